Source: an optimization exercise on an open RTL-to-GDS flow (aim: small area and a short achievable clock period). Production flows keep margins and buffers that such runs may drop.
RTL that was checked went through simulation tests only; none was proved equivalent to the original.
Order is by start time. A run may have started before the one above it ended, and the first run may already hold edits.
Some runs may be left out. An edit can pass the tests and still lose a function that they never use.
The RTL of runs 5 to 21, 24, 25, 27 to 31, 43, 45 to 50 and 54 was laid out without a check of its function.
Power figures rest on the tool's default switching activity, not on a simulated workload.

==> flow/design.v <==
module Stage1_Compare (
  input  wire         clk,
  input  wire         rst,
  input  wire [31:0]  A,
  input  wire [31:0]  B,
  input  wire         operation,    
  output reg          A_sign,
  output reg          B_sign,
  output reg          B_sign_eff,   
  output reg  [7:0]   A_exp,
  output reg  [7:0]   B_exp,
  output reg  [23:0]  A_man,
  output reg  [23:0]  B_man,
  output reg  [7:0]   exp_diff,
  output reg          A_bigger,
  output reg          op_out        
);
  always @(posedge clk or posedge rst) begin
    if (rst) begin
      {A_sign,B_sign,B_sign_eff,A_exp,B_exp,A_man,B_man,exp_diff,A_bigger,op_out} <= 0;
    end else begin
      A_sign <= A[31];
      B_sign <= B[31];
      B_sign_eff <= B[31] ^ operation;  
      op_out     <= operation;
      A_exp  <= A[30:23];
      B_exp  <= B[30:23];
      A_man  <= (A[30:23]==0) ? {1'b0, A[22:0]} : {1'b1, A[22:0]};  
      B_man  <= (B[30:23]==0) ? {1'b0, B[22:0]} : {1'b1, B[22:0]};
      if (A[30:23] >= B[30:23]) begin
        exp_diff  <= A[30:23] - B[30:23];
        A_bigger  <= 1;
      end else begin
        exp_diff  <= B[30:23] - A[30:23];
        A_bigger  <= 0;
      end
    end
  end
endmodule
module Stage1_5_SpecialCase (
  input  wire        clk,
  input  wire        rst,
  input  wire        sign_A,
  input  wire        sign_B_eff,
  input  wire [7:0]  exp_A,
  input  wire [7:0]  exp_B,
  input  wire [23:0] man_A,        
  input  wire [23:0] man_B,
  input  wire [7:0]  exp_diff,
  input  wire        A_is_bigger,
  input  wire        operation,    
  output reg         bypass,         
  output reg  [31:0] bypass_result,  
  output reg         sign_A_out,
  output reg         sign_B_out,
  output reg  [7:0]  exp_A_out,
  output reg  [7:0]  exp_B_out,
  output reg  [23:0] man_A_out,
  output reg  [23:0] man_B_out,
  output reg  [7:0]  exp_diff_out,
  output reg         A_is_bigger_out
);
  wire A_zero = (exp_A == 8'd0    && man_A[22:0] == 0);  
  wire B_zero = (exp_B == 8'd0    && man_B[22:0] == 0); 
  wire A_inf  = (exp_A == 8'hFF   && man_A[22:0] == 0);  
  wire B_inf  = (exp_B == 8'hFF   && man_B[22:0] == 0);
  wire A_nan  = (exp_A == 8'hFF   && man_A[22:0] != 0);  
  wire B_nan  = (exp_B == 8'hFF   && man_B[22:0] != 0);
  always @(posedge clk or posedge rst) begin
    if (rst) begin
      bypass         <= 1'b0;
      bypass_result  <= 32'd0;
      {sign_A_out, sign_B_out, exp_A_out, exp_B_out, man_A_out, man_B_out, exp_diff_out, A_is_bigger_out}
                     <= 0;
    end else begin
      bypass            <= 1'b0;
      sign_A_out        <= sign_A;
      sign_B_out        <= sign_B_eff;
      exp_A_out         <= exp_A;
      exp_B_out         <= exp_B;
      man_A_out         <= man_A;
      man_B_out         <= man_B;
      exp_diff_out      <= exp_diff;
      A_is_bigger_out   <= A_is_bigger;
      if (A_nan || B_nan) begin
        bypass        <= 1'b1;
        bypass_result <= A_nan ? {sign_A, 8'hFF, man_A[22:0]} 
                               : {sign_B_eff, 8'hFF, man_B[22:0]};
      end
      else if (A_inf || B_inf) begin
        bypass       <= 1'b1;
        if (A_inf && B_inf) begin
          if (operation && (sign_A ^ sign_B_eff)) begin  
            bypass_result <= 32'h7FC00000;  
          end else begin
            bypass_result <= { sign_A, 8'hFF, 23'd0 };
          end
        end else if (A_inf) begin
          bypass_result <= { sign_A, 8'hFF, 23'd0 };
        end else begin
          bypass_result <= { sign_B_eff, 8'hFF, 23'd0 };
        end
      end
      else if (A_zero || B_zero) begin
        bypass       <= 1'b1;
        if (A_zero && B_zero) begin
          bypass_result <= {(operation ? {sign_A ^ 1'b1} : {sign_A}) , 8'd0, 23'd0 };
        end
        else if (A_zero) begin
          bypass_result <= { sign_B_eff, exp_B, man_B[22:0] };
        end else begin
          bypass_result <= { sign_A, exp_A, man_A[22:0] };
        end
      end
    end
  end
endmodule
module Stage2_Align (
  input  wire        clk,
  input  wire        rst,
  input  wire [23:0] A_man,
  input  wire [23:0] B_man,
  input  wire [7:0]  exp_diff,
  input  wire        A_bigger,
  input  wire [7:0]  A_exp,
  input  wire [7:0]  B_exp,
  output reg  [23:0] A_man_aligned,
  output reg  [23:0] B_man_aligned,
  output reg  [7:0]  exp_out
);
  always @(posedge clk or posedge rst) begin
    if (rst) begin
      {A_man_aligned,B_man_aligned,exp_out} <= 0;
    end else if (A_bigger) begin
      A_man_aligned <= A_man;
      B_man_aligned <= B_man >> exp_diff;
      exp_out       <= A_exp;
    end else begin
      A_man_aligned <= A_man >> exp_diff;
      B_man_aligned <= B_man;
      exp_out       <= B_exp;
    end
  end
endmodule
module Stage3_Adder (
  input  wire        clk,
  input  wire        rst,
  input  wire [23:0] A_man_aligned,
  input  wire [23:0] B_man_aligned,
  input  wire        A_sign,
  input  wire        B_sign_eff,    
  output reg  [24:0] sum_man,
  output reg         sum_sign
);
  wire same_sign = (A_sign == B_sign_eff);
  reg  [24:0] temp_result;  
  always @(posedge clk or posedge rst) begin
    if (rst) begin
      sum_man  <= 0;
      sum_sign <= 0;
    end else begin
      if (same_sign) begin
        temp_result = A_man_aligned + B_man_aligned;
        sum_sign <= A_sign;   
      end else begin
        if (A_man_aligned >= B_man_aligned) begin
          temp_result = A_man_aligned - B_man_aligned;
          sum_sign <= A_sign;   
        end else begin
          temp_result = B_man_aligned - A_man_aligned;
          sum_sign <= B_sign_eff;   
        end
      end
      sum_man <= temp_result;
    end
  end
endmodule
module Stage4_Normalize (
  input  wire        clk,
  input  wire        rst,
  input  wire [24:0] sum_man,  
  input  wire [7:0]  exp_in,  
  input  wire        sum_sign,
  output reg  [31:0] result
);
  reg [7:0]  exp_adj;  
  reg [23:0] norm_man; 
  reg [4:0]  shift;  
  function integer leading_zeros;
    input [23:0] val;
    integer i;
    begin
      leading_zeros = 0;
      for (i = 0; i <= 23; i = i + 1) begin
        if (val[i] == 1'b1) begin
          leading_zeros = 23 - i;
        end
      end
    end
  endfunction
  always @(posedge clk or posedge rst) begin
    if (rst) begin
      result <= 0;
    end else begin
      if (sum_man[24]) begin
        exp_adj   = exp_in + 1;
        norm_man  = sum_man[24:1];  
      end else begin
        shift     = leading_zeros(sum_man[23:0]);
        exp_adj   = exp_in - shift;
        norm_man  = sum_man[23:0] << shift;
      end
      result <= { sum_sign, exp_adj, norm_man[22:0] };
    end
  end
endmodule
module PipelinedFAdd (
  input  wire        clk,
  input  wire        rst,
  input  wire [31:0] A,
  input  wire [31:0] B,
  input  wire        operation,
  input  wire        in_valid,
  output wire [31:0] result,
  output wire        out_valid
);
  wire        A_sign1, B_sign1_eff, A_bigger1, op1;
  wire [7:0]  A_exp1, B_exp1, diff1;
  wire [23:0] A_man1, B_man1;
  Stage1_Compare U1 (
    .clk(clk),
    .rst(rst),
    .A(A),
    .B(B),
    .operation(operation),
    .A_sign(A_sign1),
    .B_sign_eff(B_sign1_eff),
    .A_exp(A_exp1),
    .B_exp(B_exp1),
    .A_man(A_man1),
    .B_man(B_man1),
    .exp_diff(diff1),
    .A_bigger(A_bigger1),
    .op_out(op1)
  );
  wire        bypass_1_5;
  wire [31:0] bypass_res;
  wire        sA2, sB2, A_big2;
  wire [7:0]  eA2, eB2, diff2;
  wire [23:0] mA2, mB2;
  Stage1_5_SpecialCase U1_5 (
    .clk(clk),
    .rst(rst),
    .sign_A(A_sign1),
    .sign_B_eff(B_sign1_eff),
    .exp_A(A_exp1),
    .exp_B(B_exp1),
    .man_A(A_man1),
    .man_B(B_man1),
    .exp_diff(diff1),
    .A_is_bigger(A_bigger1),
    .operation(op1),
    .bypass(bypass_1_5),
    .bypass_result(bypass_res),
    .sign_A_out(sA2),
    .sign_B_out(sB2),
    .exp_A_out(eA2),
    .exp_B_out(eB2),
    .man_A_out(mA2),
    .man_B_out(mB2),
    .exp_diff_out(diff2),
    .A_is_bigger_out(A_big2)
  );
  wire [23:0] A_man2, B_man2;
  wire [7:0]  exp2;
  Stage2_Align U2 (
    .clk(clk),
    .rst(rst),
    .A_man(mA2),
    .B_man(mB2),
    .exp_diff(diff2),
    .A_bigger(A_big2),
    .A_exp(eA2),
    .B_exp(eB2),
    .A_man_aligned(A_man2),
    .B_man_aligned(B_man2),
    .exp_out(exp2)
  );
  reg        sA3, sB3;
  reg [7:0]  exp4;
  reg [2:0]  bypass_d;
  reg [31:0] bypass_res_d0, bypass_res_d1, bypass_res_d2;
  reg [4:0]  valid_d;
  always @(posedge clk or posedge rst) begin
    if (rst) begin
      {sA3, sB3, exp4, bypass_d, valid_d} <= 0;
      {bypass_res_d0, bypass_res_d1, bypass_res_d2} <= 0;
    end else begin
      sA3             <= sA2;
      sB3             <= sB2;
      exp4            <= exp2;
      bypass_d        <= {bypass_d[1:0], bypass_1_5};
      bypass_res_d0   <= bypass_res;
      bypass_res_d1   <= bypass_res_d0;
      bypass_res_d2   <= bypass_res_d1;
      valid_d         <= {valid_d[3:0], in_valid};
    end
  end
  assign out_valid = valid_d[4];
  wire [24:0] sum3;
  wire        sum_sign3;
  Stage3_Adder U3 (
    .clk(clk),
    .rst(rst),
    .A_man_aligned(A_man2),
    .B_man_aligned(B_man2),
    .A_sign(sA3),
    .B_sign_eff(sB3),
    .sum_man(sum3),
    .sum_sign(sum_sign3)
  );
  wire [31:0] result_stage4;
  Stage4_Normalize U4 (
    .clk(clk),
    .rst(rst),
    .sum_man(sum3),
    .exp_in(exp4),
    .sum_sign(sum_sign3),
    .result(result_stage4)
  );
  assign result = bypass_d[2] ? bypass_res_d2 : result_stage4;
endmodule
==> flow/run.sh <==
#!/bin/bash
# synth_recipe.tcl (not shown) runs the flow's synth.tcl, then flattens the netlist and writes it again
# the make line also repeats each setting of config.mk as NAME=value (left out here)
make -C /OpenROAD-flow-scripts/flow DESIGN_CONFIG=/design/flow/config.mk WORK_HOME=/design/flow/orfs CLKGATE_MAP_FILE= SYNTH_SCRIPT=/design/flow/synth_recipe.tcl finish
==> flow/config.mk <==
export PLATFORM = sky130hd
export DESIGN_NAME = PipelinedFAdd
export DESIGN_NICKNAME = PipelinedFAdd
export VERILOG_FILES = /design/flow/design.v
export SDC_FILE = /design/flow/constraint.sdc
export NUM_CORES = 4
export LEC_CHECK = 0
export CAP_MARGIN = 20
export CORE_MARGIN = 2
export CORE_UTILIZATION = 40
export SLEW_MARGIN = 20
==> flow/constraint.sdc <==
create_clock -name core_clock -period 8.0 [get_ports {clk}]
set_input_delay 1.6000 -clock core_clock [delete_from_list [all_inputs] [get_ports {clk}]]
set_output_delay 1.6000 -clock core_clock [all_outputs]
set_load 0.01 [all_outputs]
==> metrics.csv, run 1 <==
stage,metric,value,unit
detailed_routing,met3 wire len,2.58,mm
clocking,Clock Path Buffers,3,
clocking,Root Driver,clkbuf_16,
grt,first-pass GRT wire length,89.5,mm
detailed_routing,residual DRC count,0,
cells_and_area,Multi-input gate area,0.00915,mm^2
power,Max VDD drop,0.139,mV
critical_path,startpoint types,input pin,
yosys,Post-Synth Simple-Gate Area,11.2,%
die,Die ar.,0.0528,mm^2
run,max cap viols,0,
yosys,syn avg cell area,10.4,um^2
timing,Fmax,226,MHz
power,power per cell area,325,mW/mm^2
place,port buffer count,100,
timing,setup TNS,0,ns
critical_path,WP data arrival,4.89,ns
die,Initial Util,40.6,%
grt,vias in the first global route,15199,
yosys,top_reg_cell synth,dfrtp_1,
timing,Setup Skew,0.0167,ns
timing,Hold Slack,0.341,ns
yosys,largest family of logic cells by synthesized area,compound AO/OA/AOI/OAI gates,
critical_path,critical path class,in -> reg,
grt,grt total ovfl,0,
critical_path,crit end category,flop,
detailed_routing,wire length per cell,21.1,um
cells_and_area,Filler cells,4754,
yosys,Syn Nets,2122,
yosys,sequential area share after synthesis,50.6,%
place,HPWL Detailed,42.9,mm
detailed_routing,post-route ant nets,0,
detailed_routing,drt via density,5.48,
status,outcome,no timing/DRC/antenna violations,
clocking,"Clk pin slew, worst setup/hold paths",0.06,ns
critical_path,CP Launch Point,A[23],
detailed_routing,Via Count,14896,
cells_and_area,Post-Layout Cell Count,2720,
yosys,post-synthesis compound-gate area fraction,16.0,%
clocking,CTS buffer count,43,
detailed_routing,DR iter-0 viols,1156,
cells_and_area,nets@finish,2186,
clocking,CTS resizes,0,
die,Chip Width,230,um
clocking,CTS HTree Levels,2,
timing,Final Hold Fails,0,
yosys,multiplexer share of the synthesized area,9.42,%
clocking,post-CTS setup buffers,0,
die,I/O pin count,101,
critical_path,Required @ worst endpoint,8.47,ns
clocking,number of clock sinks,412,
timing,max-slew violations,0,
place,dpl cells,2641,
grt,Tot GR Track Use,21.8,%
grt,largest net degree at the start of global routing,152,
yosys,Synth Cell Area,0.0204,mm^2
cells_and_area,Area Growth Syn to Fin,15.6,%
die,core box area,0.0503,mm^2
clocking,Skew-Pair Late Insertion Delay,0.56,ns
grt,initial antenna violation count,0,
yosys,async set-reset flop share out of synthesis,100,%
yosys,synthesized flop and latch total,412,
clocking,Post-CTS Hold Buffers,0,
detailed_routing,max layer used,met4,
critical_path,R2R depth,16,
critical_path,Worst Path Max Fanout,12,
place,gp weighted congestion,0.901,
critical_path,R2R Path End,U4.result[30],
yosys,synth unique cells,85,
cells_and_area,Reg area,0.0103,mm^2
yosys,Adder-Cell Fraction of Synth Area,6.42,%
critical_path,end of the critical path,U1.exp_diff[7],
power,leakage,0.0104,uW
yosys,Synth Warn #,6,
timing,Final period util,55.2,%
timing,fin crit period,4.42,ns
detailed_routing,DRT Wirelength,57.3,mm
critical_path,R2R Setup Slk,3.89,ns
timing,Worst-Margin Slew,1.06,ns
die,num rows,82,
yosys,"EDFF count, synth",0,
cells_and_area,Ant. Diodes,0,
cells_and_area,layout cell share with drive strength beyond 1,9.96,%
detailed_routing,1st-pass router iterations,5,
clocking,CTS tree,yes,
detailed_routing,met2 WL,27.1,mm
yosys,XOR/XNOR share of the synthesized area,1.72,%
timing,Rel. slew slack,28.6,%
worst_hold_path,worst hold path type,reg -> reg,
timing,RSZ-0062 raised after global routing,false,
yosys,Post-Synthesis Cells,1953,
critical_path,R2R Path Start,U3.sum_man[15],
detailed_routing,DRT met1 WL,25.7,mm
timing,final setup violation count,0,
die,Die Y,230,um
sequential cells by signal, indices dropped and copies added (netlist names), 3 cells and up:
name                count
U1.B_exp                8
U2.exp_out              8
U1_5.exp_diff_out       8
U4.result              32
bypass_res_d2          32
valid_d                 5
U1.A_exp                8
bypass_res_d1          32
U1_5.man_B_out         24
U1_5.bypass_result     32
U1.A_man               24
bypass_res_d0          32
U2.A_man_aligned       24
bypass_d                3
U2.B_man_aligned       24
U1.exp_diff             8
U1_5.exp_B_out          8
U1.B_man               24
U1_5.exp_A_out          8
U1_5.man_A_out         24
U3.sum_man             25
exp4                    8
worst min path at each step:
stage               depth (start not counted)             from                    to  slack, ns
floorplan                                   0      U1.A_bigger  U1_5.A_is_bigger_out       0.33
global placement                            0  U1_5.sign_A_out                   sA3       0.33
detailed placement                          0      bypass_d[1]           bypass_d[2]       0.33
CTS                                         0      bypass_d[1]           bypass_d[2]       0.34
global route                                0      bypass_d[0]           bypass_d[1]       0.35
finish                                      0  U1_5.sign_A_out                   sA3       0.34
worst max-delay path: stages:
cell and delay [ns]:
clkdlybuf4s50_1 0.56, inv_1 0.07, ha_1 0.24, fa_1 0.39
nor2b_1 0.11, o21ai_0 0.11, a31oi_1 0.24, a31o_2 0.39
mux2_2 0.40, o31ai_1 0.22, a21oi_1 0.14, o2111a_1 0.25
nor3_1 0.17
stage by stage:
stage               power [uW]  util [%]  setup slack, ns  area [um^2]
global route              8110      46.9             3.40        23600
CTS                       7700      46.7             3.61        23500
floorplan                 4690         -            0.846        20400
global placement          5620      43.8             3.00        22000
finish                    7670      46.9             3.58        23600
detailed placement        5630      43.8             3.04        22000
synthesized netlist by cell type (all sizes together) (5+ instances only):
| master | n | area (um^2) |
|---|---|---|
| a221oi | 30 | 263 |
| dfrtp | 412 | 10300 |
| o21bai | 20 | 150 |
| o31ai | 18 | 145 |
| mux4 | 11 | 248 |
| nand2b | 9 | 56.3 |
| o221ai | 6 | 52.6 |
| mux2i | 88 | 881 |
| nand4 | 10 | 62.6 |
| nor4 | 30 | 188 |
| fa | 6 | 120 |
| a22oi | 10 | 75.1 |
| a21o | 16 | 120 |
| ha | 95 | 1190 |
| nand3 | 25 | 125 |
| o211ai | 9 | 67.6 |
| o22a | 6 | 52.6 |
| nor2 | 166 | 639 |
| o21ai | 106 | 531 |
| a21oi | 110 | 562 |
| a31oi | 22 | 138 |
| or4 | 6 | 48.8 |
| nor3 | 41 | 210 |
| a211oi | 22 | 170 |
| a22o | 20 | 175 |
| o22ai | 39 | 244 |
| xor2 | 12 | 105 |
| inv | 139 | 527 |
| xnor2 | 28 | 245 |
| or2 | 6 | 37.5 |
| clkbuf | 71 | 267 |
| and2 | 5 | 31.3 |
| nor2b | 21 | 131 |
| mux2 | 70 | 792 |
| o21a | 7 | 52.6 |
| or3 | 6 | 37.5 |
| a2bb2oi | 5 | 43.8 |
| nand2 | 154 | 578 |
| buf | 34 | 171 |
cell usage in the layout (no fill, tap or decap), types with 38 or more instances in the layout:
cell / count
mux2_2: 68
dfrtp_1: 409
mux2i_1: 88
nor3_1: 39
a21oi_1: 108
nor2_1: 164
clkdlybuf4s50_1: 100
clkbuf_16: 45
o21ai_0: 100
inv_1: 135
nand2_1: 154
ha_1: 95
o22ai_1: 38
report_power, final:
group	switching [uW]	internal, uW	total (uW)
Clock	799	1250	2050
Sequential	318	2480	2790
Combinational	1650	1180	2820
metal layers:
metal	vias to the layer above	track usage, %
met5	-	0
met4	0	7.54
met3	101	2.77
met2	442	35.9
met1	7311	29.9
li1	7042	-
final cells by class:
class	count	share of cell area, %
Tap cell	672	3.57
Sequential cell	412	43.8
Clock inverter	17	0.961
Multi-Input combinational cell	1295	38.8
Inverter	141	2.28
Clock buffer	59	5.30
Timing Repair Buffer	124	5.34
logic make-up after synthesis:
kind of cell | after synthesis
AO/OA/AOI/OAI | 489
XOR/XNOR | 40
adder cells (fa/ha/maj) | 101
buffers and inverters | 246
flip-flops | 412
multiplexers | 169
AND/OR/NAND/NOR | 496
==> inputs of run 2 (changes only) <==
==> flow/design.v (replaced) <==
module PipelinedFAdd (
  input  wire        clk,
  input  wire        rst,
  input  wire [31:0] A,
  input  wire [31:0] B,
  input  wire        operation,
  input  wire        in_valid,
  output wire [31:0] result,
  output wire        out_valid
);
  wire       sa = A[31];
  wire       sb = B[31] ^ operation;
  wire [7:0] ea = A[30:23];
  wire [7:0] eb = B[30:23];
  wire [22:0] fa = A[22:0];
  wire [22:0] fb = B[22:0];
  wire ea_max = &ea;
  wire eb_max = &eb;
  wire ea_nz  = |ea;
  wire eb_nz  = |eb;
  wire fa_nz  = |fa;
  wire fb_nz  = |fb;
  wire a_nan  = ea_max & fa_nz;
  wire a_inf  = ea_max & ~fa_nz;
  wire b_inf  = eb_max & ~fb_nz;
  wire a_zero = ~ea_nz & ~fa_nz;
  wire b_zero = ~eb_nz & ~fb_nz;
  wire special = ea_max | eb_max | a_zero | b_zero;
  wire b_gt_a = B[30:0] > A[30:0];
  wire swap   = b_gt_a & ~a_nan;
  wire [8:0] dab = {1'b0, ea} - {1'b0, eb};
  wire [7:0] dba = eb - ea;
  wire [7:0] d   = dab[8] ? dba : dab[7:0];
  wire [7:0]  e_big   = swap ? eb : ea;
  wire [22:0] f_big   = swap ? fb : fa;
  wire [22:0] f_small = swap ? fa : fb;
  wire        h_small = swap ? ea_nz : eb_nz;
  wire        h_big   = (swap ? eb_nz : ea_nz) | special;
  reg  [7:0]  r1_e;
  reg  [23:0] r1_mb, r1_ms;
  reg  [4:0]  r1_d;
  reg         r1_kill, r1_s, r1_sub, r1_qnan, r1_zflip;
  always @(posedge clk) begin
    r1_e     <= e_big;
    r1_mb    <= {h_big, f_big};
    r1_ms    <= {h_small, f_small};
    r1_d     <= d[4:0];
    r1_kill  <= special | (d > 8'd23);
    r1_s     <= swap ? sb : sa;
    r1_sub   <= sa ^ sb;
    r1_qnan  <= a_inf & b_inf & operation & (sa ^ sb);
    r1_zflip <= a_zero & b_zero & operation;
  end
  wire [23:0] ms_al = r1_kill ? 24'd0 : (r1_ms >> r1_d);
  wire [24:0] sum   = r1_sub ? ({1'b0, r1_mb} - {1'b0, ms_al})
                             : ({1'b0, r1_mb} + {1'b0, ms_al});
  reg [4:0] lz;
  integer i;
  always @(*) begin
    lz = 5'd1;
    for (i = 0; i <= 24; i = i + 1)
      if (sum[i]) lz = 5'd24 - i[4:0];
  end
  reg  [7:0]  r2_e;
  reg  [24:0] r2_sum;
  reg  [4:0]  r2_lz;
  reg         r2_s, r2_qnan;
  always @(posedge clk) begin
    r2_e    <= r1_e;
    r2_sum  <= sum;
    r2_lz   <= lz;
    r2_s    <= r1_qnan ? 1'b0 : (r1_s ^ r1_zflip);
    r2_qnan <= r1_qnan;
  end
  wire [24:0] nsum = r2_sum << r2_lz;
  wire [7:0]  e_out = r2_e + 8'd1 - {3'd0, r2_lz};
  assign result = {r2_s, e_out, nsum[23] | r2_qnan, nsum[22:1]};
  reg [1:0] vld;
  always @(posedge clk or posedge rst)
    if (rst) vld <= 2'b00;
    else     vld <= {vld[0], in_valid};
  assign out_valid = vld[1];
endmodule
==> run 2 against run 1 <==
Area after synthesis is 55% lower. Power fell by 48%. First-iteration DRC count is 55% lower. Register-to-register slack worse by 1.8 ns. Via count is 43% lower. Critical path type is now reg -> reg. Largest cell class is now multi-input combinational cells. Highest routed layer unchanged.
==> metrics.csv, run 2 <==
stage,metric,value,unit,change
clocking,Root Driver,clkbuf_16,,unchanged
die,num rows,55,,was 82
detailed_routing,Via Count,8548,,"was 14,896"
critical_path,Worst Path Max Fanout,30,,was 12
yosys,syn avg cell area,8.14,um^2,was 10.4 um^2
detailed_routing,residual DRC count,0,,unchanged
place,dpl cells,1481,,"was 2,641"
grt,initial antenna violation count,1,,was 0
critical_path,WP data arrival,6.18,ns,was 4.89 ns
cells_and_area,Area Growth Syn to Fin,16.4,%,was 15.6%
clocking,post-CTS setup buffers,0,,unchanged
place,gp weighted congestion,0.924,,was 0.901
cells_and_area,most frequent cells in the layout,"123 x nand2_1, 105 x dfxtp_1, 100 x clkdlybuf4s50_1",,"was 409 x dfrtp_1, 164 x nor2_1, 154 x nand2_1"
status,outcome,no timing/DRC/antenna violations,,unchanged
cells_and_area,layout cell share with drive strength beyond 1,9.32,%,was 9.96%
timing,Fmax,169,MHz,was 226 MHz
yosys,Post-Synthesis Cells,1135,,"was 1,953"
cells_and_area,Util after Layout,47.5,%,was 46.9%
clocking,CTS tree,yes,,unchanged
power,power per cell area,370,mW/mm^2,was 325 mW/mm^2
timing,Setup Skew,0.0125,ns,was 0.0167 ns
yosys,Syn Nets,1282,,"was 2,122"
critical_path,worst-path cell chain,buf_4 > mux4_2 > mux2i_1 > o22ai_1 > inv_1 > ha_1 > inv_1 > nor4_4 > nor2b_1 > nor2_1 > xnor2_1 > ha_1 > a21oi_1 > a21boi_0 > o2bb2ai_1 > or4_1 > nand2_1 > a21oi_1 > xnor2_1 > nor4_1 > inv_1 > a2111oi_4,,was clkdlybuf4s50_1 > inv_1 > ha_1 > fa_1 > nor2b_1 > o21ai_0 > a31oi_1 > a31o_2 > mux2_2 > o31ai_1 > a21oi_1 > o2111a_1 > nor3_1
timing,final setup violation count,0,,unchanged
timing,RSZ-0062 raised after global routing,false,,unchanged
grt,largest net degree at the start of global routing,55,,was 152
detailed_routing,post-route ant nets,0,,unchanged
clocking,Clock Path Buffers,2,,was 3
critical_path,CP bufs+invs,4,,was 2
cells_and_area,"commonest non-fill, non-tap cell in the layout",nand2_1,,was dfrtp_1
cells_and_area,Regs by FF count,"r1_mb: 24 flops, r1_ms: 24 flops, r2_sum: 24 flops",,
grt,vias in the first global route,7996,,"was 15,199"
cells_and_area,Post-Layout Cell Count,1497,,"was 2,720"
clocking,"Clk pin slew, worst setup/hold paths",0.08,ns,was 0.06 ns
yosys,most numerous cell in the Yosys netlist,nand2_1,,was dfrtp_1
timing,Worst-Margin Slew,0.836,ns,was 1.06 ns
yosys,share of the synthesized area in the top cell type,22.7,%,was 50.6%
yosys,Synth Cell Area,0.00924,mm^2,was 0.0204 mm^2
die,Die Y,156,um,was 230 um
cells_and_area,nets@finish,1354,,"was 2,186"
die,Initial Util,40.8,%,was 40.6%
detailed_routing,wire length per cell,17.3,um,was 21.1 um
detailed_routing,1st-pass router iterations,4,,was 5
yosys,Synth area leader,dfxtp_1,,was dfrtp_1
critical_path,Worst path top cell family by delay,simple AND/OR/NAND/NOR gates,,was compound AO/OA/AOI/OAI gates
yosys,top_reg_cell synth,dfxtp_1,,was dfrtp_1
critical_path,Required @ worst endpoint,8.25,ns,was 8.47 ns
power,Max VDD drop,0.163,mV,was 0.139 mV
grt,Tot GR Track Use,21.4,%,was 21.8%
critical_path,CP dominant cell by count,inv_1,,
clocking,CTS resizes,0,,unchanged
timing,Final Hold Fails,0,,unchanged
critical_path,startpoint types,flop,,was input pin
timing,Rel. slew slack,44.1,%,was 28.6%
yosys,Synth Warn #,1,,was 6
die,I/O pin count,101,,unchanged
critical_path,CP peak stage delay,0.58,ns,was 0.56 ns
grt,first-pass GRT wire length,41.3,mm,was 89.5 mm
place,port buffer count,100,,unchanged
yosys,"EDFF count, synth",0,,unchanged
timing,setup TNS,0,ns,unchanged
die,core box area,0.0226,mm^2,was 0.0503 mm^2
clocking,CTS buffer count,9,,was 43
critical_path,crit end category,flop,,unchanged
yosys,Synth area leaders,"dfxtp_1 23%, ha_1 10%, mux4_2 6.8%, nand2_1 5.0%, mux2_2 4.9%",,"was dfrtp_1 51%, ha_1 5.8%, mux2i_1 4.3%, mux2_2 3.8%, nor2_1 3.0%"
critical_path,critical path class,reg -> reg,,was in -> reg
yosys,Post-synth top cells,"123 x nand2_1, 105 x dfxtp_1, 85 x nor2_1",,"was 412 x dfrtp_1, 165 x nor2_1, 154 x nand2_1"
clocking,CTS HTree Levels,3,,was 2
power,leakage,0.00443,uW,was 0.0104 uW
grt,grt total ovfl,0,,unchanged
yosys,synth unique cells,81,,was 85
[run 2: cell types whose count changed after synthesis, moves of 34 or more]
cell	before	now
clkbuf_1	71	37
dfrtp_1	412	2
dfxtp_1	0	105
inv_1	136	81
mux2i_1	88	31
nor2_1	165	85
[run 2: final timing paths]
check / start / to / slack [ns] / depth (start not counted)
max in group asynchronous: rst / vld[1] / 6.49 / 2
hold / removal: r1_e[0] / r2_e[0] / 0.33 / 0
min in group asynchronous: rst / vld[0] / 1.39 / 2
setup reg to reg: r1_d[0] / r2_lz[4] / 2.07 / 22
setup / recovery: r1_d[0] / r2_lz[4] / 2.07 / 22
hold reg to reg: r1_e[0] / r2_e[0] / 0.33 / 0
[run 2: cells by family after synthesis]
| kind of cell | after synthesis | share of synthesized area (%) |
|---|---|---|
| fa+ha+maj | 79 | 11.0 |
| simple gates | 378 | 20.1 |
| compound gates | 291 | 20.2 |
| mux | 101 | 15.5 |
| xor+xnor | 45 | 4.26 |
| buf+inv | 134 | 5.62 |
| flops | 107 | 23.3 |
[run 2: per-stage QoR]
| step | cell area (um^2) | total power [uW] | worst slack (ns) |
|---|---|---|---|
| finish | 10800 | 3980 | 2.07 |
| global route | 10800 | 4320 | 1.46 |
| CTS | 10800 | 3990 | 2.07 |
| detailed placement | 10500 | 3560 | 2.11 |
| global placement | 10500 | 3540 | 2.23 |
| floorplan | 9240 | 2720 | 2.65 |
[run 2: layer usage]
metal  global-route usage, %  part of all wire (%)  vias up
li1                        -                     -     4274
met1                    30.1                    48     3964
met2                    34.5                    45      285
met3                    2.78                   5.3       25
met4                    5.68                   1.7        0
met5                       0                     0        -
[run 2: power breakdown]
group | switching, uW | total [uW] | internal [uW]
logic | 1530 | 2800 | 1270
registers | 97.4 | 771 | 674
clock network | 203 | 417 | 215
total | 1830 | 3980 | 2160
[run 2: layout make-up]
class	count	area, um^2
clock buffer	10	229
timing repair buffer	109	1070
inverter	86	323
sequential	107	2150
clock inverter	6	51.3
fill	2185	11900
multi-input combinational	894	6580
tap	285	357
==> inputs of run 3 (changes only) <==
--- a/flow/config.mk
+++ b/flow/config.mk
@@ -7,2 +7,3 @@
 export LEC_CHECK = 0
+export ABC_CLOCK_PERIOD_IN_PS = 4500
 export CAP_MARGIN = 20
@@ -10,2 +11,3 @@
 export CORE_UTILIZATION = 40
+export SETUP_SLACK_MARGIN = 3.5
 export SLEW_MARGIN = 20
==> run 3 against run 2 <==
Still clean on timing, DRC and antenna. Critical path depth unchanged. Flip-flop and latch count unchanged. Combinational power increased by 23%. Global-route usage increased by 0.76 points. Largest cell class unchanged.
==> metrics.csv, run 3 <==
stage,metric,value,unit,change
status,outcome,no timing/DRC/antenna violations,,unchanged
yosys,Syn Nets,1282,,unchanged
clocking,Skew-Pair Late Insertion Delay,0.36,ns,was 0.35 ns
detailed_routing,wire length per cell,17.6,um,was 17.3 um
timing,fin crit period,4.98,ns,was 5.93 ns
timing,Setup Skew,0.0204,ns,was 0.0125 ns
detailed_routing,1st-pass router iterations,5,,was 4
clocking,CTS HTree Levels,3,,unchanged
worst_hold_path,worst hold path type,reg -> reg,,unchanged
cells_and_area,"commonest non-fill, non-tap cell in the layout",nand2_1,,unchanged
place,port buffer count,100,,unchanged
run,max cap viols,0,,unchanged
clocking,Root Driver,clkbuf_16,,unchanged
die,num rows,55,,unchanged
die,Initial Util,40.8,%,unchanged
detailed_routing,residual DRC count,0,,unchanged
clocking,"Clk pin slew, worst setup/hold paths",0.09,ns,was 0.08 ns
critical_path,crit end category,flop,,unchanged
clocking,Clock Path Buffers,2,,unchanged
power,power per cell area,394,mW/mm^2,was 370 mW/mm^2
clocking,CTS buffer count,9,,unchanged
yosys,share of the synthesized area in the top cell type,22.7,%,unchanged
critical_path,Required @ worst endpoint,8.26,ns,was 8.25 ns
critical_path,Worst Path Max Fanout,7,,was 30
yosys,Post-Synthesis Cells,1135,,unchanged
grt,initial antenna violation count,0,,was 1
yosys,synth unique cells,81,,unchanged
yosys,Post-synth top cells,"123 x nand2_1, 105 x dfxtp_1, 85 x nor2_1",,unchanged
yosys,async set-reset flop share out of synthesis,1.87,%,unchanged
timing,Worst-Margin Slew,0.672,ns,was 0.836 ns
timing,Final period util,62.2,%,was 74.1%
detailed_routing,post-route ant nets,0,,unchanged
die,I/O pin count,101,,unchanged
die,Chip Width,156,um,unchanged
timing,final setup violation count,0,,unchanged
yosys,"EDFF count, synth",0,,unchanged
timing,Final Hold Fails,0,,unchanged
clocking,CTS tree,yes,,unchanged
timing,Hold Slack,0.323,ns,was 0.330 ns
die,Die ar.,0.0243,mm^2,unchanged
timing,Fmax,201,MHz,was 169 MHz
yosys,Synth area leader,dfxtp_1,,unchanged
yosys,top_reg_cell synth,dfxtp_1,,unchanged
cells_and_area,layout cell share with drive strength beyond 1,21.5,%,was 9.32%
critical_path,startpoint types,flop,,unchanged
place,pre-CTS WS,2.02,ns,was 2.11 ns
yosys,Synth Warn #,1,,unchanged
yosys,sequential area share after synthesis,23.3,%,unchanged
detailed_routing,DR iter-0 viols,647,,was 518
grt,Tot GR Track Use,22.2,%,was 21.4%
cells_and_area,Final Instance Area,0.0119,mm^2,was 0.0108 mm^2
power,sw frac,45.4,%,was 45.9%
cells_and_area,Ant. Diodes,0,,unchanged
yosys,most numerous cell in the Yosys netlist,nand2_1,,unchanged
detailed_routing,DRT Wirelength,27.4,mm,was 25.9 mm
die,Die Y,156,um,unchanged
power,Design Power,4690,uW,was 3980 uW
grt,grt total ovfl,0,,unchanged
cells_and_area,Post-Layout Cell Count,1558,,"was 1,497"
cells_and_area,nets@finish,1415,,"was 1,354"
place,HPWL Detailed,21.0,mm,was 21.1 mm
power,Max VDD drop,0.210,mV,was 0.163 mV
clocking,number of clock sinks,107,,unchanged
timing,final critical-path setup slack,3.02,ns,was 2.07 ns
critical_path,critical path class,reg -> reg,,unchanged
grt,vias in the first global route,8220,,"was 7,996"
cells_and_area,Area Growth Syn to Fin,28.9,%,was 16.4%
timing,Rel. slew slack,55.1,%,was 44.1%
place,dpl cell area,0.0105,mm^2,about the same
clocking,Post-CTS Hold Buffers,0,,unchanged
yosys,syn avg cell area,8.14,um^2,unchanged
[run 3: cell counts after synthesis]
No cell type changed its count.
[run 3: final timing paths]
check | from | end | slack [ns] | cells past startpoint
setup / recovery | r1_d[0] | r2_lz[4] | 3.02 | 22
hold / removal | r1_e[1] | r2_e[1] | 0.32 | 0
setup reg to reg | r1_d[0] | r2_lz[4] | 3.02 | 22
hold reg to reg | r1_e[1] | r2_e[1] | 0.32 | 0
max in group asynchronous | rst | vld[0] | 6.52 | 2
min in group asynchronous | rst | vld[1] | 1.37 | 2
[run 3: per-layer routing]
metal  track usage, %  vias up  wire length (um)
met5                0        -                 0
met4             5.50        0               416
met3             2.75       23              1460
met2             35.7      265             12600
met1             31.5     4235             12900
li1                 -     4395                 -
[run 3: cells by family after synthesis]
family,synth area share [%]
AO/OA/AOI/OAI,20.2
multiplexers,15.5
flip-flops,23.3
XOR/XNOR,4.26
buffers and inverters,5.62
AND/OR/NAND/NOR,20.1
adder cells (fa/ha/maj),11.0
[run 3: worst max-delay path: stages (launching register included)]
cell       delay (ns)
dfxtp_4          0.42
buf_6            0.15
mux4_2           0.56
mux2_4           0.29
a221o_2          0.40
nor4b_2          0.22
and4b_2          0.40
a31oi_4          0.11
xor2_1           0.18
ha_2             0.30
buf_4            0.17
a21o_1           0.17
a21oi_2          0.15
nor2_1           0.08
nor3b_2          0.19
buf_4            0.16
nand2_4          0.06
a21oi_4          0.15
o211a_1          0.22
inv_2            0.06
nor2_4           0.10
nand2_4          0.08
a2111oi_4        0.25
[run 3: cell type report]
cell class | instances | area, um^2
multi-input cells | 895 | 7140
clock inverters | 7 | 83.8
flip-flops and latches | 107 | 2160
repair buffers | 169 | 1610
well taps | 285 | 357
clock buffers | 9 | 225
fillers | 2122 | 10700
inverters | 86 | 332
[run 3: power groups by stage]
stage	clock network (uW)	registers, uW	logic (uW)
2_1_floorplan	0	738	2070
3_3_place_gp	0	794	2810
3_5_place_dp	0	796	2830
4_1_cts	469	781	3140
5_1_grt	496	800	3730
6_report	461	784	3440
[run 3: repair_timing]
item                                    4_1_cts  5_1_grt
gates cloned                                  2        0
buffers inserted                             42       19
endpoints found under the setup margin       78       40
resized for setup                            75       60
pin swaps                                    35       20
==> inputs of run 4 (changes only) <==
--- a/flow/config.mk
+++ b/flow/config.mk
@@ -7,3 +7,3 @@
 export LEC_CHECK = 0
-export ABC_CLOCK_PERIOD_IN_PS = 4500
+export ABC_CLOCK_PERIOD_IN_PS = 3500
 export CAP_MARGIN = 20
@@ -11,3 +11,3 @@
 export CORE_UTILIZATION = 40
-export SETUP_SLACK_MARGIN = 3.5
+export SETUP_SLACK_MARGIN = 4.5
 export SLEW_MARGIN = 20
==> run 4 against run 3 <==
Sequential share of layout area is 2.2 points lower. Clock power is 8.2% lower. Synthesized cell count stayed put. Worst hold slack better by 0.0086 ns. Non-clock buffer count is 66 higher. Global-route usage is 1.5 points higher. Die area stayed put. Register-to-register slack worse by 0.02 ns.
==> metrics.csv, run 4 <==
stage,metric,value,unit,change
clocking,Post-CTS Hold Buffers,0,,unchanged
timing,fin crit period,5.00,ns,was 4.98 ns
clocking,CTS HTree Levels,3,,unchanged
yosys,async set-reset flop share out of synthesis,1.87,%,unchanged
detailed_routing,1st-pass router iterations,5,,unchanged
clocking,"Clk pin slew, worst setup/hold paths",0.08,ns,was 0.09 ns
power,Design Power,5240,uW,was 4690 uW
grt,met3 Usage GRT,3.47,%,was 2.75%
clocking,CTS buffer count,9,,unchanged
cells_and_area,Post-Layout Cell Count,1623,,"was 1,558"
timing,Worst-Margin Slew,0.735,ns,was 0.672 ns
power,leakage,0.00576,uW,was 0.00489 uW
timing,Hold Slack,0.331,ns,was 0.323 ns
power,Power Internal,2880,uW,was 2560 uW
clocking,number of clock sinks,107,,unchanged
critical_path,Worst Path Max Fanout,8,,was 7
power,Comb power frac,76.7,%,was 73.5%
timing,Final Hold Fails,0,,unchanged
detailed_routing,drt via density,5.78,,was 5.72
place,port buffer count,100,,unchanged
run,max cap viols,0,,unchanged
detailed_routing,DR iter-0 viols,657,,was 647
status,outcome,no timing/DRC/antenna violations,,unchanged
die,Die Y,156,um,unchanged
cells_and_area,Ant. Diodes,0,,unchanged
grt,M1 GR Usage,31.3,%,was 31.5%
cells_and_area,most frequent cells in the layout,"98 x dfxtp_1, 89 x nand2_1, 87 x buf_4",,"was 120 x nand2_1, 101 x dfxtp_1, 95 x clkdlybuf4s50_1"
cells_and_area,Reg area,0.00217,mm^2,was 0.00216 mm^2
timing,Rel. slew slack,50.8,%,was 55.1%
yosys,Post-synth top cells,"123 x nand2_1, 105 x dfxtp_1, 85 x nor2_1",,unchanged
timing,Final period util,62.5,%,was 62.2%
cells_and_area,Multi-input gate area,0.00806,mm^2,was 0.00714 mm^2
cells_and_area,Filler cells,1915,,"was 2,122"
die,core box area,0.0226,mm^2,unchanged
place,dpl cells,1478,,"was 1,479"
cells_and_area,Regs by FF count,"r1_mb: 24 flops, r1_ms: 24 flops, r2_sum: 24 flops",,unchanged
critical_path,startpoint types,flop,,unchanged
yosys,Synth area leader,dfxtp_1,,unchanged
timing,setup TNS,0,ns,unchanged
die,I/O pin count,101,,unchanged
critical_path,WP data arrival,5.26,ns,was 5.24 ns
power,Max VDD drop,0.178,mV,was 0.210 mV
timing,final critical-path setup slack,3.00,ns,was 3.02 ns
cells_and_area,"commonest non-fill, non-tap cell in the layout",dfxtp_1,,was nand2_1
cells_and_area,Util after Layout,60.1,%,was 52.6%
timing,Fmax,200,MHz,was 201 MHz
yosys,Post-Synthesis Cells,1135,,unchanged
timing,max-slew violations,0,,unchanged
yosys,Synth area leaders,"dfxtp_1 23%, ha_1 10%, mux4_2 6.8%, nand2_1 5.0%, mux2_2 4.9%",,unchanged
yosys,most numerous cell in the Yosys netlist,nand2_1,,unchanged
grt,initial antenna violation count,1,,was 0
grt,Tot GR Track Use,23.7,%,was 22.2%
yosys,Syn Nets,1282,,unchanged
detailed_routing,wire length per cell,18.9,um,was 17.6 um
detailed_routing,Via Count,9375,,"was 8,918"
yosys,top_reg_cell synth,dfxtp_1,,unchanged
critical_path,critical path class,reg -> reg,,unchanged
critical_path,crit end category,flop,,unchanged
grt,GR peak layer,met2,,unchanged
power,Reg power frac,15.3,%,was 16.7%
grt,first-pass GRT wire length,45.8,mm,was 42.9 mm
cells_and_area,Area Growth Syn to Fin,47.2,%,was 28.9%
yosys,Synth Warn #,1,,unchanged
place,dpl cell area,0.0108,mm^2,was 0.0105 mm^2
timing,Setup Skew,0.0124,ns,was 0.0204 ns
timing,RSZ-0062 raised after global routing,true,,unchanged
die,num rows,55,,unchanged
die,Chip Width,156,um,unchanged
yosys,syn avg cell area,8.14,um^2,unchanged
cells_and_area,nets@finish,1480,,"was 1,415"
yosys,share of the synthesized area in the top cell type,22.7,%,unchanged
[run 4: cell counts after synthesis]
No cell type changed its count.
[run 4: layout make-up]
cell class	instances	share of cell area, %
sequential	107	15.9
inverter	86	2.69
clock inverter	6	0.423
clock buffer	10	1.68
tap	285	2.62
multi-input combinational	894	59.2
timing repair buffer	235	17.4
[run 4: cells by family after synthesis]
logic type	share of synthesized area, %
XOR/XNOR	4.26
adder cells (fa/ha/maj)	11.0
AO/OA/AOI/OAI	20.2
multiplexers	15.5
AND/OR/NAND/NOR	20.1
buffers and inverters	5.62
flip-flops	23.3
[run 4: worst max-delay path, cell delays in order, from the launching register on]
cell	delay, ns
dfxtp_4	0.43
buf_6	0.11
mux4_2	0.54
mux2_4	0.29
a221o_2	0.44
nor4b_4	0.21
and4b_2	0.31
buf_12	0.13
a31oi_4	0.07
xor2_1	0.20
ha_4	0.36
and4_4	0.25
nand2_2	0.06
or4_4	0.57
nand2_4	0.10
a21oi_4	0.07
xnor2_4	0.17
buf_6	0.14
a21oi_2	0.13
o31ai_1	0.10
a211oi_1	0.21
[run 4: timing repair]
item / 4_1_cts / 5_1_grt
cloned: 6 / 8
resized for setup: 301 / 185
endpoints found under the setup margin: 121 / 114
setup buffers: 67 / 48
pin swaps: 85 / 65
[run 4: routing by layer]
| layer | up-vias | wire (um) |
|---|---|---|
| li1 | 4532 | - |
| met1 | 4516 | 13300 |
| met2 | 272 | 15000 |
| met3 | 55 | 1510 |
| met4 | 0 | 872 |
| met5 | - | 0 |
[run 4: power groups by stage]
stage	logic (uW)	registers, uW	clock network (uW)
detailed placement	2910	804	0
CTS	3490	797	434
floorplan	2190	739	0
global placement	2900	804	0
global route	4320	818	454
finish	4020	800	423
[run 4: worst paths after layout]
check,startpoint,to,slack [ns],cells past startpoint
setup / recovery,r1_d[0],r2_lz[0],3.00,20
hold / removal,r1_e[5],r2_e[5],0.33,0
setup reg to reg,r1_d[0],r2_lz[0],3.00,20
hold reg to reg,r1_e[5],r2_e[5],0.33,0
max in group asynchronous,rst,vld[1],6.49,2
min in group asynchronous,rst,vld[0],1.39,2
==> inputs of run 5 (changes only) <==
==> flow/design.v (replaced) <==
module PipelinedFAdd (
  input  wire        clk,
  input  wire        rst,
  input  wire [31:0] A,
  input  wire [31:0] B,
  input  wire        operation,
  input  wire        in_valid,
  output wire [31:0] result,
  output wire        out_valid
);
  reg [31:0] r1_a, r1_b;
  reg        r1_op;
  always @(posedge clk) begin
    r1_a  <= A;
    r1_b  <= B;
    r1_op <= operation;
  end
  wire        sa = r1_a[31];
  wire        sb = r1_b[31] ^ r1_op;
  wire [7:0]  ea = r1_a[30:23];
  wire [7:0]  eb = r1_b[30:23];
  wire [22:0] fa = r1_a[22:0];
  wire [22:0] fb = r1_b[22:0];
  wire ea_max = &ea;
  wire eb_max = &eb;
  wire ea_nz  = |ea;
  wire eb_nz  = |eb;
  wire fa_nz  = |fa;
  wire fb_nz  = |fb;
  wire a_nan  = ea_max & fa_nz;
  wire a_inf  = ea_max & ~fa_nz;
  wire b_inf  = eb_max & ~fb_nz;
  wire a_zero = ~ea_nz & ~fa_nz;
  wire b_zero = ~eb_nz & ~fb_nz;
  wire special = ea_max | eb_max | a_zero | b_zero;
  wire b_gt_a = r1_b[30:0] > r1_a[30:0];
  wire swap   = b_gt_a & ~a_nan;
  wire [8:0] dab = {1'b0, ea} - {1'b0, eb};
  wire [7:0] dba = eb - ea;
  wire [7:0] d   = dab[8] ? dba : dab[7:0];
  reg  [7:0]  r2_e;
  reg  [23:0] r2_mb, r2_ms;
  reg  [4:0]  r2_d;
  reg         r2_kill, r2_s, r2_sub, r2_qnan;
  always @(posedge clk) begin
    r2_e    <= swap ? eb : ea;
    r2_mb   <= {(swap ? eb_nz : ea_nz) | special, swap ? fb : fa};
    r2_ms   <= {swap ? ea_nz : eb_nz, swap ? fa : fb};
    r2_d    <= d[4:0];
    r2_kill <= special | (d > 8'd23);
    r2_sub  <= sa ^ sb;
    r2_qnan <= a_inf & b_inf & r1_op & (sa ^ sb);
    r2_s    <= (a_inf & b_inf & r1_op & (sa ^ sb)) ? 1'b0 :
               ((swap ? sb : sa) ^ (a_zero & b_zero & r1_op));
  end
  wire [23:0] ms_al = r2_kill ? 24'd0 : (r2_ms >> r2_d);
  wire [24:0] sum   = r2_sub ? ({1'b0, r2_mb} - {1'b0, ms_al})
                             : ({1'b0, r2_mb} + {1'b0, ms_al});
  reg  [7:0]  r3_e;
  reg  [24:0] r3_sum;
  reg         r3_s, r3_qnan;
  always @(posedge clk) begin
    r3_e    <= r2_e;
    r3_sum  <= sum;
    r3_s    <= r2_s;
    r3_qnan <= r2_qnan;
  end
  reg [4:0] lz;
  integer i;
  always @(*) begin
    lz = 5'd1;
    for (i = 0; i <= 24; i = i + 1)
      if (r3_sum[i]) lz = 5'd24 - i[4:0];
  end
  wire [24:0] nsum  = r3_sum << lz;
  wire [7:0]  e_out = r3_e + 8'd1 - {3'd0, lz};
  reg [31:0] r4_res;
  always @(posedge clk)
    r4_res <= {r3_s, e_out, nsum[23] | r3_qnan, nsum[22:1]};
  assign result = r4_res;
  reg [3:0] vld;
  always @(posedge clk or posedge rst)
    if (rst) vld <= 4'b0000;
    else     vld <= {vld[2:0], in_valid};
  assign out_valid = vld[3];
endmodule
--- a/flow/config.mk
+++ b/flow/config.mk
@@ -7,3 +7,3 @@
 export LEC_CHECK = 0
-export ABC_CLOCK_PERIOD_IN_PS = 3500
+export ABC_CLOCK_PERIOD_IN_PS = 2500
 export CAP_MARGIN = 20
@@ -11,3 +11,3 @@
 export CORE_UTILIZATION = 40
-export SETUP_SLACK_MARGIN = 4.5
+export SETUP_SLACK_MARGIN = 5
 export SLEW_MARGIN = 20
==> run 5 against run 4 <==
Sequential power rose by 86%. Die area rose by 19%. Count of clock-buffer cells in the layout rose by 17. Maximum frequency rose by 5.8%. Synthesized cell count rose by 7.1%. Final area rose by 5.8%. Power rose by 6.7%. Critical path type unchanged. Largest power group unchanged.
==> metrics.csv, run 5 <==
stage,metric,value,unit,change
critical_path,Required @ worst endpoint,8.41,ns,was 8.26 ns
place,dpl cells,1618,,"was 1,478"
detailed_routing,wire length per cell,17.4,um,was 18.9 um
critical_path,R2R Path Start,r2_d[1],,was r1_d[0]
die,TAP cells,341,,was 285
critical_path,critical path class,reg -> reg,,unchanged
status,outcome,no timing/DRC/antenna violations,,unchanged
power,Max VDD drop,0.175,mV,was 0.178 mV
grt,met3 Usage GRT,2.58,%,was 3.47%
die,core box area,0.0270,mm^2,was 0.0226 mm^2
place,port buffer count,100,,unchanged
timing,Setup Skew,0.0160,ns,was 0.0124 ns
cells_and_area,nets@finish,1520,,"was 1,480"
grt,Tot GR Track Use,20.0,%,was 23.7%
cells_and_area,"commonest non-fill, non-tap cell in the layout",dfxtp_1,,unchanged
detailed_routing,residual DRC count,0,,unchanged
cells_and_area,# clk buffers,27,,was 10
place,HPWL Detailed,22.1,mm,was 21.6 mm
die,Initial Util,40.9,%,was 40.8%
yosys,Synth Cell Area,0.0111,mm^2,was 0.00924 mm^2
clocking,number of clock sinks,201,,was 107
critical_path,Worst Path Max Fanout,8,,unchanged
die,num rows,60,,was 55
cells_and_area,sequential cell count,201,,was 107
critical_path,R2R Setup Slk,3.27,ns,was 3.00 ns
yosys,sequential area share after synthesis,36.5,%,was 23.3%
grt,initial antenna violation count,0,,was 1
timing,Final Hold Fails,0,,unchanged
grt,first-pass GRT wire length,46.6,mm,was 45.8 mm
worst_hold_path,Worst Hold End,r3_s,,was r2_e[5]
cells_and_area,Regs by FF count,"r1_a: 32 flops, r1_b: 32 flops, r4_res: 32 flops",,"was r1_mb: 24 flops, r1_ms: 24 flops, r2_sum: 24 flops"
detailed_routing,DR iter-0 viols,490,,was 657
yosys,top_reg_cell synth,dfxtp_1,,unchanged
yosys,synth unique cells,78,,was 81
grt,largest net degree at the start of global routing,65,,was 33
detailed_routing,max layer used,met4,,unchanged
run,max cap viols,0,,unchanged
critical_path,R2R depth,21,,was 20
yosys,synthesized flop and latch total,201,,was 107
yosys,Synth area leader,dfxtp_1,,unchanged
clocking,CTS tree,yes,,unchanged
power,power per cell area,388,mW/mm^2,was 385 mW/mm^2
die,Chip Width,170,um,was 156 um
grt,grt total ovfl,0,,unchanged
timing,max-slew violations,0,,unchanged
cells_and_area,count of non-CTS inverters in the layout,89,,was 86
timing,RSZ-0062 raised after global routing,true,,unchanged
detailed_routing,DRT Wirelength,30.2,mm,was 30.7 mm
clocking,post-CTS setup buffers,44,,was 67
timing,setup TNS,0,ns,unchanged
yosys,Synth Warn #,1,,unchanged
die,Die Y,170,um,was 156 um
place,gp weighted congestion,0.955,,was 0.923
clocking,CTS HTree Levels,1,,was 3
clocking,CTS buffer count,23,,was 9
critical_path,startpoint types,flop,,unchanged
detailed_routing,DRT met1 WL,13.0,mm,was 13.3 mm
detailed_routing,met3 wire len,1.44,mm,was 1.51 mm
grt,M1 GR Usage,25.3,%,was 31.3%
critical_path,crit end category,flop,,unchanged
clocking,CTS resizes,60,,was 301
die,I/O pin count,101,,unchanged
clocking,Post-CTS Hold Buffers,0,,unchanged
detailed_routing,1st-pass router iterations,7,,was 5
detailed_routing,met2 WL,14.4,mm,was 15.0 mm
grt,vias in the first global route,9104,,"was 8,857"
clocking,Root Driver,clkbuf_16,,unchanged
timing,Worst-Margin Slew,0.932,ns,was 0.735 ns
cells_and_area,layout cell share with drive strength beyond 1,19.9,%,was 37.1%
cells_and_area,NonClk Buf Share,11.8,%,was 17.4%
timing,Final period util,59.1,%,was 62.5%
[run 5: cell count changes in the layout (fill, tap and decap cells not counted), moves of 21 or more]
cell | previous run | this run
mux2i_1 | 20 | 54
mux2_2 | 11 | 32
clkdlybuf4s50_1 | 17 | 91
dlygate4sd2_1 | 46 | 2
xnor2_1 | 18 | 39
o21ai_0 | 29 | 70
mux2_4 | 30 | 0
o21ai_2 | 28 | 0
dfxtp_1 | 98 | 187
buf_4 | 87 | 65
[run 5: stage by stage]
step	total power, uW	hold slack, ns	setup slack [ns]
3_5_place_dp	4010	0.312	2.42
4_1_cts	5400	0.326	3.28
3_3_place_gp	3990	0.311	2.57
5_1_grt	5960	0.327	3.06
6_report	5590	0.326	3.27
2_1_floorplan	3370	0.310	3.48
[run 5: kinds of logic (layout without fill, tap and decap cells)]
kind of cell | Yosys count | in the layout | share of synthesized area [%]
AND/OR/NAND/NOR | 339 | 339 | 14.7
AO/OA/AOI/OAI | 302 | 302 | 17.8
flip-flops | 201 | 201 | 36.5
buffers and inverters | 133 | 307 | 4.78
multiplexers | 110 | 110 | 12.8
adder cells (fa/ha/maj) | 79 | 79 | 9.20
XOR/XNOR | 52 | 52 | 4.12
[run 5: worst max-delay path by stage]
stage	start	to	slack [ns]	cells past startpoint
2_1_floorplan	r2_d[1]	r3_sum[21]	3.48	21
3_3_place_gp	r2_d[1]	r3_sum[21]	2.57	17
3_5_place_dp	r2_d[1]	r3_sum[21]	2.42	17
4_1_cts	r2_d[1]	r3_sum[21]	3.28	20
5_1_grt	r2_d[1]	r3_sum[21]	3.06	20
6_report	r2_d[1]	r3_sum[21]	3.27	21
[run 5: worst max-delay path: stages (launching register included)]
cell and delay, ns:
dfxtp_4 0.42, buf_6 0.15, mux4_2 0.51, a222oi_1 0.27, buf_4 0.20, a2bb2oi_2 0.15, or2_4 0.14, ha_4 0.12
inv_2 0.03, or4_4 0.46, nor2_4 0.12, a21oi_2 0.07, xor2_1 0.19, ha_1 0.34, nand2_2 0.10, nor3_2 0.18
a31oi_1 0.12, o311a_1 0.15, or4_4 0.45, a31oi_4 0.24, nand4_1 0.11, o311ai_0 0.08
[run 5: where the power goes]
| group | switching (uW) | internal (uW) |
|---|---|---|
| registers | 233 | 1260 |
| logic | 1550 | 1440 |
| clock network | 414 | 687 |
==> inputs of run 6 (changes only) <==
==> flow/design.v (replaced) <==
module Cmp31 (
  input  wire [30:0] a,
  input  wire [30:0] b,
  output wire        gt,
  output wire        eq
);
  wire [31:0] g0 = {1'b0, b & ~a};
  wire [31:0] e0 = {1'b1, ~(a ^ b)};
  wire [15:0] g1, e1;
  wire [7:0]  g2, e2;
  wire [3:0]  g3, e3;
  wire [1:0]  g4, e4;
  genvar i;
  generate
    for (i = 0; i < 16; i = i + 1) begin : l1
      assign g1[i] = g0[2*i+1] | (e0[2*i+1] & g0[2*i]);
      assign e1[i] = e0[2*i+1] & e0[2*i];
    end
    for (i = 0; i < 8; i = i + 1) begin : l2
      assign g2[i] = g1[2*i+1] | (e1[2*i+1] & g1[2*i]);
      assign e2[i] = e1[2*i+1] & e1[2*i];
    end
    for (i = 0; i < 4; i = i + 1) begin : l3
      assign g3[i] = g2[2*i+1] | (e2[2*i+1] & g2[2*i]);
      assign e3[i] = e2[2*i+1] & e2[2*i];
    end
    for (i = 0; i < 2; i = i + 1) begin : l4
      assign g4[i] = g3[2*i+1] | (e3[2*i+1] & g3[2*i]);
      assign e4[i] = e3[2*i+1] & e3[2*i];
    end
  endgenerate
  assign gt = g4[1] | (e4[1] & g4[0]);
  assign eq = e4[1] & e4[0];
endmodule
module Adder24 (
  input  wire [23:0] x,
  input  wire [23:0] y,
  input  wire        cin,
  output wire [23:0] s,
  output wire [23:0] cout
);
  wire [23:0] p = x ^ y;
  wire [23:0] g0 = x & y;
  wire [23:0] gi = {g0[23:1], g0[0] | (p[0] & cin)};
  wire [23:0] g [0:5];
  wire [23:0] pp [0:5];
  assign g[0] = gi;
  assign pp[0] = p;
  genvar l, i;
  generate
    for (l = 0; l < 5; l = l + 1) begin : lvl
      for (i = 0; i < 24; i = i + 1) begin : bt
        if (i >= (1 << l)) begin : comb
          assign g[l+1][i]  = g[l][i] | (pp[l][i] & g[l][i - (1 << l)]);
          assign pp[l+1][i] = pp[l][i] & pp[l][i - (1 << l)];
        end else begin : ps
          assign g[l+1][i]  = g[l][i];
          assign pp[l+1][i] = pp[l][i];
        end
      end
    end
  endgenerate
  assign cout = g[5];
  assign s = p ^ {g[5][22:0], cin};
endmodule
module Lzc32 (
  input  wire [31:0] x,
  output wire [4:0]  cnt,
  output wire        zero
);
  wire [15:0] z1; wire [15:0] c1;           
  wire [7:0]  z2; wire [15:0] c2;           
  wire [3:0]  z3; wire [11:0] c3;           
  wire [1:0]  z4; wire [7:0]  c4;           
  genvar i;
  generate
    for (i = 0; i < 16; i = i + 1) begin : l1
      assign z1[i] = ~(x[2*i+1] | x[2*i]);
      assign c1[i] = ~x[2*i+1];
    end
    for (i = 0; i < 8; i = i + 1) begin : l2
      assign z2[i] = z1[2*i+1] & z1[2*i];
      assign c2[2*i+1:2*i] = z1[2*i+1] ? {1'b1, c1[2*i]} : {1'b0, c1[2*i+1]};
    end
    for (i = 0; i < 4; i = i + 1) begin : l3
      assign z3[i] = z2[2*i+1] & z2[2*i];
      assign c3[3*i+2:3*i] = z2[2*i+1] ? {1'b1, c2[4*i+1:4*i]} : {1'b0, c2[4*i+3:4*i+2]};
    end
    for (i = 0; i < 2; i = i + 1) begin : l4
      assign z4[i] = z3[2*i+1] & z3[2*i];
      assign c4[4*i+3:4*i] = z3[2*i+1] ? {1'b1, c3[6*i+2:6*i]} : {1'b0, c3[6*i+5:6*i+3]};
    end
  endgenerate
  assign zero = z4[1] & z4[0];
  assign cnt  = z4[1] ? {1'b1, c4[3:0]} : {1'b0, c4[7:4]};
endmodule
module PipelinedFAdd (
  input  wire        clk,
  input  wire        rst,
  input  wire [31:0] A,
  input  wire [31:0] B,
  input  wire        operation,
  input  wire        in_valid,
  output wire [31:0] result,
  output wire        out_valid
);
  wire        sa = A[31];
  wire        sb = B[31] ^ operation;
  wire [7:0]  ea = A[30:23];
  wire [7:0]  eb = B[30:23];
  wire [22:0] fa = A[22:0];
  wire [22:0] fb = B[22:0];
  wire ea_max = &ea;
  wire eb_max = &eb;
  wire fa_nz  = |fa;
  wire fb_nz  = |fb;
  wire a_nan  = ea_max & fa_nz;
  wire a_inf  = ea_max & ~fa_nz;
  wire b_inf  = eb_max & ~fb_nz;
  wire a_zero = ~(|ea) & ~fa_nz;
  wire b_zero = ~(|eb) & ~fb_nz;
  wire special = ea_max | eb_max | a_zero | b_zero;
  wire b_gt_a, ab_eq;
  Cmp31 u_cmp (.a(A[30:0]), .b(B[30:0]), .gt(b_gt_a), .eq(ab_eq));
  wire swap = b_gt_a & ~a_nan;
  wire [8:0] dab = {1'b0, ea} - {1'b0, eb};
  wire [7:0] dba = eb - ea;
  wire [7:0] d   = dab[8] ? dba : dab[7:0];
  wire qnan  = a_inf & b_inf & operation & (sa ^ sb);
  wire zflip = a_zero & b_zero & operation;
  reg  [7:0]  r1_ea, r1_eb;
  reg  [22:0] r1_fa, r1_fb;
  reg  [4:0]  r1_d;
  reg         r1_swap, r1_kill, r1_s, r1_sub, r1_qnan;
  always @(posedge clk) begin
    r1_ea   <= ea;
    r1_eb   <= eb;
    r1_fa   <= fa;
    r1_fb   <= fb;
    r1_swap <= swap;
    r1_d    <= d[4:0];
    r1_kill <= special | (dab[8] ? (dba > 8'd23) : (dab[7:0] > 8'd23));
    r1_sub  <= sa ^ sb;
    r1_qnan <= qnan;
    r1_s    <= ~qnan & ((swap ? sb : sa) ^ zflip);
  end
  wire r1_special = (&r1_ea) | (&r1_eb) | ~(|r1_ea) & ~(|r1_fa) | ~(|r1_eb) & ~(|r1_fb);
  wire [7:0]  e_big   = r1_swap ? r1_eb : r1_ea;
  wire [22:0] f_big   = r1_swap ? r1_fb : r1_fa;
  wire [22:0] f_small = r1_swap ? r1_fa : r1_fb;
  wire        h_big   = (|e_big) | r1_special;
  wire        h_small = r1_swap ? (|r1_ea) : (|r1_eb);
  wire [23:0] ms_al   = r1_kill ? 24'd0 : ({h_small, f_small} >> r1_d);
  reg  [7:0]  r2_e;
  reg  [23:0] r2_mb, r2_ms;
  reg         r2_s, r2_sub, r2_qnan;
  always @(posedge clk) begin
    r2_e    <= e_big;
    r2_mb   <= {h_big, f_big};
    r2_ms   <= ms_al ^ {24{r1_sub}};
    r2_s    <= r1_s;
    r2_sub  <= r1_sub;
    r2_qnan <= r1_qnan;
  end
  wire [23:0] ad_s, ad_c;
  Adder24 u_add (.x(r2_mb), .y(r2_ms), .cin(r2_sub), .s(ad_s), .cout(ad_c));
  reg  [7:0]  r3_e;
  reg  [24:0] r3_sum;
  reg         r3_s, r3_qnan;
  always @(posedge clk) begin
    r3_e    <= r2_e;
    r3_sum  <= {ad_c[23] & ~r2_sub, ad_s};
    r3_s    <= r2_s;
    r3_qnan <= r2_qnan;
  end
  wire [4:0] lz;
  wire       sum_zero;
  Lzc32 u_lzc (.x({r3_sum, 7'd0}), .cnt(lz), .zero(sum_zero));
  wire [24:0] nsum  = r3_sum << lz;
  wire [7:0]  e_out = sum_zero ? r3_e : (r3_e + 8'd1 - {3'd0, lz});
  reg [31:0] r4_res;
  always @(posedge clk)
    r4_res <= {r3_s, e_out, nsum[23] | r3_qnan, nsum[22:1]};
  assign result = r4_res;
  reg [3:0] vld;
  always @(posedge clk or posedge rst)
    if (rst) vld <= 4'b0000;
    else     vld <= {vld[2:0], in_valid};
  assign out_valid = vld[3];
endmodule
==> run 6 against run 5 <==
Still clean. Synthesized cell count decreased by 8.5%. Clock skew rose by 0.0070 ns. Critical path depth decreased by 6. Count of clock-buffer cells in the layout rose by 3. Flip-flop and latch count is 1 higher. Maximum frequency rose by 41%.
==> metrics.csv, run 6 <==
stage,metric,value,unit,change
die,Die Y,167,um,was 170 um
status,outcome,no timing/DRC/antenna violations,,unchanged
cells_and_area,Final Instance Area,0.0139,mm^2,was 0.0144 mm^2
yosys,Synth Warn #,2,,was 1
clocking,CTS buffer count,24,,was 23
detailed_routing,met3 wire len,1.38,mm,was 1.44 mm
critical_path,WP data arrival,3.76,ns,was 5.14 ns
timing,Worst-Margin Slew,1.08,ns,was 0.932 ns
yosys,Syn Nets,1258,,"was 1,363"
die,I/O pin count,101,,unchanged
yosys,async set-reset flop share out of synthesis,1.98,%,was 1.99%
yosys,Post-Synthesis Cells,1113,,"was 1,216"
critical_path,CP dominant cell by count,xnor2_1,,was or4_4
place,dpl cells,1509,,"was 1,618"
yosys,"EDFF count, synth",0,,unchanged
timing,RSZ-0062 raised after global routing,true,,unchanged
detailed_routing,met2 WL,14.1,mm,was 14.4 mm
grt,first-pass GRT wire length,45.0,mm,was 46.6 mm
cells_and_area,Regs by FF count,"r4_res: 32 flops, r3_sum: 25 flops",,"was r1_a: 32 flops, r1_b: 32 flops, r4_res: 32 flops"
place,port buffer count,100,,unchanged
yosys,top_reg_cell synth,dfxtp_1,,unchanged
clocking,number of clock sinks,202,,was 201
critical_path,critical path class,reg -> reg,,unchanged
timing,Rel. slew slack,28.1,%,was 37.8%
timing,max-slew violations,0,,unchanged
yosys,sequential area share after synthesis,38.3,%,was 36.5%
critical_path,"Slowest-stage cell, CP",or4_4,,was mux4_2
detailed_routing,post-route ant nets,0,,unchanged
detailed_routing,residual DRC count,0,,unchanged
grt,largest net degree at the start of global routing,57,,was 65
worst_hold_path,worst hold path type,reg -> reg,,unchanged
detailed_routing,DRT Wirelength,28.7,mm,was 30.2 mm
critical_path,R2R Setup Slk,4.64,ns,was 3.27 ns
worst_hold_path,min-delay src,r3_s,,was r2_s
detailed_routing,wire length per cell,17.8,um,was 17.4 um
grt,vias in the first global route,8558,,"was 9,104"
worst_hold_path,Worst Hold End,r4_res[31],,was r3_s
cells_and_area,Util after Layout,53.5,%,was 53.3%
cells_and_area,Post-Layout Cell Count,1610,,"was 1,731"
grt,grt total ovfl,0,,unchanged
power,Max VDD drop,0.274,mV,was 0.175 mV
critical_path,CP bufs+invs,3,,unchanged
timing,Final period util,42.0,%,was 59.1%
grt,initial antenna violation count,1,,was 0
critical_path,Required @ worst endpoint,8.40,ns,was 8.41 ns
die,Chip Width,167,um,was 170 um
die,Initial Util,40.7,%,was 40.9%
timing,final setup violation count,0,,unchanged
yosys,Post-synth top cells,"198 x dfxtp_1, 115 x nand2_1, 76 x inv_1, 76 x nor2_1, 72 x ha_1",,"was 197 x dfxtp_1, 100 x nand2_1, 93 x nor2_1"
-- run 6: cell count changes in the layout (fill, tap and decap cells not counted), moves of 12 or more --
| cell | delta |
|---|---|
| clkdlybuf4s50_1 | -66 |
| o21ai_0 | -45 |
| a21oi_1 | -24 |
| dlygate4sd2_1 | +21 |
| ha_1 | -17 |
| nand2_1 | +17 |
| ha_4 | +16 |
| clkbuf_2 | +12 |
| inv_1 | -12 |
| mux2i_1 | -12 |
-- run 6: per-layer routing --
layer | vias to the layer above | GRT usage [%]
met3 | 70 | 3.07
li1 | 4303 | -
met5 | - | 0
met2 | 272 | 34.8
met1 | 4079 | 25.1
met4 | 0 | 6.37
-- run 6: layout make-up --
cell class | count | area, um^2
Tap cell | 335 | 419
Sequential cell | 202 | 4090
Fill cell | 2317 | 12100
Inverter | 80 | 343
Timing Repair Buffer | 161 | 1450
Multi-Input combinational cell | 790 | 6850
Clock buffer | 30 | 664
Clock inverter | 12 | 114
-- run 6: kinds of logic after synthesis --
group,synth area share (%)
XOR/XNOR,5.03
AO/OA/AOI/OAI,12.8
adder cells (fa/ha/maj),9.43
buffers and inverters,4.56
multiplexers,15.2
AND/OR/NAND/NOR,14.6
flip-flops,38.3
-- run 6: timing repair --
item / 4_1_cts / 5_1_grt
buffers inserted: 32 / 26
pin swaps: 66 / 53
gates cloned: 1 / 0
setup endpoints to repair: 41 / 40
hold buffers: 0 / 0
resized for setup: 198 / 118
-- run 6: how the worst max path moves through the flow --
stage,from,to,slack [ns],cells past startpoint
3_3_place_gp,r3_sum[23],r4_res[30],3.33,18
6_report,r3_sum[7],r4_res[30],4.64,15
5_1_grt,r3_sum[7],r4_res[30],4.51,16
3_5_place_dp,r3_sum[23],r4_res[30],3.28,18
4_1_cts,r3_sum[4],r4_res[30],4.65,16
2_1_floorplan,A[23],r1_d[2],4.39,11
-- run 6: power breakdown --
| group | leakage, uW | switching (uW) | internal [uW] | total [uW] |
|---|---|---|---|---|
| logic | 0.00383 | 1140 | 1070 | 2200 |
| registers | 0.00172 | 224 | 1260 | 1490 |
| clock network | 0.000381 | 424 | 627 | 1050 |
| total | 0.00593 | 1780 | 2950 | 4740 |
==> inputs of run 7 (changes only) <==
--- a/flow/config.mk
+++ b/flow/config.mk
@@ -7,3 +7,3 @@
 export LEC_CHECK = 0
-export ABC_CLOCK_PERIOD_IN_PS = 2500
+export ABC_CLOCK_PERIOD_IN_PS = 2000
 export CAP_MARGIN = 20
==> run 7 against run 6 <==
Final area is the same. Maximum frequency is the same. Routed wire length is the same. Power is the same. Largest cell class unchanged. Largest power group unchanged. Flip-flop and latch count is the same. Synthesized cell count is the same. Highest routed layer unchanged.
==> metrics.csv, run 7 <==
stage,metric,value,unit,change
status,outcome,no timing/DRC/antenna violations,,unchanged
yosys,Synth area leader,dfxtp_1,,unchanged
detailed_routing,post-route ant nets,0,,unchanged
yosys,sequential area share after synthesis,38.3,%,unchanged
critical_path,CP bufs+invs,3,,unchanged
critical_path,Required @ worst endpoint,8.40,ns,about the same
grt,vias in the first global route,8558,,unchanged
yosys,Synth Cell Area,0.0106,mm^2,unchanged
cells_and_area,Final Instance Area,0.0139,mm^2,unchanged
grt,Tot GR Track Use,19.9,%,unchanged
clocking,Post-CTS Hold Buffers,0,,unchanged
die,core box area,0.0261,mm^2,unchanged
clocking,Root Driver,clkbuf_16,,unchanged
cells_and_area,Biggest register,r4_res,,unchanged
die,Chip Width,167,um,unchanged
yosys,async set-reset flop share out of synthesis,1.98,%,unchanged
timing,RSZ-0062 raised after global routing,true,,unchanged
yosys,Synth area leaders,"dfxtp_1 37%, ha_1 8.5%, mux4_2 5.7%, mux2i_1 5.5%, nand2_1 4.1%",,unchanged
yosys,synthesized flop and latch total,202,,unchanged
yosys,Synth Warn #,2,,unchanged
clocking,"Clk pin slew, worst setup/hold paths",0.06,ns,about the same
critical_path,critical path class,reg -> reg,,unchanged
timing,max-slew violations,0,,unchanged
clocking,Clock Path Buffers,3,,unchanged
critical_path,crit end category,flop,,unchanged
run,max cap viols,0,,unchanged
detailed_routing,Via Count,8724,,unchanged
detailed_routing,1st-pass router iterations,5,,unchanged
timing,Final Hold Fails,0,,unchanged
timing,setup TNS,0,ns,unchanged
yosys,"EDFF count, synth",0,,unchanged
yosys,Post-Synthesis Cells,1113,,unchanged
grt,first-pass GRT wire length,45.0,mm,unchanged
critical_path,startpoint types,flop,,unchanged
cells_and_area,Ant. Diodes,0,,unchanged
yosys,share of the synthesized area in the top cell type,37.3,%,unchanged
place,dpl cell area,0.0121,mm^2,unchanged
yosys,top_reg_cell synth,dfxtp_1,,unchanged
cells_and_area,most frequent cells in the layout,"187 x dfxtp_1, 113 x nand2_1, 73 x nor2_1",,unchanged
die,Initial Util,40.7,%,unchanged
cells_and_area,Area Growth Syn to Fin,31.3,%,unchanged
cells_and_area,nets@finish,1404,,unchanged
die,Die Y,167,um,unchanged
grt,initial antenna violation count,1,,unchanged
cells_and_area,max reg flops,32,,unchanged
cells_and_area,Post-Layout Cell Count,1610,,unchanged
timing,Setup Skew,0.0230,ns,unchanged
worst_hold_path,worst hold path type,reg -> reg,,unchanged
cells_and_area,Regs by FF count,"r4_res: 32 flops, r3_sum: 25 flops",,unchanged
critical_path,worst-path cell chain,or4_4 > buf_4 > buf_6 > a311oi_2 > o21a_2 > inv_8 > ha_4 > fa_2 > a21o_1 > a21oi_2 > o21bai_1 > a21oi_1 > xnor2_1 > nand2_1 > xnor2_1,,unchanged
grt,largest net degree at the start of global routing,57,,unchanged
critical_path,Worst Path Max Fanout,3,,unchanged
timing,final setup violation count,0,,unchanged
yosys,syn avg cell area,9.54,um^2,unchanged
grt,grt total ovfl,0,,unchanged
critical_path,CP peak stage delay,0.56,ns,about the same
timing,Rel. slew slack,28.1,%,unchanged
timing,Fmax,297,MHz,unchanged
detailed_routing,drt via density,5.42,,unchanged
detailed_routing,wire length per cell,17.8,um,unchanged
place,port buffer count,100,,unchanged
yosys,most numerous cell in the Yosys netlist,dfxtp_1,,unchanged
clocking,number of clock sinks,202,,unchanged
yosys,Post-synth top cells,"198 x dfxtp_1, 115 x nand2_1, 76 x inv_1, 76 x nor2_1, 72 x ha_1",,unchanged
die,num rows,59,,unchanged
clocking,Skew-Pair Late Insertion Delay,0.52,ns,about the same
timing,Final period util,42.0,%,unchanged
power,leakage,0.00593,uW,unchanged
yosys,synth unique cells,70,,unchanged
place,gp weighted congestion,0.925,,unchanged
clocking,CTS HTree Levels,1,,unchanged
run 7: cell counts after synthesis:
Identical to the previous run, type by type.
run 7: metal layers:
layer | vias up | part of all wire [%] | global-route usage [%] | wire [um]
li1 | 4303 | - | - | -
met1 | 4079 | 43 | 25.1 | 12400
met2 | 272 | 49 | 34.8 | 14100
met3 | 70 | 4.8 | 3.07 | 1380
met4 | 0 | 2.9 | 6.37 | 842
met5 | - | 0 | 0 | 0
run 7: cell families after synthesis:
family | after synthesis | synth area share (%)
mux | 123 | 15.2
flops | 202 | 38.3
fa+ha+maj | 77 | 9.43
xor+xnor | 61 | 5.03
buf+inv | 122 | 4.56
simple gates | 322 | 14.6
compound gates | 206 | 12.8
run 7: timing repair:
action,4_1_cts,5_1_grt
setup buffers,32,26
cloned,1,0
endpoints found under the setup margin,41,40
resized for setup,198,118
pin swaps,66,53
run 7: worst paths after layout:
| path | slack, ns | end | startpoint | cells after the start |
|---|---|---|---|---|
| max | 4.64 | r4_res[30] | r3_sum[7] | 15 |
| min in group asynchronous | 1.28 | vld[1] | rst | 2 |
| min reg2reg | 0.32 | r4_res[31] | r3_s | 0 |
| max in group asynchronous | 6.58 | vld[0] | rst | 2 |
| min | 0.32 | r4_res[31] | r3_s | 0 |
| max reg2reg | 4.64 | r4_res[30] | r3_sum[7] | 15 |
run 7: cell type report:
cell class | instances | area (um^2) | share of cell area (%)
Clock inverter | 12 | 114 | 0.817
Tap cell | 335 | 419 | 3.01
Clock buffer | 30 | 664 | 4.77
Sequential cell | 202 | 4090 | 29.3
Inverter | 80 | 343 | 2.46
Multi-Input combinational cell | 790 | 6850 | 49.2
Timing Repair Buffer | 161 | 1450 | 10.4
run 7: stage by stage:
stage | hold slack, ns | setup slack (ns) | power, uW
3_5_place_dp | 0.312 | 3.28 | 3270
2_1_floorplan | 0.310 | 4.39 | 2720
6_report | 0.325 | 4.64 | 4740
5_1_grt | 0.332 | 4.51 | 5030
3_3_place_gp | 0.312 | 3.33 | 3270
4_1_cts | 0.325 | 4.65 | 4470
run 7: power breakdown:
| part | switching, uW | total, uW | internal, uW |
|---|---|---|---|
| Combinational | 1140 | 2200 | 1070 |
| Sequential | 224 | 1490 | 1260 |
| Clock | 424 | 1050 | 627 |
| Total | 1780 | 4740 | 2950 |
==> inputs of run 8 (changes only) <==
--- a/flow/config.mk
+++ b/flow/config.mk
@@ -7,3 +7,2 @@
 export LEC_CHECK = 0
-export ABC_CLOCK_PERIOD_IN_PS = 2000
 export CAP_MARGIN = 20
@@ -11,3 +10,3 @@
 export CORE_UTILIZATION = 40
-export SETUP_SLACK_MARGIN = 5
+export SETUP_SLACK_MARGIN = 4.0
 export SLEW_MARGIN = 20
==> run 8 against run 7 <==
Combinational power shrank 16%. Register-to-register slack worse by 0.44 ns. Global-route usage fell by 0.73 points. Highest routed layer unchanged. Synthesized cell count is the same. Worst hold slack hardly changed. Clock power rose by 5%. Largest power group unchanged. Maximum frequency shrank 13%.
==> metrics.csv, run 8 <==
stage,metric,value,unit,change
cells_and_area,most frequent cells in the layout,"197 x dfxtp_1, 115 x nand2_1, 99 x clkdlybuf4s50_1",,"was 187 x dfxtp_1, 113 x nand2_1, 73 x nor2_1"
power,Max VDD drop,0.210,mV,was 0.274 mV
place,gp weighted congestion,0.968,,was 0.925
clocking,Clock Path Buffers,3,,unchanged
cells_and_area,Reg area,0.00407,mm^2,was 0.00409 mm^2
timing,final critical-path setup slack,4.13,ns,was 4.64 ns
yosys,synthesized flop and latch total,202,,unchanged
die,core box area,0.0261,mm^2,unchanged
detailed_routing,post-route ant nets,0,,unchanged
worst_hold_path,worst hold path type,reg -> reg,,unchanged
critical_path,WP data arrival,4.27,ns,was 3.76 ns
die,Initial Util,40.7,%,unchanged
die,Chip Width,167,um,unchanged
yosys,Synth Cell Area,0.0106,mm^2,unchanged
timing,final setup violation count,0,,unchanged
clocking,"Clk pin slew, worst setup/hold paths",0.06,ns,about the same
timing,fin crit period,3.87,ns,was 3.36 ns
yosys,Synth area leader,dfxtp_1,,unchanged
grt,Tot GR Track Use,19.2,%,was 19.9%
timing,RSZ-0062 raised after global routing,false,,was true
clocking,number of clock sinks,202,,unchanged
clocking,CTS HTree Levels,1,,unchanged
place,port buffer count,100,,unchanged
place,HPWL Detailed,21.4,mm,about the same
die,I/O pin count,101,,unchanged
yosys,"EDFF count, synth",0,,unchanged
grt,vias in the first global route,8361,,"was 8,558"
cells_and_area,Area Growth Syn to Fin,21.1,%,was 31.3%
cells_and_area,Multi-input gate area,0.00615,mm^2,was 0.00685 mm^2
clocking,Post-CTS Hold Buffers,0,,unchanged
yosys,Synth Warn #,2,,unchanged
timing,Rel. slew slack,26.9,%,was 28.1%
yosys,async set-reset flop share out of synthesis,1.98,%,unchanged
detailed_routing,1st-pass router iterations,5,,unchanged
detailed_routing,DRT Wirelength,27.0,mm,was 28.7 mm
power,power per cell area,342,mW/mm^2,was 340 mW/mm^2
yosys,most numerous cell in the Yosys netlist,dfxtp_1,,unchanged
yosys,Synth area leaders,"dfxtp_1 37%, ha_1 8.5%, mux4_2 5.7%, mux2i_1 5.5%, nand2_1 4.1%",,unchanged
grt,initial antenna violation count,0,,was 1
critical_path,"Slowest-stage cell, CP",clkdlybuf4s50_1,,was or4_4
timing,Final Hold Fails,0,,unchanged
clocking,CTS tree,yes,,unchanged
yosys,synth unique cells,70,,unchanged
detailed_routing,DR iter-0 viols,489,,was 447
place,dpl cell area,0.0119,mm^2,was 0.0121 mm^2
cells_and_area,Filler cells,2454,,"was 2,317"
place,dpl cells,1509,,unchanged
timing,Worst-Margin Slew,1.09,ns,was 1.08 ns
clocking,CTS buffer count,23,,was 24
cells_and_area,Ant. Diodes,0,,unchanged
timing,Setup Skew,0.0229,ns,was 0.0230 ns
status,outcome,no timing/DRC/antenna violations,,unchanged
clocking,Root Driver,clkbuf_16,,unchanged
grt,grt total ovfl,0,,unchanged
cells_and_area,nets@finish,1353,,"was 1,404"
yosys,sequential area share after synthesis,38.3,%,unchanged
grt,largest net degree at the start of global routing,57,,unchanged
die,num rows,59,,unchanged
place,pre-CTS WS,2.82,ns,was 3.28 ns
cells_and_area,max reg flops,32,,unchanged
yosys,Post-Synthesis Cells,1113,,unchanged
cells_and_area,Final Instance Area,0.0129,mm^2,was 0.0139 mm^2
detailed_routing,Via Count,8483,,"was 8,724"
cells_and_area,Biggest register,r4_res,,unchanged
critical_path,worst-path cell chain,clkdlybuf4s50_1 > ha_1 > inv_1 > fa_1 > a21o_1 > a21oi_2 > nor2_1 > o21a_1 > o41ai_4 > buf_6 > mux2_2,,was or4_4 > buf_4 > buf_6 > a311oi_2 > o21a_2 > inv_8 > ha_4 > fa_2 > a21o_1 > a21oi_2 > o21bai_1 > a21oi_1 > xnor2_1 > nand2_1 > xnor2_1
yosys,top_reg_cell synth,dfxtp_1,,unchanged
die,Die Y,167,um,unchanged
cells_and_area,Post-Layout Cell Count,1560,,"was 1,610"
critical_path,Worst Path Max Fanout,6,,was 3
critical_path,Required @ worst endpoint,8.40,ns,about the same
timing,Fmax,259,MHz,was 297 MHz
[run 8: worst paths after layout]
check	slack (ns)	to	cells after the start	start
max	4.13	r1_d[1]	11	B[23]
min	0.32	r3_e[3]	0	r2_e[3]
max reg2reg	4.20	r4_res[30]	13	r3_sum[8]
min reg2reg	0.32	r3_e[3]	0	r2_e[3]
max in group asynchronous	6.59	vld[2]	2	rst
min in group asynchronous	1.25	vld[3]	2	rst
[run 8: where the power goes]
part	switching [uW]	internal [uW]	total, uW
registers	189	1250	1440
logic	999	845	1840
clock network	407	698	1100
[run 8: timing repair]
item / CTS / global route
setup buffers: 2 / 6
endpoints found under the setup margin: 11 / 7
gates resized for setup: 6 / 17
cloned: 1 / 0
pin swaps: 3 / 7
[run 8: layout make-up]
class | instances | area share (%)
clock buffers | 31 | 5.02
multi-input cells | 790 | 47.9
well taps | 335 | 3.26
inverters | 80 | 2.40
flip-flops and latches | 202 | 31.6
repair buffers | 111 | 8.48
clock inverters | 11 | 1.33
[run 8: layer usage]
| metal | vias up | GRT usage (%) | wire length (um) |
|---|---|---|---|
| met5 | - | 0 | 0 |
| met4 | 0 | 6.67 | 879 |
| met3 | 69 | 2.45 | 1230 |
| met2 | 257 | 33.2 | 12900 |
| met1 | 3950 | 24.6 | 12100 |
| li1 | 4207 | - | - |
[run 8: logic make-up after synthesis]
| family | after synthesis | synth area share (%) |
|---|---|---|
| AND/OR/NAND/NOR | 322 | 14.6 |
| AO/OA/AOI/OAI | 206 | 12.8 |
| flip-flops | 202 | 38.3 |
| multiplexers | 123 | 15.2 |
| buffers and inverters | 122 | 4.56 |
| adder cells (fa/ha/maj) | 77 | 9.43 |
| XOR/XNOR | 61 | 5.03 |
[run 8: stage by stage]
step | power (uW) | hold slack (ns) | util [%]
2_1_floorplan | 2670 | 0.310 | -
3_5_place_dp | 3230 | 0.312 | 45.6
5_1_grt | 4670 | 0.336 | 49.3
4_1_cts | 4360 | 0.326 | 48.9
3_3_place_gp | 3230 | 0.313 | 45.6
6_report | 4390 | 0.325 | 49.3
[run 8: worst max-delay path, delay by kind of cell]
kind | cells | cell delay, ns
buffers and inverters | 3 | 0.81
adders and majority gates | 2 | 0.57
muxes | 1 | 0.34
and+or+nand+nor | 1 | 0.06
AOI/OAI and AO/OA | 4 | 0.88
==> inputs of run 9 (changes only) <==
--- a/flow/config.mk
+++ b/flow/config.mk
@@ -10,3 +10,3 @@
 export CORE_UTILIZATION = 40
-export SETUP_SLACK_MARGIN = 4.0
+export SETUP_SLACK_MARGIN = 4.5
 export SLEW_MARGIN = 20
==> run 9 against run 8 <==
Global-route usage shrank 0.16 points. Power shrank 0.75%. Count of clock-buffer cells in the layout shrank 3. Utilization grew 0.62 points.
==> metrics.csv, run 9 <==
stage,metric,value,unit,change
detailed_routing,residual DRC count,0,,unchanged
die,core box area,0.0261,mm^2,unchanged
critical_path,worst-path cell chain,clkdlybuf4s50_1 > inv_1 > ha_1 > a21o_1 > a21o_1 > a21oi_1 > o21ai_1 > and2_1 > o31a_1 > nor2_1 > a211oi_1,,was clkdlybuf4s50_1 > ha_1 > inv_1 > fa_1 > a21o_1 > a21oi_2 > nor2_1 > o21a_1 > o41ai_4 > buf_6 > mux2_2
place,dpl cells,1509,,unchanged
grt,M1 GR Usage,23.9,%,was 24.6%
power,power per cell area,335,mW/mm^2,was 342 mW/mm^2
critical_path,CP dominant cell by count,a21o_1,,
power,Max VDD drop,0.245,mV,was 0.210 mV
detailed_routing,drt via density,5.43,,was 5.44
critical_path,Required @ worst endpoint,8.39,ns,was 8.40 ns
yosys,Syn Nets,1258,,unchanged
critical_path,WP data arrival,3.79,ns,was 4.27 ns
critical_path,Worst Path Max Fanout,3,,was 6
cells_and_area,Area Growth Syn to Fin,22.6,%,was 21.1%
cells_and_area,max reg flops,32,,unchanged
power,Seq. pwr,1450,uW,was 1440 uW
critical_path,CP bufs+invs,2,,was 3
power,Comb power frac,44.4,%,was 42.0%
critical_path,startpoint types,input pin,,unchanged
grt,GR peak layer,met2,,unchanged
cells_and_area,most frequent cells in the layout,"191 x dfxtp_1, 114 x nand2_1, 90 x clkdlybuf4s50_1",,"was 197 x dfxtp_1, 115 x nand2_1, 99 x clkdlybuf4s50_1"
timing,Setup Skew,0.0148,ns,was 0.0229 ns
cells_and_area,Biggest register,r4_res,,unchanged
grt,largest net degree at the start of global routing,57,,unchanged
yosys,share of the synthesized area in the top cell type,37.3,%,unchanged
grt,M2 GR Usage,33.1,%,was 33.2%
timing,Worst-Margin Slew,1.05,ns,was 1.09 ns
place,pre-CTS WS,2.98,ns,was 2.82 ns
timing,RSZ-0062 raised after global routing,true,,was false
yosys,async set-reset flop share out of synthesis,1.98,%,unchanged
power,Top power group,combinational cells,,unchanged
cells_and_area,Post-Layout Cell Count,1570,,"was 1,560"
critical_path,critical path class,in -> reg,,unchanged
yosys,top_reg_cell synth,dfxtp_1,,unchanged
place,gp weighted congestion,0.971,,was 0.968
status,outcome,no timing/DRC/antenna violations,,unchanged
run,max cap viols,0,,unchanged
timing,fin crit period,3.40,ns,was 3.87 ns
critical_path,crit end category,flop,,unchanged
clocking,CTS tree,yes,,unchanged
power,comb pwr,1930,uW,was 1840 uW
power,leakage,0.00552,uW,was 0.00547 uW
grt,initial antenna violation count,1,,was 0
die,Die ar.,0.0279,mm^2,unchanged
die,Die Y,167,um,unchanged
power,P_clk,974,uW,was 1100 uW
timing,final critical-path setup slack,4.60,ns,was 4.13 ns
timing,Rel. slew slack,29.8,%,was 26.9%
timing,Final Hold Fails,0,,unchanged
yosys,Synth area leaders,"dfxtp_1 37%, ha_1 8.5%, mux4_2 5.7%, mux2i_1 5.5%, nand2_1 4.1%",,unchanged
yosys,synth unique cells,70,,unchanged
power,sw frac,37.2,%,was 36.4%
cells_and_area,layout cell share with drive strength beyond 1,14.6,%,was 11.3%
die,Initial Util,40.7,%,unchanged
detailed_routing,post-route ant nets,0,,unchanged
yosys,Post-synth top cells,"198 x dfxtp_1, 115 x nand2_1, 76 x inv_1, 76 x nor2_1, 72 x ha_1",,unchanged
yosys,Synth Cell Area,0.0106,mm^2,unchanged
die,num rows,59,,unchanged
clocking,Skew-Pair Late Insertion Delay,0.51,ns,about the same
power,Power Internal,2740,uW,was 2790 uW
yosys,synthesized flop and latch total,202,,unchanged
timing,final setup violation count,0,,unchanged
detailed_routing,DR iter-0 viols,529,,was 489
clocking,Clock Path Buffers,3,,unchanged
grt,first-pass GRT wire length,43.0,mm,was 43.8 mm
yosys,"EDFF count, synth",0,,unchanged
critical_path,"Slowest-stage cell, CP",clkdlybuf4s50_1,,unchanged
critical_path,CP peak stage delay,0.54,ns,was 0.57 ns
cells_and_area,Ant. Diodes,0,,unchanged
power,Net Sw Power,1620,uW,was 1600 uW
grt,met3 Usage GRT,2.40,%,was 2.45%
==> run 9: cell counts after synthesis <==
Identical to the previous run, type by type.
==> run 9: worst paths after layout <==
path	from	to	slack (ns)	cells past startpoint
max in group asynchronous	rst	vld[3]	6.58	2
min in group asynchronous	rst	vld[0]	1.28	2
min	r1_qnan	r2_qnan	0.33	0
max reg2reg	r3_sum[4]	r4_res[30]	4.63	16
max	A[17]	r1_s	4.60	11
min reg2reg	r1_qnan	r2_qnan	0.33	0
==> run 9: per-stage QoR <==
| stage | util [%] | area [um^2] | power (uW) | hold slack, ns |
|---|---|---|---|---|
| 2_1_floorplan | - | 10700 | 2680 | 0.310 |
| 3_3_place_gp | 45.8 | 11900 | 3240 | 0.313 |
| 3_5_place_dp | 45.8 | 11900 | 3240 | 0.312 |
| 4_1_cts | 49.2 | 12800 | 4300 | 0.325 |
| 5_1_grt | 49.9 | 13000 | 4610 | 0.330 |
| 6_report | 49.9 | 13000 | 4360 | 0.325 |
==> run 9: what timing repair did <==
item	in CTS	in global routing
endpoints found under the setup margin	35	9
gates cloned	1	0
hold endpoints to repair	0	0
pin swaps	9	17
hold buffers	0	0
gates resized for setup	51	27
setup buffers	10	13
==> run 9: cells by family (layout without fill, tap and decap cells) <==
family / Yosys count / in the layout / synth area share, %
and+or+nand+nor: 322 / 322 / 14.6
AOI/OAI and AO/OA: 206 / 207 / 12.8
DFF: 202 / 202 / 38.3
muxes: 123 / 123 / 15.2
buffers and inverters: 122 / 243 / 4.56
adders and majority gates: 77 / 77 / 9.43
xor gates and xnor gates: 61 / 61 / 5.03
==> run 9: cell type report <==
cell class | count | area [um^2]
clock inverters | 9 | 115
inverters | 80 | 325
flip-flops and latches | 202 | 4080
well taps | 335 | 419
clock buffers | 28 | 593
fillers | 2434 | 13000
repair buffers | 126 | 1180
multi-input cells | 790 | 6300
==> run 9: routing by layer <==
| layer | routed length (um) | share of wire (%) | up-vias |
|---|---|---|---|
| li1 | - | - | 4230 |
| met1 | 12200 | 44 | 3976 |
| met2 | 13000 | 47 | 261 |
| met3 | 1160 | 4.2 | 59 |
| met4 | 1070 | 3.9 | 0 |
| met5 | 0 | 0 | - |
==> inputs of run 10 (changes only) <==
==> flow/design.v (replaced) <==
module CmpTree #(parameter N = 8) (
  input  wire [N-1:0] a,
  input  wire [N-1:0] b,
  output wire         gt,
  output wire         eq
);
  localparam L = $clog2(N);
  localparam M = 1 << L;
  wire [M-1:0] g [0:L];
  wire [M-1:0] e [0:L];
  assign g[0] = {{(M-N){1'b0}}, b & ~a};
  assign e[0] = {{(M-N){1'b1}}, ~(a ^ b)};
  genvar l, i;
  generate
    for (l = 0; l < L; l = l + 1) begin : lvl
      for (i = 0; i < (M >> (l + 1)); i = i + 1) begin : nd
        assign g[l+1][i] = g[l][2*i+1] | (e[l][2*i+1] & g[l][2*i]);
        assign e[l+1][i] = e[l][2*i+1] & e[l][2*i];
      end
      if ((M >> (l + 1)) < M) begin : pad
        assign g[l+1][M-1:(M >> (l + 1))] = 0;
        assign e[l+1][M-1:(M >> (l + 1))] = 0;
      end
    end
  endgenerate
  assign gt = g[L][0];
  assign eq = e[L][0];
endmodule
module KsAdd #(parameter N = 24) (
  input  wire [N-1:0] x,
  input  wire [N-1:0] y,
  output wire [N-1:0] s,
  output wire         co
);
  localparam L = $clog2(N);
  wire [N-1:0] p = x ^ y;
  wire [N-1:0] g [0:L];
  wire [N-1:0] pp [0:L];
  assign g[0]  = x & y;
  assign pp[0] = p;
  genvar l, i;
  generate
    for (l = 0; l < L; l = l + 1) begin : lvl
      for (i = 0; i < N; i = i + 1) begin : bt
        if (i >= (1 << l)) begin : cb
          assign g[l+1][i]  = g[l][i] | (pp[l][i] & g[l][i - (1 << l)]);
          assign pp[l+1][i] = pp[l][i] & pp[l][i - (1 << l)];
        end else begin : ps
          assign g[l+1][i]  = g[l][i];
          assign pp[l+1][i] = pp[l][i];
        end
      end
    end
  endgenerate
  assign s  = p ^ {g[L][N-2:0], 1'b0};
  assign co = g[L][N-1];
endmodule
module Lzc32 (
  input  wire [31:0] x,
  output wire [4:0]  cnt,
  output wire        zero
);
  wire [15:0] z1; wire [15:0] c1;           
  wire [7:0]  z2; wire [15:0] c2;           
  wire [3:0]  z3; wire [11:0] c3;           
  wire [1:0]  z4; wire [7:0]  c4;           
  genvar i;
  generate
    for (i = 0; i < 16; i = i + 1) begin : l1
      assign z1[i] = ~(x[2*i+1] | x[2*i]);
      assign c1[i] = ~x[2*i+1];
    end
    for (i = 0; i < 8; i = i + 1) begin : l2
      assign z2[i] = z1[2*i+1] & z1[2*i];
      assign c2[2*i+1:2*i] = z1[2*i+1] ? {1'b1, c1[2*i]} : {1'b0, c1[2*i+1]};
    end
    for (i = 0; i < 4; i = i + 1) begin : l3
      assign z3[i] = z2[2*i+1] & z2[2*i];
      assign c3[3*i+2:3*i] = z2[2*i+1] ? {1'b1, c2[4*i+1:4*i]} : {1'b0, c2[4*i+3:4*i+2]};
    end
    for (i = 0; i < 2; i = i + 1) begin : l4
      assign z4[i] = z3[2*i+1] & z3[2*i];
      assign c4[4*i+3:4*i] = z3[2*i+1] ? {1'b1, c3[6*i+2:6*i]} : {1'b0, c3[6*i+5:6*i+3]};
    end
  endgenerate
  assign zero = z4[1] & z4[0];
  assign cnt  = z4[1] ? {1'b1, c4[3:0]} : {1'b0, c4[7:4]};
endmodule
module PipelinedFAdd (
  input  wire        clk,
  input  wire        rst,
  input  wire [31:0] A,
  input  wire [31:0] B,
  input  wire        operation,
  input  wire        in_valid,
  output wire [31:0] result,
  output wire        out_valid
);
  wire        sa = A[31];
  wire        sb = B[31] ^ operation;
  wire [7:0]  ea = A[30:23];
  wire [7:0]  eb = B[30:23];
  wire [22:0] fa = A[22:0];
  wire [22:0] fb = B[22:0];
  wire fa_nz  = |fa;
  wire fb_nz  = |fb;
  wire a_nan  = (&ea) & fa_nz;
  wire a_inf  = (&ea) & ~fa_nz;
  wire b_inf  = (&eb) & ~fb_nz;
  wire a_zero = ~(|ea) & ~fa_nz;
  wire b_zero = ~(|eb) & ~fb_nz;
  wire special = (&ea) | (&eb) | a_zero | b_zero;
  wire e_gt, e_eq, f_gt, f_eq;
  CmpTree #(8)  u_ce (.a(ea), .b(eb), .gt(e_gt), .eq(e_eq));
  CmpTree #(23) u_cf (.a(fa), .b(fb), .gt(f_gt), .eq(f_eq));
  wire swap = (e_gt | (e_eq & f_gt)) & ~a_nan;
  wire [4:0] nd_ab, nd_ba;
  wire       co_ab, co_ba;
  KsAdd #(5) u_dab (.x(~ea[4:0]), .y(eb[4:0]), .s(nd_ab), .co(co_ab));
  KsAdd #(5) u_dba (.x(~eb[4:0]), .y(ea[4:0]), .s(nd_ba), .co(co_ba));
  wire [4:0] d = e_gt ? ~nd_ba : ~nd_ab;
  reg  [7:0]  r1_ea, r1_eb;
  reg  [22:0] r1_fa, r1_fb;
  reg  [4:0]  r1_d;
  reg         r1_swap, r1_sa, r1_sb, r1_qnan, r1_zflip, r1_cancel;
  always @(posedge clk) begin
    r1_ea     <= ea;
    r1_eb     <= eb;
    r1_fa     <= fa;
    r1_fb     <= fb;
    r1_sa     <= sa;
    r1_sb     <= sb;
    r1_swap   <= swap;
    r1_d      <= d;
    r1_qnan   <= a_inf & b_inf & operation & (sa ^ sb);
    r1_zflip  <= a_zero & b_zero & operation;
    r1_cancel <= e_eq & f_eq & (sa ^ sb) & ~special;
  end
  wire r1_special = (&r1_ea) | (&r1_eb) | (~(|r1_ea) & ~(|r1_fa)) |
                    (~(|r1_eb) & ~(|r1_fb));
  wire [7:0]  e_big   = r1_swap ? r1_eb : r1_ea;
  wire [7:0]  e_small = r1_swap ? r1_ea : r1_eb;
  wire [22:0] f_big   = r1_swap ? r1_fb : r1_fa;
  wire [22:0] f_small = r1_swap ? r1_fa : r1_fb;
  wire        h_big   = (|e_big) | r1_special;
  wire        h_small = |e_small;
  wire [7:0]  dab8    = r1_ea - r1_eb;
  wire [7:0]  dba8    = r1_eb - r1_ea;
  wire        kill    = r1_special | (r1_swap ? (dba8 > 8'd23) : (dab8 > 8'd23));
  wire [23:0] ms_al   = kill ? 24'd0 : ({h_small, f_small} >> r1_d);
  wire        sub     = r1_sa ^ r1_sb;
  reg  [7:0]  r2_q;
  reg  [23:0] r2_xb, r2_ys;
  reg         r2_s, r2_sub, r2_qnan;
  always @(posedge clk) begin
    r2_q    <= r1_cancel ? (~e_big - 8'd25) : (~e_big - 8'd1);
    r2_xb   <= {h_big, f_big} ^ {24{sub}};
    r2_ys   <= ms_al;
    r2_sub  <= sub;
    r2_qnan <= r1_qnan;
    r2_s    <= ~r1_qnan & ((r1_swap ? r1_sb : r1_sa) ^ r1_zflip);
  end
  wire [23:0] ad_s;
  wire        ad_co;
  KsAdd #(24) u_add (.x(r2_xb), .y(r2_ys), .s(ad_s), .co(ad_co));
  reg  [7:0]  r3_q;
  reg  [24:0] r3_sum;
  reg         r3_s, r3_qnan;
  always @(posedge clk) begin
    r3_q    <= r2_q;
    r3_sum  <= {ad_co & ~r2_sub, ad_s ^ {24{r2_sub}}};
    r3_s    <= r2_s;
    r3_qnan <= r2_qnan;
  end
  wire [4:0] lz;
  wire       lz_zero;
  Lzc32 u_lzc (.x({r3_sum, 7'h7F}), .cnt(lz), .zero(lz_zero));
  wire [24:0] sh4 = lz[4] ? {r3_sum[8:0], 16'd0} : r3_sum;
  wire [24:0] sh3 = lz[3] ? {sh4[16:0], 8'd0} : sh4;
  wire [24:0] sh2 = lz[2] ? {sh3[20:0], 4'd0} : sh3;
  wire [24:0] sh1 = lz[1] ? {sh2[22:0], 2'd0} : sh2;
  wire [24:0] sh0 = lz[0] ? {sh1[23:0], 1'd0} : sh1;
  wire [7:0] ne_out;
  wire       ne_co;
  KsAdd #(8) u_exp (.x(r3_q), .y({3'd0, lz}), .s(ne_out), .co(ne_co));
  reg [31:0] r4_res;
  always @(posedge clk)
    r4_res <= {r3_s, ~ne_out, sh0[23] | r3_qnan, sh0[22:1]};
  assign result = r4_res;
  reg [3:0] vld;
  always @(posedge clk or posedge rst)
    if (rst) vld <= 4'b0000;
    else     vld <= {vld[2:0], in_valid};
  assign out_valid = vld[3];
endmodule
--- a/flow/config.mk
+++ b/flow/config.mk
@@ -10,3 +10,3 @@
 export CORE_UTILIZATION = 40
-export SETUP_SLACK_MARGIN = 4.5
+export SETUP_SLACK_MARGIN = 5
 export SLEW_MARGIN = 20
==> run 10 against run 9 <==
Setup slack gained 0.33 ns. Critical endpoint is now r1_d[3]. Critical path depth increased by 1. Routed wire length rose by 8.2%. Flip-flop and latch count rose by 1. Non-clock buffer count up 9. Clock power is 7% higher. Count of clock-buffer cells in the layout is 4 lower. Worst hold slack gained 0.0014 ns. Clock skew grew 0.0086 ns. Via count increased by 8.9%.
==> metrics.csv, run 10 <==
stage,metric,value,unit,change
power,leakage,0.00601,uW,was 0.00552 uW
detailed_routing,residual DRC count,0,,unchanged
die,Die ar.,0.0307,mm^2,was 0.0279 mm^2
critical_path,CP bufs+invs,3,,was 2
worst_hold_path,worst hold path type,reg -> reg,,unchanged
critical_path,Required @ worst endpoint,8.45,ns,was 8.39 ns
run,max cap viols,0,,unchanged
timing,final setup violation count,0,,unchanged
timing,Final Hold Fails,0,,unchanged
timing,max-slew violations,0,,unchanged
detailed_routing,drt via density,5.46,,was 5.43
power,power per cell area,300,mW/mm^2,was 335 mW/mm^2
timing,Final period util,38.4,%,was 42.5%
yosys,Synth Cell Area,0.0117,mm^2,was 0.0106 mm^2
power,Reg power frac,34.6,%,was 33.3%
critical_path,Worst Path Max Fanout,4,,was 3
clocking,CTS HTree Levels,1,,unchanged
timing,Rel. slew slack,22.8,%,was 29.8%
power,Net Sw Power,1630,uW,was 1620 uW
timing,setup TNS,0,ns,unchanged
critical_path,critical path class,in -> reg,,unchanged
power,Top power group,combinational cells,,unchanged
die,core box area,0.0288,mm^2,was 0.0261 mm^2
yosys,Syn Nets,1349,,"was 1,258"
power,sw frac,37.3,%,was 37.2%
cells_and_area,most frequent cells in the layout,"189 x dfxtp_1, 87 x mux2i_1, 79 x inv_1",,"was 191 x dfxtp_1, 114 x nand2_1, 90 x clkdlybuf4s50_1"
critical_path,"Slowest-stage cell, CP",fa_2,,was clkdlybuf4s50_1
clocking,"Clk pin slew, worst setup/hold paths",0.06,ns,about the same
cells_and_area,Multi-input gate area,0.00754,mm^2,was 0.00630 mm^2
timing,fin crit period,3.07,ns,was 3.40 ns
place,gp weighted congestion,0.938,,was 0.971
clocking,Post-CTS Hold Buffers,0,,unchanged
clocking,Skew-Pair Late Insertion Delay,0.52,ns,was 0.51 ns
die,Die Y,175,um,was 167 um
detailed_routing,wire length per cell,17.4,um,was 17.5 um
cells_and_area,layout cell share with drive strength beyond 1,18.7,%,was 14.6%
power,P_clk,1040,uW,was 974 uW
yosys,top_reg_cell synth,dfxtp_1,,unchanged
status,outcome,no timing/DRC/antenna violations,,unchanged
die,Initial Util,40.8,%,was 40.7%
detailed_routing,post-route ant nets,0,,unchanged
cells_and_area,Regs by FF count,"r4_res: 32 flops, r3_sum: 25 flops",,unchanged
critical_path,CP peak stage delay,0.39,ns,was 0.54 ns
yosys,Post-Synthesis Cells,1193,,"was 1,113"
clocking,Clock Path Buffers,3,,unchanged
grt,largest net degree at the start of global routing,60,,was 57
die,num rows,62,,was 59
critical_path,Worst path top cell family by delay,compound AO/OA/AOI/OAI gates,,unchanged
yosys,share of the synthesized area in the top cell type,34.0,%,was 37.3%
## run 10: cell type report
class                   instances  share of cell area [%]
repair buffers                135                    9.02
flip-flops and latches        203                    28.1
clock buffers                  24                    3.97
clock inverters                18                    1.25
multi-input cells             846                    51.7
well taps                     384                    3.29
inverters                      91                    2.58
repair inverters                1                  0.0600
## run 10: path summary, 6_finish.rpt
| kind | start | slack, ns | endpoint | cells after the start |
|---|---|---|---|---|
| max in group asynchronous | rst | 6.58 | vld[2] | 2 |
| setup / recovery | A[23] | 4.93 | r1_d[3] | 12 |
| hold / removal | r2_q[3] | 0.33 | r3_q[3] | 0 |
| min in group asynchronous | rst | 1.28 | vld[0] | 2 |
| setup reg to reg | r1_eb[0] | 5.05 | r2_ys[10] | 12 |
| hold reg to reg | r2_q[3] | 0.33 | r3_q[3] | 0 |
## run 10: what timing repair did
action / CTS / global route
gates cloned: 3 / 3
pin swaps: 24 / 35
setup buffers: 12 / 16
setup endpoints to repair: 62 / 36
resized for setup: 108 / 80
## run 10: worst reg2reg max path: cells and delay by family, from the launching register on
family | cells | cell delay [ns]
fa+ha+maj | 2 | 0.58
flops | 1 | 0.39
buf+inv | 3 | 0.42
simple gates | 1 | 0.14
compound gates | 5 | 1.03
mux | 1 | 0.28
## run 10: stage by stage
stage	worst slack (ns)	utilization [%]	power, uW	area [um^2]	hold WS, ns
global route	4.86	50.7	4630	14600	0.331
CTS	4.96	49.0	4330	14100	0.326
detailed placement	3.74	45.3	3210	13100	0.312
finish	4.93	50.7	4380	14600	0.326
floorplan	4.61	-	2720	11800	0.310
global placement	3.77	45.3	3190	13100	0.312
## run 10: layer usage
layer / global-route usage (%) / wire [um] / vias to the layer above / part of all wire, %
li1: - / - / 4597 / -
met1: 23.6 / 13200 / 4346 / 44
met2: 32.4 / 14500 / 277 / 49
met3: 2.15 / 1150 / 66 / 3.9
met5: 0 / 0 / - / 0
met4: 6.70 / 871 / 0 / 2.9
## run 10: cell families (layout without fill, tap and decap cells)
logic type / after synthesis / in the layout / share of synthesized area [%]
AOI/OAI and AO/OA: 269 / 272 / 16.0
xor gates and xnor gates: 90 / 90 / 6.72
adders and majority gates: 88 / 88 / 9.77
buffers and inverters: 147 / 269 / 5.53
DFF: 203 / 203 / 34.8
muxes: 144 / 144 / 15.6
and+or+nand+nor: 252 / 252 / 11.6
==> inputs of run 11 (changes only) <==
--- a/flow/config.mk
+++ b/flow/config.mk
@@ -10,3 +10,3 @@
 export CORE_UTILIZATION = 40
-export SETUP_SLACK_MARGIN = 5
+export SETUP_SLACK_MARGIN = 4.5
 export SLEW_MARGIN = 20
==> run 11 against run 10 <==
Sequential share of layout area grew 1.4 points. Largest cell class unchanged. Still clean on timing, DRC and antenna. Largest power group unchanged. Utilization down 2.6 points. Area after synthesis did not move. Routed wire length is 5.0% lower.
==> metrics.csv, run 11 <==
stage,metric,value,unit,change
cells_and_area,Ant. Diodes,0,,unchanged
timing,final critical-path setup slack,4.60,ns,was 4.93 ns
power,Max VDD drop,0.159,mV,was 0.150 mV
timing,Rel. slew slack,30.1,%,was 22.8%
yosys,synthesized flop and latch total,203,,unchanged
yosys,Post-Synthesis Cells,1193,,unchanged
die,Initial Util,40.8,%,unchanged
timing,Final period util,42.5,%,was 38.4%
clocking,CTS buffer count,23,,unchanged
grt,vias in the first global route,9092,,"was 9,073"
timing,final setup violation count,0,,unchanged
clocking,number of clock sinks,203,,unchanged
die,core box area,0.0288,mm^2,unchanged
cells_and_area,Biggest register,r4_res,,unchanged
clocking,CTS HTree Levels,1,,unchanged
detailed_routing,1st-pass router iterations,5,,unchanged
critical_path,crit end category,flop,,unchanged
yosys,Synth Cell Area,0.0117,mm^2,unchanged
detailed_routing,wire length per cell,16.9,um,was 17.4 um
timing,fin crit period,3.40,ns,was 3.07 ns
die,num rows,62,,unchanged
clocking,Clock Path Buffers,3,,unchanged
cells_and_area,"commonest non-fill, non-tap cell in the layout",dfxtp_1,,unchanged
detailed_routing,DRT Wirelength,28.2,mm,was 29.7 mm
critical_path,Worst Path Max Fanout,12,,was 4
yosys,share of the synthesized area in the top cell type,34.0,%,unchanged
status,outcome,no timing/DRC/antenna violations,,unchanged
power,leakage,0.00575,uW,was 0.00601 uW
critical_path,WP data arrival,3.78,ns,was 3.52 ns
timing,Worst-Margin Slew,1.05,ns,was 1.16 ns
yosys,Synth Warn #,6,,unchanged
place,HPWL Detailed,22.2,mm,was 22.1 mm
clocking,CTS tree,yes,,unchanged
yosys,largest family of logic cells by synthesized area,compound AO/OA/AOI/OAI gates,,unchanged
detailed_routing,residual DRC count,0,,unchanged
timing,max-slew violations,0,,unchanged
timing,Fmax,294,MHz,was 326 MHz
cells_and_area,Area Growth Syn to Fin,18.1,%,was 24.4%
place,port buffer count,100,,unchanged
power,Net Sw Power,1530,uW,was 1630 uW
grt,Tot GR Track Use,18.4,%,was 18.6%
yosys,Synth area leaders,"dfxtp_1 34%, ha_1 8.7%, mux2i_1 7.5%, mux4_2 5.4%, xnor2_1 4.9%",,unchanged
grt,first-pass GRT wire length,46.3,mm,was 46.6 mm
power,Power Internal,2720,uW,was 2740 uW
critical_path,Required @ worst endpoint,8.38,ns,was 8.45 ns
yosys,XOR/XNOR share of the synthesized area,6.72,%,unchanged
timing,RSZ-0062 raised after global routing,true,,unchanged
critical_path,critical path class,reg -> reg,,was in -> reg
cells_and_area,max reg flops,32,,unchanged
yosys,top_reg_cell synth,dfxtp_1,,unchanged
critical_path,startpoint types,flop,,was input pin
timing,Final Hold Fails,0,,unchanged
power,Design Power,4250,uW,was 4380 uW
cells_and_area,nets@finish,1427,,"was 1,457"
yosys,synth unique cells,78,,unchanged
place,gp weighted congestion,0.956,,was 0.938
timing,setup TNS,0,ns,unchanged
yosys,multiplexer share of the synthesized area,15.6,%,unchanged
timing,Hold Slack,0.326,ns,about the same
cells_and_area,Util after Layout,48.1,%,was 50.7%
timing,Setup Skew,0.00972,ns,was 0.0234 ns
yosys,syn avg cell area,9.83,um^2,unchanged
power,power per cell area,307,mW/mm^2,was 300 mW/mm^2
yosys,Post-synth top cells,"199 x dfxtp_1, 88 x mux2i_1, 87 x inv_1",,unchanged
yosys,Post-Synth Simple-Gate Area,11.6,%,unchanged
yosys,sequential area share after synthesis,34.8,%,unchanged
detailed_routing,drt via density,5.35,,was 5.46
yosys,most numerous cell in the Yosys netlist,dfxtp_1,,unchanged
yosys,Adder-Cell Fraction of Synth Area,9.77,%,unchanged
die,I/O pin count,101,,unchanged
detailed_routing,post-route ant nets,0,,unchanged
## run 11: cell counts after synthesis
Identical to the previous run, type by type.
## run 11: per-stage QoR
step                instance area, um^2  std cells
global route                      13800       1671
global placement                  13000       1627
CTS                               13800       1671
finish                            13800       1671
floorplan                         11700       1193
detailed placement                13000       1627
## run 11: final timing paths
kind	from	endpoint	depth (start not counted)
worst max-delay path	r3_sum[11]	r4_res[29]	11
worst min-delay path	r2_q[2]	r3_q[2]	0
worst max register to register	r3_sum[11]	r4_res[29]	11
worst min register to register	r2_q[2]	r3_q[2]	0
max in group asynchronous	rst	vld[3]	2
min in group asynchronous	rst	vld[0]	2
## run 11: final cells by class
cell class                 instances  area [um^2]
timing repair buffer             108         1070
clock buffer                      32          659
clock inverter                     9          113
sequential                       203         4090
multi-input combinational        844         7090
fill                            2722        14900
tap                              384          480
inverter                          91          349
## run 11: metal layers
layer | vias up | GRT usage, % | part of all wire (%)
met4 | 0 | 6.84 | 3.6
met2 | 246 | 31.5 | 47
met1 | 4108 | 23.9 | 45
met5 | - | 0 | 0
li1 | 4517 | - | -
met3 | 69 | 2.22 | 4.4
## run 11: logic make-up after synthesis
logic type | after synthesis
fa+ha+maj | 88
mux | 144
flops | 203
compound gates | 269
xor+xnor | 90
buf+inv | 147
simple gates | 252
## run 11: worst max-delay path: stages, from the launching register on
cell and delay (ns):
dfxtp_1 0.40, nor4_2 0.52, nand4_4 0.23, or4_4 0.53, o21ai_4 0.24, inv_4 0.17, fa_1 0.49, nor2b_1 0.12
o21ai_0 0.11, a21oi_1 0.19, o21ai_0 0.12, xor2_1 0.15
## run 11: what timing repair did
item / 4_1_cts / 5_1_grt
resized for setup: 8 / 16
pin swaps: 1 / 2
gates cloned: 1 / 0
endpoints found under the setup margin: 5 / 19
hold buffers: 0 / 0
buffers inserted: 2 / 0
## run 11: power groups by stage
stage | logic (uW) | registers (uW) | clock network (uW)
6_report | 1710 | 1500 | 1040
5_1_grt | 1880 | 1530 | 1120
4_1_cts | 1700 | 1500 | 1070
3_5_place_dp | 1680 | 1520 | 0
3_3_place_gp | 1670 | 1520 | 0
2_1_floorplan | 1270 | 1430 | 0
==> inputs of run 12 (changes only) <==
--- a/flow/config.mk
+++ b/flow/config.mk
@@ -9,4 +9,5 @@
 export CORE_MARGIN = 2
-export CORE_UTILIZATION = 40
-export SETUP_SLACK_MARGIN = 4.5
+export CORE_UTILIZATION = 65
+export PLACE_DENSITY = 0.75
+export SETUP_SLACK_MARGIN = 5
 export SLEW_MARGIN = 20
==> run 12 against run 11 <==
Largest power group unchanged. Combinational power rose by 9%. Count of clock-buffer cells in the layout fell by 7. Flip-flop and latch count did not move. Still clean on timing, DRC and antenna. Critical endpoint is now r1_d[3]. Final cell count fell by 6.9%. Area after synthesis did not move. Utilization rose by 33 points. Register-to-register slack improved by 0.30 ns. Die area fell by 38%. Global-route usage rose by 12 points. Clock skew rose by 0.011 ns. Routed wire length rose by 8.1%.
==> metrics.csv, run 12 <==
stage,metric,value,unit,change
cells_and_area,Multi-input gate area,0.00754,mm^2,was 0.00709 mm^2
power,power per cell area,301,mW/mm^2,was 307 mW/mm^2
cells_and_area,Area Growth Syn to Fin,22.8,%,was 18.1%
yosys,"EDFF count, synth",0,,unchanged
die,core box area,0.0178,mm^2,was 0.0288 mm^2
critical_path,end of the critical path,r1_d[3],,was r4_res[29]
critical_path,Worst path top cell family by delay,adder cells,,was simple AND/OR/NAND/NOR gates
critical_path,Required @ worst endpoint,8.38,ns,about the same
critical_path,CP bufs+invs,4,,was 1
place,HPWL Detailed,21.3,mm,was 22.2 mm
die,Die Y,138,um,was 175 um
cells_and_area,nets@finish,1469,,"was 1,427"
power,Power Internal,2680,uW,was 2720 uW
timing,setup TNS,0,ns,unchanged
clocking,"Clk pin slew, worst setup/hold paths",0.06,ns,about the same
yosys,Synth area leaders,"dfxtp_1 34%, ha_1 8.7%, mux2i_1 7.5%, mux4_2 5.4%, xnor2_1 4.9%",,unchanged
detailed_routing,post-route ant nets,0,,unchanged
die,Chip Width,138,um,was 175 um
critical_path,crit end category,flop,,unchanged
timing,max-slew violations,0,,unchanged
power,Reg power frac,35.2,%,was 35.3%
cells_and_area,Biggest register,r4_res,,unchanged
detailed_routing,Via Count,9644,,"was 8,940"
power,Design Power,4330,uW,was 4250 uW
critical_path,startpoint types,input pin,,was flop
cells_and_area,Reg area,0.00410,mm^2,was 0.00409 mm^2
yosys,Synth Cell Area,0.0117,mm^2,unchanged
clocking,Clock Path Buffers,3,,unchanged
cells_and_area,layout cell share with drive strength beyond 1,19.5,%,was 10.7%
timing,Rel. slew slack,25.9,%,was 30.1%
yosys,XOR/XNOR share of the synthesized area,6.72,%,unchanged
cells_and_area,most frequent cells in the layout,"187 x dfxtp_1, 87 x mux2i_1, 79 x inv_1",,"was 198 x dfxtp_1, 90 x clkdlybuf4s50_1, 88 x mux2i_1"
grt,vias in the first global route,9302,,"was 9,092"
yosys,most numerous cell in the Yosys netlist,dfxtp_1,,unchanged
timing,Setup Skew,0.0211,ns,was 0.00972 ns
yosys,Syn Nets,1349,,unchanged
detailed_routing,drt via density,6.20,,was 5.35
timing,Fmax,321,MHz,was 294 MHz
yosys,top_reg_cell synth,dfxtp_1,,unchanged
worst_hold_path,worst hold path type,reg -> reg,,unchanged
clocking,Root Driver,clkbuf_16,,unchanged
clocking,CTS buffer count,22,,was 23
critical_path,Crit path depth,13,,was 11
status,outcome,no timing/DRC/antenna violations,,unchanged
critical_path,R2R Path Start,r1_ea[1],,was r3_sum[11]
critical_path,R2R Path End,r2_ys[12],,was r4_res[29]
timing,Final period util,38.9,%,was 42.5%
place,gp weighted congestion,0.972,,was 0.956
detailed_routing,DRT Wirelength,30.5,mm,was 28.2 mm
critical_path,CP peak stage delay,0.38,ns,was 0.53 ns
power,leakage,0.00605,uW,was 0.00575 uW
power,sw frac,38.1,%,was 36.0%
yosys,async set-reset flop share out of synthesis,1.97,%,unchanged
yosys,Synth Warn #,6,,unchanged
yosys,Post-Synthesis Cells,1193,,unchanged
yosys,post-synthesis compound-gate area fraction,16.0,%,unchanged
timing,Final Hold Fails,0,,unchanged
critical_path,R2R Setup Slk,4.90,ns,was 4.60 ns
yosys,synth unique cells,78,,unchanged
cells_and_area,Regs by FF count,"r4_res: 32 flops, r3_sum: 25 flops",,unchanged
cells_and_area,Post-Layout Cell Count,1555,,"was 1,671"
timing,final setup violation count,0,,unchanged
yosys,Adder-Cell Fraction of Synth Area,9.77,%,unchanged
place,port buffer count,100,,unchanged
detailed_routing,DR iter-0 viols,567,,was 454
yosys,synthesized flop and latch total,203,,unchanged
run,max cap viols,0,,unchanged
grt,grt total ovfl,0,,unchanged
cells_and_area,max reg flops,32,,unchanged
yosys,multiplexer share of the synthesized area,15.6,%,unchanged
grt,largest net degree at the start of global routing,60,,unchanged
## run 12: cell counts after synthesis
Identical to the previous run, type by type.
## run 12: metrics by stage
stage | setup slack (ns) | hold slack (ns) | utilization, % | area (um^2)
CTS | 4.94 | 0.326 | 78.0 | 13900
floorplan | 4.61 | 0.310 | - | 11800
detailed placement | 3.70 | 0.312 | 72.1 | 12900
finish | 4.89 | 0.326 | 80.7 | 14400
global route | 4.82 | 0.331 | 80.7 | 14400
global placement | 3.77 | 0.310 | 72.1 | 12900
## run 12: how the worst min path moves through the flow
stage                             to  slack [ns]  cells past startpoint
after CTS                    r3_q[3]        0.33                      0
after detailed placement     r3_q[3]        0.31                      0
after floorplan              r3_q[0]        0.31                      0
after global placement    r4_res[31]        0.31                      0
after global routing         r3_qnan        0.33                      0
final                        r3_q[3]        0.33                      0
## run 12: routing by layer
layer / global-route usage, % / part of all wire, % / vias to the layer above / wire, um
li1: - / - / 4611 / -
met1: 37.4 / 40 / 4554 / 12300
met2: 52.0 / 49 / 396 / 15000
met3: 4.43 / 6.2 / 83 / 1890
met4: 13.1 / 4.2 / 0 / 1270
met5: 0 / 0 / - / 0
## run 12: timing repair
action,CTS,global route
setup endpoints to repair,61,34
gates resized for setup,121,78
gates cloned,2,3
pin swaps,20,34
buffers inserted,19,23
endpoints found under the hold margin,0,0
## run 12: cells by family after synthesis
| kind of cell | after synthesis |
|---|---|
| AO/OA/AOI/OAI | 269 |
| XOR/XNOR | 90 |
| adder cells (fa/ha/maj) | 88 |
| buffers and inverters | 147 |
| flip-flops | 203 |
| multiplexers | 144 |
| AND/OR/NAND/NOR | 252 |
## run 12: power groups by stage
| stage | Sequential (uW) | Clock (uW) | Combinational (uW) |
|---|---|---|---|
| 2_1_floorplan | 1430 | 0 | 1290 |
| 3_3_place_gp | 1510 | 0 | 1660 |
| 3_5_place_dp | 1510 | 0 | 1680 |
| 4_1_cts | 1500 | 954 | 1780 |
| 5_1_grt | 1540 | 1000 | 2010 |
| 6_report | 1520 | 947 | 1860 |
## run 12: area by class of cell
cell class / instances / share of cell area [%]
timing repair buffer: 149 / 9.76
inverter: 91 / 2.60
clock buffer: 25 / 4.04
clock inverter: 12 / 0.686
sequential: 203 / 28.5
tap: 229 / 1.99
timing repair inverter: 1 / 0.0608
multi-input combinational: 845 / 52.4
==> inputs of run 13 (changes only) <==
--- a/flow/design.v
+++ b/flow/design.v
@@ -47,2 +47,67 @@
           assign pp[l+1][i] = pp[l][i] & pp[l][i - (1 << l)];
+        end else begin : ps
+          assign g[l+1][i]  = g[l][i];
+          assign pp[l+1][i] = pp[l][i];
+        end
+      end
+    end
+  endgenerate
+  assign s  = p ^ {g[L][N-2:0], 1'b0};
+  assign co = g[L][N-1];
+endmodule
+module ExpDiff (
+  input  wire [7:0] ea,
+  input  wire [7:0] eb,
+  output wire [7:0] dab,     
+  output wire [7:0] dba,     
+  output wire       ge,      
+  output wire       eq       
+);
+  wire [7:0] x = ea;
+  wire [7:0] y = ~eb;
+  wire [7:0] p = x ^ y;
+  wire [7:0] g [0:3];
+  wire [7:0] pp [0:3];
+  assign g[0]  = x & y;
+  assign pp[0] = p;
+  genvar l, i;
+  generate
+    for (l = 0; l < 3; l = l + 1) begin : lvl
+      for (i = 0; i < 8; i = i + 1) begin : bt
+        if (i >= (1 << l)) begin : cb
+          assign g[l+1][i]  = g[l][i] | (pp[l][i] & g[l][i - (1 << l)]);
+          assign pp[l+1][i] = pp[l][i] & pp[l][i - (1 << l)];
+        end else begin : ps
+          assign g[l+1][i]  = g[l][i];
+          assign pp[l+1][i] = pp[l][i];
+        end
+      end
+    end
+  endgenerate
+  wire [7:0] c0 = {g[3][6:0], 1'b0};
+  wire [7:0] c1 = {g[3][6:0] | pp[3][6:0], 1'b1};
+  assign dba = ~(p ^ c0);
+  assign dab = p ^ c1;
+  assign ge  = g[3][7] | pp[3][7];
+  assign eq  = pp[3][7];
+endmodule
+module SkAdd #(parameter N = 24) (
+  input  wire [N-1:0] x,
+  input  wire [N-1:0] y,
+  output wire [N-1:0] s,
+  output wire         co
+);
+  localparam L = $clog2(N);
+  wire [N-1:0] p = x ^ y;
+  wire [N-1:0] g [0:L];
+  wire [N-1:0] pp [0:L];
+  assign g[0]  = x & y;
+  assign pp[0] = p;
+  genvar l, i;
+  generate
+    for (l = 0; l < L; l = l + 1) begin : lvl
+      for (i = 0; i < N; i = i + 1) begin : bt
+        if ((i >> l) & 1) begin : cb
+          assign g[l+1][i]  = g[l][i] | (pp[l][i] & g[l][((i >> l) << l) - 1]);
+          assign pp[l+1][i] = pp[l][i] & pp[l][((i >> l) << l) - 1];
         end else begin : ps
@@ -112,11 +177,9 @@
   wire special = (&ea) | (&eb) | a_zero | b_zero;
-  wire e_gt, e_eq, f_gt, f_eq;
-  CmpTree #(8)  u_ce (.a(ea), .b(eb), .gt(e_gt), .eq(e_eq));
+  wire [7:0] dab, dba;
+  wire       e_ge, e_eq;
+  ExpDiff u_ed (.ea(ea), .eb(eb), .dab(dab), .dba(dba), .ge(e_ge), .eq(e_eq));
+  wire f_gt, f_eq;
   CmpTree #(23) u_cf (.a(fa), .b(fb), .gt(f_gt), .eq(f_eq));
-  wire swap = (e_gt | (e_eq & f_gt)) & ~a_nan;
-  wire [4:0] nd_ab, nd_ba;
-  wire       co_ab, co_ba;
-  KsAdd #(5) u_dab (.x(~ea[4:0]), .y(eb[4:0]), .s(nd_ab), .co(co_ab));
-  KsAdd #(5) u_dba (.x(~eb[4:0]), .y(ea[4:0]), .s(nd_ba), .co(co_ba));
-  wire [4:0] d = e_gt ? ~nd_ba : ~nd_ab;
+  wire swap = (~e_ge | (e_eq & f_gt)) & ~a_nan;
+  wire [7:0] d = e_ge ? dab : dba;
   reg  [7:0]  r1_ea, r1_eb;
@@ -125,2 +188,3 @@
   reg         r1_swap, r1_sa, r1_sb, r1_qnan, r1_zflip, r1_cancel;
+  reg         r1_special, r1_kill;
   always @(posedge clk) begin
@@ -133,3 +197,5 @@
     r1_swap   <= swap;
-    r1_d      <= d;
+    r1_d      <= d[4:0];
+    r1_special <= special;
+    r1_kill   <= special | (d > 8'd23);
     r1_qnan   <= a_inf & b_inf & operation & (sa ^ sb);
@@ -138,6 +204,3 @@
   end
-  wire r1_special = (&r1_ea) | (&r1_eb) | (~(|r1_ea) & ~(|r1_fa)) |
-                    (~(|r1_eb) & ~(|r1_fb));
   wire [7:0]  e_big   = r1_swap ? r1_eb : r1_ea;
-  wire [7:0]  e_small = r1_swap ? r1_ea : r1_eb;
   wire [22:0] f_big   = r1_swap ? r1_fb : r1_fa;
@@ -145,7 +208,4 @@
   wire        h_big   = (|e_big) | r1_special;
-  wire        h_small = |e_small;
-  wire [7:0]  dab8    = r1_ea - r1_eb;
-  wire [7:0]  dba8    = r1_eb - r1_ea;
-  wire        kill    = r1_special | (r1_swap ? (dba8 > 8'd23) : (dab8 > 8'd23));
-  wire [23:0] ms_al   = kill ? 24'd0 : ({h_small, f_small} >> r1_d);
+  wire        h_small = r1_swap ? (|r1_ea) : (|r1_eb);
+  wire [23:0] ms_al   = r1_kill ? 24'd0 : ({h_small, f_small} >> r1_d);
   wire        sub     = r1_sa ^ r1_sb;
@@ -164,3 +224,3 @@
   wire        ad_co;
-  KsAdd #(24) u_add (.x(r2_xb), .y(r2_ys), .s(ad_s), .co(ad_co));
+  SkAdd #(24) u_add (.x(r2_xb), .y(r2_ys), .s(ad_s), .co(ad_co));
   reg  [7:0]  r3_q;
--- a/flow/config.mk
+++ b/flow/config.mk
@@ -9,4 +9,3 @@
 export CORE_MARGIN = 2
-export CORE_UTILIZATION = 65
-export PLACE_DENSITY = 0.75
+export CORE_UTILIZATION = 40
 export SETUP_SLACK_MARGIN = 5
==> run 13 against run 12 <==
Still clean on timing, DRC and antenna. Clock skew decreased by 0.014 ns. Sequential share of layout area increased by 3.6 points. Maximum frequency decreased by 2.2%. Final area decreased by 10%. Die area increased by 42%. Count of clock-buffer cells in the layout increased by 3. Synthesized cell count decreased by 11%. Final cell count decreased by 2.4%. Setup slack got worse by 0.069 ns. Area after synthesis decreased by 12%. Critical path depth decreased by 2. Utilization decreased by 30 points. Largest cell class unchanged.
==> metrics.csv, run 13 <==
stage,metric,value,unit,change
cells_and_area,multi-input combinational area share,46.9,%,was 52.4%
cells_and_area,NonClk Buf Share,9.56,%,was 9.76%
die,Chip Width,165,um,was 138 um
critical_path,R2R depth,11,,unchanged
detailed_routing,residual DRC count,0,,unchanged
yosys,Synth Warn #,5,,was 6
critical_path,CP Launch Point,B[23],,was A[23]
critical_path,startpoint types,input pin,,unchanged
power,leakage,0.00562,uW,was 0.00605 uW
worst_hold_path,Worst Hold Depth,0,,unchanged
yosys,Synth Cell Area,0.0103,mm^2,was 0.0117 mm^2
clocking,CTS buffer count,22,,unchanged
yosys,top_reg_cell synth,dfxtp_1,,unchanged
worst_hold_path,min-delay src,r2_q[0],,was r2_q[3]
cells_and_area,sequential cell count,205,,was 203
yosys,share of the synthesized area in the top cell type,38.9,%,was 34.0%
clocking,Post-CTS Hold Buffers,0,,unchanged
run,max cap viols,0,,unchanged
power,Max VDD drop,0.191,mV,was 0.291 mV
detailed_routing,post-route ant nets,0,,unchanged
yosys,XOR/XNOR share of the synthesized area,7.20,%,was 6.72%
clocking,number of clock sinks,205,,was 203
detailed_routing,DR iter-0 viols,397,,was 567
yosys,sequential area share after synthesis,39.9,%,was 34.8%
clocking,CTS tree,yes,,unchanged
clocking,Skew-Pair Late Insertion Delay,0.50,ns,was 0.51 ns
die,num rows,58,,was 49
yosys,"EDFF count, synth",0,,unchanged
die,Die Y,165,um,was 138 um
timing,Rel. slew slack,43.6,%,was 25.9%
critical_path,Worst Path Max Fanout,5,,unchanged
yosys,Synth area leaders,"dfxtp_1 39%, ha_1 7.7%, mux2i_1 7.0%, xnor2_1 5.3%, mux4_2 5.2%",,"was dfxtp_1 34%, ha_1 8.7%, mux2i_1 7.5%, mux4_2 5.4%, xnor2_1 4.9%"
status,outcome,no timing/DRC/antenna violations,,unchanged
grt,grt total ovfl,0,,unchanged
clocking,CTS HTree Levels,1,,unchanged
grt,largest net degree at the start of global routing,58,,was 60
timing,Worst-Margin Slew,0.845,ns,was 1.11 ns
yosys,Adder-Cell Fraction of Synth Area,9.10,%,was 9.77%
cells_and_area,"commonest non-fill, non-tap cell in the layout",dfxtp_1,,unchanged
timing,RSZ-0062 raised after global routing,true,,unchanged
critical_path,crit end category,flop,,unchanged
cells_and_area,# clk buffers,28,,was 25
yosys,multiplexer share of the synthesized area,13.6,%,was 15.6%
critical_path,critical path class,in -> reg,,unchanged
cells_and_area,most frequent cells in the layout,"194 x dfxtp_1, 81 x nand2_1, 72 x mux2i_1",,"was 187 x dfxtp_1, 87 x mux2i_1, 79 x inv_1"
grt,Tot GR Track Use,18.9,%,was 30.0%
detailed_routing,wire length per cell,16.9,um,was 19.6 um
timing,max-slew violations,0,,unchanged
cells_and_area,ClkCell Share,6.01,%,was 4.73%
clocking,"Clk pin slew, worst setup/hold paths",0.06,ns,about the same
timing,setup TNS,0,ns,unchanged
clocking,Root Driver,clkbuf_16,,unchanged
detailed_routing,DRT Wirelength,25.6,mm,was 30.5 mm
yosys,Post-synth top cells,"201 x dfxtp_1, 82 x nand2_1, 72 x mux2i_1",,"was 199 x dfxtp_1, 88 x mux2i_1, 87 x inv_1"
grt,first-pass GRT wire length,40.6,mm,was 47.2 mm
detailed_routing,Via Count,8022,,"was 9,644"
detailed_routing,drt via density,5.28,,was 6.20
yosys,largest family of logic cells by synthesized area,multiplexers,,was compound AO/OA/AOI/OAI gates
yosys,synth unique cells,67,,was 78
yosys,synthesized flop and latch total,205,,was 203
cells_and_area,layout cell share with drive strength beyond 1,15.4,%,was 19.5%
yosys,most numerous cell in the Yosys netlist,dfxtp_1,,unchanged
grt,initial antenna violation count,0,,unchanged
timing,Final period util,39.8,%,was 38.9%
cells_and_area,Util after Layout,51.1,%,was 80.7%
cells_and_area,max reg flops,32,,unchanged
cells_and_area,Largest cell class,multi-input combinational cells,,unchanged
cells_and_area,nets@finish,1311,,"was 1,469"
cells_and_area,count of non-CTS buffers in the layout,129,,was 149
yosys,Post-Synth Simple-Gate Area,12.8,%,was 11.6%
yosys,Post-Synthesis Cells,1064,,"was 1,193"
==> run 13: changes by cell type in the layout (fill, tap and decap cells not counted), sizes merged, moves of 9 or more <==
cell | before | now
nor4 | 37 | 27
nand4 | 22 | 13
a211oi | 27 | 9
ha | 82 | 64
o211ai | 11 | 1
nand2 | 52 | 82
mux2 | 28 | 13
mux2i | 88 | 72
inv | 94 | 70
buf | 58 | 34
a2111oi | 12 | 0
dlygate4sd2 | 7 | 20
==> run 13: worst max path at each step <==
stage / endpoint / slack (ns)
finish: r1_kill / 4.82
global route: r1_kill / 4.74
CTS: r1_kill / 4.86
detailed placement: r1_kill / 3.59
global placement: r1_kill / 3.64
floorplan: r1_kill / 4.48
==> run 13: power by group <==
part           switching [uW]  total [uW]  internal [uW]  leakage, uW
registers                 233        1510           1270      0.00173
clock network             407        1060            652     0.000375
logic                     860        1680            825      0.00351
==> run 13: metrics by stage <==
| step | worst slack [ns] | total power (uW) | hold WS [ns] | area [um^2] | std cells |
|---|---|---|---|---|---|
| detailed placement | 3.59 | 3090 | 0.312 | 11700 | 1453 |
| floorplan | 4.48 | 2620 | 0.310 | 10500 | 1064 |
| global route | 4.74 | 4530 | 0.330 | 12900 | 1518 |
| finish | 4.82 | 4250 | 0.326 | 12900 | 1518 |
| global placement | 3.64 | 3080 | 0.312 | 11700 | 1453 |
| CTS | 4.86 | 4220 | 0.326 | 12700 | 1507 |
==> run 13: layer usage <==
metal / vias to the layer above / GRT usage (%) / share of wire, %
li1: 4007 / - / -
met1: 3723 / 23.7 / 44
met4: 0 / 7.71 / 3.1
met3: 61 / 2.81 / 4.8
met5: - / 0 / 0
met2: 231 / 32.5 / 48
==> run 13: timing repair <==
action / 4_1_cts / 5_1_grt
resized for setup: 98 / 41
pin swaps: 18 / 27
cloned: 2 / 0
setup endpoints to repair: 37 / 23
buffers inserted: 12 / 11
==> run 13: worst max-delay path: stages <==
cell     delay [ns]
buf_12         0.09
inv_8          0.03
ha_4           0.14
fa_2           0.34
a21o_1         0.18
or3_4          0.34
a21oi_4        0.26
mux2i_1        0.25
xor2_1         0.09
a21oi_1        0.12
nand4_1        0.11
==> run 13: kinds of logic after synthesis <==
group           after synthesis
simple gates                273
flops                       205
compound gates              203
buf+inv                     118
mux                         109
xor+xnor                     85
fa+ha+maj                    71
==> inputs of run 14 (changes only) <==
--- a/flow/design.v
+++ b/flow/design.v
@@ -169,2 +169,4 @@
   wire [22:0] fb = B[22:0];
+  wire ea_nz  = |ea;
+  wire eb_nz  = |eb;
   wire fa_nz  = |fa;
@@ -174,4 +176,4 @@
   wire b_inf  = (&eb) & ~fb_nz;
-  wire a_zero = ~(|ea) & ~fa_nz;
-  wire b_zero = ~(|eb) & ~fb_nz;
+  wire a_zero = ~ea_nz & ~fa_nz;
+  wire b_zero = ~eb_nz & ~fb_nz;
   wire special = (&ea) | (&eb) | a_zero | b_zero;
@@ -183,52 +185,31 @@
   wire swap = (~e_ge | (e_eq & f_gt)) & ~a_nan;
-  wire [7:0] d = e_ge ? dab : dba;
-  reg  [7:0]  r1_ea, r1_eb;
-  reg  [22:0] r1_fa, r1_fb;
+  wire [7:0] d    = e_ge ? dab : dba;
+  wire       qnan = a_inf & b_inf & operation & (sa ^ sb);
+  reg  [7:0]  r1_e;
+  reg  [23:0] r1_mb, r1_ms;
   reg  [4:0]  r1_d;
-  reg         r1_swap, r1_sa, r1_sb, r1_qnan, r1_zflip, r1_cancel;
-  reg         r1_special, r1_kill;
+  reg         r1_kill, r1_s, r1_sub, r1_qnan, r1_cancel;
   always @(posedge clk) begin
-    r1_ea     <= ea;
-    r1_eb     <= eb;
-    r1_fa     <= fa;
-    r1_fb     <= fb;
-    r1_sa     <= sa;
-    r1_sb     <= sb;
-    r1_swap   <= swap;
+    r1_e      <= swap ? eb : ea;
+    r1_mb     <= {(swap ? eb_nz : ea_nz) | special, swap ? fb : fa};
+    r1_ms     <= {swap ? ea_nz : eb_nz, swap ? fa : fb};
     r1_d      <= d[4:0];
-    r1_special <= special;
     r1_kill   <= special | (d > 8'd23);
-    r1_qnan   <= a_inf & b_inf & operation & (sa ^ sb);
-    r1_zflip  <= a_zero & b_zero & operation;
+    r1_sub    <= sa ^ sb;
+    r1_qnan   <= qnan;
     r1_cancel <= e_eq & f_eq & (sa ^ sb) & ~special;
+    r1_s      <= ~qnan & ((swap ? sb : sa) ^ (a_zero & b_zero & operation));
   end
-  wire [7:0]  e_big   = r1_swap ? r1_eb : r1_ea;
-  wire [22:0] f_big   = r1_swap ? r1_fb : r1_fa;
-  wire [22:0] f_small = r1_swap ? r1_fa : r1_fb;
-  wire        h_big   = (|e_big) | r1_special;
-  wire        h_small = r1_swap ? (|r1_ea) : (|r1_eb);
-  wire [23:0] ms_al   = r1_kill ? 24'd0 : ({h_small, f_small} >> r1_d);
-  wire        sub     = r1_sa ^ r1_sb;
-  reg  [7:0]  r2_q;
-  reg  [23:0] r2_xb, r2_ys;
-  reg         r2_s, r2_sub, r2_qnan;
-  always @(posedge clk) begin
-    r2_q    <= r1_cancel ? (~e_big - 8'd25) : (~e_big - 8'd1);
-    r2_xb   <= {h_big, f_big} ^ {24{sub}};
-    r2_ys   <= ms_al;
-    r2_sub  <= sub;
-    r2_qnan <= r1_qnan;
-    r2_s    <= ~r1_qnan & ((r1_swap ? r1_sb : r1_sa) ^ r1_zflip);
-  end
+  wire [23:0] ms_al = r1_kill ? 24'd0 : (r1_ms >> r1_d);
   wire [23:0] ad_s;
   wire        ad_co;
-  SkAdd #(24) u_add (.x(r2_xb), .y(r2_ys), .s(ad_s), .co(ad_co));
-  reg  [7:0]  r3_q;
-  reg  [24:0] r3_sum;
-  reg         r3_s, r3_qnan;
+  SkAdd #(24) u_add (.x(r1_mb ^ {24{r1_sub}}), .y(ms_al), .s(ad_s), .co(ad_co));
+  reg  [7:0]  r2_q;
+  reg  [24:0] r2_sum;
+  reg         r2_s, r2_qnan;
   always @(posedge clk) begin
-    r3_q    <= r2_q;
-    r3_sum  <= {ad_co & ~r2_sub, ad_s ^ {24{r2_sub}}};
-    r3_s    <= r2_s;
-    r3_qnan <= r2_qnan;
+    r2_q    <= r1_cancel ? (~r1_e - 8'd25) : (~r1_e - 8'd1);
+    r2_sum  <= {ad_co & ~r1_sub, ad_s ^ {24{r1_sub}}};
+    r2_s    <= r1_s;
+    r2_qnan <= r1_qnan;
   end
@@ -236,4 +217,4 @@
   wire       lz_zero;
-  Lzc32 u_lzc (.x({r3_sum, 7'h7F}), .cnt(lz), .zero(lz_zero));
-  wire [24:0] sh4 = lz[4] ? {r3_sum[8:0], 16'd0} : r3_sum;
+  Lzc32 u_lzc (.x({r2_sum, 7'h7F}), .cnt(lz), .zero(lz_zero));
+  wire [24:0] sh4 = lz[4] ? {r2_sum[8:0], 16'd0} : r2_sum;
   wire [24:0] sh3 = lz[3] ? {sh4[16:0], 8'd0} : sh4;
@@ -244,12 +225,12 @@
   wire       ne_co;
-  KsAdd #(8) u_exp (.x(r3_q), .y({3'd0, lz}), .s(ne_out), .co(ne_co));
-  reg [31:0] r4_res;
+  KsAdd #(8) u_exp (.x(r2_q), .y({3'd0, lz}), .s(ne_out), .co(ne_co));
+  reg [31:0] r3_res;
   always @(posedge clk)
-    r4_res <= {r3_s, ~ne_out, sh0[23] | r3_qnan, sh0[22:1]};
-  assign result = r4_res;
-  reg [3:0] vld;
+    r3_res <= {r2_s, ~ne_out, sh0[23] | r2_qnan, sh0[22:1]};
+  assign result = r3_res;
+  reg [2:0] vld;
   always @(posedge clk or posedge rst)
-    if (rst) vld <= 4'b0000;
-    else     vld <= {vld[2:0], in_valid};
-  assign out_valid = vld[3];
-endmodule
+    if (rst) vld <= 3'b000;
+    else     vld <= {vld[1:0], in_valid};
+  assign out_valid = vld[2];
+endmodule
--- a/flow/config.mk
+++ b/flow/config.mk
@@ -10,3 +10,3 @@
 export CORE_UTILIZATION = 40
-export SETUP_SLACK_MARGIN = 5
+export SETUP_SLACK_MARGIN = 4.5
 export SLEW_MARGIN = 20
==> run 14 against run 13 <==
Still clean. Synthesized cell count down 7.9%. Routed wire length shrank 1.3%. Critical path depth up 2. Utilization is 2.0 points higher. Flip-flop and latch count shrank 69. Setup slack worse by 0.74 ns. Register-to-register slack worse by 0.89 ns. Critical path type is now reg -> reg. Via count shrank 4.2%. Count of clock-buffer cells in the layout fell by 8. Clock skew up 0.0058 ns. Area after synthesis fell by 13%.
==> metrics.csv, run 14 <==
stage,metric,value,unit,change
status,outcome,no timing/DRC/antenna violations,,unchanged
cells_and_area,Filler cells,1907,,"was 2,405"
critical_path,"Slowest-stage cell, CP",fa_2,,unchanged
die,Initial Util,41.0,%,was 40.9%
critical_path,Required @ worst endpoint,8.27,ns,was 8.36 ns
power,Clock power frac,21.6,%,was 24.9%
yosys,synthesized flop and latch total,136,,was 205
detailed_routing,1st-pass router iterations,5,,unchanged
cells_and_area,max reg flops,32,,unchanged
grt,first-pass GRT wire length,39.4,mm,was 40.6 mm
cells_and_area,Ant. Diodes,0,,unchanged
place,port buffer count,100,,unchanged
die,Die ar.,0.0237,mm^2,was 0.0272 mm^2
place,dpl cells,1315,,"was 1,453"
timing,Worst-Margin Slew,0.873,ns,was 0.845 ns
power,power per cell area,306,mW/mm^2,was 329 mW/mm^2
grt,vias in the first global route,7562,,"was 7,897"
critical_path,startpoint types,flop,,was input pin
detailed_routing,Via Count,7687,,"was 8,022"
die,Die Y,154,um,was 165 um
place,gp weighted congestion,0.892,,was 0.934
timing,setup TNS,0,ns,unchanged
yosys,Synth area leader,dfxtp_1,,unchanged
yosys,largest family of logic cells by synthesized area,compound AO/OA/AOI/OAI gates,,was multiplexers
timing,Setup Skew,0.0132,ns,was 0.00746 ns
clocking,Root Driver,clkbuf_16,,unchanged
detailed_routing,DR iter-0 viols,403,,was 397
critical_path,crit end category,flop,,unchanged
yosys,syn avg cell area,9.20,um^2,was 9.72 um^2
yosys,"EDFF count, synth",0,,unchanged
place,HPWL Detailed,18.4,mm,was 19.3 mm
yosys,share of the synthesized area in the top cell type,29.5,%,was 38.9%
power,Net Sw Power,1360,uW,was 1500 uW
timing,fin crit period,3.92,ns,was 3.18 ns
yosys,synth unique cells,73,,was 67
die,num rows,54,,was 58
timing,final setup violation count,0,,unchanged
clocking,CTS HTree Levels,4,,was 1
cells_and_area,"commonest non-fill, non-tap cell in the layout",dfxtp_1,,unchanged
detailed_routing,drt via density,5.52,,was 5.28
timing,Final Hold Fails,0,,unchanged
yosys,Adder-Cell Fraction of Synth Area,10.3,%,was 9.10%
place,pre-CTS WS,3.15,ns,was 3.59 ns
yosys,Synth Warn #,5,,unchanged
yosys,post-synthesis compound-gate area fraction,16.5,%,was 12.7%
cells_and_area,Area Growth Syn to Fin,29.5,%,was 24.9%
timing,Hold Slack,0.328,ns,was 0.326 ns
grt,grt total ovfl,0,,unchanged
yosys,Post-Synthesis Cells,980,,"was 1,064"
critical_path,CP peak stage delay,0.53,ns,was 0.34 ns
yosys,most numerous cell in the Yosys netlist,dfxtp_1,,unchanged
yosys,XOR/XNOR share of the synthesized area,8.46,%,was 7.20%
detailed_routing,wire length per cell,18.2,um,was 16.9 um
power,sw frac,38.0,%,was 35.3%
timing,final critical-path setup slack,4.08,ns,was 4.82 ns
yosys,Post-synth top cells,"133 x dfxtp_1, 72 x mux2i_1, 65 x inv_1",,"was 201 x dfxtp_1, 82 x nand2_1, 72 x mux2i_1"
clocking,Clock Path Buffers,2,,was 3
yosys,Post-Synth Simple-Gate Area,12.4,%,was 12.8%
detailed_routing,residual DRC count,0,,unchanged
clocking,number of clock sinks,136,,was 205
detailed_routing,DRT Wirelength,25.3,mm,was 25.6 mm
power,Max VDD drop,0.129,mV,was 0.191 mV
cells_and_area,Util after Layout,53.2,%,was 51.1%
critical_path,WP data arrival,4.19,ns,was 3.54 ns
timing,Rel. slew slack,41.6,%,was 43.6%
cells_and_area,Biggest register,r3_res,,was r4_res
die,I/O pin count,101,,unchanged
power,Design Power,3580,uW,was 4250 uW
grt,Tot GR Track Use,20.9,%,was 18.9%
timing,Fmax,255,MHz,was 314 MHz
clocking,CTS tree,yes,,unchanged
-- run 14: cell count changes after synthesis, moves of 8 or more --
cell	change
o21ai_0	+14
xnor2_1	-21
xor2_1	+23
nor3_1	-22
mux2_2	+33
nand3_1	-8
mux4_2	-16
nor2_1	-10
nor4_1	-10
nand2_1	-21
a21oi_1	-15
dfxtp_1	-68
-- run 14: metal layers --
metal | global-route usage, % | vias to the layer above | routed length (um) | share of wire, %
met5 | 0 | - | 0 | 0
met4 | 8.10 | 0 | 693 | 2.7
met3 | 3.38 | 48 | 1350 | 5.3
met2 | 35.4 | 290 | 12100 | 48
met1 | 26.8 | 3583 | 11100 | 44
li1 | - | 3766 | - | -
-- run 14: cells by family after synthesis --
group	Yosys count
compound gates	222
xor+xnor	87
fa+ha+maj	70
buf+inv	118
flops	136
mux	129
simple gates	218
-- run 14: power by group through the flow --
stage / combinational (uW) / sequential, uW / clock, uW
6_report: 1710 / 1100 / 774
3_5_place_dp: 1550 / 1110 / 0
3_3_place_gp: 1550 / 1110 / 0
2_1_floorplan: 1180 / 1040 / 0
5_1_grt: 1870 / 1110 / 824
4_1_cts: 1630 / 1090 / 789
-- run 14: path summary, 6_finish.rpt --
path,start,slack (ns),endpoint
hold / removal,r2_s,0.33,r3_res[31]
max in group asynchronous,rst,6.55,vld[2]
min in group asynchronous,rst,1.33,vld[0]
hold reg to reg,r2_s,0.33,r3_res[31]
setup reg to reg,r1_d[0],4.08,r2_sum[8]
setup / recovery,r1_d[0],4.08,r2_sum[8]
-- run 14: timing repair --
| item | in CTS | in global routing |
|---|---|---|
| endpoints found under the hold margin | 0 | 0 |
| hold buffers | 0 | 0 |
| setup endpoints to repair | 86 | 64 |
| resized for setup | 130 | 75 |
| pin swaps | 28 | 22 |
| buffers inserted | 26 | 15 |
| gates cloned | 3 | 2 |
-- run 14: final cells by class --
type | instances | area [um^2] | share of cell area [%]
multi-input combinational | 727 | 6280 | 53.8
sequential | 136 | 2750 | 23.5
timing repair buffer | 151 | 1440 | 12.3
clock buffer | 20 | 457 | 3.91
tap | 280 | 350 | 3.00
inverter | 67 | 269 | 2.30
clock inverter | 12 | 129 | 1.10
==> inputs of run 15 (changes only) <==
--- a/flow/config.mk
+++ b/flow/config.mk
@@ -10,3 +10,3 @@
 export CORE_UTILIZATION = 40
-export SETUP_SLACK_MARGIN = 4.5
+export SETUP_SLACK_MARGIN = 5
 export SLEW_MARGIN = 20
==> run 15 against run 14 <==
Still clean on timing, DRC and antenna. Die area unchanged. Power up 9.5%. Final cell count up 5.2%. Count of clock-buffer cells in the layout unchanged. Synthesized cell count unchanged. Combinational power up 15%. Clock skew down 0.0031 ns. Register-to-register slack about the same. Largest power group unchanged.
==> metrics.csv, run 15 <==
stage,metric,value,unit,change
power,Max VDD drop,0.140,mV,was 0.129 mV
critical_path,CP bufs+invs,1,,unchanged
cells_and_area,layout cell share with drive strength beyond 1,38.6,%,was 22.7%
critical_path,Worst path top cell family by delay,adder cells,,was compound AO/OA/AOI/OAI gates
yosys,sequential area share after synthesis,30.4,%,unchanged
yosys,Synth area leader,dfxtp_1,,unchanged
timing,setup TNS,0,ns,unchanged
yosys,Synth Warn #,5,,unchanged
clocking,"Clk pin slew, worst setup/hold paths",0.07,ns,about the same
die,Chip Width,154,um,unchanged
yosys,Synth Cell Area,0.00901,mm^2,unchanged
clocking,CTS buffer count,17,,unchanged
yosys,Post-synth top cells,"133 x dfxtp_1, 72 x mux2i_1, 65 x inv_1",,unchanged
timing,Fmax,255,MHz,about the same
detailed_routing,drt via density,5.66,,was 5.52
grt,Tot GR Track Use,22.9,%,was 20.9%
clocking,CTS HTree Levels,4,,unchanged
die,Initial Util,41.0,%,unchanged
timing,Setup Skew,0.0101,ns,was 0.0132 ns
critical_path,CP peak stage delay,0.54,ns,was 0.53 ns
critical_path,worst-path cell chain,buf_12 > mux4_2 > mux4_2 > a21oi_2 > nor2_1 > ha_2 > fa_2 > a211o_1 > a21oi_4 > o311a_1 > nand3b_1 > nand2b_1 > fa_2 > xor2_1,,was buf_12 > mux4_2 > mux4_2 > a21oi_2 > nor2_1 > ha_2 > fa_2 > a211o_1 > a221o_1 > a21oi_2 > o21bai_1 > fa_2 > xor2_1
critical_path,"Slowest-stage cell, CP",fa_2,,unchanged
timing,Final Hold Fails,0,,unchanged
yosys,async set-reset flop share out of synthesis,2.21,%,unchanged
yosys,top_reg_cell synth,dfxtp_1,,unchanged
die,num rows,54,,unchanged
yosys,synth unique cells,73,,unchanged
grt,first-pass GRT wire length,42.3,mm,was 39.4 mm
cells_and_area,Ant. Diodes,0,,unchanged
grt,largest net degree at the start of global routing,51,,unchanged
power,leakage,0.00555,uW,was 0.00511 uW
critical_path,Worst Path Max Fanout,7,,was 5
clocking,Clock Path Buffers,2,,unchanged
timing,fin crit period,3.92,ns,about the same
detailed_routing,1st-pass router iterations,5,,unchanged
timing,Final period util,49.0,%,was 49.1%
die,core box area,0.0220,mm^2,unchanged
cells_and_area,Biggest register,r3_res,,unchanged
critical_path,startpoint types,flop,,unchanged
critical_path,R2R Setup Slk,4.08,ns,about the same
yosys,Post-Synthesis Cells,980,,unchanged
place,gp weighted congestion,0.892,,about the same
cells_and_area,most frequent cells in the layout,"126 x dfxtp_1, 71 x buf_4, 59 x mux2i_1",,"was 129 x dfxtp_1, 64 x mux2i_1, 61 x nand2_1"
cells_and_area,Area Growth Syn to Fin,44.5,%,was 29.5%
clocking,Post-CTS Hold Buffers,0,,unchanged
detailed_routing,Via Count,8298,,"was 7,687"
status,outcome,no timing/DRC/antenna violations,,unchanged
detailed_routing,DRT Wirelength,29.1,mm,was 25.3 mm
die,I/O pin count,101,,unchanged
critical_path,Required @ worst endpoint,8.28,ns,was 8.27 ns
yosys,most numerous cell in the Yosys netlist,dfxtp_1,,unchanged
timing,final setup violation count,0,,unchanged
cells_and_area,Regs by FF count,"r3_res: 32 flops, r2_sum: 25 flops",,unchanged
cells_and_area,max reg flops,32,,unchanged
clocking,Skew-Pair Late Insertion Delay,0.43,ns,about the same
yosys,synthesized flop and latch total,136,,unchanged
critical_path,crit end category,flop,,unchanged
clocking,number of clock sinks,136,,unchanged
timing,Worst-Margin Slew,0.793,ns,was 0.873 ns
yosys,share of the synthesized area in the top cell type,29.5,%,unchanged
worst_hold_path,worst hold path type,reg -> reg,,unchanged
clocking,Root Driver,clkbuf_16,,unchanged
grt,grt total ovfl,0,,unchanged
place,HPWL Detailed,18.1,mm,was 18.4 mm
grt,vias in the first global route,8000,,"was 7,562"
cells_and_area,"commonest non-fill, non-tap cell in the layout",dfxtp_1,,unchanged
power,Design Power,3920,uW,was 3580 uW
place,port buffer count,100,,unchanged
die,Die Y,154,um,unchanged
yosys,Synth area leaders,"dfxtp_1 30%, ha_1 8.7%, mux2i_1 8.0%, mux2_2 5.7%, xor2_1 4.4%",,unchanged
critical_path,critical path class,reg -> reg,,unchanged
[run 15: timing repair]
item | 4_1_cts | 5_1_grt
resized for setup | 371 | 122
setup buffers | 68 | 38
pin swaps | 64 | 67
endpoints found under the setup margin | 114 | 89
gates cloned | 11 | 1
[run 15: through the flow]
stage	instance area, um^2	utilization, %	std cells	setup WS (ns)
global route	13000	59.3	1465	3.96
detailed placement	10300	46.8	1315	2.98
global placement	10300	46.8	1315	3.05
CTS	12500	56.8	1426	4.01
floorplan	9250	-	980	4.28
finish	13000	59.3	1465	4.08
[run 15: path summary, 6_finish.rpt]
kind	start	endpoint	cells after the start
hold / removal	r2_s	r3_res[31]	0
setup reg to reg	r1_d[0]	r2_sum[16]	14
setup / recovery	r1_d[0]	r2_sum[16]	14
hold reg to reg	r2_s	r3_res[31]	0
min in group asynchronous	rst	vld[2]	2
max in group asynchronous	rst	vld[0]	2
[run 15: worst register-to-register path, cell delays in order (launching register included)]
cell and delay, ns:
dfxtp_4 0.36, buf_12 0.12, mux4_2 0.52, mux4_2 0.47
a21oi_2 0.16, nor2_1 0.06, ha_2 0.19, fa_2 0.35
a211o_1 0.33, a21oi_4 0.24, o311a_1 0.20, nand3b_1 0.12
nand2b_1 0.07, fa_2 0.54, xor2_1 0.06
[run 15: cells by family (layout without fill, tap and decap cells)]
logic type	after synthesis	in the layout	share of synthesized area [%]
AO/OA/AOI/OAI	222	226	16.5
AND/OR/NAND/NOR	218	218	12.4
flip-flops	136	136	30.4
multiplexers	129	129	16.2
buffers and inverters	118	319	5.80
XOR/XNOR	87	87	8.46
adder cells (fa/ha/maj)	70	70	10.3
[run 15: report_power, final]
part	switching, uW	leakage [uW]	total, uW	internal, uW
sequential	229	0.00115	1120	894
clock	331	0.000286	835	504
combinational	918	0.00411	1960	1040
[run 15: final cells by class]
cell class,instances,area (um^2)
multi-input cells,730,6890
repair buffers,220,2140
fillers,1795,8940
inverters,67,274
well taps,280,350
clock inverters,12,166
flip-flops and latches,136,2750
clock buffers,20,447
[run 15: layer usage]
| layer | vias to the layer above | GRT usage [%] | routed length, um |
|---|---|---|---|
| li1 | 3910 | - | - |
| met1 | 3945 | 27.6 | 12100 |
| met2 | 346 | 39.7 | 14100 |
| met4 | 0 | 10.5 | 1270 |
| met3 | 97 | 4.14 | 1610 |
| met5 | - | 0 | 0 |
==> inputs of run 16 (changes only) <==
--- a/flow/config.mk
+++ b/flow/config.mk
@@ -7,2 +7,3 @@
 export LEC_CHECK = 0
+export ABC_AREA = 1
 export CAP_MARGIN = 20
==> run 16 against run 15 <==
Sequential share of layout area fell by 0.32 points. Register-to-register slack improved by 0.63 ns. Global-route usage rose by 0.27 points. Maximum frequency rose by 19%. Critical path depth rose by 2. Utilization fell by 0.58 points. Power fell by 0.20%. Final cell count rose by 24%. Non-clock buffer count fell by 27. Clock skew barely moved. Largest cell class unchanged. Largest power group unchanged. Highest routed layer unchanged.
==> metrics.csv, run 16 <==
stage,metric,value,unit,change
timing,Worst-Margin Slew,0.663,ns,was 0.793 ns
critical_path,Worst path top cell family by delay,simple AND/OR/NAND/NOR gates,,was adder cells
worst_hold_path,worst hold path type,reg -> reg,,unchanged
yosys,most numerous cell in the Yosys netlist,nand2_1,,was dfxtp_1
power,Max VDD drop,0.138,mV,was 0.140 mV
die,Die ar.,0.0240,mm^2,was 0.0237 mm^2
cells_and_area,Area Growth Syn to Fin,44.8,%,was 44.5%
cells_and_area,Biggest register,r3_res,,unchanged
grt,initial antenna violation count,0,,unchanged
detailed_routing,DR iter-0 viols,497,,was 465
critical_path,"Slowest-stage cell, CP",fa_2,,unchanged
detailed_routing,met3 wire len,1.24,mm,was 1.61 mm
die,I/O pin count,101,,unchanged
clocking,Post-CTS Hold Buffers,0,,unchanged
cells_and_area,Regs by FF count,"r3_res: 32 flops, r2_sum: 25 flops",,unchanged
timing,final setup violation count,0,,unchanged
critical_path,Worst Path Max Fanout,8,,was 7
grt,largest net degree at the start of global routing,41,,was 51
timing,max-slew violations,0,,unchanged
yosys,Synth area leaders,"dfxtp_1 29%, nand2_1 15%, ha_1 8.6%, inv_1 6.4%, o21ai_0 6.4%",,"was dfxtp_1 30%, ha_1 8.7%, mux2i_1 8.0%, mux2_2 5.7%, xor2_1 4.4%"
clocking,CTS HTree Levels,4,,unchanged
cells_and_area,Ant. Diodes,0,,unchanged
place,port buffer count,100,,unchanged
power,power per cell area,296,mW/mm^2,was 301 mW/mm^2
grt,vias in the first global route,8973,,"was 8,000"
yosys,Synth Cell Area,0.00913,mm^2,was 0.00901 mm^2
yosys,Synth Warn #,5,,unchanged
clocking,Clock Path Buffers,2,,unchanged
timing,Setup Skew,0.00979,ns,was 0.0101 ns
die,Die Y,155,um,was 154 um
place,gp weighted congestion,0.965,,was 0.892
yosys,syn avg cell area,6.82,um^2,was 9.20 um^2
clocking,CTS buffer count,17,,unchanged
die,core box area,0.0225,mm^2,was 0.0220 mm^2
timing,RSZ-0062 raised after global routing,true,,unchanged
timing,Fmax,304,MHz,was 255 MHz
status,outcome,no timing/DRC/antenna violations,,unchanged
critical_path,CP peak stage delay,0.43,ns,was 0.54 ns
clocking,Skew-Pair Late Insertion Delay,0.43,ns,about the same
timing,fin crit period,3.29,ns,was 3.92 ns
place,HPWL Detailed,18.9,mm,was 18.1 mm
detailed_routing,drt via density,5.37,,was 5.66
power,Design Power,3910,uW,was 3920 uW
yosys,Synth area leader,dfxtp_1,,unchanged
detailed_routing,wire length per cell,16.7,um,was 19.8 um
clocking,CTS tree,yes,,unchanged
grt,grt total ovfl,0,,unchanged
timing,Final Hold Fails,0,,unchanged
critical_path,Required @ worst endpoint,8.29,ns,was 8.28 ns
==> run 16: layout make-up <==
class	instances	area, um^2
Fill cell	1995	9290
Multi-Input combinational cell	1008	6960
Sequential cell	136	2750
Timing Repair Buffer	193	1780
Inverter	161	663
Clock buffer	20	447
Tap cell	285	357
Clock inverter	12	210
Timing Repair inverter	7	51.3
==> run 16: kinds of logic after synthesis <==
| family | count (synthesis) | share of synthesized area [%] |
|---|---|---|
| adders and majority gates | 70 | 10.2 |
| DFF | 136 | 30.0 |
| AOI/OAI and AO/OA | 235 | 14.3 |
| buffers and inverters | 212 | 9.28 |
| and+or+nand+nor | 607 | 28.7 |
| xor gates and xnor gates | 74 | 7.10 |
| muxes | 4 | 0.439 |
==> run 16: worst paths after layout <==
path | startpoint | end | slack (ns) | cells after the start
max reg2reg | r1_d[1] | r2_sum[16] | 4.71 | 16
min in group asynchronous | rst | vld[2] | 1.35 | 2
max | r1_d[1] | r2_sum[16] | 4.71 | 16
max in group asynchronous | rst | vld[1] | 6.53 | 2
min reg2reg | r1_qnan | r2_qnan | 0.33 | 0
min | r1_qnan | r2_qnan | 0.33 | 0
==> run 16: report_power, final <==
part	switching [uW]	internal (uW)	total, uW	leakage, uW
sequential	132	900	1030	0.00116
clock	320	568	888	0.000317
combinational	1170	818	1990	0.00478
total	1620	2290	3910	0.00625
==> run 16: per-stage QoR <==
step,util (%),cell area [um^2],worst slack [ns],instances,hold slack (ns)
3_5_place_dp,46.0,10300,3.10,1676,0.328
5_1_grt,58.7,13200,4.55,1822,0.346
3_3_place_gp,46.0,10300,3.14,1676,0.314
4_1_cts,54.8,12300,4.78,1784,0.336
2_1_floorplan,-,9260,4.59,1338,0.310
6_report,58.7,13200,4.71,1822,0.335
==> run 16: per-layer routing <==
layer	track usage [%]	up-vias
met5	0	-
met4	10.9	0
met3	2.76	93
met2	41.0	318
met1	28.1	4568
li1	-	4797
==> run 16: what timing repair did <==
| action | 4_1_cts | 5_1_grt |
|---|---|---|
| endpoints found under the setup margin | 89 | 85 |
| pin swaps | 72 | 51 |
| gates cloned | 18 | 8 |
| setup buffers | 58 | 30 |
| resized for setup | 275 | 199 |
==> inputs of run 17 (changes only) <==
==> flow/flow/run.sh (new file) <==
#!/bin/bash
# Standard layout, with the adder cells left to ABC (no full/half adder
# extraction before it). make's output goes to standard.log, each ORFS step
# logs to orfs/logs/.
bash standard.sh ADDER_MAP_FILE= finish > standard.log 2>&1
==> flow/standard.sh (new file) <==
#!/bin/bash
# synth_recipe.tcl (not shown) runs the flow's synth.tcl, then flattens the netlist and writes it again
# the make line also repeats each setting of config.mk as NAME=value (left out here)
make -C /OpenROAD-flow-scripts/flow DESIGN_CONFIG=/design/flow/config.mk WORK_HOME=/design/flow/orfs CLKGATE_MAP_FILE= SYNTH_SCRIPT=/design/flow/synth_recipe.tcl "${@:-finish}"
removed: flow/run.sh
==> run 17 against run 16 <==
First-iteration DRC count up 32%. Power down 9.4%. Maximum frequency shrank 0.32%. Final area down 2.4%. Combinational power is 17% lower. Still clean. Die area decreased by 0.44%. Register-to-register slack gained 0.55 ns. Worst hold slack worse by 0.0051 ns. Final cell count grew 7.1%. Non-clock buffer count increased by 27. Routed wire length increased by 0.52%.
==> metrics.csv, run 17 <==
stage,metric,value,unit,change
place,gp weighted congestion,0.938,,was 0.965
timing,fin crit period,3.30,ns,was 3.29 ns
yosys,synth unique cells,56,,was 49
worst_hold_path,Worst Hold Depth,0,,unchanged
grt,initial antenna violation count,0,,unchanged
yosys,Synth Cell Area,0.00908,mm^2,was 0.00913 mm^2
yosys,share of the synthesized area in the top cell type,29.3,%,was 29.2%
yosys,Post-synth top cells,"420 x nand2_1, 186 x inv_1, 160 x nand3_1",,"was 353 x nand2_1, 156 x inv_1, 133 x dfxtp_1"
timing,Fmax,303,MHz,was 304 MHz
clocking,Skew-Pair Late Insertion Delay,0.43,ns,about the same
detailed_routing,met2 WL,14.9,mm,was 15.4 mm
cells_and_area,layout cell share with drive strength beyond 1,26.2,%,was 28.2%
detailed_routing,wire length per cell,15.7,um,was 16.7 um
detailed_routing,1st-pass router iterations,8,,was 5
die,num rows,55,,unchanged
die,Chip Width,155,um,about the same
timing,Rel. slew slack,63.1,%,was 55.8%
clocking,CTS tree,yes,,unchanged
detailed_routing,drt via density,5.31,,was 5.37
yosys,synthesized flop and latch total,136,,unchanged
clocking,number of clock sinks,136,,unchanged
die,core box area,0.0224,mm^2,was 0.0225 mm^2
cells_and_area,nets@finish,1724,,"was 1,662"
detailed_routing,DRT met1 WL,12.7,mm,was 12.4 mm
grt,grt total ovfl,0,,unchanged
cells_and_area,"commonest non-fill, non-tap cell in the layout",nand2_1,,unchanged
grt,largest net degree at the start of global routing,47,,was 41
yosys,Synth Warn #,5,,unchanged
timing,Final period util,41.3,%,was 41.1%
power,power per cell area,275,mW/mm^2,was 296 mW/mm^2
place,pre-CTS WS,3.18,ns,was 3.10 ns
critical_path,Required @ worst endpoint,8.31,ns,was 8.29 ns
detailed_routing,DRT Wirelength,30.6,mm,was 30.4 mm
cells_and_area,Ant. Diodes,0,,unchanged
status,outcome,no timing/DRC/antenna violations,,unchanged
yosys,sequential area share after synthesis,30.1,%,was 30.0%
detailed_routing,post-route ant nets,0,,unchanged
cells_and_area,Area Growth Syn to Fin,41.9,%,was 44.8%
die,Initial Util,40.5,%,was 40.6%
clocking,"Clk pin slew, worst setup/hold paths",0.06,ns,about the same
cells_and_area,Post-Layout Cell Count,1951,,"was 1,822"
timing,final critical-path setup slack,4.70,ns,was 4.71 ns
timing,Hold Slack,0.330,ns,was 0.335 ns
power,leakage,0.00628,uW,was 0.00625 uW
worst_hold_path,worst hold path type,reg -> reg,,unchanged
clocking,Root Driver,clkbuf_16,,unchanged
yosys,syn avg cell area,6.21,um^2,was 6.82 um^2
grt,Tot GR Track Use,23.6,%,was 23.2%
place,dpl cells,1803,,"was 1,676"
die,Die ar.,0.0239,mm^2,was 0.0240 mm^2
timing,Worst-Margin Slew,0.552,ns,was 0.663 ns
yosys,Syn Nets,1532,,"was 1,476"
clocking,Post-CTS Hold Buffers,0,,unchanged
critical_path,Worst Path Max Fanout,4,,was 8
die,I/O pin count,101,,unchanged
yosys,"EDFF count, synth",0,,unchanged
cells_and_area,Util after Layout,57.5,%,was 58.7%
detailed_routing,max layer used,met4,,unchanged
detailed_routing,Via Count,10363,,"was 9,776"
cells_and_area,max reg flops,32,,unchanged
critical_path,WP data arrival,3.62,ns,was 3.58 ns
clocking,Clock Path Buffers,2,,unchanged
place,port buffer count,100,,unchanged
yosys,async set-reset flop share out of synthesis,2.21,%,unchanged
yosys,Synth area leader,dfxtp_1,,unchanged
clocking,post-CTS setup buffers,71,,was 58
yosys,most numerous cell in the Yosys netlist,nand2_1,,unchanged
timing,RSZ-0062 raised after global routing,true,,unchanged
critical_path,startpoint types,input pin,,was flop
cells_and_area,Final Instance Area,0.0129,mm^2,was 0.0132 mm^2
timing,Setup Skew,0.0224,ns,was 0.00979 ns
==> run 17: changes by cell type after synthesis, moves of 9 or more <==
| cell | before | now |
|---|---|---|
| nor2_1 | 76 | 114 |
| xnor2_1 | 16 | 29 |
| nor4_1 | 5 | 15 |
| ha_1 | 63 | 0 |
| nand2_1 | 353 | 420 |
| nand3_1 | 112 | 160 |
| inv_1 | 156 | 186 |
| xor2_1 | 58 | 37 |
| clkbuf_1 | 26 | 14 |
| o211ai_1 | 18 | 4 |
| o22ai_1 | 5 | 17 |
| a31oi_1 | 11 | 2 |
| o21ai_1 | 16 | 7 |
==> run 17: worst max-delay path, cell delays in order <==
cell and delay, ns:
dlygate4sd2_1 0.29, inv_1 0.10, nand2_1 0.09, nand3_2 0.11
nor2_1 0.05, nor3_1 0.25, o21ai_1 0.13, nand2_1 0.09
nand3_2 0.10, nand2_4 0.11, nand3_4 0.10, buf_4 0.16
buf_6 0.13, nand3b_1 0.12, nand3_2 0.09, nand2_2 0.06
nor2_1 0.04
==> run 17: metal layers <==
layer | global-route usage, % | vias up
met3 | 3.03 | 90
met2 | 41.4 | 420
met5 | 0 | -
met4 | 10.5 | 0
met1 | 28.8 | 4728
li1 | - | 5125
==> run 17: logic make-up (layout without fill, tap and decap cells) <==
logic type             after synthesis  after routing  share of synthesized area, %
buffers and inverters              244            445                          10.9
XOR/XNOR                            67             67                          6.61
AO/OA/AOI/OAI                      221            221                          13.5
flip-flops                         136            136                          30.1
AND/OR/NAND/NOR                    785            786                          37.6
multiplexers                        11             11                          1.21
==> run 17: area by class of cell <==
type	instances	area (um^2)
clock inverters	12	225
repair inverters	1	5.00
fillers	2013	9540
multi-input cells	1085	6180
clock buffers	17	425
flip-flops and latches	136	2750
well taps	285	357
inverters	195	797
repair buffers	220	2150
==> run 17: final timing paths <==
check	startpoint	slack [ns]	to
hold / removal	r1_s	0.33	r2_s
min in group asynchronous	rst	1.34	vld[2]
setup / recovery	A[2]	4.70	r1_s
hold reg to reg	r1_s	0.33	r2_s
max in group asynchronous	rst	6.53	vld[1]
setup reg to reg	r1_d[0]	5.26	r2_sum[11]
==> run 17: report_power, final <==
group / switching (uW) / internal, uW / leakage [uW]
Clock: 295 / 580 / 0.000319
Sequential: 135 / 885 / 0.00116
Combinational: 962 / 685 / 0.00481
Total: 1390 / 2150 / 0.00628
==> inputs of run 18 (changes only) <==
==> flow/design.v: back to that of run 13 <==
==> run 18 against run 17 <==
Still clean on timing, DRC and antenna. Final cell count increased by 6.0%. Via count decreased by 3.0%. Critical endpoint is now out_valid. Sequential share of layout area is 10 points higher. Synthesized cell count grew 11%. Die area up 20%. Utilization is 8.6 points lower. Flip-flop and latch count up 69. Clock skew decreased by 0.0058 ns. Non-clock buffer count fell by 110. Largest power group unchanged. First-iteration DRC count decreased by 20%. Count of clock-buffer cells in the layout increased by 14.
==> metrics.csv, run 18 <==
stage,metric,value,unit,change
critical_path,Worst path top cell family by delay,buffers and inverters,,was simple AND/OR/NAND/NOR gates
timing,fin crit period,2.95,ns,was 3.30 ns
timing,setup TNS,0,ns,unchanged
power,Reg power frac,33.2,%,was 28.8%
power,leakage,0.00652,uW,was 0.00628 uW
yosys,syn avg cell area,6.73,um^2,was 6.21 um^2
grt,M2 GR Usage,33.2,%,was 41.4%
yosys,Post-synth top cells,"506 x nand2_1, 201 x dfxtp_1, 183 x inv_1",,"was 420 x nand2_1, 186 x inv_1, 160 x nand3_1"
cells_and_area,Filler cells,2784,,"was 2,013"
yosys,"EDFF count, synth",0,,unchanged
cells_and_area,Seq area share,31.4,%,was 21.3%
clocking,CTS HTree Levels,1,,was 4
place,gp weighted congestion,0.950,,was 0.938
place,port buffer count,100,,unchanged
cells_and_area,layout cell share with drive strength beyond 1,8.56,%,was 26.2%
cells_and_area,count of non-CTS buffers in the layout,110,,was 220
critical_path,Worst Path Max Fanout,1,,was 4
grt,vias in the first global route,9394,,"was 9,515"
cells_and_area,nets@finish,1781,,"was 1,724"
cells_and_area,NonClk Buf Share,8.42,%,was 16.7%
grt,initial antenna violation count,0,,unchanged
critical_path,R2R Setup Slk,5.37,ns,was 5.26 ns
timing,Setup Skew,0.0167,ns,was 0.0224 ns
yosys,async set-reset flop share out of synthesis,1.95,%,was 2.21%
cells_and_area,sequential cell count,205,,was 136
die,I/O pin count,101,,unchanged
timing,Final period util,36.9,%,was 41.3%
die,Die ar.,0.0287,mm^2,was 0.0239 mm^2
detailed_routing,DR iter-0 viols,526,,was 654
clocking,number of clock sinks,205,,was 136
yosys,Syn Nets,1693,,"was 1,532"
detailed_routing,residual DRC count,0,,unchanged
yosys,top_reg_cell synth,dfxtp_1,,unchanged
grt,M1 GR Usage,25.0,%,was 28.8%
die,core box area,0.0269,mm^2,was 0.0224 mm^2
yosys,sequential area share after synthesis,37.7,%,was 30.1%
status,outcome,no timing/DRC/antenna violations,,unchanged
timing,Worst-Margin Slew,0.926,ns,was 0.552 ns
critical_path,R2R depth,9,,was 20
critical_path,R2R Path Start,r3_sum[23],,was r1_d[0]
cells_and_area,"commonest non-fill, non-tap cell in the layout",nand2_1,,unchanged
timing,Final Hold Fails,0,,unchanged
die,Die Y,169,um,was 155 um
power,power per cell area,324,mW/mm^2,was 275 mW/mm^2
timing,Fmax,339,MHz,was 303 MHz
cells_and_area,Reg area,0.00412,mm^2,was 0.00275 mm^2
detailed_routing,Via Count,10054,,"was 10,363"
yosys,most numerous cell in the Yosys netlist,nand2_1,,unchanged
critical_path,CP bufs+invs,1,,was 4
critical_path,Required @ worst endpoint,6.40,ns,was 8.31 ns
detailed_routing,1st-pass router iterations,5,,was 8
critical_path,CP Launch Point,vld[3],,was A[2]
critical_path,"Slowest-stage cell, CP",clkdlybuf4s50_1,,was dlygate4sd2_1
cells_and_area,# clk buffers,31,,was 17
run,max cap viols,0,,unchanged
clocking,Post-CTS Hold Buffers,0,,unchanged
critical_path,crit end category,primary output,,was flop
cells_and_area,count of non-CTS inverters in the layout,199,,was 196
clocking,Clock Path Buffers,3,,was 2
cells_and_area,#MultiIn Comb,1173,,"was 1,085"
grt,largest net degree at the start of global routing,56,,was 47
power,Power Internal,2630,uW,was 2150 uW
yosys,synth unique cells,43,,was 56
timing,final setup violation count,0,,unchanged
critical_path,startpoint types,flop,,was input pin
cells_and_area,Ant. Diodes,0,,unchanged
place,HPWL Detailed,22.2,mm,was 19.8 mm
cells_and_area,Util after Layout,48.9,%,was 57.5%
die,Chip Width,169,um,was 155 um
yosys,Synth area leader,dfxtp_1,,unchanged
timing,max-slew violations,0,,unchanged
run 18: cell count changes after synthesis, moves of 10 or more:
cell,change
nand2_1,+86
dfxtp_1,+68
nand3_1,-51
nor2_1,+28
o21ai_0,-23
o211ai_1,+16
o22ai_1,-13
xnor2_1,+11
or2_2,+10
run 18: what timing repair did:
item                                    CTS  global route
cloned                                    1             1
buffers inserted                          0             3
pin swaps                                 1             7
endpoints found under the setup margin   25            29
gates resized for setup                   7            43
run 18: metrics by stage:
stage          setup WS (ns)  instance area, um^2  cells  power [uW]  hold WS [ns]
6_report                5.05                13100   2069        4250         0.323
5_1_grt                 4.98                13100   2069        4600         0.336
4_1_cts                 5.01                13000   2065        4280         0.325
3_3_place_gp            4.42                12200   2023        3160         0.312
2_1_floorplan           5.24                10900   1625        2670         0.310
3_5_place_dp            4.42                12200   2023        3170         0.312
run 18: power groups by stage:
stage	Clock [uW]	Sequential [uW]	Combinational (uW)
after global placement	0	1440	1720
after floorplan	0	1430	1240
after CTS	1120	1420	1740
after detailed placement	0	1440	1730
final	1090	1410	1750
after global routing	1160	1440	1990
run 18: metal layers:
layer | part of all wire [%] | wire length [um]
met2 | 46 | 12800
met1 | 45 | 12700
met5 | 0 | 0
met4 | 4.4 | 1230
met3 | 4.6 | 1300
run 18: kinds of logic (layout without fill, tap and decap cells):
kind of cell	count (synthesis)	count (layout)	synth area share, %
compound gates	210	210	11.2
xor+xnor	80	80	6.53
flops	205	205	37.7
mux	17	17	1.56
simple gates	865	866	33.7
buf+inv	248	350	9.25
run 18: how the worst min path moves through the flow:
| stage | from | endpoint | slack, ns | depth (start not counted) |
|---|---|---|---|---|
| 6_report | r2_q[1] | r3_q[1] | 0.32 | 0 |
| 5_1_grt | r2_q[4] | r3_q[4] | 0.34 | 0 |
| 4_1_cts | r2_q[1] | r3_q[1] | 0.32 | 0 |
| 3_5_place_dp | r2_q[0] | r3_q[0] | 0.31 | 0 |
| 3_3_place_gp | r2_q[6] | r3_q[6] | 0.31 | 0 |
| 2_1_floorplan | r2_q[0] | r3_q[0] | 0.31 | 0 |
==> inputs of run 19 (changes only) <==
==> flow/run.sh (new file) <==
#!/bin/bash
# synth_recipe.tcl (not shown) runs the flow's synth.tcl, then flattens the netlist and writes it again
# the make line also repeats each setting of config.mk as NAME=value (left out here)
make -C /OpenROAD-flow-scripts/flow DESIGN_CONFIG=/design/flow/config.mk WORK_HOME=/design/flow/orfs CLKGATE_MAP_FILE= SYNTH_SCRIPT=/design/flow/synth_recipe.tcl finish
removed: flow/flow/run.sh
removed: flow/standard.sh
==> run 19 against run 18 <==
Synthesized cell count shrank 8.8%. Register-to-register slack worse by 0.16 ns. Worst hold slack better by 0.0036 ns. Combinational power is 3% lower. Critical path type unchanged. Critical endpoint is now result[1]. Highest routed layer unchanged.
==> metrics.csv, run 19 <==
stage,metric,value,unit,change
timing,Final period util,36.9,%,about the same
power,leakage,0.00669,uW,was 0.00652 uW
critical_path,Worst Path Max Fanout,1,,unchanged
critical_path,Worst path top cell family by delay,buffers and inverters,,unchanged
power,Max VDD drop,0.138,mV,was 0.132 mV
place,dpl cell area,0.0122,mm^2,about the same
timing,Final Hold Fails,0,,unchanged
yosys,synthesized flop and latch total,205,,unchanged
yosys,Synth Warn #,5,,unchanged
die,Chip Width,170,um,was 169 um
yosys,share of the synthesized area in the top cell type,36.7,%,was 36.8%
clocking,"Clk pin slew, worst setup/hold paths",0.06,ns,about the same
cells_and_area,nets@finish,1706,,"was 1,781"
critical_path,startpoint types,flop,,unchanged
clocking,Skew-Pair Late Insertion Delay,0.52,ns,about the same
detailed_routing,drt via density,4.84,,was 4.86
cells_and_area,Biggest register,r4_res,,unchanged
critical_path,WP data arrival,1.35,ns,about the same
yosys,most numerous cell in the Yosys netlist,nand2_1,,unchanged
cells_and_area,max reg flops,32,,unchanged
cells_and_area,Filler cells,2686,,"was 2,784"
power,power per cell area,314,mW/mm^2,was 324 mW/mm^2
detailed_routing,residual DRC count,0,,unchanged
grt,Tot GR Track Use,18.7,%,was 19.6%
clocking,number of clock sinks,205,,unchanged
worst_hold_path,Worst Hold Depth,0,,unchanged
grt,grt total ovfl,0,,unchanged
clocking,CTS tree,yes,,unchanged
die,I/O pin count,101,,unchanged
cells_and_area,layout cell share with drive strength beyond 1,8.77,%,was 8.56%
critical_path,"Slowest-stage cell, CP",clkdlybuf4s50_1,,unchanged
yosys,Synth area leaders,"dfxtp_1 37%, nand2_1 14%, ha_1 7.3%, nand3_1 6.9%, inv_1 5.8%",,"was dfxtp_1 37%, nand2_1 17%, inv_1 6.3%, nand3_1 5.0%, nor2_1 4.9%"
yosys,Synth area leader,dfxtp_1,,unchanged
critical_path,CP Launch Point,r4_res[1],,was vld[3]
grt,initial antenna violation count,0,,unchanged
yosys,post-synthesis compound-gate area fraction,8.68,%,was 11.2%
power,Design Power,4190,uW,was 4250 uW
cells_and_area,Regs by FF count,"r4_res: 32 flops, r3_sum: 25 flops",,unchanged
clocking,Root Driver,clkbuf_16,,unchanged
timing,Fmax,339,MHz,about the same
die,core box area,0.0270,mm^2,was 0.0269 mm^2
place,port buffer count,100,,unchanged
critical_path,CP peak stage delay,0.52,ns,about the same
timing,setup TNS,0,ns,unchanged
timing,max-slew violations,0,,unchanged
critical_path,R2R depth,13,,was 9
detailed_routing,DR iter-0 viols,473,,was 526
detailed_routing,wire length per cell,14.0,um,was 13.5 um
critical_path,end of the critical path,result[1],,was out_valid
cells_and_area,"commonest non-fill, non-tap cell in the layout",nand2_1,,unchanged
critical_path,worst-path cell chain,clkdlybuf4s50_1,,unchanged
yosys,Post-Synthesis Cells,1482,,"was 1,625"
die,Die ar.,0.0288,mm^2,was 0.0287 mm^2
grt,first-pass GRT wire length,43.8,mm,was 45.9 mm
yosys,XOR/XNOR share of the synthesized area,6.54,%,was 6.53%
yosys,Post-synth top cells,"397 x nand2_1, 201 x dfxtp_1, 168 x inv_1",,"was 506 x nand2_1, 201 x dfxtp_1, 183 x inv_1"
critical_path,R2R Path End,r4_res[29],,was r4_res[6]
clocking,CTS buffer count,24,,unchanged
timing,Setup Skew,0.0210,ns,was 0.0167 ns
place,gp weighted congestion,0.924,,was 0.950
yosys,Adder-Cell Fraction of Synth Area,8.58,%,was 0%
critical_path,Required @ worst endpoint,6.40,ns,about the same
timing,fin crit period,2.95,ns,about the same
timing,RSZ-0062 raised after global routing,true,,unchanged
timing,final setup violation count,0,,unchanged
yosys,top_reg_cell synth,dfxtp_1,,unchanged
status,outcome,no timing/DRC/antenna violations,,unchanged
critical_path,critical path class,reg -> out,,unchanged
critical_path,R2R Path Start,r3_sum[11],,was r3_sum[23]
die,num rows,60,,unchanged
place,HPWL Detailed,21.2,mm,was 22.2 mm
-- run 19: cell count changes in the layout (fill, tap and decap cells not counted), sizes merged, moves of 7 or more --
cell,change
nand2,-109
nor2,-66
ha,+64
nand3,+42
o21ai,-33
clkdlybuf4s50,-24
dlymetal6s2s,+18
o211ai,-17
inv,-16
a21oi,+11
nor3,-9
fa,+7
mux2i,-7
nor4,-7
-- run 19: layout make-up --
cell class | instances | share of cell area, %
clock buffers | 33 | 5.36
repair buffers | 106 | 8.46
clock inverters | 11 | 0.676
flip-flops and latches | 205 | 30.9
inverters | 183 | 5.36
well taps | 341 | 3.20
multi-input cells | 1047 | 46.0
-- run 19: metal layers --
metal  vias to the layer above  wire length, um  track usage, %
met5                         -                0               0
met4                         0              673            5.65
met3                        44             1070            2.17
met2                       195            12700            32.5
met1                      4139            12600            24.4
li1                       4939                -               -
-- run 19: power breakdown --
| group | switching (uW) | internal (uW) | leakage (uW) |
|---|---|---|---|
| sequential | 158 | 1280 | 0.00173 |
| combinational | 1020 | 672 | 0.00455 |
| clock | 431 | 631 | 0.000400 |
| total | 1610 | 2580 | 0.00669 |
-- run 19: timing repair --
action,in CTS,in global routing
buffers inserted,1,2
hold endpoints to repair,0,0
pin swaps,4,10
gates cloned,0,2
hold buffers,0,0
gates resized for setup,24,58
setup endpoints to repair,12,28
-- run 19: cells by family after synthesis --
logic type | Yosys count
adder cells (fa/ha/maj) | 71
multiplexers | 10
AO/OA/AOI/OAI | 170
flip-flops | 205
buffers and inverters | 232
AND/OR/NAND/NOR | 713
XOR/XNOR | 81
-- run 19: worst min-delay path by stage --
stage,endpoint,slack [ns],from
after global routing,r3_q[0],0.34,r2_q[0]
after detailed placement,r3_s,0.31,r2_s
after floorplan,r3_q[0],0.31,r2_q[0]
after global placement,r3_q[6],0.31,r2_q[6]
final,r3_q[7],0.33,r2_q[7]
after CTS,r3_s,0.33,r2_s
-- run 19: stage by stage --
stage / setup slack, ns / hold WS (ns) / instances / utilization, %
after floorplan: 4.95 / 0.310 / 1482 / -
after global placement: 4.07 / 0.311 / 1876 / 45.3
after detailed placement: 4.06 / 0.314 / 1876 / 45.3
after CTS: 4.91 / 0.327 / 1921 / 48.7
after global routing: 4.96 / 0.335 / 1926 / 49.5
final: 5.05 / 0.326 / 1926 / 49.5
==> inputs of run 20 (changes only) <==
==> flow/flow/run.sh (new file) <==
#!/bin/bash
# Standard layout, with the adder cells left to ABC (no full/half adder
# extraction before it) and timing repair aiming at a tighter setup margin.
# make's output goes to standard.log, each ORFS step logs to orfs/logs/.
bash standard.sh ADDER_MAP_FILE= SETUP_SLACK_MARGIN=5.6 finish > standard.log 2>&1
==> flow/standard.sh (new file) <==
#!/bin/bash
# synth_recipe.tcl (not shown) runs the flow's synth.tcl, then flattens the netlist and writes it again
# the make line also repeats each setting of config.mk as NAME=value (left out here)
make -C /OpenROAD-flow-scripts/flow DESIGN_CONFIG=/design/flow/config.mk WORK_HOME=/design/flow/orfs CLKGATE_MAP_FILE= SYNTH_SCRIPT=/design/flow/synth_recipe.tcl "${@:-finish}"
removed: flow/run.sh
==> run 20 against run 19 <==
Non-clock buffer count is 40 higher. Via count is 10% higher. Synthesized cell count is 9.6% higher. Area after synthesis is 0.30% lower. First-iteration DRC count is 21% higher. Clock skew is 0.0073 ns lower. Count of clock-buffer cells in the layout is 5 lower. Worst hold slack worse by 0.0019 ns. Combinational power is 4% higher. Routed wire length is 6.8% higher.
==> metrics.csv, run 20 <==
stage,metric,value,unit,change
die,core box area,0.0269,mm^2,was 0.0270 mm^2
critical_path,R2R Setup Slk,5.80,ns,was 5.21 ns
place,gp weighted congestion,0.928,,was 0.924
cells_and_area,Ant. Diodes,0,,unchanged
cells_and_area,Multi-input gate area,0.00643,mm^2,was 0.00614 mm^2
yosys,Synth area leader,dfxtp_1,,unchanged
critical_path,WP data arrival,0.99,ns,was 1.35 ns
place,dpl cell area,0.0123,mm^2,was 0.0122 mm^2
detailed_routing,Via Count,10287,,"was 9,317"
power,leakage,0.00682,uW,was 0.00669 uW
timing,Setup Skew,0.0137,ns,was 0.0210 ns
place,HPWL Detailed,22.2,mm,was 21.2 mm
grt,Tot GR Track Use,19.9,%,was 18.7%
cells_and_area,Regs by FF count,"r4_res: 32 flops, r3_sum: 25 flops",,unchanged
timing,fin crit period,2.59,ns,was 2.95 ns
timing,setup TNS,0,ns,unchanged
power,Power Internal,2600,uW,was 2580 uW
yosys,async set-reset flop share out of synthesis,1.95,%,unchanged
worst_hold_path,min-delay src,r2_q[7],,unchanged
cells_and_area,Reg area,0.00414,mm^2,was 0.00412 mm^2
cells_and_area,Util after Layout,51.1,%,was 49.5%
critical_path,Worst path top cell family by delay,flip-flops,,was buffers and inverters
clocking,number of clock sinks,205,,unchanged
worst_hold_path,Worst Hold End,r3_q[7],,unchanged
critical_path,crit end category,primary output,,unchanged
power,Reg power frac,33.4,%,was 34.2%
cells_and_area,Final Instance Area,0.0137,mm^2,was 0.0133 mm^2
yosys,Post-synth top cells,"506 x nand2_1, 201 x dfxtp_1, 183 x inv_1",,"was 397 x nand2_1, 201 x dfxtp_1, 168 x inv_1"
run,max cap viols,0,,unchanged
clocking,CTS buffer count,24,,unchanged
power,Clock power frac,25.6,%,was 25.3%
yosys,synth unique cells,43,,was 49
yosys,Synth area leaders,"dfxtp_1 37%, nand2_1 17%, inv_1 6.3%, nand3_1 5.0%, nor2_1 4.9%",,"was dfxtp_1 37%, nand2_1 14%, ha_1 7.3%, nand3_1 6.9%, inv_1 5.8%"
clocking,Clock Path Buffers,3,,unchanged
cells_and_area,most frequent cells in the layout,"459 x nand2_1, 189 x dfxtp_1, 144 x inv_1",,"was 393 x nand2_1, 201 x dfxtp_1, 163 x inv_1"
critical_path,R2R Path End,r4_res[11],,was r4_res[29]
die,Initial Util,40.7,%,about the same
clocking,CTS HTree Levels,1,,unchanged
die,Die Y,169,um,was 170 um
clocking,"Clk pin slew, worst setup/hold paths",0.06,ns,about the same
cells_and_area,Filler cells,2687,,"was 2,686"
die,Die ar.,0.0287,mm^2,was 0.0288 mm^2
status,outcome,no timing/DRC/antenna violations,,unchanged
timing,RSZ-0062 raised after global routing,true,,unchanged
timing,max-slew violations,0,,unchanged
detailed_routing,drt via density,4.87,,was 4.84
yosys,Synth Warn #,5,,unchanged
critical_path,critical path class,reg -> out,,unchanged
grt,first-pass GRT wire length,46.8,mm,was 43.8 mm
grt,grt total ovfl,0,,unchanged
detailed_routing,residual DRC count,0,,unchanged
yosys,synthesized flop and latch total,205,,unchanged
detailed_routing,DR iter-0 viols,573,,was 473
worst_hold_path,Worst Hold Depth,0,,unchanged
yosys,top_reg_cell synth,dfxtp_1,,unchanged
detailed_routing,DRT Wirelength,28.9,mm,was 27.0 mm
power,sw frac,39.3,%,was 38.5%
detailed_routing,1st-pass router iterations,5,,unchanged
yosys,share of the synthesized area in the top cell type,36.8,%,was 36.7%
grt,initial antenna violation count,0,,unchanged
timing,Rel. slew slack,39.0,%,was 32.5%
detailed_routing,post-route ant nets,0,,unchanged
critical_path,Worst Path Max Fanout,1,,unchanged
cells_and_area,nets@finish,1820,,"was 1,706"
power,Comb power frac,41.0,%,was 40.4%
timing,Final period util,32.4,%,was 36.9%
timing,final setup violation count,0,,unchanged
cells_and_area,Biggest register,r4_res,,unchanged
critical_path,CP peak stage delay,0.35,ns,was 0.52 ns
die,I/O pin count,101,,unchanged
place,port buffer count,100,,unchanged
## run 20: logic make-up (layout without fill, tap and decap cells)
group                  after synthesis  after routing  synth area share (%)
AND/OR/NAND/NOR                    865            867                  33.7
flip-flops                         205            205                  37.7
XOR/XNOR                            80             80                  6.53
AO/OA/AOI/OAI                      210            210                  11.2
multiplexers                        17             17                  1.56
buffers and inverters              248            391                  9.25
## run 20: how the worst max path moves through the flow
stage | endpoint | depth (start not counted) | startpoint | slack, ns
5_1_grt | out_valid | 1 | vld[3] | 5.37
6_report | out_valid | 1 | vld[3] | 5.41
4_1_cts | out_valid | 1 | vld[3] | 5.38
2_1_floorplan | r1_kill | 12 | B[27] | 5.34
3_3_place_gp | r1_d[1] | 13 | B[27] | 4.41
3_5_place_dp | r1_d[4] | 12 | B[27] | 4.37
## run 20: repair_timing
| item | in CTS | in global routing |
|---|---|---|
| setup buffers | 26 | 15 |
| resized for setup | 419 | 132 |
| pin swaps | 46 | 58 |
| gates cloned | 3 | 2 |
| setup endpoints to repair | 99 | 79 |
## run 20: final cells by class
| class | count | area share [%] |
|---|---|---|
| well taps | 341 | 3.11 |
| repair buffers | 146 | 7.90 |
| multi-input cells | 1174 | 46.8 |
| clock inverters | 16 | 1.11 |
| repair inverters | 3 | 0.164 |
| clock buffers | 28 | 4.87 |
| flip-flops and latches | 205 | 30.2 |
| inverters | 198 | 5.86 |
## run 20: stage by stage
stage	cells	worst slack [ns]	total power, uW	hold WS [ns]
3_3_place_gp	2021	4.41	3170	0.310
2_1_floorplan	1625	5.34	2680	0.310
3_5_place_dp	2021	4.37	3180	0.312
6_report	2111	5.41	4280	0.324
4_1_cts	2094	5.38	4260	0.327
5_1_grt	2111	5.37	4610	0.333
## run 20: layer usage
layer | up-vias | share of wire, % | GRT usage, %
met4 | 0 | 2.9 | 5.54
li1 | 5440 | - | -
met3 | 54 | 4.0 | 2.47
met1 | 4573 | 46 | 25.9
met2 | 220 | 47 | 34.9
met5 | - | 0 | 0
## run 20: power groups by stage
| stage | registers (uW) | clock network [uW] | logic, uW |
|---|---|---|---|
| after CTS | 1430 | 1130 | 1710 |
| after floorplan | 1430 | 0 | 1250 |
| after global routing | 1450 | 1170 | 1990 |
| final | 1430 | 1100 | 1760 |
| after detailed placement | 1450 | 0 | 1730 |
| after global placement | 1440 | 0 | 1730 |
==> inputs of run 21 (changes only) <==
--- a/flow/flow/run.sh
+++ b/flow/flow/run.sh
@@ -4,2 +4,2 @@
 # make's output goes to standard.log, each ORFS step logs to orfs/logs/.
-bash standard.sh ADDER_MAP_FILE= SETUP_SLACK_MARGIN=5.6 finish > standard.log 2>&1
+bash standard.sh ADDER_MAP_FILE= SETUP_SLACK_MARGIN=5.3 finish > standard.log 2>&1
==> run 21 against run 20 <==
Routed wire length shrank 2.3%. Synthesized cell count unchanged. Maximum frequency shrank 2.7%.
==> metrics.csv, run 21 <==
stage,metric,value,unit,change
clocking,Root Driver,clkbuf_16,,unchanged
timing,RSZ-0062 raised after global routing,false,,was true
die,Die ar.,0.0287,mm^2,unchanged
detailed_routing,residual DRC count,0,,unchanged
critical_path,Required @ worst endpoint,6.40,ns,about the same
cells_and_area,Biggest register,r4_res,,unchanged
run,max cap viols,0,,unchanged
yosys,synth unique cells,43,,unchanged
detailed_routing,drt via density,4.86,,was 4.87
clocking,CTS tree,yes,,unchanged
clocking,"Clk pin slew, worst setup/hold paths",0.06,ns,about the same
grt,vias in the first global route,9389,,"was 9,632"
grt,GR peak layer,met2,,unchanged
place,dpl cells,2021,,unchanged
yosys,post-synthesis compound-gate area fraction,11.2,%,unchanged
place,gp weighted congestion,0.939,,was 0.928
yosys,most numerous cell in the Yosys netlist,nand2_1,,unchanged
timing,Fmax,375,MHz,was 386 MHz
power,power per cell area,319,mW/mm^2,was 312 mW/mm^2
yosys,Synth area leaders,"dfxtp_1 37%, nand2_1 17%, inv_1 6.3%, nand3_1 5.0%, nor2_1 4.9%",,unchanged
worst_hold_path,Worst Hold Depth,0,,unchanged
yosys,Post-Synthesis Cells,1625,,unchanged
timing,fin crit period,2.66,ns,was 2.59 ns
yosys,Adder-Cell Fraction of Synth Area,0,%,unchanged
cells_and_area,layout cell share with drive strength beyond 1,12.7,%,was 23.1%
grt,M2 GR Usage,34.2,%,was 34.9%
grt,grt total ovfl,0,,unchanged
grt,Tot GR Track Use,19.7,%,was 19.9%
detailed_routing,1st-pass router iterations,5,,unchanged
power,Design Power,4240,uW,was 4280 uW
yosys,multiplexer share of the synthesized area,1.56,%,unchanged
power,Clock power frac,26.2,%,was 25.6%
place,port buffer count,100,,unchanged
yosys,Post-synth top cells,"506 x nand2_1, 201 x dfxtp_1, 183 x inv_1",,unchanged
die,Initial Util,40.7,%,unchanged
yosys,sequential area share after synthesis,37.7,%,unchanged
critical_path,CP peak stage delay,0.29,ns,was 0.35 ns
power,Power Internal,2610,uW,was 2600 uW
clocking,CTS HTree Levels,1,,unchanged
yosys,Synth Cell Area,0.0109,mm^2,unchanged
power,Reg power frac,33.5,%,was 33.4%
cells_and_area,"commonest non-fill, non-tap cell in the layout",nand2_1,,unchanged
power,leakage,0.00677,uW,was 0.00682 uW
die,Die Y,169,um,unchanged
critical_path,startpoint types,flop,,unchanged
critical_path,crit end category,primary output,,unchanged
grt,largest net degree at the start of global routing,56,,unchanged
timing,Setup Skew,0.00679,ns,was 0.0137 ns
yosys,Synth area leader,dfxtp_1,,unchanged
yosys,synthesized flop and latch total,205,,unchanged
yosys,Post-Synth Simple-Gate Area,33.7,%,unchanged
grt,first-pass GRT wire length,46.2,mm,was 46.8 mm
yosys,XOR/XNOR share of the synthesized area,6.53,%,unchanged
power,Net Sw Power,1630,uW,was 1680 uW
critical_path,Worst path top cell family by delay,flip-flops,,unchanged
critical_path,Worst Path Max Fanout,1,,unchanged
clocking,Skew-Pair Late Insertion Delay,0.51,ns,was 0.52 ns
status,outcome,no timing/DRC/antenna violations,,unchanged
yosys,async set-reset flop share out of synthesis,1.95,%,unchanged
grt,initial antenna violation count,0,,unchanged
yosys,"EDFF count, synth",0,,unchanged
critical_path,worst-path cell chain,dlygate4sd2_1,,was buf_2
timing,Rel. slew slack,37.8,%,was 39.0%
power,Comb power frac,40.2,%,was 41.0%
cells_and_area,most frequent cells in the layout,"485 x nand2_1, 200 x dfxtp_1, 163 x inv_1",,"was 459 x nand2_1, 189 x dfxtp_1, 144 x inv_1"
die,I/O pin count,101,,unchanged
timing,Final Hold Fails,0,,unchanged
timing,final setup violation count,0,,unchanged
cells_and_area,Area Growth Syn to Fin,21.7,%,was 25.5%
yosys,Synth Warn #,5,,unchanged
clocking,Post-CTS Hold Buffers,0,,unchanged
[run 21: layer usage]
metal  share of wire, %  vias up
li1                   -     5365
met1                 46     4442
met2                 47      220
met3                3.9       60
met4                3.1        0
met5                  0        -
[run 21: cell type report]
type                       count  area, um^2  area share, %
clock buffer                  34         729           5.48
clock inverter                 9         106          0.799
inverter                     198         758           5.70
multi-input combinational   1173        6090           45.7
sequential                   205        4130           31.0
tap                          341         427           3.21
timing repair buffer         114        1070           8.01
timing repair inverter         2        12.5         0.0940
[run 21: cell families after synthesis]
logic type,Yosys count
and+or+nand+nor,865
buffers and inverters,248
AOI/OAI and AO/OA,210
DFF,205
xor gates and xnor gates,80
muxes,17
[run 21: metrics by stage]
stage / utilization, % / cell area (um^2)
floorplan: - / 11000
global placement: 45.4 / 12200
detailed placement: 45.4 / 12200
CTS: 48.9 / 13200
global route: 49.5 / 13300
finish: 49.5 / 13300
[run 21: final timing paths]
check                             endpoint  startpoint  slack [ns]
worst max-delay path            result[19]  r4_res[19]        5.34
worst min-delay path               r3_q[0]     r2_q[0]        0.32
worst max register to register    r2_ys[9]     r1_d[1]        5.54
worst min register to register     r3_q[0]     r2_q[0]        0.32
max in group asynchronous           vld[2]         rst        6.59
min in group asynchronous           vld[0]         rst        1.27
[run 21: power by group through the flow]
stage | sequential (uW) | combinational, uW | clock, uW
6_report | 1420 | 1710 | 1110
5_1_grt | 1450 | 1930 | 1190
4_1_cts | 1430 | 1700 | 1150
3_5_place_dp | 1450 | 1730 | 0
3_3_place_gp | 1450 | 1720 | 0
2_1_floorplan | 1430 | 1240 | 0
[run 21: repair_timing]
| action | CTS | global route |
|---|---|---|
| gates resized for setup | 112 | 101 |
| gates cloned | 2 | 1 |
| pin swaps | 16 | 30 |
| endpoints found under the setup margin | 73 | 62 |
| buffers inserted | 3 | 6 |
==> inputs of run 22 (changes only) <==
--- a/flow/design.v
+++ b/flow/design.v
@@ -6,3 +6,3 @@
 );
-  localparam L = $clog2(N);
+  localparam L = (N > 16) ? 5 : (N > 8) ? 4 : (N > 4) ? 3 : (N > 2) ? 2 : 1;
   localparam M = 1 << L;
@@ -34,3 +34,3 @@
 );
-  localparam L = $clog2(N);
+  localparam L = (N > 16) ? 5 : (N > 8) ? 4 : (N > 4) ? 3 : (N > 2) ? 2 : 1;
   wire [N-1:0] p = x ^ y;
@@ -99,3 +99,3 @@
 );
-  localparam L = $clog2(N);
+  localparam L = (N > 16) ? 5 : (N > 8) ? 4 : (N > 4) ? 3 : (N > 2) ? 2 : 1;
   wire [N-1:0] p = x ^ y;
==> flow/run.sh (new file) <==
#!/bin/bash
# synth_recipe.tcl (not shown) runs the flow's synth.tcl, then flattens the netlist and writes it again
# the make line also repeats each setting of config.mk as NAME=value (left out here)
make -C /OpenROAD-flow-scripts/flow DESIGN_CONFIG=/design/flow/config.mk WORK_HOME=/design/flow/orfs CLKGATE_MAP_FILE= SYNTH_SCRIPT=/design/flow/synth_recipe.tcl finish
removed: flow/flow/run.sh
removed: flow/standard.sh
==> run 22 against run 21 <==
Area after synthesis up 0.30%. Critical path depth unchanged. Routed wire length down 4.2%. Power down 1.2%. Register-to-register slack worse by 0.33 ns. Die area up 0.29%. Clock power down 5%. Final cell count down 7.2%. Clock skew up 0.014 ns. Critical endpoint is now result[1].
==> metrics.csv, run 22 <==
stage,metric,value,unit,change
status,outcome,no timing/DRC/antenna violations,,unchanged
clocking,CTS buffer count,24,,unchanged
timing,setup TNS,0,ns,unchanged
detailed_routing,met3 wire len,1.07,mm,was 1.10 mm
detailed_routing,residual DRC count,0,,unchanged
detailed_routing,Via Count,9317,,"was 10,087"
cells_and_area,nets@finish,1706,,"was 1,786"
cells_and_area,Area Growth Syn to Fin,21.6,%,was 21.7%
cells_and_area,Reg area,0.00412,mm^2,was 0.00413 mm^2
die,Chip Width,170,um,was 169 um
critical_path,startpoint types,flop,,unchanged
yosys,Synth area leader,dfxtp_1,,unchanged
clocking,Skew-Pair Late Insertion Delay,0.52,ns,was 0.51 ns
timing,Final Hold Fails,0,,unchanged
yosys,most numerous cell in the Yosys netlist,nand2_1,,unchanged
timing,Rel. slew slack,32.5,%,was 37.8%
die,num rows,60,,unchanged
timing,fin crit period,2.95,ns,was 2.66 ns
power,Reg power frac,34.2,%,was 33.5%
clocking,"Clk pin slew, worst setup/hold paths",0.06,ns,about the same
grt,vias in the first global route,8828,,"was 9,389"
power,leakage,0.00669,uW,was 0.00677 uW
yosys,Post-synth top cells,"397 x nand2_1, 201 x dfxtp_1, 168 x inv_1",,"was 506 x nand2_1, 201 x dfxtp_1, 183 x inv_1"
timing,final setup violation count,0,,unchanged
power,sw frac,38.5,%,about the same
cells_and_area,Ant. Diodes,0,,unchanged
cells_and_area,Filler cells,2686,,"was 2,739"
timing,Setup Skew,0.0210,ns,was 0.00679 ns
grt,Tot GR Track Use,18.7,%,was 19.7%
critical_path,Worst Path Max Fanout,1,,unchanged
detailed_routing,DRT Wirelength,27.0,mm,was 28.2 mm
place,gp weighted congestion,0.924,,was 0.939
yosys,synth unique cells,49,,was 43
detailed_routing,DRT met1 WL,12.6,mm,was 13.0 mm
yosys,Syn Nets,1621,,"was 1,693"
power,Comb power frac,40.4,%,was 40.2%
cells_and_area,Regs by FF count,"r4_res: 32 flops, r3_sum: 25 flops",,unchanged
detailed_routing,1st-pass router iterations,5,,unchanged
cells_and_area,"commonest non-fill, non-tap cell in the layout",nand2_1,,unchanged
critical_path,CP peak stage delay,0.52,ns,was 0.29 ns
die,Initial Util,40.7,%,about the same
critical_path,crit end category,primary output,,unchanged
place,HPWL Detailed,21.2,mm,was 22.1 mm
yosys,sequential area share after synthesis,37.6,%,was 37.7%
grt,M2 GR Usage,32.5,%,was 34.2%
yosys,"EDFF count, synth",0,,unchanged
timing,max-slew violations,0,,unchanged
place,port buffer count,100,,unchanged
timing,RSZ-0062 raised after global routing,true,,was false
critical_path,worst-path cell chain,clkdlybuf4s50_1,,was dlygate4sd2_1
yosys,Synth area leaders,"dfxtp_1 37%, nand2_1 14%, ha_1 7.3%, nand3_1 6.9%, inv_1 5.8%",,"was dfxtp_1 37%, nand2_1 17%, inv_1 6.3%, nand3_1 5.0%, nor2_1 4.9%"
grt,GR peak layer,met2,,unchanged
die,core box area,0.0270,mm^2,was 0.0269 mm^2
critical_path,WP data arrival,1.35,ns,was 1.06 ns
clocking,number of clock sinks,205,,unchanged
power,Net Sw Power,1610,uW,was 1630 uW
grt,initial antenna violation count,0,,unchanged
yosys,Synth Cell Area,0.0110,mm^2,was 0.0109 mm^2
detailed_routing,drt via density,4.84,,was 4.86
yosys,share of the synthesized area in the top cell type,36.7,%,was 36.8%
power,Design Power,4190,uW,was 4240 uW
grt,first-pass GRT wire length,43.8,mm,was 46.2 mm
detailed_routing,DR iter-0 viols,473,,was 549
power,Clock power frac,25.3,%,was 26.2%
yosys,Synth Warn #,5,,unchanged
yosys,syn avg cell area,7.40,um^2,was 6.73 um^2
yosys,async set-reset flop share out of synthesis,1.95,%,unchanged
critical_path,critical path class,reg -> out,,unchanged
grt,grt total ovfl,0,,unchanged
yosys,top_reg_cell synth,dfxtp_1,,unchanged
die,I/O pin count,101,,unchanged
==> run 22: cell types whose count changed after synthesis, sizes merged, moves of 6 or more <==
cell,delta
ha,+64
o211ai,-17
mux2i,-7
a31oi,-6
nand3,+42
nor3,-9
inv,-18
fa,+7
nand2,-110
o21ai,-33
a21oi,+11
nor2,-66
nor4,-7
==> run 22: what timing repair did <==
item / 4_1_cts / 5_1_grt
buffers inserted: 1 / 2
pin swaps: 4 / 10
resized for setup: 24 / 58
endpoints found under the setup margin: 12 / 28
gates cloned: 0 / 2
==> run 22: final timing paths <==
check,startpoint,cells past startpoint,end,slack (ns)
min reg2reg,r2_q[7],0,r3_q[7],0.33
min,r2_q[7],0,r3_q[7],0.33
min in group asynchronous,rst,2,vld[3],1.26
max reg2reg,r3_sum[11],13,r4_res[29],5.21
max in group asynchronous,rst,2,vld[1],6.59
max,r4_res[1],1,result[1],5.05
==> run 22: cell type report <==
class / instances / share of cell area (%)
Multi-Input combinational cell: 1047 / 46.0
Sequential cell: 205 / 30.9
Timing Repair Buffer: 106 / 8.46
Clock buffer: 33 / 5.36
Inverter: 183 / 5.36
Tap cell: 341 / 3.20
Clock inverter: 11 / 0.676
==> run 22: metrics by stage <==
stage / instances / util [%] / cell area, um^2 / hold slack (ns)
2_1_floorplan: 1482 / - / 11000 / 0.310
3_3_place_gp: 1876 / 45.3 / 12200 / 0.311
3_5_place_dp: 1876 / 45.3 / 12200 / 0.314
4_1_cts: 1921 / 48.7 / 13100 / 0.327
5_1_grt: 1926 / 49.5 / 13300 / 0.335
6_report: 1926 / 49.5 / 13300 / 0.326
==> run 22: power groups by stage <==
stage | sequential, uW | combinational [uW] | clock, uW
after floorplan | 1430 | 1230 | 0
after global placement | 1460 | 1660 | 0
after detailed placement | 1460 | 1670 | 0
after CTS | 1440 | 1690 | 1090
after global routing | 1460 | 1920 | 1140
final | 1440 | 1690 | 1060
==> run 22: cells by family after synthesis <==
family | Yosys count | synth area share, %
compound gates | 170 | 8.68
mux | 10 | 0.913
flops | 205 | 37.6
buf+inv | 232 | 8.83
xor+xnor | 81 | 6.54
simple gates | 713 | 28.9
fa+ha+maj | 71 | 8.58
==> inputs of run 23 (changes only) <==
==> flow/flow/run.sh (new file) <==
#!/bin/bash
# Standard layout, with the adder cells left to ABC (no full/half adder
# extraction before it) and timing repair aiming at a tighter setup margin.
# make's output goes to standard.log, each ORFS step logs to orfs/logs/.
bash standard.sh ADDER_MAP_FILE= SETUP_SLACK_MARGIN=6.0 finish > standard.log 2>&1
==> flow/standard.sh (new file) <==
#!/bin/bash
# synth_recipe.tcl (not shown) runs the flow's synth.tcl, then flattens the netlist and writes it again
# the make line also repeats each setting of config.mk as NAME=value (left out here)
make -C /OpenROAD-flow-scripts/flow DESIGN_CONFIG=/design/flow/config.mk WORK_HOME=/design/flow/orfs CLKGATE_MAP_FILE= SYNTH_SCRIPT=/design/flow/synth_recipe.tcl "${@:-finish}"
removed: flow/run.sh
==> run 23 against run 22 <==
Routed wire length increased by 17%. Maximum frequency up 14%. Critical path type unchanged. Still clean. Clock skew fell by 0.0019 ns. Flip-flop and latch count unchanged. Final area is 13% higher. Final cell count up 13%. Critical endpoint is now out_valid.
==> metrics.csv, run 23 <==
stage,metric,value,unit,change
status,outcome,no timing/DRC/antenna violations,,unchanged
detailed_routing,DRT Wirelength,31.6,mm,was 27.0 mm
cells_and_area,most frequent cells in the layout,"440 x nand2_1, 179 x dfxtp_1, 141 x inv_1",,"was 393 x nand2_1, 201 x dfxtp_1, 163 x inv_1"
grt,largest net degree at the start of global routing,54,,was 79
grt,Tot GR Track Use,20.5,%,was 18.7%
timing,setup TNS,0,ns,unchanged
yosys,XOR/XNOR share of the synthesized area,6.53,%,was 6.54%
detailed_routing,drt via density,4.96,,was 4.84
yosys,largest family of logic cells by synthesized area,simple AND/OR/NAND/NOR gates,,unchanged
cells_and_area,nets@finish,1883,,"was 1,706"
critical_path,CP peak stage delay,0.35,ns,was 0.52 ns
die,Initial Util,40.7,%,about the same
detailed_routing,1st-pass router iterations,5,,unchanged
detailed_routing,residual DRC count,0,,unchanged
yosys,syn avg cell area,6.73,um^2,was 7.40 um^2
worst_hold_path,Worst Hold Depth,0,,unchanged
cells_and_area,Biggest register,r4_res,,unchanged
yosys,Synth area leaders,"dfxtp_1 37%, nand2_1 17%, inv_1 6.3%, nand3_1 5.0%, nor2_1 4.9%",,"was dfxtp_1 37%, nand2_1 14%, ha_1 7.3%, nand3_1 6.9%, inv_1 5.8%"
detailed_routing,DR iter-0 viols,602,,was 473
yosys,share of the synthesized area in the top cell type,36.8,%,was 36.7%
clocking,Post-CTS Hold Buffers,0,,unchanged
timing,max-slew violations,0,,unchanged
timing,Setup Skew,0.0190,ns,was 0.0210 ns
timing,RSZ-0062 raised after global routing,true,,unchanged
die,Chip Width,169,um,was 170 um
clocking,Clock Path Buffers,3,,unchanged
yosys,synth unique cells,43,,was 49
yosys,Synth Warn #,5,,unchanged
yosys,top_reg_cell synth,dfxtp_1,,unchanged
critical_path,Required @ worst endpoint,6.40,ns,about the same
clocking,Skew-Pair Late Insertion Delay,0.52,ns,about the same
timing,Worst-Margin Slew,0.663,ns,was 1.01 ns
cells_and_area,Filler cells,2535,,"was 2,686"
die,Die Y,169,um,was 170 um
detailed_routing,Via Count,10763,,"was 9,317"
cells_and_area,Regs by FF count,"r4_res: 32 flops, r3_sum: 25 flops",,unchanged
yosys,Post-Synthesis Cells,1625,,"was 1,482"
grt,vias in the first global route,9911,,"was 8,828"
die,I/O pin count,101,,unchanged
timing,Hold Slack,0.325,ns,was 0.326 ns
timing,Final Hold Fails,0,,unchanged
yosys,Syn Nets,1693,,"was 1,621"
grt,grt total ovfl,0,,unchanged
critical_path,crit end category,primary output,,unchanged
critical_path,startpoint types,flop,,unchanged
power,Max VDD drop,0.143,mV,was 0.138 mV
critical_path,CP Launch Point,vld[3],,was r4_res[1]
cells_and_area,"commonest non-fill, non-tap cell in the layout",nand2_1,,unchanged
worst_hold_path,Worst Hold End,r3_q[7],,unchanged
clocking,CTS buffer count,24,,unchanged
yosys,sequential area share after synthesis,37.7,%,was 37.6%
worst_hold_path,worst hold path type,reg -> reg,,unchanged
yosys,multiplexer share of the synthesized area,1.56,%,was 0.913%
critical_path,Worst path top cell family by delay,flip-flops,,was buffers and inverters
cells_and_area,max reg flops,32,,unchanged
timing,fin crit period,2.59,ns,was 2.95 ns
yosys,Post-Synth Simple-Gate Area,33.7,%,was 28.9%
critical_path,R2R Path Start,r3_sum[20],,was r3_sum[11]
clocking,CTS HTree Levels,1,,unchanged
run,max cap viols,0,,unchanged
critical_path,"Slowest-stage cell, CP",dfrtp_1,,was clkdlybuf4s50_1
cells_and_area,Ant. Diodes,0,,unchanged
yosys,most numerous cell in the Yosys netlist,nand2_1,,unchanged
cells_and_area,layout cell share with drive strength beyond 1,29.2,%,was 8.77%
timing,final setup violation count,0,,unchanged
timing,Fmax,387,MHz,was 339 MHz
critical_path,R2R Setup Slk,6.02,ns,was 5.21 ns
clocking,number of clock sinks,205,,unchanged
yosys,Synth Cell Area,0.0109,mm^2,was 0.0110 mm^2
grt,first-pass GRT wire length,48.0,mm,was 43.8 mm
critical_path,R2R Path End,r4_res[22],,was r4_res[29]
run 23: per-stage QoR:
stage / instances / setup WS, ns / instance area (um^2)
finish: 2172 / 5.41 / 15000
global route: 2172 / 5.38 / 15000
CTS: 2129 / 5.38 / 14000
detailed placement: 2022 / 4.44 / 12300
global placement: 2022 / 4.46 / 12300
floorplan: 1625 / 5.34 / 11100
run 23: report_power, final:
group / internal (uW) / switching (uW) / leakage, uW / total [uW]
Sequential: 1290 / 163 / 0.00173 / 1450
Combinational: 801 / 1240 / 0.00513 / 2040
Clock: 726 / 411 / 0.000402 / 1140
run 23: layout make-up:
class | count | area, um^2 | area share [%]
timing repair inverter | 5 | 35.0 | 0.233
multi-input combinational | 1176 | 6970 | 46.3
clock buffer | 34 | 689 | 4.58
clock inverter | 8 | 149 | 0.990
timing repair buffer | 205 | 1750 | 11.6
tap | 341 | 427 | 2.84
sequential | 205 | 4160 | 27.6
inverter | 198 | 861 | 5.72
run 23: logic make-up (layout without fill, tap and decap cells):
family	count (synthesis)	in the layout
muxes	17	17
xor gates and xnor gates	80	80
buffers and inverters	248	450
DFF	205	205
AOI/OAI and AO/OA	210	210
and+or+nand+nor	865	869
run 23: how the worst max path moves through the flow:
stage | end | slack [ns] | depth (start not counted)
after floorplan | r1_kill | 5.34 | 12
after global placement | r1_d[1] | 4.46 | 13
after detailed placement | r1_d[1] | 4.44 | 13
after CTS | out_valid | 5.38 | 1
after global routing | out_valid | 5.38 | 1
final | out_valid | 5.41 | 1
run 23: timing repair:
item | 4_1_cts | 5_1_grt
gates cloned | 9 | 4
gates resized for setup | 547 | 210
endpoints found under the hold margin | 0 | 0
buffers inserted | 56 | 39
endpoints found under the setup margin | 105 | 95
pin swaps | 79 | 88
run 23: layer usage:
| metal | wire length [um] | global-route usage, % |
|---|---|---|
| met1 | 13800 | 25.8 |
| met5 | 0 | 0 |
| met4 | 1240 | 7.69 |
| met2 | 15200 | 36.0 |
| met3 | 1290 | 2.45 |
==> inputs of run 24 (changes only) <==
--- a/flow/design.v
+++ b/flow/design.v
@@ -180,5 +180,3 @@
   ExpDiff u_ed (.ea(ea), .eb(eb), .dab(dab), .dba(dba), .ge(e_ge), .eq(e_eq));
-  wire f_gt, f_eq;
-  CmpTree #(23) u_cf (.a(fa), .b(fb), .gt(f_gt), .eq(f_eq));
-  wire swap = (~e_ge | (e_eq & f_gt)) & ~a_nan;
+  wire swap = ~e_ge | (e_eq & special & ~fa_nz & fb_nz);
   wire [7:0] d = e_ge ? dab : dba;
@@ -187,18 +185,18 @@
   reg  [4:0]  r1_d;
-  reg         r1_swap, r1_sa, r1_sb, r1_qnan, r1_zflip, r1_cancel;
+  reg         r1_swap, r1_sa, r1_sb, r1_qnan, r1_zflip, r1_eeq;
   reg         r1_special, r1_kill;
   always @(posedge clk) begin
-    r1_ea     <= ea;
-    r1_eb     <= eb;
-    r1_fa     <= fa;
-    r1_fb     <= fb;
-    r1_sa     <= sa;
-    r1_sb     <= sb;
-    r1_swap   <= swap;
-    r1_d      <= d[4:0];
+    r1_ea      <= ea;
+    r1_eb      <= eb;
+    r1_fa      <= fa;
+    r1_fb      <= fb;
+    r1_sa      <= sa;
+    r1_sb      <= sb;
+    r1_swap    <= swap;
+    r1_d       <= d[4:0];
     r1_special <= special;
-    r1_kill   <= special | (d > 8'd23);
-    r1_qnan   <= a_inf & b_inf & operation & (sa ^ sb);
-    r1_zflip  <= a_zero & b_zero & operation;
-    r1_cancel <= e_eq & f_eq & (sa ^ sb) & ~special;
+    r1_kill    <= special | (e_ge ? (dab > 8'd23) : (dba > 8'd23));
+    r1_qnan    <= a_inf & b_inf & operation & (sa ^ sb);
+    r1_zflip   <= a_zero & b_zero & operation;
+    r1_eeq     <= e_eq;
   end
@@ -209,4 +207,8 @@
   wire        h_small = r1_swap ? (|r1_ea) : (|r1_eb);
-  wire [23:0] ms_al   = r1_kill ? 24'd0 : ({h_small, f_small} >> r1_d);
+  wire [23:0] ms_sh   = {h_small, f_small} >> r1_d;
   wire        sub     = r1_sa ^ r1_sb;
+  wire f_gt, f_eq;
+  CmpTree #(23) u_cf (.a(r1_fa), .b(r1_fb), .gt(f_gt), .eq(f_eq));
+  wire rev    = r1_eeq & ~r1_special & sub & f_gt;
+  wire cancel = r1_eeq & ~r1_special & sub & f_eq;
   reg  [7:0]  r2_q;
@@ -215,8 +217,8 @@
   always @(posedge clk) begin
-    r2_q    <= r1_cancel ? (~e_big - 8'd25) : (~e_big - 8'd1);
-    r2_xb   <= {h_big, f_big} ^ {24{sub}};
-    r2_ys   <= ms_al;
+    r2_q    <= cancel ? (~e_big - 8'd25) : (~e_big - 8'd1);
+    r2_xb   <= {h_big, f_big} ^ {24{sub & ~rev}};
+    r2_ys   <= rev ? ~{h_small, f_small} : (r1_kill ? 24'd0 : ms_sh);
     r2_sub  <= sub;
     r2_qnan <= r1_qnan;
-    r2_s    <= ~r1_qnan & ((r1_swap ? r1_sb : r1_sa) ^ r1_zflip);
+    r2_s    <= ~r1_qnan & (((r1_swap ^ rev) ? r1_sb : r1_sa) ^ r1_zflip);
   end
--- a/flow/flow/run.sh
+++ b/flow/flow/run.sh
@@ -4,2 +4,2 @@
 # make's output goes to standard.log, each ORFS step logs to orfs/logs/.
-bash standard.sh ADDER_MAP_FILE= SETUP_SLACK_MARGIN=6.0 finish > standard.log 2>&1
+bash standard.sh ADDER_MAP_FILE= SETUP_SLACK_MARGIN=5.6 finish > standard.log 2>&1
==> run 24 against run 23 <==
Register-to-register slack worse by 0.29 ns. Worst hold slack worse by 0.0058 ns. Via count fell by 7.8%. Combinational power decreased by 17%. Routed wire length fell by 12%. Critical path depth increased by 7.
==> metrics.csv, run 24 <==
stage,metric,value,unit,change
die,Die ar.,0.0289,mm^2,was 0.0287 mm^2
timing,Fmax,378,MHz,was 387 MHz
cells_and_area,most frequent cells in the layout,"407 x nand2_1, 195 x dfxtp_1, 164 x inv_1",,"was 440 x nand2_1, 179 x dfxtp_1, 141 x inv_1"
die,Die Y,170,um,was 169 um
detailed_routing,DRT Wirelength,27.6,mm,was 31.6 mm
grt,first-pass GRT wire length,43.6,mm,was 48.0 mm
detailed_routing,wire length per cell,13.5,um,was 14.5 um
yosys,Synth Cell Area,0.0110,mm^2,was 0.0109 mm^2
yosys,share of the synthesized area in the top cell type,36.6,%,was 36.8%
timing,Final period util,33.0,%,was 32.3%
die,num rows,60,,unchanged
clocking,Root Driver,clkbuf_16,,unchanged
cells_and_area,Ant. Diodes,0,,unchanged
status,outcome,no timing/DRC/antenna violations,,unchanged
timing,Setup Skew,0.0106,ns,was 0.0190 ns
cells_and_area,max reg flops,32,,unchanged
clocking,Skew-Pair Late Insertion Delay,0.51,ns,was 0.52 ns
cells_and_area,Biggest register,r4_res,,unchanged
yosys,async set-reset flop share out of synthesis,1.95,%,unchanged
yosys,most numerous cell in the Yosys netlist,nand2_1,,unchanged
cells_and_area,Regs by FF count,"r4_res: 32 flops, r3_sum: 25 flops",,unchanged
place,gp weighted congestion,0.907,,was 0.949
yosys,sequential area share after synthesis,37.5,%,was 37.7%
timing,Rel. slew slack,42.7,%,was 55.7%
critical_path,Worst Path Max Fanout,3,,was 1
clocking,CTS HTree Levels,1,,unchanged
yosys,Post-Synthesis Cells,1565,,"was 1,625"
critical_path,Required @ worst endpoint,8.44,ns,was 6.40 ns
die,Chip Width,170,um,was 169 um
detailed_routing,DR iter-0 viols,647,,was 602
yosys,Syn Nets,1633,,"was 1,693"
place,HPWL Detailed,20.6,mm,was 22.1 mm
timing,Worst-Margin Slew,0.859,ns,was 0.663 ns
power,Max VDD drop,0.146,mV,was 0.143 mV
grt,grt total ovfl,0,,unchanged
cells_and_area,layout cell share with drive strength beyond 1,18.4,%,was 29.2%
critical_path,CP Launch Point,B[8],,was vld[3]
timing,max-slew violations,0,,unchanged
yosys,syn avg cell area,7.03,um^2,was 6.73 um^2
timing,Final Hold Fails,0,,unchanged
place,port buffer count,100,,unchanged
timing,Hold Slack,0.319,ns,was 0.325 ns
worst_hold_path,worst hold path type,reg -> reg,,unchanged
power,leakage,0.00658,uW,was 0.00727 uW
critical_path,crit end category,flop,,was primary output
critical_path,WP data arrival,3.09,ns,was 0.99 ns
yosys,"EDFF count, synth",0,,unchanged
cells_and_area,"commonest non-fill, non-tap cell in the layout",nand2_1,,unchanged
yosys,top_reg_cell synth,dfxtp_1,,unchanged
run,max cap viols,0,,unchanged
place,dpl cells,1957,,"was 2,022"
cells_and_area,Util after Layout,50.3,%,was 56.0%
grt,initial antenna violation count,0,,unchanged
detailed_routing,1st-pass router iterations,6,,was 5
detailed_routing,post-route ant nets,0,,unchanged
die,I/O pin count,101,,unchanged
grt,largest net degree at the start of global routing,100,,was 54
cells_and_area,nets@finish,1758,,"was 1,883"
detailed_routing,drt via density,4.85,,was 4.96
cells_and_area,Area Growth Syn to Fin,23.3,%,was 37.6%
power,power per cell area,304,mW/mm^2,was 308 mW/mm^2
yosys,Synth Warn #,5,,unchanged
clocking,number of clock sinks,205,,unchanged
critical_path,critical path class,in -> reg,,was reg -> out
grt,Tot GR Track Use,18.5,%,was 20.5%
yosys,Synth area leader,dfxtp_1,,unchanged
yosys,Post-synth top cells,"422 x nand2_1, 201 x dfxtp_1, 181 x inv_1",,"was 506 x nand2_1, 201 x dfxtp_1, 183 x inv_1"
die,core box area,0.0270,mm^2,was 0.0269 mm^2
clocking,"Clk pin slew, worst setup/hold paths",0.06,ns,about the same
worst_hold_path,min-delay src,r2_q[3],,was r2_q[7]
yosys,synthesized flop and latch total,205,,unchanged
==> run 24: layout make-up <==
type | instances | area (um^2)
tap | 341 | 427
multi-input combinational | 1112 | 6210
timing repair buffer | 145 | 1210
clock buffer | 33 | 673
sequential | 205 | 4130
inverter | 199 | 811
clock inverter | 7 | 68.8
fill | 2652 | 13400
timing repair inverter | 4 | 27.5
==> run 24: report_power, final <==
part           switching (uW)  leakage [uW]  internal (uW)
clock                     400      0.000362            614
combinational            1060       0.00449            634
sequential                139       0.00173           1280
total                    1600       0.00658           2530
==> run 24: metrics by stage <==
step	worst slack, ns	area, um^2
3_3_place_gp	4.28	12200
3_5_place_dp	4.25	12200
6_report	5.36	13600
4_1_cts	5.34	13300
2_1_floorplan	5.13	11100
5_1_grt	5.26	13600
==> run 24: kinds of logic after synthesis <==
logic type | count (synthesis) | synth area share [%]
mux | 24 | 2.18
simple gates | 731 | 28.9
compound gates | 266 | 13.5
flops | 205 | 37.5
buf+inv | 250 | 9.43
xor+xnor | 89 | 8.52
==> run 24: path summary, 6_finish.rpt <==
path	slack (ns)	endpoint	cells past startpoint
worst max-delay path	5.36	r1_swap	8
worst max register to register	5.73	r2_ys[0]	8
max in group asynchronous	6.57	vld[1]	2
worst min register to register	0.32	r3_q[3]	0
worst min-delay path	0.32	r3_q[3]	0
min in group asynchronous	1.28	vld[2]	2
==> run 24: critical path, stage by stage <==
cell           delay (ns)
dlygate4sd2_1        0.26
nor4_2               0.29
nand3_2              0.14
nand3b_1             0.24
nand3b_1             0.28
nand3_4              0.12
nand4_1              0.08
nand2_1              0.08
==> run 24: repair_timing <==
item | in CTS | in global routing
cloned | 3 | 4
pin swaps | 42 | 30
resized for setup | 342 | 43
setup endpoints to repair | 97 | 96
buffers inserted | 25 | 17
hold buffers | 0 | 0
==> run 24: routing by layer <==
layer	track usage [%]	share of wire [%]	up-vias
met4	6.06	3.3	0
li1	-	-	5239
met5	0	0	-
met2	32.0	47	263
met3	2.56	4.6	65
met1	23.7	45	4353
==> inputs of run 25 (changes only) <==
--- a/flow/design.v
+++ b/flow/design.v
@@ -163,52 +163,46 @@
 );
-  wire        sa = A[31];
-  wire        sb = B[31] ^ operation;
-  wire [7:0]  ea = A[30:23];
-  wire [7:0]  eb = B[30:23];
-  wire [22:0] fa = A[22:0];
-  wire [22:0] fb = B[22:0];
+  wire [7:0] dab, dba;
+  wire       e_ge, e_eq;
+  ExpDiff u_ed (.ea(A[30:23]), .eb(B[30:23]), .dab(dab), .dba(dba), .ge(e_ge), .eq(e_eq));
+  reg  [31:0] r1_a, r1_b;
+  reg  [7:0]  r1_d;
+  reg         r1_op, r1_swap, r1_eeq;
+  always @(posedge clk) begin
+    r1_a    <= A;
+    r1_b    <= B;
+    r1_op   <= operation;
+    r1_swap <= ~e_ge;
+    r1_eeq  <= e_eq;
+    r1_d    <= e_ge ? dab : dba;
+  end
+  wire        sa = r1_a[31];
+  wire        sb = r1_b[31] ^ r1_op;
+  wire [7:0]  ea = r1_a[30:23];
+  wire [7:0]  eb = r1_b[30:23];
+  wire [22:0] fa = r1_a[22:0];
+  wire [22:0] fb = r1_b[22:0];
+  wire ea_nz  = |ea;
+  wire eb_nz  = |eb;
   wire fa_nz  = |fa;
   wire fb_nz  = |fb;
-  wire a_nan  = (&ea) & fa_nz;
   wire a_inf  = (&ea) & ~fa_nz;
   wire b_inf  = (&eb) & ~fb_nz;
-  wire a_zero = ~(|ea) & ~fa_nz;
-  wire b_zero = ~(|eb) & ~fb_nz;
+  wire a_zero = ~ea_nz & ~fa_nz;
+  wire b_zero = ~eb_nz & ~fb_nz;
   wire special = (&ea) | (&eb) | a_zero | b_zero;
-  wire [7:0] dab, dba;
-  wire       e_ge, e_eq;
-  ExpDiff u_ed (.ea(ea), .eb(eb), .dab(dab), .dba(dba), .ge(e_ge), .eq(e_eq));
-  wire swap = ~e_ge | (e_eq & special & ~fa_nz & fb_nz);
-  wire [7:0] d = e_ge ? dab : dba;
-  reg  [7:0]  r1_ea, r1_eb;
-  reg  [22:0] r1_fa, r1_fb;
-  reg  [4:0]  r1_d;
-  reg         r1_swap, r1_sa, r1_sb, r1_qnan, r1_zflip, r1_eeq;
-  reg         r1_special, r1_kill;
-  always @(posedge clk) begin
-    r1_ea      <= ea;
-    r1_eb      <= eb;
-    r1_fa      <= fa;
-    r1_fb      <= fb;
-    r1_sa      <= sa;
-    r1_sb      <= sb;
-    r1_swap    <= swap;
-    r1_d       <= d[4:0];
-    r1_special <= special;
-    r1_kill    <= special | (e_ge ? (dab > 8'd23) : (dba > 8'd23));
-    r1_qnan    <= a_inf & b_inf & operation & (sa ^ sb);
-    r1_zflip   <= a_zero & b_zero & operation;
-    r1_eeq     <= e_eq;
-  end
-  wire [7:0]  e_big   = r1_swap ? r1_eb : r1_ea;
-  wire [22:0] f_big   = r1_swap ? r1_fb : r1_fa;
-  wire [22:0] f_small = r1_swap ? r1_fa : r1_fb;
-  wire        h_big   = (|e_big) | r1_special;
-  wire        h_small = r1_swap ? (|r1_ea) : (|r1_eb);
-  wire [23:0] ms_sh   = {h_small, f_small} >> r1_d;
-  wire        sub     = r1_sa ^ r1_sb;
+  wire sub    = sa ^ sb;
+  wire qnan   = a_inf & b_inf & r1_op & sub;
+  wire zflip  = a_zero & b_zero & r1_op;
+  wire kill   = special | (|r1_d[7:5]) | (r1_d[4] & r1_d[3]);
+  wire pass_b = r1_eeq & special & ~fa_nz & fb_nz;
+  wire [7:0]  e_big   = r1_swap ? eb : ea;
+  wire [22:0] f_big   = r1_swap ? fb : fa;
+  wire [22:0] f_small = r1_swap ? fa : fb;
+  wire        h_big   = (r1_swap ? eb_nz : ea_nz) | special;
+  wire        h_small = r1_swap ? ea_nz : eb_nz;
+  wire [23:0] ms_sh   = {h_small, f_small} >> r1_d[4:0];
   wire f_gt, f_eq;
-  CmpTree #(23) u_cf (.a(r1_fa), .b(r1_fb), .gt(f_gt), .eq(f_eq));
-  wire rev    = r1_eeq & ~r1_special & sub & f_gt;
-  wire cancel = r1_eeq & ~r1_special & sub & f_eq;
+  CmpTree #(23) u_cf (.a(fa), .b(fb), .gt(f_gt), .eq(f_eq));
+  wire rev    = r1_eeq & ~special & sub & f_gt;
+  wire cancel = r1_eeq & ~special & sub & f_eq;
   reg  [7:0]  r2_q;
@@ -218,7 +212,7 @@
     r2_q    <= cancel ? (~e_big - 8'd25) : (~e_big - 8'd1);
-    r2_xb   <= {h_big, f_big} ^ {24{sub & ~rev}};
-    r2_ys   <= rev ? ~{h_small, f_small} : (r1_kill ? 24'd0 : ms_sh);
+    r2_xb   <= (pass_b ? {1'b1, fb} : {h_big, f_big}) ^ {24{sub & ~rev}};
+    r2_ys   <= rev ? ~{h_small, f_small} : (kill ? 24'd0 : ms_sh);
     r2_sub  <= sub;
-    r2_qnan <= r1_qnan;
-    r2_s    <= ~r1_qnan & (((r1_swap ^ rev) ? r1_sb : r1_sa) ^ r1_zflip);
+    r2_qnan <= qnan;
+    r2_s    <= ~qnan & (((r1_swap | rev | pass_b) ? sb : sa) ^ zflip);
   end
--- a/flow/config.mk
+++ b/flow/config.mk
@@ -11,2 +11,5 @@
 export CORE_UTILIZATION = 40
+export CTS_BUF_LIST = sky130_fd_sc_hd__clkbuf_8
+export CTS_CLUSTER_DIAMETER = 60
+export CTS_CLUSTER_SIZE = 25
 export SETUP_SLACK_MARGIN = 5
==> run 25 against run 24 <==
Routed wire length is 3.3% higher. Final cell count up 2.2%. First-iteration DRC count increased by 4.9%. Count of clock-buffer cells in the layout decreased by 8. Flip-flop and latch count did not move. Via count rose by 2.8%. Area after synthesis down 1.0%. Die area shrank 1.0%. Global-route usage up 0.92 points. Worst hold slack got worse by 0.0024 ns. Clock skew grew 0.019 ns. Setup slack improved by 0.0038 ns. Largest cell class unchanged.
==> metrics.csv, run 25 <==
stage,metric,value,unit,change
yosys,Syn Nets,1681,,"was 1,633"
critical_path,WP data arrival,1.04,ns,was 3.09 ns
place,gp weighted congestion,0.900,,was 0.907
yosys,Synth Cell Area,0.0109,mm^2,was 0.0110 mm^2
yosys,top_reg_cell synth,dfxtp_1,,unchanged
yosys,share of the synthesized area in the top cell type,36.9,%,was 36.6%
detailed_routing,Via Count,10196,,"was 9,920"
power,Max VDD drop,0.123,mV,was 0.146 mV
cells_and_area,most frequent cells in the layout,"452 x nand2_1, 192 x dfxtp_1, 187 x inv_1",,"was 407 x nand2_1, 195 x dfxtp_1, 164 x inv_1"
detailed_routing,post-route ant nets,0,,unchanged
detailed_routing,drt via density,4.88,,was 4.85
timing,Rel. slew slack,37.3,%,was 42.7%
grt,Tot GR Track Use,19.4,%,was 18.5%
critical_path,Worst Path Max Fanout,1,,was 3
timing,setup TNS,0,ns,unchanged
critical_path,R2R depth,10,,was 8
critical_path,CP Launch Point,vld[3],,was B[8]
timing,Fmax,379,MHz,was 378 MHz
critical_path,R2R Setup Slk,5.68,ns,was 5.73 ns
critical_path,critical path class,reg -> out,,was in -> reg
die,num rows,60,,unchanged
die,I/O pin count,101,,unchanged
critical_path,CP bufs+invs,1,,unchanged
detailed_routing,wire length per cell,13.7,um,was 13.5 um
timing,max-slew violations,0,,unchanged
critical_path,CP peak stage delay,0.36,ns,was 0.29 ns
die,Die Y,169,um,was 170 um
cells_and_area,Filler cells,2761,,"was 2,652"
status,outcome,no timing/DRC/antenna violations,,unchanged
yosys,Synth area leader,dfxtp_1,,unchanged
worst_hold_path,worst hold path type,reg -> reg,,unchanged
clocking,Post-CTS Hold Buffers,0,,unchanged
timing,final setup violation count,0,,unchanged
place,HPWL Detailed,21.1,mm,was 20.6 mm
cells_and_area,Util after Layout,48.9,%,was 50.3%
critical_path,Crit path depth,1,,was 8
cells_and_area,nets@finish,1802,,"was 1,758"
die,Chip Width,169,um,was 170 um
cells_and_area,Ant. Diodes,0,,unchanged
yosys,async set-reset flop share out of synthesis,1.95,%,unchanged
critical_path,"Slowest-stage cell, CP",dfrtp_1,,was nor4_2
clocking,Clock Path Buffers,3,,unchanged
run,max cap viols,0,,unchanged
clocking,"Clk pin slew, worst setup/hold paths",0.09,ns,was 0.06 ns
detailed_routing,DRT Wirelength,28.6,mm,was 27.6 mm
die,Die ar.,0.0286,mm^2,was 0.0289 mm^2
place,port buffer count,100,,unchanged
clocking,CTS HTree Levels,1,,unchanged
grt,largest net degree at the start of global routing,64,,was 100
clocking,number of clock sinks,205,,unchanged
yosys,most numerous cell in the Yosys netlist,nand2_1,,unchanged
clocking,CTS buffer count,23,,unchanged
critical_path,R2R Path Start,r1_b[13],,was r1_swap
power,leakage,0.00635,uW,was 0.00658 uW
detailed_routing,1st-pass router iterations,6,,unchanged
cells_and_area,Regs by FF count,"r1_a: 32 flops, r1_b: 32 flops, r4_res: 32 flops",,"was r4_res: 32 flops, r3_sum: 25 flops"
detailed_routing,residual DRC count,0,,unchanged
timing,Final period util,33.0,%,about the same
cells_and_area,layout cell share with drive strength beyond 1,13.7,%,was 18.4%
yosys,"EDFF count, synth",0,,unchanged
yosys,sequential area share after synthesis,37.9,%,was 37.5%
detailed_routing,max layer used,met4,,unchanged
detailed_routing,DR iter-0 viols,679,,was 647
yosys,Synth area leaders,"dfxtp_1 37%, nand2_1 16%, o21ai_0 6.8%, inv_1 6.8%, nor2_1 4.9%",,"was dfxtp_1 37%, nand2_1 14%, inv_1 6.2%, nor2_1 4.8%, xor2_1 4.8%"
clocking,CTS tree,yes,,unchanged
timing,fin crit period,2.64,ns,about the same
yosys,Synth Warn #,5,,unchanged
cells_and_area,Area Growth Syn to Fin,20.6,%,was 23.3%
grt,first-pass GRT wire length,45.2,mm,was 43.6 mm
critical_path,worst-path cell chain,buf_2,,was dlygate4sd2_1 > nor4_2 > nand3_2 > nand3b_1 > nand3b_1 > nand3_4 > nand4_1 > nand2_1
yosys,synth unique cells,49,,was 55
==> run 25: where the power goes <==
group,switching [uW],internal (uW)
Sequential,148,1270
Combinational,975,601
Clock,408,347
Total,1530,2220
==> run 25: area by class of cell <==
class | instances | area, um^2 | area share (%)
Timing Repair Buffer | 144 | 1270 | 9.70
Multi-Input combinational cell | 1154 | 5960 | 45.4
Tap cell | 341 | 427 | 3.25
Clock inverter | 16 | 171 | 1.30
Timing Repair inverter | 3 | 22.5 | 0.171
Sequential cell | 205 | 4140 | 31.5
Inverter | 203 | 798 | 6.08
Clock buffer | 25 | 344 | 2.62
==> run 25: worst min path at each step <==
stage,from,end,slack [ns],depth (start not counted)
floorplan,r2_q[0],r3_q[0],0.31,0
global placement,r2_q[6],r3_q[6],0.31,0
detailed placement,r2_q[4],r3_q[4],0.31,0
CTS,r2_qnan,r3_qnan,0.32,0
global route,r2_qnan,r3_qnan,0.31,0
finish,r2_qnan,r3_qnan,0.32,0
==> run 25: timing repair <==
action / 4_1_cts / 5_1_grt
setup buffers: 24 / 13
pin swaps: 30 / 25
gates cloned: 6 / 3
gates resized for setup: 239 / 57
hold endpoints to repair: 0 / 0
endpoints found under the setup margin: 119 / 115
==> run 25: cell families (layout without fill, tap and decap cells) <==
kind of cell	Yosys count	after routing	share of synthesized area, %
xor gates and xnor gates	83	83	6.74
muxes	17	17	1.56
and+or+nand+nor	766	770	29.3
AOI/OAI and AO/OA	284	284	14.3
buffers and inverters	258	391	10.2
DFF	205	205	37.9
==> run 25: routing by layer <==
layer	vias up	GRT usage, %
li1	5365	-
met1	4440	23.3
met2	308	33.8
met3	83	2.67
met4	0	10.1
met5	-	0
==> run 25: through the flow <==
stage / setup slack [ns] / hold WS [ns] / area (um^2)
after floorplan: 5.05 / 0.310 / 10900
after global placement: 4.32 / 0.313 / 12000
after detailed placement: 4.28 / 0.312 / 12000
after CTS: 5.32 / 0.319 / 12800
after global routing: 5.29 / 0.313 / 13100
final: 5.36 / 0.317 / 13100
==> inputs of run 26 (changes only) <==
==> flow/design.v: back to that of run 22 <==
==> run 26 against run 25 <==
Critical path depth unchanged. Sequential power about the same. Via count increased by 0.51%. Synthesized cell count increased by 0.74%. First-iteration DRC count decreased by 4.1%. Register-to-register slack improved by 0.07 ns. Non-clock buffer count decreased by 1. Count of clock-buffer cells in the layout decreased by 4. Still clean on timing, DRC and antenna. Critical path type unchanged.
==> metrics.csv, run 26 <==
stage,metric,value,unit,change
worst_hold_path,Worst Hold Depth,0,,unchanged
cells_and_area,most frequent cells in the layout,"465 x nand2_1, 190 x dfxtp_1, 152 x inv_1",,"was 452 x nand2_1, 192 x dfxtp_1, 187 x inv_1"
detailed_routing,residual DRC count,0,,unchanged
yosys,Post-synth top cells,"506 x nand2_1, 201 x dfxtp_1, 183 x inv_1",,"was 466 x nand2_1, 201 x dfxtp_1, 196 x inv_1"
clocking,CTS HTree Levels,1,,unchanged
timing,Final period util,32.7,%,was 33.0%
timing,Setup Skew,0.0289,ns,was 0.0297 ns
power,Reg power frac,36.7,%,was 37.8%
critical_path,Worst Path Max Fanout,1,,unchanged
critical_path,Worst path top cell family by delay,flip-flops,,unchanged
detailed_routing,wire length per cell,13.7,um,about the same
detailed_routing,drt via density,4.88,,about the same
clocking,"Clk pin slew, worst setup/hold paths",0.10,ns,was 0.09 ns
power,power per cell area,291,mW/mm^2,was 286 mW/mm^2
yosys,syn avg cell area,6.73,um^2,was 6.75 um^2
place,port buffer count,100,,unchanged
detailed_routing,post-route ant nets,0,,unchanged
grt,first-pass GRT wire length,46.4,mm,was 45.2 mm
power,Power Internal,2230,uW,was 2220 uW
grt,initial antenna violation count,0,,unchanged
timing,Rel. slew slack,40.1,%,was 37.3%
power,Clock power frac,18.3,%,was 20.1%
critical_path,CP Launch Point,vld[3],,unchanged
power,Max VDD drop,0.136,mV,was 0.123 mV
power,Design Power,3880,uW,was 3750 uW
yosys,synth unique cells,43,,was 49
critical_path,WP data arrival,1.02,ns,was 1.04 ns
yosys,sequential area share after synthesis,37.7,%,was 37.9%
yosys,Synth area leader,dfxtp_1,,unchanged
timing,fin crit period,2.62,ns,was 2.64 ns
yosys,share of the synthesized area in the top cell type,36.8,%,was 36.9%
cells_and_area,Biggest register,r4_res,,
run,max cap viols,0,,unchanged
timing,RSZ-0062 raised after global routing,true,,unchanged
critical_path,startpoint types,flop,,unchanged
critical_path,"Slowest-stage cell, CP",dfrtp_1,,unchanged
critical_path,worst-path cell chain,buf_2,,unchanged
detailed_routing,DR iter-0 viols,651,,was 679
worst_hold_path,worst hold path type,reg -> reg,,unchanged
place,dpl cell area,0.0123,mm^2,was 0.0120 mm^2
cells_and_area,Ant. Diodes,0,,unchanged
detailed_routing,DRT Wirelength,28.7,mm,was 28.6 mm
place,HPWL Detailed,22.2,mm,was 21.1 mm
die,Chip Width,169,um,about the same
die,core box area,0.0269,mm^2,unchanged
clocking,number of clock sinks,205,,unchanged
timing,setup TNS,0,ns,unchanged
clocking,CTS buffer count,19,,was 23
grt,largest net degree at the start of global routing,56,,was 64
die,Die ar.,0.0287,mm^2,was 0.0286 mm^2
yosys,Syn Nets,1693,,"was 1,681"
cells_and_area,layout cell share with drive strength beyond 1,21.1,%,was 13.7%
place,gp weighted congestion,0.928,,was 0.900
critical_path,R2R Path End,r4_res[7],,was r2_xb[11]
timing,max-slew violations,0,,unchanged
critical_path,CP peak stage delay,0.36,ns,about the same
power,Comb power frac,45.0,%,was 42.0%
cells_and_area,max reg flops,32,,
status,outcome,no timing/DRC/antenna violations,,unchanged
yosys,Synth Cell Area,0.0109,mm^2,about the same
cells_and_area,"commonest non-fill, non-tap cell in the layout",nand2_1,,unchanged
cells_and_area,Regs by FF count,"r4_res: 32 flops, r3_sum: 25 flops",,"was r1_a: 32 flops, r1_b: 32 flops, r4_res: 32 flops"
detailed_routing,Via Count,10248,,"was 10,196"
clocking,Clock Path Buffers,3,,unchanged
cells_and_area,Area Growth Syn to Fin,21.9,%,was 20.6%
yosys,async set-reset flop share out of synthesis,1.95,%,unchanged
critical_path,R2R Path Start,r3_sum[13],,was r1_b[13]
critical_path,CP bufs+invs,1,,unchanged
critical_path,crit end category,primary output,,unchanged
timing,Worst-Margin Slew,0.896,ns,was 0.939 ns
timing,Fmax,382,MHz,was 379 MHz
## run 26: power by group through the flow
stage	clock (uW)	combinational, uW	sequential (uW)
after CTS	743	1700	1420
final	710	1750	1420
after global routing	781	1970	1450
after global placement	0	1730	1440
after detailed placement	0	1730	1450
after floorplan	0	1250	1430
## run 26: worst max-delay path by stage
stage / end / slack, ns / cells past startpoint
final: out_valid / 5.38 / 1
after global routing: out_valid / 5.33 / 1
after global placement: r1_d[1] / 4.41 / 13
after CTS: out_valid / 5.33 / 1
after floorplan: r1_kill / 5.34 / 12
after detailed placement: r1_d[4] / 4.37 / 12
## run 26: layout make-up
cell class,instances,area (um^2)
clock buffer,21,289
clock inverter,13,163
inverter,198,805
multi-input combinational,1174,6390
sequential,205,4140
tap,341,427
fill,2714,13500
timing repair buffer,143,1100
timing repair inverter,3,20.0
## run 26: metal layers
| layer | vias to the layer above | GRT usage, % | wire length (um) |
|---|---|---|---|
| met4 | 0 | 6.54 | 1020 |
| met1 | 4525 | 25.7 | 13200 |
| met3 | 64 | 2.33 | 1060 |
| met2 | 233 | 34.1 | 13400 |
| met5 | - | 0 | 0 |
| li1 | 5426 | - | - |
## run 26: repair_timing
item,CTS,global route
setup endpoints to repair,99,76
cloned,3,2
gates resized for setup,350,146
hold buffers,0,0
buffers inserted,16,22
pin swaps,39,65
## run 26: metrics by stage
step,std cells,utilization (%),worst slack (ns)
floorplan,1625,-,5.34
global placement,2021,45.9,4.41
detailed placement,2021,45.9,4.37
CTS,2074,48.2,5.33
global route,2098,49.6,5.33
finish,2098,49.6,5.38
## run 26: cell families (layout without fill, tap and decap cells)
| kind of cell | count (synthesis) | count (layout) | synth area share (%) |
|---|---|---|---|
| AND/OR/NAND/NOR | 865 | 867 | 33.7 |
| buffers and inverters | 248 | 378 | 9.25 |
| AO/OA/AOI/OAI | 210 | 210 | 11.2 |
| flip-flops | 205 | 205 | 37.7 |
| XOR/XNOR | 80 | 80 | 6.53 |
| multiplexers | 17 | 17 | 1.56 |
==> inputs of run 27 (changes only) <==
==> flow/design.v: back to that of run 25 <==
==> flow/flow/run.sh (replaced) <==
#!/bin/bash
# Standard layout, with the adder cells left to ABC (no full/half adder
# extraction before it), port buffers of a plain buffer cell, and timing
# repair aiming at a tighter setup margin.
# make's output goes to standard.log, each ORFS step logs to orfs/logs/.
bash standard.sh ADDER_MAP_FILE= SETUP_SLACK_MARGIN=5.6 \
  "BUFFER_PORTS_ARGS=-buffer_cell sky130_fd_sc_hd__buf_4" finish > standard.log 2>&1
==> run 27 against run 26 <==
Still clean. Clock power rose by 12%. Final area is 1.7% lower. Power shrank 0.39%. Die area fell by 0.39%. Clock skew up 0.018 ns. Final cell count down 1.1%. Critical path type unchanged. Highest routed layer unchanged.
==> metrics.csv, run 27 <==
stage,metric,value,unit,change
status,outcome,no timing/DRC/antenna violations,,unchanged
yosys,"EDFF count, synth",0,,unchanged
critical_path,WP data arrival,1.04,ns,was 1.02 ns
critical_path,critical path class,reg -> out,,unchanged
clocking,"Clk pin slew, worst setup/hold paths",0.10,ns,about the same
yosys,Post-Synthesis Cells,1613,,"was 1,625"
yosys,synthesized flop and latch total,205,,unchanged
critical_path,Worst path top cell family by delay,flip-flops,,unchanged
timing,fin crit period,2.64,ns,was 2.62 ns
critical_path,"Slowest-stage cell, CP",dfrtp_1,,unchanged
yosys,top_reg_cell synth,dfxtp_1,,unchanged
yosys,Synth Warn #,5,,unchanged
place,HPWL Detailed,21.1,mm,was 22.2 mm
die,core box area,0.0269,mm^2,unchanged
yosys,Synth area leaders,"dfxtp_1 37%, nand2_1 16%, o21ai_0 6.8%, inv_1 6.8%, nor2_1 4.9%",,"was dfxtp_1 37%, nand2_1 17%, inv_1 6.3%, nand3_1 5.0%, nor2_1 4.9%"
detailed_routing,Via Count,10089,,"was 10,248"
clocking,Skew-Pair Late Insertion Delay,0.58,ns,was 0.56 ns
timing,Rel. slew slack,37.8,%,was 40.1%
cells_and_area,Ant. Diodes,0,,unchanged
grt,largest net degree at the start of global routing,47,,was 56
grt,grt total ovfl,0,,unchanged
detailed_routing,1st-pass router iterations,5,,unchanged
power,Reg power frac,37.4,%,was 36.7%
worst_hold_path,Worst Hold Depth,0,,unchanged
critical_path,crit end category,primary output,,unchanged
clocking,number of clock sinks,205,,unchanged
detailed_routing,DR iter-0 viols,794,,was 651
yosys,async set-reset flop share out of synthesis,1.95,%,unchanged
yosys,most numerous cell in the Yosys netlist,nand2_1,,unchanged
cells_and_area,Area Growth Syn to Fin,20.3,%,was 21.9%
cells_and_area,layout cell share with drive strength beyond 1,17.1,%,was 21.1%
clocking,Post-CTS Hold Buffers,0,,unchanged
detailed_routing,drt via density,4.86,,was 4.88
clocking,CTS resizes,89,,was 350
clocking,CTS buffer count,22,,was 19
cells_and_area,most frequent cells in the layout,"448 x nand2_1, 192 x inv_1, 175 x dfxtp_1",,"was 465 x nand2_1, 190 x dfxtp_1, 152 x inv_1"
yosys,syn avg cell area,6.75,um^2,was 6.73 um^2
cells_and_area,"commonest non-fill, non-tap cell in the layout",nand2_1,,unchanged
die,Die ar.,0.0286,mm^2,was 0.0287 mm^2
timing,max-slew violations,0,,unchanged
place,port buffer count,100,,unchanged
power,leakage,0.00638,uW,was 0.00661 uW
grt,Tot GR Track Use,19.6,%,was 19.8%
detailed_routing,wire length per cell,13.7,um,about the same
die,Die Y,169,um,about the same
timing,Final period util,33.0,%,was 32.7%
timing,Hold Slack,0.323,ns,was 0.337 ns
yosys,Synth area leader,dfxtp_1,,unchanged
grt,initial antenna violation count,0,,unchanged
critical_path,Worst Path Max Fanout,1,,unchanged
die,num rows,60,,unchanged
critical_path,R2R depth,7,,was 10
worst_hold_path,min-delay src,r2_qnan,,was r2_q[2]
critical_path,worst-path cell chain,buf_6,,was buf_2
timing,Final Hold Fails,0,,unchanged
yosys,Syn Nets,1681,,"was 1,693"
power,power per cell area,295,mW/mm^2,was 291 mW/mm^2
critical_path,R2R Setup Slk,5.72,ns,was 5.75 ns
yosys,Synth Cell Area,0.0109,mm^2,about the same
yosys,synth unique cells,49,,was 43
die,I/O pin count,101,,unchanged
timing,RSZ-0062 raised after global routing,true,,unchanged
critical_path,CP peak stage delay,0.38,ns,was 0.36 ns
power,sw frac,40.9,%,was 42.6%
yosys,sequential area share after synthesis,37.9,%,was 37.7%
timing,Fmax,379,MHz,was 382 MHz
power,Net Sw Power,1580,uW,was 1660 uW
critical_path,startpoint types,flop,,unchanged
worst_hold_path,worst hold path type,reg -> reg,,unchanged
critical_path,CP bufs+invs,1,,unchanged
timing,Worst-Margin Slew,0.932,ns,was 0.896 ns
-- run 27: cell types whose count changed in the layout (fill, tap and decap cells not counted), sizes merged, moves of 15 or more --
| cell | change |
|---|---|
| nor4 | -15 |
| nand2 | -35 |
| nand3 | -29 |
| buf | +31 |
| o21ai | +65 |
| clkbuf | -16 |
-- run 27: metal layers --
layer | part of all wire (%) | global-route usage, %
met2 | 46 | 32.7
met3 | 4.6 | 2.45
met5 | 0 | 0
met4 | 5.0 | 9.74
met1 | 45 | 25.1
-- run 27: cells by family (layout without fill, tap and decap cells) --
family                    count (synthesis)  after routing  share of synthesized area (%)
and+or+nand+nor                         766            769                           29.3
AOI/OAI and AO/OA                       284            284                           14.3
buffers and inverters                   258            376                           10.2
DFF                                     205            205                           37.9
xor gates and xnor gates                 83             83                           6.74
muxes                                    17             17                           1.56
-- run 27: per-stage QoR --
step                worst slack, ns  std cells  total power [uW]  util (%)  instance area [um^2]
floorplan                      5.05       1613              2500         -                 10900
global placement               4.77       2002              2910      43.8                 11800
detailed placement             4.71       2002              2910      43.8                 11800
CTS                            5.33       2063              3840      47.6                 12800
global route                   5.32       2075              4170      48.8                 13100
finish                         5.36       2075              3870      48.8                 13100
-- run 27: cell type report --
| class | instances | area, um^2 |
|---|---|---|
| fill | 2728 | 13800 |
| multi-input combinational | 1153 | 5960 |
| sequential | 205 | 4160 |
| timing repair buffer | 130 | 1190 |
| inverter | 203 | 798 |
| tap | 341 | 427 |
| clock buffer | 24 | 330 |
| clock inverter | 16 | 218 |
| timing repair inverter | 3 | 20.0 |
-- run 27: power by group through the flow --
| stage | clock, uW | sequential (uW) | combinational [uW] |
|---|---|---|---|
| 6_report | 796 | 1450 | 1630 |
| 5_1_grt | 867 | 1470 | 1830 |
| 4_1_cts | 830 | 1440 | 1570 |
| 3_5_place_dp | 0 | 1450 | 1470 |
| 3_3_place_gp | 0 | 1450 | 1460 |
| 2_1_floorplan | 0 | 1420 | 1090 |
-- run 27: how the worst max path moves through the flow --
stage,startpoint,endpoint,cells after the start
after floorplan,A[25],r1_d[4],11
after global placement,B[26],r1_d[4],10
after detailed placement,B[26],r1_d[4],10
after CTS,vld[3],out_valid,1
after global routing,vld[3],out_valid,1
final,vld[3],out_valid,1
==> inputs of run 28 (changes only) <==
--- a/flow/design.v
+++ b/flow/design.v
@@ -167,4 +167,4 @@
   reg  [31:0] r1_a, r1_b;
-  reg  [7:0]  r1_d;
-  reg         r1_op, r1_swap, r1_eeq;
+  reg  [4:0]  r1_dab, r1_dba;
+  reg         r1_op, r1_swap, r1_eeq, r1_far_ab, r1_far_ba;
   always @(posedge clk) begin
@@ -173,5 +173,8 @@
     r1_op   <= operation;
-    r1_swap <= ~e_ge;
+    r1_swap <= ~e_ge | (e_eq & ~(|A[22:0]) & (|B[22:0]));
     r1_eeq  <= e_eq;
-    r1_d    <= e_ge ? dab : dba;
+    r1_dab    <= dab[4:0];
+    r1_dba    <= dba[4:0];
+    r1_far_ab <= (|dab[7:5]) | (dab[4] & dab[3]);
+    r1_far_ba <= (|dba[7:5]) | (dba[4] & dba[3]);
   end
@@ -195,4 +198,4 @@
   wire zflip  = a_zero & b_zero & r1_op;
-  wire kill   = special | (|r1_d[7:5]) | (r1_d[4] & r1_d[3]);
-  wire pass_b = r1_eeq & special & ~fa_nz & fb_nz;
+  wire [4:0] d = r1_swap ? r1_dba : r1_dab;
+  wire kill   = special | (r1_swap ? r1_far_ba : r1_far_ab);
   wire [7:0]  e_big   = r1_swap ? eb : ea;
@@ -202,6 +205,6 @@
   wire        h_small = r1_swap ? ea_nz : eb_nz;
-  wire [23:0] ms_sh   = {h_small, f_small} >> r1_d[4:0];
+  wire [23:0] ms_sh   = {h_small, f_small} >> d;
   wire f_gt, f_eq;
   CmpTree #(23) u_cf (.a(fa), .b(fb), .gt(f_gt), .eq(f_eq));
-  wire rev    = r1_eeq & ~special & sub & f_gt;
+  wire rev    = r1_eeq & ~special & sub & (r1_swap ? (~f_gt & ~f_eq) : f_gt);
   wire cancel = r1_eeq & ~special & sub & f_eq;
@@ -212,3 +215,3 @@
     r2_q    <= cancel ? (~e_big - 8'd25) : (~e_big - 8'd1);
-    r2_xb   <= (pass_b ? {1'b1, fb} : {h_big, f_big}) ^ {24{sub & ~rev}};
+    r2_xb   <= {h_big, f_big} ^ {24{sub & ~rev}};
     r2_ys   <= rev ? ~{h_small, f_small} : (kill ? 24'd0 : ms_sh);
@@ -216,3 +219,3 @@
     r2_qnan <= qnan;
-    r2_s    <= ~qnan & (((r1_swap | rev | pass_b) ? sb : sa) ^ zflip);
+    r2_s    <= ~qnan & (((r1_swap ^ rev) ? sb : sa) ^ zflip);
   end
--- a/flow/config.mk
+++ b/flow/config.mk
@@ -10,6 +10,6 @@
 export CORE_MARGIN = 2
-export CORE_UTILIZATION = 40
-export CTS_BUF_LIST = sky130_fd_sc_hd__clkbuf_8
-export CTS_CLUSTER_DIAMETER = 60
-export CTS_CLUSTER_SIZE = 25
+export CORE_UTILIZATION = 55
+export CTS_BUF_LIST = sky130_fd_sc_hd__clkbuf_16
+export CTS_CLUSTER_DIAMETER = 50
+export CTS_CLUSTER_SIZE = 20
 export SETUP_SLACK_MARGIN = 5
==> run 28 against run 27 <==
Critical path depth up 12. Worst hold slack improved by 0.0015 ns. Still clean. Area after synthesis is 1.5% higher. Register-to-register slack got worse by 0.11 ns. Sequential power about the same. Clock skew shrank 0.029 ns. Maximum frequency decreased by 6.5%. Via count increased by 7.0%. Non-clock buffer count rose by 50. Setup slack worse by 0.18 ns. Highest routed layer unchanged. Count of clock-buffer cells in the layout decreased by 1.
==> metrics.csv, run 28 <==
stage,metric,value,unit,change
place,port buffer count,100,,unchanged
cells_and_area,Area Growth Syn to Fin,28.5,%,was 20.3%
detailed_routing,1st-pass router iterations,6,,was 5
clocking,CTS HTree Levels,1,,unchanged
place,HPWL Detailed,21.2,mm,was 21.1 mm
die,I/O pin count,101,,unchanged
worst_hold_path,worst hold path type,reg -> reg,,unchanged
power,Max VDD drop,0.181,mV,was 0.159 mV
detailed_routing,drt via density,5.33,,was 4.86
die,Die ar.,0.0212,mm^2,was 0.0286 mm^2
yosys,Synth area leaders,"dfxtp_1 37%, nand2_1 14%, o21ai_0 8.4%, inv_1 6.3%, nor2_1 4.5%",,"was dfxtp_1 37%, nand2_1 16%, o21ai_0 6.8%, inv_1 6.8%, nor2_1 4.9%"
timing,final setup violation count,0,,unchanged
timing,max-slew violations,0,,unchanged
timing,Worst-Margin Slew,0.853,ns,was 0.932 ns
yosys,Post-Synthesis Cells,1582,,"was 1,613"
timing,Final Hold Fails,0,,unchanged
power,Comb power frac,41.5,%,was 42.0%
critical_path,worst-path cell chain,buf_6 > inv_2 > nor2_2 > inv_1 > nand2_2 > nor2_2 > o21ai_1 > o211ai_1 > a21oi_2 > and2_4 > xor2_1 > nor3_1 > nand2_1,,was buf_6
power,Seq. pwr,1450,uW,about the same
clocking,number of clock sinks,208,,was 205
yosys,synthesized flop and latch total,208,,was 205
yosys,Syn Nets,1650,,"was 1,681"
cells_and_area,"commonest non-fill, non-tap cell in the layout",nand2_1,,unchanged
power,power per cell area,308,mW/mm^2,was 295 mW/mm^2
die,Die Y,146,um,was 169 um
power,Power Internal,2710,uW,was 2290 uW
power,Net Sw Power,1670,uW,was 1580 uW
yosys,Synth Cell Area,0.0111,mm^2,was 0.0109 mm^2
detailed_routing,Via Count,10792,,"was 10,089"
cells_and_area,most frequent cells in the layout,"411 x nand2_1, 174 x o21ai_0, 170 x dfxtp_1",,"was 448 x nand2_1, 192 x inv_1, 175 x dfxtp_1"
critical_path,CP peak stage delay,0.25,ns,was 0.38 ns
power,Design Power,4380,uW,was 3870 uW
critical_path,WP data arrival,3.21,ns,was 1.04 ns
timing,Rel. slew slack,42.6,%,was 37.8%
timing,Fmax,354,MHz,was 379 MHz
yosys,share of the synthesized area in the top cell type,37.0,%,was 36.9%
detailed_routing,DRT Wirelength,32.3,mm,was 28.5 mm
clocking,CTS tree,yes,,unchanged
grt,first-pass GRT wire length,48.7,mm,was 45.7 mm
cells_and_area,layout cell share with drive strength beyond 1,23.1,%,was 17.1%
power,sw frac,38.1,%,was 40.9%
timing,Setup Skew,0.0185,ns,was 0.0471 ns
clocking,Post-CTS Hold Buffers,0,,unchanged
die,Initial Util,56.4,%,was 40.5%
yosys,sequential area share after synthesis,37.9,%,about the same
yosys,"EDFF count, synth",0,,unchanged
clocking,Root Driver,clkbuf_16,,was clkbuf_8
power,leakage,0.00680,uW,was 0.00638 uW
timing,RSZ-0062 raised after global routing,true,,unchanged
power,Clock power frac,25.3,%,was 20.6%
clocking,Clock Path Buffers,3,,unchanged
cells_and_area,nets@finish,1813,,"was 1,786"
detailed_routing,residual DRC count,0,,unchanged
cells_and_area,Regs by FF count,"r1_a: 32 flops, r1_b: 32 flops, r4_res: 32 flops",,unchanged
critical_path,CP bufs+invs,3,,was 1
grt,Tot GR Track Use,27.9,%,was 19.6%
critical_path,"Slowest-stage cell, CP",a21oi_2,,was dfrtp_1
critical_path,startpoint types,input pin,,was flop
run,max cap viols,0,,unchanged
yosys,syn avg cell area,6.99,um^2,was 6.75 um^2
yosys,async set-reset flop share out of synthesis,1.92,%,was 1.95%
power,Top power group,combinational cells,,unchanged
clocking,CTS buffer count,22,,unchanged
yosys,synth unique cells,57,,was 49
status,outcome,no timing/DRC/antenna violations,,unchanged
detailed_routing,DR iter-0 viols,847,,was 794
timing,Final period util,35.3,%,was 33.0%
yosys,most numerous cell in the Yosys netlist,nand2_1,,unchanged
critical_path,Required @ worst endpoint,8.39,ns,was 6.40 ns
yosys,Post-synth top cells,"423 x nand2_1, 204 x dfxtp_1, 185 x inv_1, 185 x o21ai_0, 132 x nor2_1",,"was 466 x nand2_1, 201 x dfxtp_1, 196 x inv_1"
grt,vias in the first global route,9794,,"was 9,355"
[run 28: cell types whose count changed after synthesis, moves of 12 or more]
cell / previous run / this run
buf_6: 12 / 0
nand2_1: 466 / 423
nand3_1: 81 / 66
nor4_1: 1 / 14
o21ai_0: 148 / 185
o21ai_1: 36 / 14
xnor2_1: 36 / 14
xor2_2: 1 / 19
[run 28: path summary, 6_finish.rpt]
| kind | start | endpoint | slack, ns | cells past startpoint |
|---|---|---|---|---|
| setup reg to reg | r1_b[17] | r2_ys[7] | 5.61 | 14 |
| hold reg to reg | r2_q[4] | r3_q[4] | 0.32 | 0 |
| min in group asynchronous | rst | vld[3] | 0.97 | 2 |
| hold / removal | r2_q[4] | r3_q[4] | 0.32 | 0 |
| max in group asynchronous | rst | vld[2] | 6.88 | 2 |
| setup / recovery | A[26] | r1_far_ab | 5.18 | 13 |
[run 28: layer usage]
metal / routed length [um] / GRT usage, % / vias to the layer above
li1: - / - / 5415
met1: 13500 / 36.0 / 4824
met2: 15500 / 48.3 / 458
met3: 2200 / 3.67 / 95
met4: 1080 / 9.31 / 0
met5: 0 / 0 / -
[run 28: layout make-up]
cell class | instances | area (um^2)
fill | 1574 | 5390
timing repair inverter | 3 | 20.0
inverter | 198 | 795
sequential | 208 | 4230
multi-input combinational | 1132 | 6330
clock inverter | 15 | 234
clock buffer | 23 | 576
tap | 265 | 332
timing repair buffer | 180 | 1690
[run 28: cell families (layout without fill, tap and decap cells)]
logic type,count (synthesis),in the layout,synth area share (%)
AND/OR/NAND/NOR,715,722,27.9
multiplexers,19,19,1.72
XOR/XNOR,90,90,8.49
buffers and inverters,249,419,9.18
flip-flops,208,208,37.9
AO/OA/AOI/OAI,301,301,14.8
[run 28: stage by stage]
| stage | instances | setup slack (ns) | cell area (um^2) | hold slack (ns) |
|---|---|---|---|---|
| 2_1_floorplan | 1582 | 5.13 | 11100 | 0.310 |
| 3_3_place_gp | 1899 | 4.81 | 11900 | 0.310 |
| 3_5_place_dp | 1899 | 4.78 | 11900 | 0.312 |
| 4_1_cts | 1986 | 5.38 | 13600 | 0.325 |
| 5_1_grt | 2024 | 5.15 | 14200 | 0.328 |
| 6_report | 2024 | 5.18 | 14200 | 0.325 |
==> inputs of run 29 (changes only) <==
--- a/flow/config.mk
+++ b/flow/config.mk
@@ -10,6 +10,6 @@
 export CORE_MARGIN = 2
-export CORE_UTILIZATION = 55
+export CORE_UTILIZATION = 40
 export CTS_BUF_LIST = sky130_fd_sc_hd__clkbuf_16
-export CTS_CLUSTER_DIAMETER = 50
-export CTS_CLUSTER_SIZE = 20
+export CTS_CLUSTER_DIAMETER = 60
+export CTS_CLUSTER_SIZE = 30
 export SETUP_SLACK_MARGIN = 5
==> run 29 against run 28 <==
Global-route usage down 8.3 points. Critical path depth shrank 12. Final cell count grew 3.4%. Power fell by 4.3%. Count of clock-buffer cells in the layout down 2. Routed wire length is 7.4% lower. Die area grew 36%. Final area decreased by 0.55%. Clock skew up 0.0079 ns. Area after synthesis unchanged. Sequential share of layout area is 0.17 points higher. Largest cell class unchanged.
==> metrics.csv, run 29 <==
stage,metric,value,unit,change
status,outcome,no timing/DRC/antenna violations,,unchanged
yosys,Synth Cell Area,0.0111,mm^2,unchanged
cells_and_area,Regs by FF count,"r1_a: 32 flops, r1_b: 32 flops, r4_res: 32 flops",,unchanged
timing,Rel. slew slack,46.3,%,was 42.6%
power,leakage,0.00669,uW,was 0.00680 uW
yosys,async set-reset flop share out of synthesis,1.92,%,unchanged
clocking,CTS tree,yes,,unchanged
place,dpl cells,1976,,"was 1,899"
clocking,CTS HTree Levels,1,,unchanged
cells_and_area,Final Instance Area,0.0141,mm^2,was 0.0142 mm^2
critical_path,"Slowest-stage cell, CP",dfrtp_1,,was a21oi_2
detailed_routing,DR iter-0 viols,690,,was 847
yosys,Post-Synthesis Cells,1582,,unchanged
timing,max-slew violations,0,,unchanged
critical_path,crit end category,primary output,,was flop
worst_hold_path,Worst Hold End,r3_q[5],,was r3_q[4]
detailed_routing,wire length per cell,14.3,um,was 16.0 um
critical_path,CP bufs+invs,1,,was 3
place,dpl cell area,0.0121,mm^2,was 0.0119 mm^2
detailed_routing,DRT Wirelength,29.9,mm,was 32.3 mm
critical_path,startpoint types,flop,,was input pin
cells_and_area,Post-Layout Cell Count,2092,,"was 2,024"
timing,final critical-path setup slack,5.42,ns,was 5.18 ns
worst_hold_path,worst hold path type,reg -> reg,,unchanged
critical_path,WP data arrival,0.98,ns,was 3.21 ns
timing,Final period util,32.3,%,was 35.3%
timing,Hold Slack,0.330,ns,was 0.325 ns
timing,Fmax,387,MHz,was 354 MHz
die,Die Y,170,um,was 146 um
yosys,share of the synthesized area in the top cell type,37.0,%,unchanged
cells_and_area,Util after Layout,52.3,%,was 72.5%
detailed_routing,residual DRC count,0,,unchanged
detailed_routing,post-route ant nets,0,,unchanged
critical_path,Worst path top cell family by delay,flip-flops,,was simple AND/OR/NAND/NOR gates
grt,first-pass GRT wire length,46.3,mm,was 48.7 mm
yosys,top_reg_cell synth,dfxtp_1,,unchanged
clocking,Root Driver,clkbuf_16,,unchanged
detailed_routing,drt via density,5.01,,was 5.33
grt,vias in the first global route,9474,,"was 9,794"
yosys,Syn Nets,1650,,unchanged
critical_path,Worst Path Max Fanout,1,,was 4
grt,grt total ovfl,0,,unchanged
die,Die ar.,0.0290,mm^2,was 0.0212 mm^2
clocking,CTS buffer count,20,,was 22
die,core box area,0.0270,mm^2,was 0.0196 mm^2
clocking,"Clk pin slew, worst setup/hold paths",0.07,ns,about the same
power,Design Power,4190,uW,was 4380 uW
critical_path,R2R Path Start,r1_swap,,was r1_b[17]
yosys,Synth area leader,dfxtp_1,,unchanged
cells_and_area,"commonest non-fill, non-tap cell in the layout",nand2_1,,unchanged
critical_path,critical path class,reg -> out,,was in -> reg
critical_path,R2R Path End,r2_ys[6],,was r2_ys[7]
place,HPWL Detailed,21.6,mm,was 21.2 mm
clocking,Skew-Pair Late Insertion Delay,0.52,ns,was 0.51 ns
cells_and_area,most frequent cells in the layout,"408 x nand2_1, 169 x dfxtp_1, 168 x o21ai_0",,"was 411 x nand2_1, 174 x o21ai_0, 170 x dfxtp_1"
detailed_routing,1st-pass router iterations,8,,was 6
power,power per cell area,296,mW/mm^2,was 308 mW/mm^2
cells_and_area,Ant. Diodes,0,,unchanged
worst_hold_path,min-delay src,r2_q[5],,was r2_q[4]
grt,largest net degree at the start of global routing,116,,was 59
timing,setup TNS,0,ns,unchanged
timing,Setup Skew,0.0264,ns,was 0.0185 ns
worst_hold_path,Worst Hold Depth,0,,unchanged
die,num rows,60,,was 51
critical_path,R2R Setup Slk,5.70,ns,was 5.61 ns
die,Chip Width,170,um,was 146 um
yosys,synth unique cells,57,,unchanged
timing,Worst-Margin Slew,0.798,ns,was 0.853 ns
critical_path,Required @ worst endpoint,6.40,ns,was 8.39 ns
yosys,"EDFF count, synth",0,,unchanged
die,Initial Util,40.9,%,was 56.4%
-- run 29: cell counts after synthesis --
No cell type changed its count.
-- run 29: cells by family (layout without fill, tap and decap cells) --
| group | count (synthesis) | in the layout | share of synthesized area, % |
|---|---|---|---|
| compound gates | 301 | 301 | 14.8 |
| mux | 19 | 19 | 1.72 |
| flops | 208 | 208 | 37.9 |
| simple gates | 715 | 724 | 27.9 |
| xor+xnor | 90 | 90 | 8.49 |
| buf+inv | 249 | 409 | 9.18 |
-- run 29: cell type report --
| cell class | count | area (um^2) | share of cell area, % |
|---|---|---|---|
| Multi-Input combinational cell | 1134 | 6360 | 45.0 |
| Sequential cell | 208 | 4230 | 30.0 |
| Clock buffer | 21 | 526 | 3.72 |
| Inverter | 198 | 798 | 5.65 |
| Timing Repair Buffer | 171 | 1580 | 11.2 |
| Timing Repair inverter | 4 | 27.5 | 0.195 |
| Clock inverter | 15 | 176 | 1.25 |
| Tap cell | 341 | 427 | 3.02 |
-- run 29: worst max-delay path by stage --
stage               startpoint         to  cells after the start
finish                  vld[3]  out_valid                      1
detailed placement       A[25]    r1_swap                     12
global placement         A[25]    r1_swap                     12
global route            vld[3]  out_valid                      1
CTS                     vld[3]  out_valid                      1
floorplan                A[23]  r1_far_ab                     14
-- run 29: routing by layer --
layer | vias to the layer above | part of all wire [%] | global-route usage [%] | wire [um]
met2 | 344 | 48 | 34.6 | 14300
met4 | 0 | 3.8 | 6.73 | 1150
li1 | 5388 | - | - | -
met1 | 4671 | 43 | 24.9 | 13000
met3 | 73 | 4.9 | 2.19 | 1460
met5 | - | 0 | 0 | 0
-- run 29: report_power, final --
group | switching (uW) | total [uW] | internal, uW
registers | 147 | 1440 | 1300
clock network | 447 | 987 | 539
logic | 1030 | 1750 | 721
total | 1630 | 4190 | 2560
-- run 29: what timing repair did --
action,4_1_cts,5_1_grt
setup buffers,29,35
cloned,5,11
pin swaps,23,32
endpoints found under the setup margin,116,108
resized for setup,102,113
hold buffers,0,0
==> inputs of run 30 (changes only) <==
--- a/flow/design.v
+++ b/flow/design.v
@@ -27,2 +27,19 @@
   assign eq = e[L][0];
+endmodule
+module CmpChain #(parameter N = 23) (
+  input  wire [N-1:0] a,
+  input  wire [N-1:0] b,
+  output wire         gt,
+  output wire         eq
+);
+  wire [N:0] g;
+  assign g[0] = 1'b0;
+  genvar i;
+  generate
+    for (i = 0; i < N; i = i + 1) begin : bt
+      assign g[i+1] = (b[i] & ~a[i]) | (~(a[i] ^ b[i]) & g[i]);
+    end
+  endgenerate
+  assign gt = g[N];
+  assign eq = (a == b);
 endmodule
@@ -121,2 +138,61 @@
   assign co = g[L][N-1];
+endmodule
+module RcAdd #(parameter N = 8) (
+  input  wire [N-1:0] x,
+  input  wire [N-1:0] y,
+  output wire [N-1:0] s,
+  output wire         co
+);
+  wire [N:0] c;
+  assign c[0] = 1'b0;
+  genvar i;
+  generate
+    for (i = 0; i < N; i = i + 1) begin : bt
+      assign s[i]   = x[i] ^ y[i] ^ c[i];
+      assign c[i+1] = (x[i] & y[i]) | (c[i] & (x[i] | y[i]));
+    end
+  endgenerate
+  assign co = c[N];
+endmodule
+module BkAdd #(parameter N = 24) (
+  input  wire [N-1:0] x,
+  input  wire [N-1:0] y,
+  output wire [N-1:0] s,
+  output wire         co
+);
+  localparam L = (N > 16) ? 5 : (N > 8) ? 4 : (N > 4) ? 3 : (N > 2) ? 2 : 1;
+  wire [N-1:0] p = x ^ y;
+  wire [N-1:0] gu [0:L];
+  wire [N-1:0] pu [0:L];
+  assign gu[0] = x & y;
+  assign pu[0] = p;
+  genvar l, i;
+  generate
+    for (l = 0; l < L; l = l + 1) begin : up
+      for (i = 0; i < N; i = i + 1) begin : bt
+        if ((((i + 1) % (2 << l)) == 0)) begin : cb
+          assign gu[l+1][i] = gu[l][i] | (pu[l][i] & gu[l][i - (1 << l)]);
+          assign pu[l+1][i] = pu[l][i] & pu[l][i - (1 << l)];
+        end else begin : ps
+          assign gu[l+1][i] = gu[l][i];
+          assign pu[l+1][i] = pu[l][i];
+        end
+      end
+    end
+  endgenerate
+  wire [N-1:0] gd [0:L];
+  assign gd[L] = gu[L];
+  generate
+    for (l = L - 1; l >= 0; l = l - 1) begin : dn
+      for (i = 0; i < N; i = i + 1) begin : bt
+        if ((((i + 1) % (2 << l)) == (1 << l)) && (i >= (2 << l))) begin : cb
+          assign gd[l][i] = gd[l+1][i] | (pu[l][i] & gd[l+1][i - (1 << l)]);
+        end else begin : ps
+          assign gd[l][i] = gd[l+1][i];
+        end
+      end
+    end
+  endgenerate
+  assign s  = p ^ {gd[0][N-2:0], 1'b0};
+  assign co = gd[0][N-1];
 endmodule
@@ -223,3 +299,3 @@
   wire        ad_co;
-  SkAdd #(24) u_add (.x(r2_xb), .y(r2_ys), .s(ad_s), .co(ad_co));
+  BkAdd #(24) u_add (.x(r2_xb), .y(r2_ys), .s(ad_s), .co(ad_co));
   reg  [7:0]  r3_q;
--- a/flow/flow/run.sh
+++ b/flow/flow/run.sh
@@ -6,2 +6,2 @@
 bash standard.sh ADDER_MAP_FILE= SETUP_SLACK_MARGIN=5.6 \
-  "BUFFER_PORTS_ARGS=-buffer_cell sky130_fd_sc_hd__buf_4" finish > standard.log 2>&1
+  "BUFFER_PORTS_ARGS=-buffer_cell sky130_fd_sc_hd__buf_2" finish > standard.log 2>&1
--- a/flow/config.mk
+++ b/flow/config.mk
@@ -11,5 +11,5 @@
 export CORE_UTILIZATION = 40
-export CTS_BUF_LIST = sky130_fd_sc_hd__clkbuf_16
+export CTS_BUF_LIST = sky130_fd_sc_hd__clkbuf_8
 export CTS_CLUSTER_DIAMETER = 60
-export CTS_CLUSTER_SIZE = 30
+export CTS_CLUSTER_SIZE = 25
 export SETUP_SLACK_MARGIN = 5
==> run 30 against run 29 <==
Still clean. Global-route usage rose by 0.060 points. Final cell count fell by 1.8%. Flip-flop and latch count did not move. Maximum frequency fell by 1.3%. Routed wire length fell by 1.3%. First-iteration DRC count rose by 13%. Sequential power barely moved. Non-clock buffer count fell by 18. Highest routed layer unchanged.
==> metrics.csv, run 30 <==
stage,metric,value,unit,change
status,outcome,no timing/DRC/antenna violations,,unchanged
die,core box area,0.0269,mm^2,was 0.0270 mm^2
power,Max VDD drop,0.157,mV,was 0.174 mV
yosys,Synth area leader,dfxtp_1,,unchanged
clocking,Root Driver,clkbuf_8,,was clkbuf_16
timing,max-slew violations,0,,unchanged
clocking,CTS buffer count,23,,was 20
yosys,Post-synth top cells,"393 x nand2_1, 204 x dfxtp_1, 170 x inv_1",,"was 423 x nand2_1, 204 x dfxtp_1, 185 x inv_1, 185 x o21ai_0, 132 x nor2_1"
grt,initial antenna violation count,0,,unchanged
run,max cap viols,0,,unchanged
yosys,synth unique cells,53,,was 57
timing,fin crit period,2.62,ns,was 2.58 ns
timing,Worst-Margin Slew,0.834,ns,was 0.798 ns
detailed_routing,Via Count,10152,,"was 10,476"
cells_and_area,Regs by FF count,"r1_a: 32 flops, r1_b: 32 flops, r4_res: 32 flops",,unchanged
critical_path,"Slowest-stage cell, CP",dfrtp_1,,unchanged
critical_path,worst-path cell chain,buf_2,,was buf_6
power,Net Sw Power,1580,uW,was 1630 uW
detailed_routing,DR iter-0 viols,779,,was 690
place,HPWL Detailed,21.0,mm,was 21.6 mm
worst_hold_path,Worst Hold Depth,0,,unchanged
grt,vias in the first global route,9115,,"was 9,474"
clocking,number of clock sinks,208,,unchanged
cells_and_area,layout cell share with drive strength beyond 1,21.9,%,was 23.4%
detailed_routing,residual DRC count,0,,unchanged
critical_path,Crit path depth,1,,unchanged
place,port buffer count,100,,unchanged
yosys,share of the synthesized area in the top cell type,37.5,%,was 37.0%
yosys,Post-Synthesis Cells,1561,,"was 1,582"
clocking,Clock Path Buffers,3,,unchanged
yosys,"EDFF count, synth",0,,unchanged
critical_path,Required @ worst endpoint,6.40,ns,about the same
yosys,sequential area share after synthesis,38.4,%,was 37.9%
grt,largest net degree at the start of global routing,60,,was 116
critical_path,R2R Setup Slk,5.63,ns,was 5.70 ns
critical_path,crit end category,primary output,,unchanged
cells_and_area,Ant. Diodes,0,,unchanged
power,Clock power frac,21.8,%,was 23.6%
yosys,Synth Cell Area,0.0109,mm^2,was 0.0111 mm^2
timing,Hold Slack,0.331,ns,was 0.330 ns
detailed_routing,drt via density,4.94,,was 5.01
critical_path,CP bufs+invs,1,,unchanged
grt,first-pass GRT wire length,45.7,mm,was 46.3 mm
critical_path,R2R Path Start,r3_sum[20],,was r1_swap
detailed_routing,1st-pass router iterations,5,,was 8
cells_and_area,nets@finish,1765,,"was 1,805"
clocking,CTS tree,yes,,unchanged
die,I/O pin count,101,,unchanged
clocking,CTS HTree Levels,1,,unchanged
timing,Fmax,382,MHz,was 387 MHz
clocking,"Clk pin slew, worst setup/hold paths",0.08,ns,was 0.07 ns
timing,Final period util,32.7,%,was 32.3%
yosys,synthesized flop and latch total,208,,unchanged
power,leakage,0.00636,uW,was 0.00669 uW
detailed_routing,wire length per cell,14.4,um,was 14.3 um
critical_path,startpoint types,flop,,unchanged
die,Die ar.,0.0286,mm^2,was 0.0290 mm^2
yosys,async set-reset flop share out of synthesis,1.92,%,unchanged
die,Initial Util,40.6,%,was 40.9%
yosys,syn avg cell area,6.98,um^2,was 6.99 um^2
timing,Final Hold Fails,0,,unchanged
clocking,Post-CTS Hold Buffers,0,,unchanged
die,num rows,60,,unchanged
yosys,Synth Warn #,5,,unchanged
die,Chip Width,169,um,was 170 um
timing,final setup violation count,0,,unchanged
critical_path,WP data arrival,1.02,ns,was 0.98 ns
critical_path,CP Launch Point,vld[3],,unchanged
yosys,top_reg_cell synth,dfxtp_1,,unchanged
timing,Setup Skew,0.0546,ns,was 0.0264 ns
power,power per cell area,286,mW/mm^2,was 296 mW/mm^2
[run 30: cell count changes in the layout (fill, tap and decap cells not counted), sizes merged, moves of 3 or more]
cell      change
or2           -3
o211ai        -3
o21ai        -16
nor2          +8
clkinvlp      -4
buf          -16
o22ai         +3
nand2        -25
xnor2         +4
a21oi         +5
nand4         +6
[run 30: power by group through the flow]
stage                     combinational (uW)  sequential [uW]  clock, uW
final                                   1570             1410        830
after global routing                    1760             1440        898
after CTS                               1430             1410        856
after detailed placement                1360             1430          0
after floorplan                         1000             1430          0
after global placement                  1350             1430          0
[run 30: kinds of logic (layout without fill, tap and decap cells)]
group           after synthesis  in the layout  synth area share [%]
mux                          20             20                  1.84
compound gates              291            291                  14.6
xor+xnor                     93             93                  7.54
simple gates                701            710                  28.1
buf+inv                     248            391                  9.50
flops                       208            208                  38.4
[run 30: final cells by class]
| class | instances | area, um^2 |
|---|---|---|
| sequential | 208 | 4210 |
| clock buffer | 24 | 330 |
| fill | 2684 | 13500 |
| multi-input combinational | 1114 | 6250 |
| inverter | 195 | 781 |
| clock inverter | 17 | 239 |
| timing repair buffer | 153 | 1080 |
| tap | 341 | 427 |
| timing repair inverter | 2 | 15.0 |
[run 30: per-stage QoR]
step	power [uW]	cell area (um^2)	setup WS [ns]	util, %	cells
after floorplan	2430	10900	5.07	-	1561
after global placement	2780	11600	4.73	43.2	1954
after detailed placement	2790	11600	4.67	43.2	1954
after CTS	3690	12600	5.34	47.0	2020
after global routing	4100	13300	5.32	49.6	2054
final	3810	13300	5.38	49.6	2054
[run 30: layer usage]
layer | global-route usage (%) | vias up | share of wire [%]
li1 | - | 5338 | -
met1 | 25.4 | 4475 | 44
met2 | 34.4 | 279 | 48
met3 | 2.38 | 60 | 5.1
met4 | 5.98 | 0 | 3.1
met5 | 0 | - | 0
[run 30: worst max-delay path by stage]
stage | to | slack (ns)
finish | out_valid | 5.38
global route | out_valid | 5.32
CTS | out_valid | 5.34
detailed placement | r1_swap | 4.67
global placement | r1_swap | 4.73
floorplan | r1_swap | 5.07
[run 30: timing repair]
item                       in CTS  in global routing
setup endpoints to repair     106                110
setup buffers                  18                 28
gates resized for setup        51                121
pin swaps                      21                 23
gates cloned                    7                  6
==> inputs of run 31 (changes only) <==
--- a/flow/flow/run.sh
+++ b/flow/flow/run.sh
@@ -6,2 +6,2 @@
 bash standard.sh ADDER_MAP_FILE= SETUP_SLACK_MARGIN=5.6 \
-  "BUFFER_PORTS_ARGS=-buffer_cell sky130_fd_sc_hd__buf_2" finish > standard.log 2>&1
+  "BUFFER_PORTS_ARGS=-buffer_cell sky130_fd_sc_hd__buf_4" finish > standard.log 2>&1
==> run 31 against run 30 <==
Final area rose by 2.8%. Register-to-register slack improved by 0.03 ns. Worst hold slack hardly changed. Via count increased by 1.4%. First-iteration DRC count decreased by 20%. Critical path depth stayed put. Critical endpoint unchanged. Highest routed layer unchanged.
==> metrics.csv, run 31 <==
stage,metric,value,unit,change
timing,Rel. slew slack,44.6,%,was 43.8%
die,Die ar.,0.0286,mm^2,unchanged
run,max cap viols,0,,unchanged
status,outcome,no timing/DRC/antenna violations,,unchanged
detailed_routing,residual DRC count,0,,unchanged
yosys,Synth Cell Area,0.0109,mm^2,unchanged
critical_path,critical path class,reg -> out,,unchanged
power,Max VDD drop,0.144,mV,was 0.157 mV
yosys,"EDFF count, synth",0,,unchanged
die,num rows,60,,unchanged
timing,final setup violation count,0,,unchanged
yosys,syn avg cell area,6.98,um^2,unchanged
clocking,Post-CTS Hold Buffers,0,,unchanged
cells_and_area,Ant. Diodes,0,,unchanged
yosys,Synth Warn #,5,,unchanged
timing,setup TNS,0,ns,unchanged
critical_path,"Slowest-stage cell, CP",dfrtp_1,,unchanged
yosys,Syn Nets,1629,,unchanged
timing,fin crit period,2.62,ns,about the same
clocking,number of clock sinks,208,,unchanged
detailed_routing,DRT Wirelength,29.7,mm,was 29.5 mm
worst_hold_path,min-delay src,r2_q[7],,was r3_s
critical_path,Worst Path Max Fanout,1,,unchanged
yosys,share of the synthesized area in the top cell type,37.5,%,unchanged
timing,Setup Skew,0.0502,ns,was 0.0546 ns
yosys,post-synthesis compound-gate area fraction,14.6,%,unchanged
detailed_routing,Via Count,10292,,"was 10,152"
critical_path,worst-path cell chain,buf_6,,was buf_2
detailed_routing,drt via density,5.00,,was 4.94
cells_and_area,Reg area,0.00424,mm^2,was 0.00421 mm^2
detailed_routing,DR iter-0 viols,622,,was 779
yosys,synth unique cells,53,,unchanged
clocking,CTS buffer count,21,,was 23
timing,Final period util,32.7,%,about the same
critical_path,WP data arrival,1.02,ns,about the same
yosys,multiplexer share of the synthesized area,1.84,%,unchanged
grt,largest net degree at the start of global routing,60,,unchanged
clocking,CTS tree,yes,,unchanged
clocking,Root Driver,clkbuf_8,,unchanged
critical_path,Worst path top cell family by delay,flip-flops,,unchanged
yosys,Post-Synthesis Cells,1561,,unchanged
critical_path,R2R depth,11,,was 12
grt,Tot GR Track Use,19.5,%,was 19.7%
timing,RSZ-0062 raised after global routing,true,,unchanged
yosys,XOR/XNOR share of the synthesized area,7.54,%,unchanged
die,Initial Util,40.6,%,unchanged
power,leakage,0.00646,uW,was 0.00636 uW
grt,initial antenna violation count,0,,unchanged
yosys,most numerous cell in the Yosys netlist,nand2_1,,unchanged
clocking,"Clk pin slew, worst setup/hold paths",0.09,ns,was 0.08 ns
grt,grt total ovfl,0,,unchanged
timing,Fmax,382,MHz,about the same
clocking,Skew-Pair Late Insertion Delay,0.57,ns,was 0.58 ns
critical_path,startpoint types,flop,,unchanged
die,core box area,0.0269,mm^2,unchanged
detailed_routing,1st-pass router iterations,5,,unchanged
timing,Worst-Margin Slew,0.822,ns,was 0.834 ns
critical_path,R2R Path End,r2_ys[6],,was r4_res[0]
timing,max-slew violations,0,,unchanged
yosys,Adder-Cell Fraction of Synth Area,0,%,unchanged
cells_and_area,nets@finish,1770,,"was 1,765"
cells_and_area,layout cell share with drive strength beyond 1,23.5,%,was 21.9%
die,I/O pin count,101,,unchanged
critical_path,CP bufs+invs,1,,unchanged
die,Die Y,169,um,unchanged
die,Chip Width,169,um,unchanged
yosys,top_reg_cell synth,dfxtp_1,,unchanged
place,dpl cell area,0.0119,mm^2,was 0.0116 mm^2
critical_path,R2R Setup Slk,5.66,ns,was 5.63 ns
place,gp weighted congestion,0.938,,was 0.945
yosys,Synth area leader,dfxtp_1,,unchanged
run 31: cell type report:
cell class	count	area share, %
repair inverters	2	0.110
well taps	341	3.11
multi-input cells	1115	45.4
repair buffers	159	10.8
clock buffers	22	2.21
flip-flops and latches	208	30.9
clock inverters	15	1.58
inverters	195	5.80
run 31: through the flow:
stage	util (%)	hold WS, ns	std cells	setup WS [ns]	total power [uW]
2_1_floorplan	-	0.310	1561	5.07	2430
3_3_place_gp	44.1	0.312	1954	4.75	2830
3_5_place_dp	44.1	0.312	1954	4.73	2840
4_1_cts	48.4	0.335	2015	5.35	3770
5_1_grt	51.0	0.341	2057	5.34	4190
6_report	51.0	0.331	2057	5.38	3920
run 31: kinds of logic (layout without fill, tap and decap cells):
logic type | Yosys count | after routing
simple gates | 701 | 711
compound gates | 291 | 291
buf+inv | 248 | 393
flops | 208 | 208
xor+xnor | 93 | 93
mux | 20 | 20
run 31: worst max-delay path by stage:
| stage | to | slack (ns) | startpoint |
|---|---|---|---|
| 2_1_floorplan | r1_swap | 5.07 | A[24] |
| 3_3_place_gp | r1_swap | 4.75 | A[24] |
| 3_5_place_dp | r1_swap | 4.73 | A[24] |
| 4_1_cts | out_valid | 5.35 | vld[3] |
| 5_1_grt | out_valid | 5.34 | vld[3] |
| 6_report | out_valid | 5.38 | vld[3] |
run 31: repair_timing:
action	CTS	global route
setup buffers	17	33
pin swaps	25	20
endpoints found under the setup margin	103	110
resized for setup	112	113
gates cloned	7	9
hold endpoints to repair	0	0
run 31: per-layer routing:
layer / wire (um) / GRT usage, %
met5: 0 / 0
met4: 1210 / 6.95
met3: 1490 / 2.27
met2: 14100 / 33.8
met1: 13000 / 25.1
run 31: report_power, final:
group          internal (uW)  switching (uW)
clock                    361             436
sequential              1290             143
combinational            686             999
total                   2340            1580
==> inputs of run 32 (changes only) <==
--- a/flow/design.v
+++ b/flow/design.v
@@ -74,15 +74,16 @@
 endmodule
-module ExpDiff (
-  input  wire [7:0] ea,
-  input  wire [7:0] eb,
-  output wire [7:0] dab,     
-  output wire [7:0] dba,     
-  output wire       ge,      
-  output wire       eq       
-);
-  wire [7:0] x = ea;
-  wire [7:0] y = ~eb;
-  wire [7:0] p = x ^ y;
-  wire [7:0] g [0:3];
-  wire [7:0] pp [0:3];
+module ExpDiff #(parameter N = 8) (
+  input  wire [N-1:0] ea,
+  input  wire [N-1:0] eb,
+  output wire [N-1:0] dab,     
+  output wire [N-1:0] dba,     
+  output wire         ge,      
+  output wire         eq       
+);
+  localparam L = (N > 4) ? 3 : (N > 2) ? 2 : 1;
+  wire [N-1:0] x = ea;
+  wire [N-1:0] y = ~eb;
+  wire [N-1:0] p = x ^ y;
+  wire [N-1:0] g [0:L];
+  wire [N-1:0] pp [0:L];
   assign g[0]  = x & y;
@@ -91,4 +92,4 @@
   generate
-    for (l = 0; l < 3; l = l + 1) begin : lvl
-      for (i = 0; i < 8; i = i + 1) begin : bt
+    for (l = 0; l < L; l = l + 1) begin : lvl
+      for (i = 0; i < N; i = i + 1) begin : bt
         if (i >= (1 << l)) begin : cb
@@ -103,8 +104,8 @@
   endgenerate
-  wire [7:0] c0 = {g[3][6:0], 1'b0};
-  wire [7:0] c1 = {g[3][6:0] | pp[3][6:0], 1'b1};
+  wire [N-1:0] c0 = {g[L][N-2:0], 1'b0};
+  wire [N-1:0] c1 = {g[L][N-2:0] | pp[L][N-2:0], 1'b1};
   assign dba = ~(p ^ c0);
   assign dab = p ^ c1;
-  assign ge  = g[3][7] | pp[3][7];
-  assign eq  = pp[3][7];
+  assign ge  = g[L][N-1] | pp[L][N-1];
+  assign eq  = pp[L][N-1];
 endmodule
@@ -239,8 +240,10 @@
 );
-  wire [7:0] dab, dba;
-  wire       e_ge, e_eq;
-  ExpDiff u_ed (.ea(A[30:23]), .eb(B[30:23]), .dab(dab), .dba(dba), .ge(e_ge), .eq(e_eq));
+  wire e_gt, e_eq;
+  CmpTree #(8) u_ce (.a(A[30:23]), .b(B[30:23]), .gt(e_gt), .eq(e_eq));
+  wire [4:0] dab, dba;
+  wire       d_ge, d_eq;
+  ExpDiff #(5) u_ed (.ea(A[27:23]), .eb(B[27:23]), .dab(dab), .dba(dba), .ge(d_ge), .eq(d_eq));
   reg  [31:0] r1_a, r1_b;
   reg  [4:0]  r1_dab, r1_dba;
-  reg         r1_op, r1_swap, r1_eeq, r1_far_ab, r1_far_ba;
+  reg         r1_op, r1_swap, r1_eeq;
   always @(posedge clk) begin
@@ -249,8 +252,6 @@
     r1_op   <= operation;
-    r1_swap <= ~e_ge | (e_eq & ~(|A[22:0]) & (|B[22:0]));
+    r1_swap <= e_gt | (e_eq & ~(|A[22:0]) & (|B[22:0]));
     r1_eeq  <= e_eq;
-    r1_dab    <= dab[4:0];
-    r1_dba    <= dba[4:0];
-    r1_far_ab <= (|dab[7:5]) | (dab[4] & dab[3]);
-    r1_far_ba <= (|dba[7:5]) | (dba[4] & dba[3]);
+    r1_dab  <= dab;
+    r1_dba  <= dba;
   end
@@ -274,5 +275,7 @@
   wire zflip  = a_zero & b_zero & r1_op;
-  wire [4:0] d = r1_swap ? r1_dba : r1_dab;
-  wire kill   = special | (r1_swap ? r1_far_ba : r1_far_ab);
   wire [7:0]  e_big   = r1_swap ? eb : ea;
+  wire [7:0]  e_small = r1_swap ? ea : eb;
+  wire [4:0]  d       = r1_swap ? r1_dba : r1_dab;
+  wire [7:0]  e_diff  = e_big - e_small;
+  wire        kill    = special | (e_diff > 8'd23);
   wire [22:0] f_big   = r1_swap ? fb : fa;
--- a/flow/flow/run.sh
+++ b/flow/flow/run.sh
@@ -6,2 +6,2 @@
 bash standard.sh ADDER_MAP_FILE= SETUP_SLACK_MARGIN=5.6 \
-  "BUFFER_PORTS_ARGS=-buffer_cell sky130_fd_sc_hd__buf_4" finish > standard.log 2>&1
+  "BUFFER_PORTS_ARGS=-buffer_cell sky130_fd_sc_hd__buf_2" finish > standard.log 2>&1
==> run 32 against run 31 <==
Still clean. Flip-flop and latch count down 2. Count of clock-buffer cells in the layout unchanged. Via count is 7.8% higher. Register-to-register slack got worse by 0.05 ns. Global-route usage grew 1.2 points. Area after synthesis rose by 1.0%. Critical path depth did not move. Worst hold slack gained 0.0058 ns. Utilization is 0.11 points higher. Largest cell class unchanged.
==> metrics.csv, run 32 <==
stage,metric,value,unit,change
critical_path,CP peak stage delay,0.36,ns,was 0.38 ns
detailed_routing,1st-pass router iterations,6,,was 5
detailed_routing,Via Count,11099,,"was 10,292"
power,Max VDD drop,0.151,mV,was 0.144 mV
yosys,"EDFF count, synth",0,,unchanged
die,I/O pin count,101,,unchanged
cells_and_area,"commonest non-fill, non-tap cell in the layout",nand2_1,,unchanged
critical_path,startpoint types,flop,,unchanged
grt,Tot GR Track Use,20.7,%,was 19.5%
detailed_routing,wire length per cell,15.6,um,was 14.5 um
timing,max-slew violations,0,,unchanged
timing,Final period util,32.4,%,was 32.7%
yosys,Syn Nets,1716,,"was 1,629"
yosys,synth unique cells,52,,was 53
status,outcome,no timing/DRC/antenna violations,,unchanged
critical_path,"Slowest-stage cell, CP",dfrtp_1,,unchanged
critical_path,worst-path cell chain,buf_2,,was buf_6
clocking,Skew-Pair Late Insertion Delay,0.56,ns,was 0.57 ns
power,leakage,0.00657,uW,was 0.00646 uW
grt,grt total ovfl,0,,unchanged
place,HPWL Detailed,23.1,mm,was 20.8 mm
timing,setup TNS,0,ns,unchanged
cells_and_area,nets@finish,1867,,"was 1,770"
cells_and_area,Final Instance Area,0.0138,mm^2,was 0.0137 mm^2
critical_path,Worst path top cell family by delay,flip-flops,,unchanged
grt,largest net degree at the start of global routing,88,,was 60
clocking,CTS buffer count,18,,was 21
detailed_routing,DRT Wirelength,33.6,mm,was 29.7 mm
yosys,most numerous cell in the Yosys netlist,nand2_1,,unchanged
timing,Final Hold Fails,0,,unchanged
place,port buffer count,100,,unchanged
clocking,"Clk pin slew, worst setup/hold paths",0.10,ns,was 0.09 ns
grt,first-pass GRT wire length,48.1,mm,was 45.7 mm
cells_and_area,most frequent cells in the layout,"449 x nand2_1, 182 x dfxtp_1, 158 x inv_1",,"was 379 x nand2_1, 169 x dfxtp_1, 155 x inv_1"
clocking,Post-CTS Hold Buffers,0,,unchanged
timing,Worst-Margin Slew,0.683,ns,was 0.822 ns
clocking,number of clock sinks,206,,was 208
yosys,Synth area leader,dfxtp_1,,unchanged
power,power per cell area,287,mW/mm^2,was 286 mW/mm^2
grt,initial antenna violation count,0,,unchanged
clocking,CTS HTree Levels,1,,unchanged
yosys,async set-reset flop share out of synthesis,1.94,%,was 1.92%
die,Initial Util,40.7,%,was 40.6%
timing,fin crit period,2.60,ns,was 2.62 ns
timing,Fmax,385,MHz,was 382 MHz
cells_and_area,Ant. Diodes,0,,unchanged
detailed_routing,residual DRC count,0,,unchanged
place,gp weighted congestion,0.885,,was 0.938
critical_path,Worst Path Max Fanout,1,,unchanged
yosys,top_reg_cell synth,dfxtp_1,,unchanged
timing,Setup Skew,0.0727,ns,was 0.0502 ns
yosys,syn avg cell area,6.68,um^2,was 6.98 um^2
power,sw frac,41.4,%,was 40.3%
power,Net Sw Power,1640,uW,was 1580 uW
yosys,Post-synth top cells,"475 x nand2_1, 202 x dfxtp_1, 168 x inv_1",,"was 393 x nand2_1, 204 x dfxtp_1, 170 x inv_1"
timing,RSZ-0062 raised after global routing,true,,unchanged
clocking,Root Driver,clkbuf_8,,unchanged
critical_path,crit end category,primary output,,unchanged
die,Die Y,170,um,was 169 um
grt,vias in the first global route,9620,,"was 9,361"
die,Chip Width,170,um,was 169 um
die,core box area,0.0270,mm^2,was 0.0269 mm^2
run,max cap viols,0,,unchanged
critical_path,critical path class,reg -> out,,unchanged
cells_and_area,Regs by FF count,"r1_a: 32 flops, r1_b: 32 flops, r4_res: 32 flops",,unchanged
worst_hold_path,worst hold path type,reg -> reg,,unchanged
clocking,CTS tree,yes,,unchanged
power,Comb power frac,45.6,%,was 43.0%
yosys,share of the synthesized area in the top cell type,36.7,%,was 37.5%
place,dpl cell area,0.0118,mm^2,was 0.0119 mm^2
detailed_routing,post-route ant nets,0,,unchanged
## run 32: kinds of logic after synthesis
family / Yosys count / share of synthesized area [%]
compound gates: 282 / 13.9
xor+xnor: 95 / 7.62
flops: 206 / 37.6
simple gates: 813 / 30.8
buf+inv: 237 / 8.67
mux: 15 / 1.36
## run 32: timing repair
action / CTS / global route
pin swaps: 5 / 43
setup buffers: 12 / 48
hold endpoints to repair: 0 / 0
endpoints found under the setup margin: 110 / 122
resized for setup: 38 / 178
cloned: 3 / 17
## run 32: cell type report
class,instances,area [um^2]
clock buffer,22,303
tap,341,427
fill,2732,13200
multi-input combinational,1214,6610
inverter,184,749
timing repair inverter,5,36.3
clock inverter,10,169
timing repair buffer,170,1350
sequential,206,4170
## run 32: stage by stage
| stage | std cells | util, % | total power, uW | setup slack (ns) |
|---|---|---|---|---|
| finish | 2152 | 51.1 | 3960 | 5.40 |
| global route | 2152 | 51.1 | 4240 | 5.34 |
| CTS | 2087 | 46.4 | 3720 | 5.36 |
| detailed placement | 2040 | 43.6 | 2880 | 4.81 |
| global placement | 2040 | 43.5 | 2870 | 4.81 |
| floorplan | 1648 | - | 2480 | 5.37 |
## run 32: worst paths after layout
path,from,end,slack [ns],cells past startpoint
max reg2reg,r1_swap,r2_ys[16],5.61,13
max,vld[3],out_valid,5.40,1
max in group asynchronous,rst,vld[3],6.91,2
min,r3_s,r4_res[31],0.34,0
min reg2reg,r3_s,r4_res[31],0.34,0
min in group asynchronous,rst,vld[0],0.95,2
## run 32: power groups by stage
stage | sequential (uW) | clock, uW | combinational, uW
floorplan | 1420 | 0 | 1070
global placement | 1420 | 0 | 1450
detailed placement | 1430 | 0 | 1460
CTS | 1400 | 770 | 1550
global route | 1430 | 805 | 2000
finish | 1410 | 744 | 1800
## run 32: metal layers
metal | GRT usage [%] | up-vias | part of all wire, %
met5 | 0 | - | 0
li1 | - | 5631 | -
met1 | 27.3 | 5011 | 44
met4 | 5.98 | 0 | 3.5
met2 | 35.8 | 381 | 47
met3 | 2.23 | 76 | 5.9
==> inputs of run 33 (changes only) <==
==> flow/flow/run.sh (replaced) <==
#!/bin/bash
# Standard layout, with the adder cells left to ABC (no full/half adder
# extraction before it), port buffers of a plain buffer cell, a shallower
# clock tree, and timing repair aiming at a tighter setup margin.
# make's output goes to standard.log, each ORFS step logs to orfs/logs/.
bash standard.sh ADDER_MAP_FILE= SETUP_SLACK_MARGIN=5.6 \
  "BUFFER_PORTS_ARGS=-buffer_cell sky130_fd_sc_hd__buf_2" \
  "CTS_ARGS=-sink_clustering_enable -repair_clock_nets -sink_clustering_size 25 -sink_clustering_max_diameter 60 -buf_list sky130_fd_sc_hd__clkbuf_8 -root_buf sky130_fd_sc_hd__clkbuf_16 -sink_clustering_levels 1 -num_static_layers 0" \
  finish > standard.log 2>&1
==> run 33 against run 32 <==
Maximum frequency rose by 1.7%. Via count down 1.6%. Area after synthesis unchanged. Clock power grew 5.0%. Non-clock buffer count down 12. Flip-flop and latch count is the same. Global-route usage increased by 0.28 points. Worst hold slack about the same. Utilization fell by 1.3 points. Final area down 2.5%. Critical path type unchanged.
==> metrics.csv, run 33 <==
stage,metric,value,unit,change
status,outcome,no timing/DRC/antenna violations,,unchanged
critical_path,Worst path top cell family by delay,flip-flops,,unchanged
detailed_routing,DR iter-0 viols,736,,was 860
timing,final setup violation count,0,,unchanged
grt,initial antenna violation count,0,,unchanged
detailed_routing,Via Count,10922,,"was 11,099"
yosys,largest family of logic cells by synthesized area,simple AND/OR/NAND/NOR gates,,unchanged
place,dpl cells,2040,,unchanged
clocking,Post-CTS Hold Buffers,0,,unchanged
yosys,top_reg_cell synth,dfxtp_1,,unchanged
timing,max-slew violations,0,,unchanged
grt,vias in the first global route,9635,,"was 9,620"
yosys,Syn Nets,1716,,unchanged
die,core box area,0.0270,mm^2,unchanged
place,HPWL Detailed,23.1,mm,unchanged
grt,grt total ovfl,0,,unchanged
cells_and_area,nets@finish,1853,,"was 1,867"
grt,Tot GR Track Use,21.0,%,was 20.7%
worst_hold_path,worst hold path type,reg -> reg,,unchanged
yosys,Post-Synthesis Cells,1648,,unchanged
run,max cap viols,0,,unchanged
critical_path,startpoint types,flop,,unchanged
yosys,post-synthesis compound-gate area fraction,13.9,%,unchanged
power,Max VDD drop,0.152,mV,was 0.151 mV
die,num rows,60,,unchanged
timing,RSZ-0062 raised after global routing,true,,unchanged
cells_and_area,"commonest non-fill, non-tap cell in the layout",nand2_1,,unchanged
yosys,synthesized flop and latch total,206,,unchanged
yosys,Post-Synth Simple-Gate Area,30.8,%,unchanged
yosys,sequential area share after synthesis,37.6,%,unchanged
yosys,Synth Cell Area,0.0110,mm^2,unchanged
timing,Setup Skew,0.0581,ns,was 0.0727 ns
yosys,async set-reset flop share out of synthesis,1.94,%,unchanged
clocking,CTS tree,yes,,unchanged
detailed_routing,post-route ant nets,0,,unchanged
timing,setup TNS,0,ns,unchanged
yosys,synth unique cells,52,,unchanged
detailed_routing,drt via density,5.11,,was 5.16
power,leakage,0.00646,uW,was 0.00657 uW
place,gp weighted congestion,0.885,,unchanged
cells_and_area,Final Instance Area,0.0135,mm^2,was 0.0138 mm^2
grt,first-pass GRT wire length,48.4,mm,was 48.1 mm
critical_path,"Slowest-stage cell, CP",dfrtp_1,,unchanged
die,Initial Util,40.7,%,unchanged
timing,Fmax,392,MHz,was 385 MHz
cells_and_area,Regs by FF count,"r1_a: 32 flops, r1_b: 32 flops, r4_res: 32 flops",,unchanged
yosys,Synth Warn #,6,,unchanged
yosys,Adder-Cell Fraction of Synth Area,0,%,unchanged
cells_and_area,Area Growth Syn to Fin,22.3,%,was 25.5%
critical_path,WP data arrival,0.95,ns,was 1.00 ns
critical_path,CP bufs+invs,1,,unchanged
place,port buffer count,100,,unchanged
critical_path,crit end category,primary output,,unchanged
die,I/O pin count,101,,unchanged
die,Chip Width,170,um,unchanged
place,dpl cell area,0.0118,mm^2,unchanged
yosys,"EDFF count, synth",0,,unchanged
cells_and_area,layout cell share with drive strength beyond 1,17.9,%,was 20.5%
clocking,Root Driver,clkbuf_16,,was clkbuf_8
detailed_routing,wire length per cell,15.3,um,was 15.6 um
critical_path,critical path class,reg -> out,,unchanged
timing,Final period util,31.9,%,was 32.4%
timing,fin crit period,2.55,ns,was 2.60 ns
power,Design Power,3920,uW,was 3960 uW
power,power per cell area,291,mW/mm^2,was 287 mW/mm^2
yosys,Post-synth top cells,"475 x nand2_1, 202 x dfxtp_1, 168 x inv_1",,unchanged
detailed_routing,DRT Wirelength,32.7,mm,was 33.6 mm
clocking,Skew-Pair Late Insertion Delay,0.50,ns,was 0.56 ns
detailed_routing,1st-pass router iterations,5,,was 6
cells_and_area,Ant. Diodes,0,,unchanged
yosys,most numerous cell in the Yosys netlist,nand2_1,,unchanged
-- run 33: cell counts after synthesis --
No cell type changed its count.
-- run 33: what timing repair did --
action                                  4_1_cts  5_1_grt
endpoints found under the setup margin      111      122
endpoints found under the hold margin         0        0
gates cloned                                  5       12
setup buffers                                12       37
gates resized for setup                      40      118
pin swaps                                    11       26
-- run 33: layout make-up --
type                       count  area [um^2]
fill                        2799        13600
multi-input combinational   1212         6410
sequential                   206         4160
timing repair buffer         158         1180
inverter                     184          749
tap                          341          427
clock buffer                  22          337
clock inverter                10          169
timing repair inverter         5         36.3
-- run 33: logic make-up after synthesis --
kind of cell	count (synthesis)
and+or+nand+nor	813
AOI/OAI and AO/OA	282
buffers and inverters	237
DFF	206
xor gates and xnor gates	95
muxes	15
-- run 33: layer usage --
metal  vias up  track usage (%)  part of all wire (%)
met5         -                0                     0
li1       5585                -                     -
met2       346             35.3                    47
met1      4923             27.3                    44
met3        68             3.09                   5.4
met4         0             7.77                   3.7
-- run 33: power breakdown --
| part | internal, uW | total [uW] | switching, uW |
|---|---|---|---|
| Sequential | 1270 | 1410 | 140 |
| Clock | 401 | 781 | 380 |
| Combinational | 640 | 1730 | 1090 |
| Total | 2310 | 3920 | 1610 |
-- run 33: through the flow --
| step | setup slack [ns] | util (%) |
|---|---|---|
| detailed placement | 4.81 | 43.6 |
| CTS | 5.42 | 46.6 |
| finish | 5.45 | 49.8 |
| global placement | 4.81 | 43.5 |
| global route | 5.39 | 49.8 |
| floorplan | 5.37 | - |
-- run 33: final timing paths --
path	cells after the start	startpoint	slack [ns]	endpoint
max in group asynchronous	2	rst	6.86	vld[3]
min in group asynchronous	2	rst	1.00	vld[0]
worst max-delay path	1	vld[3]	5.45	out_valid
worst max register to register	11	r1_swap	5.57	r2_ys[10]
worst min-delay path	0	r3_s	0.34	r4_res[31]
worst min register to register	0	r3_s	0.34	r4_res[31]
==> inputs of run 34 (changes only) <==
==> flow/flow/run.sh (replaced) <==
#!/bin/bash
# Standard layout, with the adder cells left to ABC (no full/half adder
# extraction before it), port buffers of a plain buffer cell, a shallower
# clock tree, and timing repair aiming at a tighter setup margin.
# make's output goes to standard.log, each ORFS step logs to orfs/logs/.
bash standard.sh ADDER_MAP_FILE= SETUP_SLACK_MARGIN=5.5 \
  "BUFFER_PORTS_ARGS=-buffer_cell sky130_fd_sc_hd__buf_2" \
  "CTS_ARGS=-sink_clustering_enable -repair_clock_nets -sink_clustering_size 20 -sink_clustering_max_diameter 50 -buf_list sky130_fd_sc_hd__clkbuf_8 -root_buf sky130_fd_sc_hd__clkbuf_16 -sink_clustering_levels 1 -num_static_layers 0" \
  finish > standard.log 2>&1
==> run 34 against run 33 <==
Setup slack worse by 0.0075 ns. Highest routed layer unchanged. Worst hold slack worse by 0.0080 ns. Die area did not move. Power decreased by 0.47%.
==> metrics.csv, run 34 <==
stage,metric,value,unit,change
critical_path,crit end category,primary output,,unchanged
die,Die ar.,0.0289,mm^2,unchanged
place,gp weighted congestion,0.944,,was 0.885
cells_and_area,"commonest non-fill, non-tap cell in the layout",nand2_1,,unchanged
yosys,sequential area share after synthesis,37.6,%,unchanged
power,leakage,0.00632,uW,was 0.00646 uW
timing,max-slew violations,0,,unchanged
yosys,top_reg_cell synth,dfxtp_1,,unchanged
grt,initial antenna violation count,0,,unchanged
cells_and_area,most frequent cells in the layout,"469 x nand2_1, 189 x dfxtp_1, 159 x inv_1",,"was 456 x nand2_1, 192 x dfxtp_1, 158 x inv_1"
clocking,Skew-Pair Late Insertion Delay,0.52,ns,was 0.50 ns
detailed_routing,DRT Wirelength,32.0,mm,was 32.7 mm
detailed_routing,1st-pass router iterations,5,,unchanged
timing,fin crit period,2.56,ns,was 2.55 ns
critical_path,"Slowest-stage cell, CP",dfrtp_1,,unchanged
detailed_routing,residual DRC count,0,,unchanged
yosys,synth unique cells,52,,unchanged
clocking,"Clk pin slew, worst setup/hold paths",0.07,ns,was 0.10 ns
yosys,Post-Synth Simple-Gate Area,30.8,%,unchanged
die,I/O pin count,101,,unchanged
yosys,multiplexer share of the synthesized area,1.36,%,unchanged
detailed_routing,wire length per cell,15.1,um,was 15.3 um
yosys,"EDFF count, synth",0,,unchanged
timing,setup TNS,0,ns,unchanged
yosys,async set-reset flop share out of synthesis,1.94,%,unchanged
grt,grt total ovfl,0,,unchanged
critical_path,CP bufs+invs,1,,unchanged
critical_path,Worst path top cell family by delay,flip-flops,,unchanged
cells_and_area,nets@finish,1834,,"was 1,853"
power,Max VDD drop,0.139,mV,was 0.152 mV
place,dpl cell area,0.0118,mm^2,about the same
place,HPWL Detailed,23.5,mm,was 23.1 mm
grt,vias in the first global route,9827,,"was 9,635"
yosys,XOR/XNOR share of the synthesized area,7.62,%,unchanged
timing,Rel. slew slack,53.4,%,was 55.0%
yosys,Synth area leader,dfxtp_1,,unchanged
yosys,most numerous cell in the Yosys netlist,nand2_1,,unchanged
yosys,Post-synth top cells,"475 x nand2_1, 202 x dfxtp_1, 168 x inv_1",,unchanged
cells_and_area,Filler cells,2800,,"was 2,799"
place,port buffer count,100,,unchanged
detailed_routing,post-route ant nets,0,,unchanged
timing,RSZ-0062 raised after global routing,true,,unchanged
yosys,post-synthesis compound-gate area fraction,13.9,%,unchanged
cells_and_area,layout cell share with drive strength beyond 1,15.9,%,was 17.9%
timing,Fmax,391,MHz,was 392 MHz
critical_path,startpoint types,flop,,unchanged
clocking,CTS HTree Levels,1,,unchanged
grt,largest net degree at the start of global routing,45,,was 88
yosys,share of the synthesized area in the top cell type,36.7,%,unchanged
timing,Final period util,32.0,%,was 31.9%
detailed_routing,Via Count,10788,,"was 10,922"
cells_and_area,Regs by FF count,"r1_a: 32 flops, r1_b: 32 flops, r4_res: 32 flops",,unchanged
critical_path,Worst Path Max Fanout,1,,unchanged
timing,final setup violation count,0,,unchanged
cells_and_area,Ant. Diodes,0,,unchanged
yosys,Post-Synthesis Cells,1648,,unchanged
timing,Setup Skew,0.0456,ns,was 0.0581 ns
status,outcome,no timing/DRC/antenna violations,,unchanged
cells_and_area,Util after Layout,48.7,%,was 49.8%
yosys,largest family of logic cells by synthesized area,simple AND/OR/NAND/NOR gates,,unchanged
die,num rows,60,,unchanged
timing,Final Hold Fails,0,,unchanged
clocking,Root Driver,clkbuf_16,,unchanged
worst_hold_path,worst hold path type,reg -> reg,,unchanged
clocking,Post-CTS Hold Buffers,0,,unchanged
critical_path,worst-path cell chain,buf_2,,unchanged
yosys,Syn Nets,1716,,unchanged
yosys,Adder-Cell Fraction of Synth Area,0,%,unchanged
detailed_routing,drt via density,5.08,,was 5.11
critical_path,WP data arrival,0.96,ns,was 0.95 ns
die,Initial Util,40.7,%,unchanged
## run 34: worst paths after layout
kind | depth (start not counted) | to | slack, ns | from
max in group asynchronous | 2 | vld[3] | 6.86 | rst
worst min-delay path | 0 | r3_q[3] | 0.33 | r2_q[3]
worst max-delay path | 1 | out_valid | 5.44 | vld[3]
worst max register to register | 14 | r2_xb[18] | 5.65 | r1_b[11]
worst min register to register | 0 | r3_q[3] | 0.33 | r2_q[3]
min in group asynchronous | 2 | vld[0] | 0.99 | rst
## run 34: where the power goes
part | leakage, uW | internal (uW) | total (uW) | switching (uW)
combinational | 0.00427 | 584 | 1620 | 1040
clock | 0.000309 | 433 | 871 | 438
sequential | 0.00174 | 1280 | 1410 | 137
total | 0.00632 | 2290 | 3900 | 1610
## run 34: cell type report
class / instances / area (um^2) / area share [%]
Timing Repair Buffer: 137 / 931 / 7.07
Tap cell: 341 / 427 / 3.24
Multi-Input combinational cell: 1210 / 6270 / 47.6
Inverter: 184 / 744 / 5.65
Clock buffer: 29 / 433 / 3.29
Clock inverter: 15 / 184 / 1.40
Timing Repair inverter: 3 / 21.3 / 0.161
Sequential cell: 206 / 4160 / 31.6
## run 34: worst reg2reg max path, delay by kind of cell (launching register included)
| kind | cells | cell delay (ns) |
|---|---|---|
| XOR/XNOR | 1 | 0.32 |
| flip-flops | 1 | 0.39 |
| AND/OR/NAND/NOR | 11 | 1.34 |
| buffers and inverters | 2 | 0.16 |
## run 34: metrics by stage
stage | hold slack [ns] | worst slack, ns | std cells | power, uW
floorplan | 0.310 | 5.37 | 1648 | 2480
global placement | 0.312 | 4.51 | 2040 | 2890
detailed placement | 0.312 | 4.53 | 2040 | 2890
CTS | 0.331 | 5.41 | 2103 | 3820
global route | 0.343 | 5.38 | 2125 | 4200
finish | 0.329 | 5.44 | 2125 | 3900
## run 34: repair_timing
action                     in CTS  in global routing
pin swaps                       7                 10
gates resized for setup        36                 80
cloned                          5                  5
setup endpoints to repair     110                116
setup buffers                  14                 17
## run 34: routing by layer
metal / up-vias / track usage (%) / share of wire, %
li1: 5569 / - / -
met1: 4746 / 28.0 / 45
met2: 398 / 36.3 / 45
met3: 75 / 2.74 / 6.2
met4: 0 / 7.77 / 3.7
met5: - / 0 / 0
==> inputs of run 35 (changes only) <==
--- a/flow/flow/run.sh
+++ b/flow/flow/run.sh
@@ -5,3 +5,3 @@
 # make's output goes to standard.log, each ORFS step logs to orfs/logs/.
-bash standard.sh ADDER_MAP_FILE= SETUP_SLACK_MARGIN=5.5 \
+bash standard.sh ADDER_MAP_FILE= SETUP_SLACK_MARGIN=5.4 \
   "BUFFER_PORTS_ARGS=-buffer_cell sky130_fd_sc_hd__buf_2" \
==> run 35 against run 34 <==
Still clean. Count of clock-buffer cells in the layout fell by 6. First-iteration DRC count fell by 11%. Clock power fell by 8.5%. Utilization fell by 1.1 points. Die area did not move. Routed wire length fell by 1.8%. Non-clock buffer count fell by 9. Sequential share of layout area rose by 0.62 points. Global-route usage fell by 0.34 points. Power fell by 3.7%. Critical endpoint unchanged. Highest routed layer unchanged.
==> metrics.csv, run 35 <==
stage,metric,value,unit,change
timing,final critical-path setup slack,5.44,ns,about the same
detailed_routing,Via Count,10688,,"was 10,788"
yosys,"EDFF count, synth",0,,unchanged
die,Die ar.,0.0289,mm^2,unchanged
yosys,Synth Cell Area,0.0110,mm^2,unchanged
yosys,async set-reset flop share out of synthesis,1.94,%,unchanged
grt,largest net degree at the start of global routing,49,,was 45
yosys,Adder-Cell Fraction of Synth Area,0,%,unchanged
cells_and_area,Final Instance Area,0.0129,mm^2,was 0.0132 mm^2
power,leakage,0.00621,uW,was 0.00632 uW
place,HPWL Detailed,23.4,mm,was 23.5 mm
timing,Rel. slew slack,49.2,%,was 53.4%
detailed_routing,residual DRC count,0,,unchanged
timing,Fmax,391,MHz,about the same
yosys,Post-Synth Simple-Gate Area,30.8,%,unchanged
grt,grt total ovfl,0,,unchanged
worst_hold_path,worst hold path type,reg -> reg,,unchanged
critical_path,startpoint types,flop,,unchanged
yosys,Synth area leader,dfxtp_1,,unchanged
die,Chip Width,170,um,unchanged
yosys,synthesized flop and latch total,206,,unchanged
critical_path,WP data arrival,0.96,ns,about the same
detailed_routing,DR iter-0 viols,660,,was 742
worst_hold_path,min-delay src,r2_qnan,,was r2_q[3]
grt,initial antenna violation count,0,,unchanged
timing,max-slew violations,0,,unchanged
power,Power Internal,2170,uW,was 2290 uW
cells_and_area,nets@finish,1823,,"was 1,834"
yosys,synth unique cells,52,,unchanged
critical_path,Worst path top cell family by delay,flip-flops,,unchanged
place,gp weighted congestion,0.945,,was 0.944
timing,setup TNS,0,ns,unchanged
power,Comb power frac,41.7,%,was 41.5%
yosys,multiplexer share of the synthesized area,1.36,%,unchanged
detailed_routing,post-route ant nets,0,,unchanged
clocking,CTS HTree Levels,1,,unchanged
yosys,Post-synth top cells,"475 x nand2_1, 202 x dfxtp_1, 168 x inv_1",,unchanged
yosys,most numerous cell in the Yosys netlist,nand2_1,,unchanged
clocking,CTS tree,yes,,unchanged
detailed_routing,drt via density,5.06,,was 5.08
cells_and_area,Post-Layout Cell Count,2111,,"was 2,125"
cells_and_area,Ant. Diodes,0,,unchanged
grt,first-pass GRT wire length,49.1,mm,was 49.7 mm
power,Net Sw Power,1600,uW,was 1610 uW
timing,Final period util,32.0,%,about the same
detailed_routing,wire length per cell,14.9,um,was 15.1 um
timing,Final Hold Fails,0,,unchanged
critical_path,CP bufs+invs,1,,unchanged
critical_path,critical path class,reg -> out,,unchanged
clocking,number of clock sinks,206,,unchanged
critical_path,CP peak stage delay,0.36,ns,about the same
power,power per cell area,292,mW/mm^2,was 296 mW/mm^2
run,max cap viols,0,,unchanged
die,core box area,0.0270,mm^2,unchanged
yosys,sequential area share after synthesis,37.6,%,unchanged
critical_path,R2R Path Start,r1_b[11],,unchanged
critical_path,crit end category,primary output,,unchanged
power,Reg power frac,37.2,%,was 36.2%
critical_path,Required @ worst endpoint,6.40,ns,about the same
place,port buffer count,100,,unchanged
critical_path,Worst Path Max Fanout,1,,unchanged
clocking,Post-CTS Hold Buffers,0,,unchanged
clocking,Root Driver,clkbuf_16,,unchanged
power,Design Power,3760,uW,was 3900 uW
yosys,Post-Synthesis Cells,1648,,unchanged
clocking,"Clk pin slew, worst setup/hold paths",0.09,ns,was 0.07 ns
critical_path,worst-path cell chain,buf_2,,unchanged
place,dpl cells,2040,,unchanged
yosys,syn avg cell area,6.68,um^2,unchanged
status,outcome,no timing/DRC/antenna violations,,unchanged
die,Die Y,170,um,unchanged
run 35: changes by cell type in the layout (fill, tap and decap cells not counted), moves of 4 or more:
cell	delta
clkbuf_8	-6
xor2_1	-5
buf_6	-14
xor2_2	+5
dfxtp_1	+11
buf_2	+9
dfxtp_2	-11
buf_4	-4
run 35: kinds of logic after synthesis:
kind of cell | Yosys count
AND/OR/NAND/NOR | 813
AO/OA/AOI/OAI | 282
buffers and inverters | 237
flip-flops | 206
XOR/XNOR | 95
multiplexers | 15
run 35: timing repair:
action | 4_1_cts | 5_1_grt
resized for setup | 26 | 47
endpoints found under the setup margin | 55 | 81
buffers inserted | 8 | 15
gates cloned | 3 | 5
pin swaps | 4 | 8
run 35: cell type report:
type	count	area [um^2]
inverters	184	747
flip-flops and latches	206	4150
repair buffers	128	771
fillers	2822	14100
multi-input cells	1210	6220
repair inverters	2	16.3
well taps	341	427
clock inverters	17	194
clock buffers	23	350
run 35: routing by layer:
layer  track usage [%]  wire length [um]  up-vias
met5                 0                 0        -
met4              7.32              1210        0
met3              2.37              1880       69
met2              35.6             14300      361
met1              28.0             14100     4740
li1                  -                 -     5518
run 35: worst register-to-register path, cell delays in order, from the launching register on:
cell	delay (ns)
dfxtp_1	0.42
inv_1	0.10
nand2_1	0.09
nand2_1	0.06
nor2_1	0.15
nand4_1	0.17
nor2_2	0.20
nand2_1	0.07
nand2_1	0.09
nand2_1	0.07
nand3_1	0.27
nand3_4	0.15
buf_12	0.19
nand2_4	0.16
xor2_2	0.22
run 35: power groups by stage:
| stage | registers [uW] | clock network (uW) | logic, uW |
|---|---|---|---|
| after floorplan | 1420 | 0 | 1070 |
| after global placement | 1420 | 0 | 1460 |
| after detailed placement | 1430 | 0 | 1460 |
| after CTS | 1400 | 825 | 1510 |
| after global routing | 1420 | 866 | 1770 |
| final | 1400 | 797 | 1570 |
run 35: worst paths after layout:
path                             end  slack, ns  depth (start not counted)
hold / removal               r3_qnan       0.33                          0
hold reg to reg              r3_qnan       0.33                          0
max in group asynchronous     vld[2]       6.87                          2
setup / recovery           out_valid       5.44                          1
setup reg to reg           r2_xb[16]       5.46                         14
min in group asynchronous     vld[0]       0.99                          2
==> inputs of run 36 (changes only) <==
==> flow/flow/run.sh (replaced) <==
#!/bin/bash
# Standard layout, with the adder cells left to ABC (no full/half adder
# extraction before it), port buffers of a plain buffer cell, a shallower
# clock tree, and timing repair aiming at a tighter setup margin.
# make's output goes to standard.log, each ORFS step logs to orfs/logs/.
bash standard.sh ADDER_MAP_FILE= SETUP_SLACK_MARGIN=5.5 \
  "BUFFER_PORTS_ARGS=-buffer_cell sky130_fd_sc_hd__buf_2" \
  "CTS_ARGS=-sink_clustering_enable -repair_clock_nets -sink_clustering_size 25 -sink_clustering_max_diameter 60 -buf_list sky130_fd_sc_hd__clkbuf_8 -root_buf sky130_fd_sc_hd__clkbuf_16 -sink_clustering_levels 1 -num_static_layers 0" \
  finish > standard.log 2>&1
==> run 36 against run 35 <==
Area after synthesis is the same. Power grew 1.3%. Via count grew 0.44%. Sequential power is essentially flat. First-iteration DRC count grew 20%. Still clean. Final cell count grew 0.38%. Setup slack lost 0.022 ns. Critical path depth is the same. Critical path type unchanged. Routed wire length grew 1.9%.
==> metrics.csv, run 36 <==
stage,metric,value,unit,change
worst_hold_path,worst hold path type,reg -> reg,,unchanged
critical_path,CP bufs+invs,1,,unchanged
timing,Final period util,32.2,%,was 32.0%
clocking,Skew-Pair Late Insertion Delay,0.51,ns,was 0.52 ns
detailed_routing,residual DRC count,0,,unchanged
yosys,Synth area leader,dfxtp_1,,unchanged
clocking,number of clock sinks,206,,unchanged
status,outcome,no timing/DRC/antenna violations,,unchanged
yosys,most numerous cell in the Yosys netlist,nand2_1,,unchanged
yosys,Synth Warn #,6,,unchanged
timing,max-slew violations,0,,unchanged
power,sw frac,42.6,%,was 42.4%
critical_path,Worst Path Max Fanout,1,,unchanged
yosys,share of the synthesized area in the top cell type,36.7,%,unchanged
detailed_routing,DRT Wirelength,32.1,mm,was 31.5 mm
timing,Worst-Margin Slew,0.694,ns,was 0.759 ns
power,leakage,0.00629,uW,was 0.00621 uW
yosys,Synth Cell Area,0.0110,mm^2,unchanged
worst_hold_path,Worst Hold End,r3_q[6],,was r3_qnan
cells_and_area,nets@finish,1832,,"was 1,823"
cells_and_area,"commonest non-fill, non-tap cell in the layout",nand2_1,,unchanged
cells_and_area,Final Instance Area,0.0131,mm^2,was 0.0129 mm^2
yosys,top_reg_cell synth,dfxtp_1,,unchanged
cells_and_area,Area Growth Syn to Fin,19.0,%,was 16.9%
power,Net Sw Power,1620,uW,was 1600 uW
die,num rows,60,,unchanged
die,core box area,0.0270,mm^2,unchanged
timing,final setup violation count,0,,unchanged
place,gp weighted congestion,0.944,,was 0.945
power,Max VDD drop,0.155,mV,was 0.156 mV
die,I/O pin count,101,,unchanged
cells_and_area,Ant. Diodes,0,,unchanged
critical_path,WP data arrival,0.98,ns,was 0.96 ns
die,Chip Width,170,um,unchanged
timing,Final Hold Fails,0,,unchanged
yosys,Synth area leaders,"dfxtp_1 37%, nand2_1 16%, o21ai_0 6.3%, inv_1 5.7%, xor2_1 5.5%",,unchanged
die,Die ar.,0.0289,mm^2,unchanged
grt,first-pass GRT wire length,49.5,mm,was 49.1 mm
power,power per cell area,291,mW/mm^2,was 292 mW/mm^2
critical_path,crit end category,primary output,,unchanged
grt,largest net degree at the start of global routing,45,,was 49
place,port buffer count,100,,unchanged
grt,vias in the first global route,9775,,"was 9,607"
clocking,CTS HTree Levels,1,,unchanged
detailed_routing,post-route ant nets,0,,unchanged
critical_path,R2R Path Start,r1_swap,,was r1_b[11]
detailed_routing,1st-pass router iterations,5,,unchanged
yosys,Post-Synthesis Cells,1648,,unchanged
cells_and_area,Regs by FF count,"r1_a: 32 flops, r1_b: 32 flops, r4_res: 32 flops",,unchanged
critical_path,startpoint types,flop,,unchanged
power,Reg power frac,37.1,%,was 37.2%
critical_path,R2R Setup Slk,5.62,ns,was 5.46 ns
critical_path,Worst path top cell family by delay,flip-flops,,unchanged
critical_path,CP peak stage delay,0.37,ns,was 0.36 ns
clocking,CTS buffer count,20,,was 23
cells_and_area,layout cell share with drive strength beyond 1,15.9,%,was 14.1%
yosys,synthesized flop and latch total,206,,unchanged
critical_path,R2R Path End,r2_ys[12],,was r2_xb[16]
power,Power Internal,2190,uW,was 2170 uW
place,dpl cells,2040,,unchanged
power,Comb power frac,42.9,%,was 41.7%
place,HPWL Detailed,23.5,mm,was 23.4 mm
yosys,syn avg cell area,6.68,um^2,unchanged
clocking,"Clk pin slew, worst setup/hold paths",0.11,ns,was 0.09 ns
yosys,synth unique cells,52,,unchanged
timing,Hold Slack,0.337,ns,was 0.335 ns
worst_hold_path,Worst Hold Depth,0,,unchanged
detailed_routing,drt via density,5.07,,was 5.06
critical_path,Required @ worst endpoint,6.40,ns,about the same
clocking,Clock Path Buffers,3,,unchanged
timing,Setup Skew,0.0273,ns,was 0.0464 ns
[run 36: through the flow]
stage,setup WS [ns],total power [uW]
floorplan,5.37,2480
global placement,4.51,2890
detailed placement,4.53,2890
CTS,5.40,3710
global route,5.37,4110
finish,5.42,3810
[run 36: logic make-up (layout without fill, tap and decap cells)]
kind of cell	after synthesis	after routing	synth area share (%)
buffers and inverters	237	361	8.67
muxes	15	15	1.36
AOI/OAI and AO/OA	282	284	13.9
xor gates and xnor gates	95	95	7.62
and+or+nand+nor	813	817	30.8
DFF	206	206	37.6
[run 36: worst max path at each step]
stage	from	to	slack (ns)	cells past startpoint
4_1_cts	vld[3]	out_valid	5.40	1
2_1_floorplan	B[24]	r1_swap	5.37	11
5_1_grt	vld[3]	out_valid	5.37	1
3_5_place_dp	r1_swap	r2_ys[11]	4.53	13
3_3_place_gp	r1_swap	r2_ys[23]	4.51	10
6_report	vld[3]	out_valid	5.42	1
[run 36: timing repair]
item,in CTS,in global routing
cloned,4,6
pin swaps,7,13
setup buffers,12,21
hold buffers,0,0
setup endpoints to repair,110,120
gates resized for setup,35,86
[run 36: cell type report]
cell class	instances	area (um^2)
fillers	2783	13900
multi-input cells	1211	6290
flip-flops and latches	206	4160
repair buffers	139	955
inverters	184	752
well taps	341	427
clock buffers	21	323
clock inverters	15	186
repair inverters	2	15.0
[run 36: power groups by stage]
stage,registers [uW],logic (uW),clock network [uW]
2_1_floorplan,1420,1070,0
3_3_place_gp,1420,1460,0
3_5_place_dp,1430,1460,0
4_1_cts,1400,1520,793
5_1_grt,1440,1840,833
6_report,1410,1630,764
[run 36: routing by layer]
metal / up-vias / global-route usage [%] / wire, um / part of all wire, %
met5: - / 0 / 0 / 0
met3: 84 / 2.70 / 2040 / 6.4
met4: 0 / 7.95 / 1380 / 4.3
met2: 387 / 36.0 / 14400 / 45
li1: 5555 / - / - / -
met1: 4709 / 28.1 / 14200 / 44
==> inputs of run 37 (changes only) <==
==> flow/flow/run.sh (replaced) <==
#!/bin/bash
# Standard layout, with the adder cells left to ABC (no full/half adder
# extraction before it), port buffers of a plain buffer cell, a shallower
# clock tree, and timing repair aiming at a tighter setup margin.
# make's output goes to standard.log, each ORFS step logs to orfs/logs/.
bash standard.sh ADDER_MAP_FILE= SETUP_SLACK_MARGIN=5.2 \
  "BUFFER_PORTS_ARGS=-buffer_cell sky130_fd_sc_hd__buf_2" \
  "CTS_ARGS=-sink_clustering_enable -repair_clock_nets -sink_clustering_size 20 -sink_clustering_max_diameter 50 -buf_list sky130_fd_sc_hd__clkbuf_8 -root_buf sky130_fd_sc_hd__clkbuf_16 -sink_clustering_levels 1 -num_static_layers 0" \
  finish > standard.log 2>&1
==> run 37 against run 36 <==
Register-to-register slack lost 0.14 ns. Die area is the same. Non-clock buffer count shrank 28. Worst hold slack lost 0.0036 ns. Setup slack lost 0.031 ns. Clock power grew 18%. Routed wire length shrank 10%. Critical path depth grew 8. Critical path type is now in -> reg. Highest routed layer unchanged.
==> metrics.csv, run 37 <==
stage,metric,value,unit,change
status,outcome,no timing/DRC/antenna violations,,unchanged
timing,setup TNS,0,ns,unchanged
detailed_routing,max layer used,met4,,unchanged
yosys,multiplexer share of the synthesized area,1.36,%,unchanged
timing,Fmax,383,MHz,was 388 MHz
grt,largest net degree at the start of global routing,95,,was 45
cells_and_area,Regs by FF count,"r1_a: 32 flops, r1_b: 32 flops, r4_res: 32 flops",,unchanged
timing,Worst-Margin Slew,0.760,ns,was 0.694 ns
detailed_routing,met3 wire len,1.23,mm,was 2.04 mm
timing,final setup violation count,0,,unchanged
die,Die ar.,0.0289,mm^2,unchanged
critical_path,crit end category,flop,,was primary output
detailed_routing,met2 WL,13.2,mm,was 14.4 mm
detailed_routing,drt via density,4.94,,was 5.07
power,Max VDD drop,0.163,mV,was 0.155 mV
yosys,Synth Warn #,6,,unchanged
grt,grt total ovfl,0,,unchanged
yosys,post-synthesis compound-gate area fraction,13.9,%,unchanged
clocking,Skew-Pair Late Insertion Delay,0.52,ns,was 0.51 ns
detailed_routing,Via Count,10340,,"was 10,735"
clocking,CTS tree,yes,,unchanged
yosys,sequential area share after synthesis,37.6,%,unchanged
yosys,Post-Synth Simple-Gate Area,30.8,%,unchanged
detailed_routing,1st-pass router iterations,5,,unchanged
critical_path,Worst Path Max Fanout,4,,was 1
cells_and_area,Post-Layout Cell Count,2092,,"was 2,119"
yosys,"EDFF count, synth",0,,unchanged
grt,initial antenna violation count,0,,unchanged
worst_hold_path,worst hold path type,reg -> reg,,unchanged
timing,Final period util,32.6,%,was 32.2%
place,HPWL Detailed,22.7,mm,was 23.5 mm
cells_and_area,"commonest non-fill, non-tap cell in the layout",nand2_1,,unchanged
yosys,Synth area leaders,"dfxtp_1 37%, nand2_1 16%, o21ai_0 6.3%, inv_1 5.7%, xor2_1 5.5%",,unchanged
detailed_routing,DRT Wirelength,28.7,mm,was 32.1 mm
place,dpl cells,2042,,"was 2,040"
cells_and_area,most frequent cells in the layout,"474 x nand2_1, 201 x dfxtp_1, 167 x inv_1",,"was 468 x nand2_1, 188 x dfxtp_1, 158 x inv_1"
detailed_routing,residual DRC count,0,,unchanged
yosys,XOR/XNOR share of the synthesized area,7.62,%,unchanged
detailed_routing,DRT met1 WL,13.3,mm,was 14.2 mm
detailed_routing,wire length per cell,13.7,um,was 15.1 um
grt,Tot GR Track Use,20.0,%,was 21.4%
power,power per cell area,303,mW/mm^2,was 291 mW/mm^2
yosys,Post-Synthesis Cells,1648,,unchanged
yosys,Post-synth top cells,"475 x nand2_1, 202 x dfxtp_1, 168 x inv_1",,unchanged
clocking,CTS HTree Levels,1,,unchanged
yosys,share of the synthesized area in the top cell type,36.7,%,unchanged
place,gp weighted congestion,0.902,,was 0.944
die,Chip Width,170,um,unchanged
yosys,most numerous cell in the Yosys netlist,nand2_1,,unchanged
timing,RSZ-0062 raised after global routing,false,,was true
detailed_routing,post-route ant nets,0,,unchanged
clocking,Post-CTS Hold Buffers,0,,unchanged
critical_path,startpoint types,input pin,,was flop
timing,Final Hold Fails,0,,unchanged
yosys,largest family of logic cells by synthesized area,simple AND/OR/NAND/NOR gates,,unchanged
timing,max-slew violations,0,,unchanged
critical_path,WP data arrival,3.07,ns,was 0.98 ns
cells_and_area,Ant. Diodes,0,,unchanged
yosys,synthesized flop and latch total,206,,unchanged
timing,Rel. slew slack,49.3,%,was 53.7%
die,Die Y,170,um,unchanged
timing,fin crit period,2.61,ns,was 2.58 ns
clocking,Root Driver,clkbuf_16,,unchanged
critical_path,Required @ worst endpoint,8.46,ns,was 6.40 ns
place,port buffer count,100,,unchanged
yosys,top_reg_cell synth,dfxtp_1,,unchanged
cells_and_area,layout cell share with drive strength beyond 1,11.0,%,was 15.9%
yosys,Adder-Cell Fraction of Synth Area,0,%,unchanged
die,num rows,60,,unchanged
die,Initial Util,40.7,%,unchanged
yosys,Syn Nets,1716,,unchanged
## run 37: cell counts after synthesis
Identical to the previous run, type by type.
## run 37: kinds of logic (layout without fill, tap and decap cells)
family | count (synthesis) | after routing
AND/OR/NAND/NOR | 813 | 813
multiplexers | 15 | 15
flip-flops | 206 | 206
buffers and inverters | 237 | 340
XOR/XNOR | 95 | 95
AO/OA/AOI/OAI | 282 | 282
## run 37: area by class of cell
cell class | count | area [um^2]
well taps | 341 | 427
clock buffers | 26 | 392
fillers | 2810 | 14500
repair inverters | 1 | 5.00
inverters | 184 | 711
flip-flops and latches | 206 | 4150
multi-input cells | 1205 | 5950
repair buffers | 111 | 603
clock inverters | 18 | 256
## run 37: stage by stage
stage / worst slack, ns / utilization, % / hold WS (ns) / cell area [um^2] / power [uW]
finish: 5.39 / 46.2 / 0.334 / 12500 / 3790
global route: 5.20 / 46.2 / 0.344 / 12500 / 4100
CTS: 5.23 / 45.9 / 0.336 / 12400 / 3800
detailed placement: 4.76 / 43.4 / 0.312 / 11700 / 2880
global placement: 4.80 / 43.4 / 0.311 / 11700 / 2870
floorplan: 5.23 / - / 0.310 / 11000 / 2480
## run 37: what timing repair did
action,in CTS,in global routing
pin swaps,0,2
setup endpoints to repair,44,73
setup buffers,0,5
gates resized for setup,5,17
gates cloned,0,1
## run 37: critical path: stages
cell	delay [ns]
buf_2	0.10
inv_1	0.04
nor2_1	0.19
nor2_2	0.11
a21oi_1	0.19
nor2_1	0.08
o31ai_1	0.38
nand4_1	0.24
nand3_1	0.14
## run 37: where the power goes
part	total [uW]	leakage (uW)	switching, uW	internal [uW]
Combinational	1490	0.00403	981	514
Clock	905	0.000320	457	448
Sequential	1390	0.00174	120	1270
## run 37: path summary, 6_finish.rpt
check	slack [ns]	end	start	cells past startpoint
min reg2reg	0.33	r4_res[31]	r3_s	0
max reg2reg	5.48	r2_ys[0]	r1_swap	11
max	5.39	r1_swap	A[24]	9
min in group asynchronous	0.98	vld[1]	rst	2
min	0.33	r4_res[31]	r3_s	0
max in group asynchronous	6.88	vld[3]	rst	2
## run 37: routing by layer
layer  GRT usage (%)  vias up
met5               0        -
met4            7.36        0
met3            2.42       52
met2            34.2      232
met1            25.9     4575
li1                -     5481
==> inputs of run 38 (changes only) <==
--- a/flow/flow/run.sh
+++ b/flow/flow/run.sh
@@ -5,3 +5,3 @@
 # make's output goes to standard.log, each ORFS step logs to orfs/logs/.
-bash standard.sh ADDER_MAP_FILE= SETUP_SLACK_MARGIN=5.2 \
+bash standard.sh ADDER_MAP_FILE= SETUP_SLACK_MARGIN=5.5 TNS_END_PERCENT=10 \
   "BUFFER_PORTS_ARGS=-buffer_cell sky130_fd_sc_hd__buf_2" \
==> run 38 against run 37 <==
Combinational power up 5%. Global-route usage increased by 1.0 points. Highest routed layer unchanged. Sequential power is essentially flat. Largest cell class unchanged. Flip-flop and latch count is the same.
==> metrics.csv, run 38 <==
stage,metric,value,unit,change
yosys,synth unique cells,52,,unchanged
critical_path,"Slowest-stage cell, CP",dfrtp_1,,was o31ai_1
grt,first-pass GRT wire length,48.8,mm,was 46.7 mm
timing,Fmax,388,MHz,was 383 MHz
detailed_routing,residual DRC count,0,,unchanged
clocking,Root Driver,clkbuf_16,,unchanged
cells_and_area,nets@finish,1820,,"was 1,801"
place,port buffer count,100,,unchanged
cells_and_area,"commonest non-fill, non-tap cell in the layout",nand2_1,,unchanged
critical_path,R2R Setup Slk,5.52,ns,was 5.48 ns
power,Design Power,3810,uW,was 3790 uW
power,comb pwr,1560,uW,was 1490 uW
critical_path,CP bufs+invs,1,,was 2
die,I/O pin count,101,,unchanged
place,HPWL Detailed,23.3,mm,was 22.7 mm
yosys,Synth area leaders,"dfxtp_1 37%, nand2_1 16%, o21ai_0 6.3%, inv_1 5.7%, xor2_1 5.5%",,unchanged
power,Comb power frac,41.0,%,was 39.4%
critical_path,Required @ worst endpoint,6.40,ns,was 8.46 ns
place,dpl cell area,0.0118,mm^2,was 0.0117 mm^2
timing,Worst-Margin Slew,0.739,ns,was 0.760 ns
cells_and_area,most frequent cells in the layout,"471 x nand2_1, 199 x dfxtp_1, 163 x inv_1",,"was 474 x nand2_1, 201 x dfxtp_1, 167 x inv_1"
power,Clock power frac,22.4,%,was 23.9%
detailed_routing,1st-pass router iterations,6,,was 5
cells_and_area,Ant. Diodes,0,,unchanged
cells_and_area,Final Instance Area,0.0129,mm^2,was 0.0125 mm^2
run,max cap viols,0,,unchanged
critical_path,Worst Path Max Fanout,1,,was 4
detailed_routing,post-route ant nets,0,,unchanged
power,P_clk,852,uW,was 905 uW
clocking,CTS buffer count,25,,was 24
critical_path,crit end category,primary output,,was flop
timing,Final period util,32.2,%,was 32.6%
die,Die Y,170,um,unchanged
yosys,Post-Synthesis Cells,1648,,unchanged
critical_path,worst-path cell chain,buf_2,,was buf_2 > inv_1 > nor2_1 > nor2_2 > a21oi_1 > nor2_1 > o31ai_1 > nand4_1 > nand3_1
cells_and_area,Regs by FF count,"r1_a: 32 flops, r1_b: 32 flops, r4_res: 32 flops",,unchanged
timing,setup TNS,0,ns,unchanged
power,Power Internal,2220,uW,was 2230 uW
die,Initial Util,40.7,%,unchanged
yosys,"EDFF count, synth",0,,unchanged
clocking,Post-CTS Hold Buffers,0,,unchanged
grt,initial antenna violation count,0,,unchanged
detailed_routing,DRT Wirelength,31.2,mm,was 28.7 mm
yosys,most numerous cell in the Yosys netlist,nand2_1,,unchanged
status,outcome,no timing/DRC/antenna violations,,unchanged
critical_path,WP data arrival,0.98,ns,was 3.07 ns
place,dpl cells,2040,,"was 2,042"
power,sw frac,41.8,%,was 41.1%
timing,max-slew violations,0,,unchanged
power,Net Sw Power,1600,uW,was 1560 uW
detailed_routing,DR iter-0 viols,753,,was 642
critical_path,Worst path top cell family by delay,flip-flops,,was simple AND/OR/NAND/NOR gates
critical_path,startpoint types,flop,,was input pin
die,Chip Width,170,um,unchanged
yosys,Synth area leader,dfxtp_1,,unchanged
yosys,Synth Cell Area,0.0110,mm^2,unchanged
clocking,Skew-Pair Late Insertion Delay,0.52,ns,about the same
cells_and_area,Post-Layout Cell Count,2111,,"was 2,092"
clocking,CTS HTree Levels,1,,unchanged
detailed_routing,wire length per cell,14.8,um,was 13.7 um
place,gp weighted congestion,0.928,,was 0.902
cells_and_area,Area Growth Syn to Fin,17.0,%,was 13.5%
yosys,share of the synthesized area in the top cell type,36.7,%,unchanged
die,core box area,0.0270,mm^2,unchanged
yosys,top_reg_cell synth,dfxtp_1,,unchanged
clocking,number of clock sinks,206,,unchanged
yosys,Post-synth top cells,"475 x nand2_1, 202 x dfxtp_1, 168 x inv_1",,unchanged
grt,largest net degree at the start of global routing,50,,was 95
grt,vias in the first global route,9815,,"was 9,490"
die,num rows,60,,unchanged
worst_hold_path,worst hold path type,reg -> reg,,unchanged
## run 38: cell types whose count changed in the layout (fill, tap and decap cells not counted), moves of 3 or more
| cell | previous run | this run |
|---|---|---|
| nand2_1 | 474 | 471 |
| clkinvlp_4 | 3 | 7 |
| inv_6 | 5 | 2 |
| o21ai_0 | 138 | 134 |
| nor2_1 | 156 | 148 |
| inv_1 | 167 | 163 |
| nor2_4 | 2 | 10 |
| buf_4 | 8 | 20 |
| nand3_2 | 0 | 3 |
| nand2_2 | 2 | 5 |
| inv_4 | 1 | 5 |
| o21ai_4 | 0 | 3 |
## run 38: final timing paths
path                       depth (start not counted)        end     from
min in group asynchronous                          2     vld[2]      rst
min                                                0    r3_q[3]  r2_q[3]
max                                                1  out_valid   vld[3]
max reg2reg                                       11  r2_ys[19]  r1_swap
max in group asynchronous                          2     vld[1]      rst
min reg2reg                                        0    r3_q[3]  r2_q[3]
## run 38: metrics by stage
stage / setup slack [ns] / util [%] / hold slack (ns)
after detailed placement: 4.54 / 43.5 / 0.312
final: 5.42 / 47.7 / 0.331
after CTS: 5.34 / 46.5 / 0.332
after global placement: 4.57 / 43.5 / 0.311
after floorplan: 5.37 / - / 0.310
after global routing: 5.38 / 47.7 / 0.335
## run 38: timing repair
item,in CTS,in global routing
setup endpoints to repair,106,120
buffers inserted,8,10
gates resized for setup,24,44
gates cloned,3,5
pin swaps,3,7
## run 38: area by class of cell
cell class / count / area (um^2) / area share, %
multi-input combinational: 1210 / 6200 / 48.1
sequential: 206 / 4150 / 32.2
timing repair buffer: 124 / 756 / 5.87
inverter: 184 / 741 / 5.75
tap: 341 / 427 / 3.31
clock buffer: 26 / 392 / 3.04
clock inverter: 19 / 209 / 1.62
timing repair inverter: 1 / 7.51 / 0.0583
## run 38: routing by layer
metal | GRT usage [%] | share of wire, %
met4 | 7.43 | 3.9
met2 | 35.6 | 46
met3 | 2.86 | 6.4
met1 | 27.5 | 44
met5 | 0 | 0
## run 38: cells by family after synthesis
group                     synth area share (%)
muxes                                     1.36
xor gates and xnor gates                  7.62
and+or+nand+nor                           30.8
DFF                                       37.6
buffers and inverters                     8.67
AOI/OAI and AO/OA                         13.9
==> inputs of run 39 (changes only) <==
==> flow/flow/run.sh (replaced) <==
#!/bin/bash
# Standard layout with these changes:
#  - synthesis maps the logic with ABC after fraiging and dc2 rewriting,
#    and leaves adders to ABC (no full/half adder extraction before it);
#    the ORFS scripts are copied here and only abc_area.script is replaced;
#  - port buffers of a plain buffer cell;
#  - a clock tree of clkbuf_8 leaves under a clkbuf_16 root;
#  - timing repair aiming at a tighter setup margin.
# make's output goes to standard.log, each ORFS step logs to orfs/logs/.
S=$PWD/orfs_scripts
rm -rf "$S"
cp -r "$FLOW_HOME/scripts" "$S"
printf '%s\n' strash '&get -n' '&fraig -x' '&put' dc2 dch 'map -B 0.9' topo 'stime -c' 'buffer -c' 'upsize -c' 'dnsize -c' > "$S/abc_area.script"
bash standard.sh ADDER_MAP_FILE= SCRIPTS_DIR="$S" SETUP_SLACK_MARGIN=5.5 TNS_END_PERCENT=10 \
  "BUFFER_PORTS_ARGS=-buffer_cell sky130_fd_sc_hd__buf_2" \
  "CTS_ARGS=-sink_clustering_enable -repair_clock_nets -sink_clustering_size 20 -sink_clustering_max_diameter 50 -buf_list sky130_fd_sc_hd__clkbuf_8 -root_buf sky130_fd_sc_hd__clkbuf_16 -sink_clustering_levels 1 -num_static_layers 0" \
  finish > standard.log 2>&1
==> run 39 against run 38 <==
Non-clock buffer count grew 86. Largest power group unchanged. Final area is 1.9% higher. Routed wire length is 8.6% lower. Flip-flop and latch count did not move. Final cell count shrank 8.5%. Combinational power hardly changed.
==> metrics.csv, run 39 <==
stage,metric,value,unit,change
power,Max VDD drop,0.187,mV,was 0.142 mV
yosys,post-synthesis compound-gate area fraction,16.7,%,was 13.9%
place,pre-CTS WS,3.80,ns,was 4.54 ns
worst_hold_path,worst hold path type,reg -> reg,,unchanged
critical_path,startpoint types,flop,,unchanged
timing,Setup Skew,0.0331,ns,was 0.0425 ns
die,Chip Width,165,um,was 170 um
clocking,post-CTS setup buffers,73,,was 8
grt,first-pass GRT wire length,44.9,mm,was 48.8 mm
detailed_routing,post-route ant nets,0,,unchanged
die,core box area,0.0253,mm^2,was 0.0270 mm^2
clocking,number of clock sinks,206,,unchanged
detailed_routing,wire length per cell,14.8,um,about the same
grt,grt total ovfl,0,,unchanged
die,Die ar.,0.0271,mm^2,was 0.0289 mm^2
critical_path,WP data arrival,3.73,ns,was 0.98 ns
power,Power Internal,2260,uW,was 2220 uW
timing,setup TNS,0,ns,unchanged
status,outcome,no timing/DRC/antenna violations,,unchanged
yosys,Synth area leaders,"dfxtp_1 39%, nand2_1 13%, o21ai_0 6.7%, xor2_1 6.6%, inv_1 4.8%",,"was dfxtp_1 37%, nand2_1 16%, o21ai_0 6.3%, inv_1 5.7%, xor2_1 5.5%"
yosys,Synth Warn #,6,,unchanged
clocking,CTS HTree Levels,1,,unchanged
power,leakage,0.00610,uW,was 0.00622 uW
timing,max-slew violations,0,,unchanged
critical_path,critical path class,reg -> reg,,was reg -> out
critical_path,Required @ worst endpoint,8.37,ns,was 6.40 ns
timing,Hold Slack,0.332,ns,was 0.331 ns
timing,fin crit period,3.36,ns,was 2.58 ns
timing,final setup violation count,0,,unchanged
clocking,"Clk pin slew, worst setup/hold paths",0.10,ns,was 0.08 ns
grt,Tot GR Track Use,20.5,%,was 21.0%
cells_and_area,nets@finish,1654,,"was 1,820"
cells_and_area,Ant. Diodes,0,,unchanged
cells_and_area,Filler cells,2436,,"was 2,792"
yosys,async set-reset flop share out of synthesis,1.94,%,unchanged
clocking,Clock Path Buffers,3,,unchanged
detailed_routing,DRT Wirelength,28.5,mm,was 31.2 mm
clocking,CTS tree,yes,,unchanged
detailed_routing,drt via density,5.08,,about the same
power,sw frac,40.7,%,was 41.8%
place,port buffer count,100,,unchanged
detailed_routing,1st-pass router iterations,6,,unchanged
cells_and_area,Reg area,0.00419,mm^2,was 0.00415 mm^2
yosys,Synth area leader,dfxtp_1,,unchanged
timing,RSZ-0062 raised after global routing,true,,unchanged
yosys,Post-synth top cells,"349 x nand2_1, 202 x dfxtp_1, 138 x o21ai_0",,"was 475 x nand2_1, 202 x dfxtp_1, 168 x inv_1"
die,Die Y,165,um,was 170 um
yosys,XOR/XNOR share of the synthesized area,9.99,%,was 7.62%
run,max cap viols,0,,unchanged
grt,initial antenna violation count,0,,unchanged
cells_and_area,Regs by FF count,"r1_a: 32 flops, r1_b: 32 flops, r4_res: 32 flops",,unchanged
yosys,share of the synthesized area in the top cell type,39.2,%,was 36.7%
grt,GR peak layer,met2,,unchanged
place,gp weighted congestion,0.906,,was 0.928
critical_path,R2R Path End,r3_sum[3],,was r2_ys[19]
clocking,Post-CTS Hold Buffers,0,,unchanged
critical_path,R2R Path Start,r2_ys[2],,was r1_swap
yosys,largest family of logic cells by synthesized area,simple AND/OR/NAND/NOR gates,,unchanged
timing,Final period util,42.1,%,was 32.2%
yosys,Syn Nets,1464,,"was 1,716"
yosys,syn avg cell area,7.38,um^2,was 6.68 um^2
yosys,Synth Cell Area,0.0103,mm^2,was 0.0110 mm^2
cells_and_area,layout cell share with drive strength beyond 1,27.0,%,was 13.7%
grt,largest net degree at the start of global routing,71,,was 50
clocking,Root Driver,clkbuf_16,,unchanged
yosys,most numerous cell in the Yosys netlist,nand2_1,,unchanged
critical_path,R2R depth,24,,was 11
critical_path,Worst Path Max Fanout,2,,was 1
detailed_routing,Via Count,9813,,"was 10,730"
yosys,"EDFF count, synth",0,,unchanged
yosys,synth unique cells,50,,was 52
[run 39: layout make-up]
| type | count | area share [%] |
|---|---|---|
| Multi-Input combinational cell | 990 | 44.4 |
| Sequential cell | 206 | 31.9 |
| Timing Repair Buffer | 210 | 11.4 |
| Inverter | 152 | 4.59 |
| Tap cell | 330 | 3.15 |
| Clock buffer | 24 | 2.77 |
| Clock inverter | 16 | 1.61 |
| Timing Repair inverter | 4 | 0.181 |
[run 39: stage by stage]
| stage | cells | util [%] | area [um^2] | power, uW |
|---|---|---|---|---|
| 2_1_floorplan | 1396 | - | 10300 | 2440 |
| 3_3_place_gp | 1782 | 44.0 | 11100 | 2810 |
| 3_5_place_dp | 1782 | 44.0 | 11100 | 2820 |
| 4_1_cts | 1900 | 49.6 | 12500 | 3750 |
| 5_1_grt | 1932 | 52.0 | 13100 | 4100 |
| 6_report | 1932 | 52.0 | 13100 | 3810 |
[run 39: metal layers]
| metal | vias to the layer above | part of all wire (%) |
|---|---|---|
| met2 | 328 | 47 |
| met1 | 4400 | 43 |
| met4 | 0 | 4.3 |
| li1 | 5003 | - |
| met5 | - | 0 |
| met3 | 82 | 5.7 |
[run 39: power by group through the flow]
stage          Combinational (uW)  Clock (uW)  Sequential (uW)
2_1_floorplan                 997           0             1440
4_1_cts                      1480         848             1430
3_5_place_dp                 1370           0             1450
3_3_place_gp                 1370           0             1450
6_report                     1570         821             1420
5_1_grt                      1760         885             1450
[run 39: how the worst min path moves through the flow]
stage	startpoint	endpoint	slack [ns]
floorplan	r2_q[0]	r3_q[0]	0.31
global placement	r2_qnan	r3_qnan	0.31
detailed placement	r2_q[4]	r3_q[4]	0.31
CTS	r2_q[6]	r3_q[6]	0.33
global route	r2_q[6]	r3_q[6]	0.34
finish	r2_q[6]	r3_q[6]	0.33
[run 39: critical path, stage by stage (launching register included)]
cell	delay, ns
dfxtp_2	0.34
xor2_2	0.18
nand2_2	0.07
nand2_2	0.05
buf_4	0.13
buf_4	0.12
buf_4	0.12
buf_4	0.12
buf_4	0.13
buf_4	0.12
buf_4	0.12
buf_4	0.12
buf_4	0.12
buf_4	0.12
buf_4	0.12
buf_4	0.12
buf_4	0.12
buf_4	0.12
buf_4	0.12
buf_4	0.12
buf_4	0.13
buf_4	0.13
buf_4	0.14
xnor2_2	0.14
xor2_1	0.14
==> inputs of run 40 (changes only) <==
--- a/flow/flow/run.sh
+++ b/flow/flow/run.sh
@@ -2,3 +2,3 @@
 # Standard layout with these changes:
-#  - synthesis maps the logic with ABC after fraiging and dc2 rewriting,
+#  - synthesis maps the logic with ABC's area mapper (amap) instead of map,
 #    and leaves adders to ABC (no full/half adder extraction before it);
@@ -12,3 +12,3 @@
 cp -r "$FLOW_HOME/scripts" "$S"
-printf '%s\n' strash '&get -n' '&fraig -x' '&put' dc2 dch 'map -B 0.9' topo 'stime -c' 'buffer -c' 'upsize -c' 'dnsize -c' > "$S/abc_area.script"
+printf '%s\n' strash dch amap topo 'stime -c' 'buffer -c' 'upsize -c' 'dnsize -c' > "$S/abc_area.script"
 bash standard.sh ADDER_MAP_FILE= SCRIPTS_DIR="$S" SETUP_SLACK_MARGIN=5.5 TNS_END_PERCENT=10 \
==> run 40 against run 39 <==
Still clean on timing, DRC and antenna. Via count increased by 0.89%. First-iteration DRC count grew 54%. Synthesized cell count is 13% lower. Sequential power shrank 4%. Flip-flop and latch count stayed put. Global-route usage up 0.83 points. Area after synthesis decreased by 5.5%. Critical endpoint is now r2_ys[16]. Largest cell class unchanged. Highest routed layer unchanged.
==> metrics.csv, run 40 <==
stage,metric,value,unit,change
status,outcome,no timing/DRC/antenna violations,,unchanged
detailed_routing,residual DRC count,0,,unchanged
timing,fin crit period,3.39,ns,was 3.36 ns
grt,M1 GR Usage,28.2,%,was 25.8%
clocking,Root Driver,clkbuf_16,,unchanged
clocking,Skew-Pair Late Insertion Delay,0.52,ns,was 0.50 ns
detailed_routing,wire length per cell,17.4,um,was 14.8 um
timing,final setup violation count,0,,unchanged
yosys,syn avg cell area,8.06,um^2,was 7.38 um^2
timing,Rel. slew slack,45.8,%,was 35.7%
clocking,Clock Path Buffers,3,,unchanged
critical_path,critical path class,reg -> reg,,unchanged
timing,final critical-path setup slack,4.61,ns,was 4.64 ns
grt,GR peak layer,met2,,unchanged
cells_and_area,Reg area,0.00416,mm^2,was 0.00419 mm^2
yosys,synthesized flop and latch total,206,,unchanged
clocking,CTS HTree Levels,1,,unchanged
yosys,Synth area leader,dfxtp_1,,unchanged
yosys,sequential area share after synthesis,42.5,%,was 40.2%
die,I/O pin count,101,,unchanged
grt,grt total ovfl,0,,unchanged
clocking,Post-CTS Hold Buffers,0,,unchanged
timing,Hold Slack,0.326,ns,was 0.332 ns
cells_and_area,Ant. Diodes,0,,unchanged
die,core box area,0.0241,mm^2,was 0.0253 mm^2
cells_and_area,Area Growth Syn to Fin,26.4,%,was 27.4%
yosys,async set-reset flop share out of synthesis,1.94,%,unchanged
detailed_routing,Via Count,9900,,"was 9,813"
critical_path,R2R Path Start,r1_swap,,was r2_ys[2]
critical_path,startpoint types,flop,,unchanged
timing,Final Hold Fails,0,,unchanged
die,Chip Width,160,um,was 165 um
cells_and_area,layout cell share with drive strength beyond 1,27.6,%,was 27.0%
timing,setup TNS,0,ns,unchanged
worst_hold_path,worst hold path type,reg -> reg,,unchanged
yosys,"EDFF count, synth",0,,unchanged
yosys,Synth Cell Area,0.00974,mm^2,was 0.0103 mm^2
die,num rows,57,,was 58
detailed_routing,1st-pass router iterations,6,,unchanged
yosys,Post-Synthesis Cells,1208,,"was 1,396"
grt,M2 GR Usage,35.1,%,was 35.4%
detailed_routing,DR iter-0 viols,932,,was 606
grt,initial antenna violation count,0,,unchanged
detailed_routing,post-route ant nets,0,,unchanged
cells_and_area,Regs by FF count,"r1_a: 32 flops, r1_b: 32 flops, r4_res: 32 flops",,unchanged
timing,RSZ-0062 raised after global routing,true,,unchanged
timing,Fmax,295,MHz,was 297 MHz
power,Max VDD drop,0.175,mV,was 0.187 mV
power,leakage,0.00510,uW,was 0.00610 uW
yosys,Synth Warn #,6,,unchanged
die,Die Y,160,um,was 165 um
detailed_routing,DRT Wirelength,29.7,mm,was 28.5 mm
critical_path,Worst Path Max Fanout,63,,was 2
cells_and_area,Util after Layout,51.1,%,was 52.0%
yosys,top_reg_cell synth,dfxtp_1,,unchanged
critical_path,CP Launch Point,r1_swap,,was r2_ys[2]
cells_and_area,Filler cells,2336,,"was 2,436"
place,dpl cells,1581,,"was 1,782"
yosys,Post-synth top cells,"202 x dfxtp_1, 146 x nor2_1, 127 x o22ai_1",,"was 349 x nand2_1, 202 x dfxtp_1, 138 x o21ai_0"
power,power per cell area,294,mW/mm^2,was 290 mW/mm^2
yosys,synth unique cells,69,,was 50
die,Initial Util,40.4,%,was 40.8%
clocking,CTS tree,yes,,unchanged
grt,first-pass GRT wire length,45.1,mm,was 44.9 mm
critical_path,crit end category,flop,,unchanged
yosys,Synth area leaders,"dfxtp_1 42%, o22ai_1 8.2%, nor2_1 5.6%, o22a_1 5.6%, a21oi_1 4.6%",,"was dfxtp_1 39%, nand2_1 13%, o21ai_0 6.7%, xor2_1 6.6%, inv_1 4.8%"
yosys,share of the synthesized area in the top cell type,41.5,%,was 39.2%
worst_hold_path,min-delay src,r2_q[1],,was r2_q[6]
place,gp weighted congestion,0.912,,was 0.906
cells_and_area,Multi-input gate area,0.00538,mm^2,was 0.00583 mm^2
run,max cap viols,0,,unchanged
-- run 40: path summary, 6_finish.rpt --
kind / to / slack (ns) / depth (start not counted)
max in group asynchronous: vld[1] / 6.89 / 2
min reg2reg: r3_q[1] / 0.33 / 0
max reg2reg: r2_ys[16] / 4.61 / 15
min in group asynchronous: vld[2] / 0.97 / 2
max: r2_ys[16] / 4.61 / 15
min: r3_q[1] / 0.33 / 0
-- run 40: timing repair --
action,CTS,global route
resized for setup,32,104
buffers inserted,16,59
gates cloned,7,4
setup endpoints to repair,132,136
pin swaps,15,45
-- run 40: through the flow --
step                      area (um^2)  total power (uW)
after global routing            12300              3810
after floorplan                  9770              2200
after detailed placement        10500              2530
after CTS                       11400              3460
after global placement          10500              2530
final                           12300              3620
-- run 40: power by group --
group / leakage (uW) / internal, uW / switching, uW / total [uW]
clock network: 0.000296 / 377 / 473 / 850
registers: 0.00174 / 1230 / 139 / 1370
logic: 0.00306 / 564 / 836 / 1400
-- run 40: final cells by class --
cell class,instances,share of cell area (%)
repair inverters,3,0.142
repair buffers,187,10.3
well taps,324,3.29
clock buffers,25,3.07
clock inverters,19,1.80
inverters,116,3.87
flip-flops and latches,206,33.8
multi-input cells,831,43.7
-- run 40: cell families (layout without fill, tap and decap cells) --
logic type	Yosys count	in the layout	synth area share, %
AND/OR/NAND/NOR	344	346	15.7
XOR/XNOR	3	3	0.270
flip-flops	206	206	42.5
AO/OA/AOI/OAI	480	482	34.2
buffers and inverters	175	350	7.26
-- run 40: per-layer routing --
metal / part of all wire [%] / routed length [um]
met5: 0 / 0
met4: 5.3 / 1590
met3: 6.9 / 2070
met2: 45 / 13400
met1: 43 / 12600
-- run 40: worst max-delay path, stage by stage (launching register included) --
cell,delay [ns]
dfxtp_4,0.40
buf_12,0.17
inv_8,0.13
o22ai_2,0.21
inv_2,0.08
or2_0,0.23
a221oi_2,0.25
a21oi_2,0.08
o21ai_2,0.17
nand2_1,0.08
a31oi_1,0.18
nor3_1,0.07
nor4_2,0.34
nand2_2,0.17
or3_4,0.45
o32ai_2,0.24
==> inputs of run 41 (changes only) <==
==> flow/flow/run.sh (replaced) <==
#!/bin/bash
# Standard layout, with the adder cells left to ABC (no full/half adder
# extraction before it), port buffers of a plain buffer cell, a shallower
# clock tree, and timing repair aiming at a tighter setup margin.
# make's output goes to standard.log, each ORFS step logs to orfs/logs/.
bash standard.sh ADDER_MAP_FILE= SETUP_SLACK_MARGIN=5.4 TNS_END_PERCENT=10 \
  "BUFFER_PORTS_ARGS=-buffer_cell sky130_fd_sc_hd__buf_2" \
  "CTS_ARGS=-sink_clustering_enable -repair_clock_nets -sink_clustering_size 20 -sink_clustering_max_diameter 50 -buf_list sky130_fd_sc_hd__clkbuf_8 -root_buf sky130_fd_sc_hd__clkbuf_16 -sink_clustering_levels 1 -num_static_layers 0" \
  finish > standard.log 2>&1
==> run 41 against run 40 <==
Still clean on timing, DRC and antenna. Global-route usage shrank 0.39 points. Clock skew grew 0.0015 ns. Routed wire length grew 4.6%. Final cell count grew 23%. Critical path depth shrank 14. Area after synthesis grew 13%. Combinational power grew 11%. Largest power group unchanged. Highest routed layer unchanged.
==> metrics.csv, run 41 <==
stage,metric,value,unit,change
critical_path,startpoint types,flop,,unchanged
cells_and_area,nets@finish,1814,,"was 1,437"
detailed_routing,wire length per cell,14.8,um,was 17.4 um
critical_path,"Slowest-stage cell, CP",dfrtp_1,,was or3_4
cells_and_area,Ant. Diodes,0,,unchanged
die,core box area,0.0270,mm^2,was 0.0241 mm^2
grt,initial antenna violation count,0,,unchanged
cells_and_area,Area Growth Syn to Fin,16.1,%,was 26.4%
yosys,Post-synth top cells,"475 x nand2_1, 202 x dfxtp_1, 168 x inv_1",,"was 202 x dfxtp_1, 146 x nor2_1, 127 x o22ai_1"
critical_path,CP bufs+invs,1,,was 3
clocking,"Clk pin slew, worst setup/hold paths",0.08,ns,was 0.11 ns
yosys,Post-Synth Simple-Gate Area,30.8,%,was 15.7%
die,Initial Util,40.7,%,was 40.4%
yosys,async set-reset flop share out of synthesis,1.94,%,unchanged
grt,largest net degree at the start of global routing,50,,was 64
grt,Tot GR Track Use,21.0,%,was 21.4%
worst_hold_path,min-delay src,r2_q[3],,was r2_q[1]
critical_path,critical path class,reg -> out,,was reg -> reg
yosys,multiplexer share of the synthesized area,1.36,%,was 0%
yosys,synthesized flop and latch total,206,,unchanged
timing,final setup violation count,0,,unchanged
detailed_routing,post-route ant nets,0,,unchanged
die,Die ar.,0.0289,mm^2,was 0.0256 mm^2
die,I/O pin count,101,,unchanged
cells_and_area,Final Instance Area,0.0128,mm^2,was 0.0123 mm^2
yosys,synth unique cells,52,,was 69
critical_path,Crit path depth,1,,was 15
detailed_routing,residual DRC count,0,,unchanged
timing,Fmax,388,MHz,was 295 MHz
clocking,CTS buffer count,25,,was 24
power,leakage,0.00618,uW,was 0.00510 uW
yosys,Syn Nets,1716,,"was 1,276"
timing,setup TNS,0,ns,unchanged
timing,RSZ-0062 raised after global routing,true,,unchanged
yosys,Synth Cell Area,0.0110,mm^2,was 0.00974 mm^2
power,power per cell area,297,mW/mm^2,was 294 mW/mm^2
critical_path,R2R Path Start,r1_swap,,unchanged
timing,final critical-path setup slack,5.42,ns,was 4.61 ns
grt,first-pass GRT wire length,48.7,mm,was 45.1 mm
critical_path,R2R depth,10,,was 15
critical_path,R2R Setup Slk,5.51,ns,was 4.61 ns
timing,Worst-Margin Slew,0.760,ns,was 0.813 ns
cells_and_area,Reg area,0.00415,mm^2,was 0.00416 mm^2
timing,fin crit period,2.58,ns,was 3.39 ns
clocking,number of clock sinks,206,,unchanged
critical_path,Required @ worst endpoint,6.40,ns,was 8.40 ns
critical_path,R2R Path End,r2_ys[1],,was r2_ys[16]
cells_and_area,Multi-input gate area,0.00615,mm^2,was 0.00538 mm^2
die,Die Y,170,um,was 160 um
power,Net Sw Power,1590,uW,was 1450 uW
die,num rows,60,,was 57
timing,Rel. slew slack,49.3,%,was 45.8%
power,Comb power frac,40.7,%,was 38.7%
yosys,top_reg_cell synth,dfxtp_1,,unchanged
yosys,Synth area leaders,"dfxtp_1 37%, nand2_1 16%, o21ai_0 6.3%, inv_1 5.7%, xor2_1 5.5%",,"was dfxtp_1 42%, o22ai_1 8.2%, nor2_1 5.6%, o22a_1 5.6%, a21oi_1 4.6%"
detailed_routing,DR iter-0 viols,799,,was 932
cells_and_area,"commonest non-fill, non-tap cell in the layout",nand2_1,,was dfxtp_1
yosys,Synth Warn #,6,,unchanged
run,max cap viols,0,,unchanged
cells_and_area,Filler cells,2797,,"was 2,336"
clocking,CTS tree,yes,,unchanged
grt,vias in the first global route,9776,,"was 8,801"
grt,grt total ovfl,0,,unchanged
critical_path,Worst Path Max Fanout,1,,was 63
critical_path,WP data arrival,0.98,ns,was 3.80 ns
yosys,Synth area leader,dfxtp_1,,unchanged
status,outcome,no timing/DRC/antenna violations,,unchanged
yosys,Adder-Cell Fraction of Synth Area,0,%,unchanged
detailed_routing,Via Count,10649,,"was 9,900"
power,Max VDD drop,0.142,mV,was 0.175 mV
yosys,syn avg cell area,6.68,um^2,was 8.06 um^2
run 41: worst min path at each step:
stage,depth (start not counted),slack (ns),end
after floorplan,0,0.31,r3_q[0]
after global placement,0,0.31,r3_q[5]
after detailed placement,0,0.31,r3_q[0]
after CTS,0,0.33,r3_q[0]
after global routing,0,0.34,r3_q[0]
final,0,0.33,r3_q[3]
run 41: routing by layer:
layer	GRT usage (%)	part of all wire [%]	wire length, um	vias up
li1	-	-	-	5514
met1	27.4	45	13900	4718
met2	35.5	46	14300	335
met3	2.86	5.7	1780	82
met4	7.43	3.7	1140	0
met5	0	0	0	-
run 41: kinds of logic after synthesis:
| group | Yosys count |
|---|---|
| muxes | 15 |
| DFF | 206 |
| xor gates and xnor gates | 95 |
| buffers and inverters | 237 |
| and+or+nand+nor | 813 |
| AOI/OAI and AO/OA | 282 |
run 41: stage by stage:
stage                     utilization [%]  instances  total power, uW
after floorplan                         -       1648             2480
after global placement               43.5       2040             2880
after detailed placement             43.5       2040             2880
after CTS                            46.5       2095             3780
after global routing                 47.3       2105             4090
final                                47.3       2105             3800
run 41: power by group through the flow:
stage	logic [uW]	clock network [uW]	registers, uW
6_report	1550	852	1400
5_1_grt	1750	920	1420
4_1_cts	1500	876	1400
3_5_place_dp	1460	0	1420
3_3_place_gp	1460	0	1420
2_1_floorplan	1070	0	1420
run 41: what timing repair did:
action                                  in CTS  in global routing
pin swaps                                    3                  5
buffers inserted                             7                  5
hold buffers                                 0                  0
cloned                                       3                  5
resized for setup                           22                 28
endpoints found under the setup margin      57                 85
run 41: final cells by class:
type | instances | share of cell area (%)
repair inverters | 1 | 0.0392
repair buffers | 118 | 5.59
well taps | 341 | 3.34
flip-flops and latches | 206 | 32.4
multi-input cells | 1210 | 48.1
inverters | 184 | 5.76
clock buffers | 26 | 3.06
clock inverters | 19 | 1.63
==> inputs of run 42 (changes only) <==
--- a/flow/flow/run.sh
+++ b/flow/flow/run.sh
@@ -5,3 +5,3 @@
 # make's output goes to standard.log, each ORFS step logs to orfs/logs/.
-bash standard.sh ADDER_MAP_FILE= SETUP_SLACK_MARGIN=5.4 TNS_END_PERCENT=10 \
+bash standard.sh ADDER_MAP_FILE= SETUP_SLACK_MARGIN=5.3 TNS_END_PERCENT=10 \
   "BUFFER_PORTS_ARGS=-buffer_cell sky130_fd_sc_hd__buf_2" \
==> run 42 against run 41 <==
Power rose by 0.63%. Critical endpoint is now r2_ys[4]. Via count is 1.2% lower. Clock power grew 7.4%.
==> metrics.csv, run 42 <==
stage,metric,value,unit,change
yosys,async set-reset flop share out of synthesis,1.94,%,unchanged
grt,met3 Usage GRT,2.49,%,was 2.86%
timing,Final period util,32.6,%,was 32.2%
worst_hold_path,worst hold path type,reg -> reg,,unchanged
yosys,Post-synth top cells,"475 x nand2_1, 202 x dfxtp_1, 168 x inv_1",,unchanged
detailed_routing,post-route ant nets,0,,unchanged
clocking,Root Driver,clkbuf_16,,unchanged
detailed_routing,DRT met1 WL,13.9,mm,about the same
timing,RSZ-0062 raised after global routing,true,,unchanged
detailed_routing,Via Count,10518,,"was 10,649"
cells_and_area,"commonest non-fill, non-tap cell in the layout",nand2_1,,unchanged
critical_path,Worst Path Max Fanout,24,,was 1
detailed_routing,1st-pass router iterations,5,,unchanged
power,Max VDD drop,0.159,mV,was 0.142 mV
detailed_routing,DRT Wirelength,30.3,mm,was 31.1 mm
detailed_routing,DR iter-0 viols,768,,was 799
run,max cap viols,0,,unchanged
yosys,Synth area leaders,"dfxtp_1 37%, nand2_1 16%, o21ai_0 6.3%, inv_1 5.7%, xor2_1 5.5%",,unchanged
yosys,Synth area leader,dfxtp_1,,unchanged
timing,Rel. slew slack,50.7,%,was 49.3%
cells_and_area,Regs by FF count,"r1_a: 32 flops, r1_b: 32 flops, r4_res: 32 flops",,unchanged
grt,GR peak layer,met2,,unchanged
grt,M1 GR Usage,27.6,%,was 27.4%
place,gp weighted congestion,0.908,,was 0.928
clocking,Clock Path Buffers,3,,unchanged
place,pre-CTS WS,4.64,ns,was 4.54 ns
die,num rows,60,,unchanged
timing,Worst-Margin Slew,0.737,ns,was 0.760 ns
grt,vias in the first global route,9695,,"was 9,776"
cells_and_area,Area Growth Syn to Fin,14.1,%,was 16.1%
cells_and_area,layout cell share with drive strength beyond 1,11.5,%,was 13.0%
yosys,Post-Synthesis Cells,1648,,unchanged
yosys,share of the synthesized area in the top cell type,36.7,%,unchanged
detailed_routing,residual DRC count,0,,unchanged
grt,first-pass GRT wire length,48.3,mm,was 48.7 mm
detailed_routing,wire length per cell,14.4,um,was 14.8 um
status,outcome,no timing/DRC/antenna violations,,unchanged
clocking,number of clock sinks,206,,unchanged
detailed_routing,met3 wire len,1.70,mm,was 1.78 mm
yosys,synth unique cells,52,,unchanged
die,Initial Util,40.7,%,unchanged
place,port buffer count,100,,unchanged
critical_path,crit end category,flop,,was primary output
die,Die Y,170,um,unchanged
critical_path,Required @ worst endpoint,8.44,ns,was 6.40 ns
clocking,CTS buffer count,25,,unchanged
detailed_routing,met2 WL,13.6,mm,was 14.3 mm
yosys,"EDFF count, synth",0,,unchanged
yosys,syn avg cell area,6.68,um^2,unchanged
clocking,Skew-Pair Late Insertion Delay,0.51,ns,was 0.52 ns
grt,largest net degree at the start of global routing,65,,was 50
timing,final setup violation count,0,,unchanged
critical_path,critical path class,reg -> reg,,was reg -> out
detailed_routing,max layer used,met4,,unchanged
timing,fin crit period,2.61,ns,was 2.58 ns
die,core box area,0.0270,mm^2,unchanged
timing,final critical-path setup slack,5.39,ns,was 5.42 ns
timing,Fmax,384,MHz,was 388 MHz
yosys,Synth Warn #,6,,unchanged
cells_and_area,Ant. Diodes,0,,unchanged
cells_and_area,nets@finish,1803,,"was 1,814"
place,HPWL Detailed,23.1,mm,was 23.3 mm
clocking,CTS tree,yes,,unchanged
grt,Tot GR Track Use,20.7,%,was 21.0%
clocking,"Clk pin slew, worst setup/hold paths",0.10,ns,was 0.08 ns
yosys,most numerous cell in the Yosys netlist,nand2_1,,unchanged
grt,M2 GR Usage,35.0,%,was 35.5%
timing,max-slew violations,0,,unchanged
die,Chip Width,170,um,unchanged
power,power per cell area,304,mW/mm^2,was 297 mW/mm^2
yosys,Synth Cell Area,0.0110,mm^2,unchanged
## run 42: cell counts after synthesis
No cell type changed its count.
## run 42: final timing paths
path	from	end	cells after the start
hold / removal	r2_q[1]	r3_q[1]	0
setup / recovery	r1_dba[0]	r2_ys[4]	8
max in group asynchronous	rst	vld[3]	2
hold reg to reg	r2_q[1]	r3_q[1]	0
min in group asynchronous	rst	vld[2]	2
setup reg to reg	r1_dba[0]	r2_ys[4]	8
## run 42: stage by stage
| stage | area, um^2 | util (%) | total power (uW) | hold slack, ns | instances |
|---|---|---|---|---|---|
| finish | 12600 | 46.5 | 3820 | 0.333 | 2094 |
| global route | 12600 | 46.5 | 4120 | 0.338 | 2094 |
| CTS | 12500 | 46.1 | 3830 | 0.334 | 2088 |
| detailed placement | 11700 | 43.3 | 2880 | 0.313 | 2039 |
| global placement | 11700 | 43.3 | 2880 | 0.311 | 2039 |
| floorplan | 11000 | - | 2480 | 0.310 | 1648 |
## run 42: final cells by class
cell class | instances | area [um^2]
repair inverters | 2 | 12.5
repair buffers | 111 | 619
clock inverters | 19 | 253
fillers | 2800 | 14500
flip-flops and latches | 206 | 4150
inverters | 184 | 712
well taps | 341 | 427
multi-input cells | 1205 | 6010
clock buffers | 26 | 392
## run 42: worst max-delay path: stages (launching register included)
cell and delay (ns):
dfxtp_2 0.70, clkinvlp_4 0.44, o21ai_0 0.54, o21ai_1 0.19, nor2_1 0.17, nand2_1 0.12, o21ai_0 0.16, nand4_1 0.12
nand2_1 0.07
## run 42: cell families (layout without fill, tap and decap cells)
kind of cell              count (synthesis)  in the layout  synth area share [%]
AOI/OAI and AO/OA                       282            282                  13.9
xor gates and xnor gates                 95             95                  7.62
buffers and inverters                   237            342                  8.67
DFF                                     206            206                  37.6
muxes                                    15             15                  1.36
and+or+nand+nor                         813            813                  30.8
## run 42: report_power, final
part	total (uW)	switching (uW)	internal [uW]
combinational	1510	991	517
sequential	1400	128	1270
clock	915	444	471
total	3820	1560	2260
## run 42: repair_timing
action,4_1_cts,5_1_grt
gates resized for setup,7,17
cloned,0,2
hold buffers,0,0
pin swaps,2,0
endpoints found under the setup margin,51,78
buffers inserted,4,4
==> inputs of run 43 (changes only) <==
--- a/flow/design.v
+++ b/flow/design.v
@@ -247,3 +247,3 @@
   reg  [4:0]  r1_dab, r1_dba;
-  reg         r1_op, r1_swap, r1_eeq;
+  reg         r1_op, r1_swap;
   always @(posedge clk) begin
@@ -253,3 +253,2 @@
     r1_swap <= e_gt | (e_eq & ~(|A[22:0]) & (|B[22:0]));
-    r1_eeq  <= e_eq;
     r1_dab  <= dab;
@@ -273,2 +272,3 @@
   wire sub    = sa ^ sb;
+  wire r1_eeq = (ea == eb);
   wire qnan   = a_inf & b_inf & r1_op & sub;
@@ -305,8 +305,7 @@
   reg  [24:0] r3_sum;
-  reg         r3_s, r3_qnan;
+  reg         r3_s;
   always @(posedge clk) begin
     r3_q    <= r2_q;
-    r3_sum  <= {ad_co & ~r2_sub, ad_s ^ {24{r2_sub}}};
+    r3_sum  <= {ad_co & ~r2_sub, ad_s ^ {24{r2_sub}}} | {2'b00, r2_qnan, 22'd0};
     r3_s    <= r2_s;
-    r3_qnan <= r2_qnan;
   end
@@ -325,3 +324,3 @@
   always @(posedge clk)
-    r4_res <= {r3_s, ~ne_out, sh0[23] | r3_qnan, sh0[22:1]};
+    r4_res <= {r3_s, ~ne_out, sh0[23], sh0[22:1]};
   assign result = r4_res;
--- a/flow/flow/run.sh
+++ b/flow/flow/run.sh
@@ -5,3 +5,3 @@
 # make's output goes to standard.log, each ORFS step logs to orfs/logs/.
-bash standard.sh ADDER_MAP_FILE= SETUP_SLACK_MARGIN=5.3 TNS_END_PERCENT=10 \
+bash standard.sh ADDER_MAP_FILE= SETUP_SLACK_MARGIN=5.5 TNS_END_PERCENT=10 \
   "BUFFER_PORTS_ARGS=-buffer_cell sky130_fd_sc_hd__buf_2" \
==> run 43 against run 42 <==
Still clean on timing, DRC and antenna. Final cell count down 0.48%. Setup slack better by 0.021 ns. Clock skew up 0.0063 ns. Non-clock buffer count up 13. First-iteration DRC count up 0.13%. Global-route usage down 1.3 points. Flip-flop and latch count down 2. Synthesized cell count down 1.7%. Largest cell class unchanged.
==> metrics.csv, run 43 <==
stage,metric,value,unit,change
cells_and_area,nets@finish,1794,,"was 1,803"
grt,M2 GR Usage,32.6,%,was 35.0%
yosys,synthesized flop and latch total,204,,was 206
detailed_routing,met3 wire len,1.40,mm,was 1.70 mm
critical_path,crit end category,flop,,unchanged
yosys,Synth area leaders,"dfxtp_1 37%, nand2_1 17%, o21ai_0 7.2%, inv_1 5.9%, xor2_1 5.5%",,"was dfxtp_1 37%, nand2_1 16%, o21ai_0 6.3%, inv_1 5.7%, xor2_1 5.5%"
critical_path,critical path class,in -> reg,,was reg -> reg
clocking,Post-CTS Hold Buffers,0,,unchanged
clocking,CTS HTree Levels,1,,unchanged
die,Initial Util,40.6,%,was 40.7%
clocking,CTS tree,yes,,unchanged
yosys,async set-reset flop share out of synthesis,1.96,%,was 1.94%
detailed_routing,met2 WL,12.8,mm,was 13.6 mm
detailed_routing,drt via density,4.92,,was 5.02
detailed_routing,max layer used,met4,,unchanged
cells_and_area,"commonest non-fill, non-tap cell in the layout",nand2_1,,unchanged
cells_and_area,Post-Layout Cell Count,2084,,"was 2,094"
yosys,share of the synthesized area in the top cell type,36.8,%,was 36.7%
grt,met3 Usage GRT,2.48,%,was 2.49%
grt,GR peak layer,met2,,unchanged
cells_and_area,Area Growth Syn to Fin,15.2,%,was 14.1%
place,dpl cells,2013,,"was 2,039"
clocking,Clock Path Buffers,3,,unchanged
timing,setup TNS,0,ns,unchanged
clocking,CTS buffer count,25,,unchanged
die,Chip Width,169,um,was 170 um
die,core box area,0.0268,mm^2,was 0.0270 mm^2
grt,vias in the first global route,9267,,"was 9,695"
cells_and_area,most frequent cells in the layout,"479 x nand2_1, 197 x dfxtp_1, 165 x inv_1",,"was 474 x nand2_1, 200 x dfxtp_1, 169 x inv_1"
grt,Tot GR Track Use,19.4,%,was 20.7%
run,max cap viols,0,,unchanged
timing,Final Hold Fails,0,,unchanged
timing,Fmax,387,MHz,was 384 MHz
detailed_routing,DR iter-0 viols,769,,was 768
timing,final critical-path setup slack,5.41,ns,was 5.39 ns
detailed_routing,residual DRC count,0,,unchanged
timing,final setup violation count,0,,unchanged
yosys,Synth Cell Area,0.0109,mm^2,was 0.0110 mm^2
grt,initial antenna violation count,0,,unchanged
clocking,"Clk pin slew, worst setup/hold paths",0.11,ns,was 0.10 ns
timing,fin crit period,2.59,ns,was 2.61 ns
place,HPWL Detailed,21.5,mm,was 23.1 mm
yosys,top_reg_cell synth,dfxtp_1,,unchanged
critical_path,WP data arrival,3.04,ns,about the same
timing,Rel. slew slack,36.2,%,was 50.7%
clocking,Skew-Pair Late Insertion Delay,0.52,ns,was 0.51 ns
yosys,Post-synth top cells,"482 x nand2_1, 200 x dfxtp_1, 170 x inv_1",,"was 475 x nand2_1, 202 x dfxtp_1, 168 x inv_1"
yosys,Syn Nets,1688,,"was 1,716"
timing,Setup Skew,0.0458,ns,was 0.0395 ns
timing,Final period util,32.3,%,was 32.6%
critical_path,startpoint types,input pin,,was flop
yosys,Synth area leader,dfxtp_1,,unchanged
worst_hold_path,worst hold path type,reg -> reg,,unchanged
die,num rows,60,,unchanged
grt,grt total ovfl,0,,unchanged
status,outcome,no timing/DRC/antenna violations,,unchanged
timing,RSZ-0062 raised after global routing,true,,unchanged
timing,Worst-Margin Slew,0.958,ns,was 0.737 ns
yosys,Post-Synthesis Cells,1620,,"was 1,648"
yosys,most numerous cell in the Yosys netlist,nand2_1,,unchanged
detailed_routing,post-route ant nets,0,,unchanged
yosys,sequential area share after synthesis,37.7,%,was 37.6%
yosys,Synth Warn #,6,,unchanged
power,leakage,0.00620,uW,was 0.00611 uW
die,Die Y,169,um,was 170 um
die,Die ar.,0.0285,mm^2,was 0.0289 mm^2
cells_and_area,layout cell share with drive strength beyond 1,13.8,%,was 11.5%
yosys,syn avg cell area,6.72,um^2,was 6.68 um^2
detailed_routing,DRT met1 WL,13.1,mm,was 13.9 mm
grt,largest net degree at the start of global routing,121,,was 65
detailed_routing,wire length per cell,13.6,um,was 14.4 um
-- run 43: cell count changes after synthesis, sizes merged, moves of 3 or more --
cell	change
o21ai	-20
nand3	-11
mux2i	-4
nand2	+9
o21bai	-3
nor3	+7
a31oi	+5
-- run 43: cells by family (layout without fill, tap and decap cells) --
family	after synthesis	count (layout)	share of synthesized area [%]
AOI/OAI and AO/OA	259	260	13.0
muxes	11	11	1.01
buffers and inverters	236	355	8.71
xor gates and xnor gates	95	95	7.71
DFF	204	204	37.7
and+or+nand+nor	815	818	31.9
-- run 43: layout make-up --
class	count	area [um^2]
inverters	185	714
well taps	341	427
clock buffers	27	405
clock inverters	17	208
repair inverters	2	13.8
multi-input cells	1184	5950
repair buffers	124	713
fillers	2771	14300
flip-flops and latches	204	4110
-- run 43: critical path, cell delays in order --
cell,delay [ns]
buf_8,0.07
inv_4,0.03
nand2_2,0.05
inv_2,0.03
or2_1,0.24
nor2_2,0.14
nand2_2,0.08
nor2_2,0.12
nand3_1,0.08
or4_4,0.52
nand4_1,0.08
-- run 43: through the flow --
step                hold slack, ns  total power [uW]  area, um^2
floorplan                    0.310              2500       10900
global placement             0.311              2860       11600
detailed placement           0.312              2880       11600
CTS                          0.330              3780       12300
global route                 0.333              4110       12500
finish                       0.329              3810       12500
-- run 43: timing repair --
| action | 4_1_cts | 5_1_grt |
|---|---|---|
| endpoints found under the setup margin | 108 | 113 |
| gates cloned | 2 | 4 |
| gates resized for setup | 13 | 28 |
| pin swaps | 3 | 9 |
| buffers inserted | 2 | 19 |
| endpoints found under the hold margin | 0 | 0 |
-- run 43: worst paths after layout --
check                            to  slack (ns)  startpoint  cells past startpoint
max in group asynchronous    vld[3]        6.85         rst                      2
min                         r3_q[4]        0.33     r2_q[4]                      0
max                         r1_swap        5.41       A[23]                     11
max reg2reg                r2_ys[7]        5.50     r1_swap                      6
min in group asynchronous    vld[1]        1.00         rst                      2
min reg2reg                 r3_q[4]        0.33     r2_q[4]                      0
-- run 43: power by group --
part / total [uW] / switching, uW / internal [uW]
clock: 871 / 451 / 420
combinational: 1540 / 1000 / 543
sequential: 1390 / 129 / 1260
total: 3810 / 1580 / 2230
==> inputs of run 44 (changes only) <==
--- a/flow/design.v
+++ b/flow/design.v
@@ -247,3 +247,3 @@
   reg  [4:0]  r1_dab, r1_dba;
-  reg         r1_op, r1_swap;
+  reg         r1_op, r1_swap, r1_eeq;
   always @(posedge clk) begin
@@ -253,2 +253,3 @@
     r1_swap <= e_gt | (e_eq & ~(|A[22:0]) & (|B[22:0]));
+    r1_eeq  <= e_eq;
     r1_dab  <= dab;
@@ -272,3 +273,2 @@
   wire sub    = sa ^ sb;
-  wire r1_eeq = (ea == eb);
   wire qnan   = a_inf & b_inf & r1_op & sub;
@@ -305,7 +305,8 @@
   reg  [24:0] r3_sum;
-  reg         r3_s;
+  reg         r3_s, r3_qnan;
   always @(posedge clk) begin
     r3_q    <= r2_q;
-    r3_sum  <= {ad_co & ~r2_sub, ad_s ^ {24{r2_sub}}} | {2'b00, r2_qnan, 22'd0};
+    r3_sum  <= {ad_co & ~r2_sub, ad_s ^ {24{r2_sub}}};
     r3_s    <= r2_s;
+    r3_qnan <= r2_qnan;
   end
@@ -324,3 +325,3 @@
   always @(posedge clk)
-    r4_res <= {r3_s, ~ne_out, sh0[23], sh0[22:1]};
+    r4_res <= {r3_s, ~ne_out, sh0[23] | r3_qnan, sh0[22:1]};
   assign result = r4_res;
--- a/flow/flow/run.sh
+++ b/flow/flow/run.sh
@@ -7,3 +7,3 @@
   "BUFFER_PORTS_ARGS=-buffer_cell sky130_fd_sc_hd__buf_2" \
-  "CTS_ARGS=-sink_clustering_enable -repair_clock_nets -sink_clustering_size 20 -sink_clustering_max_diameter 50 -buf_list sky130_fd_sc_hd__clkbuf_8 -root_buf sky130_fd_sc_hd__clkbuf_16 -sink_clustering_levels 1 -num_static_layers 0" \
+  "CTS_ARGS=-sink_clustering_enable -repair_clock_nets -sink_clustering_size 16 -sink_clustering_max_diameter 120 -buf_list sky130_fd_sc_hd__clkbuf_16 -root_buf sky130_fd_sc_hd__clkbuf_16 -sink_clustering_levels 1 -num_static_layers 0" \
   finish > standard.log 2>&1
==> run 44 against run 43 <==
Via count increased by 3.9%. Non-clock buffer count is 1 lower. Worst hold slack worse by 0.0018 ns. Final cell count is essentially flat. Register-to-register slack improved by 0.03 ns. Clock power shrank 16%. Critical endpoint is now out_valid.
==> metrics.csv, run 44 <==
stage,metric,value,unit,change
status,outcome,no timing/DRC/antenna violations,,unchanged
run,max cap viols,0,,unchanged
yosys,Post-synth top cells,"475 x nand2_1, 202 x dfxtp_1, 168 x inv_1",,"was 482 x nand2_1, 200 x dfxtp_1, 170 x inv_1"
yosys,most numerous cell in the Yosys netlist,nand2_1,,unchanged
cells_and_area,"commonest non-fill, non-tap cell in the layout",nand2_1,,unchanged
die,num rows,60,,unchanged
yosys,"EDFF count, synth",0,,unchanged
place,dpl cells,2040,,"was 2,013"
critical_path,Required @ worst endpoint,6.40,ns,was 8.45 ns
clocking,CTS buffer count,16,,was 25
timing,RSZ-0062 raised after global routing,true,,unchanged
detailed_routing,1st-pass router iterations,5,,was 6
yosys,Synth area leaders,"dfxtp_1 37%, nand2_1 16%, o21ai_0 6.3%, inv_1 5.7%, xor2_1 5.5%",,"was dfxtp_1 37%, nand2_1 17%, o21ai_0 7.2%, inv_1 5.9%, xor2_1 5.5%"
detailed_routing,Via Count,10649,,"was 10,254"
critical_path,"Slowest-stage cell, CP",dfrtp_1,,was or4_4
timing,Setup Skew,0.0368,ns,was 0.0458 ns
power,leakage,0.00613,uW,was 0.00620 uW
yosys,syn avg cell area,6.68,um^2,was 6.72 um^2
cells_and_area,nets@finish,1811,,"was 1,794"
grt,first-pass GRT wire length,48.9,mm,was 45.4 mm
grt,vias in the first global route,9665,,"was 9,267"
critical_path,critical path class,reg -> out,,was in -> reg
clocking,Skew-Pair Late Insertion Delay,0.51,ns,was 0.52 ns
timing,Rel. slew slack,49.6,%,was 36.2%
die,core box area,0.0270,mm^2,was 0.0268 mm^2
cells_and_area,Ant. Diodes,0,,unchanged
detailed_routing,residual DRC count,0,,unchanged
grt,Tot GR Track Use,21.1,%,was 19.4%
place,gp weighted congestion,0.928,,was 0.940
power,Reg power frac,37.8,%,was 36.6%
power,Comb power frac,42.4,%,was 40.6%
clocking,CTS HTree Levels,1,,unchanged
timing,Final Hold Fails,0,,unchanged
critical_path,Worst Path Max Fanout,1,,was 2
power,Net Sw Power,1510,uW,was 1580 uW
timing,setup TNS,0,ns,unchanged
yosys,synthesized flop and latch total,206,,was 204
cells_and_area,most frequent cells in the layout,"470 x nand2_1, 201 x dfxtp_1, 163 x inv_1",,"was 479 x nand2_1, 197 x dfxtp_1, 165 x inv_1"
cells_and_area,Regs by FF count,"r1_a: 32 flops, r1_b: 32 flops, r4_res: 32 flops",,unchanged
detailed_routing,drt via density,5.10,,was 4.92
place,dpl cell area,0.0118,mm^2,was 0.0116 mm^2
yosys,Synth Warn #,6,,unchanged
critical_path,worst-path cell chain,buf_2,,was buf_8 > inv_4 > nand2_2 > inv_2 > or2_1 > nor2_2 > nand2_2 > nor2_2 > nand3_1 > or4_4 > nand4_1
yosys,synth unique cells,52,,was 49
power,Max VDD drop,0.151,mV,was 0.186 mV
clocking,CTS tree,yes,,unchanged
die,Initial Util,40.7,%,was 40.6%
timing,Final period util,32.1,%,was 32.3%
yosys,Syn Nets,1716,,"was 1,688"
yosys,Synth Cell Area,0.0110,mm^2,was 0.0109 mm^2
grt,grt total ovfl,0,,unchanged
critical_path,Worst path top cell family by delay,flip-flops,,was simple AND/OR/NAND/NOR gates
detailed_routing,wire length per cell,15.1,um,was 13.6 um
critical_path,CP peak stage delay,0.36,ns,was 0.52 ns
critical_path,CP bufs+invs,1,,was 3
cells_and_area,Post-Layout Cell Count,2086,,"was 2,084"
die,I/O pin count,101,,unchanged
place,pre-CTS WS,4.54,ns,was 4.80 ns
place,HPWL Detailed,23.3,mm,was 21.5 mm
power,Power Internal,2190,uW,was 2230 uW
clocking,"Clk pin slew, worst setup/hold paths",0.06,ns,was 0.11 ns
yosys,Synth area leader,dfxtp_1,,unchanged
timing,fin crit period,2.56,ns,was 2.59 ns
die,Die Y,170,um,was 169 um
clocking,Clock Path Buffers,3,,unchanged
timing,final critical-path setup slack,5.44,ns,was 5.41 ns
detailed_routing,DRT Wirelength,31.4,mm,was 28.4 mm
grt,largest net degree at the start of global routing,50,,was 121
cells_and_area,Final Instance Area,0.0127,mm^2,was 0.0125 mm^2
critical_path,WP data arrival,0.96,ns,was 3.04 ns
yosys,sequential area share after synthesis,37.6,%,was 37.7%
[run 44: timing repair]
action | CTS | global route
hold buffers | 0 | 0
setup buffers | 9 | 8
gates cloned | 3 | 6
endpoints found under the setup margin | 108 | 118
gates resized for setup | 27 | 41
pin swaps | 4 | 12
[run 44: stage by stage]
step / util [%] / power, uW / hold slack [ns]
after global placement: 43.5 / 2880 / 0.311
after global routing: 47.1 / 3980 / 0.331
after detailed placement: 43.5 / 2880 / 0.312
after CTS: 46.0 / 3660 / 0.328
after floorplan: - / 2480 / 0.310
final: 47.1 / 3710 / 0.327
[run 44: final cells by class]
type | count | area (um^2)
tap | 341 | 427
inverter | 184 | 738
multi-input combinational | 1211 | 6230
sequential | 206 | 4150
fill | 2791 | 14300
clock buffer | 17 | 425
clock inverter | 3 | 11.3
timing repair buffer | 123 | 754
timing repair inverter | 1 | 7.51
[run 44: cells by family (layout without fill, tap and decap cells)]
family | Yosys count | count (layout) | synth area share, %
xor gates and xnor gates | 95 | 95 | 7.62
AOI/OAI and AO/OA | 282 | 283 | 13.9
buffers and inverters | 237 | 328 | 8.67
and+or+nand+nor | 813 | 818 | 30.8
muxes | 15 | 15 | 1.36
DFF | 206 | 206 | 37.6
[run 44: final timing paths]
kind | startpoint | to | slack, ns | cells after the start
max | vld[3] | out_valid | 5.44 | 1
min | r2_q[5] | r3_q[5] | 0.33 | 0
max reg2reg | r1_b[11] | r2_xb[15] | 5.53 | 16
min reg2reg | r2_q[5] | r3_q[5] | 0.33 | 0
max in group asynchronous | rst | vld[3] | 6.86 | 2
min in group asynchronous | rst | vld[0] | 0.99 | 2
[run 44: metal layers]
metal  share of wire [%]  GRT usage (%)  wire length (um)
met5                   0              0                 0
met3                 5.4           2.09              1710
met4                 3.5           7.36              1090
met1                  45           28.0             14100
met2                  46           35.7             14500
[run 44: power groups by stage]
stage               logic (uW)  registers [uW]  clock network [uW]
finish                    1570            1400                 731
floorplan                 1070            1420                   0
global route              1770            1430                 786
CTS                       1500            1400                 755
detailed placement        1460            1420                   0
global placement          1460            1420                   0
==> inputs of run 45 (changes only) <==
--- a/flow/design.v
+++ b/flow/design.v
@@ -247,3 +247,3 @@
   reg  [4:0]  r1_dab, r1_dba;
-  reg         r1_op, r1_swap, r1_eeq;
+  reg         r1_op, r1_swap;
   always @(posedge clk) begin
@@ -253,3 +253,2 @@
     r1_swap <= e_gt | (e_eq & ~(|A[22:0]) & (|B[22:0]));
-    r1_eeq  <= e_eq;
     r1_dab  <= dab;
@@ -273,2 +272,3 @@
   wire sub    = sa ^ sb;
+  wire r1_eeq = (ea == eb);
   wire qnan   = a_inf & b_inf & r1_op & sub;
@@ -305,8 +305,7 @@
   reg  [24:0] r3_sum;
-  reg         r3_s, r3_qnan;
+  reg         r3_s;
   always @(posedge clk) begin
     r3_q    <= r2_q;
-    r3_sum  <= {ad_co & ~r2_sub, ad_s ^ {24{r2_sub}}};
+    r3_sum  <= {ad_co & ~r2_sub, ad_s ^ {24{r2_sub}}} | {2'b00, r2_qnan, 22'd0};
     r3_s    <= r2_s;
-    r3_qnan <= r2_qnan;
   end
@@ -325,3 +324,3 @@
   always @(posedge clk)
-    r4_res <= {r3_s, ~ne_out, sh0[23] | r3_qnan, sh0[22:1]};
+    r4_res <= {r3_s, ~ne_out, sh0[23], sh0[22:1]};
   assign result = r4_res;
==> run 45 against run 44 <==
Register-to-register slack worse by 0.04 ns. Global-route usage decreased by 1.7 points. Count of clock-buffer cells in the layout unchanged. Final cell count down 1.0%. Combinational power barely moved. Routed wire length fell by 9.8%. Final area decreased by 2.4%. Utilization fell by 0.73 points. Clock skew down 0.019 ns. Non-clock buffer count grew 7. Power about the same. Synthesized cell count is 1.7% lower. Critical endpoint is now r1_swap. Largest cell class unchanged.
==> metrics.csv, run 45 <==
stage,metric,value,unit,change
status,outcome,no timing/DRC/antenna violations,,unchanged
cells_and_area,layout cell share with drive strength beyond 1,12.9,%,was 12.4%
die,num rows,60,,unchanged
yosys,syn avg cell area,6.72,um^2,was 6.68 um^2
cells_and_area,"commonest non-fill, non-tap cell in the layout",nand2_1,,unchanged
critical_path,crit end category,flop,,was primary output
clocking,CTS HTree Levels,1,,unchanged
timing,setup TNS,0,ns,unchanged
cells_and_area,nets@finish,1791,,"was 1,811"
detailed_routing,1st-pass router iterations,6,,was 5
worst_hold_path,worst hold path type,reg -> reg,,unchanged
critical_path,R2R depth,15,,was 16
power,Power Internal,2210,uW,was 2190 uW
detailed_routing,DR iter-0 viols,750,,was 778
yosys,Adder-Cell Fraction of Synth Area,0,%,unchanged
power,Design Power,3710,uW,about the same
die,Chip Width,169,um,was 170 um
detailed_routing,residual DRC count,0,,unchanged
critical_path,R2R Setup Slk,5.49,ns,was 5.53 ns
power,leakage,0.00615,uW,was 0.00613 uW
place,port buffer count,100,,unchanged
yosys,synth unique cells,49,,was 52
critical_path,WP data arrival,3.05,ns,was 0.96 ns
run,max cap viols,0,,unchanged
clocking,Skew-Pair Late Insertion Delay,0.48,ns,was 0.51 ns
critical_path,R2R Path Start,r1_b[11],,unchanged
clocking,Post-CTS Hold Buffers,0,,unchanged
yosys,Synth area leader,dfxtp_1,,unchanged
worst_hold_path,Worst Hold End,r4_res[31],,was r3_q[5]
timing,Fmax,380,MHz,was 390 MHz
place,pre-CTS WS,4.80,ns,was 4.54 ns
timing,final critical-path setup slack,5.37,ns,was 5.44 ns
yosys,Post-synth top cells,"482 x nand2_1, 200 x dfxtp_1, 170 x inv_1",,"was 475 x nand2_1, 202 x dfxtp_1, 168 x inv_1"
yosys,async set-reset flop share out of synthesis,1.96,%,was 1.94%
yosys,"EDFF count, synth",0,,unchanged
timing,Final Hold Fails,0,,unchanged
timing,Hold Slack,0.326,ns,was 0.327 ns
cells_and_area,Ant. Diodes,0,,unchanged
yosys,Synth area leaders,"dfxtp_1 37%, nand2_1 17%, o21ai_0 7.2%, inv_1 5.9%, xor2_1 5.5%",,"was dfxtp_1 37%, nand2_1 16%, o21ai_0 6.3%, inv_1 5.7%, xor2_1 5.5%"
place,HPWL Detailed,21.5,mm,was 23.3 mm
critical_path,Worst Path Max Fanout,2,,was 1
clocking,Clock Path Buffers,3,,unchanged
timing,max-slew violations,0,,unchanged
detailed_routing,Via Count,10250,,"was 10,649"
grt,grt total ovfl,0,,unchanged
critical_path,R2R Path End,r2_ys[14],,was r2_xb[15]
die,I/O pin count,101,,unchanged
cells_and_area,Area Growth Syn to Fin,14.2,%,was 15.7%
detailed_routing,post-route ant nets,0,,unchanged
timing,Worst-Margin Slew,0.922,ns,was 0.755 ns
cells_and_area,Regs by FF count,"r1_a: 32 flops, r1_b: 32 flops, r4_res: 32 flops",,unchanged
yosys,synthesized flop and latch total,204,,was 206
grt,Tot GR Track Use,19.4,%,was 21.1%
yosys,post-synthesis compound-gate area fraction,13.0,%,was 13.9%
yosys,top_reg_cell synth,dfxtp_1,,unchanged
timing,final setup violation count,0,,unchanged
yosys,most numerous cell in the Yosys netlist,nand2_1,,unchanged
power,power per cell area,298,mW/mm^2,was 291 mW/mm^2
detailed_routing,DRT Wirelength,28.3,mm,was 31.4 mm
grt,vias in the first global route,9252,,"was 9,665"
power,Clock power frac,19.3,%,was 19.7%
timing,Rel. slew slack,38.5,%,was 49.6%
die,Die Y,169,um,was 170 um
grt,first-pass GRT wire length,45.3,mm,was 48.9 mm
cells_and_area,Filler cells,2775,,"was 2,791"
power,Comb power frac,43.1,%,was 42.4%
critical_path,"Slowest-stage cell, CP",or4_4,,was dfrtp_1
clocking,"Clk pin slew, worst setup/hold paths",0.07,ns,was 0.06 ns
grt,largest net degree at the start of global routing,121,,was 50
yosys,Post-Synthesis Cells,1620,,"was 1,648"
yosys,XOR/XNOR share of the synthesized area,7.71,%,was 7.62%
-- run 45: worst max path at each step --
| stage | startpoint | to | depth (start not counted) |
|---|---|---|---|
| 6_report | A[23] | r1_swap | 11 |
| 5_1_grt | A[23] | r1_swap | 11 |
| 4_1_cts | A[23] | r1_swap | 10 |
| 3_5_place_dp | A[9] | r1_swap | 5 |
| 3_3_place_gp | A[23] | r1_swap | 10 |
| 2_1_floorplan | A[23] | r1_swap | 9 |
-- run 45: repair_timing --
action,in CTS,in global routing
setup buffers,3,24
gates resized for setup,14,33
gates cloned,1,5
endpoints found under the setup margin,108,114
pin swaps,2,10
-- run 45: power groups by stage --
stage	combinational (uW)	sequential [uW]	clock, uW
after detailed placement	1460	1420	0
final	1600	1400	716
after global routing	1800	1420	781
after CTS	1480	1400	747
after global placement	1450	1420	0
after floorplan	1080	1420	0
-- run 45: kinds of logic (layout without fill, tap and decap cells) --
kind of cell / count (synthesis) / count (layout)
compound gates: 259 / 261
simple gates: 815 / 818
xor+xnor: 95 / 95
mux: 11 / 11
buf+inv: 236 / 335
flops: 204 / 204
-- run 45: final cells by class --
type / instances / area, um^2 / area share, %
Clock buffer: 17 / 425 / 3.42
Multi-Input combinational cell: 1185 / 5970 / 48.0
Timing Repair inverter: 1 / 7.51 / 0.0604
Tap cell: 341 / 427 / 3.43
Sequential cell: 204 / 4110 / 33.0
Inverter: 185 / 723 / 5.82
Timing Repair Buffer: 130 / 767 / 6.17
Clock inverter: 2 / 8.76 / 0.0704
-- run 45: per-layer routing --
metal / GRT usage (%) / share of wire (%) / vias up
li1: - / - / 5394
met1: 25.7 / 46 / 4470
met2: 32.8 / 45 / 334
met3: 2.67 / 6.0 / 52
met4: 5.73 / 3.1 / 0
met5: 0 / 0 / -
-- run 45: through the flow --
| step | instance area, um^2 | cells | util (%) |
|---|---|---|---|
| after floorplan | 10900 | 1620 | - |
| after global routing | 12400 | 2065 | 46.4 |
| final | 12400 | 2065 | 46.4 |
| after global placement | 11600 | 2013 | 43.2 |
| after detailed placement | 11600 | 2013 | 43.2 |
| after CTS | 12100 | 2036 | 45.2 |
==> inputs of run 46 (changes only) <==
--- a/flow/design.v
+++ b/flow/design.v
@@ -247,3 +247,5 @@
   reg  [4:0]  r1_dab, r1_dba;
-  reg         r1_op, r1_swap;
+  reg         r1_op, r1_swap, r1_fgt, r1_feq;
+  wire f_gt, f_eq;
+  CmpTree #(23) u_cf (.a(A[22:0]), .b(B[22:0]), .gt(f_gt), .eq(f_eq));
   always @(posedge clk) begin
@@ -252,2 +254,4 @@
     r1_op   <= operation;
+    r1_fgt  <= f_gt;
+    r1_feq  <= f_eq;
     r1_swap <= e_gt | (e_eq & ~(|A[22:0]) & (|B[22:0]));
@@ -285,6 +289,4 @@
   wire [23:0] ms_sh   = {h_small, f_small} >> d;
-  wire f_gt, f_eq;
-  CmpTree #(23) u_cf (.a(fa), .b(fb), .gt(f_gt), .eq(f_eq));
-  wire rev    = r1_eeq & ~special & sub & (r1_swap ? (~f_gt & ~f_eq) : f_gt);
-  wire cancel = r1_eeq & ~special & sub & f_eq;
+  wire rev    = r1_eeq & ~special & sub & (r1_swap ? (~r1_fgt & ~r1_feq) : r1_fgt);
+  wire cancel = r1_eeq & ~special & sub & r1_feq;
   reg  [7:0]  r2_q;
==> run 46 against run 45 <==
Synthesized cell count increased by 2.3%. Critical path type is now reg -> out. Count of clock-buffer cells in the layout unchanged. Largest power group unchanged. Flip-flop and latch count increased by 2. Utilization decreased by 0.81 points. Largest cell class unchanged.
==> metrics.csv, run 46 <==
stage,metric,value,unit,change
critical_path,CP bufs+invs,1,,was 3
power,Top power group,combinational cells,,unchanged
clocking,CTS buffer count,16,,unchanged
cells_and_area,"commonest non-fill, non-tap cell in the layout",nand2_1,,unchanged
critical_path,Worst path top cell family by delay,flip-flops,,was simple AND/OR/NAND/NOR gates
die,Chip Width,171,um,was 169 um
power,sw frac,40.3,%,about the same
yosys,share of the synthesized area in the top cell type,36.3,%,was 36.8%
die,Die Y,171,um,was 169 um
yosys,Synth area leader,dfxtp_1,,unchanged
die,I/O pin count,101,,unchanged
cells_and_area,nets@finish,1817,,"was 1,791"
yosys,async set-reset flop share out of synthesis,1.94,%,was 1.96%
detailed_routing,DRT Wirelength,29.6,mm,was 28.3 mm
power,Seq. pwr,1390,uW,was 1400 uW
place,HPWL Detailed,22.5,mm,was 21.5 mm
grt,vias in the first global route,9206,,"was 9,252"
timing,RSZ-0062 raised after global routing,true,,unchanged
detailed_routing,Via Count,10264,,"was 10,250"
grt,met3 Usage GRT,2.11,%,was 2.67%
power,Max VDD drop,0.124,mV,was 0.154 mV
yosys,synthesized flop and latch total,206,,was 204
power,Comb power frac,42.4,%,was 43.1%
critical_path,"Slowest-stage cell, CP",dfrtp_1,,was or4_4
timing,Final period util,32.1,%,was 32.9%
detailed_routing,post-route ant nets,0,,unchanged
detailed_routing,drt via density,4.82,,was 4.96
grt,initial antenna violation count,0,,unchanged
cells_and_area,Final Instance Area,0.0126,mm^2,was 0.0124 mm^2
clocking,Post-CTS Hold Buffers,0,,unchanged
die,Die ar.,0.0292,mm^2,was 0.0285 mm^2
timing,max-slew violations,0,,unchanged
yosys,syn avg cell area,6.72,um^2,about the same
place,gp weighted congestion,0.914,,was 0.940
timing,fin crit period,2.57,ns,was 2.63 ns
clocking,Clock Path Buffers,3,,unchanged
yosys,Synth area leaders,"dfxtp_1 36%, nand2_1 16%, inv_1 6.6%, o21ai_0 5.9%, nor2_1 5.5%",,"was dfxtp_1 37%, nand2_1 17%, o21ai_0 7.2%, inv_1 5.9%, xor2_1 5.5%"
power,leakage,0.00628,uW,was 0.00615 uW
detailed_routing,DR iter-0 viols,707,,was 750
cells_and_area,Ant. Diodes,0,,unchanged
critical_path,startpoint types,flop,,was input pin
place,dpl cell area,0.0119,mm^2,was 0.0116 mm^2
run,max cap viols,0,,unchanged
grt,Tot GR Track Use,19.7,%,was 19.4%
timing,final setup violation count,0,,unchanged
detailed_routing,residual DRC count,0,,unchanged
power,Reg power frac,37.8,%,was 37.6%
timing,Worst-Margin Slew,0.708,ns,was 0.922 ns
timing,Final Hold Fails,0,,unchanged
cells_and_area,Area Growth Syn to Fin,13.1,%,was 14.2%
status,outcome,no timing/DRC/antenna violations,,unchanged
power,Power Internal,2200,uW,was 2210 uW
yosys,Synth Cell Area,0.0111,mm^2,was 0.0109 mm^2
yosys,Post-Synthesis Cells,1658,,"was 1,620"
die,core box area,0.0276,mm^2,was 0.0268 mm^2
yosys,top_reg_cell synth,dfxtp_1,,unchanged
timing,Setup Skew,0.0146,ns,was 0.0176 ns
detailed_routing,wire length per cell,13.9,um,was 13.7 um
yosys,Syn Nets,1726,,"was 1,688"
yosys,most numerous cell in the Yosys netlist,nand2_1,,unchanged
timing,setup TNS,0,ns,unchanged
critical_path,WP data arrival,0.97,ns,was 3.05 ns
yosys,sequential area share after synthesis,37.2,%,was 37.7%
worst_hold_path,worst hold path type,reg -> reg,,unchanged
yosys,Synth Warn #,6,,unchanged
place,port buffer count,100,,unchanged
clocking,CTS tree,yes,,unchanged
power,P_clk,729,uW,was 716 uW
cells_and_area,most frequent cells in the layout,"460 x nand2_1, 200 x dfxtp_1, 194 x inv_1",,"was 478 x nand2_1, 198 x dfxtp_1, 167 x inv_1"
die,num rows,61,,was 60
die,Initial Util,40.3,%,was 40.6%
==> run 46: cell types whose count changed in the layout (fill, tap and decap cells not counted), moves of 7 or more <==
cell,previous run,this run
buf_4,28,16
inv_1,167,194
inv_2,13,5
nand2_1,478,460
nand3_1,85,109
nand4_1,25,18
nor2_1,146,158
nor3_1,20,13
o21ai_0,154,125
o21ai_1,11,41
or2_2,5,12
==> run 46: per-layer routing <==
layer	wire (um)	vias to the layer above	share of wire, %
met3	1230	43	4.2
met4	651	0	2.2
li1	-	5461	-
met5	0	-	0
met2	14100	237	48
met1	13600	4523	46
==> run 46: what timing repair did <==
item | 4_1_cts | 5_1_grt
endpoints found under the hold margin | 0 | 0
cloned | 1 | 5
pin swaps | 0 | 6
gates resized for setup | 11 | 23
setup endpoints to repair | 105 | 110
buffers inserted | 0 | 13
==> run 46: logic make-up after synthesis <==
logic type,share of synthesized area [%]
mux,0.809
compound gates,13.4
simple gates,31.4
flops,37.2
buf+inv,9.81
xor+xnor,7.44
==> run 46: cell type report <==
class                      instances  share of cell area, %
clock buffer                      17                   3.38
clock inverter                     2                 0.0596
inverter                         207                   6.38
multi-input combinational       1195                   47.7
sequential                       206                   32.9
tap                              378                   3.75
timing repair buffer             122                   5.76
timing repair inverter             1                 0.0596
==> run 46: worst paths after layout <==
check | start | cells after the start | slack, ns | end
max | vld[3] | 1 | 5.43 | out_valid
min | r2_q[7] | 0 | 0.32 | r3_q[7]
max reg2reg | r1_a[10] | 9 | 5.65 | r2_xb[7]
min reg2reg | r2_q[7] | 0 | 0.32 | r3_q[7]
max in group asynchronous | rst | 2 | 6.88 | vld[1]
min in group asynchronous | rst | 2 | 0.98 | vld[3]
==> run 46: through the flow <==
stage          hold WS, ns  setup WS (ns)  cells  utilization, %
5_1_grt              0.331           5.38   2128            45.6
3_5_place_dp         0.312           4.72   2090            43.0
3_3_place_gp         0.315           4.79   2090            43.0
2_1_floorplan        0.310           5.43   1658               -
6_report             0.325           5.43   2128            45.6
4_1_cts              0.325           5.41   2110            44.8
==> inputs of run 47 (changes only) <==
--- a/flow/design.v
+++ b/flow/design.v
@@ -242,10 +242,6 @@
   CmpTree #(8) u_ce (.a(A[30:23]), .b(B[30:23]), .gt(e_gt), .eq(e_eq));
-  wire [4:0] dab, dba;
-  wire       d_ge, d_eq;
-  ExpDiff #(5) u_ed (.ea(A[27:23]), .eb(B[27:23]), .dab(dab), .dba(dba), .ge(d_ge), .eq(d_eq));
-  reg  [31:0] r1_a, r1_b;
-  reg  [4:0]  r1_dab, r1_dba;
-  reg         r1_op, r1_swap, r1_fgt, r1_feq;
   wire f_gt, f_eq;
   CmpTree #(23) u_cf (.a(A[22:0]), .b(B[22:0]), .gt(f_gt), .eq(f_eq));
+  reg  [31:0] r1_a, r1_b;
+  reg         r1_op, r1_swap, r1_fgt, r1_feq;
   always @(posedge clk) begin
@@ -257,4 +253,2 @@
     r1_swap <= e_gt | (e_eq & ~(|A[22:0]) & (|B[22:0]));
-    r1_dab  <= dab;
-    r1_dba  <= dba;
   end
@@ -281,3 +275,2 @@
   wire [7:0]  e_small = r1_swap ? ea : eb;
-  wire [4:0]  d       = r1_swap ? r1_dba : r1_dab;
   wire [7:0]  e_diff  = e_big - e_small;
@@ -288,3 +281,7 @@
   wire        h_small = r1_swap ? ea_nz : eb_nz;
-  wire [23:0] ms_sh   = {h_small, f_small} >> d;
+  wire [23:0] al0     = e_diff[0] ? {1'd0,  h_small, f_small[22:1]} : {h_small, f_small};
+  wire [23:0] al1     = e_diff[1] ? {2'd0,  al0[23:2]}  : al0;
+  wire [23:0] al2     = e_diff[2] ? {4'd0,  al1[23:4]}  : al1;
+  wire [23:0] al3     = e_diff[3] ? {8'd0,  al2[23:8]}  : al2;
+  wire [23:0] ms_sh   = e_diff[4] ? {16'd0, al3[23:16]} : al3;
   wire rev    = r1_eeq & ~special & sub & (r1_swap ? (~r1_fgt & ~r1_feq) : r1_fgt);
==> run 47 against run 46 <==
Flip-flop and latch count decreased by 9. Global-route usage is 1.7 points higher. Critical path depth increased by 6. Critical path type is now in -> reg. Still clean. Sequential share of layout area down 2.1 points. Setup slack improved by 0.019 ns. Final area up 2.1%. Largest power group unchanged. Highest routed layer unchanged. Final cell count grew 0.23%. Maximum frequency rose by 0.74%. Routed wire length up 3.4%. Critical endpoint is now r1_swap.
==> metrics.csv, run 47 <==
stage,metric,value,unit,change
status,outcome,no timing/DRC/antenna violations,,unchanged
cells_and_area,Area Growth Syn to Fin,16.8,%,was 13.1%
power,sw frac,41.4,%,was 40.3%
detailed_routing,met3 wire len,1.16,mm,was 1.23 mm
clocking,CTS buffer count,17,,was 16
critical_path,crit end category,flop,,was primary output
yosys,Synth Warn #,5,,was 6
clocking,number of clock sinks,197,,was 206
run,max cap viols,0,,unchanged
critical_path,worst-path cell chain,buf_2 > inv_1 > nand4_1 > nor4_1 > nand4_1 > nand3_1 > nand2_1,,was buf_2
clocking,Skew-Pair Late Insertion Delay,0.44,ns,was 0.49 ns
yosys,Post-Synthesis Cells,1678,,"was 1,658"
detailed_routing,wire length per cell,14.3,um,was 13.9 um
detailed_routing,max layer used,met4,,unchanged
power,leakage,0.00647,uW,was 0.00628 uW
yosys,syn avg cell area,6.56,um^2,was 6.72 um^2
timing,final setup violation count,0,,unchanged
power,Power Internal,2290,uW,was 2200 uW
grt,initial antenna violation count,0,,unchanged
cells_and_area,Filler cells,2863,,"was 2,917"
critical_path,critical path class,in -> reg,,was reg -> out
power,Design Power,3900,uW,was 3690 uW
yosys,synthesized flop and latch total,197,,was 206
clocking,Root Driver,clkbuf_16,,unchanged
die,Die ar.,0.0289,mm^2,was 0.0292 mm^2
yosys,synth unique cells,55,,was 53
clocking,CTS HTree Levels,4,,was 1
detailed_routing,1st-pass router iterations,6,,was 5
worst_hold_path,worst hold path type,reg -> reg,,unchanged
critical_path,CP dominant cell by count,nand4_1,,
yosys,Synth area leaders,"dfxtp_1 35%, nand2_1 18%, inv_1 6.8%, xor2_1 5.8%, nor2_1 5.6%",,"was dfxtp_1 36%, nand2_1 16%, inv_1 6.6%, o21ai_0 5.9%, nor2_1 5.5%"
grt,vias in the first global route,9697,,"was 9,206"
power,Clock power frac,23.3,%,was 19.8%
cells_and_area,layout cell share with drive strength beyond 1,13.6,%,was 12.2%
timing,Fmax,392,MHz,was 389 MHz
place,port buffer count,100,,unchanged
grt,grt total ovfl,0,,unchanged
critical_path,Worst Path Max Fanout,3,,was 1
cells_and_area,nets@finish,1847,,"was 1,817"
grt,first-pass GRT wire length,48.8,mm,was 46.4 mm
critical_path,Required @ worst endpoint,8.33,ns,was 6.40 ns
timing,Final Hold Fails,0,,unchanged
clocking,CTS tree,yes,,unchanged
yosys,top_reg_cell synth,dfxtp_1,,unchanged
detailed_routing,DRT met1 WL,14.1,mm,was 13.6 mm
detailed_routing,drt via density,4.90,,was 4.82
critical_path,"Slowest-stage cell, CP",nor4_1,,was dfrtp_1
yosys,share of the synthesized area in the top cell type,35.1,%,was 36.3%
yosys,Synth Cell Area,0.0110,mm^2,was 0.0111 mm^2
timing,max-slew violations,0,,unchanged
clocking,"Clk pin slew, worst setup/hold paths",0.08,ns,was 0.07 ns
timing,Setup Skew,0.0182,ns,was 0.0146 ns
power,Comb power frac,42.4,%,about the same
place,pre-CTS WS,4.24,ns,was 4.72 ns
die,core box area,0.0270,mm^2,was 0.0276 mm^2
yosys,most numerous cell in the Yosys netlist,nand2_1,,unchanged
cells_and_area,Util after Layout,47.6,%,was 45.6%
detailed_routing,DR iter-0 viols,625,,was 707
critical_path,CP peak stage delay,0.43,ns,was 0.36 ns
timing,fin crit period,2.55,ns,was 2.57 ns
timing,RSZ-0062 raised after global routing,true,,unchanged
die,Initial Util,40.7,%,was 40.3%
cells_and_area,most frequent cells in the layout,"512 x nand2_1, 194 x inv_1, 192 x dfxtp_1",,"was 460 x nand2_1, 200 x dfxtp_1, 194 x inv_1"
die,Die Y,170,um,was 171 um
power,power per cell area,303,mW/mm^2,was 293 mW/mm^2
detailed_routing,residual DRC count,0,,unchanged
die,num rows,60,,was 61
timing,Hold Slack,0.330,ns,was 0.325 ns
cells_and_area,Ant. Diodes,0,,unchanged
critical_path,startpoint types,input pin,,was flop
cells_and_area,"commonest non-fill, non-tap cell in the layout",nand2_1,,unchanged
==> run 47: timing repair <==
action	CTS	global route
buffers inserted	11	8
setup endpoints to repair	77	108
endpoints found under the hold margin	0	0
gates cloned	11	3
pin swaps	3	6
gates resized for setup	35	21
==> run 47: final cells by class <==
type / instances / area, um^2 / area share, %
Sequential cell: 197 / 3970 / 30.8
Timing Repair Buffer: 123 / 778 / 6.05
Inverter: 209 / 832 / 6.47
Clock inverter: 14 / 179 / 1.39
Clock buffer: 18 / 450 / 3.50
Tap cell: 341 / 427 / 3.32
Multi-Input combinational cell: 1224 / 6180 / 48.1
Timing Repair inverter: 7 / 48.8 / 0.379
==> run 47: final timing paths <==
kind | from | endpoint | slack (ns) | depth (start not counted)
setup / recovery | B[3] | r1_swap | 5.45 | 7
hold / removal | r2_q[7] | r3_q[7] | 0.33 | 0
setup reg to reg | r1_swap | r2_ys[19] | 5.60 | 15
hold reg to reg | r2_q[7] | r3_q[7] | 0.33 | 0
max in group asynchronous | rst | vld[1] | 6.82 | 2
min in group asynchronous | rst | vld[3] | 1.04 | 2
==> run 47: power groups by stage <==
stage / Sequential, uW / Clock, uW / Combinational, uW
2_1_floorplan: 1370 / 0 / 1150
3_3_place_gp: 1360 / 0 / 1520
3_5_place_dp: 1360 / 0 / 1530
4_1_cts: 1340 / 923 / 1620
5_1_grt: 1370 / 971 / 1880
6_report: 1340 / 908 / 1650
==> run 47: logic make-up (layout without fill, tap and decap cells) <==
kind of cell	after synthesis	in the layout	synth area share (%)
AND/OR/NAND/NOR	870	874	33.5
buffers and inverters	261	371	9.77
AO/OA/AOI/OAI	251	251	12.7
flip-flops	197	197	36.0
XOR/XNOR	91	91	7.24
multiplexers	8	8	0.727
==> run 47: worst max-delay path, delay by kind of cell <==
kind                   cells  cell delay, ns
buffers and inverters      2            0.20
and+or+nand+nor            5            1.08
==> run 47: per-layer routing <==
layer  vias up  track usage (%)
met3        47             2.53
met5         -                0
li1       5521                -
met2       252             37.4
met1      4640             27.1
met4         0             7.47
==> run 47: through the flow <==
| stage | cells | cell area [um^2] |
|---|---|---|
| after floorplan | 1678 | 11000 |
| after global placement | 2068 | 11700 |
| after detailed placement | 2068 | 11700 |
| after CTS | 2122 | 12700 |
| after global routing | 2133 | 12900 |
| final | 2133 | 12900 |
==> inputs of run 48 (changes only) <==
--- a/flow/design.v
+++ b/flow/design.v
@@ -242,6 +242,10 @@
   CmpTree #(8) u_ce (.a(A[30:23]), .b(B[30:23]), .gt(e_gt), .eq(e_eq));
-  wire f_gt, f_eq;
-  CmpTree #(23) u_cf (.a(A[22:0]), .b(B[22:0]), .gt(f_gt), .eq(f_eq));
+  wire [4:0] dab, dba;
+  wire       d_ge, d_eq;
+  ExpDiff #(5) u_ed (.ea(A[27:23]), .eb(B[27:23]), .dab(dab), .dba(dba), .ge(d_ge), .eq(d_eq));
   reg  [31:0] r1_a, r1_b;
+  reg  [4:0]  r1_dab, r1_dba;
   reg         r1_op, r1_swap, r1_fgt, r1_feq;
+  wire f_gt, f_eq;
+  CmpTree #(23) u_cf (.a(A[22:0]), .b(B[22:0]), .gt(f_gt), .eq(f_eq));
   always @(posedge clk) begin
@@ -253,2 +257,4 @@
     r1_swap <= e_gt | (e_eq & ~(|A[22:0]) & (|B[22:0]));
+    r1_dab  <= dab;
+    r1_dba  <= dba;
   end
@@ -275,2 +281,3 @@
   wire [7:0]  e_small = r1_swap ? ea : eb;
+  wire [4:0]  d       = r1_swap ? r1_dba : r1_dab;
   wire [7:0]  e_diff  = e_big - e_small;
@@ -281,7 +288,3 @@
   wire        h_small = r1_swap ? ea_nz : eb_nz;
-  wire [23:0] al0     = e_diff[0] ? {1'd0,  h_small, f_small[22:1]} : {h_small, f_small};
-  wire [23:0] al1     = e_diff[1] ? {2'd0,  al0[23:2]}  : al0;
-  wire [23:0] al2     = e_diff[2] ? {4'd0,  al1[23:4]}  : al1;
-  wire [23:0] al3     = e_diff[3] ? {8'd0,  al2[23:8]}  : al2;
-  wire [23:0] ms_sh   = e_diff[4] ? {16'd0, al3[23:16]} : al3;
+  wire [23:0] ms_sh   = {h_small, f_small} >> d;
   wire rev    = r1_eeq & ~special & sub & (r1_swap ? (~r1_fgt & ~r1_feq) : r1_fgt);
--- a/flow/flow/run.sh
+++ b/flow/flow/run.sh
@@ -5,3 +5,3 @@
 # make's output goes to standard.log, each ORFS step logs to orfs/logs/.
-bash standard.sh ADDER_MAP_FILE= SETUP_SLACK_MARGIN=5.5 TNS_END_PERCENT=10 \
+bash standard.sh ADDER_MAP_FILE= SETUP_SLACK_MARGIN=5.42 TNS_END_PERCENT=10 \
   "BUFFER_PORTS_ARGS=-buffer_cell sky130_fd_sc_hd__buf_2" \
==> run 48 against run 47 <==
Worst hold slack got worse by 0.00072 ns. Critical path depth decreased by 6. Sequential power increased by 4%. Via count is 1.6% lower. First-iteration DRC count increased by 23%. Clock skew is essentially flat. Area after synthesis grew 1.1%. Sequential share of layout area grew 2.3 points. Setup slack worse by 0.022 ns. Flip-flop and latch count grew 9. Critical endpoint is now out_valid. Largest cell class unchanged.
==> metrics.csv, run 48 <==
stage,metric,value,unit,change
status,outcome,no timing/DRC/antenna violations,,unchanged
cells_and_area,Area Growth Syn to Fin,12.4,%,was 16.8%
cells_and_area,count of non-CTS inverters in the layout,208,,was 216
yosys,share of the synthesized area in the top cell type,36.3,%,was 35.1%
detailed_routing,residual DRC count,0,,unchanged
clocking,CTS HTree Levels,1,,was 4
critical_path,CP Launch Point,vld[3],,was B[3]
critical_path,end of the critical path,out_valid,,was r1_swap
yosys,syn avg cell area,6.72,um^2,was 6.56 um^2
timing,setup TNS,0,ns,unchanged
timing,Worst-Margin Slew,0.692,ns,was 0.589 ns
clocking,CTS buffer count,16,,was 17
cells_and_area,"commonest non-fill, non-tap cell in the layout",nand2_1,,unchanged
detailed_routing,1st-pass router iterations,5,,was 6
place,port buffer count,100,,unchanged
critical_path,CP bufs+invs,1,,was 2
critical_path,R2R Path Start,r1_swap,,unchanged
critical_path,WP data arrival,0.97,ns,was 2.88 ns
cells_and_area,Largest cell class,multi-input combinational cells,,unchanged
grt,largest net degree at the start of global routing,55,,was 42
die,Chip Width,171,um,was 170 um
critical_path,CP peak stage delay,0.36,ns,was 0.43 ns
critical_path,R2R Path End,r2_ys[6],,was r2_ys[19]
die,Initial Util,40.3,%,was 40.7%
grt,grt total ovfl,0,,unchanged
yosys,sequential area share after synthesis,37.2,%,was 36.0%
power,power per cell area,293,mW/mm^2,was 303 mW/mm^2
yosys,Post-synth top cells,"463 x nand2_1, 202 x dfxtp_1, 195 x inv_1",,"was 516 x nand2_1, 199 x inv_1, 193 x dfxtp_1"
cells_and_area,multi-input combinational area share,47.6,%,was 48.1%
power,Design Power,3660,uW,was 3900 uW
clocking,CTS tree,yes,,unchanged
clocking,Skew-Pair Late Insertion Delay,0.49,ns,was 0.44 ns
yosys,async set-reset flop share out of synthesis,1.94,%,was 2.03%
timing,Final Hold Fails,0,,unchanged
run,max cap viols,0,,unchanged
cells_and_area,ClkCell Share,3.46,%,was 4.89%
critical_path,Worst Path Max Fanout,1,,was 3
power,Max VDD drop,0.134,mV,was 0.135 mV
clocking,number of clock sinks,206,,was 197
yosys,synthesized flop and latch total,206,,was 197
detailed_routing,Via Count,10292,,"was 10,460"
detailed_routing,wire length per cell,13.8,um,was 14.3 um
yosys,most numerous cell in the Yosys netlist,nand2_1,,unchanged
yosys,Synth area leader,dfxtp_1,,unchanged
critical_path,Crit path depth,1,,was 7
die,core box area,0.0276,mm^2,was 0.0270 mm^2
clocking,Clock Path Buffers,3,,was 2
detailed_routing,DR iter-0 viols,767,,was 625
yosys,top_reg_cell synth,dfxtp_1,,unchanged
timing,RSZ-0062 raised after global routing,true,,unchanged
critical_path,worst-path cell chain,buf_2,,was buf_2 > inv_1 > nand4_1 > nor4_1 > nand4_1 > nand3_1 > nand2_1
cells_and_area,sequential cell count,206,,was 197
cells_and_area,layout cell share with drive strength beyond 1,11.5,%,was 13.6%
grt,Tot GR Track Use,19.8,%,was 21.3%
yosys,Synth Warn #,6,,was 5
critical_path,R2R Setup Slk,5.56,ns,was 5.60 ns
die,Die ar.,0.0292,mm^2,was 0.0289 mm^2
detailed_routing,DRT Wirelength,29.4,mm,was 30.6 mm
grt,initial antenna violation count,0,,unchanged
die,I/O pin count,101,,unchanged
cells_and_area,Filler cells,2922,,"was 2,863"
timing,fin crit period,2.57,ns,was 2.55 ns
die,Die Y,171,um,was 170 um
yosys,Post-Synthesis Cells,1658,,"was 1,678"
yosys,synth unique cells,53,,was 55
cells_and_area,#MultiIn Comb,1193,,"was 1,224"
critical_path,Required @ worst endpoint,6.40,ns,was 8.33 ns
place,gp weighted congestion,0.890,,was 0.894
timing,final setup violation count,0,,unchanged
timing,Final period util,32.2,%,was 31.9%
grt,vias in the first global route,9398,,"was 9,697"
## run 48: cell types whose count changed after synthesis, moves of 5 or more
cell	before	now
nand3_1	90	111
nand2_1	516	463
o21ai_1	71	37
o21ai_0	81	131
dfxtp_1	193	202
buf_6	6	11
nand3b_1	6	1
xnor2_1	18	23
## run 48: report_power, final
part / leakage (uW) / total, uW / internal (uW) / switching, uW
Sequential: 0.00174 / 1390 / 1270 / 122
Combinational: 0.00430 / 1540 / 546 / 995
Clock: 0.000216 / 727 / 377 / 350
## run 48: cell families (layout without fill, tap and decap cells)
family / count (synthesis) / in the layout / synth area share [%]
AOI/OAI and AO/OA: 267 / 267 / 13.4
and+or+nand+nor: 824 / 824 / 31.4
buffers and inverters: 259 / 345 / 9.81
xor gates and xnor gates: 93 / 93 / 7.44
muxes: 9 / 9 / 0.809
DFF: 206 / 206 / 37.2
## run 48: repair_timing
action                                  CTS  global route
hold buffers                              0             0
endpoints found under the setup margin   54            50
setup buffers                             0             9
resized for setup                         8            17
gates cloned                              1             3
pin swaps                                 0             2
## run 48: layer usage
| metal | routed length, um | GRT usage (%) | share of wire, % | up-vias |
|---|---|---|---|---|
| li1 | - | - | - | 5447 |
| met1 | 13500 | 25.4 | 46 | 4538 |
| met2 | 13700 | 34.4 | 47 | 259 |
| met3 | 1350 | 2.43 | 4.6 | 48 |
| met4 | 835 | 7.11 | 2.8 | 0 |
| met5 | 0 | 0 | 0 | - |
## run 48: worst min path at each step
| stage | startpoint | to | slack [ns] | cells after the start |
|---|---|---|---|---|
| after CTS | r2_q[5] | r3_q[5] | 0.33 | 0 |
| final | r2_q[5] | r3_q[5] | 0.33 | 0 |
| after floorplan | r2_q[0] | r3_q[0] | 0.31 | 0 |
| after global placement | r2_q[2] | r3_q[2] | 0.31 | 0 |
| after global routing | r3_s | r4_res[31] | 0.33 | 0 |
| after detailed placement | r2_q[5] | r3_q[5] | 0.32 | 0 |
## run 48: per-stage QoR
stage	std cells	worst slack, ns	cell area (um^2)	hold slack (ns)	util, %
after floorplan	1658	5.40	11200	0.310	-
after global placement	2090	4.74	11900	0.314	42.9
after detailed placement	2090	4.74	11900	0.316	42.9
after CTS	2110	5.39	12400	0.329	44.7
after global routing	2122	5.38	12500	0.335	45.3
final	2122	5.43	12500	0.329	45.3
==> inputs of run 49 (changes only) <==
==> flow/flow/run.sh (replaced) <==
#!/bin/bash
# Standard layout, with the adder cells left to ABC (no full/half adder
# extraction before it), port buffers of a plain buffer cell, a shallower
# clock tree, and timing repair aiming at a tighter setup margin.
# make's output goes to standard.log, each ORFS step logs to orfs/logs/.
bash standard.sh ADDER_MAP_FILE= SETUP_SLACK_MARGIN=5.5 TNS_END_PERCENT=10 \
  "BUFFER_PORTS_ARGS=-buffer_cell sky130_fd_sc_hd__buf_2" \
  "CTS_ARGS=-repair_clock_nets -buf_list sky130_fd_sc_hd__clkbuf_16 -root_buf sky130_fd_sc_hd__clkbuf_16" \
  finish > standard.log 2>&1
==> run 49 against run 48 <==
Synthesized cell count unchanged. Non-clock buffer count up 6. Utilization up 1.1 points. Sequential power about the same. First-iteration DRC count up 6.3%. Still clean. Combinational power about the same. Critical path depth unchanged. Worst hold slack worse by 0.0019 ns.
==> metrics.csv, run 49 <==
stage,metric,value,unit,change
critical_path,R2R Setup Slk,5.64,ns,was 5.56 ns
cells_and_area,"commonest non-fill, non-tap cell in the layout",nand2_1,,unchanged
timing,Fmax,398,MHz,was 389 MHz
detailed_routing,wire length per cell,13.9,um,was 13.8 um
die,Initial Util,40.3,%,unchanged
yosys,largest family of logic cells by synthesized area,simple AND/OR/NAND/NOR gates,,unchanged
detailed_routing,residual DRC count,0,,unchanged
timing,Worst-Margin Slew,0.701,ns,was 0.692 ns
power,Clock power frac,23.2,%,was 19.9%
grt,initial antenna violation count,0,,unchanged
power,leakage,0.00639,uW,was 0.00626 uW
detailed_routing,DR iter-0 viols,815,,was 767
clocking,CTS HTree Levels,4,,was 1
power,Net Sw Power,1560,uW,was 1470 uW
yosys,most numerous cell in the Yosys netlist,nand2_1,,unchanged
cells_and_area,# clk buffers,17,,unchanged
detailed_routing,Via Count,10412,,"was 10,292"
cells_and_area,multi-input combinational area share,47.0,%,was 47.6%
cells_and_area,Multi-input gate area,0.00601,mm^2,was 0.00595 mm^2
critical_path,CP peak stage delay,0.36,ns,about the same
status,outcome,no timing/DRC/antenna violations,,unchanged
grt,first-pass GRT wire length,46.7,mm,was 46.6 mm
cells_and_area,most frequent cells in the layout,"460 x nand2_1, 200 x dfxtp_1, 194 x inv_1",,unchanged
clocking,Post-CTS Hold Buffers,0,,unchanged
cells_and_area,Seq area share,32.4,%,was 33.2%
clocking,"Clk pin slew, worst setup/hold paths",0.07,ns,about the same
cells_and_area,sequential cell count,206,,unchanged
clocking,Skew-Pair Late Insertion Delay,0.44,ns,was 0.49 ns
power,Power Internal,2300,uW,was 2190 uW
timing,Hold Slack,0.327,ns,was 0.329 ns
clocking,Root Driver,clkbuf_16,,unchanged
cells_and_area,count of non-CTS buffers in the layout,124,,was 118
timing,Final period util,31.4,%,was 32.2%
yosys,sequential area share after synthesis,37.2,%,unchanged
critical_path,R2R Path End,r2_xb[7],,was r2_ys[6]
yosys,Post-Synth Simple-Gate Area,31.4,%,unchanged
power,power per cell area,301,mW/mm^2,was 293 mW/mm^2
timing,RSZ-0062 raised after global routing,true,,unchanged
yosys,Post-Synthesis Cells,1658,,unchanged
cells_and_area,Ant. Diodes,0,,unchanged
yosys,"EDFF count, synth",0,,unchanged
critical_path,Worst Path Max Fanout,1,,unchanged
critical_path,critical path class,reg -> out,,unchanged
cells_and_area,NonClk Buf Share,5.89,%,was 5.63%
yosys,Synth Cell Area,0.0111,mm^2,unchanged
timing,fin crit period,2.51,ns,was 2.57 ns
yosys,top_reg_cell synth,dfxtp_1,,unchanged
critical_path,end of the critical path,out_valid,,unchanged
clocking,Clock Path Buffers,2,,was 3
yosys,Synth Warn #,6,,unchanged
critical_path,startpoint types,flop,,unchanged
die,Die Y,171,um,unchanged
die,num rows,61,,unchanged
timing,Final Hold Fails,0,,unchanged
place,HPWL Detailed,22.5,mm,was 22.8 mm
die,I/O pin count,101,,unchanged
grt,largest net degree at the start of global routing,55,,unchanged
grt,vias in the first global route,9318,,"was 9,398"
timing,final setup violation count,0,,unchanged
timing,Rel. slew slack,53.1,%,was 53.7%
cells_and_area,#MultiIn Comb,1195,,"was 1,193"
yosys,synthesized flop and latch total,206,,unchanged
yosys,multiplexer share of the synthesized area,0.809,%,unchanged
yosys,post-synthesis compound-gate area fraction,13.4,%,unchanged
grt,met3 Usage GRT,2.94,%,was 2.43%
power,sw frac,40.4,%,was 40.1%
yosys,Post-synth top cells,"463 x nand2_1, 202 x dfxtp_1, 195 x inv_1",,unchanged
critical_path,"Slowest-stage cell, CP",dfrtp_1,,unchanged
yosys,async set-reset flop share out of synthesis,1.94,%,unchanged
run,max cap viols,0,,unchanged
critical_path,CP bufs+invs,1,,unchanged
==> run 49: cell count changes in the layout (fill, tap and decap cells not counted), sizes merged <==
cell / change
buf: +5
clkinv: +2
clkbuf: +1
inv: +9
nand2: +1
bufinv: +2
nor2: +1
==> run 49: per-stage QoR <==
step                      std cells  util [%]  area (um^2)  worst slack [ns]
after detailed placement       2090      43.0        11900              4.72
after global placement         2090      43.0        11900              4.79
after global routing           2143      46.4        12800              5.41
final                          2143      46.4        12800              5.49
after CTS                      2126      45.5        12600              5.43
after floorplan                1658         -        11200              5.43
==> run 49: cells by family (layout without fill, tap and decap cells) <==
| group | count (synthesis) | count (layout) |
|---|---|---|
| AO/OA/AOI/OAI | 267 | 267 |
| XOR/XNOR | 93 | 93 |
| buffers and inverters | 259 | 364 |
| flip-flops | 206 | 206 |
| multiplexers | 9 | 9 |
| AND/OR/NAND/NOR | 824 | 826 |
==> run 49: repair_timing <==
item,CTS,global route
resized for setup,12,23
cloned,1,6
pin swaps,0,8
setup buffers,3,11
setup endpoints to repair,74,105
==> run 49: per-layer routing <==
metal	wire length, um	up-vias
met5	0	-
met4	644	0
met3	1250	47
met2	14200	299
met1	13700	4580
li1	-	5486
==> run 49: worst reg2reg max path: cells and delay by family (launching register included) <==
family | cells | cell delay (ns)
buf+inv | 1 | 0.09
simple gates | 7 | 1.48
xor+xnor | 1 | 0.31
flops | 1 | 0.31
==> run 49: how the worst min path moves through the flow <==
| stage | depth (start not counted) | from | slack (ns) | end |
|---|---|---|---|---|
| after floorplan | 0 | r2_q[0] | 0.31 | r3_q[0] |
| after global placement | 0 | r2_q[3] | 0.31 | r3_q[3] |
| after detailed placement | 0 | r2_q[1] | 0.31 | r3_q[1] |
| after CTS | 0 | r2_q[1] | 0.33 | r3_q[1] |
| after global routing | 0 | r2_q[7] | 0.34 | r3_q[7] |
| final | 0 | r2_q[1] | 0.33 | r3_q[1] |
==> run 49: power by group through the flow <==
stage | clock [uW] | combinational, uW | sequential [uW]
2_1_floorplan | 0 | 1120 | 1420
3_3_place_gp | 0 | 1480 | 1420
3_5_place_dp | 0 | 1490 | 1420
4_1_cts | 917 | 1510 | 1400
5_1_grt | 960 | 1780 | 1420
6_report | 897 | 1570 | 1390
==> inputs of run 50 (changes only) <==
--- a/flow/flow/run.sh
+++ b/flow/flow/run.sh
@@ -7,3 +7,3 @@
   "BUFFER_PORTS_ARGS=-buffer_cell sky130_fd_sc_hd__buf_2" \
-  "CTS_ARGS=-repair_clock_nets -buf_list sky130_fd_sc_hd__clkbuf_16 -root_buf sky130_fd_sc_hd__clkbuf_16" \
+  "CTS_ARGS=-sink_clustering_enable -repair_clock_nets -sink_clustering_size 30 -sink_clustering_max_diameter 150 -buf_list sky130_fd_sc_hd__clkbuf_16 -root_buf sky130_fd_sc_hd__clkbuf_16 -distance_between_buffers 500" \
   finish > standard.log 2>&1
==> run 50 against run 49 <==
Worst hold slack improved by 0.0099 ns. Non-clock buffer count did not move. Flip-flop and latch count stayed put. Area after synthesis stayed put. Combinational power about the same. Global-route usage fell by 0.69 points. Clock power is 33% lower. Final cell count down 0.84%. Count of clock-buffer cells in the layout decreased by 6. Routed wire length fell by 0.55%. Still clean. Die area unchanged.
==> metrics.csv, run 50 <==
stage,metric,value,unit,change
yosys,Post-Synthesis Cells,1658,,unchanged
clocking,Skew-Pair Late Insertion Delay,0.48,ns,was 0.44 ns
yosys,"EDFF count, synth",0,,unchanged
detailed_routing,drt via density,4.85,,was 4.86
detailed_routing,DRT met1 WL,13.6,mm,was 13.7 mm
timing,Final Hold Fails,0,,unchanged
detailed_routing,max layer used,met4,,unchanged
critical_path,CP bufs+invs,1,,unchanged
clocking,CTS tree,yes,,unchanged
clocking,"Clk pin slew, worst setup/hold paths",0.11,ns,was 0.07 ns
yosys,most numerous cell in the Yosys netlist,nand2_1,,unchanged
critical_path,worst-path cell chain,buf_2,,unchanged
power,Net Sw Power,1470,uW,was 1560 uW
power,Reg power frac,38.9,%,was 36.1%
timing,Worst-Margin Slew,0.698,ns,was 0.701 ns
critical_path,CP peak stage delay,0.37,ns,was 0.36 ns
cells_and_area,"commonest non-fill, non-tap cell in the layout",nand2_1,,unchanged
power,leakage,0.00625,uW,was 0.00639 uW
critical_path,Worst Path Max Fanout,1,,unchanged
yosys,Synth Warn #,6,,unchanged
place,dpl cells,2090,,unchanged
critical_path,R2R depth,12,,was 9
die,Chip Width,171,um,unchanged
yosys,Post-synth top cells,"463 x nand2_1, 202 x dfxtp_1, 195 x inv_1",,unchanged
yosys,Synth Cell Area,0.0111,mm^2,unchanged
die,Die Y,171,um,unchanged
timing,RSZ-0062 raised after global routing,true,,unchanged
yosys,synthesized flop and latch total,206,,unchanged
critical_path,"Slowest-stage cell, CP",dfrtp_1,,unchanged
clocking,Root Driver,clkbuf_16,,unchanged
cells_and_area,Util after Layout,45.3,%,was 46.4%
status,outcome,no timing/DRC/antenna violations,,unchanged
grt,first-pass GRT wire length,46.0,mm,was 46.7 mm
clocking,CTS HTree Levels,1,,was 4
timing,fin crit period,2.57,ns,was 2.51 ns
clocking,Post-CTS Hold Buffers,0,,unchanged
cells_and_area,most frequent cells in the layout,"460 x nand2_1, 199 x dfxtp_1, 194 x inv_1",,"was 460 x nand2_1, 200 x dfxtp_1, 194 x inv_1"
yosys,share of the synthesized area in the top cell type,36.3,%,unchanged
place,port buffer count,100,,unchanged
cells_and_area,layout cell share with drive strength beyond 1,12.5,%,was 13.2%
critical_path,startpoint types,flop,,unchanged
timing,Setup Skew,0.0205,ns,was 0.0183 ns
critical_path,Required @ worst endpoint,6.40,ns,about the same
timing,setup TNS,0,ns,unchanged
place,gp weighted congestion,0.914,,unchanged
detailed_routing,DRT Wirelength,29.7,mm,was 29.8 mm
power,Power Internal,2120,uW,was 2300 uW
yosys,Syn Nets,1726,,unchanged
power,power per cell area,287,mW/mm^2,was 301 mW/mm^2
detailed_routing,wire length per cell,14.0,um,was 13.9 um
cells_and_area,Area Growth Syn to Fin,12.5,%,was 15.0%
clocking,CTS buffer count,10,,was 17
power,Max VDD drop,0.113,mV,was 0.141 mV
place,dpl cell area,0.0119,mm^2,unchanged
detailed_routing,met3 wire len,1.20,mm,was 1.25 mm
grt,Tot GR Track Use,19.5,%,was 20.2%
yosys,Synth area leader,dfxtp_1,,unchanged
die,core box area,0.0276,mm^2,unchanged
grt,initial antenna violation count,0,,unchanged
timing,Rel. slew slack,53.3,%,was 53.1%
detailed_routing,post-route ant nets,0,,unchanged
yosys,synth unique cells,53,,unchanged
timing,Fmax,388,MHz,was 398 MHz
critical_path,Crit path depth,1,,unchanged
cells_and_area,Ant. Diodes,0,,unchanged
yosys,sequential area share after synthesis,37.2,%,unchanged
yosys,async set-reset flop share out of synthesis,1.94,%,unchanged
timing,Final period util,32.2,%,was 31.4%
place,HPWL Detailed,22.5,mm,unchanged
yosys,syn avg cell area,6.72,um^2,unchanged
cells_and_area,Post-Layout Cell Count,2125,,"was 2,143"
run 50: power groups by stage:
stage          logic, uW  registers, uW  clock network (uW)
2_1_floorplan       1120           1420                   0
3_5_place_dp        1490           1420                   0
5_1_grt             1810           1420                 658
6_report            1600           1390                 599
4_1_cts             1510           1390                 626
3_3_place_gp        1480           1420                   0
run 50: cell families (layout without fill, tap and decap cells):
family	after synthesis	count (layout)	synth area share [%]
AOI/OAI and AO/OA	267	267	13.4
xor gates and xnor gates	93	93	7.44
DFF	206	206	37.2
and+or+nand+nor	824	827	31.4
muxes	9	9	0.809
buffers and inverters	259	345	9.81
run 50: routing by layer:
metal	global-route usage, %	vias up
met5	0	-
met4	5.27	0
met3	1.80	40
met2	34.3	278
met1	25.4	4520
li1	-	5459
run 50: metrics by stage:
stage,hold WS (ns),setup WS [ns]
global placement,0.315,4.79
global route,0.348,5.36
CTS,0.338,5.41
detailed placement,0.312,4.72
floorplan,0.310,5.43
finish,0.337,5.43
run 50: path summary, 6_finish.rpt:
kind / from / to / slack (ns)
setup / recovery: vld[3] / out_valid / 5.43
hold / removal: r3_s / r4_res[31] / 0.34
setup reg to reg: r1_swap / r2_ys[12] / 5.65
hold reg to reg: r3_s / r4_res[31] / 0.34
max in group asynchronous: rst / vld[1] / 6.89
min in group asynchronous: rst / vld[3] / 0.98
run 50: final cells by class:
class	instances	area [um^2]
Fill cell	2915	15100
Multi-Input combinational cell	1196	6030
Tap cell	378	473
Clock inverter	2	33.8
Timing Repair inverter	1	7.51
Sequential cell	206	4150
Inverter	207	801
Clock buffer	11	275
Timing Repair Buffer	124	754
run 50: repair_timing:
| action | CTS | global route |
|---|---|---|
| cloned | 1 | 7 |
| buffers inserted | 0 | 14 |
| gates resized for setup | 11 | 31 |
| endpoints found under the setup margin | 106 | 110 |
| pin swaps | 0 | 6 |
==> inputs of run 51 (changes only) <==
--- a/flow/design.v
+++ b/flow/design.v
@@ -247,5 +247,6 @@
   reg  [4:0]  r1_dab, r1_dba;
-  reg         r1_op, r1_swap, r1_fgt, r1_feq;
-  wire f_gt, f_eq;
-  CmpTree #(23) u_cf (.a(A[22:0]), .b(B[22:0]), .gt(f_gt), .eq(f_eq));
+  reg         r1_op, r1_swap, r1_fgt_hi, r1_feq_hi, r1_fgt_lo, r1_feq_lo;
+  wire fgt_hi, feq_hi, fgt_lo, feq_lo;
+  CmpTree #(11) u_cfh (.a(A[22:12]), .b(B[22:12]), .gt(fgt_hi), .eq(feq_hi));
+  CmpTree #(12) u_cfl (.a(A[11:0]),  .b(B[11:0]),  .gt(fgt_lo), .eq(feq_lo));
   always @(posedge clk) begin
@@ -254,4 +255,6 @@
     r1_op   <= operation;
-    r1_fgt  <= f_gt;
-    r1_feq  <= f_eq;
+    r1_fgt_hi <= fgt_hi;
+    r1_feq_hi <= feq_hi;
+    r1_fgt_lo <= fgt_lo;
+    r1_feq_lo <= feq_lo;
     r1_swap <= e_gt | (e_eq & ~(|A[22:0]) & (|B[22:0]));
@@ -289,2 +292,4 @@
   wire [23:0] ms_sh   = {h_small, f_small} >> d;
+  wire r1_fgt = r1_fgt_hi | (r1_feq_hi & r1_fgt_lo);
+  wire r1_feq = r1_feq_hi & r1_feq_lo;
   wire rev    = r1_eeq & ~special & sub & (r1_swap ? (~r1_fgt & ~r1_feq) : r1_fgt);
--- a/flow/flow/run.sh
+++ b/flow/flow/run.sh
@@ -5,3 +5,3 @@
 # make's output goes to standard.log, each ORFS step logs to orfs/logs/.
-bash standard.sh ADDER_MAP_FILE= SETUP_SLACK_MARGIN=5.5 TNS_END_PERCENT=10 \
+bash standard.sh ADDER_MAP_FILE= SETUP_SLACK_MARGIN=5.45 TNS_END_PERCENT=10 \
   "BUFFER_PORTS_ARGS=-buffer_cell sky130_fd_sc_hd__buf_2" \
==> run 51 against run 50 <==
Maximum frequency hardly changed. Die area hardly changed. Final cell count is 0.56% lower. Area after synthesis hardly changed. Setup slack better by 0.0015 ns. Non-clock buffer count is 6 lower.
==> metrics.csv, run 51 <==
stage,metric,value,unit,change
status,outcome,no timing/DRC/antenna violations,,unchanged
yosys,Synth area leader,dfxtp_1,,unchanged
clocking,Root Driver,clkbuf_16,,unchanged
clocking,"Clk pin slew, worst setup/hold paths",0.11,ns,about the same
critical_path,worst-path cell chain,buf_2,,unchanged
timing,Final period util,32.2,%,about the same
clocking,CTS tree,yes,,unchanged
critical_path,Worst Path Max Fanout,1,,unchanged
grt,met3 Usage GRT,2.17,%,was 1.80%
timing,final critical-path setup slack,5.43,ns,about the same
yosys,Synth Cell Area,0.0111,mm^2,about the same
detailed_routing,Via Count,10322,,"was 10,297"
detailed_routing,drt via density,4.88,,was 4.85
worst_hold_path,worst hold path type,reg -> reg,,unchanged
timing,Rel. slew slack,57.5,%,was 53.3%
cells_and_area,nets@finish,1802,,"was 1,814"
timing,Setup Skew,0.0210,ns,was 0.0205 ns
detailed_routing,post-route ant nets,0,,unchanged
timing,max-slew violations,0,,unchanged
place,pre-CTS WS,4.65,ns,was 4.72 ns
yosys,synthesized flop and latch total,208,,was 206
timing,Worst-Margin Slew,0.631,ns,was 0.698 ns
yosys,Post-Synthesis Cells,1651,,"was 1,658"
cells_and_area,Util after Layout,45.1,%,was 45.3%
timing,RSZ-0062 raised after global routing,true,,unchanged
cells_and_area,"commonest non-fill, non-tap cell in the layout",nand2_1,,unchanged
run,max cap viols,0,,unchanged
grt,M1 GR Usage,26.7,%,was 25.4%
yosys,top_reg_cell synth,dfxtp_1,,unchanged
cells_and_area,Filler cells,2843,,"was 2,915"
power,Max VDD drop,0.127,mV,was 0.113 mV
critical_path,WP data arrival,0.97,ns,about the same
critical_path,R2R Setup Slk,5.51,ns,was 5.65 ns
die,num rows,61,,unchanged
critical_path,CP bufs+invs,1,,unchanged
detailed_routing,DR iter-0 viols,719,,was 780
power,power per cell area,283,mW/mm^2,was 287 mW/mm^2
yosys,"EDFF count, synth",0,,unchanged
clocking,CTS buffer count,10,,unchanged
yosys,synth unique cells,53,,unchanged
die,Die Y,171,um,about the same
critical_path,"Slowest-stage cell, CP",dfxtp_1,,was dfrtp_1
critical_path,crit end category,primary output,,unchanged
yosys,syn avg cell area,6.74,um^2,was 6.72 um^2
clocking,CTS HTree Levels,1,,unchanged
grt,M2 GR Usage,33.7,%,was 34.3%
critical_path,CP peak stage delay,0.36,ns,was 0.37 ns
cells_and_area,Area Growth Syn to Fin,11.7,%,was 12.5%
detailed_routing,1st-pass router iterations,6,,unchanged
place,gp weighted congestion,0.912,,was 0.914
power,Power Internal,2080,uW,was 2120 uW
grt,initial antenna violation count,0,,unchanged
detailed_routing,residual DRC count,0,,unchanged
clocking,Skew-Pair Late Insertion Delay,0.48,ns,about the same
yosys,sequential area share after synthesis,37.6,%,was 37.2%
detailed_routing,wire length per cell,14.1,um,was 14.0 um
timing,final setup violation count,0,,unchanged
yosys,Post-synth top cells,"455 x nand2_1, 204 x dfxtp_1, 190 x inv_1",,"was 463 x nand2_1, 202 x dfxtp_1, 195 x inv_1"
yosys,Synth Warn #,7,,was 6
power,Clock power frac,16.3,%,was 16.7%
power,Reg power frac,40.3,%,was 38.9%
yosys,share of the synthesized area in the top cell type,36.7,%,was 36.3%
yosys,most numerous cell in the Yosys netlist,nand2_1,,unchanged
grt,first-pass GRT wire length,46.7,mm,was 46.0 mm
cells_and_area,Ant. Diodes,0,,unchanged
die,Chip Width,171,um,about the same
power,Design Power,3510,uW,was 3590 uW
power,Comb power frac,43.3,%,was 44.5%
critical_path,Required @ worst endpoint,6.40,ns,about the same
grt,largest net degree at the start of global routing,53,,was 55
critical_path,startpoint types,flop,,unchanged
-- run 51: final timing paths --
check | startpoint | to | cells after the start
worst min-delay path | r2_q[2] | r3_q[2] | 0
min in group asynchronous | rst | vld[1] | 2
max in group asynchronous | rst | vld[3] | 2
worst max-delay path | r4_res[24] | result[24] | 1
worst min register to register | r2_q[2] | r3_q[2] | 0
worst max register to register | r1_swap | r2_ys[20] | 12
-- run 51: metrics by stage --
step,std cells,cell area [um^2]
3_3_place_gp,2081,11900
4_1_cts,2099,12300
3_5_place_dp,2081,11900
6_report,2113,12400
5_1_grt,2113,12400
2_1_floorplan,1651,11100
-- run 51: cell type report --
cell class | instances | area [um^2] | area share (%)
multi-input combinational | 1195 | 5980 | 48.1
inverter | 198 | 766 | 6.16
timing repair inverter | 3 | 22.5 | 0.181
tap | 378 | 473 | 3.81
clock inverter | 2 | 7.51 | 0.0604
timing repair buffer | 118 | 714 | 5.75
clock buffer | 11 | 275 | 2.21
sequential | 208 | 4190 | 33.7
-- run 51: power by group through the flow --
stage | sequential, uW | clock (uW) | combinational, uW
floorplan | 1430 | 0 | 1090
global route | 1440 | 629 | 1730
finish | 1420 | 573 | 1520
CTS | 1420 | 594 | 1480
global placement | 1440 | 0 | 1440
detailed placement | 1440 | 0 | 1440
-- run 51: layer usage --
layer | vias to the layer above | wire length (um) | part of all wire [%]
li1 | 5437 | - | -
met1 | 4547 | 13700 | 46
met2 | 288 | 13800 | 46
met3 | 50 | 1450 | 4.8
met4 | 0 | 918 | 3.1
met5 | - | 0 | 0
-- run 51: cells by family after synthesis --
logic type / share of synthesized area [%]
buffers and inverters: 9.31
AOI/OAI and AO/OA: 13.5
DFF: 37.6
xor gates and xnor gates: 7.37
and+or+nand+nor: 31.2
muxes: 0.990
-- run 51: timing repair --
action	CTS	global route
hold endpoints to repair	0	0
cloned	3	4
resized for setup	11	20
endpoints found under the setup margin	85	104
pin swaps	1	3
buffers inserted	2	10
==> inputs of run 52 (changes only) <==
--- a/flow/flow/run.sh
+++ b/flow/flow/run.sh
@@ -7,3 +7,3 @@
   "BUFFER_PORTS_ARGS=-buffer_cell sky130_fd_sc_hd__buf_2" \
-  "CTS_ARGS=-sink_clustering_enable -repair_clock_nets -sink_clustering_size 30 -sink_clustering_max_diameter 150 -buf_list sky130_fd_sc_hd__clkbuf_16 -root_buf sky130_fd_sc_hd__clkbuf_16 -distance_between_buffers 500" \
+  "CTS_ARGS=-repair_clock_nets -buf_list sky130_fd_sc_hd__clkbuf_16 -root_buf sky130_fd_sc_hd__clkbuf_16 -dont_use_dummy_load" \
   finish > standard.log 2>&1
==> run 52 against run 51 <==
Die area did not move. Non-clock buffer count rose by 1. Clock power rose by 24%. Power rose by 4.4%. Critical path depth did not move. Clock skew rose by 0.0076 ns. Global-route usage rose by 0.32 points. Register-to-register slack improved by 0.06 ns. Area after synthesis did not move. Maximum frequency rose by 2.6%. Worst hold slack got worse by 0.0098 ns. Count of clock-buffer cells in the layout rose by 6.
==> metrics.csv, run 52 <==
stage,metric,value,unit,change
status,outcome,no timing/DRC/antenna violations,,unchanged
cells_and_area,Area Growth Syn to Fin,13.5,%,was 11.7%
yosys,Synth area leaders,"dfxtp_1 37%, nand2_1 15%, inv_1 6.4%, o21ai_0 6.1%, nor2_1 5.8%",,unchanged
yosys,Post-synth top cells,"455 x nand2_1, 204 x dfxtp_1, 190 x inv_1",,unchanged
critical_path,Required @ worst endpoint,6.40,ns,about the same
clocking,CTS resizes,13,,was 11
yosys,most numerous cell in the Yosys netlist,nand2_1,,unchanged
timing,setup TNS,0,ns,unchanged
yosys,Synth Warn #,7,,unchanged
grt,grt total ovfl,0,,unchanged
place,HPWL Detailed,22.8,mm,unchanged
clocking,CTS HTree Levels,4,,was 1
die,Chip Width,171,um,unchanged
timing,Rel. slew slack,59.0,%,was 57.5%
yosys,Synth Cell Area,0.0111,mm^2,unchanged
power,Max VDD drop,0.138,mV,was 0.127 mV
grt,vias in the first global route,9249,,"was 9,155"
yosys,synthesized flop and latch total,208,,unchanged
clocking,"Clk pin slew, worst setup/hold paths",0.06,ns,was 0.11 ns
critical_path,WP data arrival,0.91,ns,was 0.97 ns
yosys,top_reg_cell synth,dfxtp_1,,unchanged
grt,first-pass GRT wire length,46.7,mm,about the same
timing,final setup violation count,0,,unchanged
clocking,post-CTS setup buffers,5,,was 2
worst_hold_path,Worst Hold Depth,0,,unchanged
clocking,CTS buffer count,17,,was 10
clocking,number of clock sinks,208,,unchanged
critical_path,"Slowest-stage cell, CP",dfrtp_1,,was dfxtp_1
timing,Setup Skew,0.0286,ns,was 0.0210 ns
critical_path,startpoint types,flop,,unchanged
timing,Final period util,31.3,%,was 32.2%
die,Die Y,171,um,unchanged
yosys,Post-Synth Simple-Gate Area,31.2,%,unchanged
die,core box area,0.0276,mm^2,unchanged
yosys,synth unique cells,53,,unchanged
critical_path,Worst Path Max Fanout,1,,unchanged
place,port buffer count,100,,unchanged
power,leakage,0.00626,uW,was 0.00619 uW
yosys,share of the synthesized area in the top cell type,36.7,%,unchanged
detailed_routing,residual DRC count,0,,unchanged
yosys,syn avg cell area,6.74,um^2,unchanged
die,I/O pin count,101,,unchanged
cells_and_area,Regs by FF count,"r1_a: 32 flops, r1_b: 32 flops, r4_res: 32 flops",,unchanged
clocking,Clock Path Buffers,2,,was 3
grt,initial antenna violation count,0,,unchanged
clocking,Root Driver,clkbuf_16,,unchanged
timing,RSZ-0062 raised after global routing,true,,unchanged
die,num rows,61,,unchanged
timing,Fmax,399,MHz,was 389 MHz
die,Die ar.,0.0292,mm^2,unchanged
place,dpl cell area,0.0119,mm^2,unchanged
clocking,CTS tree,yes,,unchanged
detailed_routing,Via Count,10390,,"was 10,322"
cells_and_area,Ant. Diodes,0,,unchanged
critical_path,worst-path cell chain,buf_2,,unchanged
detailed_routing,drt via density,4.90,,was 4.88
yosys,"EDFF count, synth",0,,unchanged
clocking,Post-CTS Hold Buffers,0,,unchanged
power,power per cell area,290,mW/mm^2,was 283 mW/mm^2
critical_path,CP bufs+invs,1,,unchanged
timing,Worst-Margin Slew,0.609,ns,was 0.631 ns
detailed_routing,1st-pass router iterations,7,,was 6
yosys,largest family of logic cells by synthesized area,simple AND/OR/NAND/NOR gates,,unchanged
critical_path,R2R depth,15,,was 12
cells_and_area,"commonest non-fill, non-tap cell in the layout",nand2_1,,unchanged
detailed_routing,DR iter-0 viols,779,,was 719
grt,Tot GR Track Use,20.3,%,was 20.0%
yosys,multiplexer share of the synthesized area,0.990,%,unchanged
place,gp weighted congestion,0.912,,unchanged
clocking,Skew-Pair Late Insertion Delay,0.44,ns,was 0.48 ns
timing,Final Hold Fails,0,,unchanged
run 52: worst reg2reg max path: stages, from the launching register on:
cell and delay (ns):
dfxtp_2 0.43, buf_12 0.21, inv_4 0.16, or2_1 0.27, o21ai_2 0.09, buf_12 0.20, inv_4 0.12, nand2_1 0.09
o21ai_0 0.10, or2_1 0.25, nand3_1 0.08, nand2_1 0.06, nand2_1 0.05, o21ai_0 0.09, nand2_1 0.07, o21ai_0 0.07
run 52: routing by layer:
metal	share of wire [%]	global-route usage (%)
met3	4.5	3.08
met2	46	34.0
met5	0	0
met1	46	26.5
met4	3.1	7.47
run 52: logic make-up (layout without fill, tap and decap cells):
| group | Yosys count | count (layout) |
|---|---|---|
| compound gates | 269 | 269 |
| xor+xnor | 92 | 92 |
| buf+inv | 250 | 337 |
| flops | 208 | 208 |
| mux | 11 | 11 |
| simple gates | 821 | 824 |
run 52: report_power, final:
| group | total, uW | switching (uW) | internal (uW) |
|---|---|---|---|
| logic | 1530 | 986 | 549 |
| registers | 1420 | 136 | 1280 |
| clock network | 712 | 342 | 371 |
| total | 3670 | 1460 | 2200 |
run 52: layout make-up:
class | instances | area, um^2
sequential | 208 | 4190
inverter | 198 | 769
clock buffer | 17 | 425
fill | 2818 | 14900
timing repair inverter | 3 | 22.5
tap | 378 | 473
multi-input combinational | 1196 | 6020
timing repair buffer | 119 | 731
run 52: final timing paths:
path                          from          to  slack, ns
max                         vld[3]   out_valid       5.49
min                           r3_s  r4_res[31]       0.33
min in group asynchronous      rst      vld[1]       1.04
max reg2reg                r1_swap    r2_ys[5]       5.57
max in group asynchronous      rst      vld[3]       6.83
min reg2reg                   r3_s  r4_res[31]       0.33
run 52: stage by stage:
stage / instances / util [%] / power [uW] / hold WS [ns] / worst slack (ns)
4_1_cts: 2105 / 45.0 / 3630 / 0.328 / 5.38
6_report: 2119 / 45.8 / 3670 / 0.327 / 5.49
5_1_grt: 2119 / 45.8 / 3960 / 0.331 / 5.41
3_3_place_gp: 2081 / 43.0 / 2880 / 0.314 / 4.71
3_5_place_dp: 2081 / 43.0 / 2880 / 0.312 / 4.65
2_1_floorplan: 1651 / - / 2520 / 0.310 / 5.41
==> inputs of run 53 (changes only) <==
--- a/flow/flow/run.sh
+++ b/flow/flow/run.sh
@@ -5,3 +5,3 @@
 # make's output goes to standard.log, each ORFS step logs to orfs/logs/.
-bash standard.sh ADDER_MAP_FILE= SETUP_SLACK_MARGIN=5.45 TNS_END_PERCENT=10 \
+bash standard.sh ADDER_MAP_FILE= SETUP_SLACK_MARGIN=5.55 TNS_END_PERCENT=10 \
   "BUFFER_PORTS_ARGS=-buffer_cell sky130_fd_sc_hd__buf_2" \
==> run 53 against run 52 <==
Register-to-register slack better by 0.08 ns. First-iteration DRC count is 1.3% higher. Combinational power is 3% higher. Still clean. Critical endpoint unchanged.
==> metrics.csv, run 53 <==
stage,metric,value,unit,change
run,max cap viols,0,,unchanged
critical_path,"Slowest-stage cell, CP",dfrtp_1,,unchanged
yosys,most numerous cell in the Yosys netlist,nand2_1,,unchanged
detailed_routing,Via Count,10489,,"was 10,390"
timing,Rel. slew slack,54.8,%,was 59.0%
detailed_routing,DRT met1 WL,13.5,mm,was 13.9 mm
grt,first-pass GRT wire length,47.7,mm,was 46.7 mm
power,leakage,0.00630,uW,was 0.00626 uW
worst_hold_path,Worst Hold Depth,0,,unchanged
yosys,async set-reset flop share out of synthesis,1.92,%,unchanged
critical_path,worst-path cell chain,buf_2,,unchanged
critical_path,critical path class,reg -> out,,unchanged
cells_and_area,nets@finish,1814,,"was 1,811"
yosys,Post-Synth Simple-Gate Area,31.2,%,unchanged
clocking,number of clock sinks,208,,unchanged
yosys,synth unique cells,53,,unchanged
yosys,synthesized flop and latch total,208,,unchanged
yosys,Post-synth top cells,"455 x nand2_1, 204 x dfxtp_1, 190 x inv_1",,unchanged
worst_hold_path,worst hold path type,reg -> reg,,unchanged
detailed_routing,met3 wire len,1.42,mm,was 1.36 mm
timing,Fmax,397,MHz,was 399 MHz
die,Initial Util,40.4,%,unchanged
critical_path,Worst Path Max Fanout,1,,unchanged
yosys,sequential area share after synthesis,37.6,%,unchanged
clocking,Root Driver,clkbuf_16,,unchanged
grt,vias in the first global route,9602,,"was 9,249"
die,I/O pin count,101,,unchanged
timing,max-slew violations,0,,unchanged
timing,Worst-Margin Slew,0.670,ns,was 0.609 ns
die,num rows,61,,unchanged
yosys,largest family of logic cells by synthesized area,simple AND/OR/NAND/NOR gates,,unchanged
power,Max VDD drop,0.140,mV,was 0.138 mV
grt,Tot GR Track Use,20.6,%,was 20.3%
timing,Final Hold Fails,0,,unchanged
yosys,share of the synthesized area in the top cell type,36.7,%,unchanged
die,core box area,0.0276,mm^2,unchanged
critical_path,Worst path top cell family by delay,flip-flops,,unchanged
yosys,Synth area leader,dfxtp_1,,unchanged
die,Chip Width,171,um,unchanged
clocking,"Clk pin slew, worst setup/hold paths",0.07,ns,was 0.06 ns
power,power per cell area,290,mW/mm^2,about the same
yosys,Post-Synthesis Cells,1651,,unchanged
detailed_routing,DR iter-0 viols,789,,was 779
clocking,CTS tree,yes,,unchanged
timing,Final period util,31.5,%,was 31.3%
detailed_routing,wire length per cell,14.2,um,about the same
status,outcome,no timing/DRC/antenna violations,,unchanged
grt,grt total ovfl,0,,unchanged
cells_and_area,Ant. Diodes,0,,unchanged
timing,fin crit period,2.52,ns,was 2.51 ns
die,Die ar.,0.0292,mm^2,unchanged
yosys,post-synthesis compound-gate area fraction,13.5,%,unchanged
detailed_routing,residual DRC count,0,,unchanged
worst_hold_path,min-delay src,r2_q[6],,was r3_s
critical_path,WP data arrival,0.92,ns,was 0.91 ns
critical_path,CP bufs+invs,1,,unchanged
cells_and_area,Area Growth Syn to Fin,14.7,%,was 13.5%
power,Design Power,3710,uW,was 3670 uW
yosys,Adder-Cell Fraction of Synth Area,0,%,unchanged
grt,largest net degree at the start of global routing,53,,unchanged
detailed_routing,drt via density,4.94,,was 4.90
critical_path,startpoint types,flop,,unchanged
critical_path,R2R Setup Slk,5.65,ns,was 5.57 ns
clocking,CTS buffer count,17,,unchanged
cells_and_area,layout cell share with drive strength beyond 1,12.8,%,was 11.8%
detailed_routing,post-route ant nets,0,,unchanged
detailed_routing,max layer used,met4,,unchanged
timing,RSZ-0062 raised after global routing,true,,unchanged
critical_path,R2R depth,11,,was 15
cells_and_area,"commonest non-fill, non-tap cell in the layout",nand2_1,,unchanged
die,Die Y,171,um,unchanged
[run 53: layout make-up]
| cell class | instances | area, um^2 |
|---|---|---|
| clock buffers | 17 | 425 |
| flip-flops and latches | 208 | 4190 |
| fillers | 2859 | 14800 |
| well taps | 378 | 473 |
| multi-input cells | 1196 | 6050 |
| repair buffers | 121 | 813 |
| inverters | 198 | 785 |
| repair inverters | 4 | 27.5 |
[run 53: kinds of logic after synthesis]
kind of cell	count (synthesis)
AND/OR/NAND/NOR	821
AO/OA/AOI/OAI	269
buffers and inverters	250
flip-flops	208
XOR/XNOR	92
multiplexers	11
[run 53: repair_timing]
item	CTS	global route
setup buffers	9	4
cloned	5	6
gates resized for setup	19	22
setup endpoints to repair	112	111
pin swaps	2	3
[run 53: worst max path at each step]
stage	startpoint	endpoint	slack, ns	cells past startpoint
finish	vld[3]	out_valid	5.48	1
global route	vld[3]	out_valid	5.44	1
CTS	vld[3]	out_valid	5.46	1
detailed placement	r1_swap	r2_ys[5]	4.67	15
global placement	r1_swap	r2_ys[5]	4.73	15
floorplan	B[7]	r1_fgt_lo	5.46	8
[run 53: power by group]
part / switching (uW) / internal [uW]
sequential: 134 / 1280
combinational: 1010 / 564
clock: 343 / 371
total: 1490 / 2220
[run 53: per-stage QoR]
stage / util (%) / cell area, um^2 / hold WS (ns) / setup slack (ns) / std cells
floorplan: - / 11200 / 0.310 / 5.46 / 1651
global placement: 43.3 / 11900 / 0.313 / 4.73 / 2081
detailed placement: 43.3 / 11900 / 0.313 / 4.67 / 2081
CTS: 45.7 / 12600 / 0.330 / 5.46 / 2112
global route: 46.3 / 12800 / 0.334 / 5.44 / 2122
finish: 46.3 / 12800 / 0.328 / 5.48 / 2122
[run 53: layer usage]
layer / track usage, % / vias to the layer above
met4: 7.47 / 0
met3: 3.38 / 72
met5: 0 / -
li1: - / 5452
met2: 35.5 / 326
met1: 26.0 / 4639
==> inputs of run 54 (changes only) <==
--- a/flow/design.v
+++ b/flow/design.v
@@ -199,2 +199,37 @@
 endmodule
+module SkEac (
+  input  wire [23:0] xi,
+  input  wire [23:0] y,
+  input  wire        sub,
+  output wire [23:0] r,
+  output wire        co,
+  output wire        neg,
+  output wire        zero
+);
+  wire [23:0] p = xi ^ y;
+  wire [23:0] g [0:5];
+  wire [23:0] pp [0:5];
+  assign g[0]  = xi & y;
+  assign pp[0] = p;
+  genvar l, i;
+  generate
+    for (l = 0; l < 5; l = l + 1) begin : lvl
+      for (i = 0; i < 24; i = i + 1) begin : bt
+        if ((i >> l) & 1) begin : cb
+          assign g[l+1][i]  = g[l][i] | (pp[l][i] & g[l][((i >> l) << l) - 1]);
+          assign pp[l+1][i] = pp[l][i] & pp[l][((i >> l) << l) - 1];
+        end else begin : ps
+          assign g[l+1][i]  = g[l][i];
+          assign pp[l+1][i] = pp[l][i];
+        end
+      end
+    end
+  endgenerate
+  assign co   = g[5][23];
+  assign neg  = sub & co;
+  assign zero = sub & pp[5][23];
+  wire [23:0] s0 = p ^ {g[5][22:0], 1'b0};
+  wire [23:0] s1 = p ^ ({g[5][22:0], 1'b1} | {pp[5][22:0], 1'b1});
+  assign r = neg ? s1 : (s0 ^ {24{sub}});
+endmodule
 module Lzc32 (
@@ -247,6 +282,3 @@
   reg  [4:0]  r1_dab, r1_dba;
-  reg         r1_op, r1_swap, r1_fgt_hi, r1_feq_hi, r1_fgt_lo, r1_feq_lo;
-  wire fgt_hi, feq_hi, fgt_lo, feq_lo;
-  CmpTree #(11) u_cfh (.a(A[22:12]), .b(B[22:12]), .gt(fgt_hi), .eq(feq_hi));
-  CmpTree #(12) u_cfl (.a(A[11:0]),  .b(B[11:0]),  .gt(fgt_lo), .eq(feq_lo));
+  reg         r1_op, r1_swap;
   always @(posedge clk) begin
@@ -255,6 +287,2 @@
     r1_op   <= operation;
-    r1_fgt_hi <= fgt_hi;
-    r1_feq_hi <= feq_hi;
-    r1_fgt_lo <= fgt_lo;
-    r1_feq_lo <= feq_lo;
     r1_swap <= e_gt | (e_eq & ~(|A[22:0]) & (|B[22:0]));
@@ -292,20 +320,17 @@
   wire [23:0] ms_sh   = {h_small, f_small} >> d;
-  wire r1_fgt = r1_fgt_hi | (r1_feq_hi & r1_fgt_lo);
-  wire r1_feq = r1_feq_hi & r1_feq_lo;
-  wire rev    = r1_eeq & ~special & sub & (r1_swap ? (~r1_fgt & ~r1_feq) : r1_fgt);
-  wire cancel = r1_eeq & ~special & sub & r1_feq;
   reg  [7:0]  r2_q;
   reg  [23:0] r2_xb, r2_ys;
-  reg         r2_s, r2_sub, r2_qnan;
+  reg         r2_sb, r2_ss, r2_sub, r2_qnan;
   always @(posedge clk) begin
-    r2_q    <= cancel ? (~e_big - 8'd25) : (~e_big - 8'd1);
-    r2_xb   <= {h_big, f_big} ^ {24{sub & ~rev}};
-    r2_ys   <= rev ? ~{h_small, f_small} : (kill ? 24'd0 : ms_sh);
+    r2_q    <= ~e_big - 8'd1;
+    r2_xb   <= {h_big, f_big} ^ {24{sub}};
+    r2_ys   <= kill ? 24'd0 : ms_sh;
     r2_sub  <= sub;
     r2_qnan <= qnan;
-    r2_s    <= ~qnan & (((r1_swap ^ rev) ? sb : sa) ^ zflip);
+    r2_sb   <= ~qnan & ((r1_swap ? sb : sa) ^ zflip);
+    r2_ss   <= r1_swap ? sa : sb;
   end
-  wire [23:0] ad_s;
-  wire        ad_co;
-  BkAdd #(24) u_add (.x(r2_xb), .y(r2_ys), .s(ad_s), .co(ad_co));
+  wire [23:0] ad_r;
+  wire        ad_co, ad_neg, ad_zero;
+  SkEac u_add (.xi(r2_xb), .y(r2_ys), .sub(r2_sub), .r(ad_r), .co(ad_co), .neg(ad_neg), .zero(ad_zero));
   reg  [7:0]  r3_q;
@@ -314,5 +339,5 @@
   always @(posedge clk) begin
-    r3_q    <= r2_q;
-    r3_sum  <= {ad_co & ~r2_sub, ad_s ^ {24{r2_sub}}} | {2'b00, r2_qnan, 22'd0};
-    r3_s    <= r2_s;
+    r3_q    <= ad_zero ? (r2_q - 8'd24) : r2_q;
+    r3_sum  <= {ad_co & ~r2_sub, ad_r} | {2'b00, r2_qnan, 22'd0};
+    r3_s    <= ad_neg ? r2_ss : r2_sb;
   end
--- a/flow/flow/run.sh
+++ b/flow/flow/run.sh
@@ -5,3 +5,3 @@
 # make's output goes to standard.log, each ORFS step logs to orfs/logs/.
-bash standard.sh ADDER_MAP_FILE= SETUP_SLACK_MARGIN=5.55 TNS_END_PERCENT=10 \
+bash standard.sh ADDER_MAP_FILE= SETUP_SLACK_MARGIN=5.45 TNS_END_PERCENT=10 \
   "BUFFER_PORTS_ARGS=-buffer_cell sky130_fd_sc_hd__buf_2" \
==> run 54 against run 53 <==
Largest power group is now registers. Register-to-register slack about the same. Via count down 3.2%. Routed wire length down 8.1%. Worst hold slack worse by 0.011 ns. Final area about the same. Clock power down 1%. Critical path depth unchanged. Die area up 2.0%. Area after synthesis up 2.0%. Maximum frequency up 0.36%.
==> metrics.csv, run 54 <==
stage,metric,value,unit,change
yosys,async set-reset flop share out of synthesis,1.95,%,was 1.92%
yosys,Synth Warn #,5,,was 7
yosys,syn avg cell area,6.79,um^2,was 6.74 um^2
status,outcome,no timing/DRC/antenna violations,,unchanged
timing,Final period util,31.4,%,was 31.5%
timing,final setup violation count,0,,unchanged
worst_hold_path,worst hold path type,reg -> reg,,unchanged
critical_path,"Slowest-stage cell, CP",dfxtp_1,,was dfrtp_1
clocking,"Clk pin slew, worst setup/hold paths",0.07,ns,about the same
die,core box area,0.0279,mm^2,was 0.0276 mm^2
clocking,Post-CTS Hold Buffers,0,,unchanged
critical_path,CP bufs+invs,1,,unchanged
place,dpl cells,2104,,"was 2,081"
grt,M2 GR Usage,33.0,%,was 35.5%
cells_and_area,Ant. Diodes,0,,unchanged
detailed_routing,wire length per cell,12.9,um,was 14.2 um
clocking,Clock Path Buffers,2,,unchanged
timing,Worst-Margin Slew,0.988,ns,was 0.670 ns
grt,Tot GR Track Use,19.1,%,was 20.6%
die,I/O pin count,101,,unchanged
critical_path,WP data arrival,0.91,ns,was 0.92 ns
die,Die ar.,0.0298,mm^2,was 0.0292 mm^2
critical_path,critical path class,reg -> out,,unchanged
clocking,CTS buffer count,17,,unchanged
cells_and_area,"commonest non-fill, non-tap cell in the layout",nand2_1,,unchanged
yosys,"EDFF count, synth",0,,unchanged
yosys,synthesized flop and latch total,205,,was 208
yosys,Synth area leaders,"dfxtp_1 35%, nand2_1 16%, inv_1 5.8%, nor2_1 4.9%, xor2_1 4.8%",,"was dfxtp_1 37%, nand2_1 15%, inv_1 6.4%, o21ai_0 6.1%, nor2_1 5.8%"
clocking,CTS resizes,7,,was 19
place,HPWL Detailed,21.6,mm,was 22.4 mm
timing,Setup Skew,0.0311,ns,was 0.0270 ns
detailed_routing,met3 wire len,1.05,mm,was 1.42 mm
grt,largest net degree at the start of global routing,61,,was 53
timing,Final Hold Fails,0,,unchanged
critical_path,worst-path cell chain,buf_2,,unchanged
clocking,number of clock sinks,205,,was 208
cells_and_area,Post-Layout Cell Count,2132,,"was 2,122"
grt,M1 GR Usage,24.4,%,was 26.0%
cells_and_area,most frequent cells in the layout,"469 x nand2_1, 199 x dfxtp_1, 175 x inv_1",,"was 449 x nand2_1, 202 x dfxtp_1, 180 x inv_1"
die,Die Y,172,um,was 171 um
yosys,Post-synth top cells,"472 x nand2_1, 201 x dfxtp_1, 176 x inv_1",,"was 455 x nand2_1, 204 x dfxtp_1, 190 x inv_1"
cells_and_area,layout cell share with drive strength beyond 1,13.8,%,was 12.8%
timing,max-slew violations,0,,unchanged
grt,initial antenna violation count,0,,unchanged
detailed_routing,1st-pass router iterations,18,,was 5
detailed_routing,DRT Wirelength,27.6,mm,was 30.0 mm
clocking,post-CTS setup buffers,3,,was 9
timing,setup TNS,0,ns,unchanged
detailed_routing,Via Count,10153,,"was 10,489"
grt,first-pass GRT wire length,45.4,mm,was 47.7 mm
place,gp weighted congestion,0.918,,was 0.931
power,leakage,0.00619,uW,was 0.00630 uW
power,Max VDD drop,0.128,mV,was 0.140 mV
grt,GR peak layer,met2,,unchanged
detailed_routing,residual DRC count,0,,unchanged
critical_path,startpoint types,flop,,unchanged
power,power per cell area,261,mW/mm^2,was 290 mW/mm^2
clocking,Skew-Pair Late Insertion Delay,0.44,ns,about the same
detailed_routing,DR iter-0 viols,556,,was 789
timing,Rel. slew slack,34.0,%,was 54.8%
cells_and_area,Regs by FF count,"r1_a: 32 flops, r1_b: 32 flops, r4_res: 32 flops",,unchanged
grt,met3 Usage GRT,2.52,%,was 3.38%
cells_and_area,Reg area,0.00413,mm^2,was 0.00419 mm^2
critical_path,crit end category,primary output,,unchanged
yosys,Synth area leader,dfxtp_1,,unchanged
cells_and_area,Util after Layout,45.8,%,was 46.3%
clocking,Root Driver,clkbuf_16,,unchanged
yosys,Synth Cell Area,0.0114,mm^2,was 0.0111 mm^2
detailed_routing,met2 WL,13.0,mm,was 14.3 mm
detailed_routing,max layer used,met4,,unchanged
critical_path,Worst Path Max Fanout,1,,unchanged
==> run 54: cell types whose count changed in the layout (fill, tap and decap cells not counted), moves of 11 or more <==
cell,previous run,this run
mux2i_1,11,22
nand2_1,449,469
nor2_1,167,143
nor2_2,8,19
o211ai_1,16,31
o21ai_0,129,97
o21ai_1,38,57
==> run 54: cell families (layout without fill, tap and decap cells) <==
group                  after synthesis  in the layout  share of synthesized area (%)
AO/OA/AOI/OAI                      272            273                           13.7
flip-flops                         205            205                           36.3
AND/OR/NAND/NOR                    843            844                           32.5
multiplexers                        22             22                           1.94
XOR/XNOR                            86             86                           6.63
buffers and inverters              245            324                           8.88
==> run 54: final timing paths <==
kind,cells past startpoint,slack (ns),endpoint,startpoint
setup / recovery,1,5.49,result[24],r4_res[24]
hold / removal,0,0.32,r3_q[0],r2_q[0]
setup reg to reg,10,5.64,r4_res[0],r3_sum[16]
hold reg to reg,0,0.32,r3_q[0],r2_q[0]
max in group asynchronous,2,6.81,vld[3],rst
min in group asynchronous,2,1.05,vld[0],rst
==> run 54: power breakdown <==
part	leakage (uW)	switching [uW]	internal (uW)
registers	0.00173	103	1230
clock network	0.000209	334	370
logic	0.00424	836	464
total	0.00619	1270	2060
==> run 54: through the flow <==
stage / instance area (um^2) / hold WS [ns] / worst slack (ns) / total power [uW]
after floorplan: 11400 / 0.310 / 5.44 / 2300
after global placement: 12100 / 0.315 / 4.97 / 2620
after detailed placement: 12100 / 0.324 / 4.91 / 2620
after CTS: 12600 / 0.320 / 5.35 / 3350
after global routing: 12800 / 0.323 / 5.41 / 3610
final: 12800 / 0.317 / 5.49 / 3340
==> run 54: final cells by class <==
type,instances,share of cell area (%)
multi-input cells,1225,49.7
flip-flops and latches,205,32.3
inverters,193,5.71
repair buffers,113,5.12
well taps,378,3.70
clock buffers,17,3.33
repair inverters,1,0.0588
==> run 54: worst reg2reg max path, cell delays in order (launching register included) <==
cell	delay (ns)
dfxtp_1	0.36
nor2_1	0.16
nand3_1	0.18
nor2_2	0.25
nand2_2	0.16
inv_1	0.17
nand2_1	0.13
nand2_4	0.26
clkinvlp_4	0.31
o21ai_0	0.21
a21oi_1	0.06
==> inputs of run 55 (changes only) <==
==> flow/design.v: back to that of run 51 <==
--- a/flow/config.mk
+++ b/flow/config.mk
@@ -10,3 +10,3 @@
 export CORE_MARGIN = 2
-export CORE_UTILIZATION = 40
+export CORE_UTILIZATION = 50
 export CTS_BUF_LIST = sky130_fd_sc_hd__clkbuf_8
==> run 55 against run 54 <==
Final area decreased by 2.6%. Setup slack got worse by 0.021 ns. Synthesized cell count decreased by 1.3%. Clock power increased by 1%. Still clean on timing, DRC and antenna. Sequential share of layout area increased by 1.4 points. Highest routed layer unchanged. Count of clock-buffer cells in the layout unchanged. Worst hold slack improved by 0.0074 ns.
==> metrics.csv, run 55 <==
stage,metric,value,unit,change
timing,Worst-Margin Slew,0.656,ns,was 0.988 ns
clocking,CTS HTree Levels,4,,unchanged
grt,vias in the first global route,9570,,"was 9,363"
detailed_routing,drt via density,5.13,,was 4.76
timing,Final Hold Fails,0,,unchanged
yosys,Syn Nets,1719,,"was 1,741"
clocking,Clock Path Buffers,2,,unchanged
critical_path,WP data arrival,0.93,ns,was 0.91 ns
yosys,share of the synthesized area in the top cell type,36.7,%,was 35.4%
timing,max-slew violations,0,,unchanged
detailed_routing,Via Count,10348,,"was 10,153"
power,Reg power frac,38.9,%,was 39.9%
cells_and_area,most frequent cells in the layout,"452 x nand2_1, 202 x dfxtp_1, 187 x inv_1",,"was 469 x nand2_1, 199 x dfxtp_1, 175 x inv_1"
yosys,async set-reset flop share out of synthesis,1.92,%,was 1.95%
timing,Setup Skew,0.0220,ns,was 0.0311 ns
cells_and_area,nets@finish,1808,,"was 1,824"
grt,initial antenna violation count,0,,unchanged
die,I/O pin count,101,,unchanged
critical_path,"Slowest-stage cell, CP",dfrtp_1,,was dfxtp_1
clocking,Root Driver,clkbuf_16,,unchanged
detailed_routing,wire length per cell,15.1,um,was 12.9 um
yosys,synth unique cells,53,,was 51
cells_and_area,Area Growth Syn to Fin,11.8,%,was 12.5%
run,max cap viols,0,,unchanged
critical_path,critical path class,reg -> out,,unchanged
detailed_routing,post-route ant nets,0,,unchanged
yosys,most numerous cell in the Yosys netlist,nand2_1,,unchanged
yosys,Post-Synthesis Cells,1651,,"was 1,673"
die,Die ar.,0.0235,mm^2,was 0.0298 mm^2
grt,first-pass GRT wire length,48.7,mm,was 45.4 mm
grt,Tot GR Track Use,25.7,%,was 19.1%
grt,grt total ovfl,0,,unchanged
detailed_routing,residual DRC count,0,,unchanged
yosys,Synth area leader,dfxtp_1,,unchanged
timing,final setup violation count,0,,unchanged
critical_path,Required @ worst endpoint,6.40,ns,about the same
place,HPWL Detailed,23.1,mm,was 21.6 mm
yosys,top_reg_cell synth,dfxtp_1,,unchanged
critical_path,Worst path top cell family by delay,flip-flops,,unchanged
clocking,Post-CTS Hold Buffers,0,,unchanged
yosys,"EDFF count, synth",0,,unchanged
critical_path,crit end category,primary output,,unchanged
timing,fin crit period,2.53,ns,was 2.51 ns
clocking,Skew-Pair Late Insertion Delay,0.43,ns,was 0.44 ns
worst_hold_path,worst hold path type,reg -> reg,,unchanged
die,Chip Width,153,um,was 172 um
yosys,Synth Cell Area,0.0111,mm^2,was 0.0114 mm^2
timing,Fmax,395,MHz,was 399 MHz
status,outcome,no timing/DRC/antenna violations,,unchanged
cells_and_area,layout cell share with drive strength beyond 1,11.4,%,was 13.8%
yosys,Synth area leaders,"dfxtp_1 37%, nand2_1 15%, inv_1 6.4%, o21ai_0 6.1%, nor2_1 5.8%",,"was dfxtp_1 35%, nand2_1 16%, inv_1 5.8%, nor2_1 4.9%, xor2_1 4.8%"
power,leakage,0.00624,uW,was 0.00619 uW
critical_path,worst-path cell chain,buf_2,,unchanged
cells_and_area,Regs by FF count,"r1_a: 32 flops, r1_b: 32 flops, r4_res: 32 flops",,unchanged
yosys,syn avg cell area,6.74,um^2,was 6.79 um^2
timing,setup TNS,0,ns,unchanged
clocking,number of clock sinks,208,,was 205
grt,largest net degree at the start of global routing,53,,was 61
die,core box area,0.0218,mm^2,was 0.0279 mm^2
cells_and_area,Reg area,0.00419,mm^2,was 0.00413 mm^2
power,sw frac,40.3,%,was 38.2%
timing,Final period util,31.6,%,was 31.4%
yosys,sequential area share after synthesis,37.6,%,was 36.3%
yosys,Post-synth top cells,"455 x nand2_1, 204 x dfxtp_1, 190 x inv_1",,"was 472 x nand2_1, 201 x dfxtp_1, 176 x inv_1"
place,port buffer count,100,,unchanged
cells_and_area,Filler cells,2170,,"was 2,906"
cells_and_area,"commonest non-fill, non-tap cell in the layout",nand2_1,,unchanged
power,Net Sw Power,1480,uW,was 1270 uW
yosys,Synth Warn #,7,,was 5
critical_path,CP bufs+invs,1,,unchanged
die,Die Y,153,um,was 172 um
## run 55: cell families after synthesis
kind of cell / count (synthesis) / share of synthesized area (%)
buffers and inverters: 250 / 9.31
AO/OA/AOI/OAI: 269 / 13.5
XOR/XNOR: 92 / 7.37
flip-flops: 208 / 37.6
multiplexers: 11 / 0.990
AND/OR/NAND/NOR: 821 / 31.2
## run 55: final timing paths
kind,slack [ns],to,startpoint,depth (start not counted)
min,0.32,r3_q[0],r2_q[0],0
max reg2reg,5.55,r2_ys[2],r1_swap,10
max,5.47,out_valid,vld[3],1
min in group asynchronous,1.04,vld[3],rst,2
max in group asynchronous,6.82,vld[0],rst,2
min reg2reg,0.32,r3_q[0],r2_q[0],0
## run 55: layout make-up
class	instances	share of cell area [%]
multi-input combinational	1196	48.2
tap	280	2.82
timing repair inverter	3	0.181
sequential	208	33.7
timing repair buffer	116	5.56
clock buffer	17	3.42
inverter	198	6.14
## run 55: repair_timing
item / CTS / global route
pin swaps: 1 / 2
gates resized for setup: 10 / 20
gates cloned: 2 / 6
setup endpoints to repair: 78 / 75
buffers inserted: 3 / 6
## run 55: per-stage QoR
stage / cells / instance area (um^2) / hold WS [ns] / worst slack [ns] / util (%)
after floorplan: 1651 / 11100 / 0.310 / 5.41 / -
after global placement: 1984 / 11700 / 0.311 / 4.76 / 53.8
after detailed placement: 1984 / 11700 / 0.312 / 4.70 / 53.8
after CTS: 2006 / 12300 / 0.326 / 5.42 / 56.2
after global routing: 2018 / 12400 / 0.332 / 5.37 / 57.0
final: 2018 / 12400 / 0.325 / 5.47 / 57.0
## run 55: power groups by stage
stage                     clock network (uW)  registers [uW]  logic [uW]
after floorplan                            0            1430        1090
after global placement                     0            1450        1460
after detailed placement                   0            1450        1460
after CTS                                730            1430        1490
after global routing                     766            1450        1740
final                                    713            1430        1530
## run 55: routing by layer
| metal | vias to the layer above | wire length (um) | GRT usage, % |
|---|---|---|---|
| li1 | 5437 | - | - |
| met1 | 4597 | 14700 | 35.6 |
| met2 | 282 | 13900 | 42.6 |
| met3 | 32 | 1400 | 3.35 |
| met4 | 0 | 495 | 6.26 |
| met5 | - | 0 | 0 |

-- static timing again, ports no longer ideal --
Ports are ideal in the flow. The routed layouts listed here were re-timed in OpenROAD.
Step 1 sets driving cells, clkbuf_16 on the clock port and buf_2 on the other inputs (assumed; they add their load-dependent delay and slew).
Step 2 also shifts input and output timing later by t, the mid clock arrival at the registers, as if the neighbouring blocks saw the same clock.
a / b / c = ideal ports / drivers / drivers and shift; a / b = the first two.
| run | t, ns | setup slack, ns | worst register clock-pin slew, ns | cell pins on the clock port's net |
|---|---|---|---|---|
| run 1 | 0.606 | 3.583 / 3.612 / 3.006 | 0.06 / 0.06 | 1 |
| run 2 | 0.392 | 2.070 / 2.070 / 2.070 | 0.08 / 0.08 | 1 |
| run 3 | 0.401 | 3.022 / 3.022 / 3.022 | 0.09 / 0.09 | 1 |
| run 4 | 0.388 | 2.999 / 2.999 / 2.999 | 0.08 / 0.08 | 1 |
| run 5 | 0.563 | 3.272 / 3.272 / 3.272 | 0.06 / 0.06 | 1 |
| run 6 | 0.558 | 4.637 / 4.637 / 4.141 | 0.06 / 0.06 | 1 |
| run 7 | 0.558 | 4.637 / 4.637 / 4.141 | 0.06 / 0.06 | 1 |
| run 8 | 0.553 | 4.133 / 4.158 / 3.605 | 0.06 / 0.06 | 1 |
| run 9 | 0.548 | 4.600 / 4.624 / 4.076 | 0.06 / 0.06 | 1 |
| run 10 | 0.556 | 4.928 / 4.928 / 4.371 | 0.07 / 0.07 | 1 |
| run 11 | 0.545 | 4.598 / 4.598 / 4.085 | 0.06 / 0.06 | 1 |
| run 12 | 0.550 | 4.886 / 4.886 / 4.336 | 0.06 / 0.06 | 1 |
| run 13 | 0.547 | 4.816 / 4.801 / 4.254 | 0.06 / 0.06 | 1 |
| run 14 | 0.463 | 4.076 / 4.076 / 4.074 | 0.07 / 0.07 | 1 |
| run 15 | 0.475 | 4.078 / 4.078 / 4.078 | 0.07 / 0.07 | 1 |
| run 16 | 0.467 | 4.709 / 4.709 / 4.303 | 0.06 / 0.06 | 1 |
| run 17 | 0.461 | 4.699 / 4.718 / 4.257 | 0.06 / 0.06 | 1 |
| run 18 | 0.561 | 5.050 / 5.000 / 4.549 | 0.06 / 0.06 | 1 |
| run 19 | 0.558 | 5.049 / 5.001 / 4.517 | 0.06 / 0.06 | 1 |
| run 20 | 0.555 | 5.408 / 5.362 / 4.988 | 0.06 / 0.06 | 1 |
| run 21 | 0.554 | 5.337 / 5.288 / 4.841 | 0.06 / 0.06 | 1 |
| run 22 | 0.558 | 5.049 / 5.001 / 4.517 | 0.06 / 0.06 | 1 |
| run 23 | 0.556 | 5.413 / 5.365 / 5.041 | 0.06 / 0.06 | 1 |
| run 24 | 0.550 | 5.358 / 5.369 / 4.835 | 0.06 / 0.06 | 1 |
| run 25 | 0.603 | 5.361 / 5.314 / 4.786 | 0.09 / 0.09 | 1 |
| run 26 | 0.580 | 5.383 / 5.340 / 5.002 | 0.12 / 0.12 | 1 |
| run 27 | 0.595 | 5.362 / 5.319 / 4.816 | 0.12 / 0.12 | 1 |
| run 28 | 0.552 | 5.177 / 5.183 / 4.631 | 0.07 / 0.07 | 1 |
| run 29 | 0.553 | 5.416 / 5.369 / 4.954 | 0.08 / 0.08 | 1 |
| run 30 | 0.601 | 5.381 / 5.338 / 4.919 | 0.12 / 0.12 | 1 |
| run 31 | 0.590 | 5.380 / 5.335 / 4.938 | 0.12 / 0.12 | 1 |
| run 32 | 0.576 | 5.405 / 5.357 / 5.102 | 0.12 / 0.12 | 1 |
| run 33 | 0.526 | 5.449 / 5.399 / 5.147 | 0.12 / 0.12 | 1 |
| run 34 | 0.542 | 5.441 / 5.391 / 5.038 | 0.10 / 0.10 | 1 |
| run 35 | 0.543 | 5.443 / 5.394 / 4.976 | 0.10 / 0.10 | 1 |
| run 36 | 0.542 | 5.421 / 5.372 / 4.994 | 0.11 / 0.11 | 1 |
| run 37 | 0.543 | 5.390 / 5.384 / 4.869 | 0.10 / 0.10 | 1 |
| run 38 | 0.538 | 5.423 / 5.380 / 4.959 | 0.10 / 0.10 | 1 |
| run 39 | 0.529 | 4.636 / 4.636 / 4.636 | 0.10 / 0.10 | 1 |
| run 40 | 0.546 | 4.607 / 4.607 / 4.607 | 0.11 / 0.11 | 1 |
| run 41 | 0.538 | 5.423 / 5.380 / 4.933 | 0.09 / 0.09 | 1 |
| run 42 | 0.534 | 5.393 / 5.393 / 4.887 | 0.10 / 0.10 | 1 |
| run 43 | 0.541 | 5.414 / 5.396 / 4.869 | 0.11 / 0.11 | 1 |
| run 44 | 0.536 | 5.436 / 5.392 / 4.984 | 0.08 / 0.08 | 1 |
| run 45 | 0.523 | 5.368 / 5.365 / 4.842 | 0.07 / 0.07 | 1 |
| run 46 | 0.532 | 5.431 / 5.383 / 5.002 | 0.08 / 0.08 | 1 |
| run 47 | 0.480 | 5.450 / 5.436 / 5.000 | 0.08 / 0.08 | 1 |
| run 48 | 0.531 | 5.428 / 5.380 / 4.964 | 0.08 / 0.08 | 1 |
| run 49 | 0.483 | 5.486 / 5.438 / 5.049 | 0.08 / 0.08 | 1 |
| run 50 | 0.518 | 5.426 / 5.378 / 5.030 | 0.11 / 0.11 | 1 |
| run 51 | 0.526 | 5.427 / 5.376 / 4.968 | 0.12 / 0.12 | 1 |
| run 52 | 0.481 | 5.492 / 5.441 / 5.099 | 0.08 / 0.08 | 1 |
| run 53 | 0.475 | 5.482 / 5.436 / 5.114 | 0.08 / 0.08 | 1 |
| run 54 | 0.476 | 5.491 / 5.444 / 5.114 | 0.09 / 0.09 | 1 |
| run 55 | 0.471 | 5.470 / 5.419 / 5.079 | 0.08 / 0.08 | 1 |
After both steps every run listed still meets setup and hold. For run 1, which loses most, drivers alone change the setup slack by +0.029 ns; drivers and shift together by -0.577 ns.
